Context: an optimization exercise on an open-source flow, tuned for small area, a short achievable clock period and few clock cycles. The choices shown serve that exercise and are no tape-out recipe. RTL that was checked went through simulation tests only; none was proved equivalent to the original. The runs stand in the order in which they began. Some may have run side by side, so a run need not build on the results above it, and the first need not be the original design. The series may have gaps, and a smaller design here may also do less where the tests do not look. For runs 5 to 8, 14 to 16, 26, 33 and 34, only the layout was checked, not whether the RTL still works. Power is estimated from default activity; no workload was simulated.

==> flow/design.v <==
module divider(
	input wire [31:0] dividend,
	input wire [31:0] divisor,
	input clk,
	input rst,
	input start,
	output wire [31:0] quotient,
	output wire [31:0] remainder,
	output wire busy,
	output wire done
);
	reg [31:0] q;
	reg [31:0] temp_dividend;
	reg [31:0] d;
	reg [31:0] i;
	reg running;
	reg done_r;
	assign quotient = q;
	assign remainder = temp_dividend;
	assign busy = running;
	assign done = done_r;
	always @(posedge clk) begin
		if (rst) begin
			running <= 1'b0;
			done_r <= 1'b0;
		end
		else if (!running) begin
			if (start) begin
				i <= 31;
				q <= 0;
				temp_dividend <= dividend;
				d <= divisor;
				running <= 1'b1;
				done_r <= 1'b0;
			end
		end
		else begin
			if ({32'b0, temp_dividend} >= ({32'b0, d} << i)) begin
				temp_dividend <= temp_dividend - (d << i);
				q <= q + (1 << i);
			end
			i <= i - 1;
			if (i == 0) begin
				running <= 1'b0;
				done_r <= 1'b1;
			end
		end
	end
endmodule
==> flow/run.sh <==
#!/bin/bash
# synth_recipe.tcl (not shown) runs the flow's synth.tcl, then flattens the netlist and writes it again
# the make line also repeats each setting of config.mk as NAME=value (left out here)
make -C /OpenROAD-flow-scripts/flow DESIGN_CONFIG=/design/flow/config.mk WORK_HOME=/design/flow/orfs CLKGATE_MAP_FILE= SYNTH_SCRIPT=/design/flow/synth_recipe.tcl finish
==> flow/config.mk <==
export PLATFORM = sky130hd
export DESIGN_NAME = divider
export DESIGN_NICKNAME = divider
export VERILOG_FILES = /design/flow/design.v
export SDC_FILE = /design/flow/constraint.sdc
export NUM_CORES = 4
export LEC_CHECK = 0
export CAP_MARGIN = 20
export CORE_MARGIN = 2
export CORE_UTILIZATION = 40
export PLACE_DENSITY = 0.6
export SLEW_MARGIN = 20
==> flow/constraint.sdc <==
create_clock -name core_clock -period 8.0 [get_ports {clk}]
set_input_delay 1.6000 -clock core_clock [delete_from_list [all_inputs] [get_ports {clk}]]
set_output_delay 1.6000 -clock core_clock [all_outputs]
set_load 0.01 [all_outputs]
==> impl_metrics.json, run 1 <==
{
  "path_class": "reg2reg",
  "leakage_uw": 0.00532,
  "cts_resized": 0,
  "hold_violations": 0,
  "grt_max_degree": 69,
  "place_area_sq_mm": 0.0137,
  "first_global_vias": 10200,
  "worstRegToRegCells": 18,
  "p_switching_uw": 652,
  "p_sw_share_pct": 30.7,
  "arrival_ns": 6.89,
  "dp_hpwl_microns": 25200,
  "synth_mux_area_share_pct": 12.6,
  "worst_slew_pin_slew_ns": 0.779,
  "syn_area_per_cell_sq_um": 9.35,
  "maxCapViolCount": 0,
  "clock_power_share_pct": 38.9,
  "path_cells": "or4_1 > or4_4 > or3_1 > nor2_1 > buf_4 > nand2_1 > nor3_1 > nand2_1 > ha_1 > nor2b_1 > o31ai_1 > a211oi_1 > o41ai_1 > a211oi_1 > a2111oi_1 > o21bai_1 > xor2_1 > mux2_2",
  "synth_seq_cells": 130,
  "peakVddDrop_mv": 0.104,
  "dieWidth_microns": 178,
  "post-cts-setup-buffers": 0,
  "synth-adder-area-share_pct": 10.2,
  "startpoint_type": "flip-flop",
  "final_layout_size_suffix_gt1_share_pct": 10.3,
  "fmax_ghz": 0.149,
  "setup_viol": 0,
  "fp.dieH_microns": 178,
  "root_buffer": "clkbuf_16",
  "required_ns": 8.20,
  "grt_pass1_wl_microns": 53300,
  "async_flop_share_pct": 0,
  "clk-insertion-delay-late_ns": 0.45,
  "coreArea_sq_mm": 0.0296,
  "synth_compound_area_share_pct": 18.0,
  "hold_path_depth": 2,
  "overflow": 0,
  "multi_input_area_sq_mm": 0.00781,
  "period_needed_ns": 6.70,
  "synth_edf_count": 128,
  "hold_class": "reg2reg",
  "clock_path_buffers": 2,
  "finalCritPeriodShare_pct": 83.7,
  "wirelength_microns": 33600,
  "max_stage_delay_ns": 0.74,
  "holdBufCountCts": 0,
  "regArea_sq_mm": 0.00389,
  "num_vias": 10400,
  "rsz0062_at_grt": "false",
  "yosysSeqAreaShare_pct": 32.2,
  "synth_top_family_by_area": "simple AND/OR/NAND/NOR gates",
  "p_int_uw": 1470,
  "synth-simple-area-share_pct": 19.4,
  "initial_core_util_pct": 40.7,
  "fin_skew_ns": 0.0140,
  "crit_family": "compound AO/OA/AOI/OAI gates",
  "drc": 0,
  "syn-num-nets": 1454,
  "row_count": 63,
  "whs_ns": 0.506,
  "synth_cell_types": 85,
  "cp.buffers_inverters": 1,
  "synth-warning-count": 1,
  "io_buffer_count": 132,
  "drt-initial-drc-count": 887,
  "syn2layout_area_growth_pct": 19.0,
  "nNetsFinal": 1559,
  "finish.instance_area_sq_mm": 0.0144,
  "netlist_area_sq_mm": 0.0121,
  "cts.sinks": 130,
  "netlist_instances": 1290,
  "wl_per_cell_microns": 18.7,
  "final_common_cell": "nand2_1",
  "critPathCaptureType": "flip-flop",
  "antenna_found_initial": 0,
  "cp_num_cells": 18,
  "slew_headroom_pct": 48.0,
  "firstDrtPassIters": 5,
  "layout_common_cells": "nand2_1 (139), clkdlybuf4s50_1 (132), edfxtp_1 (128), nor2_1 (96), ha_1 (95)",
  "path_max_fanout": 32,
  "outcome": "timing/DRC/antenna clean",
  "htreeDepth": 4,
  "track_usage_pct": 21.5,
  "antenna_cells": 0,
  "ant_nets": 0,
  "dieArea_sq_mm": 0.0316,
  "synth_xor_area_share_pct": 4.40,
  "num_io_pins": 133,
  "cts_tree": "built",
  "cts_buffers": 17,
  "power.density_mw_per_mm2": 148,
  "gp_congestion": 0.891,
  "ys.flop_type": "edfxtp_1",
  "fillerInstances": 2888,
  "drv_slew": 0,
  "clk_pin_slew_worst_paths_ns": 0.07,
  "viasPerCell": 5.81,
  "crit_slowest_cell": "o41ai_1",
  "p_seq_share_pct": 40.2,
  "p_comb_share_pct": 20.9,
  "setup_tns_ns": 0
}
==> metrics by stage <==
step	cells	setup WS [ns]	power, uW	utilization [%]
after floorplan	1290	0.616	1140	-
after global placement	1766	1.54	1310	46.4
after detailed placement	1766	1.38	1310	46.4
after CTS	1798	1.36	2140	48.4
after global routing	1798	0.840	2220	48.4
final	1798	1.30	2120	48.4
==> worst register-to-register path, delay by kind of cell (launching register included) <==
| kind | cells | cell delay [ns] |
|---|---|---|
| fa+ha+maj | 1 | 0.34 |
| simple gates | 8 | 2.46 |
| xor+xnor | 1 | 0.16 |
| compound gates | 6 | 2.47 |
| buf+inv | 1 | 0.31 |
| flops | 1 | 0.43 |
| mux | 1 | 0.27 |
==> layout make-up <==
| cell class | count | share of cell area (%) |
|---|---|---|
| inverters | 36 | 0.941 |
| multi-input cells | 1066 | 54.4 |
| clock buffers | 17 | 2.96 |
| well taps | 390 | 3.40 |
| clock inverters | 15 | 1.27 |
| repair buffers | 144 | 9.92 |
| flip-flops and latches | 130 | 27.1 |
==> sequential cells by signal (all words and copies together), names as in the netlist <==
name / cells
temp_dividend: 32
d: 32
q: 32
i: 32
done_r: 1
running: 1
==> cell usage after synthesis, types with 6 or more instances <==
master | instances | share of area [%]
nor2b_1 | 16 | 0.83
or3_1 | 20 | 1.0
nor2_1 | 97 | 3.0
inv_1 | 32 | 1.0
xnor2_1 | 32 | 2.3
o31ai_1 | 7 | 0.44
xor2_1 | 26 | 1.9
mux2_2 | 48 | 4.5
nor4_1 | 12 | 0.62
nand3_1 | 34 | 1.4
a21oi_1 | 78 | 3.2
a21boi_0 | 11 | 0.68
nor3_1 | 26 | 1.1
edfxtp_1 | 128 | 32
buf_1 | 12 | 0.37
o21ai_0 | 71 | 2.9
a2111oi_0 | 7 | 0.51
and2_1 | 43 | 2.2
mux2i_1 | 25 | 2.1
a22oi_1 | 6 | 0.37
a21o_1 | 30 | 1.9
nand4_1 | 13 | 0.67
nand2_1 | 139 | 4.3
a211oi_1 | 18 | 1.1
o21a_1 | 11 | 0.68
a31oi_1 | 17 | 0.88
and3_1 | 11 | 0.57
or2_2 | 7 | 0.36
mux4_2 | 28 | 5.2
buf_2 | 7 | 0.29
o211ai_1 | 19 | 1.2
o22ai_1 | 8 | 0.41
nand2b_1 | 16 | 0.83
clkbuf_1 | 35 | 1.1
o21ai_1 | 6 | 0.25
o21bai_1 | 8 | 0.50
ha_1 | 95 | 9.9
==> metal layers <==
layer,track usage [%],vias to the layer above,share of wire (%)
li1,-,5121,-
met1,29.2,5016,46
met2,35.0,265,47
met3,4.03,45,4.6
met4,5.77,0,1.8
met5,0,-,0
==> power groups by stage <==
stage                     clock, uW  sequential [uW]  combinational [uW]
after CTS                       842              854                 445
final                           827              854                 444
after global placement            0              869                 438
after floorplan                   0              859                 283
after detailed placement          0              869                 442
after global routing            872              860                 491
==> logic make-up after synthesis <==
group | count (synthesis)
buffers and inverters | 94
AOI/OAI and AO/OA | 335
and+or+nand+nor | 467
xor gates and xnor gates | 59
DFF | 130
muxes | 108
adders and majority gates | 97
==> worst paths after layout <==
path | slack, ns | end | start
max | 1.30 | temp_dividend[26]$_DFFE_PP_ | i[21]$_SDFFCE_PN0P_
min | 0.51 | done_r$_SDFFE_PP0P_ | done_r$_SDFFE_PP0P_
max reg2reg | 1.30 | temp_dividend[26]$_DFFE_PP_ | i[21]$_SDFFCE_PN0P_
min reg2reg | 0.51 | done_r$_SDFFE_PP0P_ | done_r$_SDFFE_PP0P_
Testbench counts, summed over its fixed seeds: cycles 33,792.
==> run 2, diff against run 1 <==
==> flow/design.v (replaced) <==
module divider(
	input wire [31:0] dividend,
	input wire [31:0] divisor,
	input clk,
	input rst,
	input start,
	output wire [31:0] quotient,
	output wire [31:0] remainder,
	output wire busy,
	output wire done
);
	reg [31:0] q;
	reg [31:0] r;
	reg [31:0] d;
	reg [4:0] cnt;
	reg running;
	reg align;
	reg done_r;
	assign quotient = q;
	assign remainder = r;
	assign busy = running;
	assign done = done_r;
	function [5:0] lzc;
		input [31:0] x;
		integer k;
		begin
			lzc = 6'd32;
			for (k = 0; k < 32; k = k + 1)
				if (x[k]) lzc = 6'd31 - k;
		end
	endfunction
	wire [5:0] zr = lzc(r);
	wire [5:0] zd = lzc(d);
	wire d_zero = (d == 32'd0);
	wire r_less = (zr > zd);            
	wire [4:0] sh = zd[4:0] - zr[4:0];   
	wire [32:0] diff = {1'b0, r} - {1'b0, d};
	wire ge = ~diff[32];
	always @(posedge clk) begin
		if (rst) begin
			running <= 1'b0;
			done_r <= 1'b0;
			align <= 1'b0;
		end
		else if (!running) begin
			if (start) begin
				r <= dividend;
				d <= divisor;
				running <= 1'b1;
				align <= 1'b1;
				done_r <= 1'b0;
			end
		end
		else if (align) begin
			align <= 1'b0;
			q <= {32{d_zero}};
			d <= d << sh;
			cnt <= sh;
			if (d_zero || r_less) begin
				running <= 1'b0;
				done_r <= 1'b1;
			end
		end
		else begin
			if (ge) r <= diff[31:0];
			q <= {q[30:0], ge};
			d <= d >> 1;
			cnt <= cnt - 5'd1;
			if (cnt == 5'd0) begin
				running <= 1'b0;
				done_r <= 1'b1;
			end
		end
	end
endmodule
==> run 2 against run 1 <==
Compared with the run above: sequential share of layout area increased by 1.9 points; final cell count decreased by 26%; global-route usage up 1.1 points; count of clock-buffer cells in the layout decreased by 8; first-iteration DRC count decreased by 18%; critical endpoint is now d[30]$_DFFE_PP_; largest cell class unchanged.
==> impl_metrics.json, run 2 <==
{
  "async_flop_share_pct": 0,
  "root_buffer": "clkbuf_16",
  "worst_slew_pin_slew_ns": 1.03,
  "hold_violations": 0,
  "wl_per_cell_microns": 20.0,
  "setup_tns_ns": 0,
  "fmax_ghz": 0.196,
  "crit_start": "d[0]$_DFFE_PP_",
  "use_met3_pct": 3.58,
  "synth_compound_area_share_pct": 21.7,
  "grt_max_degree": 85,
  "synth_xor_area_share_pct": 3.26,
  "yosysTopAreaCellShare_pct": 34.5,
  "layout_common_cells": "clkdlybuf4s50_1 (132), edfxtp_1 (101), inv_1 (95), nand2_1 (87), o21ai_0 (65)",
  "peakVddDrop_mv": 0.128,
  "fp.dieH_microns": 152,
  "io_buffer_count": 132,
  "yosysSeqAreaShare_pct": 35.2,
  "cpMostUsedCell": "o311ai_1",
  "ys.flop_type": "edfxtp_1",
  "dp_hpwl_microns": 20100,
  "finalCritPeriodShare_pct": 63.7,
  "final_layout_size_suffix_gt1_share_pct": 8.12,
  "syn_area_per_cell_sq_um": 9.26,
  "leakage_uw": 0.00414,
  "netlist_area_sq_mm": 0.00879,
  "hold_class": "reg2reg",
  "cp.buffers_inverters": 1,
  "crit_family": "compound AO/OA/AOI/OAI gates",
  "top_regs": "d: 32 flops, q: 32 flops, r: 32 flops",
  "antenna_found_initial": 0,
  "max_stage_delay_ns": 0.67,
  "worstHoldStart": "q[27]$_DFFE_PP_",
  "maxCapViolCount": 0,
  "critPathCaptureType": "flip-flop",
  "synth_edf_count": 101,
  "synth-warning-count": 1,
  "slew_headroom_pct": 31.3,
  "path_cells": "nor2_1 > o311ai_1 > a311oi_1 > o31ai_1 > a211oi_1 > o311ai_1 > a311o_1 > a21o_1 > fa_1 > buf_4 > mux4_1 > mux4_2 > mux2_4 > mux2i_1 > a21oi_1",
  "synth_cell_types": 82,
  "dieWidth_microns": 152,
  "power.density_mw_per_mm2": 196,
  "rsz0062_at_grt": "false",
  "synthTopCellsByArea": "edfxtp_1 (34%), ha_1 (6.3%), inv_1 (4.1%)",
  "drc": 0,
  "grt_use_met1_pct": 31.5,
  "clk-insertion-delay-late_ns": 0.37,
  "num_vias": 7853,
  "ant_nets": 0,
  "grt_pass1_wl_microns": 42000,
  "crit_slowest_cell": "mux4_1",
  "cts.sinks": 104,
  "post-cts-setup-buffers": 0,
  "overflow": 0,
  "synth-simple-area-share_pct": 13.6,
  "antenna_cells": 0,
  "cts_tree": "built",
  "coreArea_sq_mm": 0.0217,
  "final_common_cell": "clkdlybuf4s50_1",
  "totalPowerFinal_uw": 2090,
  "path_max_fanout": 38,
  "synthTopCellsByCount": "edfxtp_1 (101), inv_1 (95), nand2_1 (87), o21ai_0 (65), nor2_1 (62)",
  "period_needed_ns": 5.09,
  "first_global_vias": 7560,
  "outcome": "timing/DRC/antenna clean",
  "num_io_pins": 133,
  "holdBufCountCts": 0,
  "drv_slew": 0,
  "gp_congestion": 0.991,
  "viasPerCell": 5.86,
  "clk_pin_slew_worst_paths_ns": 0.08,
  "startpoint_type": "flip-flop",
  "grtUsageMet2_pct": 35.8,
  "path_class": "reg2reg",
  "required_ns": 8.11,
  "cts_resized": 0,
  "initial_core_util_pct": 40.5,
  "htreeDepth": 3,
  "dieArea_sq_mm": 0.0232,
  "track_usage_pct": 22.5,
  "nNetsFinal": 1167,
  "drt-initial-drc-count": 729,
  "cts_buffers": 9,
  "synth_top_family_by_area": "compound AO/OA/AOI/OAI gates",
  "row_count": 54,
  "synth-adder-area-share_pct": 6.72,
  "fin_skew_ns": 0.0101,
  "synth_mux_area_share_pct": 12.7,
  "arrival_ns": 5.20,
  "yosys.cell_count.top_type": "edfxtp_1",
  "syn-num-nets": 1062,
  "reg2reg_from": "d[0]$_DFFE_PP_",
  "setup_viol": 0,
  "netlist_instances": 949,
  "syn2layout_area_growth_pct": 21.4,
  "grt-busiest-layer": "met2",
  "wirelength_microns": 26700,
  "yosysTopAreaCell": "edfxtp_1",
  "clock_path_buffers": 2,
  "synth_seq_cells": 104,
  "firstDrtPassIters": 7
}
-- run 2: layer usage --
metal  share of wire [%]  vias up
met1                  45     3679
met3                 7.0       43
met2                  46      356
li1                    -     3775
met4                 2.2        0
met5                   0        -
-- run 2: where the power goes --
part	switching, uW	internal (uW)	total (uW)
sequential	63.8	654	718
clock	238	253	491
combinational	495	390	885
total	797	1300	2090
-- run 2: area by class of cell --
type	instances	area, sq um
Clock buffer	9	225
Fill cell	2067	11000
Inverter	98	368
Multi-Input combinational cell	699	5120
Sequential cell	104	3100
Clock inverter	7	95.1
Timing Repair Buffer	142	1420
Tap cell	280	350
-- run 2: path summary, 6_finish.rpt --
check / endpoint / slack [ns] / cells after the start
max: d[30]$_DFFE_PP_ / 2.91 / 15
min: q[28]$_DFFE_PP_ / 0.61 / 2
max reg2reg: d[30]$_DFFE_PP_ / 2.91 / 15
min reg2reg: q[28]$_DFFE_PP_ / 0.61 / 2
-- run 2: worst reg2reg max path, delay by kind of cell, from the launching register on --
family | cells | cell delay, ns
fa+ha+maj | 1 | 0.50
simple gates | 1 | 0.20
buf+inv | 1 | 0.41
mux | 4 | 1.56
compound gates | 8 | 1.65
flops | 1 | 0.52
-- run 2: cells by family after synthesis --
logic type,count (synthesis)
compound gates,294
xor+xnor,28
fa+ha+maj,46
buf+inv,146
flops,104
mux,76
simple gates,255
-- run 2: stage by stage --
stage	setup slack (ns)	cell area, sq um	std cells	utilization [%]	hold WS [ns]
6_report	2.91	10700	1339	49.2	0.606
5_1_grt	2.73	10700	1339	49.2	0.633
4_1_cts	2.96	10600	1338	49.1	0.613
3_5_place_dp	2.96	10300	1322	47.6	0.588
3_3_place_gp	3.04	10300	1322	47.6	0.587
2_1_floorplan	3.69	8790	949	-	0.575
Testbench counts for the RTL of run 2, summed over its fixed seeds: cycles 12,180.
==> run 3, diff against run 2 <==
==> flow/design.v (replaced) <==
module divider(
	input wire [31:0] dividend,
	input wire [31:0] divisor,
	input clk,
	input rst,
	input start,
	output wire [31:0] quotient,
	output wire [31:0] remainder,
	output wire busy,
	output wire done
);
	reg [31:0] q;
	reg [31:0] r;
	reg [32:0] d;
	reg [3:0] cnt;
	reg running;
	reg align;
	reg done_r;
	assign quotient = q;
	assign remainder = r;
	assign busy = running;
	assign done = done_r;
	function [5:0] lzc;
		input [31:0] x;
		integer k;
		begin
			lzc = 6'd32;
			for (k = 0; k < 32; k = k + 1)
				if (x[k]) lzc = 6'd31 - k;
		end
	endfunction
	wire [5:0] zr = lzc(r);
	wire [5:0] zd = lzc(d[31:0]);
	wire d_zero = (d[31:0] == 32'd0);
	wire r_less = (zr > zd);             
	wire [4:0] sh = zd[4:0] - zr[4:0];    
	wire [32:0] d1 = d >> 1;
	wire [33:0] diff1 = {2'b0, r} - {1'b0, d};
	wire ge1 = ~diff1[33];
	wire [31:0] r1 = ge1 ? diff1[31:0] : r;
	wire [32:0] diff2 = {1'b0, r1} - {1'b0, d1[31:0]};
	wire ge2 = ~diff2[32];
	wire [31:0] r2 = ge2 ? diff2[31:0] : r1;
	always @(posedge clk) begin
		if (rst) begin
			running <= 1'b0;
			done_r <= 1'b0;
			align <= 1'b0;
		end
		else if (!running) begin
			if (start) begin
				r <= dividend;
				d <= {1'b0, divisor};
				running <= 1'b1;
				align <= 1'b1;
				done_r <= 1'b0;
			end
		end
		else if (align) begin
			align <= 1'b0;
			q <= {32{d_zero}};
			d <= {d[31:0], 1'b0} << {sh[4:1], 1'b0};
			cnt <= sh[4:1];
			if (d_zero || r_less) begin
				running <= 1'b0;
				done_r <= 1'b1;
			end
		end
		else begin
			r <= r2;
			q <= {q[29:0], ge1, ge2};
			d <= d >> 2;
			cnt <= cnt - 4'd1;
			if (cnt == 4'd0) begin
				running <= 1'b0;
				done_r <= 1'b1;
			end
		end
	end
endmodule
==> run 3 against run 2 <==
Compared with the run above: still clean on timing, DRC and antenna; flip-flop and latch count did not move; synthesized cell count rose by 35%; cell area rose by 15%; sequential power is 1% higher; setup slack got worse by 1.5 ns; critical path depth increased by 10; synthesized area rose by 17%; die area rose by 17%; global-route usage up 2.8 points; register-to-register slack got worse by 1.5 ns; sequential share of layout area fell by 3.7 points; highest routed layer unchanged.
==> impl_metrics.json, run 3 <==
{
  "leakage_uw": 0.00496,
  "synth_cell_types": 76,
  "synth_edf_count": 101,
  "gp_congestion": 0.981,
  "startpoint_type": "flip-flop",
  "grt_pass1_wl_microns": 53300,
  "required_ns": 8.13,
  "clk_pin_slew_worst_paths_ns": 0.08,
  "dp_hpwl_microns": 26100,
  "clock_path_buffers": 2,
  "multi_input_area_sq_mm": 0.00661,
  "largest_reg_flops": 33,
  "crit_family": "compound AO/OA/AOI/OAI gates",
  "period_needed_ns": 6.60,
  "critPathCaptureType": "flip-flop",
  "async_flop_share_pct": 0,
  "place_inst": 1700,
  "synthTopCellsByArea": "edfxtp_1 (29%), ha_1 (9.1%), a21oi_1 (5.6%)",
  "setup_ws_ns": 1.40,
  "power.density_mw_per_mm2": 223,
  "dieArea_sq_mm": 0.0271,
  "hold_violations": 0,
  "yosys.cell_count.top_type": "nand2_1",
  "fp.dieH_microns": 165,
  "row_count": 58,
  "ant_nets": 0,
  "top_regs": "d: 33 flops, q: 32 flops, r: 32 flops",
  "syn_area_per_cell_sq_um": 8.07,
  "syn-num-nets": 1423,
  "setup_viol": 0,
  "setup_tns_ns": 0,
  "yosysSeqAreaShare_pct": 30.0,
  "viasPerCell": 5.93,
  "cts_tree": "built",
  "post-cts-setup-buffers": 0,
  "clk-insertion-delay-late_ns": 0.37,
  "holdBufCountCts": 0,
  "worst_slew_pin_slew_ns": 1.06,
  "top_register": "d",
  "final_layout_size_suffix_gt1_share_pct": 4.91,
  "path_class": "reg2reg",
  "wl_per_cell_microns": 19.7,
  "fin_skew_ns": 0.0147,
  "htreeDepth": 3,
  "hold_class": "reg2reg",
  "io_buffer_count": 132,
  "cts_resized": 0,
  "track_usage_pct": 25.3,
  "dieWidth_microns": 165,
  "num_vias": 10200,
  "finalCritPeriodShare_pct": 82.5,
  "outcome": "timing/DRC/antenna clean",
  "cts_buffers": 9,
  "root_buffer": "clkbuf_16",
  "synth-warning-count": 1,
  "yosysTopAreaCell": "edfxtp_1",
  "antenna_found_initial": 0,
  "rsz0062_at_grt": "false",
  "overflow": 0,
  "regArea_sq_mm": 0.00310,
  "slew_headroom_pct": 28.8,
  "initial_core_util_pct": 40.8,
  "grt_max_degree": 75,
  "maxCapViolCount": 0,
  "nNetsFinal": 1526,
  "firstDrtPassIters": 8,
  "final_common_cell": "nand2_1",
  "wirelength_microns": 33800,
  "syn2layout_area_growth_pct": 18.7,
  "max_stage_delay_ns": 0.50,
  "synthTopCellsByCount": "nand2_1 (150), nor2_1 (124), a21oi_1 (115), o21ai_0 (105), inv_1 (102)",
  "drv_slew": 0,
  "layout_common_cells": "nand2_1 (150), clkdlybuf4s50_1 (132), nor2_1 (123), a21oi_1 (113), o21ai_0 (105)",
  "synth_seq_cells": 104,
  "fillerInstances": 2538,
  "yosysTopAreaCellShare_pct": 29.4,
  "netlist_area_sq_mm": 0.0103,
  "crit_slowest_cell": "edfxtp_1",
  "antenna_cells": 0,
  "fmax_ghz": 0.152,
  "final_cells": 1716,
  "num_io_pins": 133,
  "drt-initial-drc-count": 1060,
  "path_max_fanout": 39,
  "peakVddDrop_mv": 0.106,
  "ys.flop_type": "edfxtp_1",
  "arrival_ns": 6.73,
  "netlist_instances": 1278,
  "drc": 0,
  "cp.buffers_inverters": 4,
  "coreArea_sq_mm": 0.0253,
  "first_global_vias": 9737,
  "cts.sinks": 104,
  "dp_slack_ns": 1.51
}
-- run 3: changes by cell type in the layout (fill, tap and decap cells not counted), sizes merged, moves of 16 or more --
| cell | previous run | this run |
|---|---|---|
| a21oi | 63 | 116 |
| a31oi | 7 | 23 |
| ha | 44 | 75 |
| mux2 | 24 | 6 |
| mux4 | 23 | 6 |
| nand2 | 87 | 150 |
| nor2 | 63 | 124 |
| o21ai | 94 | 126 |
| xnor2 | 17 | 35 |
-- run 3: layer usage --
metal  GRT usage [%]  wire length (microns)  vias up
li1                -                      -     4900
met3            2.91                   2260       54
met4            7.71                    870        0
met2            40.0                  14900      371
met5               0                      0        -
met1            36.3                  15800     4853
-- run 3: cell type report --
| class | instances | share of cell area [%] |
|---|---|---|
| clock buffer | 10 | 1.87 |
| clock inverter | 6 | 0.470 |
| inverter | 102 | 3.13 |
| multi-input combinational | 1014 | 54.0 |
| sequential | 104 | 25.3 |
| tap | 330 | 3.37 |
| timing repair buffer | 150 | 11.9 |
-- run 3: worst reg2reg max path, delay by kind of cell (launching register included) --
family,cells,cell delay (ns)
compound gates,15,3.30
fa+ha+maj,3,1.02
buf+inv,4,1.01
flops,1,0.50
mux,2,0.42
simple gates,1,0.10
-- run 3: kinds of logic (layout without fill, tap and decap cells) --
family,count (synthesis),after routing,synth area share [%]
AO/OA/AOI/OAI,445,445,28.1
XOR/XNOR,58,58,4.92
adder cells (fa/ha/maj),78,78,9.68
buffers and inverters,160,268,6.28
flip-flops,104,104,30.0
multiplexers,28,28,3.59
AND/OR/NAND/NOR,405,405,17.5
-- run 3: path summary, 6_finish.rpt --
| kind | cells after the start | from | slack, ns | to |
|---|---|---|---|---|
| max | 25 | d[8]$_DFFE_PP_ | 1.40 | r[0]$_DFFE_PP_ |
| min | 1 | running$_SDFF_PP0_ | 0.45 | align$_SDFFE_PP0P_ |
| max reg2reg | 25 | d[8]$_DFFE_PP_ | 1.40 | r[0]$_DFFE_PP_ |
| min reg2reg | 1 | running$_SDFF_PP0_ | 0.45 | align$_SDFFE_PP0P_ |
-- run 3: metrics by stage --
| step | util, % | total power [uW] | hold slack, ns | cell area, sq um |
|---|---|---|---|---|
| global route | 48.5 | 2920 | 0.497 | 12200 |
| detailed placement | 47.3 | 2250 | 0.457 | 12000 |
| global placement | 47.3 | 2260 | 0.462 | 12000 |
| CTS | 48.5 | 2720 | 0.464 | 12200 |
| floorplan | - | 1830 | 0.492 | 10300 |
| finish | 48.5 | 2730 | 0.455 | 12200 |
-- run 3: power by group --
group          internal (uW)  leakage (uW)  switching, uW
Clock                    221      0.000142            243
Sequential               664      0.000979           64.7
Combinational            618       0.00384            920
Total                   1500       0.00496           1230
Testbench counts for the RTL of run 3, summed over its fixed seeds: cycles 7,313.
==> run 4, diff against run 3 <==
==> flow/design.v (replaced) <==
module divider(
	input wire [31:0] dividend,
	input wire [31:0] divisor,
	input clk,
	input rst,
	input start,
	output wire [31:0] quotient,
	output wire [31:0] remainder,
	output wire busy,
	output wire done
);
	reg [31:0] q;
	reg [31:0] r;
	reg [31:0] d;
	reg [4:0] cnt;
	reg running;
	reg align;
	reg done_r;
	assign quotient = q;
	assign remainder = r;
	assign busy = running;
	assign done = done_r;
	function [5:0] lzc;
		input [31:0] x;
		integer k;
		begin
			lzc = 6'd32;
			for (k = 0; k < 32; k = k + 1)
				if (x[k]) lzc = 6'd31 - k;
		end
	endfunction
	wire [5:0] zr = lzc(r);
	wire [5:0] zd = lzc(d);
	wire d_zero = (d == 32'd0);
	wire r_less = (zr > zd);            
	wire [4:0] sh = zd[4:0] - zr[4:0];   
	wire [32:0] diff = {1'b0, r} - {1'b0, d};
	wire ge = ~diff[32];
	always @(posedge clk) begin
		if (rst) begin
			running <= 1'b0;
			done_r <= 1'b0;
			align <= 1'b0;
		end
		else if (!running) begin
			if (start) begin
				r <= dividend;
				d <= divisor;
				running <= 1'b1;
				align <= 1'b1;
				done_r <= 1'b0;
			end
		end
		else if (align) begin
			align <= 1'b0;
			q <= {32{d_zero}};
			d <= d << sh;
			cnt <= sh;
			if (d_zero || r_less) begin
				running <= 1'b0;
				done_r <= 1'b1;
			end
		end
		else begin
			if (ge) r <= diff[31:0];
			q <= {q[30:0], ge};
			d <= d >> 1;
			cnt <= cnt - 5'd1;
			if (cnt == 5'd0) begin
				running <= 1'b0;
				done_r <= 1'b1;
			end
		end
	end
endmodule
--- a/flow/config.mk
+++ b/flow/config.mk
@@ -5,8 +5,10 @@
 export SDC_FILE = /design/flow/constraint.sdc
 export NUM_CORES = 4
 export LEC_CHECK = 0
+export ABC_CLOCK_PERIOD_IN_PS = 3000
 export CAP_MARGIN = 20
 export CORE_MARGIN = 2
 export CORE_UTILIZATION = 40
 export PLACE_DENSITY = 0.6
+export SETUP_SLACK_MARGIN = 4.5
 export SLEW_MARGIN = 20
==> run 4 against run 3 <==
Compared with the run above: critical path depth down 8; die area down 14%; sequential share of layout area up 1.2 points; power down 12%; clock skew about the same; largest power group unchanged; hold slack better by 0.16 ns; setup slack better by 2.1 ns; routed wire length down 11%; critical path type unchanged; utilization up 5.5 points; synthesized area down 15%; still clean on timing, DRC and antenna.
==> impl_metrics.json, run 4 <==
{
  "netlist_area_sq_mm": 0.00879,
  "cts_buffers": 9,
  "fmax_ghz": 0.221,
  "critPathCaptureType": "flip-flop",
  "dp_hpwl_microns": 20300,
  "finalCritPeriodShare_pct": 56.5,
  "wl_per_cell_microns": 21.4,
  "final_layout_size_suffix_gt1_share_pct": 19.6,
  "ys.flop_type": "edfxtp_1",
  "required_ns": 8.12,
  "grt_max_degree": 85,
  "fin_skew_ns": 0.0145,
  "outcome": "timing/DRC/antenna clean",
  "rrSetupSlack_ns": 3.48,
  "num_vias": 8560,
  "min_to": "q[30]$_DFFE_PP_",
  "root_buffer": "clkbuf_16",
  "overflow": 0,
  "startpoint_type": "flip-flop",
  "io_buffer_count": 132,
  "firstDrtPassIters": 6,
  "final_common_cell": "clkdlybuf4s50_1",
  "ant_nets": 0,
  "antenna_cells": 0,
  "cts.sinks": 104,
  "gp_congestion": 0.925,
  "clk_pin_slew_worst_paths_ns": 0.08,
  "layout_common_cells": "clkdlybuf4s50_1 (132), edfxtp_1 (101), inv_1 (92), nand2_1 (85)",
  "htreeDepth": 3,
  "coreArea_sq_mm": 0.0217,
  "synth_seq_cells": 104,
  "path_cells": "inv_2 > o311ai_2 > a311oi_2 > o31ai_1 > a211oi_1 > o311ai_1 > a311o_1 > a21o_1 > fa_2 > buf_12 > mux4_2 > mux2i_2 > inv_1 > mux2_4 > nand2_1 > a31oi_1 > mux2_2",
  "setup_viol": 0,
  "crit_slowest_cell": "fa_2",
  "clock_path_buffers": 2,
  "slew_headroom_pct": 30.4,
  "syn-num-nets": 1062,
  "power.density_mw_per_mm2": 206,
  "synth_cell_types": 82,
  "path_class": "reg2reg",
  "worstHoldStart": "q[29]$_DFFE_PP_",
  "syn_area_per_cell_sq_um": 9.26,
  "grt_pass1_wl_microns": 45600,
  "yosys.cell_count.top_type": "edfxtp_1",
  "cts_tree": "built",
  "fillerInstances": 1923,
  "yosysTopAreaCellShare_pct": 34.5,
  "first_global_vias": 8071,
  "reg2reg_to": "d[28]$_DFFE_PP_",
  "maxCapViolCount": 0,
  "worstRegToRegCells": 17,
  "rsz0062_at_grt": "true",
  "max_stage_delay_ns": 0.63,
  "netlist_instances": 949,
  "whs_ns": 0.615,
  "drt-initial-drc-count": 989,
  "clk-insertion-delay-late_ns": 0.37,
  "drv_slew": 0,
  "wirelength_microns": 30100,
  "track_usage_pct": 24.8,
  "antenna_found_initial": 0,
  "reg2reg_from": "d[5]$_DFFE_PP_",
  "nNetsFinal": 1235,
  "synthTopCellsByArea": "edfxtp_1 (34%), ha_1 (6.3%), inv_1 (4.1%)",
  "initial_core_util_pct": 40.5,
  "yosysSeqAreaShare_pct": 35.2,
  "dieArea_sq_mm": 0.0232,
  "fp.dieH_microns": 152,
  "hold_path_depth": 2,
  "worst_slew_pin_slew_ns": 1.04,
  "peakVddDrop_mv": 0.110,
  "num_io_pins": 133,
  "arrival_ns": 4.64,
  "period_needed_ns": 4.52,
  "hold_violations": 0,
  "dieWidth_microns": 152,
  "setup_tns_ns": 0,
  "hold_class": "reg2reg",
  "synthTopCellsByCount": "edfxtp_1 (101), inv_1 (95), nand2_1 (87), o21ai_0 (65), nor2_1 (62)",
  "row_count": 54,
  "leakage_uw": 0.00452,
  "yosysTopAreaCell": "edfxtp_1",
  "synth-warning-count": 1,
  "syn2layout_area_growth_pct": 33.1,
  "drc": 0,
  "async_flop_share_pct": 0,
  "top_regs": "d: 32 flops, q: 32 flops, r: 32 flops",
  "viasPerCell": 6.08,
  "path_max_fanout": 6,
  "synth_edf_count": 101
}
-- run 4: cell types whose count changed after synthesis, sizes merged, moves of 17 or more --
cell and change:
ha -31, nor2 -61, o21ai -32, mux2 +18, xnor2 -18, a21oi -53, mux4 +17, nand2 -63
-- run 4: final cells by class --
| type | count | area, sq um | share of cell area (%) |
|---|---|---|---|
| Clock buffer | 10 | 229 | 1.96 |
| Tap cell | 280 | 350 | 2.99 |
| Timing Repair Buffer | 210 | 2080 | 17.7 |
| Inverter | 98 | 373 | 3.19 |
| Sequential cell | 104 | 3100 | 26.5 |
| Clock inverter | 6 | 90.1 | 0.770 |
| Multi-Input combinational cell | 699 | 5490 | 46.9 |
-- run 4: layer usage --
layer / up-vias / GRT usage (%) / wire length (microns)
li1: 3895 / - / -
met1: 4016 / 33.1 / 12500
met2: 536 / 39.1 / 13600
met3: 113 / 4.84 / 2630
met4: 0 / 11.4 / 1300
met5: - / 0 / 0
-- run 4: cells by family (layout without fill, tap and decap cells) --
logic type               Yosys count  count (layout)  share of synthesized area [%]
multiplexers                      76              76                           12.7
XOR/XNOR                          28              28                           3.26
adder cells (fa/ha/maj)           46              46                           6.72
AND/OR/NAND/NOR                  255             255                           13.6
AO/OA/AOI/OAI                    294             294                           21.7
flip-flops                       104             104                           35.2
buffers and inverters            146             324                           6.87
-- run 4: critical path, delay by kind of cell (launching register included) --
family                     cells  cell delay (ns)
buffers and inverters          3             0.35
DFF                            1             0.44
muxes                          4             1.28
adders and majority gates      1             0.63
and+or+nand+nor                1             0.07
AOI/OAI and AO/OA              8             1.50
-- run 4: metrics by stage --
step | utilization (%) | instances | power, uW | cell area [sq um] | setup slack [ns]
floorplan | - | 949 | 1350 | 8860 | 3.82
global placement | 47.8 | 1323 | 1600 | 10400 | 3.16
detailed placement | 47.9 | 1324 | 1610 | 10400 | 3.04
CTS | 52.5 | 1391 | 2290 | 11400 | 3.61
global route | 54.0 | 1407 | 2510 | 11700 | 3.30
finish | 54.0 | 1407 | 2410 | 11700 | 3.48
-- run 4: power by group --
group / switching, uW / internal, uW / leakage [uW] / total [uW]
combinational: 615 / 567 / 0.00339 / 1180
clock: 228 / 277 / 0.000153 / 505
sequential: 64.7 / 654 / 0.000974 / 719
total: 908 / 1500 / 0.00452 / 2410
-- run 4: worst max path at each step --
stage / depth (start not counted) / startpoint / end
after CTS: 18 / d[0]$_DFFE_PP_ / d[30]$_DFFE_PP_
after global placement: 17 / d[4]$_DFFE_PP_ / d[16]$_DFFE_PP_
after global routing: 14 / d[6]$_DFFE_PP_ / d[30]$_DFFE_PP_
final: 17 / d[5]$_DFFE_PP_ / d[28]$_DFFE_PP_
after detailed placement: 15 / d[4]$_DFFE_PP_ / d[30]$_DFFE_PP_
after floorplan: 16 / d[0]$_DFFE_PP_ / d[30]$_DFFE_PP_
-- run 4: repair_timing --
action | in CTS | in global routing
cloned | 2 | 3
endpoints found under the setup margin | 72 | 72
pin swaps | 41 | 18
gates resized for setup | 80 | 36
hold buffers | 0 | 0
setup buffers | 49 | 13
Testbench counts for the RTL of run 4, summed over its fixed seeds: cycles 12,180.
==> run 5, diff against run 4 <==
==> flow/design.v (replaced) <==
module divider(
	input wire [31:0] dividend,
	input wire [31:0] divisor,
	input clk,
	input rst,
	input start,
	output wire [31:0] quotient,
	output wire [31:0] remainder,
	output wire busy,
	output wire done
);
	reg [31:0] q;
	reg [31:0] r;
	reg [32:0] d;
	reg [3:0] cnt;
	reg running;
	reg done_r;
	assign quotient = q;
	assign remainder = r;
	assign busy = running;
	assign done = done_r;
	function [5:0] lzc;
		input [31:0] x;
		integer k;
		begin
			lzc = 6'd32;
			for (k = 0; k < 32; k = k + 1)
				if (x[k]) lzc = 6'd31 - k;
		end
	endfunction
	wire [5:0] za = lzc(dividend);
	wire [5:0] zb = lzc(divisor);
	wire b_zero = (divisor == 32'd0);
	wire a_less = (za > zb);              
	wire [4:0] sh = zb[4:0] - za[4:0];    
	wire [32:0] s0 = {divisor, 1'b0};
	wire [32:0] s1 = sh[1] ? {s0[30:0], 2'b0} : s0;
	wire [32:0] s2 = sh[2] ? {s1[28:0], 4'b0} : s1;
	wire [32:0] s3 = sh[3] ? {s2[24:0], 8'b0} : s2;
	wire [32:0] s4 = sh[4] ? {s3[16:0], 16'b0} : s3;
	wire [32:0] d1 = d >> 1;
	wire [33:0] diff1 = {2'b0, r} - {1'b0, d};
	wire ge1 = ~diff1[33];
	wire [31:0] r1 = ge1 ? diff1[31:0] : r;
	wire [32:0] diff2 = {1'b0, r1} - {1'b0, d1[31:0]};
	wire ge2 = ~diff2[32];
	wire [31:0] r2 = ge2 ? diff2[31:0] : r1;
	always @(posedge clk) begin
		if (rst) begin
			running <= 1'b0;
			done_r <= 1'b0;
		end
		else if (!running) begin
			if (start) begin
				r <= dividend;
				d <= s4;
				cnt <= sh[4:1];
				q <= {32{b_zero}};
				running <= ~(b_zero | a_less);
				done_r <= b_zero | a_less;
			end
		end
		else begin
			r <= r2;
			q <= {q[29:0], ge1, ge2};
			d <= d >> 2;
			cnt <= cnt - 4'd1;
			if (cnt == 4'd0) begin
				running <= 1'b0;
				done_r <= 1'b1;
			end
		end
	end
endmodule
==> flow/config.mk (replaced) <==
export PLATFORM = sky130hd
export DESIGN_NAME = divider
export DESIGN_NICKNAME = divider
export VERILOG_FILES = /design/flow/design.v
export SDC_FILE = /design/flow/constraint.sdc
export NUM_CORES = 4
export LEC_CHECK = 0
export CAP_MARGIN = 20
export CORE_MARGIN = 2
export CORE_UTILIZATION = 40
export PLACE_DENSITY = 0.6
export SLEW_MARGIN = 20
==> run 5 against run 4 <==
Compared with the run above: setup slack got worse by 1.8 ns; routed wire length increased by 11%; cell area increased by 4.8%; clock power decreased by 4.2%; synthesized cell count increased by 27%; utilization decreased by 5.2 points; global-route usage decreased by 0.11 points; maximum frequency decreased by 28%; critical endpoint is now r[29]$_DFFE_PP_.
==> impl_metrics.json, run 5 <==
{
  "p_switching_uw": 1280,
  "num_io_pins": 133,
  "antenna_found_initial": 0,
  "worst_slew_pin_slew_ns": 1.02,
  "path_class": "reg2reg",
  "largest_reg_flops": 33,
  "htreeDepth": 3,
  "yosysSeqAreaShare_pct": 29.9,
  "syn_area_per_cell_sq_um": 8.52,
  "fp.dieH_microns": 164,
  "top_register": "d",
  "startpoint_type": "flip-flop",
  "clock_power_share_pct": 16.5,
  "multi_input_area_sq_mm": 0.00672,
  "yosys.cell_count.top_type": "nand2_1",
  "nNetsFinal": 1463,
  "clk-insertion-delay-late_ns": 0.37,
  "setup_viol": 0,
  "cts_resized": 0,
  "maxCapViolCount": 0,
  "wl_met1_microns": 15600,
  "drc": 0,
  "track_usage_pct": 24.7,
  "synth-warning-count": 1,
  "dp_hpwl_microns": 26000,
  "p_sw_share_pct": 43.9,
  "final_common_cell": "clkdlybuf4s50_1",
  "arrival_ns": 6.43,
  "synth_top_family_by_area": "compound AO/OA/AOI/OAI gates",
  "peakVddDrop_mv": 0.112,
  "yosysTopAreaCell": "edfxtp_1",
  "post-cts-setup-buffers": 0,
  "final_cells": 1653,
  "layout_common_cells": "clkdlybuf4s50_1 (132), nand2_1 (110), a21oi_1 (107), edfxtp_1 (101), nor2_1 (87)",
  "required_ns": 8.12,
  "p_comb_share_pct": 58.6,
  "antenna_cells": 0,
  "grt_max_degree": 66,
  "top_layer": "met4",
  "grt_pass1_wl_microns": 51500,
  "fmax_ghz": 0.159,
  "synthTopCellsByArea": "edfxtp_1 (30%), ha_1 (9.1%), a21oi_1 (5.2%)",
  "synth_compound_area_share_pct": 27.6,
  "synth_mux_area_share_pct": 6.03,
  "period_needed_ns": 6.31,
  "synth_edf_count": 101,
  "gp_congestion": 0.984,
  "power.density_mw_per_mm2": 239,
  "wl_per_cell_microns": 20.1,
  "outcome": "timing/DRC/antenna clean",
  "clk_pin_slew_worst_paths_ns": 0.09,
  "drt-initial-drc-count": 1012,
  "setup_tns_ns": 0,
  "path_max_fanout": 22,
  "hold_class": "reg2reg",
  "place_area_sq_mm": 0.0120,
  "syn2layout_area_growth_pct": 19.5,
  "dieWidth_microns": 164,
  "cts.sinks": 103,
  "ant_nets": 0,
  "synth-adder-area-share_pct": 9.72,
  "slew_headroom_pct": 31.5,
  "coreArea_sq_mm": 0.0252,
  "rsz0062_at_grt": "false",
  "ys.flop_type": "edfxtp_1",
  "holdBufCountCts": 0,
  "dieArea_sq_mm": 0.0270,
  "hold_violations": 0,
  "synthTopCellsByCount": "nand2_1 (110), a21oi_1 (107), edfxtp_1 (101), nor2_1 (89)",
  "synth_cell_types": 78,
  "cts_buffers": 9,
  "critPathCaptureType": "flip-flop",
  "firstDrtPassIters": 5,
  "clock_path_buffers": 2,
  "netlist_instances": 1206,
  "p_seq_share_pct": 24.8,
  "leakage_uw": 0.00514,
  "initial_core_util_pct": 40.8,
  "io_buffer_count": 132,
  "dr_wl_met3_microns": 1890,
  "async_flop_share_pct": 0,
  "viasPerCell": 5.98,
  "p_int_uw": 1640,
  "wirelength_microns": 33300,
  "finalCritPeriodShare_pct": 78.9,
  "synth-simple-area-share_pct": 17.3,
  "first_global_vias": 9192,
  "row_count": 58,
  "finish.utilization_pct": 48.7,
  "fillerInstances": 2480,
  "yosysTopAreaCellShare_pct": 29.5,
  "top_regs": "d: 33 flops, q: 32 flops, r: 32 flops",
  "final_layout_size_suffix_gt1_share_pct": 5.97,
  "cts_tree": "built",
  "fin_skew_ns": 0.0231,
  "wl_met2_microns": 14900,
  "overflow": 0,
  "finish.instance_area_sq_mm": 0.0123,
  "regArea_sq_mm": 0.00308,
  "netlist_area_sq_mm": 0.0103,
  "num_vias": 9893,
  "synth_xor_area_share_pct": 4.43,
  "place_inst": 1637,
  "syn-num-nets": 1351,
  "synth_seq_cells": 103,
  "drv_slew": 0,
  "root_buffer": "clkbuf_16"
}
run 5: power by group through the flow:
| stage | clock, uW | sequential (uW) | combinational, uW |
|---|---|---|---|
| 2_1_floorplan | 0 | 744 | 1220 |
| 3_3_place_gp | 0 | 738 | 1670 |
| 3_5_place_dp | 0 | 740 | 1680 |
| 4_1_cts | 490 | 728 | 1690 |
| 5_1_grt | 506 | 735 | 1890 |
| 6_report | 484 | 727 | 1720 |
run 5: worst max-delay path, cell delays in order (launching register included):
cell and delay, ns:
edfxtp_1 0.45, ha_1 0.30, nor2b_1 0.24, o2111ai_1 0.23, a211o_1 0.44, a2111oi_2 0.47, a211o_1 0.21, o211ai_2 0.15
nand2_2 0.14, buf_4 0.32, mux2_2 0.40, inv_1 0.06, ha_1 0.25, or3_1 0.36, a21oi_1 0.30, nor3_1 0.08
a2111oi_0 0.51, buf_4 0.23, o31ai_1 0.14, a211oi_1 0.33, o41ai_1 0.14, a221o_1 0.29
run 5: layout make-up:
type | instances | share of cell area [%]
clock buffers | 9 | 1.84
clock inverters | 7 | 0.704
inverters | 76 | 2.33
multi-input cells | 977 | 54.8
flip-flops and latches | 103 | 25.1
well taps | 330 | 3.37
repair buffers | 151 | 11.9
run 5: logic make-up (layout without fill, tap and decap cells):
kind of cell | Yosys count | after routing
AOI/OAI and AO/OA | 414 | 414
and+or+nand+nor | 375 | 375
buffers and inverters | 126 | 243
DFF | 103 | 103
adders and majority gates | 78 | 78
muxes | 58 | 58
xor gates and xnor gates | 52 | 52
run 5: metal layers:
| metal | vias up | track usage (%) |
|---|---|---|
| li1 | 4789 | - |
| met1 | 4711 | 36.0 |
| met2 | 348 | 38.7 |
| met3 | 45 | 2.45 |
| met4 | 0 | 7.06 |
| met5 | - | 0 |
run 5: final timing paths:
kind	start	to	slack, ns	cells after the start
setup / recovery	r[1]$_DFFE_PP_	r[29]$_DFFE_PP_	1.69	21
hold / removal	done_r$_SDFFE_PP0P_	done_r$_SDFFE_PP0P_	0.55	2
setup reg to reg	r[1]$_DFFE_PP_	r[29]$_DFFE_PP_	1.69	21
hold reg to reg	done_r$_SDFFE_PP0P_	done_r$_SDFFE_PP0P_	0.55	2
run 5: metrics by stage:
stage          setup WS [ns]  power (uW)  hold WS, ns
2_1_floorplan           1.59        1970        0.524
3_3_place_gp            1.46        2410        0.528
3_5_place_dp            1.38        2420        0.534
4_1_cts                 1.66        2910        0.553
5_1_grt                 1.25        3130        0.574
6_report                1.69        2930        0.551
==> run 6, diff against run 5 <==
--- a/flow/config.mk
+++ b/flow/config.mk
@@ -5,8 +5,10 @@
 export SDC_FILE = /design/flow/constraint.sdc
 export NUM_CORES = 4
 export LEC_CHECK = 0
+export ABC_CLOCK_PERIOD_IN_PS = 3000
 export CAP_MARGIN = 20
 export CORE_MARGIN = 2
 export CORE_UTILIZATION = 40
 export PLACE_DENSITY = 0.6
+export SETUP_SLACK_MARGIN = 4.5
 export SLEW_MARGIN = 20
==> run 6 against run 5 <==
Compared with the run above: combinational power increased by 44%; die area unchanged; count of clock-buffer cells in the layout unchanged; cell area increased by 26%; final cell count increased by 8.5%; critical path depth increased by 1; non-clock buffer count increased by 136; synthesized area unchanged.
==> impl_metrics.json, run 6 <==
{
  "root_buffer": "clkbuf_16",
  "syn-num-nets": 1351,
  "yosys.cell_count.top_type": "nand2_1",
  "slew_headroom_pct": 39.2,
  "critPathCaptureType": "flip-flop",
  "ant_nets": 0,
  "num_vias": 10900,
  "htreeDepth": 3,
  "synth-warning-count": 1,
  "period_needed_ns": 5.45,
  "cts_buffers": 9,
  "clock_path_buffers": 2,
  "drc": 0,
  "async_flop_share_pct": 0,
  "finalCritPeriodShare_pct": 68.1,
  "largest_reg_flops": 33,
  "fillerInstances": 2028,
  "antenna_found_initial": 0,
  "peakVddDrop_mv": 0.125,
  "required_ns": 8.12,
  "maxCapViolCount": 0,
  "holdBufCountCts": 0,
  "row_count": 58,
  "wirelength_microns": 39700,
  "track_usage_pct": 27.4,
  "yosysTopAreaCellShare_pct": 29.5,
  "setup_viol": 0,
  "fp.dieH_microns": 164,
  "coreArea_sq_mm": 0.0252,
  "gp_congestion": 0.953,
  "wl_per_cell_microns": 22.1,
  "power.density_mw_per_mm2": 238,
  "synthTopCellsByCount": "nand2_1 (110), a21oi_1 (107), edfxtp_1 (101), nor2_1 (89)",
  "path_max_fanout": 6,
  "cts.sinks": 103,
  "final_cells": 1793,
  "dieArea_sq_mm": 0.0270,
  "clk-insertion-delay-late_ns": 0.37,
  "arrival_ns": 5.56,
  "yosysTopAreaCell": "edfxtp_1",
  "grt_pass1_wl_microns": 57400,
  "top_regs": "d: 33 flops, q: 32 flops, r: 32 flops",
  "viasPerCell": 6.09,
  "worstRegToRegCells": 22,
  "hold_violations": 0,
  "setup_ws_ns": 2.55,
  "synth_cell_types": 78,
  "worstHoldStart": "done_r$_SDFFE_PP0P_",
  "nNetsFinal": 1603,
  "reg2reg_to": "r[19]$_DFFE_PP_",
  "rrSetupSlack_ns": 2.55,
  "firstDrtPassIters": 5,
  "place_inst": 1631,
  "clk_pin_slew_worst_paths_ns": 0.09,
  "synth_seq_cells": 103,
  "io_buffer_count": 132,
  "fmax_ghz": 0.184,
  "hold_class": "reg2reg",
  "finish.utilization_pct": 61.5,
  "netlist_area_sq_mm": 0.0103,
  "synth_edf_count": 101,
  "grt_max_degree": 64,
  "yosysSeqAreaShare_pct": 29.9,
  "outcome": "timing/DRC/antenna clean",
  "drv_slew": 0,
  "leakage_uw": 0.00631,
  "hold_path_depth": 2,
  "reg2reg_from": "r[1]$_DFFE_PP_",
  "syn_area_per_cell_sq_um": 8.52,
  "initial_core_util_pct": 40.8,
  "fin_skew_ns": 0.0212,
  "antenna_cells": 0,
  "num_io_pins": 133,
  "top_register": "d",
  "final_common_cell": "buf_4",
  "dp_slack_ns": 1.23,
  "first_global_vias": 10200,
  "final_layout_size_suffix_gt1_share_pct": 33.4,
  "whs_ns": 0.556,
  "setup_tns_ns": 0,
  "drt-initial-drc-count": 1073,
  "layout_common_cells": "buf_4 (109), edfxtp_1 (101), nand2_1 (100), clkdlybuf4s50_1 (87), a21oi_1 (78)",
  "dieWidth_microns": 164,
  "min_to": "done_r$_SDFFE_PP0P_",
  "dp_hpwl_microns": 26100,
  "netlist_instances": 1206,
  "cts_tree": "built",
  "path_class": "reg2reg",
  "rsz0062_at_grt": "true",
  "startpoint_type": "flip-flop",
  "ys.flop_type": "edfxtp_1",
  "syn2layout_area_growth_pct": 50.7,
  "overflow": 0,
  "worst_slew_pin_slew_ns": 0.911,
  "synthTopCellsByArea": "edfxtp_1 (30%), ha_1 (9.1%), a21oi_1 (5.2%)"
}
==> run 6: final cells by class <==
type	count	area [sq um]	area share [%]
multi-input combinational	980	8530	55.1
clock buffer	9	225	1.46
timing repair buffer	287	2840	18.4
timing repair inverter	1	16.3	0.105
tap	330	413	2.67
sequential	103	3080	19.9
inverter	76	293	1.89
clock inverter	7	81.3	0.525
==> run 6: cells by family after synthesis <==
kind of cell / Yosys count / share of synthesized area [%]
multiplexers: 58 / 6.03
AO/OA/AOI/OAI: 414 / 27.6
buffers and inverters: 126 / 4.91
XOR/XNOR: 52 / 4.43
AND/OR/NAND/NOR: 375 / 17.3
adder cells (fa/ha/maj): 78 / 9.72
flip-flops: 103 / 29.9
==> run 6: per-stage QoR <==
step / area (sq um) / total power, uW
detailed placement: 12200 / 2480
floorplan: 10700 / 2050
global placement: 12200 / 2480
global route: 15500 / 3870
finish: 15500 / 3680
CTS: 14300 / 3350
==> run 6: worst max-delay path by stage <==
stage                    startpoint  cells past startpoint  slack [ns]              end
floorplan           r[20]$_DFFE_PP_                     24        2.66  r[30]$_DFFE_PP_
global placement    d[19]$_DFFE_PP_                     22        1.25  r[20]$_DFFE_PP_
detailed placement  d[19]$_DFFE_PP_                     22        1.23  r[20]$_DFFE_PP_
CTS                  d[1]$_DFFE_PP_                     21        2.51  r[30]$_DFFE_PP_
global route         r[0]$_DFFE_PP_                     23        2.32  r[29]$_DFFE_PP_
finish               r[1]$_DFFE_PP_                     22        2.55  r[19]$_DFFE_PP_
==> run 6: routing by layer <==
metal  vias up  global-route usage [%]  part of all wire [%]
met5         -                       0                     0
met4         0                    8.49                   3.6
met3        95                    2.98                   5.7
met2       501                    45.1                    47
met1      5240                    37.9                    44
li1       5092                       -                     -
==> run 6: report_power, final <==
part	switching [uW]	total, uW	internal (uW)
sequential	52.5	738	685
combinational	1360	2470	1100
clock	247	472	225
total	1660	3680	2010
==> run 6: what timing repair did <==
| item | 4_1_cts | 5_1_grt |
|---|---|---|
| gates cloned | 9 | 3 |
| buffers inserted | 87 | 47 |
| pin swaps | 86 | 81 |
| gates resized for setup | 272 | 188 |
| endpoints found under the setup margin | 165 | 96 |
==> run 6: worst max-delay path: stages (launching register included) <==
cell,delay [ns]
edfxtp_1,0.47
ha_4,0.30
nor2b_4,0.17
o2111ai_4,0.15
a211o_4,0.40
a2111oi_4,0.35
a211o_1,0.20
o211a_4,0.22
buf_6,0.12
o21ai_2,0.08
o21ai_4,0.10
ha_4,0.17
inv_2,0.04
fa_2,0.33
a211o_1,0.32
a21o_1,0.22
a21oi_4,0.19
a211oi_4,0.10
a211o_4,0.38
a31oi_4,0.28
buf_12,0.18
nor2_4,0.05
a221o_1,0.38
==> run 7, diff against run 6 <==
--- a/flow/design.v
+++ b/flow/design.v
@@ -11,7 +11,7 @@
 );
 	reg [31:0] q;
 	reg [31:0] r;
-	reg [32:0] d;
+	reg [32:0] d;         
 	reg [3:0] cnt;
 	reg running;
 	reg done_r;
@@ -38,13 +38,21 @@
 	wire [32:0] s2 = sh[2] ? {s1[28:0], 4'b0} : s1;
 	wire [32:0] s3 = sh[3] ? {s2[24:0], 8'b0} : s2;
 	wire [32:0] s4 = sh[4] ? {s3[16:0], 16'b0} : s3;
-	wire [32:0] d1 = d >> 1;
-	wire [33:0] diff1 = {2'b0, r} - {1'b0, d};
-	wire ge1 = ~diff1[33];
-	wire [31:0] r1 = ge1 ? diff1[31:0] : r;
-	wire [32:0] diff2 = {1'b0, r1} - {1'b0, d1[31:0]};
-	wire ge2 = ~diff2[32];
-	wire [31:0] r2 = ge2 ? diff2[31:0] : r1;
+	wire [31:0] h = d[32:1];
+	wire [32:0] t1 = {1'b0, r} - {1'b0, h};
+	wire [33:0] t2 = {2'b0, r} - {1'b0, d};
+	wire [34:0] xr = {3'b0, r};
+	wire [34:0] xd = ~{2'b0, d};
+	wire [34:0] xh = ~{3'b0, h};
+	wire [34:0] cs_s = xr ^ xd ^ xh;
+	wire [34:0] cs_c = (xr & xd) | (xr & xh) | (xd & xh);
+	wire [34:0] t3 = cs_s - ~{cs_c[33:0], 1'b1};
+	wire g1 = ~t1[32];
+	wire g2 = ~t2[33];
+	wire g3 = ~t3[34];
+	wire q1 = g2;
+	wire q0 = g3 | (g1 & ~g2);
+	wire [31:0] rn = g3 ? t3[31:0] : g2 ? t2[31:0] : g1 ? t1[31:0] : r;
 	always @(posedge clk) begin
 		if (rst) begin
 			running <= 1'b0;
@@ -61,8 +69,8 @@
 			end
 		end
 		else begin
-			r <= r2;
-			q <= {q[29:0], ge1, ge2};
+			r <= rn;
+			q <= {q[29:0], q1, q0};
 			d <= d >> 2;
 			cnt <= cnt - 4'd1;
 			if (cnt == 4'd0) begin
==> flow/config.mk (replaced) <==
export PLATFORM = sky130hd
export DESIGN_NAME = divider
export DESIGN_NICKNAME = divider
export VERILOG_FILES = /design/flow/design.v
export SDC_FILE = /design/flow/constraint.sdc
export NUM_CORES = 4
export LEC_CHECK = 0
export CAP_MARGIN = 20
export CORE_MARGIN = 2
export CORE_UTILIZATION = 40
export PLACE_DENSITY = 0.6
export SLEW_MARGIN = 20
==> run 7 against run 6 <==
Compared with the run above: non-clock buffer count is 135 lower; power is 1.0% lower; global-route usage is 1.7 points lower; largest cell class unchanged; final cell count is 7.6% higher; count of clock-buffer cells in the layout stayed put; combinational power is 4% lower; flip-flop and latch count stayed put.
==> impl_metrics.json, run 7 <==
{
  "synth_seq_cells": 103,
  "netlist_instances": 1419,
  "p_sw_share_pct": 47.9,
  "nNetsFinal": 1745,
  "firstDrtPassIters": 6,
  "setup_tns_ns": 0,
  "dieArea_sq_mm": 0.0316,
  "cts.sinks": 103,
  "gp_congestion": 1.03,
  "row_count": 63,
  "root_buffer": "clkbuf_16",
  "clk_pin_slew_worst_paths_ns": 0.10,
  "synthTopCellsByArea": "edfxtp_1 (25%), ha_1 (11%), fa_1 (6.0%)",
  "synth-adder-area-share_pct": 17.0,
  "drt-initial-drc-count": 921,
  "outcome": "timing/DRC/antenna clean",
  "track_usage_pct": 25.7,
  "post-cts-setup-buffers": 0,
  "viasPerCell": 5.95,
  "slew_headroom_pct": 37.6,
  "reg2reg_from": "d[21]$_DFFE_PP_",
  "synth_top_family_by_area": "compound AO/OA/AOI/OAI gates",
  "final_layout_size_suffix_gt1_share_pct": 4.35,
  "io_buffer_count": 132,
  "worstRegToRegCells": 12,
  "path_class": "in2reg",
  "ant_nets": 0,
  "hold_class": "reg2reg",
  "peakVddDrop_mv": 0.157,
  "synth-simple-area-share_pct": 15.3,
  "fin_skew_ns": 0.0230,
  "clock_path_buffers": 2,
  "min_to": "q[15]$_DFFE_PP_",
  "grt_pass1_wl_microns": 62700,
  "final_common_cell": "nand2_1",
  "syn-num-nets": 1629,
  "htreeDepth": 3,
  "yosysTopAreaCell": "edfxtp_1",
  "dieWidth_microns": 178,
  "cts_resized": 0,
  "synth_compound_area_share_pct": 27.1,
  "rsz0062_at_grt": "false",
  "largest_reg_flops": 33,
  "p_switching_uw": 1740,
  "finalCritPeriodShare_pct": 82.7,
  "num_io_pins": 133,
  "holdBufCountCts": 0,
  "synthTopCellsByCount": "a21oi_1 (133), nand2_1 (133), nor2_1 (112), ha_1 (107), edfxtp_1 (101)",
  "synth_cell_types": 76,
  "layout_common_cells": "nand2_1 (133), a21oi_1 (132), clkdlybuf4s50_1 (132), nor2_1 (110), ha_1 (107)",
  "critPathCaptureType": "flip-flop",
  "hold_path_depth": 1,
  "clock_power_share_pct": 14.0,
  "first_global_vias": 11000,
  "drc": 0,
  "synth_xor_area_share_pct": 5.94,
  "top_register": "d",
  "wl_per_cell_microns": 21.1,
  "syn2layout_area_growth_pct": 17.6,
  "fp.dieH_microns": 178,
  "rrSetupSlack_ns": 2.57,
  "syn_area_per_cell_sq_um": 8.52,
  "worst_slew_pin_slew_ns": 0.936,
  "antenna_cells": 0,
  "p_int_uw": 1890,
  "dp_slack_ns": 1.19,
  "initial_core_util_pct": 40.7,
  "p_comb_share_pct": 64.9,
  "leakage_uw": 0.00589,
  "wirelength_microns": 40700,
  "netlist_area_sq_mm": 0.0121,
  "crit_start": "dividend[5]",
  "arrival_ns": 6.73,
  "coreArea_sq_mm": 0.0297,
  "synth_edf_count": 101,
  "num_vias": 11500,
  "overflow": 0,
  "top_regs": "d: 33 flops, q: 32 flops, r: 32 flops",
  "worstHoldStart": "q[13]$_DFFE_PP_",
  "synth_mux_area_share_pct": 4.66,
  "hold_violations": 0,
  "power.density_mw_per_mm2": 256,
  "fmax_ghz": 0.151,
  "required_ns": 8.11,
  "reg2reg_to": "r[3]$_DFFE_PP_",
  "cts_tree": "built",
  "yosysSeqAreaShare_pct": 25.4,
  "ys.flop_type": "edfxtp_1",
  "cts_buffers": 9,
  "p_seq_share_pct": 21.1,
  "drv_slew": 0,
  "period_needed_ns": 6.62,
  "async_flop_share_pct": 0,
  "antenna_found_initial": 0,
  "setup_viol": 0,
  "yosysTopAreaCellShare_pct": 25.1,
  "startpoint_type": "primary input",
  "dp_hpwl_microns": 32100,
  "setup_ws_ns": 1.38,
  "maxCapViolCount": 0,
  "synth-warning-count": 1,
  "grt_max_degree": 70,
  "path_max_fanout": 16,
  "clk-insertion-delay-late_ns": 0.38
}
-- run 7: final cells by class --
class	count	area, sq um
clock buffers	9	225
clock inverters	7	93.8
fillers	2882	15500
inverters	91	342
multi-input cells	1178	8520
flip-flops and latches	103	3080
well taps	390	488
repair buffers	152	1470
-- run 7: worst max-delay path by stage --
stage | to | slack (ns)
floorplan | r[0]$_DFFE_PP_ | 0.91
global placement | d[29]$_DFFE_PP_ | 1.16
detailed placement | d[29]$_DFFE_PP_ | 1.19
CTS | d[29]$_DFFE_PP_ | 1.55
global route | d[29]$_DFFE_PP_ | 1.04
finish | d[29]$_DFFE_PP_ | 1.38
-- run 7: power by group through the flow --
stage | Clock, uW | Combinational [uW] | Sequential [uW]
after floorplan | 0 | 1680 | 766
after global placement | 0 | 2300 | 781
after detailed placement | 0 | 2310 | 781
after CTS | 511 | 2320 | 769
after global routing | 529 | 2600 | 779
final | 509 | 2360 | 768
-- run 7: worst max-delay path: stages --
cell and delay (ns):
clkdlybuf4s50_1 0.45, nor2_1 0.41, o31ai_1 0.27, a211oi_1 0.31
nor3_1 0.08, nor3_1 0.14, o31a_1 0.16, o31ai_1 0.09
a211oi_1 0.23, nor3_1 0.07, o31ai_1 0.57, inv_1 0.10
ha_1 0.33, a21oi_1 0.17, o21bai_1 0.14, xnor2_2 0.66
buf_4 0.32, nor2_1 0.05, a21oi_1 0.26, nand2_1 0.09
a21oi_1 0.15, a21oi_1 0.05
-- run 7: through the flow --
| stage | area (sq um) | hold WS [ns] | std cells | power, uW | utilization (%) |
|---|---|---|---|---|---|
| 4_1_cts | 14200 | 0.552 | 1930 | 3600 | 47.8 |
| 6_report | 14200 | 0.551 | 1930 | 3640 | 47.8 |
| 5_1_grt | 14200 | 0.578 | 1930 | 3900 | 47.8 |
| 3_3_place_gp | 13900 | 0.530 | 1914 | 3080 | 46.8 |
| 2_1_floorplan | 12100 | 0.524 | 1419 | 2440 | - |
| 3_5_place_dp | 13900 | 0.535 | 1914 | 3090 | 46.8 |
-- run 7: kinds of logic after synthesis --
logic type,after synthesis
adders and majority gates,143
buffers and inverters,138
muxes,53
and+or+nand+nor,403
xor gates and xnor gates,82
DFF,103
AOI/OAI and AO/OA,497
-- run 7: per-layer routing --
layer  up-vias  routed length (microns)  part of all wire [%]  GRT usage [%]
li1       5498                        -                     -              -
met1      5510                    18200                    45           35.6
met2       409                    18800                    46           41.5
met3        67                     2420                   5.9           2.96
met4         0                     1300                   3.2           9.05
met5         -                        0                     0              0
==> run 8, diff against run 7 <==
--- a/flow/design.v
+++ b/flow/design.v
@@ -11,7 +11,7 @@
 );
 	reg [31:0] q;
 	reg [31:0] r;
-	reg [32:0] d;         
+	reg [32:0] d;
 	reg [3:0] cnt;
 	reg running;
 	reg done_r;
@@ -38,21 +38,13 @@
 	wire [32:0] s2 = sh[2] ? {s1[28:0], 4'b0} : s1;
 	wire [32:0] s3 = sh[3] ? {s2[24:0], 8'b0} : s2;
 	wire [32:0] s4 = sh[4] ? {s3[16:0], 16'b0} : s3;
-	wire [31:0] h = d[32:1];
-	wire [32:0] t1 = {1'b0, r} - {1'b0, h};
-	wire [33:0] t2 = {2'b0, r} - {1'b0, d};
-	wire [34:0] xr = {3'b0, r};
-	wire [34:0] xd = ~{2'b0, d};
-	wire [34:0] xh = ~{3'b0, h};
-	wire [34:0] cs_s = xr ^ xd ^ xh;
-	wire [34:0] cs_c = (xr & xd) | (xr & xh) | (xd & xh);
-	wire [34:0] t3 = cs_s - ~{cs_c[33:0], 1'b1};
-	wire g1 = ~t1[32];
-	wire g2 = ~t2[33];
-	wire g3 = ~t3[34];
-	wire q1 = g2;
-	wire q0 = g3 | (g1 & ~g2);
-	wire [31:0] rn = g3 ? t3[31:0] : g2 ? t2[31:0] : g1 ? t1[31:0] : r;
+	wire [32:0] d1 = d >> 1;
+	wire [33:0] diff1 = {2'b0, r} - {1'b0, d};
+	wire ge1 = ~diff1[33];
+	wire [31:0] r1 = ge1 ? diff1[31:0] : r;
+	wire [32:0] diff2 = {1'b0, r1} - {1'b0, d1[31:0]};
+	wire ge2 = ~diff2[32];
+	wire [31:0] r2 = ge2 ? diff2[31:0] : r1;
 	always @(posedge clk) begin
 		if (rst) begin
 			running <= 1'b0;
@@ -69,8 +61,8 @@
 			end
 		end
 		else begin
-			r <= rn;
-			q <= {q[29:0], q1, q0};
+			r <= r2;
+			q <= {q[29:0], ge1, ge2};
 			d <= d >> 2;
 			cnt <= cnt - 4'd1;
 			if (cnt == 4'd0) begin
==> flow/flow/run.sh (new file) <==
#!/bin/bash
set -euo pipefail
export BUFFER_PORTS_ARGS="-buffer_cell sky130_fd_sc_hd__buf_1"
bash standard.sh > standard_flow.log 2>&1
==> flow/standard.sh (new file) <==
#!/bin/bash
# synth_recipe.tcl (not shown) runs the flow's synth.tcl, then flattens the netlist and writes it again
# the make line also repeats each setting of config.mk as NAME=value (left out here)
make -C /OpenROAD-flow-scripts/flow DESIGN_CONFIG=/design/flow/config.mk WORK_HOME=/design/flow/orfs CLKGATE_MAP_FILE= SYNTH_SCRIPT=/design/flow/synth_recipe.tcl "${@:-finish}"
removed: flow/run.sh
==> run 8 against run 7 <==
Compared with the run above: still clean on timing, DRC and antenna; setup slack lost 0.20 ns; flip-flop and latch count unchanged; synthesized area shrank 15%; count of clock-buffer cells in the layout is the same; sequential power is 4.8% lower; register-to-register slack lost 1.4 ns; die area down 15%; critical path type is now reg2reg; largest cell class unchanged.
==> impl_metrics.json, run 8 <==
{
  "drc": 0,
  "slew_headroom_pct": 40.9,
  "layout_common_cells": "buf_1 (132), nand2_1 (110), a21oi_1 (107), edfxtp_1 (101), nor2_1 (87)",
  "hold_violations": 0,
  "io_buffer_count": 132,
  "ant_nets": 0,
  "period_needed_ns": 6.82,
  "nNetsFinal": 1459,
  "async_flop_share_pct": 0,
  "overflow": 0,
  "top_register": "d",
  "clk-insertion-delay-late_ns": 0.37,
  "required_ns": 8.19,
  "synth_edf_count": 101,
  "multi_input_area_sq_mm": 0.00672,
  "fillerInstances": 2536,
  "crit_slowest_cell": "a31oi_4",
  "largest_reg_flops": 33,
  "post-cts-setup-buffers": 0,
  "dp_hpwl_microns": 25800,
  "setup_ws_ns": 1.18,
  "cts_buffers": 9,
  "max_stage_delay_ns": 0.62,
  "top_regs": "d: 33 flops, q: 32 flops, r: 32 flops",
  "syn2layout_area_growth_pct": 11.2,
  "yosysTopAreaCellShare_pct": 29.5,
  "regArea_sq_mm": 0.00308,
  "netlist_area_sq_mm": 0.0103,
  "final_common_cell": "buf_1",
  "finish.utilization_pct": 45.4,
  "drt-initial-drc-count": 1010,
  "totalPowerFinal_uw": 2850,
  "setup_tns_ns": 0,
  "root_buffer": "clkbuf_16",
  "yosysSeqAreaShare_pct": 29.9,
  "first_global_vias": 9101,
  "ys.flop_type": "edfxtp_1",
  "synth_cell_types": 78,
  "arrival_ns": 7.00,
  "clk_pin_slew_worst_paths_ns": 0.09,
  "cpMostUsedCell": "a211o_1",
  "leakage_uw": 0.00477,
  "fmax_ghz": 0.147,
  "outcome": "timing/DRC/antenna clean",
  "cts_resized": 0,
  "power.density_mw_per_mm2": 250,
  "syn_area_per_cell_sq_um": 8.52,
  "setup_viol": 0,
  "worst_slew_pin_slew_ns": 0.864,
  "hold_class": "reg2reg",
  "wl_per_cell_microns": 19.9,
  "fp.dieH_microns": 164,
  "htreeDepth": 3,
  "dieArea_sq_mm": 0.0270,
  "synth-warning-count": 1,
  "peakVddDrop_mv": 0.125,
  "synth_seq_cells": 103,
  "coreArea_sq_mm": 0.0252,
  "path_cells": "inv_1 > ha_1 > a21oi_2 > o211ai_2 > a31oi_2 > a2111oi_2 > a211o_1 > o211ai_2 > buf_4 > nand2_2 > o21ai_0 > ha_1 > inv_1 > fa_1 > a211o_1 > a21o_1 > a21oi_4 > a211oi_2 > a211o_1 > a31oi_4 > nand2_1 > o21ai_0",
  "path_class": "reg2reg",
  "yosysTopAreaCell": "edfxtp_1",
  "grt_pass1_wl_microns": 50900,
  "clock_path_buffers": 2,
  "antenna_found_initial": 0,
  "track_usage_pct": 24.2,
  "num_vias": 9870,
  "rsz0062_at_grt": "false",
  "dp_slack_ns": 1.29,
  "gp_congestion": 1.03,
  "final_layout_size_suffix_gt1_share_pct": 5.69,
  "syn-num-nets": 1351,
  "wirelength_microns": 32700,
  "yosys.cell_count.top_type": "nand2_1",
  "startpoint_type": "flip-flop",
  "num_io_pins": 133,
  "critPathCaptureType": "flip-flop",
  "grt_max_degree": 65,
  "cts_tree": "built",
  "synthTopCellsByArea": "edfxtp_1 (30%), ha_1 (9.1%), a21oi_1 (5.2%)",
  "drv_slew": 0,
  "synthTopCellsByCount": "nand2_1 (110), a21oi_1 (107), edfxtp_1 (101), nor2_1 (89)",
  "dieWidth_microns": 164,
  "antenna_cells": 0,
  "firstDrtPassIters": 5,
  "path_max_fanout": 24,
  "initial_core_util_pct": 40.8,
  "maxCapViolCount": 0,
  "fin_skew_ns": 0.0176,
  "netlist_instances": 1206,
  "viasPerCell": 5.99,
  "holdBufCountCts": 0,
  "finalCritPeriodShare_pct": 85.2,
  "row_count": 58,
  "cts.sinks": 103
}
## run 8: report_power, final
| group | internal (uW) | switching, uW | leakage, uW |
|---|---|---|---|
| Combinational | 641 | 1010 | 0.00362 |
| Sequential | 685 | 46.1 | 0.000992 |
| Clock | 225 | 242 | 0.000151 |
## run 8: final timing paths
kind,from,end,slack (ns),depth (start not counted)
min reg2reg,q[3]$_DFFE_PP_,q[5]$_DFFE_PP_,0.55,1
max reg2reg,d[8]$_DFFE_PP_,r[27]$_DFFE_PP_,1.18,22
min,q[3]$_DFFE_PP_,q[5]$_DFFE_PP_,0.55,1
max,d[8]$_DFFE_PP_,r[27]$_DFFE_PP_,1.18,22
## run 8: metrics by stage
stage	std cells	instance area (sq um)	hold slack, ns
2_1_floorplan	1206	10300	0.524
3_3_place_gp	1632	11100	0.528
3_5_place_dp	1632	11100	0.535
4_1_cts	1648	11400	0.558
5_1_grt	1649	11400	0.570
6_report	1649	11400	0.554
## run 8: cells by family (layout without fill, tap and decap cells)
| kind of cell | after synthesis | after routing | synth area share (%) |
|---|---|---|---|
| flops | 103 | 103 | 29.9 |
| mux | 58 | 58 | 6.03 |
| simple gates | 375 | 375 | 17.3 |
| xor+xnor | 52 | 52 | 4.43 |
| buf+inv | 126 | 239 | 4.91 |
| fa+ha+maj | 78 | 78 | 9.72 |
| compound gates | 414 | 414 | 27.6 |
## run 8: worst max-delay path: cells and delay by family (launching register included)
kind / cells / cell delay, ns
adder cells (fa/ha/maj): 3 / 1.04
buffers and inverters: 3 / 0.47
flip-flops: 1 / 0.43
AO/OA/AOI/OAI: 14 / 3.94
AND/OR/NAND/NOR: 2 / 0.76
## run 8: metal layers
metal | up-vias | routed length, microns | track usage [%]
met5 | - | 0 | 0
met4 | 0 | 834 | 6.94
met3 | 46 | 1740 | 2.98
met2 | 326 | 14200 | 36.2
met1 | 4718 | 16000 | 36.4
li1 | 4780 | - | -
## run 8: cell type report
type	count	area share [%]
multi-input combinational	977	58.8
clock inverter	7	0.756
clock buffer	9	1.97
tap	330	3.61
timing repair buffer	147	5.43
inverter	76	2.50
sequential	103	26.9
==> run 9, diff against run 8 <==
--- a/flow/design.v
+++ b/flow/design.v
@@ -21,11 +21,32 @@
 	assign done = done_r;
 	function [5:0] lzc;
 		input [31:0] x;
+		reg [15:0] v1; reg [15:0] c1;
+		reg [7:0] v2; reg [15:0] c2;
+		reg [3:0] v3; reg [11:0] c3;
+		reg [1:0] v4; reg [7:0] c4;
+		reg v5; reg [4:0] c5;
 		integer k;
 		begin
-			lzc = 6'd32;
-			for (k = 0; k < 32; k = k + 1)
-				if (x[k]) lzc = 6'd31 - k;
+			for (k = 0; k < 16; k = k + 1) begin
+				v1[k] = x[2*k+1] | x[2*k];
+				c1[k] = ~x[2*k+1];
+			end
+			for (k = 0; k < 8; k = k + 1) begin
+				v2[k] = v1[2*k+1] | v1[2*k];
+				c2[2*k+:2] = v1[2*k+1] ? {1'b0, c1[2*k+1]} : {1'b1, c1[2*k]};
+			end
+			for (k = 0; k < 4; k = k + 1) begin
+				v3[k] = v2[2*k+1] | v2[2*k];
+				c3[3*k+:3] = v2[2*k+1] ? {1'b0, c2[4*k+2+:2]} : {1'b1, c2[4*k+:2]};
+			end
+			for (k = 0; k < 2; k = k + 1) begin
+				v4[k] = v3[2*k+1] | v3[2*k];
+				c4[4*k+:4] = v3[2*k+1] ? {1'b0, c3[6*k+3+:3]} : {1'b1, c3[6*k+:3]};
+			end
+			v5 = v4[1] | v4[0];
+			c5 = v4[1] ? {1'b0, c4[7:4]} : {1'b1, c4[3:0]};
+			lzc = v5 ? {1'b0, c5} : 6'd32;
 		end
 	endfunction
 	wire [5:0] za = lzc(dividend);
==> flow/run.sh (new file) <==
#!/bin/bash
# synth_recipe.tcl (not shown) runs the flow's synth.tcl, then flattens the netlist and writes it again
# the make line also repeats each setting of config.mk as NAME=value (left out here)
make -C /OpenROAD-flow-scripts/flow DESIGN_CONFIG=/design/flow/config.mk WORK_HOME=/design/flow/orfs CLKGATE_MAP_FILE= SYNTH_SCRIPT=/design/flow/synth_recipe.tcl finish
removed: flow/flow/run.sh
removed: flow/standard.sh
==> run 9 against run 8 <==
Compared with the run above: still clean on timing, DRC and antenna; count of clock-buffer cells in the layout did not move; flip-flop and latch count is the same; synthesized area rose by 0.22%; final cell count rose by 2.4%; non-clock buffer count up 5; routed wire length increased by 4.6%.
==> impl_metrics.json, run 9 <==
{
  "outcome": "timing/DRC/antenna clean",
  "p_switching_uw": 1290,
  "regArea_sq_mm": 0.00308,
  "nNetsFinal": 1498,
  "p_comb_share_pct": 58.6,
  "yosys.cell_count.top_type": "a21oi_1",
  "synth_edf_count": 101,
  "clk-insertion-delay-late_ns": 0.37,
  "viasPerCell": 5.92,
  "final_layout_size_suffix_gt1_share_pct": 5.08,
  "cts_tree": "built",
  "finish.instance_area_sq_mm": 0.0123,
  "synthTopCellsByArea": "edfxtp_1 (29%), ha_1 (9.1%), a21oi_1 (6.6%)",
  "worst_slew_pin_slew_ns": 0.958,
  "final_cells": 1688,
  "reg2reg_from": "d[4]$_DFFE_PP_",
  "p_seq_share_pct": 25.3,
  "post-cts-setup-buffers": 0,
  "endpoint": "d[22]$_DFFE_PP_",
  "dp_hpwl_microns": 26800,
  "cts_resized": 0,
  "drt-initial-drc-count": 933,
  "path_cells": "clkdlybuf4s50_1 > or4_1 > or4b_1 > or2_2 > nor2b_2 > o22a_1 > o21ai_1 > inv_1 > ha_1 > inv_1 > fa_2 > xnor2_2 > buf_4 > mux2i_1 > mux2i_1 > nand2_1 > o21ai_0 > a221oi_1 > a21oi_1",
  "num_vias": 9989,
  "coreArea_sq_mm": 0.0253,
  "reg2reg_to": "r[30]$_DFFE_PP_",
  "drc": 0,
  "cts_buffers": 9,
  "ant_nets": 0,
  "yosysTopAreaCell": "edfxtp_1",
  "htreeDepth": 3,
  "fp.dieH_microns": 164,
  "max_stage_delay_ns": 0.61,
  "wirelength_microns": 34200,
  "dieArea_sq_mm": 0.0270,
  "synth_seq_cells": 103,
  "worstRegToRegCells": 20,
  "synth-adder-area-share_pct": 9.70,
  "top_register": "d",
  "crit_slowest_cell": "xnor2_2",
  "io_buffer_count": 132,
  "track_usage_pct": 25.3,
  "syn_area_per_cell_sq_um": 8.25,
  "hold_class": "reg2reg",
  "ys.flop_type": "edfxtp_1",
  "synth_top_family_by_area": "compound AO/OA/AOI/OAI gates",
  "netlist_instances": 1247,
  "synth-simple-area-share_pct": 16.9,
  "syn-num-nets": 1392,
  "async_flop_share_pct": 0,
  "clk_pin_slew_worst_paths_ns": 0.09,
  "syn2layout_area_growth_pct": 19.1,
  "power.density_mw_per_mm2": 236,
  "crit_start": "dividend[30]",
  "synth_mux_area_share_pct": 5.68,
  "synth_xor_area_share_pct": 5.19,
  "place_area_sq_mm": 0.0120,
  "clock_power_share_pct": 16.1,
  "place_inst": 1672,
  "wl_per_cell_microns": 20.3,
  "top_regs": "d: 33 flops, q: 32 flops, r: 32 flops",
  "dieWidth_microns": 164,
  "synth-warning-count": 1,
  "maxCapViolCount": 0,
  "slew_headroom_pct": 36.1,
  "gp_congestion": 0.959,
  "totalPowerFinal_uw": 2900,
  "p_int_uw": 1610,
  "holdBufCountCts": 0,
  "worstHoldStart": "q[10]$_DFFE_PP_",
  "required_ns": 8.08,
  "rrSetupSlack_ns": 1.53,
  "overflow": 0,
  "setup_viol": 0,
  "yosysSeqAreaShare_pct": 29.9,
  "fin_skew_ns": 0.0139,
  "multi_input_area_sq_mm": 0.00674,
  "finish.utilization_pct": 48.5,
  "hold_violations": 0,
  "path_class": "in2reg",
  "grt_pass1_wl_microns": 52900,
  "synth_cell_types": 77,
  "setup_tns_ns": 0,
  "final_common_cell": "a21oi_1",
  "startpoint_type": "primary input",
  "period_needed_ns": 6.52,
  "antenna_found_initial": 0,
  "grt_max_degree": 64,
  "fillerInstances": 2550,
  "layout_common_cells": "a21oi_1 (135), clkdlybuf4s50_1 (132), nand2_1 (117), nor2_1 (114), edfxtp_1 (101)",
  "p_sw_share_pct": 44.5,
  "clock_path_buffers": 2,
  "synthTopCellsByCount": "a21oi_1 (135), nand2_1 (117), nor2_1 (116), edfxtp_1 (101), o21ai_0 (77)",
  "num_io_pins": 133,
  "netlist_area_sq_mm": 0.0103,
  "antenna_cells": 0,
  "arrival_ns": 6.60,
  "largest_reg_flops": 33,
  "leakage_uw": 0.00524,
  "rsz0062_at_grt": "false",
  "synth_compound_area_share_pct": 27.7,
  "drv_slew": 0,
  "root_buffer": "clkbuf_16",
  "initial_core_util_pct": 40.8,
  "fmax_ghz": 0.153,
  "critPathCaptureType": "flip-flop",
  "first_global_vias": 9454,
  "finalCritPeriodShare_pct": 81.5,
  "firstDrtPassIters": 5,
  "yosysTopAreaCellShare_pct": 29.5,
  "path_max_fanout": 12,
  "peakVddDrop_mv": 0.131,
  "cts.sinks": 103,
  "row_count": 58
}
[run 9: changes by cell type after synthesis, sizes merged, moves of 13 or more]
cell | before | now
a221o | 17 | 2
nand3 | 41 | 26
nor2 | 91 | 117
o21ai | 69 | 84
o31ai | 26 | 13
a21oi | 109 | 136
[run 9: critical path, delay by kind of cell]
family	cells	cell delay (ns)
AOI/OAI and AO/OA	5	0.83
adders and majority gates	2	0.51
and+or+nand+nor	5	1.82
xor gates and xnor gates	1	0.61
muxes	2	0.35
buffers and inverters	4	0.87
[run 9: layout make-up]
cell class | count | area share [%]
multi-input cells | 1017 | 55.0
flip-flops and latches | 103 | 25.1
inverters | 70 | 2.14
repair buffers | 152 | 12.0
clock inverters | 7 | 0.582
well taps | 330 | 3.37
clock buffers | 9 | 1.84
[run 9: layer usage]
layer	up-vias	global-route usage, %	part of all wire (%)
li1	4856	-	-
met1	4758	35.6	47
met2	317	40.8	45
met3	58	2.54	4.6
met4	0	8.18	3.0
met5	-	0	0
[run 9: stage by stage]
step | hold slack (ns) | setup slack (ns)
after floorplan | 0.524 | 1.59
after global placement | 0.530 | 1.25
after detailed placement | 0.540 | 1.14
after CTS | 0.558 | 1.50
after global routing | 0.577 | 1.13
final | 0.557 | 1.48
[run 9: cells by family (layout without fill, tap and decap cells)]
group	count (synthesis)	in the layout
and+or+nand+nor	376	376
adders and majority gates	78	78
muxes	57	57
xor gates and xnor gates	61	61
AOI/OAI and AO/OA	445	445
buffers and inverters	127	238
DFF	103	103
[run 9: worst min-delay path by stage]
stage | end | slack (ns) | cells after the start
after global routing | q[23]$_DFFE_PP_ | 0.58 | 1
after floorplan | d[5]$_DFFE_PP_ | 0.52 | 2
after detailed placement | q[23]$_DFFE_PP_ | 0.54 | 1
after CTS | q[16]$_DFFE_PP_ | 0.56 | 1
after global placement | q[13]$_DFFE_PP_ | 0.53 | 1
final | q[12]$_DFFE_PP_ | 0.56 | 1
[run 9: power by group through the flow]
stage	sequential [uW]	combinational [uW]	clock [uW]
after floorplan	741	1210	0
after global placement	743	1670	0
after detailed placement	744	1670	0
after CTS	732	1680	476
after global routing	741	1870	494
final	733	1700	468
Testbench counts for the RTL of run 9, summed over its fixed seeds: cycles 6,289.
==> run 10, diff against run 9 <==
--- a/flow/config.mk
+++ b/flow/config.mk
@@ -9,4 +9,5 @@
 export CORE_MARGIN = 2
 export CORE_UTILIZATION = 40
 export PLACE_DENSITY = 0.6
+export SETUP_SLACK_MARGIN = 2
 export SLEW_MARGIN = 20
==> run 10 against run 9 <==
Compared with the run above: synthesized cell count unchanged; still clean; power increased by 3.2%; register-to-register slack improved by 0.72 ns; largest power group unchanged; routed wire length increased by 2.8%; setup slack improved by 0.63 ns; largest cell class unchanged; synthesized area unchanged.
==> impl_metrics.json, run 10 <==
{
  "totalPowerFinal_uw": 2990,
  "track_usage_pct": 26.0,
  "dp_hpwl_microns": 27300,
  "nNetsFinal": 1514,
  "root_buffer": "clkbuf_16",
  "required_ns": 8.09,
  "leakage_uw": 0.00541,
  "initial_core_util_pct": 40.8,
  "grt_pass1_wl_microns": 54500,
  "path_max_fanout": 7,
  "grt_max_degree": 70,
  "setup_viol": 0,
  "maxCapViolCount": 0,
  "critPathCaptureType": "flip-flop",
  "cts.sinks": 103,
  "outcome": "timing/DRC/antenna clean",
  "dieArea_sq_mm": 0.0270,
  "synth_seq_cells": 103,
  "ant_nets": 0,
  "yosys.cell_count.top_type": "a21oi_1",
  "dieWidth_microns": 164,
  "slew_headroom_pct": 38.7,
  "io_buffer_count": 132,
  "largest_reg_flops": 33,
  "fin_skew_ns": 0.0162,
  "power.density_mw_per_mm2": 237,
  "syn2layout_area_growth_pct": 22.6,
  "ys.flop_type": "edfxtp_1",
  "yosysSeqAreaShare_pct": 29.9,
  "num_vias": 10100,
  "rrSetupSlack_ns": 2.25,
  "coreArea_sq_mm": 0.0253,
  "dp_slack_ns": 1.32,
  "setup_ws_ns": 2.11,
  "layout_common_cells": "a21oi_1 (130), clkdlybuf4s50_1 (129), nand2_1 (116), nor2_1 (113), edfxtp_1 (101)",
  "fp.dieH_microns": 164,
  "regArea_sq_mm": 0.00308,
  "clk_pin_slew_worst_paths_ns": 0.09,
  "synth_edf_count": 101,
  "drc": 0,
  "top_regs": "d: 33 flops, q: 32 flops, r: 32 flops",
  "rsz0062_at_grt": "false",
  "hold_violations": 0,
  "peakVddDrop_mv": 0.120,
  "antenna_found_initial": 0,
  "overflow": 0,
  "final_common_cell": "a21oi_1",
  "fillerInstances": 2486,
  "drt-initial-drc-count": 902,
  "yosysTopAreaCellShare_pct": 29.5,
  "arrival_ns": 5.98,
  "gp_congestion": 0.983,
  "num_io_pins": 133,
  "fmax_ghz": 0.170,
  "clk-insertion-delay-late_ns": 0.37,
  "multi_input_area_sq_mm": 0.00689,
  "synthTopCellsByArea": "edfxtp_1 (29%), ha_1 (9.1%), a21oi_1 (6.6%)",
  "antenna_cells": 0,
  "synth_cell_types": 77,
  "setup_tns_ns": 0,
  "synthTopCellsByCount": "a21oi_1 (135), nand2_1 (117), nor2_1 (116), edfxtp_1 (101), o21ai_0 (77)",
  "syn-num-nets": 1392,
  "wirelength_microns": 35200,
  "first_global_vias": 9747,
  "clock_path_buffers": 2,
  "cts_tree": "built",
  "top_register": "d",
  "wl_per_cell_microns": 20.7,
  "netlist_instances": 1247,
  "row_count": 58,
  "cts_buffers": 9,
  "yosysTopAreaCell": "edfxtp_1",
  "drv_slew": 0,
  "syn_area_per_cell_sq_um": 8.25,
  "finalCritPeriodShare_pct": 73.6,
  "htreeDepth": 3,
  "netlist_area_sq_mm": 0.0103,
  "period_needed_ns": 5.89,
  "worst_slew_pin_slew_ns": 0.917,
  "hold_class": "reg2reg",
  "path_class": "in2reg",
  "async_flop_share_pct": 0,
  "startpoint_type": "primary input",
  "viasPerCell": 5.93,
  "final_layout_size_suffix_gt1_share_pct": 8.15,
  "synth-warning-count": 1,
  "firstDrtPassIters": 6
}
[run 10: cell families (layout without fill, tap and decap cells)]
logic type               count (synthesis)  in the layout  synth area share, %
AND/OR/NAND/NOR                        376            376                 16.9
XOR/XNOR                                61             61                 5.19
buffers and inverters                  127            254                 4.98
multiplexers                            57             57                 5.68
adder cells (fa/ha/maj)                 78             78                 9.70
AO/OA/AOI/OAI                          445            445                 27.7
flip-flops                             103            103                 29.9
[run 10: critical path, cell delays in order]
cell	delay [ns]
clkdlybuf4s50_1	0.48
or4_4	0.46
or4b_4	0.54
or2_4	0.30
nor2b_4	0.14
o22a_1	0.14
o21ai_1	0.10
inv_1	0.09
ha_1	0.13
inv_1	0.06
fa_2	0.41
xnor2_4	0.28
buf_12	0.17
mux2i_2	0.22
nor2_1	0.07
a31oi_2	0.25
nor2_1	0.09
a21oi_2	0.15
nand2_1	0.07
a21oi_1	0.16
a21oi_1	0.05
[run 10: per-stage QoR]
| stage | utilization (%) | area, sq um | hold WS (ns) | instances |
|---|---|---|---|---|
| final | 50.0 | 12600 | 0.556 | 1704 |
| after detailed placement | 47.3 | 12000 | 0.537 | 1672 |
| after CTS | 49.2 | 12400 | 0.561 | 1695 |
| after global placement | 47.3 | 12000 | 0.530 | 1671 |
| after floorplan | - | 10300 | 0.524 | 1247 |
| after global routing | 50.0 | 12600 | 0.576 | 1704 |
[run 10: worst paths after layout]
check | start | endpoint | cells past startpoint
max | dividend[31] | d[30]$_DFFE_PP_ | 21
min | q[3]$_DFFE_PP_ | q[5]$_DFFE_PP_ | 1
max reg2reg | d[8]$_DFFE_PP_ | r[31]$_DFFE_PP_ | 22
min reg2reg | q[3]$_DFFE_PP_ | q[5]$_DFFE_PP_ | 1
[run 10: report_power, final]
group | internal (uW) | switching [uW] | total (uW)
combinational | 747 | 1040 | 1780
clock | 225 | 251 | 476
sequential | 683 | 47.0 | 730
[run 10: routing by layer]
layer  vias up  wire [microns]  global-route usage (%)
met1      4831           16100                    36.2
met5         -               0                       0
met3        54            1920                    3.77
met2       343           16300                    41.9
met4         0             903                    7.67
li1       4871               -                       -
[run 10: area by class of cell]
cell class	instances	area share, %
multi-input cells	1017	54.6
flip-flops and latches	103	24.4
clock inverters	7	0.684
repair buffers	168	13.2
clock buffers	9	1.78
inverters	70	2.08
well taps	330	3.27
[run 10: repair_timing]
action | 4_1_cts | 5_1_grt
resized for setup | 15 | 29
hold buffers | 0 | 0
gates cloned | 1 | 1
endpoints found under the setup margin | 21 | 58
setup buffers | 6 | 8
pin swaps | 2 | 6
==> run 11, diff against run 10 <==
--- a/flow/config.mk
+++ b/flow/config.mk
@@ -9,5 +9,5 @@
 export CORE_MARGIN = 2
 export CORE_UTILIZATION = 40
 export PLACE_DENSITY = 0.6
-export SETUP_SLACK_MARGIN = 2
+export SETUP_SLACK_MARGIN = 3
 export SLEW_MARGIN = 20
==> run 11 against run 10 <==
Compared with the run above: first-iteration DRC count grew 9.5%; non-clock buffer count grew 103; power grew 27%; critical endpoint unchanged; utilization rose by 11 points; still clean; highest routed layer unchanged; global-route usage increased by 2.0 points; via count increased by 8.8%; synthesized cell count unchanged.
==> impl_metrics.json, run 11 <==
{
  "nNetsFinal": 1619,
  "syn_area_per_cell_sq_um": 8.25,
  "path_max_fanout": 5,
  "grt_use_met1_pct": 38.4,
  "netlist_area_sq_mm": 0.0103,
  "num_io_pins": 133,
  "syn-num-nets": 1392,
  "slew_headroom_pct": 40.8,
  "drv_slew": 0,
  "period_needed_ns": 5.57,
  "yosysSeqAreaShare_pct": 29.9,
  "antenna_found_initial": 0,
  "required_ns": 8.10,
  "cts.sinks": 103,
  "use_met3_pct": 2.79,
  "worst_slew_pin_slew_ns": 0.889,
  "fin_skew_ns": 0.0152,
  "wl_per_cell_microns": 22.1,
  "crit_start": "divisor[11]",
  "synth_seq_cells": 103,
  "power.density_mw_per_mm2": 245,
  "firstDrtPassIters": 5,
  "startpoint_type": "primary input",
  "coreArea_sq_mm": 0.0253,
  "cts_buffers": 9,
  "setup_ws_ns": 2.43,
  "peakVddDrop_mv": 0.124,
  "worstHoldStart": "q[25]$_DFFE_PP_",
  "dieArea_sq_mm": 0.0270,
  "outcome": "timing/DRC/antenna clean",
  "drc": 0,
  "top_regs": "d: 33 flops, q: 32 flops, r: 32 flops",
  "totalPowerFinal_uw": 3790,
  "setup_tns_ns": 0,
  "arrival_ns": 5.66,
  "final_layout_size_suffix_gt1_share_pct": 30.9,
  "layout_common_cells": "clkdlybuf4s50_1 (123), nand2_1 (101), edfxtp_1 (101), nor2_1 (99), buf_4 (92)",
  "yosysTopAreaCell": "edfxtp_1",
  "synthTopCellsByArea": "edfxtp_1 (29%), ha_1 (9.1%), a21oi_1 (6.6%)",
  "overflow": 0,
  "leakage_uw": 0.00621,
  "synth_cell_types": 77,
  "reg2reg_from": "d[1]$_DFFE_PP_",
  "dp_hpwl_microns": 26800,
  "row_count": 58,
  "holdBufCountCts": 0,
  "wirelength_microns": 39900,
  "initial_core_util_pct": 40.8,
  "ys.flop_type": "edfxtp_1",
  "clk_pin_slew_worst_paths_ns": 0.09,
  "drt-initial-drc-count": 988,
  "largest_reg_flops": 33,
  "grtUsageMet2_pct": 46.3,
  "synth_edf_count": 101,
  "final_common_cell": "clkdlybuf4s50_1",
  "yosysTopAreaCellShare_pct": 29.5,
  "htreeDepth": 3,
  "hold_violations": 0,
  "yosys.cell_count.top_type": "a21oi_1",
  "num_vias": 11000,
  "top_register": "d",
  "track_usage_pct": 27.9,
  "cts_tree": "built",
  "grt_max_degree": 69,
  "path_class": "in2reg",
  "ant_nets": 0,
  "synthTopCellsByCount": "a21oi_1 (135), nand2_1 (117), nor2_1 (116), edfxtp_1 (101), o21ai_0 (77)",
  "async_flop_share_pct": 0,
  "critPathCaptureType": "flip-flop",
  "rsz0062_at_grt": "true",
  "hold_class": "reg2reg",
  "viasPerCell": 6.07,
  "first_global_vias": 10500,
  "netlist_instances": 1247,
  "clk-insertion-delay-late_ns": 0.37,
  "dp_slack_ns": 1.32,
  "antenna_cells": 0,
  "io_buffer_count": 132,
  "setup_viol": 0,
  "maxCapViolCount": 0,
  "synth-warning-count": 1,
  "syn2layout_area_growth_pct": 50.0,
  "fmax_ghz": 0.180,
  "gp_congestion": 0.979,
  "grt_pass1_wl_microns": 58400,
  "fp.dieH_microns": 164,
  "dieWidth_microns": 164,
  "root_buffer": "clkbuf_16",
  "finalCritPeriodShare_pct": 69.6,
  "clock_path_buffers": 2,
  "grt-busiest-layer": "met2"
}
-- run 11: cell count changes in the layout (fill, tap and decap cells not counted), sizes merged --
cell,previous run,this run
buf,34,141
bufbuf,1,2
clkbuf,10,9
clkdlybuf4s50,129,123
dlymetal6s2s,3,5
nand2,118,119
xnor2,33,34
-- run 11: where the power goes --
group / internal [uW] / switching, uW / total (uW) / leakage (uW)
clock network: 227 / 254 / 481 / 0.000154
registers: 683 / 55.6 / 739 / 0.000990
logic: 1190 / 1380 / 2570 / 0.00506
-- run 11: path summary, 6_finish.rpt --
| path | endpoint | slack [ns] | cells after the start |
|---|---|---|---|
| worst min register to register | q[27]$_DFFE_PP_ | 0.56 | 1 |
| worst min-delay path | q[27]$_DFFE_PP_ | 0.56 | 1 |
| worst max-delay path | d[30]$_DFFE_PP_ | 2.43 | 18 |
| worst max register to register | r[9]$_DFFE_PP_ | 2.77 | 26 |
-- run 11: timing repair --
item,4_1_cts,5_1_grt
gates resized for setup,270,180
cloned,7,0
endpoints found under the hold margin,0,0
buffers inserted,84,32
endpoints found under the setup margin,71,70
pin swaps,68,89
-- run 11: worst max-delay path: stages --
cell	delay, ns
clkdlybuf4s50_1	0.58
nor4_2	0.28
and3_4	0.29
and3_1	0.25
nand2b_2	0.21
o21a_1	0.20
ha_2	0.21
inv_2	0.05
fa_2	0.49
xnor2_4	0.23
buf_12	0.16
buf_8	0.14
mux2i_4	0.26
mux2i_2	0.13
a21oi_2	0.23
nand2_1	0.12
a21oi_2	0.17
a21oi_1	0.05
-- run 11: stage by stage --
step	instances	hold WS (ns)	cell area [sq um]	util (%)
after global routing	1809	0.582	15400	61.1
after floorplan	1247	0.524	10400	-
after global placement	1669	0.529	12000	47.6
after CTS	1776	0.560	14300	56.5
after detailed placement	1669	0.538	12000	47.6
final	1809	0.558	15400	61.1
-- run 11: cells by family after synthesis --
kind of cell | after synthesis | synth area share (%)
buffers and inverters | 127 | 4.98
AOI/OAI and AO/OA | 445 | 27.7
muxes | 57 | 5.68
DFF | 103 | 29.9
and+or+nand+nor | 376 | 16.9
xor gates and xnor gates | 61 | 5.19
adders and majority gates | 78 | 9.70
-- run 11: cell type report --
class | instances | area (sq um)
sequential | 103 | 3080
clock buffer | 9 | 225
inverter | 70 | 263
fill | 2111 | 9810
tap | 330 | 413
timing repair buffer | 271 | 2730
multi-input combinational | 1019 | 8640
clock inverter | 7 | 93.8
-- run 11: layer usage --
metal,share of wire (%),vias up
met5,0,-
met4,2.8,0
met3,6.6,85
met2,48,506
met1,43,5300
li1,-,5094
==> run 12, diff against run 11 <==
==> flow/flow/run.sh (new file) <==
#!/bin/bash
set -euo pipefail
export BUFFER_PORTS_ARGS="-buffer_cell sky130_fd_sc_hd__buf_2"
bash standard.sh > standard_flow.log 2>&1
==> flow/standard.sh (new file) <==
#!/bin/bash
# synth_recipe.tcl (not shown) runs the flow's synth.tcl, then flattens the netlist and writes it again
# the make line also repeats each setting of config.mk as NAME=value (left out here)
make -C /OpenROAD-flow-scripts/flow DESIGN_CONFIG=/design/flow/config.mk WORK_HOME=/design/flow/orfs CLKGATE_MAP_FILE= SYNTH_SCRIPT=/design/flow/synth_recipe.tcl "${@:-finish}"
--- a/flow/config.mk
+++ b/flow/config.mk
@@ -9,5 +9,5 @@
 export CORE_MARGIN = 2
 export CORE_UTILIZATION = 40
 export PLACE_DENSITY = 0.6
-export SETUP_SLACK_MARGIN = 3
+export SETUP_SLACK_MARGIN = 2
 export SLEW_MARGIN = 20
removed: flow/run.sh
==> run 12 against run 11 <==
Compared with the run above: global-route usage shrank 2.4 points; maximum frequency down 5.0%; routed wire length fell by 13%; clock skew decreased by 0.0040 ns; via count fell by 9.1%; non-clock buffer count decreased by 105; final cell count down 5.9%; count of clock-buffer cells in the layout unchanged; utilization fell by 14 points; setup slack worse by 0.29 ns; sequential power is 2% lower; synthesized cell count unchanged; highest routed layer unchanged.
==> impl_metrics.json, run 12 <==
{
  "synth_edf_count": 101,
  "antenna_cells": 0,
  "ant_nets": 0,
  "hold_violations": 0,
  "worstRegToRegCells": 21,
  "hold_class": "reg2reg",
  "htreeDepth": 3,
  "top_register": "d",
  "startpoint_type": "primary input",
  "dieWidth_microns": 164,
  "root_buffer": "clkbuf_16",
  "holdBufCountCts": 0,
  "final_layout_size_suffix_gt1_share_pct": 17.8,
  "clk_pin_slew_worst_paths_ns": 0.09,
  "top_regs": "d: 33 flops, q: 32 flops, r: 32 flops",
  "wirelength_microns": 34800,
  "syn_area_per_cell_sq_um": 8.25,
  "viasPerCell": 5.86,
  "clock_path_buffers": 2,
  "async_flop_share_pct": 0,
  "grt_max_degree": 77,
  "reg2reg_to": "r[2]$_DFFE_PP_",
  "overflow": 0,
  "ys.flop_type": "edfxtp_1",
  "fmax_ghz": 0.171,
  "first_global_vias": 9460,
  "synth_xor_area_share_pct": 5.19,
  "leakage_uw": 0.00542,
  "synth_cell_types": 77,
  "drc": 0,
  "dieArea_sq_mm": 0.0270,
  "synthTopCellsByArea": "edfxtp_1 (29%), ha_1 (9.1%), a21oi_1 (6.6%)",
  "path_max_fanout": 12,
  "clk-insertion-delay-late_ns": 0.37,
  "num_io_pins": 133,
  "worst_slew_pin_slew_ns": 0.882,
  "cts.sinks": 103,
  "endpoint": "d[30]$_DFFE_PP_",
  "synth-simple-area-share_pct": 16.9,
  "maxCapViolCount": 0,
  "syn2layout_area_growth_pct": 16.7,
  "power.density_mw_per_mm2": 246,
  "place_area_sq_mm": 0.0113,
  "required_ns": 8.08,
  "peakVddDrop_mv": 0.113,
  "yosys.cell_count.top_type": "a21oi_1",
  "drt-initial-drc-count": 990,
  "io_buffer_count": 132,
  "yosysSeqAreaShare_pct": 29.9,
  "netlist_area_sq_mm": 0.0103,
  "fin_skew_ns": 0.0112,
  "critPathCaptureType": "flip-flop",
  "cts_buffers": 9,
  "synth_seq_cells": 103,
  "gp_congestion": 0.928,
  "final_common_cell": "buf_2",
  "grt_pass1_wl_microns": 53400,
  "synth_mux_area_share_pct": 5.68,
  "track_usage_pct": 25.5,
  "reg2reg_from": "r[0]$_DFFE_PP_",
  "nNetsFinal": 1513,
  "slew_headroom_pct": 41.2,
  "synth-warning-count": 1,
  "rrSetupSlack_ns": 2.35,
  "antenna_found_initial": 0,
  "firstDrtPassIters": 6,
  "yosysTopAreaCellShare_pct": 29.5,
  "drv_slew": 0,
  "outcome": "timing/DRC/antenna clean",
  "synth_compound_area_share_pct": 27.7,
  "fp.dieH_microns": 164,
  "netlist_instances": 1247,
  "yosysTopAreaCell": "edfxtp_1",
  "syn-num-nets": 1392,
  "synth-adder-area-share_pct": 9.70,
  "num_vias": 9980,
  "cts_tree": "built",
  "dp_hpwl_microns": 26900,
  "wl_per_cell_microns": 20.4,
  "arrival_ns": 5.94,
  "initial_core_util_pct": 40.8,
  "synthTopCellsByCount": "a21oi_1 (135), nand2_1 (117), nor2_1 (116), edfxtp_1 (101), o21ai_0 (77)",
  "totalPowerFinal_uw": 2950,
  "row_count": 58,
  "finish.instance_area_sq_mm": 0.0120,
  "period_needed_ns": 5.86,
  "rsz0062_at_grt": "true",
  "synth_top_family_by_area": "compound AO/OA/AOI/OAI gates",
  "finalCritPeriodShare_pct": 73.2,
  "coreArea_sq_mm": 0.0253,
  "setup_tns_ns": 0,
  "fillerInstances": 2518,
  "layout_common_cells": "buf_2 (132), a21oi_1 (127), nand2_1 (116), nor2_1 (113), edfxtp_1 (101)",
  "largest_reg_flops": 33,
  "crit_start": "dividend[30]",
  "setup_viol": 0,
  "path_class": "in2reg"
}
[run 12: cell counts after synthesis]
Identical to the previous run, type by type.
[run 12: critical path, stage by stage]
cell     delay (ns)
buf_2          0.12
or4_4          0.55
or4b_4         0.54
or2_2          0.37
nor2b_4        0.13
o22a_1         0.13
o21ai_1        0.11
inv_1          0.09
ha_1           0.13
inv_1          0.06
fa_4           0.49
xnor2_4        0.24
buf_12         0.17
mux2i_4        0.24
nor2_1         0.07
a31oi_2        0.29
nor2_1         0.10
a21oi_2        0.17
nand2_1        0.09
a21oi_2        0.19
a21oi_1        0.06
[run 12: cell families (layout without fill, tap and decap cells)]
family	after synthesis	count (layout)
mux	57	57
simple gates	376	376
buf+inv	127	252
flops	103	103
fa+ha+maj	78	78
compound gates	445	445
xor+xnor	61	62
[run 12: worst min path at each step]
| stage | startpoint | endpoint | slack [ns] | cells after the start |
|---|---|---|---|---|
| 6_report | q[17]$_DFFE_PP_ | q[19]$_DFFE_PP_ | 0.55 | 1 |
| 5_1_grt | q[11]$_DFFE_PP_ | q[13]$_DFFE_PP_ | 0.57 | 1 |
| 2_1_floorplan | d[7]$_DFFE_PP_ | d[5]$_DFFE_PP_ | 0.52 | 2 |
| 3_3_place_gp | q[16]$_DFFE_PP_ | q[18]$_DFFE_PP_ | 0.52 | 1 |
| 4_1_cts | q[17]$_DFFE_PP_ | q[19]$_DFFE_PP_ | 0.55 | 1 |
| 3_5_place_dp | q[16]$_DFFE_PP_ | q[18]$_DFFE_PP_ | 0.53 | 1 |
[run 12: stage by stage]
step / cells / utilization [%] / hold WS (ns) / setup WS, ns
finish: 1703 / 47.6 / 0.549 / 2.14
global route: 1703 / 47.6 / 0.567 / 1.97
CTS: 1691 / 46.7 / 0.548 / 2.01
detailed placement: 1669 / 44.7 / 0.532 / 1.00
global placement: 1668 / 44.6 / 0.524 / 0.983
floorplan: 1247 / - / 0.524 / 2.09
[run 12: layout make-up]
type / count / area (sq um) / area share [%]
clock buffers: 9 / 225 / 1.88
clock inverters: 7 / 91.3 / 0.760
inverters: 70 / 263 / 2.19
multi-input cells: 1018 / 6950 / 57.9
flip-flops and latches: 103 / 3080 / 25.6
well taps: 330 / 413 / 3.44
repair buffers: 166 / 992 / 8.26
[run 12: timing repair]
item / 4_1_cts / 5_1_grt
cloned: 1 / 1
gates resized for setup: 17 / 29
pin swaps: 3 / 5
setup buffers: 5 / 11
endpoints found under the setup margin: 26 / 48
[run 12: routing by layer]
layer  vias up  part of all wire, %  global-route usage, %
li1       4859                    -                      -
met5         -                    0                      0
met3        63                  6.4                   3.82
met4         0                  3.2                   8.58
met2       358                   44                   39.7
met1      4700                   46                   36.3
[run 12: power by group]
group          internal [uW]  switching (uW)  total, uW
combinational            700            1050       1750
sequential               682            44.7        727
clock                    229             245        474
total                   1610            1340       2950
==> run 13, diff against run 12 <==
==> flow/flow/run.sh (replaced) <==
#!/bin/bash
set -euo pipefail
export BUFFER_PORTS_ARGS="-buffer_cell sky130_fd_sc_hd__buf_1"
bash standard.sh > standard_flow.log 2>&1
==> run 13 against run 12 <==
Compared with the run above: flip-flop and latch count did not move; still clean; power down 1.2%; combinational power down 3%; maximum frequency increased by 1.7%; critical path depth fell by 2; count of clock-buffer cells in the layout did not move; setup slack better by 0.098 ns; highest routed layer unchanged; via count decreased by 0.15%; cell area fell by 2.5%; die area unchanged; global-route usage is 0.12 points higher; utilization decreased by 1.2 points.
==> impl_metrics.json, run 13 <==
{
  "firstDrtPassIters": 6,
  "gp_congestion": 0.940,
  "clock_path_buffers": 2,
  "synthTopCellsByArea": "edfxtp_1 (29%), ha_1 (9.1%), a21oi_1 (6.6%)",
  "synth-warning-count": 1,
  "synth_edf_count": 101,
  "grt_max_degree": 61,
  "clk_pin_slew_worst_paths_ns": 0.09,
  "fin_skew_ns": 0.0128,
  "worst_slew_pin_slew_ns": 0.813,
  "maxCapViolCount": 0,
  "top_register": "d",
  "leakage_uw": 0.00499,
  "syn-num-nets": 1392,
  "row_count": 58,
  "overflow": 0,
  "dieWidth_microns": 164,
  "netlist_instances": 1247,
  "syn_area_per_cell_sq_um": 8.25,
  "drt-initial-drc-count": 729,
  "crit_slowest_cell": "or4_4",
  "synthTopCellsByCount": "a21oi_1 (135), nand2_1 (117), nor2_1 (116), edfxtp_1 (101), o21ai_0 (77)",
  "worstHoldStart": "q[18]$_DFFE_PP_",
  "place_area_sq_mm": 0.0112,
  "grt_pass1_wl_microns": 52900,
  "first_global_vias": 9524,
  "p_comb_share_pct": 58.4,
  "num_vias": 9965,
  "viasPerCell": 5.86,
  "setup_viol": 0,
  "path_class": "in2reg",
  "path_max_fanout": 9,
  "final_common_cell": "buf_1",
  "hold_class": "reg2reg",
  "yosysSeqAreaShare_pct": 29.9,
  "cts_buffers": 9,
  "finish.instance_area_sq_mm": 0.0117,
  "worstRegToRegCells": 21,
  "wirelength_microns": 34700,
  "min_to": "q[20]$_DFFE_PP_",
  "power.density_mw_per_mm2": 249,
  "rrSetupSlack_ns": 2.26,
  "hold_violations": 0,
  "rsz0062_at_grt": "false",
  "critPathCaptureType": "flip-flop",
  "dieArea_sq_mm": 0.0270,
  "peakVddDrop_mv": 0.140,
  "finalCritPeriodShare_pct": 72.0,
  "drc": 0,
  "nNetsFinal": 1510,
  "slew_headroom_pct": 45.2,
  "setup_tns_ns": 0,
  "yosysTopAreaCell": "edfxtp_1",
  "startpoint_type": "primary input",
  "largest_reg_flops": 33,
  "clock_power_share_pct": 16.4,
  "num_io_pins": 133,
  "ys.flop_type": "edfxtp_1",
  "p_int_uw": 1580,
  "async_flop_share_pct": 0,
  "synth_cell_types": 77,
  "reg2reg_from": "r[0]$_DFFE_PP_",
  "track_usage_pct": 25.6,
  "cts_tree": "built",
  "synth_seq_cells": 103,
  "top_regs": "d: 33 flops, q: 32 flops, r: 32 flops",
  "outcome": "timing/DRC/antenna clean",
  "htreeDepth": 3,
  "yosys.cell_count.top_type": "a21oi_1",
  "final_layout_size_suffix_gt1_share_pct": 7.30,
  "initial_core_util_pct": 40.8,
  "ant_nets": 0,
  "layout_common_cells": "buf_1 (132), a21oi_1 (130), nand2_1 (117), nor2_1 (113), edfxtp_1 (101)",
  "antenna_cells": 0,
  "period_needed_ns": 5.76,
  "root_buffer": "clkbuf_16",
  "io_buffer_count": 132,
  "clk-insertion-delay-late_ns": 0.37,
  "dp_hpwl_microns": 27200,
  "max_stage_delay_ns": 0.54,
  "wl_per_cell_microns": 20.4,
  "syn2layout_area_growth_pct": 13.7,
  "p_sw_share_pct": 45.9,
  "arrival_ns": 5.85,
  "path_cells": "buf_1 > or4_4 > or4b_4 > or2_2 > nor2b_4 > o22a_1 > o21ai_1 > inv_1 > ha_1 > inv_1 > fa_2 > xnor2_2 > buf_6 > mux2i_2 > nor2_1 > a31oi_2 > o21ai_1 > a221oi_2 > a21oi_1",
  "cts.sinks": 103,
  "required_ns": 8.09,
  "coreArea_sq_mm": 0.0253,
  "fmax_ghz": 0.174,
  "p_seq_share_pct": 25.2,
  "reg2reg_to": "r[2]$_DFFE_PP_",
  "netlist_area_sq_mm": 0.0103,
  "antenna_found_initial": 0,
  "p_switching_uw": 1340,
  "drv_slew": 0,
  "yosysTopAreaCellShare_pct": 29.5,
  "hold_path_depth": 1,
  "fp.dieH_microns": 164
}
-- run 13: through the flow --
stage / worst slack, ns / cells / total power, uW / hold WS, ns / utilization, %
after floorplan: 2.09 / 1247 / 1950 / 0.524 / -
after global placement: 1.08 / 1669 / 2370 / 0.528 / 44.0
after CTS: 1.99 / 1691 / 2870 / 0.560 / 45.7
final: 2.24 / 1700 / 2920 / 0.554 / 46.4
after detailed placement: 1.14 / 1671 / 2370 / 0.533 / 44.2
after global routing: 2.03 / 1700 / 3110 / 0.571 / 46.4
-- run 13: layout make-up --
cell class | count | area (sq um)
Fill cell | 2577 | 13500
Sequential cell | 103 | 3080
Clock inverter | 7 | 88.8
Inverter | 70 | 263
Clock buffer | 9 | 225
Timing Repair Buffer | 164 | 792
Tap cell | 330 | 413
Multi-Input combinational cell | 1017 | 6850
-- run 13: worst max-delay path by stage --
stage	start	slack (ns)	end
after CTS	dividend[29]	1.99	d[22]$_DFFE_PP_
final	dividend[29]	2.24	d[22]$_DFFE_PP_
after global placement	dividend[29]	1.08	d[22]$_DFFE_PP_
after global routing	dividend[30]	2.03	d[22]$_DFFE_PP_
after detailed placement	dividend[30]	1.14	d[22]$_DFFE_PP_
after floorplan	dividend[30]	2.09	d[30]$_DFFE_PP_
-- run 13: critical path, delay by kind of cell --
family / cells / cell delay, ns
AO/OA/AOI/OAI: 6 / 1.17
XOR/XNOR: 1 / 0.18
adder cells (fa/ha/maj): 2 / 0.52
buffers and inverters: 4 / 0.44
multiplexers: 1 / 0.23
AND/OR/NAND/NOR: 5 / 1.66
-- run 13: cell families (layout without fill, tap and decap cells) --
kind of cell / after synthesis / count (layout) / synth area share (%)
fa+ha+maj: 78 / 78 / 9.70
xor+xnor: 61 / 61 / 5.19
compound gates: 445 / 445 / 27.7
mux: 57 / 57 / 5.68
simple gates: 376 / 376 / 16.9
buf+inv: 127 / 250 / 4.98
flops: 103 / 103 / 29.9
-- run 13: power groups by stage --
stage                     combinational (uW)  clock [uW]  sequential (uW)
after floorplan                         1210           0              739
after global placement                  1630           0              744
after detailed placement                1630           0              746
after CTS                               1650         484              734
after global routing                    1870         503              742
final                                   1700         479              735
-- run 13: repair_timing --
item                       4_1_cts  5_1_grt
buffers inserted                 4        9
pin swaps                        2        3
resized for setup                8       19
setup endpoints to repair       13       40
hold buffers                     0        0
-- run 13: layer usage --
layer	vias up	GRT usage, %	wire, microns
met5	-	0	0
met4	0	9.72	1220
met3	54	2.76	1890
met2	328	41.4	15800
met1	4725	35.4	15800
li1	4858	-	-
==> run 14, diff against run 13 <==
--- a/flow/design.v
+++ b/flow/design.v
@@ -10,13 +10,14 @@
 	output wire done
 );
 	reg [31:0] q;
-	reg [31:0] r;
+	reg [33:0] r;         
 	reg [32:0] d;
 	reg [3:0] cnt;
 	reg running;
 	reg done_r;
+	reg fix;              
 	assign quotient = q;
-	assign remainder = r;
+	assign remainder = r[31:0];
 	assign busy = running;
 	assign done = done_r;
 	function [5:0] lzc;
@@ -59,21 +60,25 @@
 	wire [32:0] s2 = sh[2] ? {s1[28:0], 4'b0} : s1;
 	wire [32:0] s3 = sh[3] ? {s2[24:0], 8'b0} : s2;
 	wire [32:0] s4 = sh[4] ? {s3[16:0], 16'b0} : s3;
-	wire [32:0] d1 = d >> 1;
-	wire [33:0] diff1 = {2'b0, r} - {1'b0, d};
-	wire ge1 = ~diff1[33];
-	wire [31:0] r1 = ge1 ? diff1[31:0] : r;
-	wire [32:0] diff2 = {1'b0, r1} - {1'b0, d1[31:0]};
-	wire ge2 = ~diff2[32];
-	wire [31:0] r2 = ge2 ? diff2[31:0] : r1;
+	wire [32:0] h = d >> 1;
+	wire n0 = r[33];
+	wire [33:0] op1 = (fix ? 34'd0 : {1'b0, d}) ^ {34{~n0}};
+	wire [34:0] sum1 = {r, 1'b1} + {op1, ~n0};
+	wire [33:0] r1 = sum1[34:1];
+	wire n1 = r1[33];
+	wire [33:0] op2 = {1'b0, h} ^ {34{~n1}};
+	wire [34:0] sum2 = {r1, 1'b1} + {op2, ~n1};
+	wire [33:0] r2 = sum2[34:1];
+	wire n2 = r2[33];
 	always @(posedge clk) begin
 		if (rst) begin
 			running <= 1'b0;
 			done_r <= 1'b0;
+			fix <= 1'b0;
 		end
 		else if (!running) begin
 			if (start) begin
-				r <= dividend;
+				r <= {2'b0, dividend};
 				d <= s4;
 				cnt <= sh[4:1];
 				q <= {32{b_zero}};
@@ -81,15 +86,26 @@
 				done_r <= b_zero | a_less;
 			end
 		end
+		else if (fix) begin
+			r <= r2;
+			fix <= 1'b0;
+			running <= 1'b0;
+			done_r <= 1'b1;
+		end
 		else begin
 			r <= r2;
-			q <= {q[29:0], ge1, ge2};
-			d <= d >> 2;
+			q <= {q[29:0], ~n1, ~n2};
 			cnt <= cnt - 4'd1;
 			if (cnt == 4'd0) begin
-				running <= 1'b0;
-				done_r <= 1'b1;
+				if (n2)
+					fix <= 1'b1;
+				else begin
+					running <= 1'b0;
+					done_r <= 1'b1;
+				end
 			end
+			else
+				d <= d >> 2;
 		end
 	end
 endmodule
==> run 14 against run 13 <==
Compared with the run above: register-to-register slack got worse by 0.03 ns; hold slack got worse by 0.013 ns; global-route usage fell by 2.9 points; synthesized cell count rose by 3.4%; critical path depth fell by 4; flip-flop and latch count rose by 3; final cell count rose by 1.1%; non-clock buffer count fell by 2.
==> impl_metrics.json, run 14 <==
{
  "outcome": "timing/DRC/antenna clean",
  "slew_headroom_pct": 41.7,
  "rsz0062_at_grt": "true",
  "crit_slowest_cell": "fa_4",
  "top_register": "r",
  "num_vias": 9821,
  "io_buffer_count": 132,
  "yosysTopAreaCell": "edfxtp_1",
  "setup_viol": 0,
  "track_usage_pct": 22.7,
  "ys.flop_type": "edfxtp_1",
  "grt_max_degree": 78,
  "row_count": 60,
  "synth_edf_count": 103,
  "dp_hpwl_microns": 26500,
  "yosys.cell_count.top_type": "nand2_1",
  "cts_buffers": 9,
  "netlist_area_sq_mm": 0.0111,
  "viasPerCell": 5.71,
  "final_layout_size_suffix_gt1_share_pct": 8.64,
  "cp.buffers_inverters": 5,
  "async_flop_share_pct": 0,
  "synth_seq_cells": 106,
  "syn2layout_area_growth_pct": 11.5,
  "layout_common_cells": "buf_1 (132), nand2_1 (127), a21oi_1 (109), xnor2_1 (103), edfxtp_1 (103)",
  "setup_ws_ns": 2.20,
  "multi_input_area_sq_mm": 0.00742,
  "startpoint_type": "primary input",
  "cts.sinks": 106,
  "fin_skew_ns": 0.0156,
  "syn_area_per_cell_sq_um": 8.58,
  "maxCapViolCount": 0,
  "htreeDepth": 3,
  "worst_slew_pin_slew_ns": 0.868,
  "path_class": "in2reg",
  "first_global_vias": 9247,
  "synthTopCellsByArea": "edfxtp_1 (28%), ha_1 (8.8%), xnor2_1 (8.3%)",
  "cpMostUsedCell": "inv_1",
  "overflow": 0,
  "holdBufCountCts": 0,
  "hold_violations": 0,
  "required_ns": 8.15,
  "antenna_cells": 0,
  "antenna_found_initial": 0,
  "setup_tns_ns": 0,
  "yosysSeqAreaShare_pct": 28.5,
  "path_max_fanout": 37,
  "arrival_ns": 5.96,
  "clk-insertion-delay-late_ns": 0.37,
  "top_regs": "r: 34 flops, d: 33 flops, q: 32 flops",
  "finalCritPeriodShare_pct": 72.5,
  "num_io_pins": 133,
  "wl_per_cell_microns": 19.6,
  "coreArea_sq_mm": 0.0270,
  "wirelength_microns": 33600,
  "drv_slew": 0,
  "initial_core_util_pct": 40.9,
  "critPathCaptureType": "flip-flop",
  "nNetsFinal": 1519,
  "yosysTopAreaCellShare_pct": 28.0,
  "synth-warning-count": 1,
  "cts_tree": "built",
  "gp_congestion": 0.935,
  "synth_cell_types": 83,
  "fp.dieH_microns": 170,
  "max_stage_delay_ns": 1.13,
  "drt-initial-drc-count": 946,
  "crit_family": "adder cells",
  "regArea_sq_mm": 0.00316,
  "period_needed_ns": 5.80,
  "drc": 0,
  "path_cells": "buf_1 > or4_1 > nor4b_1 > buf_4 > nand2_1 > a31oi_4 > inv_1 > o21a_1 > inv_1 > ha_1 > inv_1 > fa_4 > mux2i_1 > mux2i_1 > a211oi_1",
  "hold_class": "reg2reg",
  "synthTopCellsByCount": "nand2_1 (127), a21oi_1 (113), xnor2_1 (105), edfxtp_1 (103), nor2_1 (95)",
  "dieWidth_microns": 170,
  "root_buffer": "clkbuf_16",
  "grt_pass1_wl_microns": 51300,
  "dieArea_sq_mm": 0.0290,
  "netlist_instances": 1290,
  "clock_path_buffers": 2,
  "largest_reg_flops": 34,
  "fmax_ghz": 0.172,
  "firstDrtPassIters": 5,
  "final_common_cell": "buf_1",
  "dp_slack_ns": 1.54,
  "clk_pin_slew_worst_paths_ns": 0.08,
  "fillerInstances": 2701,
  "syn-num-nets": 1436,
  "ant_nets": 0
}
## run 14: metrics by stage
step | std cells | util, % | hold WS (ns) | area [sq um]
floorplan | 1290 | - | 0.525 | 11100
global placement | 1688 | 43.3 | 0.491 | 11700
detailed placement | 1688 | 43.3 | 0.504 | 11700
CTS | 1708 | 44.6 | 0.533 | 12100
global route | 1719 | 45.6 | 0.574 | 12300
finish | 1719 | 45.6 | 0.541 | 12300
## run 14: metal layers
layer,track usage [%],vias up,part of all wire [%]
met1,31.9,4682,47
met3,2.44,41,5.0
met4,6.65,0,2.5
met2,36.9,284,46
li1,-,4814,-
met5,0,-,0
## run 14: tightest hold or removal path, cell delays in order (launching register included)
cell and delay, ns:
dfxtp_1 0.35, o21ai_0 0.10, nand2_1 0.07
## run 14: cells by family (layout without fill, tap and decap cells)
family	Yosys count	count (layout)	share of synthesized area, %
AO/OA/AOI/OAI	370	370	22.2
flip-flops	106	106	28.5
adder cells (fa/ha/maj)	79	79	9.00
multiplexers	72	72	6.74
XOR/XNOR	132	132	10.5
buffers and inverters	141	229	6.02
AND/OR/NAND/NOR	390	390	17.1
## run 14: path summary, 6_finish.rpt
check                      startpoint  cells past startpoint                  end  slack (ns)
setup / recovery         dividend[23]                     15  d[31]$_SDFFCE_PP0P_        2.20
hold / removal    done_r$_SDFFE_PP0P_                      2  done_r$_SDFFE_PP0P_        0.54
setup reg to reg  r[33]$_SDFFCE_PN0P_                     26      r[26]$_DFFE_PP_        2.23
hold reg to reg   done_r$_SDFFE_PP0P_                      2  done_r$_SDFFE_PP0P_        0.54
## run 14: cell type report
| type | instances | share of cell area (%) |
|---|---|---|
| multi-input combinational | 1043 | 60.2 |
| inverter | 51 | 1.55 |
| sequential | 106 | 25.6 |
| timing repair buffer | 162 | 6.66 |
| clock inverter | 7 | 0.700 |
| clock buffer | 9 | 1.83 |
| tap | 341 | 3.46 |
## run 14: repair_timing
item                                    CTS  global route
cloned                                    0             1
endpoints found under the setup margin   22            28
gates resized for setup                   4            29
setup buffers                             4             8
pin swaps                                 0             4
Power of run 14 is left out: the tool's default activity adds up to more than one toggle a clock period on the data nets, which glitch-free logic cannot reach.
==> run 15, diff against run 14 <==
--- a/flow/design.v
+++ b/flow/design.v
@@ -10,14 +10,13 @@
 	output wire done
 );
 	reg [31:0] q;
-	reg [33:0] r;         
+	reg [31:0] r;
 	reg [32:0] d;
 	reg [3:0] cnt;
 	reg running;
 	reg done_r;
-	reg fix;              
 	assign quotient = q;
-	assign remainder = r[31:0];
+	assign remainder = r;
 	assign busy = running;
 	assign done = done_r;
 	function [5:0] lzc;
@@ -60,25 +59,293 @@
 	wire [32:0] s2 = sh[2] ? {s1[28:0], 4'b0} : s1;
 	wire [32:0] s3 = sh[3] ? {s2[24:0], 8'b0} : s2;
 	wire [32:0] s4 = sh[4] ? {s3[16:0], 16'b0} : s3;
-	wire [32:0] h = d >> 1;
-	wire n0 = r[33];
-	wire [33:0] op1 = (fix ? 34'd0 : {1'b0, d}) ^ {34{~n0}};
-	wire [34:0] sum1 = {r, 1'b1} + {op1, ~n0};
-	wire [33:0] r1 = sum1[34:1];
-	wire n1 = r1[33];
-	wire [33:0] op2 = {1'b0, h} ^ {34{~n1}};
-	wire [34:0] sum2 = {r1, 1'b1} + {op2, ~n1};
-	wire [33:0] r2 = sum2[34:1];
-	wire n2 = r2[33];
+	wire [32:0] sa_x = {1'b0, r};
+	wire [32:0] sa_y = ~(d);
+	wire [32:0] sa_p = sa_x ^ sa_y;
+	wire [32:0] sa_g0 = sa_x & sa_y;
+	wire sa_G0_0 = sa_g0[0] | (sa_p[0] & 1'b1);
+	wire sa_G1_1 = sa_g0[1] | (sa_p[1] & sa_G0_0);
+	wire sa_G1_3 = sa_g0[3] | (sa_p[3] & sa_g0[2]);
+	wire sa_P1_3 = sa_p[3] & sa_p[2];
+	wire sa_G1_5 = sa_g0[5] | (sa_p[5] & sa_g0[4]);
+	wire sa_P1_5 = sa_p[5] & sa_p[4];
+	wire sa_G1_7 = sa_g0[7] | (sa_p[7] & sa_g0[6]);
+	wire sa_P1_7 = sa_p[7] & sa_p[6];
+	wire sa_G1_9 = sa_g0[9] | (sa_p[9] & sa_g0[8]);
+	wire sa_P1_9 = sa_p[9] & sa_p[8];
+	wire sa_G1_11 = sa_g0[11] | (sa_p[11] & sa_g0[10]);
+	wire sa_P1_11 = sa_p[11] & sa_p[10];
+	wire sa_G1_13 = sa_g0[13] | (sa_p[13] & sa_g0[12]);
+	wire sa_P1_13 = sa_p[13] & sa_p[12];
+	wire sa_G1_15 = sa_g0[15] | (sa_p[15] & sa_g0[14]);
+	wire sa_P1_15 = sa_p[15] & sa_p[14];
+	wire sa_G1_17 = sa_g0[17] | (sa_p[17] & sa_g0[16]);
+	wire sa_P1_17 = sa_p[17] & sa_p[16];
+	wire sa_G1_19 = sa_g0[19] | (sa_p[19] & sa_g0[18]);
+	wire sa_P1_19 = sa_p[19] & sa_p[18];
+	wire sa_G1_21 = sa_g0[21] | (sa_p[21] & sa_g0[20]);
+	wire sa_P1_21 = sa_p[21] & sa_p[20];
+	wire sa_G1_23 = sa_g0[23] | (sa_p[23] & sa_g0[22]);
+	wire sa_P1_23 = sa_p[23] & sa_p[22];
+	wire sa_G1_25 = sa_g0[25] | (sa_p[25] & sa_g0[24]);
+	wire sa_P1_25 = sa_p[25] & sa_p[24];
+	wire sa_G1_27 = sa_g0[27] | (sa_p[27] & sa_g0[26]);
+	wire sa_P1_27 = sa_p[27] & sa_p[26];
+	wire sa_G1_29 = sa_g0[29] | (sa_p[29] & sa_g0[28]);
+	wire sa_P1_29 = sa_p[29] & sa_p[28];
+	wire sa_G1_31 = sa_g0[31] | (sa_p[31] & sa_g0[30]);
+	wire sa_P1_31 = sa_p[31] & sa_p[30];
+	wire sa_G2_2 = sa_g0[2] | (sa_p[2] & sa_G1_1);
+	wire sa_G2_3 = sa_G1_3 | (sa_P1_3 & sa_G1_1);
+	wire sa_G2_6 = sa_g0[6] | (sa_p[6] & sa_G1_5);
+	wire sa_P2_6 = sa_p[6] & sa_P1_5;
+	wire sa_G2_7 = sa_G1_7 | (sa_P1_7 & sa_G1_5);
+	wire sa_P2_7 = sa_P1_7 & sa_P1_5;
+	wire sa_G2_10 = sa_g0[10] | (sa_p[10] & sa_G1_9);
+	wire sa_P2_10 = sa_p[10] & sa_P1_9;
+	wire sa_G2_11 = sa_G1_11 | (sa_P1_11 & sa_G1_9);
+	wire sa_P2_11 = sa_P1_11 & sa_P1_9;
+	wire sa_G2_14 = sa_g0[14] | (sa_p[14] & sa_G1_13);
+	wire sa_P2_14 = sa_p[14] & sa_P1_13;
+	wire sa_G2_15 = sa_G1_15 | (sa_P1_15 & sa_G1_13);
+	wire sa_P2_15 = sa_P1_15 & sa_P1_13;
+	wire sa_G2_18 = sa_g0[18] | (sa_p[18] & sa_G1_17);
+	wire sa_P2_18 = sa_p[18] & sa_P1_17;
+	wire sa_G2_19 = sa_G1_19 | (sa_P1_19 & sa_G1_17);
+	wire sa_P2_19 = sa_P1_19 & sa_P1_17;
+	wire sa_G2_22 = sa_g0[22] | (sa_p[22] & sa_G1_21);
+	wire sa_P2_22 = sa_p[22] & sa_P1_21;
+	wire sa_G2_23 = sa_G1_23 | (sa_P1_23 & sa_G1_21);
+	wire sa_P2_23 = sa_P1_23 & sa_P1_21;
+	wire sa_G2_26 = sa_g0[26] | (sa_p[26] & sa_G1_25);
+	wire sa_P2_26 = sa_p[26] & sa_P1_25;
+	wire sa_G2_27 = sa_G1_27 | (sa_P1_27 & sa_G1_25);
+	wire sa_P2_27 = sa_P1_27 & sa_P1_25;
+	wire sa_G2_30 = sa_g0[30] | (sa_p[30] & sa_G1_29);
+	wire sa_P2_30 = sa_p[30] & sa_P1_29;
+	wire sa_G2_31 = sa_G1_31 | (sa_P1_31 & sa_G1_29);
+	wire sa_P2_31 = sa_P1_31 & sa_P1_29;
+	wire sa_G3_4 = sa_g0[4] | (sa_p[4] & sa_G2_3);
+	wire sa_G3_5 = sa_G1_5 | (sa_P1_5 & sa_G2_3);
+	wire sa_G3_6 = sa_G2_6 | (sa_P2_6 & sa_G2_3);
+	wire sa_G3_7 = sa_G2_7 | (sa_P2_7 & sa_G2_3);
+	wire sa_G3_12 = sa_g0[12] | (sa_p[12] & sa_G2_11);
+	wire sa_P3_12 = sa_p[12] & sa_P2_11;
+	wire sa_G3_13 = sa_G1_13 | (sa_P1_13 & sa_G2_11);
+	wire sa_P3_13 = sa_P1_13 & sa_P2_11;
+	wire sa_G3_14 = sa_G2_14 | (sa_P2_14 & sa_G2_11);
+	wire sa_P3_14 = sa_P2_14 & sa_P2_11;
+	wire sa_G3_15 = sa_G2_15 | (sa_P2_15 & sa_G2_11);
+	wire sa_P3_15 = sa_P2_15 & sa_P2_11;
+	wire sa_G3_20 = sa_g0[20] | (sa_p[20] & sa_G2_19);
+	wire sa_P3_20 = sa_p[20] & sa_P2_19;
+	wire sa_G3_21 = sa_G1_21 | (sa_P1_21 & sa_G2_19);
+	wire sa_P3_21 = sa_P1_21 & sa_P2_19;
+	wire sa_G3_22 = sa_G2_22 | (sa_P2_22 & sa_G2_19);
+	wire sa_P3_22 = sa_P2_22 & sa_P2_19;
+	wire sa_G3_23 = sa_G2_23 | (sa_P2_23 & sa_G2_19);
+	wire sa_P3_23 = sa_P2_23 & sa_P2_19;
+	wire sa_G3_28 = sa_g0[28] | (sa_p[28] & sa_G2_27);
+	wire sa_P3_28 = sa_p[28] & sa_P2_27;
+	wire sa_G3_29 = sa_G1_29 | (sa_P1_29 & sa_G2_27);
+	wire sa_P3_29 = sa_P1_29 & sa_P2_27;
+	wire sa_G3_30 = sa_G2_30 | (sa_P2_30 & sa_G2_27);
+	wire sa_P3_30 = sa_P2_30 & sa_P2_27;
+	wire sa_G3_31 = sa_G2_31 | (sa_P2_31 & sa_G2_27);
+	wire sa_P3_31 = sa_P2_31 & sa_P2_27;
+	wire sa_G4_8 = sa_g0[8] | (sa_p[8] & sa_G3_7);
+	wire sa_G4_9 = sa_G1_9 | (sa_P1_9 & sa_G3_7);
+	wire sa_G4_10 = sa_G2_10 | (sa_P2_10 & sa_G3_7);
+	wire sa_G4_11 = sa_G2_11 | (sa_P2_11 & sa_G3_7);
+	wire sa_G4_12 = sa_G3_12 | (sa_P3_12 & sa_G3_7);
+	wire sa_G4_13 = sa_G3_13 | (sa_P3_13 & sa_G3_7);
+	wire sa_G4_14 = sa_G3_14 | (sa_P3_14 & sa_G3_7);
+	wire sa_G4_15 = sa_G3_15 | (sa_P3_15 & sa_G3_7);
+	wire sa_G4_24 = sa_g0[24] | (sa_p[24] & sa_G3_23);
+	wire sa_P4_24 = sa_p[24] & sa_P3_23;
+	wire sa_G4_25 = sa_G1_25 | (sa_P1_25 & sa_G3_23);
+	wire sa_P4_25 = sa_P1_25 & sa_P3_23;
+	wire sa_G4_26 = sa_G2_26 | (sa_P2_26 & sa_G3_23);
+	wire sa_P4_26 = sa_P2_26 & sa_P3_23;
+	wire sa_G4_27 = sa_G2_27 | (sa_P2_27 & sa_G3_23);
+	wire sa_P4_27 = sa_P2_27 & sa_P3_23;
+	wire sa_G4_28 = sa_G3_28 | (sa_P3_28 & sa_G3_23);
+	wire sa_P4_28 = sa_P3_28 & sa_P3_23;
+	wire sa_G4_29 = sa_G3_29 | (sa_P3_29 & sa_G3_23);
+	wire sa_P4_29 = sa_P3_29 & sa_P3_23;
+	wire sa_G4_30 = sa_G3_30 | (sa_P3_30 & sa_G3_23);
+	wire sa_P4_30 = sa_P3_30 & sa_P3_23;
+	wire sa_G4_31 = sa_G3_31 | (sa_P3_31 & sa_G3_23);
+	wire sa_P4_31 = sa_P3_31 & sa_P3_23;
+	wire sa_G5_16 = sa_g0[16] | (sa_p[16] & sa_G4_15);
+	wire sa_G5_17 = sa_G1_17 | (sa_P1_17 & sa_G4_15);
+	wire sa_G5_18 = sa_G2_18 | (sa_P2_18 & sa_G4_15);
+	wire sa_G5_19 = sa_G2_19 | (sa_P2_19 & sa_G4_15);
+	wire sa_G5_20 = sa_G3_20 | (sa_P3_20 & sa_G4_15);
+	wire sa_G5_21 = sa_G3_21 | (sa_P3_21 & sa_G4_15);
+	wire sa_G5_22 = sa_G3_22 | (sa_P3_22 & sa_G4_15);
+	wire sa_G5_23 = sa_G3_23 | (sa_P3_23 & sa_G4_15);
+	wire sa_G5_24 = sa_G4_24 | (sa_P4_24 & sa_G4_15);
+	wire sa_G5_25 = sa_G4_25 | (sa_P4_25 & sa_G4_15);
+	wire sa_G5_26 = sa_G4_26 | (sa_P4_26 & sa_G4_15);
+	wire sa_G5_27 = sa_G4_27 | (sa_P4_27 & sa_G4_15);
+	wire sa_G5_28 = sa_G4_28 | (sa_P4_28 & sa_G4_15);
+	wire sa_G5_29 = sa_G4_29 | (sa_P4_29 & sa_G4_15);
+	wire sa_G5_30 = sa_G4_30 | (sa_P4_30 & sa_G4_15);
+	wire sa_G5_31 = sa_G4_31 | (sa_P4_31 & sa_G4_15);
+	wire sa_G6_32 = sa_g0[32] | (sa_p[32] & sa_G5_31);
+	wire [32:0] sa_cv = {sa_G5_31, sa_G5_30, sa_G5_29, sa_G5_28, sa_G5_27, sa_G5_26, sa_G5_25, sa_G5_24, sa_G5_23, sa_G5_22, sa_G5_21, sa_G5_20, sa_G5_19, sa_G5_18, sa_G5_17, sa_G5_16, sa_G4_15, sa_G4_14, sa_G4_13, sa_G4_12, sa_G4_11, sa_G4_10, sa_G4_9, sa_G4_8, sa_G3_7, sa_G3_6, sa_G3_5, sa_G3_4, sa_G2_3, sa_G2_2, sa_G1_1, sa_G0_0, 1'b1};
+	wire [32:0] sa_d = sa_p ^ sa_cv;
+	wire sa_c = sa_G6_32;
+	wire ge1 = sa_c;
+	wire [31:0] r1 = ge1 ? sa_d[31:0] : r;
+	wire [31:0] sb_x = r1;
+	wire [31:0] sb_y = ~(d[32:1]);
+	wire [31:0] sb_p = sb_x ^ sb_y;
+	wire [31:0] sb_g0 = sb_x & sb_y;
+	wire sb_G0_0 = sb_g0[0] | (sb_p[0] & 1'b1);
+	wire sb_G1_1 = sb_g0[1] | (sb_p[1] & sb_G0_0);
+	wire sb_G1_3 = sb_g0[3] | (sb_p[3] & sb_g0[2]);
+	wire sb_P1_3 = sb_p[3] & sb_p[2];
+	wire sb_G1_5 = sb_g0[5] | (sb_p[5] & sb_g0[4]);
+	wire sb_P1_5 = sb_p[5] & sb_p[4];
+	wire sb_G1_7 = sb_g0[7] | (sb_p[7] & sb_g0[6]);
+	wire sb_P1_7 = sb_p[7] & sb_p[6];
+	wire sb_G1_9 = sb_g0[9] | (sb_p[9] & sb_g0[8]);
+	wire sb_P1_9 = sb_p[9] & sb_p[8];
+	wire sb_G1_11 = sb_g0[11] | (sb_p[11] & sb_g0[10]);
+	wire sb_P1_11 = sb_p[11] & sb_p[10];
+	wire sb_G1_13 = sb_g0[13] | (sb_p[13] & sb_g0[12]);
+	wire sb_P1_13 = sb_p[13] & sb_p[12];
+	wire sb_G1_15 = sb_g0[15] | (sb_p[15] & sb_g0[14]);
+	wire sb_P1_15 = sb_p[15] & sb_p[14];
+	wire sb_G1_17 = sb_g0[17] | (sb_p[17] & sb_g0[16]);
+	wire sb_P1_17 = sb_p[17] & sb_p[16];
+	wire sb_G1_19 = sb_g0[19] | (sb_p[19] & sb_g0[18]);
+	wire sb_P1_19 = sb_p[19] & sb_p[18];
+	wire sb_G1_21 = sb_g0[21] | (sb_p[21] & sb_g0[20]);
+	wire sb_P1_21 = sb_p[21] & sb_p[20];
+	wire sb_G1_23 = sb_g0[23] | (sb_p[23] & sb_g0[22]);
+	wire sb_P1_23 = sb_p[23] & sb_p[22];
+	wire sb_G1_25 = sb_g0[25] | (sb_p[25] & sb_g0[24]);
+	wire sb_P1_25 = sb_p[25] & sb_p[24];
+	wire sb_G1_27 = sb_g0[27] | (sb_p[27] & sb_g0[26]);
+	wire sb_P1_27 = sb_p[27] & sb_p[26];
+	wire sb_G1_29 = sb_g0[29] | (sb_p[29] & sb_g0[28]);
+	wire sb_P1_29 = sb_p[29] & sb_p[28];
+	wire sb_G1_31 = sb_g0[31] | (sb_p[31] & sb_g0[30]);
+	wire sb_P1_31 = sb_p[31] & sb_p[30];
+	wire sb_G2_2 = sb_g0[2] | (sb_p[2] & sb_G1_1);
+	wire sb_G2_3 = sb_G1_3 | (sb_P1_3 & sb_G1_1);
+	wire sb_G2_6 = sb_g0[6] | (sb_p[6] & sb_G1_5);
+	wire sb_P2_6 = sb_p[6] & sb_P1_5;
+	wire sb_G2_7 = sb_G1_7 | (sb_P1_7 & sb_G1_5);
+	wire sb_P2_7 = sb_P1_7 & sb_P1_5;
+	wire sb_G2_10 = sb_g0[10] | (sb_p[10] & sb_G1_9);
+	wire sb_P2_10 = sb_p[10] & sb_P1_9;
+	wire sb_G2_11 = sb_G1_11 | (sb_P1_11 & sb_G1_9);
+	wire sb_P2_11 = sb_P1_11 & sb_P1_9;
+	wire sb_G2_14 = sb_g0[14] | (sb_p[14] & sb_G1_13);
+	wire sb_P2_14 = sb_p[14] & sb_P1_13;
+	wire sb_G2_15 = sb_G1_15 | (sb_P1_15 & sb_G1_13);
+	wire sb_P2_15 = sb_P1_15 & sb_P1_13;
+	wire sb_G2_18 = sb_g0[18] | (sb_p[18] & sb_G1_17);
+	wire sb_P2_18 = sb_p[18] & sb_P1_17;
+	wire sb_G2_19 = sb_G1_19 | (sb_P1_19 & sb_G1_17);
+	wire sb_P2_19 = sb_P1_19 & sb_P1_17;
+	wire sb_G2_22 = sb_g0[22] | (sb_p[22] & sb_G1_21);
+	wire sb_P2_22 = sb_p[22] & sb_P1_21;
+	wire sb_G2_23 = sb_G1_23 | (sb_P1_23 & sb_G1_21);
+	wire sb_P2_23 = sb_P1_23 & sb_P1_21;
+	wire sb_G2_26 = sb_g0[26] | (sb_p[26] & sb_G1_25);
+	wire sb_P2_26 = sb_p[26] & sb_P1_25;
+	wire sb_G2_27 = sb_G1_27 | (sb_P1_27 & sb_G1_25);
+	wire sb_P2_27 = sb_P1_27 & sb_P1_25;
+	wire sb_G2_30 = sb_g0[30] | (sb_p[30] & sb_G1_29);
+	wire sb_P2_30 = sb_p[30] & sb_P1_29;
+	wire sb_G2_31 = sb_G1_31 | (sb_P1_31 & sb_G1_29);
+	wire sb_P2_31 = sb_P1_31 & sb_P1_29;
+	wire sb_G3_4 = sb_g0[4] | (sb_p[4] & sb_G2_3);
+	wire sb_G3_5 = sb_G1_5 | (sb_P1_5 & sb_G2_3);
+	wire sb_G3_6 = sb_G2_6 | (sb_P2_6 & sb_G2_3);
+	wire sb_G3_7 = sb_G2_7 | (sb_P2_7 & sb_G2_3);
+	wire sb_G3_12 = sb_g0[12] | (sb_p[12] & sb_G2_11);
+	wire sb_P3_12 = sb_p[12] & sb_P2_11;
+	wire sb_G3_13 = sb_G1_13 | (sb_P1_13 & sb_G2_11);
+	wire sb_P3_13 = sb_P1_13 & sb_P2_11;
+	wire sb_G3_14 = sb_G2_14 | (sb_P2_14 & sb_G2_11);
+	wire sb_P3_14 = sb_P2_14 & sb_P2_11;
+	wire sb_G3_15 = sb_G2_15 | (sb_P2_15 & sb_G2_11);
+	wire sb_P3_15 = sb_P2_15 & sb_P2_11;
+	wire sb_G3_20 = sb_g0[20] | (sb_p[20] & sb_G2_19);
+	wire sb_P3_20 = sb_p[20] & sb_P2_19;
+	wire sb_G3_21 = sb_G1_21 | (sb_P1_21 & sb_G2_19);
+	wire sb_P3_21 = sb_P1_21 & sb_P2_19;
+	wire sb_G3_22 = sb_G2_22 | (sb_P2_22 & sb_G2_19);
+	wire sb_P3_22 = sb_P2_22 & sb_P2_19;
+	wire sb_G3_23 = sb_G2_23 | (sb_P2_23 & sb_G2_19);
+	wire sb_P3_23 = sb_P2_23 & sb_P2_19;
+	wire sb_G3_28 = sb_g0[28] | (sb_p[28] & sb_G2_27);
+	wire sb_P3_28 = sb_p[28] & sb_P2_27;
+	wire sb_G3_29 = sb_G1_29 | (sb_P1_29 & sb_G2_27);
+	wire sb_P3_29 = sb_P1_29 & sb_P2_27;
+	wire sb_G3_30 = sb_G2_30 | (sb_P2_30 & sb_G2_27);
+	wire sb_P3_30 = sb_P2_30 & sb_P2_27;
+	wire sb_G3_31 = sb_G2_31 | (sb_P2_31 & sb_G2_27);
+	wire sb_P3_31 = sb_P2_31 & sb_P2_27;
+	wire sb_G4_8 = sb_g0[8] | (sb_p[8] & sb_G3_7);
+	wire sb_G4_9 = sb_G1_9 | (sb_P1_9 & sb_G3_7);
+	wire sb_G4_10 = sb_G2_10 | (sb_P2_10 & sb_G3_7);
+	wire sb_G4_11 = sb_G2_11 | (sb_P2_11 & sb_G3_7);
+	wire sb_G4_12 = sb_G3_12 | (sb_P3_12 & sb_G3_7);
+	wire sb_G4_13 = sb_G3_13 | (sb_P3_13 & sb_G3_7);
+	wire sb_G4_14 = sb_G3_14 | (sb_P3_14 & sb_G3_7);
+	wire sb_G4_15 = sb_G3_15 | (sb_P3_15 & sb_G3_7);
+	wire sb_G4_24 = sb_g0[24] | (sb_p[24] & sb_G3_23);
+	wire sb_P4_24 = sb_p[24] & sb_P3_23;
+	wire sb_G4_25 = sb_G1_25 | (sb_P1_25 & sb_G3_23);
+	wire sb_P4_25 = sb_P1_25 & sb_P3_23;
+	wire sb_G4_26 = sb_G2_26 | (sb_P2_26 & sb_G3_23);
+	wire sb_P4_26 = sb_P2_26 & sb_P3_23;
+	wire sb_G4_27 = sb_G2_27 | (sb_P2_27 & sb_G3_23);
+	wire sb_P4_27 = sb_P2_27 & sb_P3_23;
+	wire sb_G4_28 = sb_G3_28 | (sb_P3_28 & sb_G3_23);
+	wire sb_P4_28 = sb_P3_28 & sb_P3_23;
+	wire sb_G4_29 = sb_G3_29 | (sb_P3_29 & sb_G3_23);
+	wire sb_P4_29 = sb_P3_29 & sb_P3_23;
+	wire sb_G4_30 = sb_G3_30 | (sb_P3_30 & sb_G3_23);
+	wire sb_P4_30 = sb_P3_30 & sb_P3_23;
+	wire sb_G4_31 = sb_G3_31 | (sb_P3_31 & sb_G3_23);
+	wire sb_P4_31 = sb_P3_31 & sb_P3_23;
+	wire sb_G5_16 = sb_g0[16] | (sb_p[16] & sb_G4_15);
+	wire sb_G5_17 = sb_G1_17 | (sb_P1_17 & sb_G4_15);
+	wire sb_G5_18 = sb_G2_18 | (sb_P2_18 & sb_G4_15);
+	wire sb_G5_19 = sb_G2_19 | (sb_P2_19 & sb_G4_15);
+	wire sb_G5_20 = sb_G3_20 | (sb_P3_20 & sb_G4_15);
+	wire sb_G5_21 = sb_G3_21 | (sb_P3_21 & sb_G4_15);
+	wire sb_G5_22 = sb_G3_22 | (sb_P3_22 & sb_G4_15);
+	wire sb_G5_23 = sb_G3_23 | (sb_P3_23 & sb_G4_15);
+	wire sb_G5_24 = sb_G4_24 | (sb_P4_24 & sb_G4_15);
+	wire sb_G5_25 = sb_G4_25 | (sb_P4_25 & sb_G4_15);
+	wire sb_G5_26 = sb_G4_26 | (sb_P4_26 & sb_G4_15);
+	wire sb_G5_27 = sb_G4_27 | (sb_P4_27 & sb_G4_15);
+	wire sb_G5_28 = sb_G4_28 | (sb_P4_28 & sb_G4_15);
+	wire sb_G5_29 = sb_G4_29 | (sb_P4_29 & sb_G4_15);
+	wire sb_G5_30 = sb_G4_30 | (sb_P4_30 & sb_G4_15);
+	wire sb_G5_31 = sb_G4_31 | (sb_P4_31 & sb_G4_15);
+	wire [31:0] sb_cv = {sb_G5_30, sb_G5_29, sb_G5_28, sb_G5_27, sb_G5_26, sb_G5_25, sb_G5_24, sb_G5_23, sb_G5_22, sb_G5_21, sb_G5_20, sb_G5_19, sb_G5_18, sb_G5_17, sb_G5_16, sb_G4_15, sb_G4_14, sb_G4_13, sb_G4_12, sb_G4_11, sb_G4_10, sb_G4_9, sb_G4_8, sb_G3_7, sb_G3_6, sb_G3_5, sb_G3_4, sb_G2_3, sb_G2_2, sb_G1_1, sb_G0_0, 1'b1};
+	wire [31:0] sb_d = sb_p ^ sb_cv;
+	wire sb_c = sb_G5_31;
+	wire ge2 = sb_c;
+	wire [31:0] r2 = ge2 ? sb_d : r1;
 	always @(posedge clk) begin
 		if (rst) begin
 			running <= 1'b0;
 			done_r <= 1'b0;
-			fix <= 1'b0;
 		end
 		else if (!running) begin
 			if (start) begin
-				r <= {2'b0, dividend};
+				r <= dividend;
 				d <= s4;
 				cnt <= sh[4:1];
 				q <= {32{b_zero}};
@@ -86,26 +353,15 @@
 				done_r <= b_zero | a_less;
 			end
 		end
-		else if (fix) begin
-			r <= r2;
-			fix <= 1'b0;
-			running <= 1'b0;
-			done_r <= 1'b1;
-		end
 		else begin
 			r <= r2;
-			q <= {q[29:0], ~n1, ~n2};
+			q <= {q[29:0], ge1, ge2};
+			d <= d >> 2;
 			cnt <= cnt - 4'd1;
 			if (cnt == 4'd0) begin
-				if (n2)
-					fix <= 1'b1;
-				else begin
-					running <= 1'b0;
-					done_r <= 1'b1;
-				end
-			end
-			else
-				d <= d >> 2;
+				running <= 1'b0;
+				done_r <= 1'b1;
+			end
 		end
 	end
 endmodule
--- a/flow/config.mk
+++ b/flow/config.mk
@@ -9,5 +9,5 @@
 export CORE_MARGIN = 2
 export CORE_UTILIZATION = 40
 export PLACE_DENSITY = 0.6
-export SETUP_SLACK_MARGIN = 2
+export SETUP_SLACK_MARGIN = 2.5
 export SLEW_MARGIN = 20
==> run 15 against run 14 <==
Compared with the run above: routed wire length decreased by 14%; final cell count decreased by 12%; sequential share of layout area increased by 1.4 points; count of clock-buffer cells in the layout unchanged; via count decreased by 12%; critical path depth increased by 10; highest routed layer unchanged.
==> impl_metrics.json, run 15 <==
{
  "reg2reg_to": "r[15]$_DFFE_PP_",
  "synth-simple-area-share_pct": 13.8,
  "hold_violations": 0,
  "yosys.cell_count.top_type": "edfxtp_1",
  "row_count": 56,
  "synth_cell_types": 76,
  "coreArea_sq_mm": 0.0233,
  "async_flop_share_pct": 0,
  "maxCapViolCount": 0,
  "synth-adder-area-share_pct": 12.0,
  "syn-num-nets": 1195,
  "initial_core_util_pct": 40.6,
  "fmax_ghz": 0.183,
  "slew_headroom_pct": 40.5,
  "synth_xor_area_share_pct": 4.53,
  "synth_seq_cells": 103,
  "clk_pin_slew_worst_paths_ns": 0.09,
  "gp_congestion": 0.927,
  "clk-insertion-delay-late_ns": 0.38,
  "final_layout_size_suffix_gt1_share_pct": 12.8,
  "wl_per_cell_microns": 19.2,
  "yosysTopAreaCell": "edfxtp_1",
  "crit_start": "r[0]$_DFFE_PP_",
  "yosysTopAreaCellShare_pct": 32.0,
  "leakage_uw": 0.00482,
  "path_class": "reg2reg",
  "yosysSeqAreaShare_pct": 32.5,
  "dp_hpwl_microns": 21400,
  "synth_top_family_by_area": "compound AO/OA/AOI/OAI gates",
  "num_vias": 8615,
  "layout_common_cells": "buf_1 (132), edfxtp_1 (101), inv_1 (91), nand2_1 (88), a21oi_1 (74)",
  "outcome": "timing/DRC/antenna clean",
  "top_register": "d",
  "ys.flop_type": "edfxtp_1",
  "period_needed_ns": 5.46,
  "antenna_cells": 0,
  "power.density_mw_per_mm2": 234,
  "top_regs": "d: 33 flops, q: 32 flops, r: 32 flops",
  "synth_edf_count": 101,
  "antenna_found_initial": 0,
  "hold_class": "reg2reg",
  "peakVddDrop_mv": 0.114,
  "largest_reg_flops": 33,
  "max_stage_delay_ns": 0.41,
  "clock_path_buffers": 2,
  "endpoint": "r[15]$_DFFE_PP_",
  "drt-initial-drc-count": 772,
  "grt_max_degree": 75,
  "setup_tns_ns": 0,
  "synth_compound_area_share_pct": 22.4,
  "cp.buffers_inverters": 7,
  "cts_tree": "built",
  "reg2reg_from": "r[0]$_DFFE_PP_",
  "wirelength_microns": 29000,
  "final_common_cell": "buf_1",
  "htreeDepth": 3,
  "nNetsFinal": 1341,
  "critPathCaptureType": "flip-flop",
  "rrSetupSlack_ns": 2.54,
  "drv_slew": 0,
  "startpoint_type": "flip-flop",
  "holdBufCountCts": 0,
  "arrival_ns": 5.59,
  "netlist_area_sq_mm": 0.00947,
  "path_max_fanout": 6,
  "synthTopCellsByArea": "edfxtp_1 (32%), ha_1 (9.6%), mux2i_1 (5.3%)",
  "rsz0062_at_grt": "true",
  "viasPerCell": 5.69,
  "cp_num_cells": 25,
  "track_usage_pct": 22.9,
  "firstDrtPassIters": 7,
  "grt_pass1_wl_microns": 44100,
  "setup_viol": 0,
  "whs_ns": 0.540,
  "drc": 0,
  "crit_family": "compound AO/OA/AOI/OAI gates",
  "worstRegToRegCells": 25,
  "worst_slew_pin_slew_ns": 0.893,
  "syn2layout_area_growth_pct": 20.4,
  "overflow": 0,
  "first_global_vias": 7953,
  "synth_mux_area_share_pct": 9.09,
  "required_ns": 8.12,
  "cts_buffers": 9,
  "crit_slowest_cell": "edfxtp_1",
  "dieWidth_microns": 158,
  "netlist_instances": 1044,
  "cts.sinks": 103,
  "worstHoldStart": "done_r$_SDFFE_PP0P_",
  "num_io_pins": 133,
  "ant_nets": 0,
  "synth-warning-count": 1,
  "synthTopCellsByCount": "edfxtp_1 (101), inv_1 (96), nand2_1 (90), a21oi_1 (77)",
  "syn_area_per_cell_sq_um": 9.07,
  "fp.dieH_microns": 158,
  "fin_skew_ns": 0.0183,
  "io_buffer_count": 132,
  "finalCritPeriodShare_pct": 68.3,
  "root_buffer": "clkbuf_16",
  "dieArea_sq_mm": 0.0249
}
==> run 15: changes by cell type after synthesis, moves of 9 or more <==
cell / previous run / this run
nand2_1: 127 / 90
nor2_1: 95 / 73
xnor2_1: 105 / 27
a221o_1: 3 / 14
nor2b_1: 39 / 9
inv_1: 50 / 96
nand3_1: 30 / 20
o22ai_1: 0 / 14
a21o_1: 62 / 53
a21oi_1: 113 / 77
o21ai_0: 79 / 45
buf_4: 32 / 2
fa_1: 1 / 11
nor3_1: 14 / 25
==> run 15: worst min-delay path by stage <==
stage                                      to  slack [ns]  cells after the start
after floorplan                d[5]$_DFFE_PP_        0.52                      2
after detailed placement  done_r$_SDFFE_PP0P_        0.52                      2
after CTS                 done_r$_SDFFE_PP0P_        0.55                      2
after global placement        q[16]$_DFFE_PP_        0.52                      1
after global routing          q[14]$_DFFE_PP_        0.57                      1
final                     done_r$_SDFFE_PP0P_        0.54                      2
==> run 15: timing repair <==
action                                  4_1_cts  5_1_grt
hold endpoints to repair                      0        0
gates cloned                                  0        1
resized for setup                            29       60
buffers inserted                             13       20
pin swaps                                    11       31
endpoints found under the setup margin       62       47
==> run 15: through the flow <==
stage | setup WS [ns] | instances | power (uW) | util (%) | area [sq um]
finish | 2.54 | 1514 | 2670 | 48.8 | 11400
CTS | 2.51 | 1493 | 2540 | 46.7 | 10900
floorplan | 2.56 | 1044 | 1680 | - | 9470
global placement | 1.22 | 1464 | 1980 | 44.2 | 10300
detailed placement | 1.12 | 1464 | 1990 | 44.2 | 10300
global route | 2.39 | 1514 | 2830 | 48.8 | 11400
==> run 15: cells by family (layout without fill, tap and decap cells) <==
family | after synthesis | count (layout)
adder cells (fa/ha/maj) | 84 | 84
XOR/XNOR | 49 | 49
buffers and inverters | 140 | 291
AO/OA/AOI/OAI | 310 | 310
multiplexers | 80 | 80
flip-flops | 103 | 103
AND/OR/NAND/NOR | 278 | 278
==> run 15: worst reg2reg max path: stages, from the launching register on <==
cell	delay, ns
edfxtp_1	0.41
inv_2	0.09
ha_4	0.12
inv_2	0.04
fa_2	0.39
a211oi_4	0.31
nor3_4	0.11
o2111ai_4	0.26
a21oi_4	0.12
o21ai_2	0.14
nand3_2	0.14
o21ai_4	0.19
buf_12	0.16
buf_12	0.14
buf_8	0.13
mux2_4	0.33
ha_4	0.29
nand4_1	0.15
buf_4	0.18
nor4_4	0.36
o21ai_2	0.11
a21o_1	0.24
a21oi_4	0.21
nor2_4	0.11
buf_6	0.19
a221o_1	0.30
==> run 15: where the power goes <==
part           switching [uW]  leakage (uW)  internal (uW)
clock                     246      0.000151            225
sequential               42.4      0.000992            684
combinational             842       0.00368            628
total                    1130       0.00482           1540
==> run 15: cell type report <==
class | instances | area (sq um)
Sequential cell | 103 | 3080
Clock inverter | 7 | 91.3
Clock buffer | 9 | 225
Multi-Input combinational cell | 801 | 6300
Inverter | 96 | 360
Tap cell | 319 | 399
Timing Repair Buffer | 179 | 940
Fill cell | 2229 | 11900
==> run 15: per-layer routing <==
layer  global-route usage, %  vias up  part of all wire (%)
li1                        -     4153                     -
met1                    33.4     4107                    46
met2                    35.5      301                    45
met3                    2.55       54                   5.4
met4                    6.93        0                   3.0
met5                       0        -                     0
==> run 16, diff against run 15 <==
--- a/flow/config.mk
+++ b/flow/config.mk
@@ -9,5 +9,5 @@
 export CORE_MARGIN = 2
 export CORE_UTILIZATION = 40
 export PLACE_DENSITY = 0.6
-export SETUP_SLACK_MARGIN = 2.5
+export SETUP_SLACK_MARGIN = 2
 export SLEW_MARGIN = 20
==> run 16 against run 15 <==
Compared with the run above: utilization decreased by 2.6 points; cell area down 5.4%; register-to-register slack lost 0.32 ns; final cell count down 2.0%; die area unchanged; still clean on timing, DRC and antenna; largest power group unchanged; highest routed layer unchanged; flip-flop and latch count is the same; first-iteration DRC count is 1.4% higher; synthesized area unchanged; largest cell class unchanged; clock skew hardly changed; synthesized cell count unchanged; routed wire length down 3.5%; sequential share of layout area grew 1.5 points.
==> impl_metrics.json, run 16 <==
{
  "worst_slew_pin_slew_ns": 0.838,
  "antenna_found_initial": 0,
  "place_inst": 1464,
  "setup_ws_ns": 2.21,
  "peakVddDrop_mv": 0.106,
  "hold_path_depth": 2,
  "cp.buffers_inverters": 4,
  "ant_nets": 0,
  "synth_seq_cells": 103,
  "leakage_uw": 0.00463,
  "layout_common_cells": "buf_1 (132), edfxtp_1 (101), inv_1 (95), nand2_1 (88), a21oi_1 (77)",
  "dieWidth_microns": 158,
  "num_vias": 8394,
  "path_class": "reg2reg",
  "power.density_mw_per_mm2": 233,
  "synth-warning-count": 1,
  "first_global_vias": 7810,
  "critPathCaptureType": "flip-flop",
  "required_ns": 8.13,
  "wirelength_microns": 28000,
  "root_buffer": "clkbuf_16",
  "async_flop_share_pct": 0,
  "syn2layout_area_growth_pct": 13.9,
  "whs_ns": 0.540,
  "coreArea_sq_mm": 0.0233,
  "slew_headroom_pct": 43.7,
  "outcome": "timing/DRC/antenna clean",
  "crit_slowest_cell": "a221oi_2",
  "rsz0062_at_grt": "false",
  "drt-initial-drc-count": 783,
  "firstDrtPassIters": 6,
  "final_common_cell": "buf_1",
  "htreeDepth": 3,
  "ys.flop_type": "edfxtp_1",
  "top_regs": "d: 33 flops, q: 32 flops, r: 32 flops",
  "cts_tree": "built",
  "cts_buffers": 9,
  "drc": 0,
  "dp_slack_ns": 1.12,
  "antenna_cells": 0,
  "wl_per_cell_microns": 18.9,
  "clk_pin_slew_worst_paths_ns": 0.09,
  "fmax_ghz": 0.173,
  "worstRegToRegCells": 22,
  "rrSetupSlack_ns": 2.21,
  "yosysSeqAreaShare_pct": 32.5,
  "cts.sinks": 103,
  "netlist_instances": 1044,
  "io_buffer_count": 132,
  "track_usage_pct": 22.6,
  "final_cells": 1484,
  "syn_area_per_cell_sq_um": 9.07,
  "drv_slew": 0,
  "final_layout_size_suffix_gt1_share_pct": 7.47,
  "initial_core_util_pct": 40.6,
  "nNetsFinal": 1311,
  "netlist_area_sq_mm": 0.00947,
  "period_needed_ns": 5.79,
  "viasPerCell": 5.66,
  "synthTopCellsByCount": "edfxtp_1 (101), inv_1 (96), nand2_1 (90), a21oi_1 (77)",
  "gp_congestion": 0.927,
  "crit_family": "compound AO/OA/AOI/OAI gates",
  "path_cells": "inv_1 > ha_1 > a21oi_1 > o21ai_0 > a221oi_2 > a21oi_2 > o21ai_1 > nand3_2 > o21ai_4 > buf_12 > buf_4 > mux2_2 > ha_1 > nand4_1 > nor4_4 > o21ai_1 > a21o_1 > a21oi_1 > buf_4 > nand2_4 > o22a_1 > o21a_1",
  "yosys.cell_count.top_type": "edfxtp_1",
  "largest_reg_flops": 33,
  "hold_violations": 0,
  "hold_class": "reg2reg",
  "grt_max_degree": 75,
  "maxCapViolCount": 0,
  "fp.dieH_microns": 158,
  "grt_pass1_wl_microns": 43500,
  "yosysTopAreaCell": "edfxtp_1",
  "totalPowerFinal_uw": 2510,
  "syn-num-nets": 1195,
  "fin_skew_ns": 0.0184,
  "overflow": 0,
  "path_max_fanout": 12,
  "dieArea_sq_mm": 0.0249,
  "max_stage_delay_ns": 0.45,
  "row_count": 56,
  "synthTopCellsByArea": "edfxtp_1 (32%), ha_1 (9.6%), mux2i_1 (5.3%)",
  "clock_path_buffers": 2,
  "num_io_pins": 133,
  "setup_tns_ns": 0,
  "holdBufCountCts": 0,
  "arrival_ns": 5.92,
  "cp_num_cells": 22,
  "finalCritPeriodShare_pct": 72.4,
  "clk-insertion-delay-late_ns": 0.38,
  "top_register": "d",
  "yosysTopAreaCellShare_pct": 32.0,
  "synth_cell_types": 76,
  "startpoint_type": "flip-flop",
  "synth_edf_count": 101,
  "setup_viol": 0,
  "dp_hpwl_microns": 21400
}
-- run 16: cell counts after synthesis --
Identical to the previous run, type by type.
-- run 16: worst register-to-register path, delay by kind of cell, from the launching register on --
kind                     cells  cell delay (ns)
AO/OA/AOI/OAI               11             2.33
adder cells (fa/ha/maj)      2             0.71
buffers and inverters        4             0.84
flip-flops                   1             0.36
multiplexers                 1             0.37
AND/OR/NAND/NOR              4             0.93
-- run 16: metal layers --
layer | routed length [microns] | up-vias | GRT usage (%)
li1 | - | 4098 | -
met1 | 13400 | 4000 | 33.3
met2 | 12600 | 258 | 34.7
met3 | 1430 | 38 | 2.57
met4 | 618 | 0 | 6.62
met5 | 0 | - | 0
-- run 16: final timing paths --
kind | end | start
hold / removal | done_r$_SDFFE_PP0P_ | done_r$_SDFFE_PP0P_
setup reg to reg | r[30]$_DFFE_PP_ | d[9]$_DFFE_PP_
setup / recovery | r[30]$_DFFE_PP_ | d[9]$_DFFE_PP_
hold reg to reg | done_r$_SDFFE_PP0P_ | done_r$_SDFFE_PP0P_
-- run 16: timing repair --
item | CTS | global route
buffers inserted | 3 | 1
resized for setup | 7 | 12
pin swaps | 1 | 4
setup endpoints to repair | 33 | 39
-- run 16: cell families (layout without fill, tap and decap cells) --
logic type,after synthesis,count (layout),share of synthesized area (%)
simple gates,278,278,13.8
compound gates,310,310,22.4
xor+xnor,49,49,4.53
flops,103,103,32.5
mux,80,80,9.09
buf+inv,140,261,5.73
fa+ha+maj,84,84,12.0
-- run 16: layout make-up --
cell class              count  area [sq um]
multi-input cells         801          5970
well taps                 319           399
repair buffers            149           656
fillers                  2273         12600
clock inverters             7          91.3
inverters                  96           360
clock buffers               9           225
flip-flops and latches    103          3080
-- run 16: per-stage QoR --
stage          instance area (sq um)  utilization (%)
2_1_floorplan                   9470                -
3_3_place_gp                   10300             44.2
3_5_place_dp                   10300             44.2
4_1_cts                        10700             45.8
5_1_grt                        10800             46.2
6_report                       10800             46.2
-- run 16: where the power goes --
group          total [uW]  switching, uW  internal [uW]
clock network         471            246            225
logic                1310            781            531
registers             724           40.8            684
==> run 17, diff against run 16 <==
--- a/flow/design.v
+++ b/flow/design.v
@@ -339,6 +339,10 @@
 	wire ge2 = sb_c;
 	wire [31:0] r2 = ge2 ? sb_d : r1;
 	always @(posedge clk) begin
+		d <= running ? d >> 2 : s4;
+		cnt <= running ? cnt - 4'd1 : sh[4:1];
+	end
+	always @(posedge clk) begin
 		if (rst) begin
 			running <= 1'b0;
 			done_r <= 1'b0;
@@ -346,8 +350,6 @@
 		else if (!running) begin
 			if (start) begin
 				r <= dividend;
-				d <= s4;
-				cnt <= sh[4:1];
 				q <= {32{b_zero}};
 				running <= ~(b_zero | a_less);
 				done_r <= b_zero | a_less;
@@ -356,8 +358,6 @@
 		else begin
 			r <= r2;
 			q <= {q[29:0], ge1, ge2};
-			d <= d >> 2;
-			cnt <= cnt - 4'd1;
 			if (cnt == 4'd0) begin
 				running <= 1'b0;
 				done_r <= 1'b1;
--- a/flow/config.mk
+++ b/flow/config.mk
@@ -7,7 +7,7 @@
 export LEC_CHECK = 0
 export CAP_MARGIN = 20
 export CORE_MARGIN = 2
-export CORE_UTILIZATION = 40
-export PLACE_DENSITY = 0.6
-export SETUP_SLACK_MARGIN = 2
+export CORE_UTILIZATION = 60
+export PLACE_DENSITY = 0.75
+export SETUP_SLACK_MARGIN = 2.5
 export SLEW_MARGIN = 20
==> run 17 against run 16 <==
Compared with the run above: via count up 11%; global-route usage grew 12 points; synthesized cell count decreased by 0.38%; first-iteration DRC count is 58% higher; largest cell class unchanged.
==> impl_metrics.json, run 17 <==
{
  "outcome": "timing/DRC/antenna clean",
  "netlist_area_sq_mm": 0.00923,
  "crit_slowest_cell": "edfxtp_1",
  "grt_max_degree": 65,
  "rsz0062_at_grt": "true",
  "nNetsFinal": 1372,
  "first_global_vias": 8426,
  "period_needed_ns": 5.85,
  "gp_congestion": 0.933,
  "hold_class": "reg2reg",
  "antenna_found_initial": 0,
  "yosysTopAreaCellShare_pct": 20.8,
  "arrival_ns": 6.04,
  "synthTopCellsByCount": "nand2_1 (88), inv_1 (74), ha_1 (73), nor2_1 (73), a21oi_1 (70)",
  "yosys.cell_count.top_type": "nand2_1",
  "clk_pin_slew_worst_paths_ns": 0.08,
  "cts.sinks": 103,
  "synthTopCellsByArea": "edfxtp_1 (21%), ha_1 (9.9%), dfxtp_1 (8.5%)",
  "critPathCaptureType": "flip-flop",
  "largest_reg_flops": 33,
  "clock_path_buffers": 2,
  "drc": 0,
  "root_buffer": "clkbuf_16",
  "dieWidth_microns": 128,
  "htreeDepth": 3,
  "drv_slew": 0,
  "peakVddDrop_mv": 0.164,
  "crit_family": "compound AO/OA/AOI/OAI gates",
  "overflow": 0,
  "ys.flop_type": "edfxtp_1",
  "crit_start": "r[0]$_DFFE_PP_",
  "num_io_pins": 133,
  "regArea_sq_mm": 0.00271,
  "ant_nets": 0,
  "finish.utilization_pct": 76.8,
  "yosysTopAreaCell": "edfxtp_1",
  "antenna_cells": 0,
  "final_common_cell": "buf_1",
  "reg2reg_to": "r[27]$_DFFE_PP_",
  "fillerInstances": 1054,
  "wl_per_cell_microns": 21.6,
  "fmax_ghz": 0.171,
  "cp.buffers_inverters": 8,
  "cts_buffers": 9,
  "top_regs": "d: 33 flops, q: 32 flops, r: 32 flops",
  "slew_headroom_pct": 35.1,
  "drt-initial-drc-count": 1237,
  "top_register": "d",
  "setup_viol": 0,
  "setup_tns_ns": 0,
  "wirelength_microns": 30500,
  "viasPerCell": 6.61,
  "leakage_uw": 0.00488,
  "max_stage_delay_ns": 0.40,
  "io_buffer_count": 132,
  "row_count": 45,
  "worst_slew_pin_slew_ns": 0.963,
  "syn_area_per_cell_sq_um": 8.88,
  "finalCritPeriodShare_pct": 73.1,
  "required_ns": 8.20,
  "path_max_fanout": 6,
  "fin_skew_ns": 0.0131,
  "track_usage_pct": 34.2,
  "dieArea_sq_mm": 0.0164,
  "synth_edf_count": 64,
  "syn-num-nets": 1191,
  "hold_path_depth": 2,
  "min_to": "d[28]$_DFF_P_",
  "startpoint_type": "flip-flop",
  "firstDrtPassIters": 6,
  "syn2layout_area_growth_pct": 25.9,
  "yosysSeqAreaShare_pct": 29.3,
  "worstRegToRegCells": 28,
  "fp.dieH_microns": 128,
  "async_flop_share_pct": 0,
  "cts_tree": "built",
  "final_layout_size_suffix_gt1_share_pct": 18.8,
  "power.density_mw_per_mm2": 376,
  "coreArea_sq_mm": 0.0151,
  "path_class": "reg2reg",
  "hold_violations": 0,
  "num_vias": 9349,
  "grt_pass1_wl_microns": 44200,
  "netlist_instances": 1040,
  "worstHoldStart": "d[30]$_DFF_P_",
  "initial_core_util_pct": 61.0,
  "reg2reg_from": "r[0]$_DFFE_PP_",
  "rrSetupSlack_ns": 2.15,
  "clk-insertion-delay-late_ns": 0.37,
  "maxCapViolCount": 0,
  "synth_seq_cells": 103,
  "multi_input_area_sq_mm": 0.00679,
  "dp_hpwl_microns": 19500,
  "synth-warning-count": 1,
  "layout_common_cells": "buf_1 (132), nand2_1 (86), inv_1 (70), nor2_1 (69), a21oi_1 (65)",
  "synth_cell_types": 80
}
[run 17: cell types whose count changed in the layout (fill, tap and decap cells not counted), moves of 12 or more]
cell and delta:
inv_1 -25, ha_4 +20, buf_4 +45, edfxtp_1 -37, a21oi_1 -12, ha_1 -22, mux2_4 +18, dfxtp_1 +36
[run 17: what timing repair did]
item	4_1_cts	5_1_grt
hold endpoints to repair	0	0
gates resized for setup	74	64
setup buffers	38	26
hold buffers	0	0
gates cloned	4	4
pin swaps	17	41
setup endpoints to repair	64	62
[run 17: worst max-delay path by stage]
| stage | slack [ns] | end | depth (start not counted) |
|---|---|---|---|
| floorplan | 2.57 | r[20]$_DFFE_PP_ | 27 |
| global placement | 1.39 | r[30]$_DFFE_PP_ | 24 |
| CTS | 2.48 | r[30]$_DFFE_PP_ | 26 |
| finish | 2.15 | r[27]$_DFFE_PP_ | 28 |
| global route | 2.13 | r[3]$_DFFE_PP_ | 26 |
| detailed placement | 1.28 | r[30]$_DFFE_PP_ | 24 |
[run 17: final cells by class]
type                            count  share of cell area [%]
Clock buffer                        9                    1.94
Clock inverter                      7                   0.775
Inverter                           75                    2.42
Tap cell                          188                    2.02
Timing Repair Buffer              212                    11.1
Sequential cell                   103                    23.3
Multi-Input combinational cell    820                    58.4
[run 17: kinds of logic after synthesis]
kind of cell               Yosys count  synth area share (%)
AOI/OAI and AO/OA                  315                  23.9
xor gates and xnor gates            46                  4.45
adders and majority gates           84                  12.3
buffers and inverters              120                  5.25
DFF                                103                  29.3
muxes                               79                  9.65
and+or+nand+nor                    293                  15.2
[run 17: routing by layer]
metal	track usage [%]	wire [microns]	vias to the layer above
li1	-	-	4234
met1	46.8	12400	4358
met2	52.7	13700	638
met3	7.64	2980	119
met4	14.4	1490	0
met5	0	0	-
[run 17: worst register-to-register path: cells and delay by family (launching register included)]
family	cells	cell delay [ns]
simple gates	3	0.47
buf+inv	8	1.04
mux	1	0.32
compound gates	13	2.73
fa+ha+maj	3	0.73
flops	1	0.40
[run 17: power breakdown]
part	total, uW	internal, uW	switching (uW)
clock	477	250	227
combinational	3140	1440	1700
sequential	758	684	73.7
[run 17: through the flow]
stage | cells | power [uW] | instance area [sq um] | setup slack (ns) | hold slack, ns
5_1_grt | 1414 | 4580 | 11600 | 2.13 | 0.497
3_5_place_dp | 1326 | 2980 | 9880 | 1.28 | 0.454
2_1_floorplan | 1040 | 2510 | 9240 | 2.57 | 0.423
6_report | 1414 | 4380 | 11600 | 2.15 | 0.468
4_1_cts | 1384 | 3870 | 11000 | 2.48 | 0.472
3_3_place_gp | 1326 | 2940 | 9880 | 1.39 | 0.447
Testbench counts for the RTL of run 17, summed over its fixed seeds: cycles 6,289.
==> run 18, diff against run 17 <==
--- a/flow/config.mk
+++ b/flow/config.mk
@@ -7,7 +7,7 @@
 export LEC_CHECK = 0
 export CAP_MARGIN = 20
 export CORE_MARGIN = 2
-export CORE_UTILIZATION = 60
-export PLACE_DENSITY = 0.75
-export SETUP_SLACK_MARGIN = 2.5
+export CORE_UTILIZATION = 40
+export PLACE_DENSITY = 0.6
+export SETUP_SLACK_MARGIN = 2
 export SLEW_MARGIN = 20
==> run 18 against run 17 <==
Compared with the run above: clock skew rose by 0.0078 ns; sequential share of layout area is 2.4 points higher; maximum frequency increased by 2.0%; register-to-register slack gained 0.11 ns; utilization fell by 30 points; cell area shrank 9.5%.
==> impl_metrics.json, run 18 <==
{
  "leakage_uw": 0.00442,
  "p_seq_share_pct": 20.6,
  "worst_slew_pin_slew_ns": 0.835,
  "clk_pin_slew_worst_paths_ns": 0.08,
  "dieWidth_microns": 156,
  "htreeDepth": 3,
  "path_class": "reg2reg",
  "synth_compound_area_share_pct": 23.9,
  "grt_max_degree": 63,
  "required_ns": 8.12,
  "worstRegToRegCells": 24,
  "p_comb_share_pct": 66.3,
  "dieArea_sq_mm": 0.0243,
  "antenna_cells": 0,
  "clock_power_share_pct": 13.1,
  "synthTopCellsByArea": "edfxtp_1 (21%), ha_1 (9.9%), dfxtp_1 (8.5%)",
  "synth_xor_area_share_pct": 4.45,
  "synth_cell_types": 80,
  "fp.dieH_microns": 156,
  "hold_violations": 0,
  "crit_start": "r[0]$_DFFE_PP_",
  "wirelength_microns": 27900,
  "gp_congestion": 0.909,
  "setup_viol": 0,
  "max_stage_delay_ns": 0.37,
  "hold_path_depth": 2,
  "rsz0062_at_grt": "true",
  "power.density_mw_per_mm2": 345,
  "peakVddDrop_mv": 0.179,
  "top_regs": "d: 33 flops, q: 32 flops, r: 32 flops",
  "hold_class": "reg2reg",
  "synth_mux_area_share_pct": 9.65,
  "netlist_instances": 1040,
  "cts_tree": "built",
  "firstDrtPassIters": 5,
  "first_global_vias": 7834,
  "track_usage_pct": 23.1,
  "viasPerCell": 5.74,
  "path_max_fanout": 15,
  "synth_top_family_by_area": "compound AO/OA/AOI/OAI gates",
  "nNetsFinal": 1308,
  "totalPowerFinal_uw": 3630,
  "yosysSeqAreaShare_pct": 29.3,
  "drv_slew": 0,
  "period_needed_ns": 5.73,
  "arrival_ns": 5.85,
  "finish.instance_area_sq_mm": 0.0105,
  "largest_reg_flops": 33,
  "cp.buffers_inverters": 4,
  "startpoint_type": "flip-flop",
  "slew_headroom_pct": 44.2,
  "synthTopCellsByCount": "nand2_1 (88), inv_1 (74), ha_1 (73), nor2_1 (73), a21oi_1 (70)",
  "finalCritPeriodShare_pct": 71.6,
  "syn-num-nets": 1191,
  "drt-initial-drc-count": 676,
  "coreArea_sq_mm": 0.0226,
  "grt_pass1_wl_microns": 43700,
  "place_area_sq_mm": 0.0100,
  "synth-simple-area-share_pct": 15.2,
  "p_switching_uw": 1710,
  "overflow": 0,
  "cts_buffers": 9,
  "synth-adder-area-share_pct": 12.3,
  "syn_area_per_cell_sq_um": 8.88,
  "final_layout_size_suffix_gt1_share_pct": 9.72,
  "reg2reg_from": "r[0]$_DFFE_PP_",
  "num_vias": 8311,
  "ys.flop_type": "edfxtp_1",
  "clk-insertion-delay-late_ns": 0.37,
  "crit_slowest_cell": "edfxtp_1",
  "synth-warning-count": 1,
  "yosysTopAreaCellShare_pct": 20.8,
  "critPathCaptureType": "flip-flop",
  "cts.sinks": 103,
  "synth_seq_cells": 103,
  "fmax_ghz": 0.174,
  "final_common_cell": "buf_1",
  "yosys.cell_count.top_type": "nand2_1",
  "clock_path_buffers": 2,
  "async_flop_share_pct": 0,
  "fillerInstances": 2236,
  "worstHoldStart": "d[10]$_DFF_P_",
  "row_count": 55,
  "num_io_pins": 133,
  "outcome": "timing/DRC/antenna clean",
  "holdBufCountCts": 0,
  "antenna_found_initial": 0,
  "initial_core_util_pct": 40.8,
  "top_register": "d",
  "root_buffer": "clkbuf_16",
  "p_int_uw": 1920,
  "synth_edf_count": 64,
  "yosysTopAreaCell": "edfxtp_1",
  "path_cells": "inv_1 > ha_1 > inv_1 > fa_2 > a211oi_2 > nor3_2 > o2111ai_2 > a21o_2 > a21oi_4 > o21ai_4 > a21oi_4 > buf_12 > mux2_2 > ha_1 > and2_1 > a221o_1 > o21a_1 > a21oi_4 > a211oi_4 > o31ai_4 > nor2b_4 > buf_6 > nand2_4 > o221a_2",
  "layout_common_cells": "buf_1 (132), nand2_1 (87), inv_1 (74), ha_1 (73), nor2_1 (71)",
  "io_buffer_count": 132,
  "netlist_area_sq_mm": 0.00923,
  "p_sw_share_pct": 47.2,
  "maxCapViolCount": 0,
  "cp_num_cells": 24,
  "cpMostUsedCell": "a21oi_4",
  "drc": 0,
  "ant_nets": 0,
  "fin_skew_ns": 0.0209,
  "crit_family": "compound AO/OA/AOI/OAI gates",
  "setup_tns_ns": 0,
  "syn2layout_area_growth_pct": 14.0,
  "dp_hpwl_microns": 21500,
  "wl_per_cell_microns": 19.3
}
[run 18: area by class of cell]
| class | instances | area (sq um) | share of cell area (%) |
|---|---|---|---|
| clock buffer | 9 | 225 | 2.14 |
| clock inverter | 7 | 86.3 | 0.821 |
| inverter | 75 | 282 | 2.68 |
| multi-input combinational | 817 | 6210 | 59.0 |
| sequential | 103 | 2710 | 25.7 |
| tap | 285 | 357 | 3.39 |
| timing repair buffer | 151 | 654 | 6.22 |
[run 18: through the flow]
step	hold WS, ns	instances	utilization [%]	setup WS [ns]
finish	0.470	1447	46.5	2.27
CTS	0.472	1445	46.0	2.00
detailed placement	0.453	1425	44.2	1.31
floorplan	0.423	1040	-	2.48
global route	0.508	1447	46.5	1.99
global placement	0.449	1425	44.2	1.41
[run 18: timing repair]
item / in CTS / in global routing
setup endpoints to repair: 33 / 43
pin swaps: 5 / 6
gates cloned: 1 / 0
setup buffers: 3 / 2
hold endpoints to repair: 0 / 0
gates resized for setup: 14 / 18
[run 18: path summary, 6_finish.rpt]
check | end | slack (ns)
max | r[30]$_DFFE_PP_ | 2.27
min | d[8]$_DFF_P_ | 0.47
max reg2reg | r[30]$_DFFE_PP_ | 2.27
min reg2reg | d[8]$_DFF_P_ | 0.47
[run 18: logic make-up after synthesis]
family,Yosys count
AOI/OAI and AO/OA,315
adders and majority gates,84
muxes,79
DFF,103
xor gates and xnor gates,46
buffers and inverters,120
and+or+nand+nor,293
[run 18: power groups by stage]
stage	combinational, uW	clock [uW]	sequential (uW)
final	2410	476	750
after global routing	2650	502	764
after CTS	2310	481	752
after detailed placement	2240	0	763
after global placement	2220	0	761
after floorplan	1740	0	759
[run 18: tightest hold or removal path, cell delays in order (launching register included)]
cell and delay [ns]:
dfxtp_1 0.32, nand2_1 0.05, o21ai_0 0.06
[run 18: per-layer routing]
layer | global-route usage [%] | wire, microns
met3 | 3.42 | 1930
met2 | 35.7 | 12100
met5 | 0 | 0
met1 | 33.3 | 13200
met4 | 7.08 | 689
==> run 19, diff against run 18 <==
--- a/flow/config.mk
+++ b/flow/config.mk
@@ -7,7 +7,7 @@
 export LEC_CHECK = 0
 export CAP_MARGIN = 20
 export CORE_MARGIN = 2
-export CORE_UTILIZATION = 40
+export CORE_UTILIZATION = 50
 export PLACE_DENSITY = 0.6
 export SETUP_SLACK_MARGIN = 2
 export SLEW_MARGIN = 20
==> run 19 against run 18 <==
Compared with the run above: clock skew shrank 0.0074 ns; critical path type unchanged; largest power group unchanged; sequential power is essentially flat; non-clock buffer count grew 22; global-route usage grew 4.2 points; hold slack gained 0.020 ns.
==> impl_metrics.json, run 19 <==
{
  "p_switching_uw": 1730,
  "first_global_vias": 7764,
  "num_vias": 8514,
  "setup_viol": 0,
  "fmax_ghz": 0.172,
  "cts.sinks": 103,
  "ys.flop_type": "edfxtp_1",
  "synth_cell_types": 80,
  "slew_headroom_pct": 32.6,
  "startpoint_type": "flip-flop",
  "whs_ns": 0.490,
  "arrival_ns": 5.92,
  "clk_pin_slew_worst_paths_ns": 0.08,
  "worst_slew_pin_slew_ns": 1.01,
  "critPathCaptureType": "flip-flop",
  "min_to": "d[27]$_DFF_P_",
  "leakage_uw": 0.00456,
  "dieArea_sq_mm": 0.0196,
  "fin_skew_ns": 0.0135,
  "hold_class": "reg2reg",
  "clk-insertion-delay-late_ns": 0.37,
  "wirelength_microns": 27500,
  "antenna_cells": 0,
  "peakVddDrop_mv": 0.208,
  "power.density_mw_per_mm2": 354,
  "synth-warning-count": 1,
  "top_register": "d",
  "hold_path_depth": 2,
  "largest_reg_flops": 33,
  "path_class": "reg2reg",
  "drt-initial-drc-count": 782,
  "syn_area_per_cell_sq_um": 8.88,
  "setup_tns_ns": 0,
  "yosysTopAreaCell": "edfxtp_1",
  "syn-num-nets": 1191,
  "worstRegToRegCells": 26,
  "antenna_found_initial": 0,
  "clock_path_buffers": 2,
  "grt_pass1_wl_microns": 42400,
  "nNetsFinal": 1330,
  "cts_tree": "built",
  "drc": 0,
  "wl_per_cell_microns": 19.5,
  "top_regs": "d: 33 flops, q: 32 flops, r: 32 flops",
  "synth_edf_count": 64,
  "clock_power_share_pct": 12.8,
  "finalCritPeriodShare_pct": 72.5,
  "track_usage_pct": 27.3,
  "hold_violations": 0,
  "ant_nets": 0,
  "dp_hpwl_microns": 20700,
  "final_layout_size_suffix_gt1_share_pct": 11.6,
  "reg2reg_to": "r[19]$_DFFE_PP_",
  "synth_compound_area_share_pct": 23.9,
  "required_ns": 8.12,
  "initial_core_util_pct": 51.2,
  "drv_slew": 0,
  "p_comb_share_pct": 67.5,
  "outcome": "timing/DRC/antenna clean",
  "synthTopCellsByArea": "edfxtp_1 (21%), ha_1 (9.9%), dfxtp_1 (8.5%)",
  "netlist_instances": 1040,
  "rrSetupSlack_ns": 2.20,
  "reg2reg_from": "r[0]$_DFFE_PP_",
  "place_area_sq_mm": 0.00993,
  "num_io_pins": 133,
  "gp_congestion": 0.938,
  "synth-adder-area-share_pct": 12.3,
  "period_needed_ns": 5.80,
  "holdBufCountCts": 0,
  "syn2layout_area_growth_pct": 15.8,
  "firstDrtPassIters": 5,
  "place_inst": 1369,
  "dieWidth_microns": 140,
  "finish.instance_area_sq_mm": 0.0107,
  "fp.dieH_microns": 140,
  "final_cells": 1413,
  "worstHoldStart": "d[29]$_DFF_P_",
  "path_max_fanout": 11,
  "synth-simple-area-share_pct": 15.2,
  "rsz0062_at_grt": "false",
  "yosysSeqAreaShare_pct": 29.3,
  "p_seq_share_pct": 19.8,
  "cts_buffers": 9,
  "row_count": 49,
  "netlist_area_sq_mm": 0.00923,
  "coreArea_sq_mm": 0.0180,
  "yosysTopAreaCellShare_pct": 20.8,
  "synth_xor_area_share_pct": 4.45,
  "layout_common_cells": "buf_1 (132), nand2_1 (87), inv_1 (73), ha_1 (72), nor2_1 (71)",
  "async_flop_share_pct": 0,
  "synth_seq_cells": 103,
  "final_common_cell": "buf_1",
  "grt_max_degree": 73,
  "root_buffer": "clkbuf_16",
  "synth_top_family_by_area": "compound AO/OA/AOI/OAI gates",
  "synthTopCellsByCount": "nand2_1 (88), inv_1 (74), ha_1 (73), nor2_1 (73), a21oi_1 (70)",
  "io_buffer_count": 132,
  "htreeDepth": 3,
  "p_sw_share_pct": 45.7,
  "viasPerCell": 6.03,
  "p_int_uw": 2060,
  "synth_mux_area_share_pct": 9.65,
  "yosys.cell_count.top_type": "nand2_1",
  "overflow": 0,
  "maxCapViolCount": 0
}
run 19: cell counts after synthesis:
No cell type changed its count.
run 19: timing repair:
action                                  CTS  global route
pin swaps                                 4            18
endpoints found under the setup margin   35            60
buffers inserted                          8            18
cloned                                    0             2
gates resized for setup                  10            30
run 19: critical path: stages, from the launching register on:
cell and delay (ns):
edfxtp_1 0.41, inv_2 0.08, ha_1 0.15, inv_1 0.07
fa_2 0.40, a211oi_4 0.30, nor3_4 0.10, o2111ai_2 0.21
a21o_2 0.21, a21oi_4 0.09, o21ai_4 0.29, a21o_4 0.25
mux2_4 0.18, ha_1 0.13, inv_1 0.05, fa_2 0.35
a211oi_2 0.26, o211ai_1 0.11, buf_4 0.16, and4_2 0.21
o2111ai_2 0.24, a211oi_2 0.14, o31ai_4 0.23, nor2b_4 0.36
clkbuf_16 0.24, nor3_1 0.06, a221o_1 0.28
run 19: worst max-delay path by stage:
stage	startpoint	end
6_report	r[0]$_DFFE_PP_	r[19]$_DFFE_PP_
5_1_grt	r[0]$_DFFE_PP_	r[24]$_DFFE_PP_
4_1_cts	r[0]$_DFFE_PP_	r[24]$_DFFE_PP_
3_5_place_dp	r[0]$_DFFE_PP_	r[24]$_DFFE_PP_
3_3_place_gp	r[0]$_DFFE_PP_	r[25]$_DFFE_PP_
2_1_floorplan	divisor[24]	d[30]$_DFF_P_
run 19: power groups by stage:
stage	clock network, uW	logic, uW	registers [uW]
3_5_place_dp	0	2240	759
3_3_place_gp	0	2230	756
6_report	483	2560	748
2_1_floorplan	0	1740	759
4_1_cts	488	2310	747
5_1_grt	509	2790	761
run 19: cell type report:
class | instances | area (sq um)
fillers | 1702 | 7330
multi-input cells | 817 | 6240
flip-flops and latches | 103 | 2710
repair buffers | 173 | 871
well taps | 229 | 287
inverters | 75 | 282
clock buffers | 9 | 225
clock inverters | 7 | 87.6
run 19: metrics by stage:
stage               setup WS, ns  util [%]  power (uW)
floorplan                   2.48         -        2500
global placement            1.49      55.1        2990
detailed placement          1.32      55.1        3000
CTS                         2.02      57.5        3550
global route                1.98      59.3        4060
finish                      2.20      59.3        3790
run 19: routing by layer:
layer,vias up,part of all wire [%],global-route usage [%],routed length [microns]
met4,0,2.2,7.79,598
met1,4042,50,41.5,13700
li1,4142,-,-,-
met3,35,5.2,4.30,1430
met2,295,43,39.8,11800
met5,-,0,0,0
run 19: kinds of logic after synthesis:
family,count (synthesis)
mux,79
simple gates,293
fa+ha+maj,84
flops,103
xor+xnor,46
buf+inv,120
compound gates,315
==> run 20, diff against run 19 <==
--- a/flow/design.v
+++ b/flow/design.v
@@ -52,6 +52,7 @@
 	wire [5:0] za = lzc(dividend);
 	wire [5:0] zb = lzc(divisor);
 	wire b_zero = (divisor == 32'd0);
+	wire b_one = (divisor == 32'd1);
 	wire a_less = (za > zb);              
 	wire [4:0] sh = zb[4:0] - za[4:0];    
 	wire [32:0] s0 = {divisor, 1'b0};
@@ -349,10 +350,10 @@
 		end
 		else if (!running) begin
 			if (start) begin
-				r <= dividend;
-				q <= {32{b_zero}};
-				running <= ~(b_zero | a_less);
-				done_r <= b_zero | a_less;
+				r <= dividend & {32{~b_one}};
+				q <= {32{b_zero}} | (dividend & {32{b_one}});
+				running <= ~(b_zero | b_one | a_less);
+				done_r <= b_zero | b_one | a_less;
 			end
 		end
 		else begin
--- a/flow/config.mk
+++ b/flow/config.mk
@@ -7,7 +7,7 @@
 export LEC_CHECK = 0
 export CAP_MARGIN = 20
 export CORE_MARGIN = 2
-export CORE_UTILIZATION = 50
+export CORE_UTILIZATION = 40
 export PLACE_DENSITY = 0.6
 export SETUP_SLACK_MARGIN = 2
 export SLEW_MARGIN = 20
==> run 20 against run 19 <==
Compared with the run above: non-clock buffer count decreased by 3; largest cell class unchanged; maximum frequency down 0.53%; still clean; clock skew grew 0.00091 ns; cell area grew 2.7%; power down 1.2%; routed wire length up 14%; critical path type is now in2reg; critical endpoint is now d[26]$_DFF_P_; final cell count increased by 15%; first-iteration DRC count grew 8.7%; via count is 8.4% higher; combinational power fell by 2%.
==> impl_metrics.json, run 20 <==
{
  "outcome": "timing/DRC/antenna clean",
  "synth_edf_count": 64,
  "top_regs": "d: 33 flops, q: 32 flops, r: 32 flops",
  "synth-warning-count": 1,
  "fillerInstances": 2363,
  "nNetsFinal": 1459,
  "clock_path_buffers": 2,
  "peakVddDrop_mv": 0.166,
  "final_layout_size_suffix_gt1_share_pct": 9.44,
  "finish.utilization_pct": 46.8,
  "setup_tns_ns": 0,
  "syn_area_per_cell_sq_um": 8.12,
  "leakage_uw": 0.00439,
  "path_cells": "buf_1 > or4_1 > nor2_1 > o311ai_0 > o311ai_0 > a211oi_1 > or3_1 > a21o_1 > fa_2 > buf_4 > clkinvlp_2 > nand2_1 > o31ai_1 > o21ai_0 > o21ai_0",
  "antenna_found_initial": 1,
  "worst_slew_pin_slew_ns": 0.972,
  "num_io_pins": 133,
  "viasPerCell": 5.66,
  "synth_cell_types": 82,
  "fmax_ghz": 0.172,
  "power.density_mw_per_mm2": 341,
  "clk_pin_slew_worst_paths_ns": 0.08,
  "startpoint_type": "primary input",
  "wirelength_microns": 31300,
  "initial_core_util_pct": 40.8,
  "io_buffer_count": 132,
  "cts.sinks": 103,
  "required_ns": 8.22,
  "drv_slew": 0,
  "dieWidth_microns": 159,
  "drt-initial-drc-count": 850,
  "yosysTopAreaCellShare_pct": 20.1,
  "final_common_cell": "nand2_1",
  "synth_seq_cells": 103,
  "yosysSeqAreaShare_pct": 28.2,
  "yosys.cell_count.top_type": "nand2_1",
  "slew_headroom_pct": 35.0,
  "overflow": 0,
  "rsz0062_at_grt": "false",
  "gp_congestion": 0.944,
  "hold_violations": 0,
  "wl_per_cell_microns": 19.2,
  "place_area_sq_mm": 0.0104,
  "root_buffer": "clkbuf_16",
  "synthTopCellsByArea": "edfxtp_1 (20%), ha_1 (9.5%), dfxtp_1 (8.1%)",
  "arrival_ns": 6.05,
  "totalPowerFinal_uw": 3740,
  "maxCapViolCount": 0,
  "netlist_area_sq_mm": 0.00958,
  "ant_nets": 0,
  "rrSetupSlack_ns": 2.28,
  "cts_tree": "built",
  "critPathCaptureType": "flip-flop",
  "track_usage_pct": 24.1,
  "netlist_instances": 1180,
  "coreArea_sq_mm": 0.0235,
  "final_cells": 1632,
  "firstDrtPassIters": 5,
  "layout_common_cells": "nand2_1 (152), buf_1 (132), a21oi_1 (126), nor2_1 (92), o21ai_0 (88)",
  "first_global_vias": 8719,
  "path_class": "in2reg",
  "max_stage_delay_ns": 0.60,
  "fin_skew_ns": 0.0144,
  "cts_buffers": 9,
  "finish.instance_area_sq_mm": 0.0110,
  "crit_slowest_cell": "or4_1",
  "grt_max_degree": 79,
  "setup_viol": 0,
  "row_count": 56,
  "fp.dieH_microns": 159,
  "ys.flop_type": "edfxtp_1",
  "grt_pass1_wl_microns": 48300,
  "num_vias": 9229,
  "syn2layout_area_growth_pct": 14.6,
  "path_max_fanout": 22,
  "clk-insertion-delay-late_ns": 0.37,
  "yosysTopAreaCell": "edfxtp_1",
  "antenna_cells": 0,
  "period_needed_ns": 5.83,
  "synthTopCellsByCount": "nand2_1 (152), a21oi_1 (128), nor2_1 (96), o21ai_0 (91), inv_1 (80)",
  "dieArea_sq_mm": 0.0252,
  "largest_reg_flops": 33,
  "drc": 0,
  "async_flop_share_pct": 0,
  "htreeDepth": 3,
  "finalCritPeriodShare_pct": 72.9,
  "top_register": "d",
  "dp_hpwl_microns": 24200,
  "syn-num-nets": 1331,
  "hold_class": "reg2reg",
  "place_inst": 1592
}
-- run 20: changes by cell type after synthesis, moves of 7 or more --
cell	change
and3_1	+8
xnor2_1	+11
mux2_4	-11
a22o_1	+7
nor4_1	-12
a221o_1	-10
mux2_2	-8
o22ai_1	-8
o21ai_0	+38
a21oi_1	+58
nor2_1	+23
nand2_1	+64
a21o_1	-38
-- run 20: kinds of logic (layout without fill, tap and decap cells) --
group | count (synthesis) | count (layout) | share of synthesized area, %
multiplexers | 56 | 56 | 5.95
buffers and inverters | 134 | 267 | 5.82
adder cells (fa/ha/maj) | 84 | 84 | 11.8
AO/OA/AOI/OAI | 376 | 376 | 25.5
AND/OR/NAND/NOR | 375 | 375 | 17.9
XOR/XNOR | 52 | 52 | 4.75
flip-flops | 103 | 103 | 28.2
-- run 20: report_power, final --
| group | leakage, uW | internal, uW | switching, uW |
|---|---|---|---|
| Sequential | 0.000942 | 691 | 93.7 |
| Clock | 0.000145 | 220 | 233 |
| Combinational | 0.00331 | 1050 | 1460 |
| Total | 0.00439 | 1960 | 1780 |
-- run 20: repair_timing --
| action | CTS | global route |
|---|---|---|
| hold buffers | 0 | 0 |
| setup buffers | 9 | 14 |
| endpoints found under the setup margin | 33 | 45 |
| resized for setup | 7 | 23 |
| cloned | 0 | 1 |
| pin swaps | 2 | 5 |
-- run 20: critical path, delay by kind of cell --
kind / cells / cell delay (ns)
and+or+nand+nor: 4 / 1.59
buffers and inverters: 3 / 0.97
AOI/OAI and AO/OA: 7 / 1.30
adders and majority gates: 1 / 0.55
-- run 20: layout make-up --
class / count / area, sq um / share of cell area (%)
multi-input combinational: 943 / 6490 / 59.1
clock buffer: 9 / 225 / 2.05
clock inverter: 7 / 62.6 / 0.570
timing repair buffer: 170 / 793 / 7.22
tap: 319 / 399 / 3.63
inverter: 80 / 304 / 2.77
timing repair inverter: 1 / 5.00 / 0.0456
sequential: 103 / 2710 / 24.6
-- run 20: final timing paths --
kind | from | depth (start not counted) | end
setup / recovery | dividend[14] | 15 | d[26]$_DFF_P_
hold / removal | d[7]$_DFF_P_ | 2 | d[5]$_DFF_P_
setup reg to reg | d[13]$_DFF_P_ | 21 | r[22]$_DFFE_PP_
hold reg to reg | d[7]$_DFF_P_ | 2 | d[5]$_DFF_P_
-- run 20: per-stage QoR --
step	hold slack (ns)	setup slack [ns]
floorplan	0.425	2.50
global placement	0.436	1.40
detailed placement	0.442	1.36
CTS	0.463	2.02
global route	0.490	2.00
finish	0.461	2.17
-- run 20: layer usage --
metal  part of all wire, %  up-vias  global-route usage, %
met1                    45     4290                   32.5
met2                    46      320                   39.0
met5                 0.035        -                      0
met3                   5.2       65                   3.34
li1                      -     4552                      -
met4                   3.5        2                   9.80
Testbench counts for the RTL of run 20, summed over its fixed seeds: cycles 5,255.
==> run 21, diff against run 20 <==
--- a/flow/config.mk
+++ b/flow/config.mk
@@ -9,5 +9,5 @@
 export CORE_MARGIN = 2
 export CORE_UTILIZATION = 40
 export PLACE_DENSITY = 0.6
-export SETUP_SLACK_MARGIN = 2
+export SETUP_SLACK_MARGIN = 2.5
 export SLEW_MARGIN = 20
==> run 21 against run 20 <==
Compared with the run above: die area did not move; synthesized cell count unchanged; critical endpoint is now r[18]$_DFFE_PP_; non-clock buffer count rose by 24; flip-flop and latch count unchanged; first-iteration DRC count shrank 1.6%.
==> impl_metrics.json, run 21 <==
{
  "peakVddDrop_mv": 0.187,
  "overflow": 0,
  "regArea_sq_mm": 0.00271,
  "coreArea_sq_mm": 0.0235,
  "drv_slew": 0,
  "top_regs": "d: 33 flops, q: 32 flops, r: 32 flops",
  "dp_slack_ns": 1.36,
  "outcome": "timing/DRC/antenna clean",
  "cp.buffers_inverters": 3,
  "setup_ws_ns": 2.61,
  "drc": 0,
  "power.density_mw_per_mm2": 350,
  "synth_seq_cells": 103,
  "netlist_instances": 1180,
  "layout_common_cells": "nand2_1 (152), buf_1 (130), a21oi_1 (121), nor2_1 (88), o21ai_0 (80)",
  "viasPerCell": 5.73,
  "dieWidth_microns": 159,
  "track_usage_pct": 24.6,
  "antenna_found_initial": 1,
  "synth_edf_count": 64,
  "row_count": 56,
  "gp_congestion": 0.944,
  "path_max_fanout": 10,
  "max_stage_delay_ns": 0.45,
  "grt_max_degree": 79,
  "fin_skew_ns": 0.0103,
  "path_cells": "inv_1 > ha_1 > nand4_1 > or3_1 > a31o_1 > nand3_4 > nand4_4 > a21oi_4 > nor2_4 > buf_4 > buf_4 > and2_1 > or2_2 > ha_1 > or3_1 > o22a_1 > a21oi_2 > o211a_4 > o21bai_4 > or3_4 > o221a_2",
  "crit_slowest_cell": "or3_4",
  "multi_input_area_sq_mm": 0.00697,
  "wl_per_cell_microns": 19.8,
  "fp.dieH_microns": 159,
  "top_register": "d",
  "syn-num-nets": 1331,
  "rsz0062_at_grt": "true",
  "grt_pass1_wl_microns": 49300,
  "leakage_uw": 0.00458,
  "num_io_pins": 133,
  "setup_tns_ns": 0,
  "netlist_area_sq_mm": 0.00958,
  "maxCapViolCount": 0,
  "yosysTopAreaCellShare_pct": 20.1,
  "clk-insertion-delay-late_ns": 0.37,
  "root_buffer": "clkbuf_16",
  "holdBufCountCts": 0,
  "worst_slew_pin_slew_ns": 1.22,
  "setup_viol": 0,
  "final_common_cell": "nand2_1",
  "io_buffer_count": 132,
  "yosysTopAreaCell": "edfxtp_1",
  "num_vias": 9493,
  "nNetsFinal": 1484,
  "yosys.cell_count.top_type": "nand2_1",
  "cts.sinks": 103,
  "antenna_cells": 0,
  "dieArea_sq_mm": 0.0252,
  "critPathCaptureType": "flip-flop",
  "yosysSeqAreaShare_pct": 28.2,
  "finalCritPeriodShare_pct": 67.3,
  "slew_headroom_pct": 18.4,
  "totalPowerFinal_uw": 4100,
  "cts_buffers": 9,
  "ant_nets": 0,
  "cts_tree": "built",
  "hold_violations": 0,
  "ys.flop_type": "edfxtp_1",
  "startpoint_type": "flip-flop",
  "fmax_ghz": 0.186,
  "synth_cell_types": 82,
  "drt-initial-drc-count": 836,
  "synth-warning-count": 1,
  "syn_area_per_cell_sq_um": 8.12,
  "place_inst": 1592,
  "fillerInstances": 2283,
  "htreeDepth": 3,
  "final_cells": 1657,
  "hold_class": "reg2reg",
  "wirelength_microns": 32800,
  "synthTopCellsByCount": "nand2_1 (152), a21oi_1 (128), nor2_1 (96), o21ai_0 (91), inv_1 (80)",
  "largest_reg_flops": 33,
  "arrival_ns": 5.51,
  "period_needed_ns": 5.39,
  "syn2layout_area_growth_pct": 22.1,
  "clk_pin_slew_worst_paths_ns": 0.08,
  "final_layout_size_suffix_gt1_share_pct": 16.0,
  "firstDrtPassIters": 5,
  "synthTopCellsByArea": "edfxtp_1 (20%), ha_1 (9.5%), dfxtp_1 (8.1%)",
  "required_ns": 8.13,
  "initial_core_util_pct": 40.8,
  "clock_path_buffers": 2,
  "path_class": "reg2reg",
  "first_global_vias": 8880,
  "crit_family": "simple AND/OR/NAND/NOR gates",
  "async_flop_share_pct": 0,
  "dp_hpwl_microns": 24200
}
## run 21: cell counts after synthesis
Identical to the previous run, type by type.
## run 21: layer usage
metal / wire (microns) / global-route usage, % / part of all wire, % / up-vias
met4: 1140 / 9.88 / 3.5 / 2
met2: 15400 / 40.4 / 47 / 336
met3: 1750 / 3.47 / 5.3 / 61
met5: 13 / 0 / 0.040 / -
li1: - / - / - / 4606
met1: 14500 / 32.7 / 44 / 4488
## run 21: tightest hold or removal path: cells and delay by family, from the launching register on
family / cells / cell delay (ns)
compound gates: 1 / 0.05
flops: 1 / 0.33
simple gates: 1 / 0.05
## run 21: power by group
group	internal (uW)	total (uW)	leakage [uW]	switching (uW)
clock	220	453	0.000145	234
sequential	692	790	0.000943	98.1
combinational	1250	2850	0.00349	1600
total	2160	4100	0.00458	1940
## run 21: cell families (layout without fill, tap and decap cells)
family / Yosys count / in the layout / synth area share (%)
AO/OA/AOI/OAI: 376 / 376 / 25.5
XOR/XNOR: 52 / 52 / 4.75
adder cells (fa/ha/maj): 84 / 84 / 11.8
buffers and inverters: 134 / 291 / 5.82
flip-flops: 103 / 103 / 28.2
multiplexers: 56 / 56 / 5.95
AND/OR/NAND/NOR: 375 / 376 / 17.9
## run 21: layout make-up
class / count / share of cell area (%)
clock buffers: 9 / 1.93
clock inverters: 7 / 0.535
inverters: 80 / 2.60
multi-input cells: 944 / 59.6
flip-flops and latches: 103 / 23.2
well taps: 319 / 3.41
repair buffers: 194 / 8.70
repair inverters: 1 / 0.0642
## run 21: final timing paths
check | from | to | slack (ns) | depth (start not counted)
setup / recovery | d[16]$_DFF_P_ | r[18]$_DFFE_PP_ | 2.61 | 21
setup reg to reg | d[16]$_DFF_P_ | r[18]$_DFFE_PP_ | 2.61 | 21
hold / removal | d[7]$_DFF_P_ | d[5]$_DFF_P_ | 0.46 | 2
hold reg to reg | d[7]$_DFF_P_ | d[5]$_DFF_P_ | 0.46 | 2
## run 21: through the flow
| stage | util, % | hold slack (ns) | cell area, sq um |
|---|---|---|---|
| after floorplan | - | 0.425 | 9580 |
| after global placement | 44.2 | 0.436 | 10400 |
| after detailed placement | 44.2 | 0.442 | 10400 |
| after CTS | 47.1 | 0.463 | 11100 |
| after global routing | 49.8 | 0.490 | 11700 |
| final | 49.8 | 0.461 | 11700 |
## run 21: what timing repair did
action,in CTS,in global routing
pin swaps,14,32
gates cloned,2,2
setup buffers,21,24
endpoints found under the setup margin,65,62
resized for setup,52,86
==> run 22, diff against run 21 <==
--- a/flow/design.v
+++ b/flow/design.v
@@ -12,7 +12,6 @@
 	reg [31:0] q;
 	reg [31:0] r;
 	reg [32:0] d;
-	reg [3:0] cnt;
 	reg running;
 	reg done_r;
 	assign quotient = q;
@@ -339,10 +338,10 @@
 	wire sb_c = sb_G5_31;
 	wire ge2 = sb_c;
 	wire [31:0] r2 = ge2 ? sb_d : r1;
-	always @(posedge clk) begin
+	always @(posedge clk)
 		d <= running ? d >> 2 : s4;
-		cnt <= running ? cnt - 4'd1 : sh[4:1];
-	end
+	wire trivial = b_zero | b_one | a_less;
+	wire [31:0] mark = 32'h40000000 >> {sh[4:1], 1'b0};
 	always @(posedge clk) begin
 		if (rst) begin
 			running <= 1'b0;
@@ -351,15 +350,15 @@
 		else if (!running) begin
 			if (start) begin
 				r <= dividend & {32{~b_one}};
-				q <= {32{b_zero}} | (dividend & {32{b_one}});
-				running <= ~(b_zero | b_one | a_less);
-				done_r <= b_zero | b_one | a_less;
+				q <= {32{b_zero}} | (dividend & {32{b_one}}) | (mark & {32{~trivial}});
+				running <= ~trivial;
+				done_r <= trivial;
 			end
 		end
 		else begin
 			r <= r2;
 			q <= {q[29:0], ge1, ge2};
-			if (cnt == 4'd0) begin
+			if (q[30]) begin
 				running <= 1'b0;
 				done_r <= 1'b1;
 			end
--- a/flow/config.mk
+++ b/flow/config.mk
@@ -9,5 +9,5 @@
 export CORE_MARGIN = 2
 export CORE_UTILIZATION = 40
 export PLACE_DENSITY = 0.6
-export SETUP_SLACK_MARGIN = 2.5
+export SETUP_SLACK_MARGIN = 2
 export SLEW_MARGIN = 20
==> run 22 against run 21 <==
Compared with the run above: setup slack lost 0.40 ns; clock skew grew 0.0032 ns; cell area shrank 6.9%; critical path type unchanged; largest power group unchanged.
==> impl_metrics.json, run 22 <==
{
  "antenna_found_initial": 3,
  "outcome": "timing/DRC/antenna clean",
  "viasPerCell": 5.95,
  "leakage_uw": 0.00419,
  "grt_max_degree": 66,
  "setup_tns_ns": 0,
  "clock_path_buffers": 2,
  "cts.sinks": 99,
  "drt-initial-drc-count": 842,
  "final_layout_size_suffix_gt1_share_pct": 8.80,
  "synthTopCellsByArea": "edfxtp_1 (20%), ha_1 (9.5%), dfxtp_1 (7.4%)",
  "wirelength_microns": 33300,
  "fillerInstances": 2392,
  "top_regs": "d: 33 flops, q: 32 flops, r: 32 flops",
  "critPathCaptureType": "flip-flop",
  "row_count": 56,
  "cts_tree": "built",
  "place_inst": 1555,
  "fin_skew_ns": 0.0136,
  "worstHoldStart": "d[31]$_SDFF_PP0_",
  "firstDrtPassIters": 5,
  "setup_ws_ns": 2.22,
  "coreArea_sq_mm": 0.0234,
  "netlist_area_sq_mm": 0.00950,
  "finish.utilization_pct": 46.5,
  "hold_path_depth": 2,
  "worst_slew_pin_slew_ns": 0.972,
  "required_ns": 8.11,
  "dieWidth_microns": 158,
  "overflow": 0,
  "final_cells": 1582,
  "syn-num-nets": 1289,
  "hold_class": "reg2reg",
  "slew_headroom_pct": 35.2,
  "path_max_fanout": 22,
  "cts_buffers": 9,
  "async_flop_share_pct": 0,
  "num_vias": 9405,
  "root_buffer": "clkbuf_16",
  "arrival_ns": 5.90,
  "ys.flop_type": "edfxtp_1",
  "yosys.cell_count.top_type": "nand2_1",
  "reg2reg_from": "r[17]$_DFFE_PP_",
  "synth-warning-count": 1,
  "fp.dieH_microns": 158,
  "clk_pin_slew_worst_paths_ns": 0.08,
  "synth_edf_count": 64,
  "track_usage_pct": 26.8,
  "syn_area_per_cell_sq_um": 8.34,
  "startpoint_type": "flip-flop",
  "rsz0062_at_grt": "false",
  "peakVddDrop_mv": 0.148,
  "finalCritPeriodShare_pct": 72.3,
  "top_register": "d",
  "dp_slack_ns": 1.31,
  "grt_pass1_wl_microns": 50900,
  "ant_nets": 0,
  "worstRegToRegCells": 19,
  "initial_core_util_pct": 40.6,
  "rrSetupSlack_ns": 2.22,
  "netlist_instances": 1139,
  "period_needed_ns": 5.78,
  "first_global_vias": 8838,
  "synth_seq_cells": 99,
  "final_common_cell": "buf_1",
  "yosysSeqAreaShare_pct": 27.6,
  "dieArea_sq_mm": 0.0250,
  "reg2reg_to": "r[15]$_DFFE_PP_",
  "yosysTopAreaCell": "edfxtp_1",
  "drc": 0,
  "synthTopCellsByCount": "nand2_1 (107), o21ai_0 (97), a21oi_1 (88), nor2_1 (81), inv_1 (75)",
  "path_class": "reg2reg",
  "hold_violations": 0,
  "power.density_mw_per_mm2": 316,
  "htreeDepth": 3,
  "gp_congestion": 0.959,
  "layout_common_cells": "buf_1 (132), nand2_1 (107), o21ai_0 (96), a21oi_1 (86), nor2_1 (80)",
  "min_to": "d[29]$_DFF_P_",
  "num_io_pins": 133,
  "wl_per_cell_microns": 21.0,
  "synth_cell_types": 81,
  "yosysTopAreaCellShare_pct": 20.2,
  "fmax_ghz": 0.173,
  "io_buffer_count": 132,
  "drv_slew": 0,
  "clk-insertion-delay-late_ns": 0.36,
  "dp_hpwl_microns": 25400,
  "largest_reg_flops": 33,
  "nNetsFinal": 1407,
  "maxCapViolCount": 0,
  "setup_viol": 0,
  "syn2layout_area_growth_pct": 14.6
}
run 22: worst max-delay path: stages (launching register included):
cell	delay, ns
edfxtp_1	0.44
ha_1	0.43
a21oi_1	0.31
o21ai_1	0.11
a221o_1	0.41
nor3b_4	0.22
o21ai_4	0.14
buf_4	0.21
nand2_8	0.18
mux2_1	0.38
ha_1	0.38
nand4_1	0.22
o22ai_2	0.26
o211ai_2	0.18
a211oi_2	0.35
nor2_2	0.13
o32a_1	0.40
nor3b_2	0.19
buf_6	0.23
a221o_1	0.35
run 22: power breakdown:
part | switching, uW | internal (uW) | leakage [uW]
logic | 1370 | 923 | 0.00314
clock network | 232 | 218 | 0.000137
registers | 51.3 | 651 | 0.000908
total | 1650 | 1790 | 0.00419
run 22: cell type report:
type | instances | area (sq um) | share of cell area [%]
Tap cell | 319 | 399 | 3.66
Multi-Input combinational cell | 912 | 6600 | 60.6
Sequential cell | 99 | 2620 | 24.1
Clock buffer | 9 | 225 | 2.07
Antenna cell | 1 | 2.50 | 0.0230
Inverter | 78 | 293 | 2.69
Clock inverter | 7 | 60.1 | 0.551
Timing Repair Buffer | 157 | 691 | 6.34
run 22: metal layers:
layer  wire, microns  up-vias  global-route usage [%]
met5              13        -                       0
met4             714        2                    8.19
met3            2650       48                    4.79
met2           15000      424                    42.1
met1           14900     4460                    37.4
li1                -     4471                       -
run 22: worst max-delay path by stage:
stage / startpoint / endpoint / slack, ns / depth (start not counted)
after global routing: r[0]$_DFFE_PP_ / r[18]$_DFFE_PP_ / 1.99 / 22
after detailed placement: divisor[14] / d[17]$_DFF_P_ / 1.31 / 19
after floorplan: divisor[10] / d[31]$_SDFF_PP0_ / 2.39 / 18
after CTS: divisor[14] / d[17]$_DFF_P_ / 2.01 / 19
after global placement: divisor[10] / d[17]$_DFF_P_ / 1.27 / 19
final: r[17]$_DFFE_PP_ / r[15]$_DFFE_PP_ / 2.22 / 19
run 22: repair_timing:
item | in CTS | in global routing
setup buffers | 3 | 7
gates resized for setup | 11 | 21
hold buffers | 0 | 0
pin swaps | 1 | 6
endpoints found under the setup margin | 62 | 74
run 22: kinds of logic after synthesis:
| group | Yosys count | synth area share, % |
|---|---|---|
| flip-flops | 99 | 27.6 |
| AND/OR/NAND/NOR | 337 | 17.1 |
| AO/OA/AOI/OAI | 371 | 25.5 |
| adder cells (fa/ha/maj) | 83 | 11.8 |
| multiplexers | 74 | 8.43 |
| buffers and inverters | 128 | 5.33 |
| XOR/XNOR | 47 | 4.33 |
run 22: metrics by stage:
step | power (uW) | area, sq um | hold slack, ns
final | 3450 | 10900 | 0.481
after global routing | 3710 | 10900 | 0.535
after CTS | 3370 | 10700 | 0.486
after detailed placement | 2890 | 10300 | 0.470
after global placement | 2880 | 10300 | 0.464
after floorplan | 2380 | 9500 | 0.425
Testbench counts for the RTL of run 22, summed over its fixed seeds: cycles 5,255.
==> run 23, diff against run 22 <==
--- a/flow/config.mk
+++ b/flow/config.mk
@@ -9,5 +9,6 @@
 export CORE_MARGIN = 2
 export CORE_UTILIZATION = 40
 export PLACE_DENSITY = 0.6
-export SETUP_SLACK_MARGIN = 2
+export SETUP_SLACK_MARGIN = 2.5
 export SLEW_MARGIN = 20
+export TNS_END_PERCENT = 0
==> run 23 against run 22 <==
Compared with the run above: flip-flop and latch count unchanged; cell area increased by 7.0%; utilization increased by 3.3 points; via count increased by 4.2%; synthesized cell count unchanged; maximum frequency increased by 4.9%; first-iteration DRC count increased by 1.8%; routed wire length increased by 5.3%; setup slack improved by 0.27 ns; power increased by 8.3%; highest routed layer is now met4.
==> impl_metrics.json, run 23 <==
{
  "grt_pass1_wl_microns": 52100,
  "clk-insertion-delay-late_ns": 0.36,
  "coreArea_sq_mm": 0.0234,
  "dp_hpwl_microns": 25800,
  "max_stage_delay_ns": 0.41,
  "crit_slowest_cell": "a211oi_4",
  "num_vias": 9802,
  "cts.sinks": 99,
  "startpoint_type": "flip-flop",
  "hold_class": "reg2reg",
  "path_max_fanout": 10,
  "gp_congestion": 0.938,
  "critPathCaptureType": "flip-flop",
  "syn2layout_area_growth_pct": 22.6,
  "rrSetupSlack_ns": 2.48,
  "fin_skew_ns": 0.0173,
  "final_common_cell": "buf_1",
  "layout_common_cells": "buf_1 (132), nand2_1 (107), o21ai_0 (95), a21oi_1 (82), nor2_1 (79)",
  "reg2reg_to": "r[17]$_DFFE_PP_",
  "ys.flop_type": "edfxtp_1",
  "slew_headroom_pct": 35.3,
  "hold_violations": 0,
  "clk_pin_slew_worst_paths_ns": 0.08,
  "synth_seq_cells": 99,
  "track_usage_pct": 27.1,
  "path_cells": "inv_1 > ha_2 > inv_2 > fa_2 > a211oi_4 > nor3_4 > o21ai_2 > a21oi_4 > o21ai_4 > buf_6 > and2_4 > mux2_4 > ha_4 > o211ai_1 > nor3_4 > o211ai_2 > a211oi_4 > nor2_4 > o32a_1 > nor3b_4 > buf_12 > clkbuf_16 > a221o_1",
  "endpoint": "r[17]$_DFFE_PP_",
  "setup_viol": 0,
  "drt-initial-drc-count": 857,
  "worst_slew_pin_slew_ns": 0.969,
  "clock_path_buffers": 2,
  "synth_edf_count": 64,
  "required_ns": 8.11,
  "syn_area_per_cell_sq_um": 8.34,
  "cts_buffers": 9,
  "rsz0062_at_grt": "true",
  "cp.buffers_inverters": 5,
  "cp_num_cells": 23,
  "netlist_instances": 1139,
  "grt_max_degree": 77,
  "syn-num-nets": 1289,
  "synthTopCellsByCount": "nand2_1 (107), o21ai_0 (97), a21oi_1 (88), nor2_1 (81), inv_1 (75)",
  "ant_nets": 0,
  "crit_start": "r[0]$_DFFE_PP_",
  "htreeDepth": 3,
  "yosysTopAreaCell": "edfxtp_1",
  "nNetsFinal": 1452,
  "grt-busiest-layer": "met2",
  "maxCapViolCount": 0,
  "crit_family": "compound AO/OA/AOI/OAI gates",
  "hold_path_depth": 2,
  "initial_core_util_pct": 40.6,
  "setup_tns_ns": 0,
  "root_buffer": "clkbuf_16",
  "outcome": "timing/DRC/antenna clean",
  "top_register": "d",
  "synth-warning-count": 1,
  "grt_use_met1_pct": 37.3,
  "num_io_pins": 133,
  "io_buffer_count": 132,
  "dieArea_sq_mm": 0.0250,
  "overflow": 0,
  "wl_per_cell_microns": 21.5,
  "yosys.cell_count.top_type": "nand2_1",
  "netlist_area_sq_mm": 0.00950,
  "top_regs": "d: 33 flops, q: 32 flops, r: 32 flops",
  "leakage_uw": 0.00449,
  "viasPerCell": 6.03,
  "whs_ns": 0.477,
  "final_layout_size_suffix_gt1_share_pct": 14.8,
  "reg2reg_from": "r[0]$_DFFE_PP_",
  "cts_tree": "built",
  "yosysSeqAreaShare_pct": 27.6,
  "first_global_vias": 9111,
  "finalCritPeriodShare_pct": 68.9,
  "final_cells": 1626,
  "antenna_found_initial": 0,
  "grtUsageMet2_pct": 44.5,
  "use_met3_pct": 4.85,
  "synthTopCellsByArea": "edfxtp_1 (20%), ha_1 (9.5%), dfxtp_1 (7.4%)",
  "firstDrtPassIters": 5,
  "fillerInstances": 2217,
  "antenna_cells": 0,
  "drv_slew": 0,
  "period_needed_ns": 5.52,
  "worstRegToRegCells": 23,
  "async_flop_share_pct": 0,
  "fmax_ghz": 0.181,
  "dieWidth_microns": 158,
  "largest_reg_flops": 33,
  "synth_cell_types": 81,
  "wirelength_microns": 35000,
  "power.density_mw_per_mm2": 320,
  "yosysTopAreaCellShare_pct": 20.2,
  "drc": 0,
  "totalPowerFinal_uw": 3730,
  "place_inst": 1556,
  "arrival_ns": 5.63,
  "peakVddDrop_mv": 0.129,
  "row_count": 56,
  "path_class": "reg2reg",
  "fp.dieH_microns": 158
}
## run 23: worst min-delay path by stage
stage                                 from             to  slack, ns
after floorplan           d[31]$_SDFF_PP0_  d[29]$_DFF_P_       0.43
after global placement    d[31]$_SDFF_PP0_  d[29]$_DFF_P_       0.44
after detailed placement  d[31]$_SDFF_PP0_  d[29]$_DFF_P_       0.47
after CTS                 d[31]$_SDFF_PP0_  d[29]$_DFF_P_       0.48
after global routing      d[31]$_SDFF_PP0_  d[29]$_DFF_P_       0.52
final                     d[31]$_SDFF_PP0_  d[29]$_DFF_P_       0.48
## run 23: layout make-up
cell class              instances  area (sq um)  share of cell area, %
repair buffers                199          1100                   9.43
inverters                      78           293                   2.51
well taps                     319           399                   3.42
multi-input cells             915          6940                   59.5
clock inverters                 7          75.1                  0.644
flip-flops and latches         99          2620                   22.5
clock buffers                   9           225                   1.93
## run 23: through the flow
stage                     instance area (sq um)  utilization (%)  worst slack, ns
after floorplan                            9500                -             2.41
after global placement                    10300             44.2             1.07
after detailed placement                  10300             44.2             1.14
after CTS                                 11000             46.9             2.44
after global routing                      11700             49.8             2.31
final                                     11700             49.8             2.48
## run 23: power by group
part	total (uW)	internal, uW	switching (uW)
Sequential	701	651	49.9
Clock	468	245	223
Combinational	2560	1070	1490
## run 23: logic make-up (layout without fill, tap and decap cells)
family                     after synthesis  in the layout  synth area share, %
xor gates and xnor gates                47             48                 4.33
and+or+nand+nor                        337            338                 17.1
DFF                                     99             99                 27.6
adders and majority gates               83             83                 11.8
AOI/OAI and AO/OA                      371            372                 25.5
buffers and inverters                  128            293                 5.33
muxes                                   74             74                 8.43
## run 23: worst min-delay path, delay by kind of cell (launching register included)
kind,cells,cell delay [ns]
simple gates,1,0.05
flops,1,0.33
compound gates,1,0.07
## run 23: metal layers
layer | vias to the layer above | part of all wire, %
li1 | 4589 | -
met1 | 4704 | 44
met2 | 441 | 46
met3 | 68 | 7.9
met4 | 0 | 2.2
met5 | - | 0
## run 23: repair_timing
action,in CTS,in global routing
pin swaps,11,33
gates cloned,1,4
gates resized for setup,37,57
hold buffers,0,0
setup endpoints to repair,82,75
buffers inserted,12,37
==> run 24, diff against run 23 <==
--- a/flow/config.mk
+++ b/flow/config.mk
@@ -9,6 +9,6 @@
 export CORE_MARGIN = 2
 export CORE_UTILIZATION = 40
 export PLACE_DENSITY = 0.6
-export SETUP_SLACK_MARGIN = 2.5
+export SETUP_SLACK_MARGIN = 3
 export SLEW_MARGIN = 20
 export TNS_END_PERCENT = 0
==> run 24 against run 23 <==
Compared with the run above: count of clock-buffer cells in the layout did not move; clock power fell by 1%; power fell by 2.3%; routed wire length fell by 1.5%; sequential share of layout area rose by 0.10 points; synthesized cell count did not move; global-route usage rose by 0.36 points; sequential power rose by 0.7%; via count fell by 1.1%; critical path type is now in2reg.
==> impl_metrics.json, run 24 <==
{
  "outcome": "timing/DRC/antenna clean",
  "dieWidth_microns": 158,
  "reg2reg_from": "r[0]$_DFFE_PP_",
  "top_register": "d",
  "peakVddDrop_mv": 0.124,
  "totalPowerFinal_uw": 3650,
  "fmax_ghz": 0.188,
  "cpMostUsedCell": "o21ai_0",
  "netlist_instances": 1139,
  "path_max_fanout": 13,
  "gp_congestion": 0.914,
  "initial_core_util_pct": 40.6,
  "cts_tree": "built",
  "antenna_found_initial": 0,
  "dieArea_sq_mm": 0.0250,
  "synth-warning-count": 1,
  "ant_nets": 0,
  "syn2layout_area_growth_pct": 22.1,
  "top_regs": "d: 33 flops, q: 32 flops, r: 32 flops",
  "netlist_area_sq_mm": 0.00950,
  "power.density_mw_per_mm2": 314,
  "required_ns": 8.29,
  "path_class": "in2reg",
  "grt-busiest-layer": "met2",
  "grt_use_met1_pct": 38.8,
  "clk-insertion-delay-late_ns": 0.38,
  "period_needed_ns": 5.31,
  "finish.utilization_pct": 49.6,
  "critPathCaptureType": "flip-flop",
  "fillerInstances": 2319,
  "async_flop_share_pct": 0,
  "rrSetupSlack_ns": 2.73,
  "fin_skew_ns": 0.0207,
  "viasPerCell": 6.00,
  "overflow": 0,
  "maxCapViolCount": 0,
  "synth_edf_count": 64,
  "yosysTopAreaCell": "edfxtp_1",
  "hold_class": "reg2reg",
  "use_met3_pct": 4.19,
  "syn-num-nets": 1289,
  "largest_reg_flops": 33,
  "synthTopCellsByArea": "edfxtp_1 (20%), ha_1 (9.5%), dfxtp_1 (7.4%)",
  "arrival_ns": 5.60,
  "coreArea_sq_mm": 0.0234,
  "htreeDepth": 3,
  "layout_common_cells": "buf_1 (132), nand2_1 (107), o21ai_0 (95), a21oi_1 (81), nor2_1 (79)",
  "final_common_cell": "buf_1",
  "fp.dieH_microns": 158,
  "clock_path_buffers": 2,
  "setup_viol": 0,
  "antenna_cells": 0,
  "worstHoldStart": "d[31]$_SDFF_PP0_",
  "cts_buffers": 9,
  "setup_tns_ns": 0,
  "rsz0062_at_grt": "true",
  "holdBufCountCts": 0,
  "firstDrtPassIters": 5,
  "cts.sinks": 99,
  "hold_violations": 0,
  "startpoint_type": "primary input",
  "syn_area_per_cell_sq_um": 8.34,
  "min_to": "d[29]$_DFF_P_",
  "synth_seq_cells": 99,
  "dp_hpwl_microns": 25400,
  "finalCritPeriodShare_pct": 66.4,
  "worst_slew_pin_slew_ns": 0.950,
  "clk_pin_slew_worst_paths_ns": 0.08,
  "drt-initial-drc-count": 1038,
  "path_cells": "buf_1 > nor4_4 > nand3_2 > nor4_4 > inv_1 > o21ai_4 > nor2_1 > a22oi_2 > ha_1 > inv_1 > fa_4 > buf_12 > xor2_4 > buf_12 > mux2i_1 > o21ai_0 > mux2i_1 > nand2_1 > o21ai_0 > o21ai_0",
  "slew_headroom_pct": 36.6,
  "final_layout_size_suffix_gt1_share_pct": 14.2,
  "drv_slew": 0,
  "ys.flop_type": "edfxtp_1",
  "yosys.cell_count.top_type": "nand2_1",
  "drc": 0,
  "num_vias": 9690,
  "track_usage_pct": 27.5,
  "grtUsageMet2_pct": 43.0,
  "grt_max_degree": 57,
  "worstRegToRegCells": 22,
  "yosysTopAreaCellShare_pct": 20.2,
  "first_global_vias": 9117,
  "reg2reg_to": "r[18]$_DFFE_PP_",
  "io_buffer_count": 132,
  "root_buffer": "clkbuf_16",
  "hold_path_depth": 2,
  "nNetsFinal": 1442,
  "max_stage_delay_ns": 0.51,
  "yosysSeqAreaShare_pct": 27.6,
  "crit_slowest_cell": "fa_4",
  "leakage_uw": 0.00446,
  "wirelength_microns": 34500,
  "synthTopCellsByCount": "nand2_1 (107), o21ai_0 (97), a21oi_1 (88), nor2_1 (81), inv_1 (75)",
  "wl_per_cell_microns": 21.4,
  "row_count": 56,
  "synth_cell_types": 81,
  "num_io_pins": 133,
  "grt_pass1_wl_microns": 52300
}
run 24: layout make-up:
type	count	area [sq um]	area share (%)
Inverter	78	293	2.52
Sequential cell	99	2620	22.6
Timing Repair Buffer	189	1010	8.70
Clock buffer	9	225	1.94
Clock inverter	7	76.3	0.658
Multi-Input combinational cell	915	6970	60.1
Tap cell	319	399	3.44
run 24: worst max path at each step:
| stage | endpoint | from |
|---|---|---|
| floorplan | q[8]$_DFFE_PP_ | divisor[31] |
| global placement | d[19]$_DFF_P_ | divisor[10] |
| detailed placement | r[29]$_DFFE_PP_ | r[0]$_DFFE_PP_ |
| CTS | q[16]$_DFFE_PP_ | divisor[28] |
| global route | q[20]$_DFFE_PP_ | divisor[9] |
| finish | d[30]$_DFF_P_ | divisor[15] |
run 24: report_power, final:
| part | internal [uW] | leakage, uW | switching (uW) |
|---|---|---|---|
| Clock | 223 | 0.000149 | 238 |
| Sequential | 651 | 0.000908 | 54.9 |
| Combinational | 1020 | 0.00340 | 1460 |
| Total | 1900 | 0.00446 | 1750 |
run 24: logic make-up after synthesis:
group | synth area share [%]
AND/OR/NAND/NOR | 17.1
flip-flops | 27.6
multiplexers | 8.43
XOR/XNOR | 4.33
adder cells (fa/ha/maj) | 11.8
buffers and inverters | 5.33
AO/OA/AOI/OAI | 25.5
run 24: through the flow:
stage | area [sq um] | instances | hold WS, ns | worst slack, ns
finish | 11600 | 1616 | 0.476 | 2.69
global route | 11600 | 1616 | 0.514 | 2.49
CTS | 11400 | 1611 | 0.475 | 2.71
detailed placement | 10400 | 1551 | 0.459 | 1.64
global placement | 10400 | 1551 | 0.444 | 1.68
floorplan | 9670 | 1139 | 0.425 | 2.84
run 24: critical path: cells and delay by family:
kind                     cells  cell delay (ns)
AO/OA/AOI/OAI                5             1.18
AND/OR/NAND/NOR              5             0.91
buffers and inverters        5             0.72
adder cells (fa/ha/maj)      2             0.71
multiplexers                 2             0.32
XOR/XNOR                     1             0.15
run 24: what timing repair did:
item / in CTS / in global routing
gates resized for setup: 55 / 20
pin swaps: 23 / 17
buffers inserted: 41 / 5
gates cloned: 3 / 0
endpoints found under the setup margin: 82 / 82
run 24: metal layers:
metal | wire [microns] | vias up
li1 | - | 4554
met1 | 15300 | 4630
met2 | 15400 | 453
met3 | 2860 | 53
met4 | 932 | 0
met5 | 0 | -
==> run 25, diff against run 24 <==
--- a/flow/config.mk
+++ b/flow/config.mk
@@ -9,6 +9,5 @@
 export CORE_MARGIN = 2
 export CORE_UTILIZATION = 40
 export PLACE_DENSITY = 0.6
-export SETUP_SLACK_MARGIN = 3
+export SETUP_SLACK_MARGIN = 2.5
 export SLEW_MARGIN = 20
-export TNS_END_PERCENT = 0
==> run 25 against run 24 <==
Compared with the run above: largest cell class unchanged; clock skew up 0.00079 ns; count of clock-buffer cells in the layout up 1; largest power group unchanged; sequential share of layout area up 0.28 points; sequential power down 0.6%; setup slack worse by 0.054 ns.
==> impl_metrics.json, run 25 <==
{
  "outcome": "timing/DRC/antenna clean",
  "cts_tree": "built",
  "htreeDepth": 3,
  "final_common_cell": "buf_1",
  "initial_core_util_pct": 40.6,
  "grtUsageMet2_pct": 42.8,
  "worstHoldStart": "d[31]$_SDFF_PP0_",
  "top_register": "d",
  "maxCapViolCount": 0,
  "yosysSeqAreaShare_pct": 27.6,
  "rsz0062_at_grt": "false",
  "dp_hpwl_microns": 25500,
  "use_met3_pct": 5.47,
  "dieArea_sq_mm": 0.0250,
  "wl_per_cell_microns": 21.0,
  "holdBufCountCts": 0,
  "synth_seq_cells": 99,
  "finalCritPeriodShare_pct": 67.0,
  "slew_headroom_pct": 35.6,
  "dieWidth_microns": 158,
  "ys.flop_type": "edfxtp_1",
  "cts.sinks": 99,
  "setup_tns_ns": 0,
  "required_ns": 8.20,
  "drt-initial-drc-count": 808,
  "period_needed_ns": 5.36,
  "antenna_found_initial": 1,
  "crit_start": "divisor[31]",
  "num_vias": 9616,
  "path_class": "in2reg",
  "reg2reg_from": "r[17]$_DFFE_PP_",
  "clock_path_buffers": 2,
  "grt_pass1_wl_microns": 50900,
  "viasPerCell": 5.99,
  "firstDrtPassIters": 5,
  "synthTopCellsByCount": "nand2_1 (107), o21ai_0 (97), a21oi_1 (88), nor2_1 (81), inv_1 (75)",
  "netlist_area_sq_mm": 0.00950,
  "setup_viol": 0,
  "antenna_cells": 0,
  "ant_nets": 0,
  "track_usage_pct": 26.6,
  "path_max_fanout": 20,
  "synth_cell_types": 81,
  "syn_area_per_cell_sq_um": 8.34,
  "drc": 0,
  "num_io_pins": 133,
  "synthTopCellsByArea": "edfxtp_1 (20%), ha_1 (9.5%), dfxtp_1 (7.4%)",
  "final_layout_size_suffix_gt1_share_pct": 14.1,
  "clk-insertion-delay-late_ns": 0.36,
  "grt-busiest-layer": "met2",
  "fmax_ghz": 0.186,
  "hold_class": "reg2reg",
  "wirelength_microns": 33800,
  "layout_common_cells": "buf_1 (132), nand2_1 (107), o21ai_0 (95), nor2_1 (80), a21oi_1 (79)",
  "synth_edf_count": 64,
  "worst_slew_pin_slew_ns": 0.965,
  "top_regs": "d: 33 flops, q: 32 flops, r: 32 flops",
  "syn-num-nets": 1289,
  "fillerInstances": 2330,
  "coreArea_sq_mm": 0.0234,
  "yosysTopAreaCellShare_pct": 20.2,
  "startpoint_type": "primary input",
  "critPathCaptureType": "flip-flop",
  "largest_reg_flops": 33,
  "row_count": 56,
  "nNetsFinal": 1432,
  "power.density_mw_per_mm2": 320,
  "io_buffer_count": 132,
  "synth-warning-count": 1,
  "grt_max_degree": 76,
  "overflow": 0,
  "place_area_sq_mm": 0.0103,
  "yosysTopAreaCell": "edfxtp_1",
  "syn2layout_area_growth_pct": 20.6,
  "first_global_vias": 8959,
  "leakage_uw": 0.00436,
  "hold_violations": 0,
  "drv_slew": 0,
  "fp.dieH_microns": 158,
  "async_flop_share_pct": 0,
  "fin_skew_ns": 0.0215,
  "grt_use_met1_pct": 37.2,
  "finish.instance_area_sq_mm": 0.0115,
  "yosys.cell_count.top_type": "nand2_1",
  "root_buffer": "clkbuf_16",
  "gp_congestion": 0.975,
  "cts_buffers": 9,
  "arrival_ns": 5.56,
  "netlist_instances": 1139,
  "peakVddDrop_mv": 0.135,
  "clk_pin_slew_worst_paths_ns": 0.08
}
run 25: report_power, final:
group          internal [uW]  total [uW]  switching (uW)
Combinational           1050        2520            1470
Clock                    219         445             226
Sequential               651         702            51.0
Total                   1920        3670            1750
run 25: worst max-delay path, cell delays in order:
cell,delay (ns)
buf_1,0.12
or4_4,0.56
nand2b_4,0.18
nor3b_4,0.31
buf_4,0.20
nor2_1,0.05
o2111ai_1,0.11
o41a_1,0.28
inv_2,0.07
fa_2,0.47
a21o_1,0.21
a21oi_1,0.24
xor2_1,0.20
buf_6,0.22
nand3_4,0.17
or3_1,0.46
o211ai_1,0.10
run 25: what timing repair did:
item,CTS,global route
cloned,1,0
gates resized for setup,42,60
setup buffers,17,19
endpoints found under the setup margin,82,71
pin swaps,13,27
run 25: kinds of logic after synthesis:
kind of cell,Yosys count,synth area share [%]
XOR/XNOR,47,4.33
adder cells (fa/ha/maj),83,11.8
AND/OR/NAND/NOR,337,17.1
buffers and inverters,128,5.33
multiplexers,74,8.43
AO/OA/AOI/OAI,371,25.5
flip-flops,99,27.6
run 25: layout make-up:
| type | instances | area, sq um | share of cell area [%] |
|---|---|---|---|
| clock buffers | 10 | 229 | 2.00 |
| clock inverters | 6 | 56.3 | 0.491 |
| inverters | 78 | 293 | 2.56 |
| multi-input cells | 913 | 6980 | 60.9 |
| flip-flops and latches | 99 | 2620 | 22.9 |
| well taps | 319 | 399 | 3.48 |
| repair buffers | 181 | 882 | 7.70 |
run 25: path summary, 6_finish.rpt:
check / cells after the start / to / slack [ns]
hold / removal: 2 / d[29]$_DFF_P_ / 0.47
hold reg to reg: 2 / d[29]$_DFF_P_ / 0.47
setup / recovery: 17 / q[24]$_DFFE_PP_ / 2.64
setup reg to reg: 21 / r[10]$_DFFE_PP_ / 2.68
run 25: layer usage:
metal | vias to the layer above | wire length, microns
met5 | - | 0
met4 | 0 | 583
met3 | 41 | 2980
li1 | 4538 | -
met2 | 440 | 15300
met1 | 4597 | 14900
run 25: metrics by stage:
step / hold WS (ns) / total power, uW / worst slack, ns / util (%) / cells
2_1_floorplan: 0.425 / 2380 / 2.51 / - / 1139
3_3_place_gp: 0.442 / 2880 / 1.26 / 44.1 / 1553
3_5_place_dp: 0.454 / 2890 / 1.30 / 44.1 / 1553
4_1_cts: 0.474 / 3440 / 2.48 / 47.0 / 1587
5_1_grt: 0.490 / 3950 / 2.45 / 49.0 / 1606
6_report: 0.468 / 3670 / 2.64 / 49.0 / 1606
==> run 26, diff against run 25 <==
--- a/flow/design.v
+++ b/flow/design.v
@@ -51,7 +51,6 @@
 	wire [5:0] za = lzc(dividend);
 	wire [5:0] zb = lzc(divisor);
 	wire b_zero = (divisor == 32'd0);
-	wire b_one = (divisor == 32'd1);
 	wire a_less = (za > zb);              
 	wire [4:0] sh = zb[4:0] - za[4:0];    
 	wire [32:0] s0 = {divisor, 1'b0};
@@ -340,7 +339,7 @@
 	wire [31:0] r2 = ge2 ? sb_d : r1;
 	always @(posedge clk)
 		d <= running ? d >> 2 : s4;
-	wire trivial = b_zero | b_one | a_less;
+	wire trivial = b_zero | a_less;
 	wire [31:0] mark = 32'h40000000 >> {sh[4:1], 1'b0};
 	always @(posedge clk) begin
 		if (rst) begin
@@ -349,8 +348,8 @@
 		end
 		else if (!running) begin
 			if (start) begin
-				r <= dividend & {32{~b_one}};
-				q <= {32{b_zero}} | (dividend & {32{b_one}}) | (mark & {32{~trivial}});
+				r <= dividend;
+				q <= {32{b_zero}} | (mark & {32{~trivial}});
 				running <= ~trivial;
 				done_r <= trivial;
 			end
==> run 26 against run 25 <==
Compared with the run above: still clean on timing, DRC and antenna; sequential share of layout area is 0.23 points higher; via count is 9.8% lower; non-clock buffer count is 10 higher; setup slack worse by 0.42 ns; clock power is 4% higher; global-route usage is 2.7 points lower; clock skew is 0.0080 ns lower; utilization is 1.6 points higher; count of clock-buffer cells in the layout is 1 lower; sequential power hardly changed; synthesized area is 4.7% lower; critical endpoint is now r[26]$_DFFE_PP_; largest cell class unchanged.
==> impl_metrics.json, run 26 <==
{
  "dp_hpwl_microns": 21700,
  "dp_slack_ns": 1.11,
  "layout_common_cells": "buf_1 (125), inv_1 (89), nand2_1 (79), a21oi_1 (70)",
  "clk_pin_slew_worst_paths_ns": 0.08,
  "startpoint_type": "flip-flop",
  "rsz0062_at_grt": "true",
  "critPathCaptureType": "flip-flop",
  "synth-warning-count": 1,
  "final_cells": 1483,
  "synth-adder-area-share_pct": 12.4,
  "synth_mux_area_share_pct": 9.36,
  "top_register": "d",
  "p_switching_uw": 1820,
  "antenna_found_initial": 0,
  "gp_congestion": 0.906,
  "wirelength_microns": 29900,
  "crit_family": "compound AO/OA/AOI/OAI gates",
  "antenna_cells": 0,
  "wl_per_cell_microns": 20.2,
  "clk-insertion-delay-late_ns": 0.37,
  "viasPerCell": 5.85,
  "power.density_mw_per_mm2": 346,
  "multi_input_area_sq_mm": 0.00661,
  "drt-initial-drc-count": 711,
  "syn-num-nets": 1181,
  "drv_slew": 0,
  "final_common_cell": "buf_1",
  "setup_tns_ns": 0,
  "p_int_uw": 2100,
  "fp.dieH_microns": 155,
  "io_buffer_count": 132,
  "setup_ws_ns": 2.21,
  "syn2layout_area_growth_pct": 25.2,
  "synth_cell_types": 74,
  "maxCapViolCount": 0,
  "num_io_pins": 133,
  "place_inst": 1421,
  "totalPowerFinal_uw": 3920,
  "fmax_ghz": 0.173,
  "synth_top_family_by_area": "compound AO/OA/AOI/OAI gates",
  "path_max_fanout": 7,
  "setup_viol": 0,
  "holdBufCountCts": 0,
  "final_layout_size_suffix_gt1_share_pct": 17.6,
  "ys.flop_type": "edfxtp_1",
  "synth_edf_count": 64,
  "overflow": 0,
  "yosysTopAreaCellShare_pct": 21.2,
  "dieArea_sq_mm": 0.0239,
  "yosys.cell_count.top_type": "inv_1",
  "fillerInstances": 2138,
  "row_count": 55,
  "htreeDepth": 3,
  "dieWidth_microns": 155,
  "first_global_vias": 7987,
  "cts.sinks": 99,
  "root_buffer": "clkbuf_16",
  "peakVddDrop_mv": 0.183,
  "path_class": "reg2reg",
  "required_ns": 8.11,
  "fin_skew_ns": 0.0135,
  "top_regs": "d: 33 flops, q: 32 flops, r: 32 flops",
  "max_stage_delay_ns": 0.52,
  "slew_headroom_pct": 41.8,
  "largest_reg_flops": 33,
  "synth_seq_cells": 99,
  "async_flop_share_pct": 0,
  "synth_xor_area_share_pct": 4.54,
  "hold_class": "reg2reg",
  "synth-simple-area-share_pct": 13.5,
  "drc": 0,
  "netlist_area_sq_mm": 0.00906,
  "clock_power_share_pct": 11.8,
  "p_comb_share_pct": 70.3,
  "p_seq_share_pct": 17.8,
  "place_area_sq_mm": 0.00996,
  "period_needed_ns": 5.79,
  "worst_slew_pin_slew_ns": 0.872,
  "yosysTopAreaCell": "edfxtp_1",
  "finalCritPeriodShare_pct": 72.3,
  "arrival_ns": 5.90,
  "netlist_instances": 1031,
  "regArea_sq_mm": 0.00262,
  "initial_core_util_pct": 40.4,
  "outcome": "timing/DRC/antenna clean",
  "grt_pass1_wl_microns": 44500,
  "synth_compound_area_share_pct": 25.3,
  "clock_path_buffers": 2,
  "p_sw_share_pct": 46.4,
  "cts_buffers": 9,
  "cp.buffers_inverters": 5,
  "hold_violations": 0,
  "synthTopCellsByCount": "inv_1 (92), nand2_1 (81), a21oi_1 (77), ha_1 (72), nor2_1 (71)",
  "num_vias": 8675,
  "ant_nets": 0,
  "coreArea_sq_mm": 0.0224,
  "yosysSeqAreaShare_pct": 28.9,
  "crit_slowest_cell": "or4_4",
  "firstDrtPassIters": 7,
  "synthTopCellsByArea": "edfxtp_1 (21%), ha_1 (9.9%), dfxtp_1 (7.7%)",
  "cts_tree": "built",
  "grt_max_degree": 73,
  "finish.instance_area_sq_mm": 0.0113,
  "leakage_uw": 0.00458,
  "syn_area_per_cell_sq_um": 8.79,
  "track_usage_pct": 23.9,
  "nNetsFinal": 1343
}
run 26: cell count changes after synthesis, sizes merged, moves of 11 or more:
cell   previous run  this run
o21ai           107        60
nand2           108        81
inv              78        93
a21o             22        34
nand3            25        13
or3              13         1
and2             16         5
nor2             82        71
run 26: metrics by stage:
stage	utilization [%]	hold WS [ns]
final	50.6	0.551
after global routing	50.6	0.572
after CTS	48.3	0.541
after detailed placement	44.4	0.530
after global placement	44.4	0.513
after floorplan	-	0.462
run 26: routing by layer:
metal / share of wire, % / global-route usage, % / wire length [microns]
met4: 3.5 / 10.1 / 1040
met3: 6.1 / 3.05 / 1830
met5: 0 / 0 / 0
met2: 46 / 36.8 / 13600
met1: 45 / 33.8 / 13400
run 26: layout make-up:
type	instances	share of cell area [%]
clock inverters	7	0.717
clock buffers	9	1.98
well taps	285	3.14
inverters	93	3.08
repair buffers	191	9.67
multi-input cells	799	58.3
flip-flops and latches	99	23.1
run 26: final timing paths:
kind                            slack [ns]  depth (start not counted)      startpoint              end
worst min register to register        0.55                          2    d[7]$_DFF_P_     d[5]$_DFF_P_
worst max register to register        2.21                         25  r[0]$_DFFE_PP_  r[26]$_DFFE_PP_
worst min-delay path                  0.55                          2    d[7]$_DFF_P_     d[5]$_DFF_P_
worst max-delay path                  2.21                         25  r[0]$_DFFE_PP_  r[26]$_DFFE_PP_
run 26: repair_timing:
action	CTS	global route
setup endpoints to repair	82	82
pin swaps	28	19
setup buffers	26	15
cloned	4	1
gates resized for setup	61	64
run 26: cells by family after synthesis:
| logic type | Yosys count |
|---|---|
| DFF | 99 |
| and+or+nand+nor | 259 |
| buffers and inverters | 137 |
| xor gates and xnor gates | 47 |
| muxes | 74 |
| AOI/OAI and AO/OA | 332 |
| adders and majority gates | 83 |
run 26: worst reg2reg max path, stage by stage, from the launching register on:
cell,delay [ns]
edfxtp_1,0.40
inv_2,0.09
ha_4,0.12
inv_2,0.03
fa_2,0.36
a211oi_2,0.26
o211ai_1,0.24
a32o_2,0.36
a21oi_4,0.16
o21a_4,0.17
nor3_4,0.05
o31ai_4,0.21
buf_12,0.17
buf_8,0.13
buf_4,0.11
mux2_4,0.33
ha_4,0.28
and4_4,0.22
nand3_1,0.08
or4_4,0.52
a21oi_4,0.19
nor2_4,0.06
o21ai_4,0.22
a211o_4,0.30
nor2_4,0.12
a221o_1,0.35
run 26: power by group through the flow:
stage          logic (uW)  clock network, uW  registers (uW)
2_1_floorplan        1660                  0             717
3_3_place_gp         2120                  0             710
3_5_place_dp         2140                  0             711
4_1_cts              2430                471             700
5_1_grt              2980                488             711
6_report             2760                464             700
==> run 27, diff against run 26 <==
--- a/flow/design.v
+++ b/flow/design.v
@@ -51,6 +51,7 @@
 	wire [5:0] za = lzc(dividend);
 	wire [5:0] zb = lzc(divisor);
 	wire b_zero = (divisor == 32'd0);
+	wire b_one = (divisor == 32'd1);
 	wire a_less = (za > zb);              
 	wire [4:0] sh = zb[4:0] - za[4:0];    
 	wire [32:0] s0 = {divisor, 1'b0};
@@ -339,7 +340,7 @@
 	wire [31:0] r2 = ge2 ? sb_d : r1;
 	always @(posedge clk)
 		d <= running ? d >> 2 : s4;
-	wire trivial = b_zero | a_less;
+	wire trivial = b_zero | b_one | a_less;
 	wire [31:0] mark = 32'h40000000 >> {sh[4:1], 1'b0};
 	always @(posedge clk) begin
 		if (rst) begin
@@ -348,8 +349,8 @@
 		end
 		else if (!running) begin
 			if (start) begin
-				r <= dividend;
-				q <= {32{b_zero}} | (mark & {32{~trivial}});
+				r <= dividend & {32{~b_one}};
+				q <= {32{b_zero}} | (dividend & {32{b_one}}) | (mark & {32{~trivial}});
 				running <= ~trivial;
 				done_r <= trivial;
 			end
--- a/flow/config.mk
+++ b/flow/config.mk
@@ -9,5 +9,5 @@
 export CORE_MARGIN = 2
 export CORE_UTILIZATION = 40
 export PLACE_DENSITY = 0.6
-export SETUP_SLACK_MARGIN = 2.5
+export SETUP_SLACK_MARGIN = 2.75
 export SLEW_MARGIN = 20
==> run 27 against run 26 <==
Compared with the run above: still clean on timing, DRC and antenna; clock skew grew 0.0021 ns; combinational power shrank 3%; register-to-register slack gained 0.64 ns; die area grew 4.8%; synthesized area grew 4.9%; first-iteration DRC count grew 33%; clock power grew 16%; sequential power grew 1%; via count grew 15%; maximum frequency grew 10%; sequential share of layout area shrank 2.0 points; utilization grew 2.6 points.
==> impl_metrics.json, run 27 <==
{
  "yosys.cell_count.top_type": "nand2_1",
  "hold_class": "reg2reg",
  "cts_tree": "built",
  "final_common_cell": "buf_1",
  "initial_core_util_pct": 40.6,
  "fillerInstances": 2211,
  "yosysSeqAreaShare_pct": 27.6,
  "hold_violations": 0,
  "overflow": 0,
  "clk_pin_slew_worst_paths_ns": 0.07,
  "finalCritPeriodShare_pct": 65.6,
  "reg2reg_from": "r[0]$_DFFE_PP_",
  "worst_slew_pin_slew_ns": 0.978,
  "fp.dieH_microns": 158,
  "rsz0062_at_grt": "true",
  "fmax_ghz": 0.191,
  "outcome": "timing/DRC/antenna clean",
  "grt_max_degree": 59,
  "first_global_vias": 9080,
  "clk-insertion-delay-late_ns": 0.37,
  "synthTopCellsByCount": "nand2_1 (107), o21ai_0 (97), a21oi_1 (88), nor2_1 (81), inv_1 (75)",
  "multi_input_area_sq_mm": 0.00735,
  "worstRegToRegCells": 22,
  "syn_area_per_cell_sq_um": 8.34,
  "worstHoldStart": "d[31]$_SDFF_PP0_",
  "ant_nets": 0,
  "synth-warning-count": 1,
  "finish.utilization_pct": 53.1,
  "synthTopCellsByArea": "edfxtp_1 (20%), ha_1 (9.5%), dfxtp_1 (7.4%)",
  "max_stage_delay_ns": 0.52,
  "antenna_found_initial": 0,
  "cts_buffers": 9,
  "viasPerCell": 6.01,
  "final_layout_size_suffix_gt1_share_pct": 21.7,
  "dp_hpwl_microns": 25300,
  "fin_skew_ns": 0.0156,
  "power.density_mw_per_mm2": 316,
  "antenna_cells": 0,
  "num_io_pins": 133,
  "drc": 0,
  "period_needed_ns": 5.25,
  "crit_start": "divisor[30]",
  "path_cells": "buf_8 > or4_4 > nand2b_4 > nor3b_4 > o21ai_4 > or2_1 > o41a_1 > inv_2 > ha_4 > a21o_1 > a21o_1 > xnor2_2 > buf_4 > bufbuf_16 > a21oi_1 > a211o_1 > o21ai_0",
  "top_register": "d",
  "maxCapViolCount": 0,
  "clock_path_buffers": 2,
  "leakage_uw": 0.00479,
  "firstDrtPassIters": 5,
  "place_area_sq_mm": 0.0104,
  "yosysTopAreaCell": "edfxtp_1",
  "nNetsFinal": 1485,
  "netlist_instances": 1139,
  "path_max_fanout": 12,
  "htreeDepth": 3,
  "setup_viol": 0,
  "root_buffer": "clkbuf_16",
  "wl_per_cell_microns": 21.3,
  "slew_headroom_pct": 34.7,
  "hold_path_depth": 2,
  "gp_congestion": 0.919,
  "yosysTopAreaCellShare_pct": 20.2,
  "place_inst": 1554,
  "finish.instance_area_sq_mm": 0.0124,
  "row_count": 56,
  "largest_reg_flops": 33,
  "arrival_ns": 5.48,
  "syn2layout_area_growth_pct": 30.9,
  "top_regs": "d: 33 flops, q: 32 flops, r: 32 flops",
  "wirelength_microns": 35400,
  "coreArea_sq_mm": 0.0234,
  "final_cells": 1659,
  "drv_slew": 0,
  "async_flop_share_pct": 0,
  "layout_common_cells": "buf_1 (126), nand2_1 (105), o21ai_0 (92), buf_4 (84), nor2_1 (78)",
  "dieWidth_microns": 158,
  "cts.sinks": 99,
  "netlist_area_sq_mm": 0.00950,
  "drt-initial-drc-count": 944,
  "cp.buffers_inverters": 4,
  "required_ns": 8.23,
  "min_to": "d[29]$_DFF_P_",
  "setup_tns_ns": 0,
  "peakVddDrop_mv": 0.155,
  "synth_seq_cells": 99,
  "synth_cell_types": 81,
  "reg2reg_to": "r[18]$_DFFE_PP_",
  "grt_pass1_wl_microns": 52000,
  "syn-num-nets": 1289,
  "critPathCaptureType": "flip-flop",
  "track_usage_pct": 27.3,
  "dp_slack_ns": 1.51,
  "synth_edf_count": 64,
  "dieArea_sq_mm": 0.0250,
  "crit_family": "compound AO/OA/AOI/OAI gates",
  "regArea_sq_mm": 0.00263,
  "crit_slowest_cell": "or4_4",
  "startpoint_type": "primary input",
  "setup_ws_ns": 2.75,
  "rrSetupSlack_ns": 2.85,
  "holdBufCountCts": 0,
  "ys.flop_type": "edfxtp_1",
  "num_vias": 9967,
  "io_buffer_count": 132,
  "path_class": "in2reg",
  "cpMostUsedCell": "a21o_1"
}
==> run 27: cell count changes in the layout (fill, tap and decap cells not counted), sizes merged, moves of 15 or more <==
cell | previous run | this run
inv | 96 | 81
o21ai | 60 | 108
buf | 184 | 229
nand2 | 81 | 109
==> run 27: layout make-up <==
type / instances / area share, %
inverter: 78 / 2.35
timing repair buffer: 233 / 11.3
multi-input combinational: 914 / 59.1
clock buffer: 9 / 1.81
tap: 319 / 3.21
sequential: 99 / 21.1
clock inverter: 7 / 1.06
==> run 27: power by group <==
group | total, uW | switching [uW] | internal, uW
clock network | 540 | 228 | 313
registers | 709 | 57.1 | 651
logic | 2680 | 1540 | 1140
total | 3930 | 1820 | 2110
==> run 27: worst max-delay path by stage <==
| stage | slack, ns | cells after the start | endpoint |
|---|---|---|---|
| 3_5_place_dp | 1.51 | 19 | d[26]$_DFF_P_ |
| 2_1_floorplan | 2.75 | 22 | r[27]$_DFFE_PP_ |
| 3_3_place_gp | 1.55 | 19 | d[26]$_DFF_P_ |
| 6_report | 2.75 | 17 | d[26]$_DFF_P_ |
| 5_1_grt | 2.60 | 19 | d[26]$_DFF_P_ |
| 4_1_cts | 2.75 | 24 | r[27]$_DFFE_PP_ |
==> run 27: routing by layer <==
| layer | part of all wire [%] | track usage (%) | vias to the layer above |
|---|---|---|---|
| met1 | 45 | 39.2 | 4784 |
| met3 | 8.1 | 4.13 | 80 |
| li1 | - | - | 4630 |
| met4 | 2.6 | 8.24 | 0 |
| met5 | 0 | 0 | - |
| met2 | 45 | 42.3 | 473 |
==> run 27: what timing repair did <==
item / CTS / global route
resized for setup: 59 / 125
setup endpoints to repair: 79 / 79
pin swaps: 28 / 63
setup buffers: 44 / 39
cloned: 5 / 1
==> run 27: logic make-up (layout without fill, tap and decap cells) <==
family                     after synthesis  count (layout)  synth area share (%)
muxes                                   74              74                  8.43
adders and majority gates               83              83                  11.8
AOI/OAI and AO/OA                      371             372                  25.5
DFF                                     99              99                  27.6
xor gates and xnor gates                47              47                  4.33
and+or+nand+nor                        337             338                  17.1
buffers and inverters                  128             327                  5.33
==> run 27: metrics by stage <==
stage          hold WS, ns  total power [uW]
3_5_place_dp         0.449              2890
4_1_cts              0.467              3600
5_1_grt              0.523              4190
6_report             0.467              3930
3_3_place_gp         0.441              2880
2_1_floorplan        0.425              2390
==> run 27: worst register-to-register path: stages (launching register included) <==
cell and delay (ns):
edfxtp_1 0.39, inv_1 0.08, ha_2 0.16, inv_1 0.05, fa_2 0.37, a211oi_4 0.27
nor3_4 0.10, o21ai_4 0.20, a21oi_4 0.09, o21ai_4 0.17, buf_12 0.14, and2_4 0.23
mux2_4 0.35, ha_4 0.27, o211ai_1 0.14, nor3_4 0.29, o211ai_4 0.15, a211oi_4 0.30
nor2_2 0.08, o32a_1 0.38, nor3b_4 0.19, buf_6 0.18, a221o_1 0.32
Testbench counts for the RTL of run 27, summed over its fixed seeds: cycles 5,255.
==> run 28, diff against run 27 <==
--- a/flow/config.mk
+++ b/flow/config.mk
@@ -7,7 +7,7 @@
 export LEC_CHECK = 0
 export CAP_MARGIN = 20
 export CORE_MARGIN = 2
-export CORE_UTILIZATION = 40
-export PLACE_DENSITY = 0.6
-export SETUP_SLACK_MARGIN = 2.75
+export CORE_UTILIZATION = 45
+export PLACE_DENSITY = 0.7
+export SETUP_SLACK_MARGIN = 2.5
 export SLEW_MARGIN = 20
==> run 28 against run 27 <==
Compared with the run above: synthesized cell count is the same; clock power shrank 12%; sequential power shrank 1%; count of clock-buffer cells in the layout grew 3; still clean on timing, DRC and antenna; routed wire length shrank 4.0%; setup slack lost 0.20 ns; combinational power shrank 7%.
==> impl_metrics.json, run 28 <==
{
  "num_vias": 9895,
  "drt-initial-drc-count": 1213,
  "required_ns": 8.21,
  "cpMostUsedCell": "o21ai_4",
  "ant_nets": 0,
  "hold_class": "reg2reg",
  "cts_tree": "built",
  "crit_slowest_cell": "or4_4",
  "maxCapViolCount": 0,
  "fp.dieH_microns": 149,
  "nNetsFinal": 1456,
  "yosysTopAreaCellShare_pct": 20.2,
  "grt_max_degree": 80,
  "cp.buffers_inverters": 4,
  "row_count": 53,
  "syn_area_per_cell_sq_um": 8.34,
  "fin_skew_ns": 0.0174,
  "setup_tns_ns": 0,
  "startpoint_type": "primary input",
  "first_global_vias": 9229,
  "final_cells": 1587,
  "crit_family": "simple AND/OR/NAND/NOR gates",
  "coreArea_sq_mm": 0.0209,
  "path_class": "in2reg",
  "top_regs": "d: 33 flops, q: 32 flops, r: 32 flops",
  "yosys.cell_count.top_type": "nand2_1",
  "root_buffer": "clkbuf_16",
  "clock_path_buffers": 2,
  "holdBufCountCts": 0,
  "cts.sinks": 99,
  "period_needed_ns": 5.44,
  "num_io_pins": 133,
  "ys.flop_type": "edfxtp_1",
  "wl_per_cell_microns": 21.4,
  "path_cells": "buf_1 > or4_4 > nand2b_4 > nor3b_4 > buf_6 > o21ai_4 > or2_1 > o41a_1 > inv_2 > ha_1 > nor2b_1 > o21a_1 > o21ai_1 > nand2b_1 > a211oi_4 > buf_4 > o21ai_4 > or3_1 > a31oi_1",
  "firstDrtPassIters": 5,
  "drv_slew": 0,
  "worst_slew_pin_slew_ns": 0.929,
  "netlist_area_sq_mm": 0.00950,
  "finalCritPeriodShare_pct": 68.0,
  "final_common_cell": "buf_1",
  "outcome": "timing/DRC/antenna clean",
  "critPathCaptureType": "flip-flop",
  "rsz0062_at_grt": "true",
  "synthTopCellsByCount": "nand2_1 (107), o21ai_0 (97), a21oi_1 (88), nor2_1 (81), inv_1 (75)",
  "grt_pass1_wl_microns": 50300,
  "slew_headroom_pct": 38.0,
  "io_buffer_count": 132,
  "synth_edf_count": 64,
  "cts_buffers": 9,
  "netlist_instances": 1139,
  "overflow": 0,
  "dp_slack_ns": 1.48,
  "cp_num_cells": 19,
  "track_usage_pct": 29.1,
  "hold_path_depth": 2,
  "top_register": "d",
  "htreeDepth": 3,
  "place_inst": 1510,
  "worstRegToRegCells": 20,
  "synthTopCellsByArea": "edfxtp_1 (20%), ha_1 (9.5%), dfxtp_1 (7.4%)",
  "max_stage_delay_ns": 0.57,
  "drc": 0,
  "antenna_found_initial": 1,
  "initial_core_util_pct": 45.5,
  "syn-num-nets": 1289,
  "leakage_uw": 0.00451,
  "synth-warning-count": 1,
  "whs_ns": 0.471,
  "largest_reg_flops": 33,
  "arrival_ns": 5.65,
  "syn2layout_area_growth_pct": 21.5,
  "power.density_mw_per_mm2": 319,
  "dieArea_sq_mm": 0.0223,
  "fmax_ghz": 0.184,
  "gp_congestion": 0.935,
  "viasPerCell": 6.24,
  "synth_seq_cells": 99,
  "peakVddDrop_mv": 0.155,
  "setup_ws_ns": 2.56,
  "synth_cell_types": 81,
  "yosysSeqAreaShare_pct": 27.6,
  "dieWidth_microns": 149,
  "wirelength_microns": 34000,
  "layout_common_cells": "buf_1 (132), nand2_1 (107), o21ai_0 (93), nor2_1 (79), a21oi_1 (79)",
  "clk-insertion-delay-late_ns": 0.36,
  "final_layout_size_suffix_gt1_share_pct": 14.9,
  "hold_violations": 0,
  "totalPowerFinal_uw": 3680,
  "setup_viol": 0,
  "clk_pin_slew_worst_paths_ns": 0.08,
  "yosysTopAreaCell": "edfxtp_1",
  "path_max_fanout": 8,
  "async_flop_share_pct": 0,
  "dp_hpwl_microns": 24500
}
==> run 28: worst reg2reg max path, cell delays in order, from the launching register on <==
cell      delay [ns]
dfxtp_1         0.40
inv_1           0.14
ha_1            0.40
nand4_1         0.16
nor3_2          0.41
o21ai_2         0.15
a21oi_2         0.29
o21ai_4         0.14
and2_4          0.23
clkbuf_2        0.15
a21o_1          0.22
ha_1            0.31
nand4_1         0.19
nor3_4          0.29
o211ai_4        0.14
a211oi_4        0.33
nor2_4          0.10
o32a_1          0.36
nor3b_4         0.18
buf_8           0.20
a221o_1         0.36
==> run 28: final timing paths <==
path / startpoint / slack [ns] / to
max: divisor[31] / 2.56 / q[20]$_DFFE_PP_
min reg2reg: d[31]$_SDFF_PP0_ / 0.47 / d[29]$_DFF_P_
min: d[31]$_SDFF_PP0_ / 0.47 / d[29]$_DFF_P_
max reg2reg: d[9]$_DFF_P_ / 2.59 / r[15]$_DFFE_PP_
==> run 28: final cells by class <==
| class | count | area (sq um) |
|---|---|---|
| fillers | 1898 | 9340 |
| multi-input cells | 915 | 6880 |
| flip-flops and latches | 99 | 2620 |
| repair buffers | 203 | 1090 |
| well taps | 275 | 344 |
| inverters | 78 | 293 |
| clock buffers | 12 | 256 |
| clock inverters | 4 | 53.8 |
| diodes | 1 | 2.50 |
==> run 28: cell families (layout without fill, tap and decap cells) <==
| kind of cell | count (synthesis) | count (layout) | share of synthesized area, % |
|---|---|---|---|
| AO/OA/AOI/OAI | 371 | 372 | 25.5 |
| XOR/XNOR | 47 | 48 | 4.33 |
| adder cells (fa/ha/maj) | 83 | 83 | 11.8 |
| buffers and inverters | 128 | 297 | 5.33 |
| flip-flops | 99 | 99 | 27.6 |
| multiplexers | 74 | 74 | 8.43 |
| other | 0 | 1 | 0 |
| AND/OR/NAND/NOR | 337 | 338 | 17.1 |
==> run 28: power breakdown <==
group          switching, uW  internal [uW]
clock network            214            263
logic                   1470           1030
registers               51.1            651
==> run 28: repair_timing <==
item,in CTS,in global routing
buffers inserted,23,33
gates cloned,2,2
setup endpoints to repair,82,73
pin swaps,11,29
gates resized for setup,38,56
==> run 28: per-stage QoR <==
| step | util, % | instance area [sq um] |
|---|---|---|
| finish | 55.3 | 11500 |
| global route | 55.3 | 11500 |
| CTS | 52.7 | 11000 |
| detailed placement | 49.2 | 10300 |
| global placement | 49.2 | 10300 |
| floorplan | - | 9520 |
==> run 28: per-layer routing <==
metal	vias up	track usage (%)	part of all wire, %
li1	4572	-	-
met1	4686	38.3	41
met2	536	46.1	46
met3	99	6.76	9.6
met4	2	11.9	3.8
met5	-	0	0.038
==> run 29, diff against run 28 <==
--- a/flow/config.mk
+++ b/flow/config.mk
@@ -7,7 +7,9 @@
 export LEC_CHECK = 0
 export CAP_MARGIN = 20
 export CORE_MARGIN = 2
-export CORE_UTILIZATION = 45
-export PLACE_DENSITY = 0.7
+export CORE_UTILIZATION = 40
+export CTS_CLUSTER_DIAMETER = 150
+export CTS_CLUSTER_SIZE = 60
+export PLACE_DENSITY = 0.6
 export SETUP_SLACK_MARGIN = 2.5
 export SLEW_MARGIN = 20
==> run 29 against run 28 <==
Compared with the run above: critical path type unchanged; still clean; routed wire length fell by 0.67%; die area rose by 12%; synthesized area did not move; flip-flop and latch count did not move; hold slack got worse by 0.0039 ns.
==> impl_metrics.json, run 29 <==
{
  "outcome": "timing/DRC/antenna clean",
  "clock_path_buffers": 2,
  "hold_path_depth": 2,
  "setup_tns_ns": 0,
  "cp.buffers_inverters": 4,
  "reg2reg_to": "r[10]$_DFFE_PP_",
  "place_area_sq_mm": 0.0103,
  "whs_ns": 0.468,
  "max_stage_delay_ns": 0.56,
  "synth_cell_types": 81,
  "num_vias": 9616,
  "setup_viol": 0,
  "drt-initial-drc-count": 808,
  "layout_common_cells": "buf_1 (132), nand2_1 (107), o21ai_0 (95), nor2_1 (80), a21oi_1 (79)",
  "fin_skew_ns": 0.0215,
  "top_regs": "d: 33 flops, q: 32 flops, r: 32 flops",
  "track_usage_pct": 26.6,
  "crit_family": "simple AND/OR/NAND/NOR gates",
  "rrSetupSlack_ns": 2.68,
  "first_global_vias": 8959,
  "async_flop_share_pct": 0,
  "startpoint_type": "primary input",
  "hold_class": "reg2reg",
  "netlist_instances": 1139,
  "grt_pass1_wl_microns": 50900,
  "fillerInstances": 2330,
  "p_switching_uw": 1750,
  "gp_congestion": 0.975,
  "clock_power_share_pct": 12.1,
  "finalCritPeriodShare_pct": 67.0,
  "dp_hpwl_microns": 25500,
  "p_int_uw": 1920,
  "final_cells": 1606,
  "antenna_found_initial": 1,
  "place_inst": 1553,
  "cts.sinks": 99,
  "cts_tree": "built",
  "finish.utilization_pct": 49.0,
  "row_count": 56,
  "synth-warning-count": 1,
  "viasPerCell": 5.99,
  "fmax_ghz": 0.186,
  "antenna_cells": 0,
  "yosysTopAreaCell": "edfxtp_1",
  "clk_pin_slew_worst_paths_ns": 0.08,
  "drc": 0,
  "min_to": "d[29]$_DFF_P_",
  "dieArea_sq_mm": 0.0250,
  "netlist_area_sq_mm": 0.00950,
  "rsz0062_at_grt": "false",
  "path_class": "in2reg",
  "syn-num-nets": 1289,
  "maxCapViolCount": 0,
  "final_common_cell": "buf_1",
  "final_layout_size_suffix_gt1_share_pct": 14.1,
  "grt_max_degree": 76,
  "io_buffer_count": 132,
  "worstRegToRegCells": 21,
  "coreArea_sq_mm": 0.0234,
  "crit_slowest_cell": "or4_4",
  "ant_nets": 0,
  "top_register": "d",
  "p_sw_share_pct": 47.6,
  "largest_reg_flops": 33,
  "nNetsFinal": 1432,
  "num_io_pins": 133,
  "cts_buffers": 9,
  "ys.flop_type": "edfxtp_1",
  "synth_edf_count": 64,
  "synth_seq_cells": 99,
  "period_needed_ns": 5.36,
  "firstDrtPassIters": 5,
  "path_max_fanout": 20,
  "reg2reg_from": "r[17]$_DFFE_PP_",
  "yosys.cell_count.top_type": "nand2_1",
  "arrival_ns": 5.56,
  "overflow": 0,
  "clk-insertion-delay-late_ns": 0.36,
  "worstHoldStart": "d[31]$_SDFF_PP0_",
  "critPathCaptureType": "flip-flop",
  "cp_num_cells": 17,
  "hold_violations": 0,
  "required_ns": 8.20,
  "synthTopCellsByArea": "edfxtp_1 (20%), ha_1 (9.5%), dfxtp_1 (7.4%)",
  "finish.instance_area_sq_mm": 0.0115,
  "yosysSeqAreaShare_pct": 27.6,
  "syn2layout_area_growth_pct": 20.6,
  "path_cells": "buf_1 > or4_4 > nand2b_4 > nor3b_4 > buf_4 > nor2_1 > o2111ai_1 > o41a_1 > inv_2 > fa_2 > a21o_1 > a21oi_1 > xor2_1 > buf_6 > nand3_4 > or3_1 > o211ai_1",
  "root_buffer": "clkbuf_16",
  "wirelength_microns": 33800,
  "wl_per_cell_microns": 21.0,
  "syn_area_per_cell_sq_um": 8.34,
  "worst_slew_pin_slew_ns": 0.965,
  "p_seq_share_pct": 19.1,
  "drv_slew": 0,
  "peakVddDrop_mv": 0.135,
  "yosysTopAreaCellShare_pct": 20.2,
  "p_comb_share_pct": 68.7,
  "htreeDepth": 3,
  "synthTopCellsByCount": "nand2_1 (107), o21ai_0 (97), a21oi_1 (88), nor2_1 (81), inv_1 (75)",
  "dieWidth_microns": 158,
  "initial_core_util_pct": 40.6,
  "power.density_mw_per_mm2": 320,
  "leakage_uw": 0.00436,
  "fp.dieH_microns": 158,
  "slew_headroom_pct": 35.6
}
-- run 29: worst max path at each step --
stage / from / end / slack (ns)
floorplan: divisor[31] / q[12]$_DFFE_PP_ / 2.51
global placement: divisor[10] / d[29]$_DFF_P_ / 1.26
detailed placement: divisor[10] / d[22]$_DFF_P_ / 1.30
CTS: divisor[31] / q[0]$_DFFE_PP_ / 2.48
global route: r[0]$_DFFE_PP_ / r[1]$_DFFE_PP_ / 2.45
finish: divisor[31] / q[24]$_DFFE_PP_ / 2.64
-- run 29: timing repair --
item / CTS / global route
gates resized for setup: 42 / 60
setup endpoints to repair: 82 / 71
setup buffers: 17 / 19
hold buffers: 0 / 0
gates cloned: 1 / 0
pin swaps: 13 / 27
-- run 29: final cells by class --
type,instances,area (sq um),share of cell area [%]
inverter,78,293,2.56
sequential,99,2620,22.9
clock buffer,10,229,2.00
timing repair buffer,181,882,7.70
tap,319,399,3.48
clock inverter,6,56.3,0.491
multi-input combinational,913,6980,60.9
-- run 29: cell families (layout without fill, tap and decap cells) --
kind of cell	after synthesis	after routing	synth area share (%)
XOR/XNOR	47	47	4.33
buffers and inverters	128	275	5.33
multiplexers	74	74	8.43
AND/OR/NAND/NOR	337	338	17.1
AO/OA/AOI/OAI	371	371	25.5
adder cells (fa/ha/maj)	83	83	11.8
flip-flops	99	99	27.6
-- run 29: power groups by stage --
stage          registers [uW]  clock network (uW)  logic (uW)
6_report                  702                 445        2520
3_3_place_gp              711                   0        2170
2_1_floorplan             717                   0        1660
4_1_cts                   700                 449        2290
3_5_place_dp              711                   0        2180
5_1_grt                   714                 471        2760
-- run 29: routing by layer --
layer  GRT usage, %  vias up  share of wire [%]
met4           5.19        0                1.7
met5              0        -                  0
met2           42.8      440                 45
met3           5.47       41                8.8
li1               -     4538                  -
met1           37.2     4597                 44
-- run 29: worst register-to-register path: cells and delay by family (launching register included) --
| kind | cells | cell delay, ns |
|---|---|---|
| compound gates | 13 | 2.80 |
| fa+ha+maj | 3 | 1.04 |
| buf+inv | 3 | 0.48 |
| flops | 1 | 0.46 |
| simple gates | 2 | 0.31 |
-- run 29: through the flow --
step | power, uW | setup WS, ns
6_report | 3670 | 2.64
5_1_grt | 3950 | 2.45
4_1_cts | 3440 | 2.48
3_5_place_dp | 2890 | 1.30
3_3_place_gp | 2880 | 1.26
2_1_floorplan | 2380 | 2.51
==> run 30, diff against run 29 <==
--- a/flow/config.mk
+++ b/flow/config.mk
@@ -8,8 +8,7 @@
 export CAP_MARGIN = 20
 export CORE_MARGIN = 2
 export CORE_UTILIZATION = 40
-export CTS_CLUSTER_DIAMETER = 150
-export CTS_CLUSTER_SIZE = 60
+export CTS_CLUSTER_SIZE = 35
 export PLACE_DENSITY = 0.6
 export SETUP_SLACK_MARGIN = 2.5
 export SLEW_MARGIN = 20
==> run 30 against run 29 <==
Compared with the run above: critical endpoint unchanged; first-iteration DRC count is the same; highest routed layer unchanged; flip-flop and latch count unchanged; combinational power hardly changed; cell area stayed put; clock power about the same; still clean.
==> impl_metrics.json, run 30 <==
{
  "fin_skew_ns": 0.0215,
  "cts_tree": "built",
  "path_class": "in2reg",
  "fmax_ghz": 0.186,
  "clock_path_buffers": 2,
  "yosys.cell_count.top_type": "nand2_1",
  "htreeDepth": 3,
  "outcome": "timing/DRC/antenna clean",
  "finalCritPeriodShare_pct": 67.0,
  "maxCapViolCount": 0,
  "firstDrtPassIters": 5,
  "required_ns": 8.20,
  "synthTopCellsByArea": "edfxtp_1 (20%), ha_1 (9.5%), dfxtp_1 (7.4%)",
  "coreArea_sq_mm": 0.0234,
  "drc": 0,
  "path_max_fanout": 20,
  "synth_seq_cells": 99,
  "wirelength_microns": 33800,
  "setup_tns_ns": 0,
  "syn2layout_area_growth_pct": 20.6,
  "synthTopCellsByCount": "nand2_1 (107), o21ai_0 (97), a21oi_1 (88), nor2_1 (81), inv_1 (75)",
  "root_buffer": "clkbuf_16",
  "layout_common_cells": "buf_1 (132), nand2_1 (107), o21ai_0 (95), nor2_1 (80), a21oi_1 (79)",
  "syn-num-nets": 1289,
  "finish.utilization_pct": 49.0,
  "top_register": "d",
  "drt-initial-drc-count": 808,
  "worst_slew_pin_slew_ns": 0.965,
  "cts.sinks": 99,
  "ys.flop_type": "edfxtp_1",
  "critPathCaptureType": "flip-flop",
  "row_count": 56,
  "antenna_cells": 0,
  "grt_pass1_wl_microns": 50900,
  "arrival_ns": 5.56,
  "synth-warning-count": 1,
  "num_vias": 9616,
  "setup_viol": 0,
  "yosysSeqAreaShare_pct": 27.6,
  "leakage_uw": 0.00436,
  "io_buffer_count": 132,
  "viasPerCell": 5.99,
  "netlist_instances": 1139,
  "overflow": 0,
  "path_cells": "buf_1 > or4_4 > nand2b_4 > nor3b_4 > buf_4 > nor2_1 > o2111ai_1 > o41a_1 > inv_2 > fa_2 > a21o_1 > a21oi_1 > xor2_1 > buf_6 > nand3_4 > or3_1 > o211ai_1",
  "first_global_vias": 8959,
  "antenna_found_initial": 1,
  "wl_per_cell_microns": 21.0,
  "max_stage_delay_ns": 0.56,
  "dp_slack_ns": 1.30,
  "ant_nets": 0,
  "holdBufCountCts": 0,
  "largest_reg_flops": 33,
  "clk_pin_slew_worst_paths_ns": 0.08,
  "initial_core_util_pct": 40.6,
  "setup_ws_ns": 2.64,
  "nNetsFinal": 1432,
  "drv_slew": 0,
  "crit_slowest_cell": "or4_4",
  "gp_congestion": 0.975,
  "top_regs": "d: 33 flops, q: 32 flops, r: 32 flops",
  "yosysTopAreaCell": "edfxtp_1",
  "async_flop_share_pct": 0,
  "dieWidth_microns": 158,
  "startpoint_type": "primary input",
  "grt_max_degree": 76,
  "fp.dieH_microns": 158,
  "dieArea_sq_mm": 0.0250,
  "syn_area_per_cell_sq_um": 8.34,
  "num_io_pins": 133,
  "synth_edf_count": 64,
  "synth_cell_types": 81,
  "rsz0062_at_grt": "false",
  "final_common_cell": "buf_1",
  "clk-insertion-delay-late_ns": 0.36,
  "final_layout_size_suffix_gt1_share_pct": 14.1,
  "slew_headroom_pct": 35.6,
  "yosysTopAreaCellShare_pct": 20.2,
  "hold_class": "reg2reg",
  "hold_violations": 0,
  "track_usage_pct": 26.6,
  "netlist_area_sq_mm": 0.00950,
  "peakVddDrop_mv": 0.135,
  "period_needed_ns": 5.36,
  "power.density_mw_per_mm2": 320,
  "dp_hpwl_microns": 25500,
  "cts_buffers": 9
}
-- run 30: worst max-delay path, delay by kind of cell --
family / cells / cell delay [ns]
AOI/OAI and AO/OA: 5 / 0.94
xor gates and xnor gates: 1 / 0.20
buffers and inverters: 4 / 0.61
adders and majority gates: 1 / 0.47
and+or+nand+nor: 6 / 1.73
-- run 30: cell families (layout without fill, tap and decap cells) --
logic type               Yosys count  count (layout)  synth area share [%]
AO/OA/AOI/OAI                    371             371                  25.5
multiplexers                      74              74                  8.43
AND/OR/NAND/NOR                  337             338                  17.1
flip-flops                        99              99                  27.6
XOR/XNOR                          47              47                  4.33
adder cells (fa/ha/maj)           83              83                  11.8
buffers and inverters            128             275                  5.33
-- run 30: power by group --
part / leakage [uW] / internal [uW] / total, uW / switching [uW]
Combinational: 0.00331 / 1050 / 2520 / 1470
Clock: 0.000138 / 219 / 445 / 226
Sequential: 0.000908 / 651 / 702 / 51.0
-- run 30: final cells by class --
class                      instances  area (sq um)
tap                              319           399
inverter                          78           293
clock buffer                      10           229
fill                            2330         11900
clock inverter                     6          56.3
multi-input combinational        913          6980
timing repair buffer             181           882
sequential                        99          2620
-- run 30: per-stage QoR --
step | hold slack (ns) | instances | instance area (sq um) | power (uW)
detailed placement | 0.454 | 1553 | 10300 | 2890
finish | 0.468 | 1606 | 11500 | 3670
global placement | 0.442 | 1553 | 10300 | 2880
floorplan | 0.425 | 1139 | 9520 | 2380
global route | 0.490 | 1606 | 11500 | 3950
CTS | 0.474 | 1587 | 11000 | 3440
-- run 30: worst paths after layout --
kind	cells past startpoint	start	end	slack [ns]
max	17	divisor[31]	q[24]$_DFFE_PP_	2.64
min reg2reg	2	d[31]$_SDFF_PP0_	d[29]$_DFF_P_	0.47
max reg2reg	21	r[17]$_DFFE_PP_	r[10]$_DFFE_PP_	2.68
min	2	d[31]$_SDFF_PP0_	d[29]$_DFF_P_	0.47
-- run 30: routing by layer --
metal	share of wire, %	global-route usage, %	up-vias
met3	8.8	5.47	41
met2	45	42.8	440
li1	-	-	4538
met4	1.7	5.19	0
met1	44	37.2	4597
met5	0	0	-
-- run 30: what timing repair did --
item	CTS	global route
gates cloned	1	0
pin swaps	13	27
setup buffers	17	19
gates resized for setup	42	60
endpoints found under the setup margin	82	71
==> run 31, diff against run 30 <==
--- a/flow/design.v
+++ b/flow/design.v
@@ -342,6 +342,13 @@
 		d <= running ? d >> 2 : s4;
 	wire trivial = b_zero | b_one | a_less;
 	wire [31:0] mark = 32'h40000000 >> {sh[4:1], 1'b0};
+	wire acc = ~running & start;
+	wire hold = ~running & ~start;
+	always @(posedge clk) begin
+		r <= ({32{acc}} & dividend & {32{~b_one}}) | ({32{running}} & r2) | ({32{hold}} & r);
+		q <= ({32{acc}} & ({32{b_zero}} | (dividend & {32{b_one}}) | (mark & {32{~trivial}})))
+			| ({32{running}} & {q[29:0], ge1, ge2}) | ({32{hold}} & q);
+	end
 	always @(posedge clk) begin
 		if (rst) begin
 			running <= 1'b0;
@@ -349,19 +356,13 @@
 		end
 		else if (!running) begin
 			if (start) begin
-				r <= dividend & {32{~b_one}};
-				q <= {32{b_zero}} | (dividend & {32{b_one}}) | (mark & {32{~trivial}});
 				running <= ~trivial;
 				done_r <= trivial;
 			end
 		end
-		else begin
-			r <= r2;
-			q <= {q[29:0], ge1, ge2};
-			if (q[30]) begin
-				running <= 1'b0;
-				done_r <= 1'b1;
-			end
+		else if (q[30]) begin
+			running <= 1'b0;
+			done_r <= 1'b1;
 		end
 	end
 endmodule
--- a/flow/config.mk
+++ b/flow/config.mk
@@ -8,7 +8,6 @@
 export CAP_MARGIN = 20
 export CORE_MARGIN = 2
 export CORE_UTILIZATION = 40
-export CTS_CLUSTER_SIZE = 35
 export PLACE_DENSITY = 0.6
-export SETUP_SLACK_MARGIN = 2.5
+export SETUP_SLACK_MARGIN = 2
 export SLEW_MARGIN = 20
==> run 31 against run 30 <==
Compared with the run above: via count decreased by 2.6%; maximum frequency decreased by 6.9%; still clean on timing, DRC and antenna; setup slack got worse by 0.39 ns; sequential share of layout area decreased by 3.6 points; global-route usage decreased by 1.1 points; flip-flop and latch count unchanged; routed wire length decreased by 7.5%; count of clock-buffer cells in the layout decreased by 1.
==> impl_metrics.json, run 31 <==
{
  "synth_seq_cells": 99,
  "yosysSeqAreaShare_pct": 21.8,
  "fp.dieH_microns": 155,
  "grt_pass1_wl_microns": 48000,
  "maxCapViolCount": 0,
  "ant_nets": 0,
  "top_register": "d",
  "nNetsFinal": 1424,
  "num_io_pins": 133,
  "path_max_fanout": 43,
  "drt-initial-drc-count": 945,
  "clock_path_buffers": 2,
  "dieArea_sq_mm": 0.0239,
  "path_cells": "buf_1 > or4_1 > nor2_1 > nand3_1 > nor2_1 > nor4_1 > o21ai_1 > ha_1 > inv_1 > fa_4 > nor2_1 > and3_1 > a21oi_1 > a211o_1 > o21ai_0",
  "crit_slowest_cell": "fa_4",
  "ys.flop_type": "dfxtp_1",
  "synthTopCellsByCount": "nand2_1 (107), dfxtp_1 (99), a21oi_1 (97), nor2_1 (92), inv_1 (86)",
  "syn2layout_area_growth_pct": 13.1,
  "cts_tree": "built",
  "final_common_cell": "buf_1",
  "place_inst": 1543,
  "netlist_area_sq_mm": 0.00908,
  "initial_core_util_pct": 40.5,
  "htreeDepth": 3,
  "wl_per_cell_microns": 20.0,
  "drv_slew": 0,
  "synth-warning-count": 1,
  "synth_cell_types": 79,
  "track_usage_pct": 25.5,
  "yosysTopAreaCellShare_pct": 21.8,
  "synth_edf_count": 0,
  "period_needed_ns": 5.76,
  "largest_reg_flops": 33,
  "critPathCaptureType": "flip-flop",
  "outcome": "timing/DRC/antenna clean",
  "required_ns": 8.24,
  "coreArea_sq_mm": 0.0224,
  "io_buffer_count": 132,
  "yosysTopAreaCell": "dfxtp_1",
  "row_count": 55,
  "top_regs": "d: 33 flops, q: 32 flops, r: 32 flops",
  "slew_headroom_pct": 44.3,
  "cts.sinks": 99,
  "final_cells": 1564,
  "final_layout_size_suffix_gt1_share_pct": 6.80,
  "syn-num-nets": 1319,
  "antenna_cells": 0,
  "setup_tns_ns": 0,
  "firstDrtPassIters": 6,
  "crit_family": "simple AND/OR/NAND/NOR gates",
  "viasPerCell": 5.99,
  "async_flop_share_pct": 0,
  "num_vias": 9370,
  "fin_skew_ns": 0.0126,
  "first_global_vias": 8506,
  "yosys.cell_count.top_type": "nand2_1",
  "synthTopCellsByArea": "dfxtp_1 (22%), ha_1 (9.9%), mux2i_1 (5.4%)",
  "cts_buffers": 9,
  "clk_pin_slew_worst_paths_ns": 0.07,
  "dp_hpwl_microns": 24200,
  "setup_viol": 0,
  "worst_slew_pin_slew_ns": 0.828,
  "syn_area_per_cell_sq_um": 7.77,
  "fmax_ghz": 0.174,
  "hold_class": "reg2reg",
  "rsz0062_at_grt": "false",
  "path_class": "in2reg",
  "dieWidth_microns": 155,
  "max_stage_delay_ns": 1.20,
  "antenna_found_initial": 0,
  "cpMostUsedCell": "nor2_1",
  "arrival_ns": 5.99,
  "overflow": 0,
  "hold_violations": 0,
  "clk-insertion-delay-late_ns": 0.37,
  "finalCritPeriodShare_pct": 72.0,
  "startpoint_type": "primary input",
  "layout_common_cells": "buf_1 (128), nand2_1 (107), dfxtp_1 (98), a21oi_1 (96), nor2_1 (89)",
  "root_buffer": "clkbuf_16",
  "holdBufCountCts": 0,
  "grt_max_degree": 51,
  "netlist_instances": 1169,
  "wirelength_microns": 31200,
  "drc": 0,
  "gp_congestion": 0.913,
  "cp.buffers_inverters": 2
}
## run 31: final cells by class
| type | count | area, sq um |
|---|---|---|
| clock buffer | 9 | 225 |
| clock inverter | 7 | 82.6 |
| fill | 2313 | 12200 |
| inverter | 87 | 327 |
| multi-input combinational | 926 | 6630 |
| sequential | 99 | 1990 |
| tap | 285 | 357 |
| timing repair buffer | 151 | 659 |
## run 31: timing repair
item / in CTS / in global routing
resized for setup: 3 / 17
setup buffers: 0 / 5
pin swaps: 0 / 3
endpoints found under the setup margin: 32 / 73
## run 31: final timing paths
path,slack (ns),start,end,cells past startpoint
min,0.47,d[4]$_DFF_P_,d[2]$_DFF_P_,2
max,2.24,divisor[12],d[26]$_DFF_P_,15
min reg2reg,0.47,d[4]$_DFF_P_,d[2]$_DFF_P_,2
max reg2reg,2.37,r[0]$_DFF_P_,r[29]$_DFF_P_,24
## run 31: tightest hold or removal path, stage by stage, from the launching register on
cell and delay (ns):
dfxtp_1 0.33, nand2_1 0.05, o21ai_0 0.06
## run 31: stage by stage
| step | util, % | hold slack, ns | cell area [sq um] | setup slack, ns |
|---|---|---|---|---|
| floorplan | - | 0.428 | 9080 | 2.60 |
| global placement | 43.8 | 0.458 | 9830 | 1.41 |
| detailed placement | 43.8 | 0.459 | 9840 | 1.61 |
| CTS | 45.3 | 0.475 | 10200 | 2.04 |
| global route | 45.8 | 0.490 | 10300 | 2.01 |
| finish | 45.8 | 0.469 | 10300 | 2.24 |
## run 31: cells by family (layout without fill, tap and decap cells)
logic type | Yosys count | after routing | synth area share [%]
and+or+nand+nor | 335 | 335 | 17.3
AOI/OAI and AO/OA | 399 | 399 | 30.4
buffers and inverters | 144 | 254 | 6.24
adders and majority gates | 83 | 83 | 12.3
DFF | 99 | 99 | 21.8
xor gates and xnor gates | 49 | 49 | 4.73
muxes | 60 | 60 | 7.10
## run 31: per-layer routing
layer / global-route usage [%] / vias up / share of wire (%)
met4: 9.30 / 0 / 3.3
li1: - / 4522 / -
met1: 35.6 / 4394 / 45
met2: 40.6 / 400 / 45
met3: 3.11 / 54 / 7.0
met5: 0 / - / 0
Testbench counts for the RTL of run 31, summed over its fixed seeds: cycles 5,255.
Power of run 31 is not shown: the default activity estimate is doubtful for this run.
==> run 32, diff against run 31 <==
--- a/flow/config.mk
+++ b/flow/config.mk
@@ -9,5 +9,5 @@
 export CORE_MARGIN = 2
 export CORE_UTILIZATION = 40
 export PLACE_DENSITY = 0.6
-export SETUP_SLACK_MARGIN = 2
+export SETUP_SLACK_MARGIN = 2.5
 export SLEW_MARGIN = 20
==> run 32 against run 31 <==
Compared with the run above: final cell count increased by 1.3%; synthesized area unchanged; register-to-register slack improved by 0.32 ns; global-route usage increased by 0.21 points; synthesized cell count unchanged; still clean; cell area increased by 4.3%.
==> impl_metrics.json, run 32 <==
{
  "outcome": "timing/DRC/antenna clean",
  "clock_path_buffers": 2,
  "cp_num_cells": 16,
  "viasPerCell": 6.01,
  "first_global_vias": 8539,
  "ant_nets": 0,
  "synth_cell_types": 79,
  "critPathCaptureType": "flip-flop",
  "final_layout_size_suffix_gt1_share_pct": 11.2,
  "fillerInstances": 2274,
  "required_ns": 8.23,
  "root_buffer": "clkbuf_16",
  "layout_common_cells": "buf_1 (122), nand2_1 (106), dfxtp_1 (98), a21oi_1 (93)",
  "synthTopCellsByArea": "dfxtp_1 (22%), ha_1 (9.9%), mux2i_1 (5.4%)",
  "gp_congestion": 0.913,
  "top_layer": "met4",
  "period_needed_ns": 5.31,
  "coreArea_sq_mm": 0.0224,
  "syn2layout_area_growth_pct": 17.9,
  "yosysTopAreaCellShare_pct": 21.8,
  "slew_headroom_pct": 59.1,
  "hold_path_depth": 2,
  "io_buffer_count": 132,
  "drt-initial-drc-count": 938,
  "largest_reg_flops": 33,
  "setup_viol": 0,
  "netlist_instances": 1169,
  "fp.dieH_microns": 155,
  "wl_met1_microns": 14300,
  "firstDrtPassIters": 6,
  "dr_wl_met3_microns": 1950,
  "yosysSeqAreaShare_pct": 21.8,
  "initial_core_util_pct": 40.5,
  "holdBufCountCts": 0,
  "rsz0062_at_grt": "false",
  "synth_seq_cells": 99,
  "wl_met2_microns": 14700,
  "overflow": 0,
  "cts.sinks": 99,
  "drc": 0,
  "cpMostUsedCell": "mux2i_1",
  "crit_slowest_cell": "or4_1",
  "fin_skew_ns": 0.0118,
  "maxCapViolCount": 0,
  "arrival_ns": 5.54,
  "grt_max_degree": 51,
  "clk_pin_slew_worst_paths_ns": 0.07,
  "worst_slew_pin_slew_ns": 0.608,
  "clk-insertion-delay-late_ns": 0.36,
  "cts_tree": "built",
  "dp_hpwl_microns": 24200,
  "syn_area_per_cell_sq_um": 7.77,
  "num_io_pins": 133,
  "nNetsFinal": 1444,
  "yosysTopAreaCell": "dfxtp_1",
  "htreeDepth": 3,
  "path_class": "in2reg",
  "antenna_found_initial": 0,
  "track_usage_pct": 25.7,
  "path_max_fanout": 15,
  "top_register": "d",
  "hold_class": "reg2reg",
  "synth-warning-count": 1,
  "worstRegToRegCells": 25,
  "async_flop_share_pct": 0,
  "drv_slew": 0,
  "cts_buffers": 9,
  "cp.buffers_inverters": 3,
  "antenna_cells": 0,
  "startpoint_type": "primary input",
  "crit_family": "simple AND/OR/NAND/NOR gates",
  "finalCritPeriodShare_pct": 66.4,
  "ys.flop_type": "dfxtp_1",
  "wirelength_microns": 32200,
  "grt_pass1_wl_microns": 48400,
  "dieWidth_microns": 155,
  "wl_per_cell_microns": 20.3,
  "top_regs": "d: 33 flops, q: 32 flops, r: 32 flops",
  "netlist_area_sq_mm": 0.00908,
  "num_vias": 9520,
  "path_cells": "buf_1 > or4_1 > nand2b_1 > nor2_1 > o21ai_1 > o31ai_2 > ha_1 > inv_1 > fa_4 > xnor2_4 > buf_12 > mux2i_1 > mux2i_1 > mux2i_1 > a211o_1 > o21ai_0",
  "dieArea_sq_mm": 0.0239,
  "final_common_cell": "buf_1",
  "yosys.cell_count.top_type": "nand2_1",
  "hold_violations": 0,
  "syn-num-nets": 1319,
  "setup_tns_ns": 0,
  "synth_edf_count": 0,
  "fmax_ghz": 0.188,
  "synthTopCellsByCount": "nand2_1 (107), dfxtp_1 (99), a21oi_1 (97), nor2_1 (92), inv_1 (86)",
  "max_stage_delay_ns": 0.57,
  "finish.utilization_pct": 47.7,
  "row_count": 55
}
-- run 32: what timing repair did --
item	in CTS	in global routing
resized for setup	27	62
buffers inserted	8	16
pin swaps	6	17
gates cloned	0	1
setup endpoints to repair	79	80
-- run 32: cells by family (layout without fill, tap and decap cells) --
group           Yosys count  after routing  synth area share (%)
compound gates          399            399                  30.4
simple gates            335            335                  17.3
flops                    99             99                  21.8
xor+xnor                 49             49                  4.73
mux                      60             60                  7.10
buf+inv                 144            274                  6.24
fa+ha+maj                83             83                  12.3
-- run 32: area by class of cell --
class / count / area, sq um / area share (%)
sequential: 99 / 1990 / 18.5
clock inverter: 7 / 82.6 / 0.771
timing repair buffer: 171 / 876 / 8.18
clock buffer: 9 / 225 / 2.10
multi-input combinational: 926 / 6850 / 64.0
inverter: 87 / 327 / 3.05
tap: 285 / 357 / 3.33
-- run 32: worst paths after layout --
check / startpoint / endpoint / slack, ns
hold reg to reg: d[4]$_DFF_P_ / d[2]$_DFF_P_ / 0.47
setup / recovery: dividend[30] / d[28]$_DFF_P_ / 2.69
hold / removal: d[4]$_DFF_P_ / d[2]$_DFF_P_ / 0.47
setup reg to reg: r[0]$_DFF_P_ / r[29]$_DFF_P_ / 2.69
-- run 32: layer usage --
layer	GRT usage [%]	vias to the layer above
li1	-	4575
met1	35.7	4530
met2	41.0	354
met3	3.22	61
met4	9.48	0
met5	0	-
-- run 32: tightest hold or removal path, cell delays in order, from the launching register on --
cell     delay [ns]
dfxtp_1        0.33
nand2_1        0.05
o21ai_0        0.06
-- run 32: metrics by stage --
stage                     cell area (sq um)  std cells  worst slack (ns)  hold WS, ns
after global routing                  10700       1584              2.48        0.490
after global placement                 9830       1543              1.41        0.458
after CTS                             10300       1567              2.51        0.475
after detailed placement               9840       1543              1.61        0.459
final                                 10700       1584              2.69        0.470
after floorplan                        9080       1169              2.60        0.428
Power of run 32 is not shown: the default activity estimate is doubtful for this run.
==> run 33, diff against run 32 <==
--- a/flow/design.v
+++ b/flow/design.v
@@ -58,7 +58,6 @@
 	wire [32:0] s1 = sh[1] ? {s0[30:0], 2'b0} : s0;
 	wire [32:0] s2 = sh[2] ? {s1[28:0], 4'b0} : s1;
 	wire [32:0] s3 = sh[3] ? {s2[24:0], 8'b0} : s2;
-	wire [32:0] s4 = sh[4] ? {s3[16:0], 16'b0} : s3;
 	wire [32:0] sa_x = {1'b0, r};
 	wire [32:0] sa_y = ~(d);
 	wire [32:0] sa_p = sa_x ^ sa_y;
@@ -339,7 +338,9 @@
 	wire ge2 = sb_c;
 	wire [31:0] r2 = ge2 ? sb_d : r1;
 	always @(posedge clk)
-		d <= running ? d >> 2 : s4;
+		d <= ({33{running}} & (d >> 2))
+			| ({33{~running & sh[4]}} & {s3[16:0], 16'b0})
+			| ({33{~running & ~sh[4]}} & s3);
 	wire trivial = b_zero | b_one | a_less;
 	wire [31:0] mark = 32'h40000000 >> {sh[4:1], 1'b0};
 	wire acc = ~running & start;
==> run 33 against run 32 <==
Compared with the run above: first-iteration DRC count up 9.4%; routed wire length grew 0.79%; via count shrank 1.4%; maximum frequency decreased by 1.7%; critical endpoint is now r[19]$_DFF_P_; largest cell class unchanged.
==> impl_metrics.json, run 33 <==
{
  "synthTopCellsByArea": "dfxtp_1 (22%), ha_1 (10%), a21oi_1 (5.9%)",
  "grt_max_degree": 67,
  "grt_pass1_wl_microns": 49000,
  "async_flop_share_pct": 0,
  "netlist_area_sq_mm": 0.00897,
  "coreArea_sq_mm": 0.0219,
  "overflow": 0,
  "peakVddDrop_mv": 0.166,
  "top_register": "d",
  "crit_family": "compound AO/OA/AOI/OAI gates",
  "synth_edf_count": 0,
  "hold_violations": 0,
  "cts.sinks": 99,
  "clock_path_buffers": 2,
  "synthTopCellsByCount": "nand2_1 (133), a21oi_1 (106), dfxtp_1 (99), nor2_1 (82), inv_1 (76)",
  "netlist_instances": 1148,
  "cts_tree": "built",
  "yosys.cell_count.top_type": "nand2_1",
  "setup_tns_ns": 0,
  "path_max_fanout": 21,
  "layout_common_cells": "buf_1 (132), nand2_1 (131), a21oi_1 (98), dfxtp_1 (97)",
  "slew_headroom_pct": 44.0,
  "period_needed_ns": 5.40,
  "worst_slew_pin_slew_ns": 0.835,
  "syn2layout_area_growth_pct": 19.0,
  "setup_viol": 0,
  "yosysSeqAreaShare_pct": 22.1,
  "clk-insertion-delay-late_ns": 0.37,
  "cpMostUsedCell": "buf_4",
  "whs_ns": 0.509,
  "drt-initial-drc-count": 1026,
  "dieArea_sq_mm": 0.0236,
  "wirelength_microns": 32400,
  "wl_per_cell_microns": 20.8,
  "top_regs": "d: 33 flops, q: 32 flops, r: 32 flops",
  "io_buffer_count": 132,
  "arrival_ns": 5.67,
  "power.density_mw_per_mm2": 483,
  "cp.buffers_inverters": 5,
  "path_cells": "inv_1 > ha_1 > nand4_1 > o22ai_4 > o2111ai_4 > a21oi_4 > o211ai_4 > a211oi_4 > buf_4 > buf_4 > buf_4 > mux2_2 > ha_1 > a21oi_1 > o21ai_0 > nand2_1 > o31a_1 > and2_4 > o21ai_2 > and2_4 > buf_12 > a222oi_1 > a21bo_2",
  "initial_core_util_pct": 41.0,
  "fp.dieH_microns": 154,
  "syn_area_per_cell_sq_um": 7.81,
  "path_class": "reg2reg",
  "drv_slew": 0,
  "synth_seq_cells": 99,
  "synth-warning-count": 1,
  "num_vias": 9384,
  "fmax_ghz": 0.185,
  "clk_pin_slew_worst_paths_ns": 0.08,
  "critPathCaptureType": "flip-flop",
  "antenna_cells": 0,
  "syn-num-nets": 1298,
  "finish.utilization_pct": 48.7,
  "required_ns": 8.27,
  "antenna_found_initial": 0,
  "max_stage_delay_ns": 0.35,
  "synth_cell_types": 74,
  "track_usage_pct": 26.3,
  "final_common_cell": "buf_1",
  "dp_hpwl_microns": 23900,
  "final_layout_size_suffix_gt1_share_pct": 11.2,
  "nNetsFinal": 1423,
  "startpoint_type": "flip-flop",
  "outcome": "timing/DRC/antenna clean",
  "firstDrtPassIters": 5,
  "largest_reg_flops": 33,
  "gp_congestion": 0.954,
  "yosysTopAreaCell": "dfxtp_1",
  "num_io_pins": 133,
  "cts_buffers": 9,
  "yosysTopAreaCellShare_pct": 22.1,
  "root_buffer": "clkbuf_16",
  "htreeDepth": 3,
  "finalCritPeriodShare_pct": 67.5,
  "ys.flop_type": "dfxtp_1",
  "hold_class": "reg2reg",
  "dieWidth_microns": 154,
  "rsz0062_at_grt": "true",
  "first_global_vias": 8577,
  "row_count": 54,
  "crit_slowest_cell": "ha_1",
  "ant_nets": 0,
  "leakage_uw": 0.00438,
  "viasPerCell": 6.02,
  "drc": 0,
  "fin_skew_ns": 0.0122,
  "maxCapViolCount": 0
}
-- run 33: path summary, 6_finish.rpt --
path	slack, ns	startpoint	cells after the start	end
hold reg to reg	0.51	done_r$_SDFFE_PP0P_	2	done_r$_SDFFE_PP0P_
setup / recovery	2.60	d[8]$_DFF_P_	23	r[19]$_DFF_P_
hold / removal	0.51	done_r$_SDFFE_PP0P_	2	done_r$_SDFFE_PP0P_
setup reg to reg	2.60	d[8]$_DFF_P_	23	r[19]$_DFF_P_
-- run 33: repair_timing --
item,in CTS,in global routing
setup buffers,7,10
setup endpoints to repair,61,72
cloned,3,0
pin swaps,4,19
resized for setup,26,63
hold buffers,0,0
-- run 33: cell families (layout without fill, tap and decap cells) --
family | Yosys count | count (layout) | synth area share [%]
muxes | 63 | 63 | 7.52
DFF | 99 | 99 | 22.1
adders and majority gates | 83 | 83 | 12.5
buffers and inverters | 130 | 260 | 5.62
and+or+nand+nor | 357 | 357 | 18.8
AOI/OAI and AO/OA | 366 | 366 | 28.6
xor gates and xnor gates | 50 | 50 | 4.88
-- run 33: layer usage --
metal | part of all wire [%] | track usage, % | routed length [microns]
met5 | 0 | 0 | 0
met4 | 2.6 | 8.91 | 829
met3 | 5.9 | 3.61 | 1910
met2 | 46 | 42.5 | 14900
met1 | 46 | 36.1 | 14800
-- run 33: layout make-up --
class / count / area (sq um)
flip-flops and latches: 99 / 1990
well taps: 280 / 350
clock inverters: 6 / 78.8
inverters: 77 / 289
clock buffers: 10 / 239
repair buffers: 167 / 822
multi-input cells: 919 / 6910
fillers: 2214 / 11200
-- run 33: per-stage QoR --
| step | setup slack [ns] | instance area (sq um) | std cells | power [uW] |
|---|---|---|---|---|
| 3_5_place_dp | 1.76 | 9740 | 1522 | 4180 |
| 4_1_cts | 2.41 | 10300 | 1548 | 4810 |
| 3_3_place_gp | 1.81 | 9740 | 1522 | 4170 |
| 5_1_grt | 2.40 | 10700 | 1558 | 5570 |
| 2_1_floorplan | 2.73 | 8970 | 1148 | 3390 |
| 6_report | 2.60 | 10700 | 1558 | 5150 |
-- run 33: worst min-delay path, cell delays in order, from the launching register on --
cell     delay (ns)
dfxtp_1        0.32
nor2_1         0.10
nor3_1         0.05
-- run 33: power by group --
group | internal, uW | switching, uW | leakage (uW)
registers | 640 | 154 | 0.000821
clock network | 259 | 231 | 0.000157
logic | 1700 | 2170 | 0.00340
total | 2600 | 2550 | 0.00438
==> run 34, diff against run 33 <==
--- a/flow/config.mk
+++ b/flow/config.mk
@@ -9,5 +9,5 @@
 export CORE_MARGIN = 2
 export CORE_UTILIZATION = 40
 export PLACE_DENSITY = 0.6
-export SETUP_SLACK_MARGIN = 2.5
+export SETUP_SLACK_MARGIN = 2.75
 export SLEW_MARGIN = 20
==> run 34 against run 33 <==
Compared with the run above: hold slack is essentially flat; clock skew grew 0.0041 ns; critical endpoint is now r[25]$_DFF_P_; maximum frequency grew 4.4%; largest power group unchanged; die area is the same; final cell count grew 2.4%; register-to-register slack gained 0.23 ns; critical path depth is the same; synthesized cell count is the same; cell area grew 6.7%; sequential power grew 1%; global-route usage is essentially flat; combinational power grew 7.0%.
==> impl_metrics.json, run 34 <==
{
  "required_ns": 8.25,
  "track_usage_pct": 26.3,
  "coreArea_sq_mm": 0.0219,
  "netlist_area_sq_mm": 0.00897,
  "antenna_cells": 0,
  "worstRegToRegCells": 23,
  "first_global_vias": 8775,
  "syn2layout_area_growth_pct": 26.9,
  "max_stage_delay_ns": 0.44,
  "wirelength_microns": 32900,
  "hold_class": "reg2reg",
  "io_buffer_count": 132,
  "synthTopCellsByArea": "dfxtp_1 (22%), ha_1 (10%), a21oi_1 (5.9%)",
  "synth-warning-count": 1,
  "gp_congestion": 0.949,
  "fmax_ghz": 0.193,
  "setup_tns_ns": 0,
  "slew_headroom_pct": 48.1,
  "synthTopCellsByCount": "nand2_1 (133), a21oi_1 (106), dfxtp_1 (99), nor2_1 (82), inv_1 (76)",
  "cp.buffers_inverters": 5,
  "syn_area_per_cell_sq_um": 7.81,
  "startpoint_type": "flip-flop",
  "cpMostUsedCell": "a21o_1",
  "synth_seq_cells": 99,
  "p_int_uw": 2790,
  "finalCritPeriodShare_pct": 64.7,
  "hold_path_depth": 2,
  "critPathCaptureType": "flip-flop",
  "final_layout_size_suffix_gt1_share_pct": 18.4,
  "netlist_instances": 1148,
  "path_max_fanout": 6,
  "clock_path_buffers": 2,
  "firstDrtPassIters": 8,
  "dieWidth_microns": 154,
  "rrSetupSlack_ns": 2.82,
  "num_io_pins": 133,
  "async_flop_share_pct": 0,
  "drv_slew": 0,
  "drc": 0,
  "final_common_cell": "buf_1",
  "cts_tree": "built",
  "fillerInstances": 2163,
  "cts_buffers": 9,
  "yosysTopAreaCellShare_pct": 22.1,
  "top_regs": "d: 33 flops, q: 32 flops, r: 32 flops",
  "reg2reg_from": "d[21]$_DFF_P_",
  "arrival_ns": 5.43,
  "largest_reg_flops": 33,
  "row_count": 54,
  "ys.flop_type": "dfxtp_1",
  "synth_cell_types": 74,
  "rsz0062_at_grt": "true",
  "nNetsFinal": 1461,
  "min_to": "done_r$_SDFFE_PP0P_",
  "fin_skew_ns": 0.0163,
  "reg2reg_to": "r[25]$_DFF_P_",
  "worst_slew_pin_slew_ns": 0.774,
  "path_class": "reg2reg",
  "period_needed_ns": 5.18,
  "yosys.cell_count.top_type": "nand2_1",
  "yosysTopAreaCell": "dfxtp_1",
  "power.density_mw_per_mm2": 475,
  "yosysSeqAreaShare_pct": 22.1,
  "dp_hpwl_microns": 23900,
  "num_vias": 9557,
  "hold_violations": 0,
  "grt_pass1_wl_microns": 49600,
  "leakage_uw": 0.00461,
  "initial_core_util_pct": 41.0,
  "p_switching_uw": 2620,
  "wl_per_cell_microns": 20.6,
  "drt-initial-drc-count": 937,
  "root_buffer": "clkbuf_16",
  "clk_pin_slew_worst_paths_ns": 0.08,
  "peakVddDrop_mv": 0.197,
  "layout_common_cells": "buf_1 (131), nand2_1 (130), a21oi_1 (96), dfxtp_1 (93), nor2_1 (76)",
  "path_cells": "inv_1 > ha_1 > a21o_1 > a21o_1 > a21oi_2 > o22ai_2 > nor3_2 > buf_4 > a211oi_4 > buf_6 > buf_6 > mux2_4 > ha_4 > a21o_1 > a21oi_1 > nor2b_1 > o41a_1 > o41ai_4 > o21ai_2 > and2_4 > buf_12 > a32o_1 > a221o_1",
  "top_register": "d",
  "setup_viol": 0,
  "viasPerCell": 5.99,
  "outcome": "timing/DRC/antenna clean",
  "p_sw_share_pct": 48.5,
  "cts.sinks": 99,
  "p_seq_share_pct": 14.9,
  "maxCapViolCount": 0,
  "antenna_found_initial": 0,
  "crit_slowest_cell": "o41a_1",
  "ant_nets": 0,
  "synth_edf_count": 0,
  "fp.dieH_microns": 154,
  "grt_max_degree": 66,
  "dieArea_sq_mm": 0.0236,
  "syn-num-nets": 1298,
  "p_comb_share_pct": 76.5,
  "worstHoldStart": "done_r$_SDFFE_PP0P_",
  "clk-insertion-delay-late_ns": 0.37,
  "crit_family": "compound AO/OA/AOI/OAI gates",
  "overflow": 0,
  "clock_power_share_pct": 8.6,
  "finish.utilization_pct": 52.0,
  "htreeDepth": 3
}
-- run 34: cells by family after synthesis --
kind of cell    Yosys count  share of synthesized area (%)
compound gates          366                           28.6
simple gates            357                           18.8
mux                      63                           7.52
fa+ha+maj                83                           12.5
buf+inv                 130                           5.62
flops                    99                           22.1
xor+xnor                 50                           4.88
-- run 34: power by group through the flow --
stage	logic [uW]	registers (uW)	clock network [uW]
finish	4140	804	467
floorplan	2600	790	0
global route	4530	823	488
detailed placement	3370	797	0
global placement	3370	796	0
CTS	3530	788	472
-- run 34: worst max path at each step --
stage               cells after the start           from  slack, ns       endpoint
floorplan                              17   dividend[30]       2.87  d[29]$_DFF_P_
global placement                       16   dividend[22]       1.52  q[26]$_DFF_P_
detailed placement                     21   d[9]$_DFF_P_       1.56  r[12]$_DFF_P_
CTS                                    19   d[9]$_DFF_P_       2.74  r[30]$_DFF_P_
global route                           25   r[0]$_DFF_P_       2.64  r[25]$_DFF_P_
finish                                 23  d[21]$_DFF_P_       2.82  r[25]$_DFF_P_
-- run 34: cell type report --
class / instances / area (sq um) / area share [%]
Timing Repair Buffer: 202 / 1120 / 9.84
Inverter: 77 / 289 / 2.54
Multi-Input combinational cell: 922 / 7340 / 64.4
Sequential cell: 99 / 1990 / 17.5
Tap cell: 280 / 350 / 3.08
Clock inverter: 6 / 72.6 / 0.637
Clock buffer: 9 / 225 / 1.98
-- run 34: per-layer routing --
layer	share of wire (%)	up-vias	global-route usage [%]
li1	-	4577	-
met1	44	4568	36.4
met2	46	371	42.6
met3	7.3	41	3.92
met4	2.3	0	7.78
met5	0	-	0
-- run 34: timing repair --
action,CTS,global route
gates cloned,2,4
gates resized for setup,37,129
buffers inserted,14,39
endpoints found under the hold margin,0,0
setup endpoints to repair,75,81
hold buffers,0,0
pin swaps,10,59
-- run 34: worst min-delay path, delay by kind of cell (launching register included) --
family	cells	cell delay, ns
flops	1	0.32
simple gates	2	0.15
-- run 34: per-stage QoR --
| step | cells | hold slack [ns] | total power [uW] | worst slack (ns) | area (sq um) |
|---|---|---|---|---|---|
| 3_5_place_dp | 1521 | 0.491 | 4170 | 1.56 | 9760 |
| 6_report | 1595 | 0.509 | 5410 | 2.82 | 11400 |
| 2_1_floorplan | 1148 | 0.465 | 3390 | 2.87 | 8980 |
| 4_1_cts | 1552 | 0.509 | 4790 | 2.74 | 10400 |
| 3_3_place_gp | 1521 | 0.495 | 4160 | 1.52 | 9750 |
| 5_1_grt | 1595 | 0.539 | 5840 | 2.64 | 11400 |
==> run 35, diff against run 34 <==
--- a/flow/design.v
+++ b/flow/design.v
@@ -51,7 +51,6 @@
 	wire [5:0] za = lzc(dividend);
 	wire [5:0] zb = lzc(divisor);
 	wire b_zero = (divisor == 32'd0);
-	wire b_one = (divisor == 32'd1);
 	wire a_less = (za > zb);              
 	wire [4:0] sh = zb[4:0] - za[4:0];    
 	wire [32:0] s0 = {divisor, 1'b0};
@@ -341,13 +340,13 @@
 		d <= ({33{running}} & (d >> 2))
 			| ({33{~running & sh[4]}} & {s3[16:0], 16'b0})
 			| ({33{~running & ~sh[4]}} & s3);
-	wire trivial = b_zero | b_one | a_less;
+	wire trivial = b_zero | a_less;
 	wire [31:0] mark = 32'h40000000 >> {sh[4:1], 1'b0};
 	wire acc = ~running & start;
 	wire hold = ~running & ~start;
 	always @(posedge clk) begin
-		r <= ({32{acc}} & dividend & {32{~b_one}}) | ({32{running}} & r2) | ({32{hold}} & r);
-		q <= ({32{acc}} & ({32{b_zero}} | (dividend & {32{b_one}}) | (mark & {32{~trivial}})))
+		r <= ({32{acc}} & dividend) | ({32{running}} & r2) | ({32{hold}} & r);
+		q <= ({32{acc}} & ({32{b_zero}} | (mark & {32{~trivial}})))
 			| ({32{running}} & {q[29:0], ge1, ge2}) | ({32{hold}} & q);
 	end
 	always @(posedge clk) begin
--- a/flow/config.mk
+++ b/flow/config.mk
@@ -9,5 +9,5 @@
 export CORE_MARGIN = 2
 export CORE_UTILIZATION = 40
 export PLACE_DENSITY = 0.6
-export SETUP_SLACK_MARGIN = 2.75
+export SETUP_SLACK_MARGIN = 2.5
 export SLEW_MARGIN = 20
==> run 35 against run 34 <==
Compared with the run above: die area grew 2.7%; setup slack lost 0.14 ns; hold slack lost 0.045 ns; synthesized cell count grew 4.0%; flip-flop and latch count is the same; synthesized area grew 2.8%; global-route usage shrank 0.85 points; via count grew 1.4%; utilization shrank 4.5 points; critical path depth shrank 3; largest cell class unchanged; highest routed layer unchanged.
==> impl_metrics.json, run 35 <==
{
  "yosys.cell_count.top_type": "a21oi_1",
  "synthTopCellsByArea": "dfxtp_1 (21%), ha_1 (9.8%), mux2i_1 (6.0%)",
  "hold_path_depth": 2,
  "crit_family": "compound AO/OA/AOI/OAI gates",
  "async_flop_share_pct": 0,
  "cts.sinks": 99,
  "setup_tns_ns": 0,
  "cp.buffers_inverters": 3,
  "cp_num_cells": 20,
  "num_io_pins": 133,
  "layout_common_cells": "buf_1 (131), a21oi_1 (100), dfxtp_1 (98), nor2_1 (89), nand2_1 (89)",
  "first_global_vias": 8855,
  "ant_nets": 0,
  "path_cells": "inv_1 > ha_1 > inv_1 > fa_1 > a211oi_2 > o211ai_2 > a211o_1 > a311o_1 > a32o_1 > mux2_2 > ha_1 > nand2_1 > o21ai_1 > a211oi_2 > or2_2 > a21oi_4 > o311a_4 > buf_12 > nor2_2 > a311o_1",
  "rsz0062_at_grt": "false",
  "rrSetupSlack_ns": 2.68,
  "yosysTopAreaCellShare_pct": 21.5,
  "max_stage_delay_ns": 0.43,
  "yosysSeqAreaShare_pct": 21.5,
  "clock_path_buffers": 2,
  "gp_congestion": 0.976,
  "setup_viol": 0,
  "fmax_ghz": 0.188,
  "hold_class": "reg2reg",
  "drt-initial-drc-count": 804,
  "finish.instance_area_sq_mm": 0.0108,
  "synth_edf_count": 0,
  "startpoint_type": "flip-flop",
  "dp_slack_ns": 1.48,
  "nNetsFinal": 1461,
  "antenna_found_initial": 0,
  "firstDrtPassIters": 6,
  "reg2reg_from": "r[0]$_DFF_P_",
  "syn-num-nets": 1344,
  "synth-warning-count": 1,
  "grt_max_degree": 94,
  "min_to": "q[5]$_DFF_P_",
  "fin_skew_ns": 0.0150,
  "dp_hpwl_microns": 23700,
  "fillerInstances": 2289,
  "wl_per_cell_microns": 19.7,
  "coreArea_sq_mm": 0.0226,
  "hold_violations": 0,
  "dieArea_sq_mm": 0.0243,
  "clk_pin_slew_worst_paths_ns": 0.09,
  "netlist_area_sq_mm": 0.00922,
  "critPathCaptureType": "flip-flop",
  "initial_core_util_pct": 40.7,
  "htreeDepth": 3,
  "place_inst": 1561,
  "slew_headroom_pct": 26.0,
  "reg2reg_to": "r[14]$_DFF_P_",
  "row_count": 55,
  "top_regs": "d: 33 flops, q: 32 flops, r: 32 flops",
  "synthTopCellsByCount": "a21oi_1 (105), dfxtp_1 (99), nand2_1 (91), nor2_1 (91), ha_1 (72)",
  "viasPerCell": 6.05,
  "ys.flop_type": "dfxtp_1",
  "wirelength_microns": 31600,
  "setup_ws_ns": 2.68,
  "overflow": 0,
  "num_vias": 9693,
  "outcome": "timing/DRC/antenna clean",
  "antenna_cells": 0,
  "period_needed_ns": 5.32,
  "track_usage_pct": 25.5,
  "synth_seq_cells": 99,
  "place_area_sq_mm": 0.00994,
  "yosysTopAreaCell": "dfxtp_1",
  "maxCapViolCount": 0,
  "cts_buffers": 9,
  "syn_area_per_cell_sq_um": 7.72,
  "io_buffer_count": 132,
  "final_cells": 1601,
  "fp.dieH_microns": 156,
  "path_class": "reg2reg",
  "crit_slowest_cell": "fa_1",
  "required_ns": 8.25,
  "path_max_fanout": 24,
  "root_buffer": "clkbuf_16",
  "cts_tree": "built",
  "holdBufCountCts": 0,
  "finalCritPeriodShare_pct": 66.5,
  "netlist_instances": 1194,
  "drv_slew": 0,
  "worst_slew_pin_slew_ns": 1.11,
  "top_register": "d",
  "worstRegToRegCells": 20,
  "final_common_cell": "buf_1",
  "dieWidth_microns": 156,
  "clk-insertion-delay-late_ns": 0.36,
  "worstHoldStart": "q[3]$_DFF_P_",
  "largest_reg_flops": 33,
  "synth_cell_types": 73,
  "grt_pass1_wl_microns": 49100,
  "syn2layout_area_growth_pct": 16.7,
  "arrival_ns": 5.56,
  "final_layout_size_suffix_gt1_share_pct": 9.65,
  "drc": 0
}
## run 35: routing by layer
metal	part of all wire [%]	wire length [microns]	up-vias	global-route usage (%)
li1	-	-	4701	-
met1	46	14600	4601	35.9
met2	44	14100	339	40.3
met3	6.2	1960	52	3.31
met4	3.1	966	0	8.52
met5	0	0	-	0
## run 35: worst max-delay path by stage
stage / start / to / slack [ns]
2_1_floorplan: divisor[24] / d[25]$_DFF_P_ / 2.71
3_3_place_gp: dividend[10] / d[29]$_DFF_P_ / 1.48
3_5_place_dp: dividend[10] / d[29]$_DFF_P_ / 1.48
4_1_cts: r[0]$_DFF_P_ / r[21]$_DFF_P_ / 2.50
5_1_grt: r[0]$_DFF_P_ / r[28]$_DFF_P_ / 2.48
6_report: r[0]$_DFF_P_ / r[14]$_DFF_P_ / 2.68
## run 35: per-stage QoR
| step | hold WS [ns] | utilization, % |
|---|---|---|
| detailed placement | 0.461 | 43.9 |
| CTS | 0.471 | 46.1 |
| global route | 0.491 | 47.5 |
| floorplan | 0.463 | - |
| finish | 0.465 | 47.5 |
| global placement | 0.463 | 43.9 |
## run 35: cell type report
class,count,area (sq um),area share [%]
multi-input cells,961,7010,65.1
clock buffers,9,225,2.09
flip-flops and latches,99,1990,18.5
repair buffers,168,823,7.65
well taps,285,357,3.31
clock inverters,7,91.3,0.849
inverters,72,270,2.51
## run 35: cells by family (layout without fill, tap and decap cells)
| kind of cell | after synthesis | after routing | share of synthesized area (%) |
|---|---|---|---|
| compound gates | 423 | 423 | 31.3 |
| simple gates | 349 | 349 | 18.1 |
| buf+inv | 136 | 256 | 5.97 |
| flops | 99 | 99 | 21.5 |
| fa+ha+maj | 83 | 83 | 12.2 |
| mux | 67 | 67 | 7.44 |
| xor+xnor | 37 | 39 | 3.51 |
## run 35: worst min-delay path, stage by stage (launching register included)
cell	delay (ns)
dfxtp_1	0.33
nand2_1	0.06
o21ai_1	0.05
## run 35: what timing repair did
action                     in CTS  in global routing
cloned                          0                  2
setup endpoints to repair      61                 73
buffers inserted                5                 17
pin swaps                       5                 11
gates resized for setup        22                 30
Testbench counts for the RTL of run 35, summed over its fixed seeds: cycles 6,289.
Power of run 35 is not shown: the default activity estimate is doubtful for this run.
==> run 36, diff against run 35 <==
--- a/flow/design.v
+++ b/flow/design.v
@@ -51,12 +51,14 @@
 	wire [5:0] za = lzc(dividend);
 	wire [5:0] zb = lzc(divisor);
 	wire b_zero = (divisor == 32'd0);
+	wire b_one = (divisor == 32'd1);
 	wire a_less = (za > zb);              
 	wire [4:0] sh = zb[4:0] - za[4:0];    
 	wire [32:0] s0 = {divisor, 1'b0};
 	wire [32:0] s1 = sh[1] ? {s0[30:0], 2'b0} : s0;
 	wire [32:0] s2 = sh[2] ? {s1[28:0], 4'b0} : s1;
 	wire [32:0] s3 = sh[3] ? {s2[24:0], 8'b0} : s2;
+	wire [32:0] s4 = sh[4] ? {s3[16:0], 16'b0} : s3;
 	wire [32:0] sa_x = {1'b0, r};
 	wire [32:0] sa_y = ~(d);
 	wire [32:0] sa_p = sa_x ^ sa_y;
@@ -337,16 +339,14 @@
 	wire ge2 = sb_c;
 	wire [31:0] r2 = ge2 ? sb_d : r1;
 	always @(posedge clk)
-		d <= ({33{running}} & (d >> 2))
-			| ({33{~running & sh[4]}} & {s3[16:0], 16'b0})
-			| ({33{~running & ~sh[4]}} & s3);
-	wire trivial = b_zero | a_less;
+		d <= running ? d >> 2 : s4;
+	wire trivial = b_zero | b_one | a_less;
 	wire [31:0] mark = 32'h40000000 >> {sh[4:1], 1'b0};
 	wire acc = ~running & start;
 	wire hold = ~running & ~start;
 	always @(posedge clk) begin
-		r <= ({32{acc}} & dividend) | ({32{running}} & r2) | ({32{hold}} & r);
-		q <= ({32{acc}} & ({32{b_zero}} | (mark & {32{~trivial}})))
+		r <= ({32{acc}} & dividend & {32{~b_one}}) | ({32{running}} & r2) | ({32{hold}} & r);
+		q <= ({32{acc}} & ({32{b_zero}} | (dividend & {32{b_one}}) | (mark & {32{~trivial}})))
 			| ({32{running}} & {q[29:0], ge1, ge2}) | ({32{hold}} & q);
 	end
 	always @(posedge clk) begin
==> flow/flow/run.sh (replaced) <==
#!/bin/bash
set -euo pipefail
export BUFFER_PORTS_ARGS="-buffer_cell sky130_fd_sc_hd__buf_1"
export CTS_ARGS="-sink_clustering_enable -repair_clock_nets -dont_use_dummy_load"
bash standard.sh > standard_flow.log 2>&1
==> run 36 against run 35 <==
Compared with the run above: global-route usage grew 0.23 points; cell area is 1.3% lower; count of clock-buffer cells in the layout stayed put; setup slack worse by 0.0089 ns; final cell count decreased by 1.6%; utilization decreased by 0.19 points; synthesized cell count shrank 2.1%; flip-flop and latch count unchanged; synthesized area shrank 1.5%; clock skew grew 0.0071 ns; hold slack better by 0.0024 ns.
==> impl_metrics.json, run 36 <==
{
  "setup_ws_ns": 2.67,
  "arrival_ns": 5.55,
  "synth_seq_cells": 99,
  "clock_path_buffers": 2,
  "clk-insertion-delay-late_ns": 0.36,
  "fmax_ghz": 0.188,
  "drv_slew": 0,
  "grt_max_degree": 51,
  "ys.flop_type": "dfxtp_1",
  "netlist_instances": 1169,
  "path_max_fanout": 15,
  "synthTopCellsByArea": "dfxtp_1 (22%), ha_1 (9.9%), mux2i_1 (5.4%)",
  "startpoint_type": "primary input",
  "viasPerCell": 5.99,
  "nNetsFinal": 1443,
  "whs_ns": 0.467,
  "num_io_pins": 133,
  "cts.sinks": 99,
  "top_regs": "d: 33 flops, q: 32 flops, r: 32 flops",
  "syn2layout_area_growth_pct": 17.0,
  "overflow": 0,
  "synth-warning-count": 1,
  "maxCapViolCount": 0,
  "worst_slew_pin_slew_ns": 0.622,
  "final_common_cell": "buf_1",
  "final_layout_size_suffix_gt1_share_pct": 10.7,
  "wl_per_cell_microns": 20.3,
  "num_vias": 9434,
  "first_global_vias": 8511,
  "syn-num-nets": 1319,
  "finalCritPeriodShare_pct": 66.6,
  "worstRegToRegCells": 22,
  "crit_start": "dividend[30]",
  "endpoint": "d[7]$_DFF_P_",
  "wirelength_microns": 32000,
  "synth_cell_types": 79,
  "dp_slack_ns": 1.61,
  "antenna_found_initial": 0,
  "cts_buffers": 9,
  "synthTopCellsByCount": "nand2_1 (107), dfxtp_1 (99), a21oi_1 (97), nor2_1 (92), inv_1 (86)",
  "reg2reg_to": "r[29]$_DFF_P_",
  "yosysTopAreaCell": "dfxtp_1",
  "dieArea_sq_mm": 0.0239,
  "syn_area_per_cell_sq_um": 7.77,
  "row_count": 55,
  "place_inst": 1543,
  "grt_use_met1_pct": 36.0,
  "ant_nets": 0,
  "synth_edf_count": 0,
  "yosysTopAreaCellShare_pct": 21.8,
  "drt-initial-drc-count": 959,
  "fp.dieH_microns": 155,
  "fin_skew_ns": 0.0221,
  "clk_pin_slew_worst_paths_ns": 0.06,
  "setup_viol": 0,
  "hold_class": "reg2reg",
  "holdBufCountCts": 0,
  "required_ns": 8.22,
  "final_cells": 1576,
  "critPathCaptureType": "flip-flop",
  "hold_violations": 0,
  "path_class": "in2reg",
  "top_register": "d",
  "firstDrtPassIters": 6,
  "async_flop_share_pct": 0,
  "grt-busiest-layer": "met2",
  "htreeDepth": 3,
  "rsz0062_at_grt": "false",
  "dieWidth_microns": 155,
  "drc": 0,
  "track_usage_pct": 25.7,
  "initial_core_util_pct": 40.5,
  "largest_reg_flops": 33,
  "grt_pass1_wl_microns": 48300,
  "cts_tree": "built",
  "yosysSeqAreaShare_pct": 21.8,
  "dp_hpwl_microns": 24200,
  "io_buffer_count": 132,
  "root_buffer": "clkbuf_16",
  "outcome": "timing/DRC/antenna clean",
  "coreArea_sq_mm": 0.0224,
  "gp_congestion": 0.913,
  "rrSetupSlack_ns": 2.71,
  "grtUsageMet2_pct": 40.8,
  "antenna_cells": 0,
  "period_needed_ns": 5.33,
  "yosys.cell_count.top_type": "nand2_1",
  "setup_tns_ns": 0,
  "layout_common_cells": "buf_1 (122), nand2_1 (106), dfxtp_1 (98), a21oi_1 (93), inv_1 (86)",
  "netlist_area_sq_mm": 0.00908,
  "slew_headroom_pct": 58.1,
  "use_met3_pct": 3.00,
  "reg2reg_from": "d[16]$_DFF_P_"
}
run 36: changes by cell type after synthesis, moves of 14 or more:
| cell | delta |
|---|---|
| nand3_1 | -15 |
| o21ai_0 | +19 |
| a31oi_1 | -17 |
| inv_1 | +17 |
| a211oi_1 | -32 |
| o221ai_1 | -14 |
| nand2_1 | +16 |
| a22oi_1 | +29 |
| nor2b_1 | -15 |
run 36: kinds of logic after synthesis:
family / Yosys count / share of synthesized area, %
xor gates and xnor gates: 49 / 4.73
DFF: 99 / 21.8
adders and majority gates: 83 / 12.3
muxes: 60 / 7.10
AOI/OAI and AO/OA: 399 / 30.4
buffers and inverters: 144 / 6.24
and+or+nand+nor: 335 / 17.3
run 36: repair_timing:
action                                  CTS  global route
setup buffers                             7            16
resized for setup                        25            62
cloned                                    0             1
pin swaps                                 6            17
endpoints found under the setup margin   79            80
run 36: cell type report:
cell class | instances | area (sq um)
fill | 2271 | 11800
timing repair buffer | 170 | 877
tap | 285 | 357
multi-input combinational | 926 | 6850
clock buffer | 9 | 225
inverter | 87 | 327
sequential | 99 | 1990
run 36: stage by stage:
stage	utilization (%)	cell area, sq um
2_1_floorplan	-	9080
3_3_place_gp	43.8	9830
3_5_place_dp	43.8	9840
4_1_cts	45.5	10200
5_1_grt	47.3	10600
6_report	47.3	10600
run 36: critical path, stage by stage:
cell      delay (ns)
buf_1           0.17
or4_1           0.57
nand2b_1        0.23
nor2_1          0.13
o21ai_1         0.15
o31ai_2         0.38
ha_1            0.21
inv_1           0.07
fa_4            0.55
a21o_1          0.24
a21oi_2         0.19
xor2_1          0.20
buf_6           0.19
nand2_2         0.14
nor2_4          0.19
nand2_1         0.12
o21ai_0         0.20
run 36: how the worst min path moves through the flow:
stage / start / depth (start not counted) / to / slack [ns]
CTS: d[4]$_DFF_P_ / 2 / d[2]$_DFF_P_ / 0.47
finish: d[4]$_DFF_P_ / 2 / d[2]$_DFF_P_ / 0.47
global route: d[4]$_DFF_P_ / 2 / d[2]$_DFF_P_ / 0.49
floorplan: d[4]$_DFF_P_ / 2 / d[2]$_DFF_P_ / 0.43
global placement: d[4]$_DFF_P_ / 2 / d[2]$_DFF_P_ / 0.46
detailed placement: d[4]$_DFF_P_ / 2 / d[2]$_DFF_P_ / 0.46
run 36: routing by layer:
metal,part of all wire (%),vias up
met5,0,-
met2,45,346
li1,-,4554
met1,45,4476
met3,6.0,58
met4,4.1,0
Testbench counts for the RTL of run 36, summed over its fixed seeds: cycles 5,255.
Power of run 36 is not shown: the default activity estimate is doubtful for this run.
==> run 37, diff against run 36 <==
==> flow/flow/run.sh (replaced) <==
#!/bin/bash
set -euo pipefail
export BUFFER_PORTS_ARGS="-buffer_cell sky130_fd_sc_hd__buf_1"
export CTS_ARGS="-sink_clustering_enable -repair_clock_nets -dont_use_dummy_load -sink_clustering_size 30 -sink_clustering_max_diameter 200"
bash standard.sh > standard_flow.log 2>&1
==> run 37 against run 36 <==
Compared with the run above: still clean; register-to-register slack barely moved; first-iteration DRC count did not move; synthesized area did not move; flip-flop and latch count did not move; clock skew did not move; die area did not move; final cell count did not move; critical path depth did not move; non-clock buffer count did not move; global-route usage did not move; setup slack did not move; sequential share of layout area did not move; largest cell class unchanged.
==> impl_metrics.json, run 37 <==
{
  "outcome": "timing/DRC/antenna clean",
  "syn2layout_area_growth_pct": 17.0,
  "reg2reg_from": "d[16]$_DFF_P_",
  "setup_tns_ns": 0,
  "ant_nets": 0,
  "fp.dieH_microns": 155,
  "dieWidth_microns": 155,
  "period_needed_ns": 5.33,
  "nNetsFinal": 1443,
  "slew_headroom_pct": 58.1,
  "synth_edf_count": 0,
  "track_usage_pct": 25.7,
  "viasPerCell": 5.99,
  "path_class": "in2reg",
  "antenna_cells": 0,
  "startpoint_type": "primary input",
  "grt_max_degree": 51,
  "wirelength_microns": 32000,
  "first_global_vias": 8511,
  "drv_slew": 0,
  "final_common_cell": "buf_1",
  "yosysTopAreaCellShare_pct": 21.8,
  "finish.instance_area_sq_mm": 0.0106,
  "cp.buffers_inverters": 3,
  "clk_pin_slew_worst_paths_ns": 0.06,
  "synth-warning-count": 1,
  "path_max_fanout": 15,
  "cts_tree": "built",
  "rsz0062_at_grt": "false",
  "required_ns": 8.22,
  "syn_area_per_cell_sq_um": 7.77,
  "top_layer": "met4",
  "async_flop_share_pct": 0,
  "num_vias": 9434,
  "syn-num-nets": 1319,
  "dr_wl_met3_microns": 1910,
  "ys.flop_type": "dfxtp_1",
  "yosysTopAreaCell": "dfxtp_1",
  "netlist_area_sq_mm": 0.00908,
  "row_count": 55,
  "cts.sinks": 99,
  "wl_met1_microns": 14400,
  "top_regs": "d: 33 flops, q: 32 flops, r: 32 flops",
  "worst_slew_pin_slew_ns": 0.622,
  "drc": 0,
  "finalCritPeriodShare_pct": 66.6,
  "htreeDepth": 3,
  "hold_class": "reg2reg",
  "place_inst": 1543,
  "coreArea_sq_mm": 0.0224,
  "critPathCaptureType": "flip-flop",
  "yosysSeqAreaShare_pct": 21.8,
  "worstRegToRegCells": 22,
  "clk-insertion-delay-late_ns": 0.36,
  "clock_path_buffers": 2,
  "setup_viol": 0,
  "synth_seq_cells": 99,
  "cts_buffers": 9,
  "hold_path_depth": 2,
  "maxCapViolCount": 0,
  "wl_met2_microns": 14400,
  "fillerInstances": 2271,
  "io_buffer_count": 132,
  "worstHoldStart": "d[4]$_DFF_P_",
  "firstDrtPassIters": 6,
  "place_area_sq_mm": 0.00984,
  "fin_skew_ns": 0.0221,
  "finish.utilization_pct": 47.3,
  "final_layout_size_suffix_gt1_share_pct": 10.7,
  "reg2reg_to": "r[29]$_DFF_P_",
  "gp_congestion": 0.913,
  "max_stage_delay_ns": 0.57,
  "yosys.cell_count.top_type": "nand2_1",
  "num_io_pins": 133,
  "synthTopCellsByArea": "dfxtp_1 (22%), ha_1 (9.9%), mux2i_1 (5.4%)",
  "crit_family": "simple AND/OR/NAND/NOR gates",
  "grt_pass1_wl_microns": 48300,
  "rrSetupSlack_ns": 2.71,
  "largest_reg_flops": 33,
  "layout_common_cells": "buf_1 (122), nand2_1 (106), dfxtp_1 (98), a21oi_1 (93), inv_1 (86)",
  "initial_core_util_pct": 40.5,
  "netlist_instances": 1169,
  "root_buffer": "clkbuf_16",
  "top_register": "d",
  "holdBufCountCts": 0,
  "final_cells": 1576,
  "wl_per_cell_microns": 20.3,
  "path_cells": "buf_1 > or4_1 > nand2b_1 > nor2_1 > o21ai_1 > o31ai_2 > ha_1 > inv_1 > fa_4 > a21o_1 > a21oi_2 > xor2_1 > buf_6 > nand2_2 > nor2_4 > nand2_1 > o21ai_0",
  "dieArea_sq_mm": 0.0239,
  "min_to": "d[2]$_DFF_P_",
  "crit_slowest_cell": "or4_1",
  "synthTopCellsByCount": "nand2_1 (107), dfxtp_1 (99), a21oi_1 (97), nor2_1 (92), inv_1 (86)",
  "dp_hpwl_microns": 24200,
  "fmax_ghz": 0.188,
  "hold_violations": 0,
  "overflow": 0,
  "antenna_found_initial": 0,
  "drt-initial-drc-count": 959,
  "synth_cell_types": 79,
  "arrival_ns": 5.55
}
-- run 37: cell counts after synthesis --
No cell type changed its count.
-- run 37: area by class of cell --
class                           count  area, sq um  area share [%]
Sequential cell                    99         1990            18.7
Inverter                           87          327            3.07
Tap cell                          285          357            3.36
Clock buffer                        9          225            2.12
Multi-Input combinational cell    926         6850            64.5
Timing Repair Buffer              170          877            8.26
-- run 37: kinds of logic after synthesis --
kind of cell | count (synthesis) | synth area share, %
buffers and inverters | 144 | 6.24
xor gates and xnor gates | 49 | 4.73
muxes | 60 | 7.10
AOI/OAI and AO/OA | 399 | 30.4
DFF | 99 | 21.8
and+or+nand+nor | 335 | 17.3
adders and majority gates | 83 | 12.3
-- run 37: repair_timing --
| action | CTS | global route |
|---|---|---|
| resized for setup | 25 | 62 |
| hold endpoints to repair | 0 | 0 |
| gates cloned | 0 | 1 |
| buffers inserted | 7 | 16 |
| endpoints found under the setup margin | 79 | 80 |
| pin swaps | 6 | 17 |
-- run 37: worst max-delay path by stage --
stage | to | from | cells after the start | slack [ns]
2_1_floorplan | d[23]$_DFF_P_ | divisor[12] | 18 | 2.60
3_3_place_gp | d[26]$_DFF_P_ | divisor[12] | 16 | 1.41
3_5_place_dp | d[26]$_DFF_P_ | divisor[12] | 15 | 1.61
4_1_cts | d[7]$_DFF_P_ | divisor[12] | 18 | 2.50
5_1_grt | r[29]$_DFF_P_ | d[17]$_DFF_P_ | 22 | 2.48
6_report | d[7]$_DFF_P_ | dividend[30] | 17 | 2.67
-- run 37: per-stage QoR --
stage	setup slack, ns	hold WS (ns)
4_1_cts	2.50	0.474
6_report	2.67	0.467
3_5_place_dp	1.61	0.459
2_1_floorplan	2.60	0.428
5_1_grt	2.48	0.489
3_3_place_gp	1.41	0.458
-- run 37: routing by layer --
metal / global-route usage [%] / up-vias
met4: 9.39 / 0
met1: 36.0 / 4476
met5: 0 / -
met3: 3.00 / 58
met2: 40.8 / 346
li1: - / 4554
-- run 37: tightest hold or removal path, delay by kind of cell (launching register included) --
family / cells / cell delay [ns]
AND/OR/NAND/NOR: 1 / 0.05
flip-flops: 1 / 0.33
AO/OA/AOI/OAI: 1 / 0.06
Power of run 37 is not shown: the default activity estimate is doubtful for this run.
==> run 38, diff against run 37 <==
==> flow/flow/run.sh (replaced) <==
#!/bin/bash
set -euo pipefail
export BUFFER_PORTS_ARGS="-buffer_cell sky130_fd_sc_hd__buf_1"
export CTS_ARGS="-sink_clustering_enable -repair_clock_nets -dont_use_dummy_load"
bash standard.sh > standard_flow.log 2>&1
--- a/flow/config.mk
+++ b/flow/config.mk
@@ -7,7 +7,7 @@
 export LEC_CHECK = 0
 export CAP_MARGIN = 20
 export CORE_MARGIN = 2
-export CORE_UTILIZATION = 40
+export CORE_UTILIZATION = 50
 export PLACE_DENSITY = 0.6
 export SETUP_SLACK_MARGIN = 2.5
 export SLEW_MARGIN = 20
==> run 38 against run 37 <==
Compared with the run above: clock skew grew 0.0048 ns; count of clock-buffer cells in the layout is the same; global-route usage grew 6.7 points; register-to-register slack gained 0.05 ns; non-clock buffer count shrank 5; routed wire length grew 1.2%; synthesized cell count is the same.
==> impl_metrics.json, run 38 <==
{
  "outcome": "timing/DRC/antenna clean",
  "netlist_instances": 1169,
  "root_buffer": "clkbuf_16",
  "finalCritPeriodShare_pct": 66.8,
  "synth_mux_area_share_pct": 7.10,
  "synthTopCellsByArea": "dfxtp_1 (22%), ha_1 (9.9%), mux2i_1 (5.4%)",
  "dieWidth_microns": 139,
  "row_count": 49,
  "yosys.cell_count.top_type": "nand2_1",
  "fin_skew_ns": 0.0269,
  "worst_slew_pin_slew_ns": 0.776,
  "hold_class": "reg2reg",
  "wirelength_microns": 32400,
  "fillerInstances": 1757,
  "setup_viol": 0,
  "drv_slew": 0,
  "dp_hpwl_microns": 23900,
  "cts_tree": "built",
  "htreeDepth": 3,
  "yosysSeqAreaShare_pct": 21.8,
  "required_ns": 8.19,
  "hold_violations": 0,
  "yosysTopAreaCell": "dfxtp_1",
  "period_needed_ns": 5.34,
  "coreArea_sq_mm": 0.0179,
  "hold_path_depth": 2,
  "cpMostUsedCell": "nand2_1",
  "worstHoldStart": "q[19]$_DFF_P_",
  "crit_family": "simple AND/OR/NAND/NOR gates",
  "dieArea_sq_mm": 0.0193,
  "reg2reg_from": "r[0]$_DFF_P_",
  "min_to": "q[21]$_DFF_P_",
  "synthTopCellsByCount": "nand2_1 (107), dfxtp_1 (99), a21oi_1 (97), nor2_1 (92), inv_1 (86)",
  "setup_tns_ns": 0,
  "viasPerCell": 6.24,
  "max_stage_delay_ns": 0.60,
  "synth_compound_area_share_pct": 30.4,
  "nNetsFinal": 1439,
  "ys.flop_type": "dfxtp_1",
  "synth_xor_area_share_pct": 4.73,
  "reg2reg_to": "r[29]$_DFF_P_",
  "syn-num-nets": 1319,
  "synth-warning-count": 1,
  "num_vias": 9474,
  "antenna_found_initial": 2,
  "cts.sinks": 99,
  "firstDrtPassIters": 5,
  "maxCapViolCount": 0,
  "path_class": "in2reg",
  "track_usage_pct": 32.4,
  "top_register": "d",
  "syn2layout_area_growth_pct": 15.3,
  "fmax_ghz": 0.187,
  "final_common_cell": "buf_1",
  "cts_buffers": 9,
  "first_global_vias": 8748,
  "holdBufCountCts": 0,
  "synth-simple-area-share_pct": 17.3,
  "clk_pin_slew_worst_paths_ns": 0.08,
  "wl_per_cell_microns": 21.3,
  "yosysTopAreaCellShare_pct": 21.8,
  "drc": 0,
  "synth-adder-area-share_pct": 12.3,
  "whs_ns": 0.474,
  "crit_slowest_cell": "or4_1",
  "clock_path_buffers": 2,
  "async_flop_share_pct": 0,
  "overflow": 0,
  "synth_cell_types": 79,
  "worstRegToRegCells": 24,
  "cp.buffers_inverters": 3,
  "gp_congestion": 0.948,
  "rrSetupSlack_ns": 2.76,
  "arrival_ns": 5.53,
  "synth_top_family_by_area": "compound AO/OA/AOI/OAI gates",
  "layout_common_cells": "buf_1 (122), nand2_1 (107), dfxtp_1 (98), a21oi_1 (92), nor2_1 (86)",
  "drt-initial-drc-count": 817,
  "num_io_pins": 133,
  "largest_reg_flops": 33,
  "clk-insertion-delay-late_ns": 0.36,
  "io_buffer_count": 132,
  "startpoint_type": "primary input",
  "syn_area_per_cell_sq_um": 7.77,
  "ant_nets": 0,
  "path_max_fanout": 19,
  "critPathCaptureType": "flip-flop",
  "grt_pass1_wl_microns": 49300,
  "slew_headroom_pct": 48.3,
  "grt_max_degree": 65,
  "rsz0062_at_grt": "true",
  "top_regs": "d: 33 flops, q: 32 flops, r: 32 flops",
  "fp.dieH_microns": 139,
  "synth_seq_cells": 99,
  "netlist_area_sq_mm": 0.00908,
  "initial_core_util_pct": 50.7,
  "final_layout_size_suffix_gt1_share_pct": 10.3,
  "synth_edf_count": 0,
  "path_cells": "buf_1 > or4_1 > nor2_1 > nand3_2 > nor2_4 > nor4_1 > o21ai_1 > ha_1 > inv_1 > fa_4 > xnor2_4 > buf_12 > mux2i_2 > o21ai_0 > nand2_1 > nand2_1 > a221oi_1 > a21oi_1"
}
[run 38: cell counts after synthesis]
No cell type changed its count.
[run 38: what timing repair did]
item / CTS / global route
setup buffers: 8 / 10
gates resized for setup: 28 / 47
pin swaps: 5 / 11
setup endpoints to repair: 72 / 80
cloned: 1 / 1
[run 38: cell families (layout without fill, tap and decap cells)]
logic type      count (synthesis)  in the layout
compound gates                399            400
mux                            60             60
other cells                     0              2
buf+inv                       144            261
simple gates                  335            335
fa+ha+maj                      83             83
flops                          99             99
xor+xnor                       49             49
[run 38: area by class of cell]
cell class | count | area [sq um] | share of cell area (%)
Antenna cell | 2 | 5.00 | 0.0478
Clock buffer | 9 | 225 | 2.15
Inverter | 87 | 327 | 3.12
Multi-Input combinational cell | 927 | 6830 | 65.3
Sequential cell | 99 | 1990 | 19.0
Tap cell | 229 | 287 | 2.74
Timing Repair Buffer | 165 | 810 | 7.73
[run 38: worst reg2reg max path: cells and delay by family, from the launching register on]
kind	cells	cell delay, ns
AO/OA/AOI/OAI	12	2.45
adder cells (fa/ha/maj)	3	0.78
buffers and inverters	5	0.58
flip-flops	1	0.36
AND/OR/NAND/NOR	4	1.04
[run 38: worst max-delay path by stage]
stage	startpoint	to	slack [ns]	cells past startpoint
after detailed placement	dividend[13]	d[7]$_DFF_P_	1.37	17
after global routing	divisor[12]	d[30]$_DFF_P_	2.47	17
final	divisor[12]	d[22]$_DFF_P_	2.66	18
after global placement	dividend[13]	d[3]$_DFF_P_	1.33	17
after floorplan	divisor[12]	d[23]$_DFF_P_	2.60	18
after CTS	d[17]$_DFF_P_	r[29]$_DFF_P_	2.49	21
[run 38: per-layer routing]
layer	part of all wire, %	routed length (microns)	track usage (%)
met5	0	0	0
met4	3.9	1260	12.2
met3	8.9	2890	7.04
met2	44	14400	50.4
met1	43	13800	44.2
[run 38: metrics by stage]
step	instance area (sq um)	setup WS [ns]	std cells	util (%)
after floorplan	9080	2.60	1169	-
after global placement	9770	1.33	1487	54.6
after detailed placement	9770	1.37	1487	54.6
after CTS	10200	2.49	1505	56.8
after global routing	10500	2.47	1517	58.5
final	10500	2.66	1518	58.5
Power of run 38 is not shown: the default activity estimate is doubtful for this run.
==> run 39, diff against run 38 <==
--- a/flow/design.v
+++ b/flow/design.v
@@ -11,7 +11,8 @@
 );
 	reg [31:0] q;
 	reg [31:0] r;
-	reg [32:0] d;
+	reg [32:0] dn;        
+	wire [32:0] d = ~dn;
 	reg running;
 	reg done_r;
 	assign quotient = q;
@@ -339,7 +340,7 @@
 	wire ge2 = sb_c;
 	wire [31:0] r2 = ge2 ? sb_d : r1;
 	always @(posedge clk)
-		d <= running ? d >> 2 : s4;
+		dn <= running ? {2'b11, dn[32:2]} : ~s4;
 	wire trivial = b_zero | b_one | a_less;
 	wire [31:0] mark = 32'h40000000 >> {sh[4:1], 1'b0};
 	wire acc = ~running & start;
--- a/flow/config.mk
+++ b/flow/config.mk
@@ -7,7 +7,7 @@
 export LEC_CHECK = 0
 export CAP_MARGIN = 20
 export CORE_MARGIN = 2
-export CORE_UTILIZATION = 50
+export CORE_UTILIZATION = 40
 export PLACE_DENSITY = 0.6
 export SETUP_SLACK_MARGIN = 2.5
 export SLEW_MARGIN = 20
==> run 39 against run 38 <==
Compared with the run above: maximum frequency fell by 2.2%; die area up 22%; count of clock-buffer cells in the layout is the same; flip-flop and latch count unchanged; critical endpoint is now r[7]$_DFF_P_.
==> impl_metrics.json, run 39 <==
{
  "final_common_cell": "buf_1",
  "fillerInstances": 2134,
  "worstRegToRegCells": 24,
  "dieWidth_microns": 153,
  "antenna_cells": 0,
  "p_comb_share_pct": 75.2,
  "layout_common_cells": "buf_1 (126), a21oi_1 (96), dfxtp_1 (93), nand2_1 (86), o21ai_0 (77)",
  "fmax_ghz": 0.183,
  "cts.sinks": 99,
  "antenna_found_initial": 0,
  "firstDrtPassIters": 5,
  "clock_power_share_pct": 7.5,
  "grt_pass1_wl_microns": 48100,
  "reg2reg_from": "r[0]$_DFF_P_",
  "endpoint": "r[7]$_DFF_P_",
  "final_layout_size_suffix_gt1_share_pct": 15.8,
  "totalPowerFinal_uw": 5070,
  "fin_skew_ns": 0.0180,
  "setup_tns_ns": 0,
  "top_regs": "dn: 33 flops, q: 32 flops, r: 32 flops",
  "netlist_area_sq_mm": 0.00888,
  "clk_pin_slew_worst_paths_ns": 0.07,
  "arrival_ns": 5.69,
  "netlist_instances": 1103,
  "reg2reg_to": "r[7]$_DFF_P_",
  "row_count": 54,
  "yosysTopAreaCellShare_pct": 22.3,
  "rsz0062_at_grt": "true",
  "htreeDepth": 3,
  "p_int_uw": 2560,
  "crit_slowest_cell": "o211ai_1",
  "drv_slew": 0,
  "gp_congestion": 0.936,
  "ys.flop_type": "dfxtp_1",
  "async_flop_share_pct": 0,
  "drc": 0,
  "syn_area_per_cell_sq_um": 8.05,
  "setup_viol": 0,
  "dieArea_sq_mm": 0.0234,
  "largest_reg_flops": 33,
  "hold_class": "reg2reg",
  "cts_tree": "built",
  "clk-insertion-delay-late_ns": 0.35,
  "overflow": 0,
  "wl_per_cell_microns": 21.4,
  "p_sw_share_pct": 49.6,
  "critPathCaptureType": "flip-flop",
  "power.density_mw_per_mm2": 464,
  "path_class": "reg2reg",
  "path_cells": "inv_1 > ha_1 > fa_2 > nand2b_4 > a211oi_4 > o21ai_4 > a211oi_2 > buf_4 > a211oi_4 > a21oi_4 > buf_12 > mux2_4 > ha_1 > nand2_2 > o21ai_2 > a221oi_2 > o211ai_1 > nand3_2 > a21oi_4 > nor3_4 > buf_4 > buf_4 > a222oi_1 > o21ai_1",
  "yosysSeqAreaShare_pct": 22.3,
  "synthTopCellsByArea": "dfxtp_1 (22%), ha_1 (10%), a21oi_1 (5.7%)",
  "slew_headroom_pct": 55.9,
  "peakVddDrop_mv": 0.208,
  "finalCritPeriodShare_pct": 68.3,
  "clock_path_buffers": 2,
  "p_switching_uw": 2510,
  "synth-warning-count": 1,
  "dp_hpwl_microns": 23800,
  "io_buffer_count": 132,
  "synthTopCellsByCount": "a21oi_1 (101), dfxtp_1 (99), o21ai_0 (92), nand2_1 (90), ha_1 (72)",
  "leakage_uw": 0.00439,
  "viasPerCell": 6.05,
  "cpMostUsedCell": "buf_4",
  "wirelength_microns": 32900,
  "drt-initial-drc-count": 663,
  "synth_seq_cells": 99,
  "ant_nets": 0,
  "nNetsFinal": 1408,
  "p_seq_share_pct": 17.3,
  "startpoint_type": "flip-flop",
  "top_register": "dn",
  "coreArea_sq_mm": 0.0218,
  "yosysTopAreaCell": "dfxtp_1",
  "yosys.cell_count.top_type": "a21oi_1",
  "grt_max_degree": 64,
  "worst_slew_pin_slew_ns": 0.660,
  "synth_cell_types": 73,
  "required_ns": 8.23,
  "maxCapViolCount": 0,
  "num_io_pins": 133,
  "path_max_fanout": 6,
  "synth_edf_count": 0,
  "first_global_vias": 8422,
  "crit_start": "r[0]$_DFF_P_",
  "rrSetupSlack_ns": 2.54,
  "root_buffer": "clkbuf_16",
  "hold_violations": 0,
  "finish.utilization_pct": 50.0,
  "max_stage_delay_ns": 0.48,
  "initial_core_util_pct": 40.7,
  "syn-num-nets": 1253,
  "track_usage_pct": 26.2,
  "cts_buffers": 9,
  "outcome": "timing/DRC/antenna clean",
  "period_needed_ns": 5.46,
  "fp.dieH_microns": 153,
  "num_vias": 9293,
  "syn2layout_area_growth_pct": 23.0
}
run 39: cell count changes in the layout (fill, tap and decap cells not counted), sizes merged, moves of 11 or more:
cell and change:
inv -37, nor2 -27, buf +25, a311oi -19
nand2b +19, nand2 -18, o21ai +18, a221o +17
a22oi -17, o211ai -11
run 39: per-layer routing:
layer  vias up  GRT usage, %  share of wire, %
met5         -             0                 0
li1       4430             -                 -
met3        71          3.26               6.4
met1      4436          35.9                44
met4         0          10.4               4.2
met2       356          42.1                45
run 39: timing repair:
action                     CTS  global route
gates resized for setup     26            95
gates cloned                 3             5
pin swaps                   14            21
setup buffers               19            28
setup endpoints to repair   65            70
hold endpoints to repair     0             0
hold buffers                 0             0
run 39: worst min-delay path by stage:
stage                         from              to  slack [ns]  cells past startpoint
global route        dn[13]$_DFF_P_  dn[11]$_DFF_P_        0.52                      2
CTS                 dn[12]$_DFF_P_  dn[10]$_DFF_P_        0.51                      2
global placement    dn[12]$_DFF_P_  dn[10]$_DFF_P_        0.50                      2
finish              dn[12]$_DFF_P_  dn[10]$_DFF_P_        0.50                      2
detailed placement  dn[12]$_DFF_P_  dn[10]$_DFF_P_        0.50                      2
floorplan           dn[12]$_DFF_P_  dn[10]$_DFF_P_        0.45                      2
run 39: logic make-up (layout without fill, tap and decap cells):
| logic type | count (synthesis) | after routing | share of synthesized area, % |
|---|---|---|---|
| AOI/OAI and AO/OA | 399 | 401 | 30.3 |
| and+or+nand+nor | 294 | 294 | 16.3 |
| buffers and inverters | 108 | 258 | 4.84 |
| DFF | 99 | 99 | 22.3 |
| adders and majority gates | 83 | 83 | 12.6 |
| muxes | 69 | 69 | 8.56 |
| xor gates and xnor gates | 51 | 52 | 5.03 |
run 39: area by class of cell:
class | count | area, sq um | area share [%]
clock buffer | 9 | 225 | 2.06
timing repair buffer | 199 | 1130 | 10.4
tap | 280 | 350 | 3.21
inverter | 50 | 188 | 1.72
sequential | 99 | 1990 | 18.2
multi-input combinational | 899 | 7030 | 64.4
run 39: critical path: cells and delay by family, from the launching register on:
| kind | cells | cell delay (ns) |
|---|---|---|
| buffers and inverters | 5 | 0.68 |
| AO/OA/AOI/OAI | 11 | 2.45 |
| adder cells (fa/ha/maj) | 3 | 0.94 |
| flip-flops | 1 | 0.36 |
| AND/OR/NAND/NOR | 4 | 0.57 |
| multiplexers | 1 | 0.31 |
run 39: power by group through the flow:
| stage | Sequential (uW) | Combinational [uW] | Clock, uW |
|---|---|---|---|
| global route | 893 | 4160 | 400 |
| floorplan | 819 | 2430 | 0 |
| finish | 878 | 3810 | 381 |
| global placement | 869 | 3170 | 0 |
| CTS | 861 | 3420 | 385 |
| detailed placement | 871 | 3170 | 0 |
run 39: stage by stage:
step / setup slack [ns] / cell area, sq um / hold slack, ns / cells
after CTS: 2.53 / 10200 / 0.510 / 1503
after floorplan: 2.68 / 8880 / 0.449 / 1103
after global routing: 2.36 / 10900 / 0.521 / 1536
after global placement: 1.19 / 9640 / 0.496 / 1472
final: 2.54 / 10900 / 0.502 / 1536
after detailed placement: 1.31 / 9650 / 0.499 / 1472
Testbench counts for the RTL of run 39, summed over its fixed seeds: cycles 5,255.
==> run 40, diff against run 39 <==
--- a/flow/config.mk
+++ b/flow/config.mk
@@ -7,7 +7,7 @@
 export LEC_CHECK = 0
 export CAP_MARGIN = 20
 export CORE_MARGIN = 2
-export CORE_UTILIZATION = 40
+export CORE_UTILIZATION = 50
 export PLACE_DENSITY = 0.6
 export SETUP_SLACK_MARGIN = 2.5
 export SLEW_MARGIN = 20
==> run 40 against run 39 <==
Compared with the run above: highest routed layer unchanged; routed wire length decreased by 4.6%; global-route usage increased by 6.6 points; still clean on timing, DRC and antenna; final cell count down 5.1%; hold slack got worse by 0.0086 ns; critical path depth shrank 7; non-clock buffer count is 21 lower.
==> impl_metrics.json, run 40 <==
{
  "outcome": "timing/DRC/antenna clean",
  "wl_per_cell_microns": 21.5,
  "clk-insertion-delay-late_ns": 0.36,
  "max_stage_delay_ns": 0.50,
  "clock_path_buffers": 2,
  "final_layout_size_suffix_gt1_share_pct": 11.5,
  "arrival_ns": 5.55,
  "yosysTopAreaCellShare_pct": 22.3,
  "synth_edf_count": 0,
  "track_usage_pct": 32.9,
  "fin_skew_ns": 0.0194,
  "crit_slowest_cell": "a211oi_1",
  "firstDrtPassIters": 7,
  "critPathCaptureType": "flip-flop",
  "largest_reg_flops": 33,
  "netlist_instances": 1103,
  "first_global_vias": 8023,
  "cts_tree": "built",
  "finish.utilization_pct": 60.1,
  "p_seq_share_pct": 17.7,
  "coreArea_sq_mm": 0.0173,
  "wirelength_microns": 31400,
  "p_comb_share_pct": 74.5,
  "hold_class": "reg2reg",
  "worst_slew_pin_slew_ns": 1.12,
  "top_regs": "dn: 33 flops, q: 32 flops, r: 32 flops",
  "viasPerCell": 6.23,
  "num_vias": 9082,
  "p_sw_share_pct": 50.2,
  "startpoint_type": "primary input",
  "synth_seq_cells": 99,
  "setup_viol": 0,
  "slew_headroom_pct": 25.3,
  "syn2layout_area_growth_pct": 17.2,
  "io_buffer_count": 132,
  "setup_tns_ns": 0,
  "clock_power_share_pct": 7.8,
  "initial_core_util_pct": 51.3,
  "drt-initial-drc-count": 687,
  "layout_common_cells": "buf_1 (130), a21oi_1 (96), dfxtp_1 (92), nand2_1 (89), o21ai_0 (79)",
  "drc": 0,
  "dp_hpwl_microns": 23800,
  "period_needed_ns": 5.35,
  "final_common_cell": "buf_1",
  "async_flop_share_pct": 0,
  "ant_nets": 0,
  "peakVddDrop_mv": 0.265,
  "top_register": "dn",
  "fillerInstances": 1655,
  "clk_pin_slew_worst_paths_ns": 0.07,
  "fmax_ghz": 0.187,
  "holdBufCountCts": 0,
  "p_int_uw": 2440,
  "synthTopCellsByCount": "a21oi_1 (101), dfxtp_1 (99), o21ai_0 (92), nand2_1 (90), ha_1 (72)",
  "grt_pass1_wl_microns": 46700,
  "antenna_cells": 0,
  "p_switching_uw": 2460,
  "path_cells": "buf_1 > nor4_2 > and2_1 > a221oi_1 > o221ai_1 > a211oi_1 > ha_1 > inv_1 > fa_2 > xor2_1 > buf_4 > and2_1 > a211oi_1 > a211oi_1 > a211oi_1 > a21oi_1 > o21ai_0",
  "synth-warning-count": 1,
  "required_ns": 8.20,
  "finalCritPeriodShare_pct": 66.9,
  "leakage_uw": 0.00423,
  "syn-num-nets": 1253,
  "path_class": "in2reg",
  "row_count": 48,
  "setup_ws_ns": 2.65,
  "grt_max_degree": 63,
  "fp.dieH_microns": 137,
  "netlist_area_sq_mm": 0.00888,
  "syn_area_per_cell_sq_um": 8.05,
  "dieWidth_microns": 137,
  "ys.flop_type": "dfxtp_1",
  "antenna_found_initial": 0,
  "gp_congestion": 0.949,
  "synthTopCellsByArea": "dfxtp_1 (22%), ha_1 (10%), a21oi_1 (5.7%)",
  "rsz0062_at_grt": "true",
  "root_buffer": "clkbuf_16",
  "cpMostUsedCell": "a211oi_1",
  "yosysSeqAreaShare_pct": 22.3,
  "dieArea_sq_mm": 0.0188,
  "cts.sinks": 99,
  "crit_family": "compound AO/OA/AOI/OAI gates",
  "yosys.cell_count.top_type": "a21oi_1",
  "dp_slack_ns": 1.78,
  "power.density_mw_per_mm2": 472,
  "path_max_fanout": 18,
  "yosysTopAreaCell": "dfxtp_1",
  "drv_slew": 0,
  "cp.buffers_inverters": 3,
  "htreeDepth": 3,
  "synth_cell_types": 73,
  "overflow": 0,
  "nNetsFinal": 1384,
  "cts_buffers": 9,
  "num_io_pins": 133,
  "hold_violations": 0,
  "maxCapViolCount": 0
}
-- run 40: cell counts after synthesis --
No cell type changed its count.
-- run 40: cell families after synthesis --
| group | count (synthesis) | synth area share (%) |
|---|---|---|
| AO/OA/AOI/OAI | 399 | 30.3 |
| XOR/XNOR | 51 | 5.03 |
| adder cells (fa/ha/maj) | 83 | 12.6 |
| buffers and inverters | 108 | 4.84 |
| flip-flops | 99 | 22.3 |
| multiplexers | 69 | 8.56 |
| AND/OR/NAND/NOR | 294 | 16.3 |
-- run 40: through the flow --
stage	instances	power [uW]	instance area [sq um]	hold WS, ns
after floorplan	1103	3240	8880	0.449
final	1457	4910	10400	0.493
after global routing	1457	5320	10400	0.520
after detailed placement	1418	4060	9590	0.494
after CTS	1437	4550	9960	0.498
after global placement	1418	4060	9580	0.484
-- run 40: final timing paths --
kind	cells after the start	to	from	slack [ns]
setup / recovery	17	dn[29]$_DFF_P_	dividend[15]	2.65
hold / removal	2	dn[9]$_DFF_P_	dn[11]$_DFF_P_	0.49
setup reg to reg	23	r[11]$_DFF_P_	r[0]$_DFF_P_	2.67
hold reg to reg	2	dn[9]$_DFF_P_	dn[11]$_DFF_P_	0.49
-- run 40: cell type report --
class | instances | area (sq um) | share of cell area (%)
clock buffer | 9 | 225 | 2.17
inverter | 50 | 188 | 1.80
multi-input combinational | 896 | 6800 | 65.4
sequential | 99 | 2000 | 19.2
tap | 225 | 282 | 2.71
timing repair buffer | 178 | 908 | 8.73
-- run 40: tightest hold or removal path, stage by stage (launching register included) --
cell	delay [ns]
dfxtp_1	0.33
nand2_1	0.07
nand2_1	0.05
-- run 40: what timing repair did --
| item | 4_1_cts | 5_1_grt |
|---|---|---|
| resized for setup | 14 | 68 |
| setup endpoints to repair | 63 | 67 |
| pin swaps | 7 | 23 |
| buffers inserted | 10 | 20 |
-- run 40: layer usage --
layer	track usage, %	up-vias	part of all wire, %
li1	-	4374	-
met1	46.9	4299	46
met2	50.2	356	44
met3	5.37	53	7.3
met4	11.2	0	3.1
met5	0	-	0
-- run 40: power groups by stage --
stage | clock (uW) | sequential [uW] | combinational, uW
2_1_floorplan | 0 | 819 | 2430
3_3_place_gp | 0 | 860 | 3200
3_5_place_dp | 0 | 860 | 3200
4_1_cts | 389 | 850 | 3310
5_1_grt | 404 | 884 | 4030
6_report | 384 | 867 | 3660
==> run 41, diff against run 40 <==
--- a/flow/config.mk
+++ b/flow/config.mk
@@ -7,7 +7,7 @@
 export LEC_CHECK = 0
 export CAP_MARGIN = 20
 export CORE_MARGIN = 2
-export CORE_UTILIZATION = 50
-export PLACE_DENSITY = 0.6
+export CORE_UTILIZATION = 60
+export PLACE_DENSITY = 0.65
 export SETUP_SLACK_MARGIN = 2.5
 export SLEW_MARGIN = 20
==> run 41 against run 40 <==
Compared with the run above: critical endpoint is now dn[26]$_DFF_P_; register-to-register slack got worse by 0.02 ns; clock skew decreased by 0.0048 ns; largest cell class unchanged; global-route usage increased by 4.7 points; cell area increased by 1.7%; synthesized cell count unchanged; routed wire length decreased by 0.49%; highest routed layer unchanged.
==> impl_metrics.json, run 41 <==
{
  "outcome": "timing/DRC/antenna clean",
  "initial_core_util_pct": 61.3,
  "syn2layout_area_growth_pct": 19.2,
  "coreArea_sq_mm": 0.0145,
  "critPathCaptureType": "flip-flop",
  "yosysSeqAreaShare_pct": 22.3,
  "final_common_cell": "buf_1",
  "grt_max_degree": 67,
  "arrival_ns": 5.65,
  "drt-initial-drc-count": 978,
  "syn_area_per_cell_sq_um": 8.05,
  "antenna_found_initial": 0,
  "nNetsFinal": 1392,
  "setup_ws_ns": 2.57,
  "path_cells": "buf_1 > or4_4 > nor2_2 > nand3_1 > or2_4 > nand2b_1 > a211oi_1 > o21ai_1 > ha_1 > inv_1 > fa_2 > xor2_4 > buf_12 > nor2_1 > a31oi_2 > a21oi_1 > o21ai_0",
  "htreeDepth": 3,
  "period_needed_ns": 5.43,
  "synth_seq_cells": 99,
  "clk-insertion-delay-late_ns": 0.36,
  "hold_violations": 0,
  "gp_congestion": 0.950,
  "layout_common_cells": "buf_1 (130), a21oi_1 (94), dfxtp_1 (91), nand2_1 (88), o21ai_0 (76)",
  "firstDrtPassIters": 6,
  "antenna_cells": 0,
  "cts_tree": "built",
  "root_buffer": "clkbuf_16",
  "io_buffer_count": 132,
  "path_max_fanout": 16,
  "track_usage_pct": 37.6,
  "holdBufCountCts": 0,
  "synthTopCellsByArea": "dfxtp_1 (22%), ha_1 (10%), a21oi_1 (5.7%)",
  "wirelength_microns": 31200,
  "hold_class": "reg2reg",
  "synth-warning-count": 1,
  "finalCritPeriodShare_pct": 67.9,
  "crit_family": "simple AND/OR/NAND/NOR gates",
  "cp.buffers_inverters": 3,
  "largest_reg_flops": 33,
  "cts_buffers": 9,
  "dp_hpwl_microns": 22500,
  "top_register": "dn",
  "yosysTopAreaCellShare_pct": 22.3,
  "synth_cell_types": 73,
  "yosysTopAreaCell": "dfxtp_1",
  "setup_tns_ns": 0,
  "final_layout_size_suffix_gt1_share_pct": 13.6,
  "clock_path_buffers": 2,
  "num_io_pins": 133,
  "dieArea_sq_mm": 0.0158,
  "wl_per_cell_microns": 21.9,
  "num_vias": 9399,
  "dp_slack_ns": 1.36,
  "netlist_area_sq_mm": 0.00888,
  "fmax_ghz": 0.184,
  "netlist_instances": 1103,
  "synth_edf_count": 0,
  "path_class": "in2reg",
  "top_regs": "dn: 33 flops, q: 32 flops, r: 32 flops",
  "clk_pin_slew_worst_paths_ns": 0.07,
  "required_ns": 8.22,
  "setup_viol": 0,
  "drv_slew": 0,
  "rsz0062_at_grt": "true",
  "first_global_vias": 8424,
  "async_flop_share_pct": 0,
  "overflow": 0,
  "drc": 0,
  "synthTopCellsByCount": "a21oi_1 (101), dfxtp_1 (99), o21ai_0 (92), nand2_1 (90), ha_1 (72)",
  "max_stage_delay_ns": 0.56,
  "ant_nets": 0,
  "syn-num-nets": 1253,
  "yosys.cell_count.top_type": "a21oi_1",
  "viasPerCell": 6.60,
  "maxCapViolCount": 0,
  "crit_slowest_cell": "or4_4",
  "fin_skew_ns": 0.0146,
  "grt_pass1_wl_microns": 46800,
  "startpoint_type": "primary input",
  "whs_ns": 0.494,
  "fp.dieH_microns": 126,
  "dieWidth_microns": 126,
  "row_count": 44,
  "slew_headroom_pct": 25.9,
  "worst_slew_pin_slew_ns": 1.11,
  "cts.sinks": 99,
  "ys.flop_type": "dfxtp_1"
}
==> run 41: cell count changes in the layout (fill, tap and decap cells not counted), sizes merged <==
cell / before / now
xor2: 24 / 25
clkbuf: 10 / 14
buf: 177 / 179
a21o: 24 / 25
==> run 41: logic make-up after synthesis <==
family,Yosys count,synth area share [%]
and+or+nand+nor,294,16.3
DFF,99,22.3
xor gates and xnor gates,51,5.03
AOI/OAI and AO/OA,399,30.3
muxes,69,8.56
adders and majority gates,83,12.6
buffers and inverters,108,4.84
==> run 41: worst min-delay path, stage by stage, from the launching register on <==
cell     delay (ns)
dfxtp_1        0.33
nand2_1        0.08
nand2_1        0.04
==> run 41: through the flow <==
step	cells	utilization [%]	instance area, sq um
6_report	1424	73.0	10600
5_1_grt	1424	73.0	10600
4_1_cts	1397	69.1	10000
3_5_place_dp	1373	65.6	9510
3_3_place_gp	1373	65.6	9510
2_1_floorplan	1103	-	8880
==> run 41: worst paths after layout <==
kind / end / startpoint / slack, ns / cells after the start
max reg2reg: r[21]$_DFF_P_ / r[0]$_DFF_P_ / 2.65 / 23
min reg2reg: dn[10]$_DFF_P_ / dn[12]$_DFF_P_ / 0.49 / 2
min: dn[10]$_DFF_P_ / dn[12]$_DFF_P_ / 0.49 / 2
max: dn[26]$_DFF_P_ / divisor[8] / 2.57 / 17
==> run 41: cell type report <==
cell class	count	area [sq um]
fillers	1147	3900
multi-input cells	898	6920
flip-flops and latches	99	2000
clock buffers	9	225
inverters	50	188
repair buffers	184	1010
well taps	184	230
==> run 41: metal layers <==
| metal | track usage, % | vias up | share of wire (%) |
|---|---|---|---|
| met1 | 53.9 | 4404 | 42 |
| met3 | 5.65 | 81 | 9.8 |
| met4 | 15.4 | 0 | 4.5 |
| met2 | 56.6 | 511 | 44 |
| met5 | 0 | - | 0 |
| li1 | - | 4403 | - |
==> run 41: timing repair <==
item | 4_1_cts | 5_1_grt
setup buffers | 13 | 24
endpoints found under the setup margin | 64 | 67
gates resized for setup | 30 | 78
pin swaps | 12 | 33
cloned | 2 | 3
Power of run 41 is not shown: the default activity estimate is doubtful for this run.
==> run 42, diff against run 41 <==
--- a/flow/config.mk
+++ b/flow/config.mk
@@ -7,7 +7,7 @@
 export LEC_CHECK = 0
 export CAP_MARGIN = 20
 export CORE_MARGIN = 2
-export CORE_UTILIZATION = 60
-export PLACE_DENSITY = 0.65
-export SETUP_SLACK_MARGIN = 2.5
+export CORE_UTILIZATION = 50
+export PLACE_DENSITY = 0.6
+export SETUP_SLACK_MARGIN = 2.25
 export SLEW_MARGIN = 20
==> run 42 against run 41 <==
Compared with the run above: flip-flop and latch count is the same; final cell count increased by 1.3%; critical path depth rose by 6; highest routed layer unchanged; count of clock-buffer cells in the layout is the same; cell area is 3.7% lower; still clean on timing, DRC and antenna; hold slack improved by 0.0035 ns; utilization is 14 points lower; via count fell by 3.9%; largest cell class unchanged; critical path type is now reg2reg.
==> impl_metrics.json, run 42 <==
{
  "top_regs": "dn: 33 flops, q: 32 flops, r: 32 flops",
  "drc": 0,
  "htreeDepth": 3,
  "synth-adder-area-share_pct": 12.6,
  "overflow": 0,
  "row_count": 48,
  "viasPerCell": 6.26,
  "period_needed_ns": 5.54,
  "required_ns": 8.22,
  "top_register": "dn",
  "place_inst": 1417,
  "ys.flop_type": "dfxtp_1",
  "crit_slowest_cell": "fa_1",
  "startpoint_type": "flip-flop",
  "io_buffer_count": 132,
  "path_max_fanout": 10,
  "drt-initial-drc-count": 688,
  "cts.sinks": 99,
  "fmax_ghz": 0.181,
  "gp_congestion": 0.885,
  "dp_hpwl_microns": 23900,
  "ant_nets": 0,
  "cts_buffers": 9,
  "syn-num-nets": 1253,
  "synth-warning-count": 1,
  "synth_top_family_by_area": "compound AO/OA/AOI/OAI gates",
  "setup_tns_ns": 0,
  "synthTopCellsByArea": "dfxtp_1 (22%), ha_1 (10%), a21oi_1 (5.7%)",
  "final_cells": 1442,
  "antenna_found_initial": 0,
  "peakVddDrop_mv": 0.233,
  "hold_class": "reg2reg",
  "yosys.cell_count.top_type": "a21oi_1",
  "setup_viol": 0,
  "synthTopCellsByCount": "a21oi_1 (101), dfxtp_1 (99), o21ai_0 (92), nand2_1 (90), ha_1 (72)",
  "first_global_vias": 7997,
  "synth_compound_area_share_pct": 30.3,
  "wirelength_microns": 31100,
  "synth_xor_area_share_pct": 5.03,
  "path_cells": "inv_1 > ha_1 > fa_1 > nand2b_4 > a211oi_4 > o21ai_4 > a211oi_4 > a211oi_4 > a21o_4 > a21oi_1 > ha_1 > inv_1 > fa_2 > a211oi_2 > o21ai_2 > o311ai_2 > o211ai_1 > buf_4 > a21o_1 > a21o_1 > a21oi_1 > xnor2_1 > a221o_1",
  "antenna_cells": 0,
  "cts_tree": "built",
  "grt_max_degree": 65,
  "num_io_pins": 133,
  "final_layout_size_suffix_gt1_share_pct": 8.63,
  "synth-simple-area-share_pct": 16.3,
  "grt_pass1_wl_microns": 45700,
  "leakage_uw": 0.00414,
  "initial_core_util_pct": 51.3,
  "rrSetupSlack_ns": 2.46,
  "clk_pin_slew_worst_paths_ns": 0.07,
  "path_class": "reg2reg",
  "async_flop_share_pct": 0,
  "clk-insertion-delay-late_ns": 0.34,
  "root_buffer": "clkbuf_16",
  "track_usage_pct": 32.1,
  "dieWidth_microns": 137,
  "netlist_instances": 1103,
  "dieArea_sq_mm": 0.0188,
  "coreArea_sq_mm": 0.0173,
  "yosysSeqAreaShare_pct": 22.3,
  "firstDrtPassIters": 6,
  "worst_slew_pin_slew_ns": 1.16,
  "wl_per_cell_microns": 21.6,
  "fin_skew_ns": 0.0185,
  "syn_area_per_cell_sq_um": 8.05,
  "critPathCaptureType": "flip-flop",
  "largest_reg_flops": 33,
  "max_stage_delay_ns": 0.42,
  "slew_headroom_pct": 22.5,
  "drv_slew": 0,
  "synth_edf_count": 0,
  "fp.dieH_microns": 137,
  "crit_family": "compound AO/OA/AOI/OAI gates",
  "num_vias": 9029,
  "cp.buffers_inverters": 3,
  "power.density_mw_per_mm2": 464,
  "hold_violations": 0,
  "nNetsFinal": 1369,
  "synth_cell_types": 73,
  "synth_mux_area_share_pct": 8.56,
  "yosysTopAreaCell": "dfxtp_1",
  "rsz0062_at_grt": "false",
  "final_common_cell": "buf_1",
  "synth_seq_cells": 99,
  "netlist_area_sq_mm": 0.00888,
  "outcome": "timing/DRC/antenna clean",
  "yosysTopAreaCellShare_pct": 22.3,
  "finalCritPeriodShare_pct": 69.3,
  "arrival_ns": 5.76,
  "layout_common_cells": "buf_1 (132), a21oi_1 (100), dfxtp_1 (98), nand2_1 (88), o21ai_0 (85)",
  "clock_path_buffers": 2,
  "maxCapViolCount": 0,
  "syn2layout_area_growth_pct": 14.7,
  "cpMostUsedCell": "a211oi_4"
}
## run 42: cell counts after synthesis
No cell type changed its count.
## run 42: area by class of cell
| cell class | instances | area, sq um |
|---|---|---|
| multi-input combinational | 897 | 6730 |
| clock buffer | 9 | 225 |
| inverter | 50 | 188 |
| tap | 225 | 282 |
| fill | 1722 | 7110 |
| sequential | 99 | 1990 |
| timing repair buffer | 162 | 773 |
## run 42: cells by family (layout without fill, tap and decap cells)
kind of cell    count (synthesis)  after routing
simple gates                  294            294
xor+xnor                       51             52
compound gates                399            399
fa+ha+maj                      83             83
mux                            69             69
buf+inv                       108            221
flops                          99             99
## run 42: layer usage
metal,GRT usage (%),wire [microns],vias up
met5,0,0,-
met1,45.6,14200,4284
met4,11.0,913,0
met2,49.0,13600,351
met3,5.45,2390,49
li1,-,-,4345
## run 42: worst paths after layout
| check | startpoint | to | depth (start not counted) |
|---|---|---|---|
| worst max-delay path | r[0]$_DFF_P_ | r[26]$_DFF_P_ | 23 |
| worst min-delay path | dn[11]$_DFF_P_ | dn[9]$_DFF_P_ | 2 |
| worst max register to register | r[0]$_DFF_P_ | r[26]$_DFF_P_ | 23 |
| worst min register to register | dn[11]$_DFF_P_ | dn[9]$_DFF_P_ | 2 |
## run 42: stage by stage
step	area, sq um	hold WS, ns	util [%]	setup WS (ns)	power [uW]
floorplan	8880	0.449	-	2.50	3240
global placement	9580	0.483	55.4	1.69	4050
detailed placement	9580	0.485	55.4	1.50	4040
CTS	9880	0.494	57.1	2.27	4480
global route	10200	0.536	58.9	2.18	5120
finish	10200	0.497	58.9	2.46	4730
## run 42: where the power goes
group / leakage, uW / switching [uW] / internal, uW / total (uW)
sequential: 0.000822 / 204 / 645 / 849
combinational: 0.00321 / 2010 / 1490 / 3500
clock: 0.000111 / 178 / 199 / 377
## run 42: tightest hold or removal path, delay by kind of cell (launching register included)
family	cells	cell delay, ns
flip-flops	1	0.34
AND/OR/NAND/NOR	2	0.11
## run 42: timing repair
item,in CTS,in global routing
gates resized for setup,8,36
setup buffers,4,11
cloned,0,1
endpoints found under the setup margin,33,66
hold buffers,0,0
pin swaps,4,15
==> run 43, diff against run 42 <==
--- a/flow/config.mk
+++ b/flow/config.mk
@@ -9,5 +9,5 @@
 export CORE_MARGIN = 2
 export CORE_UTILIZATION = 50
 export PLACE_DENSITY = 0.6
-export SETUP_SLACK_MARGIN = 2.25
+export SETUP_SLACK_MARGIN = 2.75
 export SLEW_MARGIN = 20
==> run 43 against run 42 <==
Compared with the run above: still clean; first-iteration DRC count increased by 39%; sequential share of layout area decreased by 1.8 points; final cell count increased by 4.0%; maximum frequency increased by 5.0%; count of clock-buffer cells in the layout unchanged; via count increased by 6.1%.
==> impl_metrics.json, run 43 <==
{
  "clk_pin_slew_worst_paths_ns": 0.07,
  "startpoint_type": "flip-flop",
  "initial_core_util_pct": 51.3,
  "antenna_found_initial": 0,
  "synth_cell_types": 73,
  "clock_path_buffers": 2,
  "firstDrtPassIters": 6,
  "setup_viol": 0,
  "max_stage_delay_ns": 0.37,
  "grt_pass1_wl_microns": 48300,
  "largest_reg_flops": 33,
  "synth_seq_cells": 99,
  "top_register": "dn",
  "final_layout_size_suffix_gt1_share_pct": 23.1,
  "overflow": 0,
  "cp.buffers_inverters": 6,
  "row_count": 48,
  "reg2reg_to": "r[22]$_DFF_P_",
  "nNetsFinal": 1426,
  "arrival_ns": 5.52,
  "place_inst": 1417,
  "ys.flop_type": "dfxtp_1",
  "yosysTopAreaCellShare_pct": 22.3,
  "drt-initial-drc-count": 954,
  "first_global_vias": 8228,
  "synth-warning-count": 1,
  "syn-num-nets": 1253,
  "critPathCaptureType": "flip-flop",
  "hold_path_depth": 2,
  "fillerInstances": 1499,
  "worst_slew_pin_slew_ns": 1.11,
  "yosysSeqAreaShare_pct": 22.3,
  "drc": 0,
  "dieArea_sq_mm": 0.0188,
  "reg2reg_from": "r[0]$_DFF_P_",
  "outcome": "timing/DRC/antenna clean",
  "num_io_pins": 133,
  "synthTopCellsByArea": "dfxtp_1 (22%), ha_1 (10%), a21oi_1 (5.7%)",
  "synthTopCellsByCount": "a21oi_1 (101), dfxtp_1 (99), o21ai_0 (92), nand2_1 (90), ha_1 (72)",
  "root_buffer": "clkbuf_16",
  "synth_edf_count": 0,
  "rrSetupSlack_ns": 2.72,
  "worstRegToRegCells": 25,
  "drv_slew": 0,
  "clk-insertion-delay-late_ns": 0.36,
  "layout_common_cells": "buf_1 (124), a21oi_1 (86), nand2_1 (84), dfxtp_1 (70), nor2_1 (63)",
  "fp.dieH_microns": 137,
  "final_common_cell": "buf_1",
  "antenna_cells": 0,
  "gp_congestion": 0.970,
  "yosysTopAreaCell": "dfxtp_1",
  "num_vias": 9580,
  "syn2layout_area_growth_pct": 29.2,
  "final_cells": 1499,
  "setup_tns_ns": 0,
  "wirelength_microns": 34100,
  "path_class": "reg2reg",
  "io_buffer_count": 132,
  "cpMostUsedCell": "a211oi_4",
  "maxCapViolCount": 0,
  "cts.sinks": 99,
  "crit_slowest_cell": "a221o_1",
  "required_ns": 8.25,
  "crit_family": "compound AO/OA/AOI/OAI gates",
  "rsz0062_at_grt": "true",
  "cts_tree": "built",
  "async_flop_share_pct": 0,
  "fin_skew_ns": 0.0214,
  "hold_violations": 0,
  "coreArea_sq_mm": 0.0173,
  "dp_hpwl_microns": 24200,
  "top_regs": "dn: 33 flops, q: 32 flops, r: 32 flops",
  "ant_nets": 0,
  "netlist_area_sq_mm": 0.00888,
  "syn_area_per_cell_sq_um": 8.05,
  "holdBufCountCts": 0,
  "worstHoldStart": "done_r$_SDFFE_PP0P_",
  "period_needed_ns": 5.28,
  "yosys.cell_count.top_type": "a21oi_1",
  "finalCritPeriodShare_pct": 66.0,
  "grt_max_degree": 72,
  "cts_buffers": 9,
  "viasPerCell": 6.39,
  "min_to": "done_r$_SDFFE_PP0P_",
  "slew_headroom_pct": 26.1,
  "hold_class": "reg2reg",
  "netlist_instances": 1103,
  "track_usage_pct": 34.0,
  "fmax_ghz": 0.190,
  "path_max_fanout": 6,
  "wl_per_cell_microns": 22.7,
  "htreeDepth": 3,
  "dieWidth_microns": 137
}
## run 43: tightest hold or removal path, stage by stage (launching register included)
cell	delay [ns]
dfxtp_1	0.31
nor2_1	0.10
nor3_1	0.05
## run 43: how the worst max path moves through the flow
| stage | from | endpoint | slack (ns) | depth (start not counted) |
|---|---|---|---|---|
| after floorplan | divisor[12] | q[0]$_DFF_P_ | 2.77 | 17 |
| after global placement | r[0]$_DFF_P_ | r[7]$_DFF_P_ | 1.56 | 21 |
| after detailed placement | r[0]$_DFF_P_ | r[7]$_DFF_P_ | 1.71 | 21 |
| after CTS | r[17]$_DFF_P_ | r[26]$_DFF_P_ | 2.70 | 22 |
| after global routing | dn[21]$_DFF_P_ | r[18]$_DFF_P_ | 2.57 | 23 |
| final | r[0]$_DFF_P_ | r[22]$_DFF_P_ | 2.72 | 25 |
## run 43: cell families after synthesis
group	count (synthesis)	share of synthesized area, %
DFF	99	22.3
AOI/OAI and AO/OA	399	30.3
muxes	69	8.56
and+or+nand+nor	294	16.3
xor gates and xnor gates	51	5.03
adders and majority gates	83	12.6
buffers and inverters	108	4.84
## run 43: what timing repair did
item / in CTS / in global routing
endpoints found under the setup margin: 79 / 79
gates cloned: 1 / 2
gates resized for setup: 74 / 167
buffers inserted: 34 / 36
pin swaps: 22 / 53
## run 43: per-stage QoR
stage / hold slack, ns / setup WS (ns) / util (%) / instance area [sq um]
after floorplan: 0.449 / 2.77 / - / 8890
after global placement: 0.494 / 1.56 / 55.4 / 9580
after detailed placement: 0.492 / 1.71 / 55.4 / 9590
after CTS: 0.504 / 2.70 / 60.7 / 10500
after global routing: 0.523 / 2.57 / 66.3 / 11500
final: 0.504 / 2.72 / 66.3 / 11500
## run 43: area by class of cell
type | instances | area (sq um) | area share (%)
well taps | 225 | 282 | 2.46
flip-flops and latches | 99 | 2030 | 17.7
inverters | 50 | 188 | 1.64
clock buffers | 9 | 225 | 1.96
repair buffers | 218 | 1320 | 11.5
multi-input cells | 898 | 7420 | 64.7
## run 43: per-layer routing
metal,global-route usage [%],wire (microns),vias up
li1,-,-,4471
met1,48.5,14900,4536
met2,52.4,14800,487
met3,4.49,2770,86
met4,12.5,1510,0
met5,0,0,-
Power of run 43 is not shown: the default activity estimate is doubtful for this run.
==> run 44, diff against run 43 <==
--- a/flow/design.v
+++ b/flow/design.v
@@ -52,7 +52,6 @@
 	wire [5:0] za = lzc(dividend);
 	wire [5:0] zb = lzc(divisor);
 	wire b_zero = (divisor == 32'd0);
-	wire b_one = (divisor == 32'd1);
 	wire a_less = (za > zb);              
 	wire [4:0] sh = zb[4:0] - za[4:0];    
 	wire [32:0] s0 = {divisor, 1'b0};
@@ -341,13 +340,13 @@
 	wire [31:0] r2 = ge2 ? sb_d : r1;
 	always @(posedge clk)
 		dn <= running ? {2'b11, dn[32:2]} : ~s4;
-	wire trivial = b_zero | b_one | a_less;
+	wire trivial = b_zero | a_less;
 	wire [31:0] mark = 32'h40000000 >> {sh[4:1], 1'b0};
 	wire acc = ~running & start;
 	wire hold = ~running & ~start;
 	always @(posedge clk) begin
-		r <= ({32{acc}} & dividend & {32{~b_one}}) | ({32{running}} & r2) | ({32{hold}} & r);
-		q <= ({32{acc}} & ({32{b_zero}} | (dividend & {32{b_one}}) | (mark & {32{~trivial}})))
+		r <= ({32{acc}} & dividend) | ({32{running}} & r2) | ({32{hold}} & r);
+		q <= ({32{acc}} & ({32{b_zero}} | (mark & {32{~trivial}})))
 			| ({32{running}} & {q[29:0], ge1, ge2}) | ({32{hold}} & q);
 	end
 	always @(posedge clk) begin
--- a/flow/config.mk
+++ b/flow/config.mk
@@ -9,5 +9,5 @@
 export CORE_MARGIN = 2
 export CORE_UTILIZATION = 50
 export PLACE_DENSITY = 0.6
-export SETUP_SLACK_MARGIN = 2.75
+export SETUP_SLACK_MARGIN = 2.5
 export SLEW_MARGIN = 20
==> run 44 against run 43 <==
Compared with the run above: critical path depth decreased by 11; setup slack worse by 0.017 ns; via count is 4.3% lower.
==> impl_metrics.json, run 44 <==
{
  "synth-warning-count": 1,
  "syn-num-nets": 1321,
  "slew_headroom_pct": 52.5,
  "dieArea_sq_mm": 0.0193,
  "dr_wl_met3_microns": 1600,
  "final_cells": 1505,
  "clock_path_buffers": 2,
  "grt_max_degree": 69,
  "track_usage_pct": 29.6,
  "setup_viol": 0,
  "rrSetupSlack_ns": 2.72,
  "fmax_ghz": 0.189,
  "place_inst": 1482,
  "antenna_cells": 0,
  "yosysTopAreaCell": "dfxtp_1",
  "netlist_area_sq_mm": 0.00913,
  "worst_slew_pin_slew_ns": 0.712,
  "cts_tree": "built",
  "cts_buffers": 9,
  "worstRegToRegCells": 21,
  "async_flop_share_pct": 0,
  "synth-adder-area-share_pct": 12.3,
  "arrival_ns": 5.50,
  "viasPerCell": 6.09,
  "wl_met1_microns": 13800,
  "regArea_sq_mm": 0.00199,
  "final_common_cell": "buf_1",
  "top_regs": "dn: 33 flops, q: 32 flops, r: 32 flops",
  "synth_compound_area_share_pct": 28.8,
  "synth_cell_types": 75,
  "drv_slew": 0,
  "io_buffer_count": 132,
  "top_register": "dn",
  "yosysSeqAreaShare_pct": 21.7,
  "required_ns": 8.21,
  "final_layout_size_suffix_gt1_share_pct": 9.01,
  "rsz0062_at_grt": "true",
  "dieWidth_microns": 139,
  "synth_edf_count": 0,
  "synthTopCellsByCount": "nand2_1 (125), a21oi_1 (117), dfxtp_1 (99), nor2_1 (99), ha_1 (72)",
  "row_count": 49,
  "first_global_vias": 8424,
  "layout_common_cells": "buf_1 (131), nand2_1 (125), a21oi_1 (115), dfxtp_1 (97), nor2_1 (95)",
  "grt_pass1_wl_microns": 45800,
  "hold_violations": 0,
  "fillerInstances": 1725,
  "yosys.cell_count.top_type": "nand2_1",
  "top_layer": "met4",
  "path_max_fanout": 35,
  "fin_skew_ns": 0.0239,
  "startpoint_type": "primary input",
  "period_needed_ns": 5.29,
  "multi_input_area_sq_mm": 0.00687,
  "netlist_instances": 1171,
  "wirelength_microns": 29400,
  "overflow": 0,
  "dp_hpwl_microns": 22000,
  "synth-simple-area-share_pct": 17.8,
  "critPathCaptureType": "flip-flop",
  "syn2layout_area_growth_pct": 13.2,
  "gp_congestion": 0.939,
  "hold_class": "reg2reg",
  "ys.flop_type": "dfxtp_1",
  "root_buffer": "clkbuf_16",
  "firstDrtPassIters": 5,
  "coreArea_sq_mm": 0.0180,
  "reg2reg_to": "r[5]$_DFF_P_",
  "maxCapViolCount": 0,
  "nNetsFinal": 1428,
  "hold_path_depth": 2,
  "cts.sinks": 99,
  "finalCritPeriodShare_pct": 66.2,
  "largest_reg_flops": 33,
  "setup_tns_ns": 0,
  "reg2reg_from": "r[0]$_DFF_P_",
  "clk_pin_slew_worst_paths_ns": 0.07,
  "drc": 0,
  "min_to": "done_r$_SDFFE_PP0P_",
  "num_vias": 9172,
  "drt-initial-drc-count": 614,
  "synthTopCellsByArea": "dfxtp_1 (22%), ha_1 (9.9%), mux2i_1 (6.6%)",
  "path_class": "in2reg",
  "num_io_pins": 133,
  "clk-insertion-delay-late_ns": 0.36,
  "synth_seq_cells": 99,
  "htreeDepth": 3,
  "wl_met2_microns": 13000,
  "synth_top_family_by_area": "compound AO/OA/AOI/OAI gates",
  "wl_per_cell_microns": 19.5,
  "outcome": "timing/DRC/antenna clean",
  "worstHoldStart": "done_r$_SDFFE_PP0P_",
  "initial_core_util_pct": 50.8,
  "synth_xor_area_share_pct": 4.03,
  "antenna_found_initial": 0,
  "ant_nets": 0,
  "syn_area_per_cell_sq_um": 7.79,
  "fp.dieH_microns": 139,
  "synth_mux_area_share_pct": 10.2,
  "yosysTopAreaCellShare_pct": 21.7
}
-- run 44: cell types whose count changed in the layout (fill, tap and decap cells not counted), moves of 27 or more --
cell | before | now
buf_4 | 62 | 20
a21oi_1 | 86 | 115
nand2b_1 | 38 | 11
nand2_1 | 84 | 125
a211oi_1 | 10 | 43
dfxtp_1 | 70 | 97
nor2_1 | 63 | 95
-- run 44: critical path: stages --
cell and delay (ns):
buf_1 0.15, nor4_1 0.49, and2_1 0.22, nand4_1 0.16
a41oi_1 0.49, inv_1 0.17, fa_4 0.57, a21o_1 0.18
a21oi_1 0.22, xnor2_2 0.18, buf_6 0.28, nand2_1 0.21
o32ai_1 0.45, o21ai_0 0.13
-- run 44: how the worst max path moves through the flow --
stage | start | endpoint | slack (ns) | depth (start not counted)
floorplan | r[0]$_DFF_P_ | r[29]$_DFF_P_ | 2.90 | 25
global placement | r[0]$_DFF_P_ | q[0]$_DFF_P_ | 1.68 | 20
detailed placement | r[0]$_DFF_P_ | q[0]$_DFF_P_ | 1.53 | 20
CTS | r[0]$_DFF_P_ | r[12]$_DFF_P_ | 2.50 | 22
global route | dividend[2] | dn[19]$_DFF_P_ | 2.49 | 19
finish | divisor[13] | dn[20]$_DFF_P_ | 2.71 | 14
-- run 44: cell type report --
type                    instances  share of cell area (%)
clock buffers                   9                    2.18
inverters                      46                    1.67
multi-input cells             962                    66.5
flip-flops and latches         99                    19.2
well taps                     229                    2.77
repair buffers                160                    7.58
-- run 44: repair_timing --
action                                  in CTS  in global routing
pin swaps                                    2                  9
endpoints found under the setup margin      35                 65
gates cloned                                 0                  2
gates resized for setup                     15                 33
setup buffers                                4                  8
hold buffers                                 0                  0
-- run 44: kinds of logic after synthesis --
family / count (synthesis)
AO/OA/AOI/OAI: 397
AND/OR/NAND/NOR: 354
multiplexers: 86
XOR/XNOR: 42
buffers and inverters: 110
adder cells (fa/ha/maj): 83
flip-flops: 99
-- run 44: metrics by stage --
step           cell area [sq um]  hold WS, ns  setup WS (ns)  util (%)
2_1_floorplan               9130        0.449           2.90         -
3_3_place_gp                9760        0.457           1.68      54.3
3_5_place_dp                9760        0.467           1.53      54.3
4_1_cts                    10100        0.483           2.50      56.2
5_1_grt                    10300        0.493           2.49      57.5
6_report                   10300        0.476           2.71      57.5
-- run 44: metal layers --
metal | global-route usage (%) | vias up
met1 | 42.0 | 4231
met5 | 0 | -
met2 | 46.9 | 345
li1 | - | 4533
met3 | 3.14 | 63
met4 | 10.2 | 0
Testbench counts for the RTL of run 44, summed over its fixed seeds: cycles 6,289.
Power of run 44 is not shown: the default activity estimate is doubtful for this run.
==> run 45, diff against run 44 <==
--- a/flow/design.v
+++ b/flow/design.v
@@ -52,6 +52,7 @@
 	wire [5:0] za = lzc(dividend);
 	wire [5:0] zb = lzc(divisor);
 	wire b_zero = (divisor == 32'd0);
+	wire b_one = (divisor == 32'd1);
 	wire a_less = (za > zb);              
 	wire [4:0] sh = zb[4:0] - za[4:0];    
 	wire [32:0] s0 = {divisor, 1'b0};
@@ -340,13 +341,13 @@
 	wire [31:0] r2 = ge2 ? sb_d : r1;
 	always @(posedge clk)
 		dn <= running ? {2'b11, dn[32:2]} : ~s4;
-	wire trivial = b_zero | a_less;
+	wire trivial = b_zero | b_one | a_less;
 	wire [31:0] mark = 32'h40000000 >> {sh[4:1], 1'b0};
 	wire acc = ~running & start;
 	wire hold = ~running & ~start;
 	always @(posedge clk) begin
-		r <= ({32{acc}} & dividend) | ({32{running}} & r2) | ({32{hold}} & r);
-		q <= ({32{acc}} & ({32{b_zero}} | (mark & {32{~trivial}})))
+		r <= ({32{acc}} & dividend & {32{~b_one}}) | ({32{running}} & r2) | ({32{hold}} & r);
+		q <= ({32{acc}} & ({32{b_zero}} | (dividend & {32{b_one}}) | (mark & {32{~trivial}})))
 			| ({32{running}} & {q[29:0], ge1, ge2}) | ({32{hold}} & q);
 	end
 	always @(posedge clk) begin
--- a/flow/config.mk
+++ b/flow/config.mk
@@ -8,6 +8,6 @@
 export CAP_MARGIN = 20
 export CORE_MARGIN = 2
 export CORE_UTILIZATION = 50
-export PLACE_DENSITY = 0.6
+export PLACE_DENSITY = 0.7
 export SETUP_SLACK_MARGIN = 2.5
 export SLEW_MARGIN = 20
==> run 45 against run 44 <==
Compared with the run above: via count increased by 1.7%; die area decreased by 2.6%; critical path type unchanged; flip-flop and latch count unchanged; largest cell class unchanged; routed wire length increased by 4.9%; highest routed layer unchanged; final cell count decreased by 2.9%; first-iteration DRC count increased by 42%; critical path depth increased by 2; register-to-register slack got worse by 0.04 ns; hold slack improved by 0.023 ns; global-route usage increased by 2.5 points.
==> impl_metrics.json, run 45 <==
{
  "outcome": "timing/DRC/antenna clean",
  "path_max_fanout": 8,
  "fp.dieH_microns": 137,
  "dieArea_sq_mm": 0.0188,
  "gp_congestion": 0.963,
  "multi_input_area_sq_mm": 0.00685,
  "firstDrtPassIters": 5,
  "critPathCaptureType": "flip-flop",
  "yosys.cell_count.top_type": "a21oi_1",
  "top_register": "dn",
  "synth_edf_count": 0,
  "track_usage_pct": 32.1,
  "synth_cell_types": 73,
  "dieWidth_microns": 137,
  "antenna_found_initial": 0,
  "setup_tns_ns": 0,
  "setup_viol": 0,
  "io_buffer_count": 132,
  "layout_common_cells": "buf_1 (129), a21oi_1 (94), dfxtp_1 (92), nand2_1 (88), o21ai_0 (80)",
  "clk_pin_slew_worst_paths_ns": 0.07,
  "yosysSeqAreaShare_pct": 22.3,
  "viasPerCell": 6.39,
  "regArea_sq_mm": 0.00199,
  "coreArea_sq_mm": 0.0173,
  "clock_path_buffers": 2,
  "hold_class": "reg2reg",
  "row_count": 48,
  "synth_seq_cells": 99,
  "syn_area_per_cell_sq_um": 8.05,
  "synth-warning-count": 1,
  "grt_pass1_wl_microns": 46200,
  "rrSetupSlack_ns": 2.68,
  "yosysTopAreaCellShare_pct": 22.3,
  "worst_slew_pin_slew_ns": 1.10,
  "startpoint_type": "primary input",
  "clk-insertion-delay-late_ns": 0.35,
  "cts_tree": "built",
  "wl_per_cell_microns": 21.1,
  "arrival_ns": 5.61,
  "async_flop_share_pct": 0,
  "finalCritPeriodShare_pct": 67.5,
  "synthTopCellsByCount": "a21oi_1 (101), dfxtp_1 (99), o21ai_0 (92), nand2_1 (90), ha_1 (72)",
  "drc": 0,
  "final_common_cell": "buf_1",
  "fillerInstances": 1556,
  "hold_violations": 0,
  "htreeDepth": 3,
  "hold_path_depth": 2,
  "nNetsFinal": 1388,
  "final_layout_size_suffix_gt1_share_pct": 12.1,
  "fin_skew_ns": 0.0149,
  "syn-num-nets": 1253,
  "top_regs": "dn: 33 flops, q: 32 flops, r: 32 flops",
  "antenna_cells": 0,
  "yosysTopAreaCell": "dfxtp_1",
  "slew_headroom_pct": 26.7,
  "peakVddDrop_mv": 0.260,
  "setup_ws_ns": 2.60,
  "ant_nets": 0,
  "drt-initial-drc-count": 871,
  "ys.flop_type": "dfxtp_1",
  "dp_hpwl_microns": 22900,
  "first_global_vias": 8350,
  "grt_max_degree": 67,
  "cts.sinks": 99,
  "synthTopCellsByArea": "dfxtp_1 (22%), ha_1 (10%), a21oi_1 (5.7%)",
  "finish.utilization_pct": 60.6,
  "largest_reg_flops": 33,
  "syn2layout_area_growth_pct": 18.0,
  "power.density_mw_per_mm2": 466,
  "num_vias": 9330,
  "path_class": "in2reg",
  "dp_slack_ns": 1.59,
  "required_ns": 8.21,
  "cts_buffers": 9,
  "netlist_area_sq_mm": 0.00888,
  "drv_slew": 0,
  "worstRegToRegCells": 23,
  "leakage_uw": 0.00425,
  "initial_core_util_pct": 51.3,
  "netlist_instances": 1103,
  "overflow": 0,
  "wirelength_microns": 30800,
  "period_needed_ns": 5.40,
  "rsz0062_at_grt": "false",
  "root_buffer": "clkbuf_16",
  "num_io_pins": 133,
  "fmax_ghz": 0.185,
  "maxCapViolCount": 0
}
## run 45: cell families after synthesis
group,after synthesis,synth area share (%)
AO/OA/AOI/OAI,399,30.3
AND/OR/NAND/NOR,294,16.3
buffers and inverters,108,4.84
flip-flops,99,22.3
adder cells (fa/ha/maj),83,12.6
multiplexers,69,8.56
XOR/XNOR,51,5.03
## run 45: stage by stage
| step | power, uW | instances | instance area, sq um | hold WS (ns) |
|---|---|---|---|---|
| 5_1_grt | 5250 | 1461 | 10500 | 0.524 |
| 2_1_floorplan | 3240 | 1103 | 8880 | 0.449 |
| 6_report | 4880 | 1461 | 10500 | 0.500 |
| 3_5_place_dp | 4000 | 1419 | 9600 | 0.490 |
| 3_3_place_gp | 3950 | 1419 | 9590 | 0.481 |
| 4_1_cts | 4540 | 1440 | 10100 | 0.503 |
## run 45: path summary, 6_finish.rpt
kind                                           from                  end
worst max-delay path                    dividend[9]       dn[17]$_DFF_P_
worst min-delay path            done_r$_SDFFE_PP0P_  done_r$_SDFFE_PP0P_
worst max register to register       dn[13]$_DFF_P_        r[26]$_DFF_P_
worst min register to register  done_r$_SDFFE_PP0P_  done_r$_SDFFE_PP0P_
## run 45: layer usage
layer,global-route usage [%],part of all wire (%),vias up
met4,14.7,4.6,0
met5,0,0,-
met2,49.5,44,435
li1,-,-,4388
met3,5.45,8.1,80
met1,43.7,43,4427
## run 45: report_power, final
| group | total [uW] | internal (uW) | switching [uW] |
|---|---|---|---|
| clock | 380 | 199 | 181 |
| combinational | 3620 | 1600 | 2020 |
| sequential | 882 | 648 | 234 |
| total | 4880 | 2450 | 2430 |
## run 45: area by class of cell
cell class	instances	area share (%)
Clock buffer	9	2.15
Inverter	50	1.79
Multi-Input combinational cell	897	65.4
Sequential cell	99	19.0
Tap cell	225	2.69
Timing Repair Buffer	181	8.94
## run 45: worst max-delay path: stages
cell and delay [ns]:
buf_1 0.42, nor4_1 0.11, and2_1 0.20, a221oi_1 0.32, o221ai_1 0.18, a211oi_1 0.50, ha_1 0.23, inv_1 0.07
fa_2 0.46, a21o_1 0.19, a21oi_1 0.27, xnor2_2 0.15, nor2b_2 0.42, nand3_1 0.12, o21ai_1 0.23, o21ai_0 0.12
## run 45: timing repair
item	in CTS	in global routing
pin swaps	12	23
endpoints found under the setup margin	56	65
gates cloned	0	1
hold buffers	0	0
gates resized for setup	23	52
setup buffers	12	20
Testbench counts for the RTL of run 45, summed over its fixed seeds: cycles 5,255.

==> afterwards: timing with drivers on the ports <==
In the flow no input, the clock included, has a driving cell. The finished layouts below were timed again as built, in two steps.
Step 1: set_driving_cell puts a clkbuf_16 on clk and a buf_2 on each other input, an assumption about the parent block.
Step 2 moves the port delays by t, midway between the first and last clock arrival at a register: inputs arrive t later, outputs are due t later. That takes back most of the time a late clock gives input paths.
Slacks: no drivers / after step 1 / after step 2; pairs: no drivers / after step 1.
run | t, ns | slack for setup (ns) | worst slew at a driven data input, ns
run 1 | 0.490 | 1.304 / 1.304 / 1.304 | 0.05
run 2 | 0.412 | 2.906 / 2.906 / 2.906 | 0.05
run 3 | 0.411 | 1.402 / 1.402 / 1.402 | 0.05
run 4 | 0.412 | 3.480 / 3.480 / 3.480 | 0.06
run 5 | 0.407 | 1.692 / 1.692 / 1.350 | 0.04
run 6 | 0.406 | 2.552 / 2.552 / 2.252 | 0.06
run 7 | 0.417 | 1.382 / 1.402 / 0.984 | 0.04
run 8 | 0.404 | 1.182 / 1.182 / 1.182 | 0.04
run 9 | 0.407 | 1.482 / 1.504 / 1.097 | 0.05
run 10 | 0.411 | 2.108 / 2.127 / 1.715 | 0.04
run 11 | 0.416 | 2.435 / 2.437 / 2.021 | 0.06
run 12 | 0.408 | 2.143 / 2.166 / 1.758 | 0.03
run 13 | 0.414 | 2.242 / 2.263 / 1.849 | 0.03
run 14 | 0.407 | 2.198 / 2.223 / 1.816 | 0.04
run 15 | 0.411 | 2.536 / 2.536 / 2.301 | 0.05
run 16 | 0.412 | 2.211 / 2.211 / 1.904 | 0.05
run 17 | 0.405 | 2.154 / 2.154 / 2.154 | 0.04
run 18 | 0.402 | 2.268 / 2.268 / 1.914 | 0.04
run 19 | 0.406 | 2.201 / 2.201 / 1.910 | 0.04
run 20 | 0.409 | 2.170 / 2.192 / 1.783 | 0.07
run 21 | 0.413 | 2.615 / 2.615 / 2.280 | 0.07
run 22 | 0.404 | 2.216 / 2.216 / 1.923 | 0.05
run 23 | 0.400 | 2.484 / 2.484 / 2.253 | 0.04
run 24 | 0.410 | 2.690 / 2.716 / 2.306 | 0.04
run 25 | 0.398 | 2.636 / 2.656 / 2.258 | 0.05
run 26 | 0.411 | 2.214 / 2.214 / 2.214 | 0.06
run 27 | 0.409 | 2.752 / 2.759 / 2.350 | 0.05
run 28 | 0.393 | 2.556 / 2.574 / 2.181 | 0.06
run 29 | 0.398 | 2.636 / 2.656 / 2.258 | 0.05
run 30 | 0.398 | 2.636 / 2.656 / 2.258 | 0.05
run 31 | 0.405 | 2.242 / 2.267 / 1.861 | 0.04
run 32 | 0.404 | 2.692 / 2.695 / 2.313 | 0.04
run 33 | 0.407 | 2.597 / 2.597 / 2.273 | 0.04
run 34 | 0.403 | 2.825 / 2.825 / 2.521 | 0.05
run 35 | 0.403 | 2.682 / 2.682 / 2.349 | 0.04
run 36 | 0.397 | 2.673 / 2.699 / 2.302 | 0.04
run 37 | 0.397 | 2.673 / 2.699 / 2.302 | 0.04
run 38 | 0.396 | 2.659 / 2.688 / 2.292 | 0.03
run 39 | 0.392 | 2.539 / 2.539 / 2.267 | 0.06
run 40 | 0.394 | 2.646 / 2.663 / 2.269 | 0.05
run 41 | 0.393 | 2.569 / 2.593 / 2.200 | 0.06
run 42 | 0.383 | 2.460 / 2.460 / 2.147 | 0.06
run 43 | 0.396 | 2.724 / 2.724 / 2.428 | 0.05
run 44 | 0.396 | 2.707 / 2.717 / 2.337 | 0.04
run 45 | 0.394 | 2.600 / 2.624 / 2.231 | 0.05
After both steps setup and hold are still met in every run listed. The setup slack of run 11, which loses most, moves by +0.002 ns with the drivers and by -0.414 ns with both steps.
